Source: an optimization exercise on an open RTL-to-GDS flow (aim: small area, a short achievable clock period and few clock cycles per item). Production flows keep margins and buffers that such runs may drop.
RTL that was checked went through simulation tests only; none was proved equivalent to the original.
Runs are listed by start time; runs that overlapped did not see each other's results, and the first one shown may already differ from the original design.
The series may have gaps, and a smaller design here may also do less where the tests do not look.
Only the layout flow was run in runs 1 to 4, 19 and 21; the RTL was not checked for function there.

==> flow/design.v <==
module vs4x400_core (
    input clk, input reset,
    input start_search,
    input [9:0] vector_count, 
    input [7:0] dim_size,
    output reg [11:0] mem_addr,
    input signed [63:0] mem_data,
    output reg signed [31:0] max_score,
    output reg [7:0] winner_id,
    output reg busy
);
    reg signed [31:0] acc [0:7];
    reg [7:0] current_vec_id;
    reg [7:0] dim_cnt;
    integer i;
    localparam IDLE = 1'b0, RUN = 1'b1;
    reg state;
    wire signed [31:0] current_total_score = 
        (acc[0] + acc[1]) + (acc[2] + acc[3]) + 
        (acc[4] + acc[5]) + (acc[6] + acc[7]);
    wire signed [31:0] word_score =
        ($signed(mem_data[7:0])   * $signed(mem_data[15:8])) +
        ($signed(mem_data[23:16]) * $signed(mem_data[31:24])) +
        ($signed(mem_data[39:32]) * $signed(mem_data[47:40])) +
        ($signed(mem_data[55:48]) * $signed(mem_data[63:56]));
    wire signed [31:0] final_score = current_total_score + word_score;
    wire is_last_dim = (dim_cnt >= (dim_size >> 3) - 1);
    wire is_last_vec = (current_vec_id >= vector_count - 1);
    always @(posedge clk or posedge reset) begin
        if (reset) begin
            state <= IDLE; busy <= 0; max_score <= -32'sh7FFFFFFF;
            winner_id <= 8'hFF; mem_addr <= 0;
            current_vec_id <= 0; dim_cnt <= 0;
            for (i = 0; i < 8; i = i + 1) acc[i] <= 0;
        end else begin
            case (state)
                IDLE: begin
                    busy <= 0;
                    if (start_search) begin
                        state <= RUN; busy <= 1;
                        current_vec_id <= 0; dim_cnt <= 0; mem_addr <= 0;
                        max_score <= -32'sh7FFFFFFF;
                        for (i = 0; i < 8; i = i + 1) acc[i] <= 0;
                    end
                end
                RUN: begin
                    acc[0] <= acc[0] + ($signed(mem_data[7:0])   * $signed(mem_data[15:8]));
                    acc[1] <= acc[1] + ($signed(mem_data[23:16]) * $signed(mem_data[31:24]));
                    acc[2] <= acc[2] + ($signed(mem_data[39:32]) * $signed(mem_data[47:40]));
                    acc[3] <= acc[3] + ($signed(mem_data[55:48]) * $signed(mem_data[63:56]));
                    if (is_last_dim) begin
                        if (final_score > max_score) begin
                            max_score <= final_score;
                            winner_id <= current_vec_id;
                        end
                        if (is_last_vec) begin
                            state <= IDLE;
                        end else begin
                            current_vec_id <= current_vec_id + 1;
                            dim_cnt <= 0;
                            mem_addr <= mem_addr + 1;
                            for (i = 0; i < 8; i = i + 1) acc[i] <= 0;
                        end
                    end else begin
                        dim_cnt <= dim_cnt + 1;
                        mem_addr <= mem_addr + 1;
                    end
                end
            endcase
        end
    end
endmodule
==> flow/run.sh <==
#!/bin/bash
# synth_recipe.tcl (not shown) runs the flow's synth.tcl, then flattens the netlist and writes it again
# the make line also repeats each setting of config.mk as NAME=value (left out here)
make -C /OpenROAD-flow-scripts/flow DESIGN_CONFIG=/design/flow/config.mk WORK_HOME=/design/flow/orfs CLKGATE_MAP_FILE= SYNTH_SCRIPT=/design/flow/synth_recipe.tcl finish
==> flow/config.mk <==
export PLATFORM = sky130hd
export DESIGN_NAME = vs4x400_core
export DESIGN_NICKNAME = vs4x400_core
export VERILOG_FILES = /design/flow/design.v
export SDC_FILE = /design/flow/constraint.sdc
export NUM_CORES = 4
export LEC_CHECK = 0
export CAP_MARGIN = 20
export CORE_MARGIN = 2
export CORE_UTILIZATION = 40
export SLEW_MARGIN = 20
==> flow/constraint.sdc <==
create_clock -name core_clock -period 16.0 [get_ports {clk}]
set_input_delay 3.2000 -clock core_clock [delete_from_list [all_inputs] [get_ports {clk}]]
set_output_delay 3.2000 -clock core_clock [all_outputs]
set_load 0.01 [all_outputs]
==> results of run 1 <==
-- sequential cells by signal, summed over array words and instances (netlist names) --
register and flops:
winner_id 8, state 1, acc 128, mem_addr 12, max_score 32, dim_cnt 8, current_vec_id 8, busy 1
-- through the flow --
stage	setup TNS (ns)	cells	util, %
after detailed placement	-6.41	4672	46.2
after global routing	-0.297	4710	47.3
after floorplan	0	3371	-
final	0	4710	47.3
after global placement	-7.64	4672	46.2
after CTS	0	4704	46.9
-- layer usage --
layer	wire length, um	vias to the layer above	GRT usage [%]
met5	0	-	0
met4	1070	0	4.36
met3	2970	57	1.96
met2	33500	379	30.6
met1	36200	11632	28.1
li1	-	11838	-
-- cell usage after synthesis, drive strengths merged (45+ instances only) --
cell type,instances
nor2,166
a21oi,172
xnor2,149
o21ai,167
and2,172
o22ai,48
nand3,47
xor2,91
a21o,70
nor3,45
nand2,213
ha,343
dfrtp,188
inv,640
fa,349
-- worst max path at each step --
stage | startpoint | to | cells after the start
after floorplan | mem_data[40] | max_score[1]$_DFFE_PP0P_ | 53
after global placement | mem_data[3] | max_score[5]$_DFFE_PP0P_ | 54
after detailed placement | mem_data[3] | max_score[7]$_DFFE_PP0P_ | 54
after CTS | mem_data[9] | max_score[7]$_DFFE_PP0P_ | 56
after global routing | mem_data[9] | max_score[25]$_DFFE_PP0P_ | 63
final | mem_data[9] | max_score[17]$_DFFE_PP0P_ | 59
-- cell type report --
type                       count  area (um^2)
fill                        7214        39300
tap                          969         1210
sequential                   198         4970
timing repair buffer         385         3310
multi-input combinational   2486        22800
clock inverter                 8         76.3
clock buffer                  24          482
inverter                     640         2410
-- cells by family after synthesis --
| group | after synthesis | synth area share [%] |
|---|---|---|
| AO/OA/AOI/OAI | 686 | 14.9 |
| XOR/XNOR | 240 | 7.00 |
| adder cells (fa/ha/maj) | 692 | 37.4 |
| buffers and inverters | 687 | 8.70 |
| flip-flops | 198 | 16.5 |
| multiplexers | 48 | 1.77 |
| AND/OR/NAND/NOR | 820 | 13.7 |
-- critical path: cells and delay by family --
family,cells,cell delay [ns]
adders and majority gates,14,5.36
AOI/OAI and AO/OA,19,3.40
buffers and inverters,15,1.96
and+or+nand+nor,9,1.41
muxes,1,0.34
xor gates and xnor gates,1,0.14
-- repair_timing --
| item | 4_1_cts | 5_1_grt |
|---|---|---|
| setup endpoints to repair | 0 | 40 |
| buffers inserted | 0 | 5 |
| resized for setup | 0 | 45 |
==> results.txt, run 1 <==
RR Endpoint max_score[17]$_DFFE_PP0P_; clk root buf clkbuf_16; Min-Delay Endpoint busy$_DFFE_PP0N_; Hold Path Cell Cnt 2; full die area roughly 0.078 mm^2; Synth top area share a little under a quarter; ant diodes 0; io pins between 100 and 150; Num CTS Buffers 17; Synth Register Bits 198; largest net degree at the start of global routing slightly below 100; hold_sp busy$_DFFE_PP0N_; setup ws final ~0.53 ns; DIE HEIGHT about 280 um; most common cell after layout, fill and taps aside inv_1; detailed placement HPWL roughly 61,000 um; TritonCTS clock tree yes; fmax roughly 65 MHz; Hold Crit Class flip-flop to flip-flop; antenna violations before repair 0; drt via density 5.08; fin crit share between 90% and 100%; Vias 23.9k; Area Overhead vs Synth 17.0%; outcome timing/DRC/antenna clean; first-pass GRT wire length about 120,000 um; Avg Cell Area, Syn about 8.9 um^2; hold buffers post-CTS 0; CP Launch Type input pin; most frequent cells in the layout 638 x inv_1, 348 x fa_1, 341 x ha_1; CTS Buffer Depth 2; Initial Utilization between 40% and 50%; Crit Path Category input pin to flip-flop; Synthesis Warnings 2; proportion of layout cells with a drive suffix above 1 approximately 11%; number of global-route vias before repair 23.8k; DRC 0; CP max stage delay about 0.55 ns; Worst EP required 16.36 ns; Min Clock Period, post-route 15.47 ns; leading area contributor after synthesis fa_1; DR iter-0 viols approximately 1.2k; Worst R2R Path Depth 31; r2r setup slk ~8.7 ns; Fin. Hold Viols 0; critical path peak fanout 7; ranking of synthesized cells by area fa_1 23%, dfrtp_1 16%, ha_1 14%, inv_1 8.0%, xnor2_1 4.3%; clock skew between 0.01 and 0.015 ns; placer's final routability congestion estimate approximately 0.91; syn_nets between 4k and 5k; dominant synthesized flop cell dfrtp_1; pre-CTS setup slack -0.199 ns; worst skew pair latency approximately 0.47 ns; Min Hold Slack roughly 0.50 ns; ys async rst share 100%; reg-to-reg startpoint acc[0][1]$_DFFE_PP0P_; FP Rows 100; H-tree Lvls 4; slowest CP cell fa_1; final slew viol count 0; Post-DRT Antenna Nets 0; Final Instance Area about 0.035 mm^2; Core Box Area about 0.075 mm^2; final setup vio count 0; Rel. slew slack approximately 26%; synthesized netlist cell count 3,371; number of synthesized flops with an enable pin 0; Worst Tran Pin Value 1.11 ns; final wirelength about 74,000 um; sequential fraction of the synthesis area 16.5%; Die Span X approximately 280 um; IO Port Bufs between 100 and 150; clock slew at reported path FFs approximately 0.07 ns; grt ovf 0; final net count between 4k and 5k; DRT Pass-1 Iters 5; placed inst area approximately 0.034 mm^2; Setup crit end kind flip-flop; Most common cell on crit path fa_1; clock sinks between 150 and 200; Global Route Usage Sum between 10% and 20%; Yosys cell types 89; crit path DAT 15.83 ns; mapped cell area 0.0301 mm^2; maxcap violations 0; post-DR wirelength/cell roughly 16 um
Power of run 1 is not shown: default switching activity piles up to over one toggle a cycle in this logic, so the estimate is an artifact.
==> run 2, diff against run 1 <==
==> flow/design.v (replaced) <==
module vs4x400_core (
    input clk, input reset,
    input start_search,
    input [9:0] vector_count,
    input [7:0] dim_size,
    output reg [11:0] mem_addr,
    input signed [63:0] mem_data,
    output [31:0] max_score,
    output reg [7:0] winner_id,
    output reg busy
);
    reg fetch;             
    reg first;             
    reg [4:0] krem;        
    reg [8:0] vrem;        
    wire last_word = (krem == 5'd1);
    wire last_vec = (vrem == 9'd1);
    always @(posedge clk or posedge reset) begin
        if (reset) begin
            fetch <= 1'b0;
            mem_addr <= 12'd0;
        end else begin
            fetch <= start_search | (fetch & ~(last_word & last_vec));
            mem_addr <= fetch ? mem_addr + 12'd1 : 12'd0;
        end
    end
    always @(posedge clk) begin
        krem <= (~fetch | last_word) ? dim_size[7:3] : krem - 5'd1;
        vrem <= ~fetch ? vector_count[8:0] : (last_word ? vrem - 9'd1 : vrem);
        first <= ~fetch | last_word;
    end
    reg [63:0] d1;
    reg f1;                
    reg l1;                
    reg e1;                
    reg [21:0] acc_s, acc_c;
    wire [21:0] as_q = f1 ? 22'd0 : acc_s;
    wire [21:0] ac_q = f1 ? 22'd0 : acc_c;
    wire pp1;
    wire pp2;
    wire pp3;
    wire pp4;
    wire pp5;
    wire pp6;
    wire pp7;
    wire pp8;
    wire nb9;
    wire pp10;
    wire pp11;
    wire pp12;
    wire pp13;
    wire pp14;
    wire pp15;
    wire pp16;
    wire pp17;
    wire nb18;
    wire pp19;
    wire pp20;
    wire pp21;
    wire pp22;
    wire pp23;
    wire pp24;
    wire pp25;
    wire pp26;
    wire nb27;
    wire pp28;
    wire pp29;
    wire pp30;
    wire pp31;
    wire pp32;
    wire pp33;
    wire pp34;
    wire pp35;
    wire nb36;
    wire pp37;
    wire pp38;
    wire pp39;
    wire pp40;
    wire pp41;
    wire pp42;
    wire pp43;
    wire pp44;
    wire nb45;
    wire pp46;
    wire pp47;
    wire pp48;
    wire pp49;
    wire pp50;
    wire pp51;
    wire pp52;
    wire pp53;
    wire nb54;
    wire pp55;
    wire pp56;
    wire pp57;
    wire pp58;
    wire pp59;
    wire pp60;
    wire pp61;
    wire pp62;
    wire nb63;
    wire pp64;
    wire nb65;
    wire pp66;
    wire nb67;
    wire pp68;
    wire nb69;
    wire pp70;
    wire nb71;
    wire pp72;
    wire nb73;
    wire pp74;
    wire nb75;
    wire pp76;
    wire nb77;
    wire pp78;
    wire pp79;
    wire pp80;
    wire pp81;
    wire pp82;
    wire pp83;
    wire pp84;
    wire pp85;
    wire pp86;
    wire nb87;
    wire pp88;
    wire pp89;
    wire pp90;
    wire pp91;
    wire pp92;
    wire pp93;
    wire pp94;
    wire pp95;
    wire nb96;
    wire pp97;
    wire pp98;
    wire pp99;
    wire pp100;
    wire pp101;
    wire pp102;
    wire pp103;
    wire pp104;
    wire nb105;
    wire pp106;
    wire pp107;
    wire pp108;
    wire pp109;
    wire pp110;
    wire pp111;
    wire pp112;
    wire pp113;
    wire nb114;
    wire pp115;
    wire pp116;
    wire pp117;
    wire pp118;
    wire pp119;
    wire pp120;
    wire pp121;
    wire pp122;
    wire nb123;
    wire pp124;
    wire pp125;
    wire pp126;
    wire pp127;
    wire pp128;
    wire pp129;
    wire pp130;
    wire pp131;
    wire nb132;
    wire pp133;
    wire pp134;
    wire pp135;
    wire pp136;
    wire pp137;
    wire pp138;
    wire pp139;
    wire pp140;
    wire nb141;
    wire pp142;
    wire nb143;
    wire pp144;
    wire nb145;
    wire pp146;
    wire nb147;
    wire pp148;
    wire nb149;
    wire pp150;
    wire nb151;
    wire pp152;
    wire nb153;
    wire pp154;
    wire nb155;
    wire pp156;
    wire pp157;
    wire pp158;
    wire pp159;
    wire pp160;
    wire pp161;
    wire pp162;
    wire pp163;
    wire pp164;
    wire nb165;
    wire pp166;
    wire pp167;
    wire pp168;
    wire pp169;
    wire pp170;
    wire pp171;
    wire pp172;
    wire pp173;
    wire nb174;
    wire pp175;
    wire pp176;
    wire pp177;
    wire pp178;
    wire pp179;
    wire pp180;
    wire pp181;
    wire pp182;
    wire nb183;
    wire pp184;
    wire pp185;
    wire pp186;
    wire pp187;
    wire pp188;
    wire pp189;
    wire pp190;
    wire pp191;
    wire nb192;
    wire pp193;
    wire pp194;
    wire pp195;
    wire pp196;
    wire pp197;
    wire pp198;
    wire pp199;
    wire pp200;
    wire nb201;
    wire pp202;
    wire pp203;
    wire pp204;
    wire pp205;
    wire pp206;
    wire pp207;
    wire pp208;
    wire pp209;
    wire nb210;
    wire pp211;
    wire pp212;
    wire pp213;
    wire pp214;
    wire pp215;
    wire pp216;
    wire pp217;
    wire pp218;
    wire nb219;
    wire pp220;
    wire nb221;
    wire pp222;
    wire nb223;
    wire pp224;
    wire nb225;
    wire pp226;
    wire nb227;
    wire pp228;
    wire nb229;
    wire pp230;
    wire nb231;
    wire pp232;
    wire nb233;
    wire pp234;
    wire pp235;
    wire pp236;
    wire pp237;
    wire pp238;
    wire pp239;
    wire pp240;
    wire pp241;
    wire pp242;
    wire nb243;
    wire pp244;
    wire pp245;
    wire pp246;
    wire pp247;
    wire pp248;
    wire pp249;
    wire pp250;
    wire pp251;
    wire nb252;
    wire pp253;
    wire pp254;
    wire pp255;
    wire pp256;
    wire pp257;
    wire pp258;
    wire pp259;
    wire pp260;
    wire nb261;
    wire pp262;
    wire pp263;
    wire pp264;
    wire pp265;
    wire pp266;
    wire pp267;
    wire pp268;
    wire pp269;
    wire nb270;
    wire pp271;
    wire pp272;
    wire pp273;
    wire pp274;
    wire pp275;
    wire pp276;
    wire pp277;
    wire pp278;
    wire nb279;
    wire pp280;
    wire pp281;
    wire pp282;
    wire pp283;
    wire pp284;
    wire pp285;
    wire pp286;
    wire pp287;
    wire nb288;
    wire pp289;
    wire pp290;
    wire pp291;
    wire pp292;
    wire pp293;
    wire pp294;
    wire pp295;
    wire pp296;
    wire nb297;
    wire pp298;
    wire nb299;
    wire pp300;
    wire nb301;
    wire pp302;
    wire nb303;
    wire pp304;
    wire nb305;
    wire pp306;
    wire nb307;
    wire pp308;
    wire nb309;
    wire pp310;
    wire nb311;
    wire pp312;
    wire s1;
    wire c1;
    wire s2;
    wire c2;
    wire s3;
    wire c3;
    wire s4;
    wire c4;
    wire s5;
    wire c5;
    wire s6;
    wire c6;
    wire s7;
    wire c7;
    wire s8;
    wire c8;
    wire s9;
    wire c9;
    wire s10;
    wire c10;
    wire s11;
    wire c11;
    wire s12;
    wire c12;
    wire s13;
    wire c13;
    wire s14;
    wire c14;
    wire s15;
    wire c15;
    wire s16;
    wire c16;
    wire s17;
    wire c17;
    wire s18;
    wire c18;
    wire s19;
    wire c19;
    wire s20;
    wire c20;
    wire s21;
    wire c21;
    wire s22;
    wire c22;
    wire s23;
    wire c23;
    wire s24;
    wire c24;
    wire s25;
    wire c25;
    wire s26;
    wire c26;
    wire s27;
    wire c27;
    wire s28;
    wire c28;
    wire s29;
    wire c29;
    wire s30;
    wire c30;
    wire s31;
    wire c31;
    wire s32;
    wire c32;
    wire s33;
    wire c33;
    wire s34;
    wire c34;
    wire s35;
    wire c35;
    wire s36;
    wire c36;
    wire s37;
    wire c37;
    wire s38;
    wire c38;
    wire s39;
    wire c39;
    wire s40;
    wire c40;
    wire s41;
    wire c41;
    wire s42;
    wire c42;
    wire s43;
    wire c43;
    wire s44;
    wire c44;
    wire s45;
    wire c45;
    wire s46;
    wire c46;
    wire s47;
    wire c47;
    wire s48;
    wire c48;
    wire s49;
    wire c49;
    wire s50;
    wire c50;
    wire s51;
    wire c51;
    wire s52;
    wire c52;
    wire s53;
    wire c53;
    wire s54;
    wire c54;
    wire s55;
    wire c55;
    wire s56;
    wire c56;
    wire s57;
    wire c57;
    wire s58;
    wire c58;
    wire s59;
    wire c59;
    wire s60;
    wire c60;
    wire s61;
    wire c61;
    wire s62;
    wire c62;
    wire s63;
    wire c63;
    wire s64;
    wire c64;
    wire s65;
    wire c65;
    wire s66;
    wire c66;
    wire s67;
    wire c67;
    wire s68;
    wire c68;
    wire s69;
    wire c69;
    wire s70;
    wire c70;
    wire s71;
    wire c71;
    wire s72;
    wire c72;
    wire s73;
    wire c73;
    wire s74;
    wire c74;
    wire s75;
    wire c75;
    wire s76;
    wire c76;
    wire s77;
    wire c77;
    wire s78;
    wire c78;
    wire s79;
    wire c79;
    wire s80;
    wire c80;
    wire s81;
    wire c81;
    wire s82;
    wire c82;
    wire s83;
    wire c83;
    wire s84;
    wire c84;
    wire s85;
    wire c85;
    wire s86;
    wire c86;
    wire s87;
    wire c87;
    wire s88;
    wire c88;
    wire s89;
    wire c89;
    wire s90;
    wire c90;
    wire s91;
    wire c91;
    wire s92;
    wire c92;
    wire s93;
    wire c93;
    wire s94;
    wire c94;
    wire s95;
    wire c95;
    wire s96;
    wire c96;
    wire s97;
    wire c97;
    wire s98;
    wire c98;
    wire s99;
    wire c99;
    wire s100;
    wire c100;
    wire s101;
    wire c101;
    wire s102;
    wire c102;
    wire s103;
    wire c103;
    wire s104;
    wire c104;
    wire s105;
    wire c105;
    wire s106;
    wire c106;
    wire s107;
    wire c107;
    wire s108;
    wire c108;
    wire s109;
    wire c109;
    wire s110;
    wire c110;
    wire s111;
    wire c111;
    wire s112;
    wire c112;
    wire s113;
    wire c113;
    wire s114;
    wire c114;
    wire s115;
    wire c115;
    wire s116;
    wire c116;
    wire s117;
    wire c117;
    wire s118;
    wire c118;
    wire s119;
    wire c119;
    wire s120;
    wire c120;
    wire s121;
    wire c121;
    wire s122;
    wire c122;
    wire s123;
    wire c123;
    wire s124;
    wire c124;
    wire s125;
    wire c125;
    wire s126;
    wire c126;
    wire s127;
    wire c127;
    wire s128;
    wire c128;
    wire s129;
    wire c129;
    wire s130;
    wire c130;
    wire s131;
    wire c131;
    wire s132;
    wire c132;
    wire s133;
    wire c133;
    wire s134;
    wire c134;
    wire s135;
    wire c135;
    wire s136;
    wire c136;
    wire s137;
    wire c137;
    wire s138;
    wire c138;
    wire s139;
    wire c139;
    wire s140;
    wire c140;
    wire s141;
    wire c141;
    wire s142;
    wire c142;
    wire s143;
    wire c143;
    wire s144;
    wire c144;
    wire s145;
    wire c145;
    wire s146;
    wire c146;
    wire s147;
    wire c147;
    wire s148;
    wire c148;
    wire s149;
    wire c149;
    wire s150;
    wire c150;
    wire s151;
    wire c151;
    wire s152;
    wire c152;
    wire s153;
    wire c153;
    wire s154;
    wire c154;
    wire s155;
    wire c155;
    wire s156;
    wire c156;
    wire s157;
    wire c157;
    wire s158;
    wire c158;
    wire s159;
    wire c159;
    wire s160;
    wire c160;
    wire s161;
    wire c161;
    wire s162;
    wire c162;
    wire s163;
    wire c163;
    wire s164;
    wire c164;
    wire s165;
    wire c165;
    wire s166;
    wire c166;
    wire s167;
    wire c167;
    wire s168;
    wire c168;
    wire s169;
    wire c169;
    wire s170;
    wire c170;
    wire s171;
    wire c171;
    wire s172;
    wire c172;
    wire s173;
    wire c173;
    wire s174;
    wire c174;
    wire s175;
    wire c175;
    wire s176;
    wire c176;
    wire s177;
    wire c177;
    wire s178;
    wire c178;
    wire s179;
    wire c179;
    wire s180;
    wire c180;
    wire s181;
    wire c181;
    wire s182;
    wire c182;
    wire s183;
    wire c183;
    wire s184;
    wire c184;
    wire s185;
    wire c185;
    wire s186;
    wire c186;
    wire s187;
    wire c187;
    wire s188;
    wire c188;
    wire s189;
    wire c189;
    wire s190;
    wire c190;
    wire s191;
    wire c191;
    wire s192;
    wire c192;
    wire s193;
    wire c193;
    wire s194;
    wire c194;
    wire s195;
    wire c195;
    wire s196;
    wire c196;
    wire s197;
    wire c197;
    wire s198;
    wire c198;
    wire s199;
    wire c199;
    wire s200;
    wire c200;
    wire s201;
    wire c201;
    wire s202;
    wire c202;
    wire s203;
    wire c203;
    wire s204;
    wire c204;
    wire s205;
    wire c205;
    wire s206;
    wire c206;
    wire s207;
    wire c207;
    wire s208;
    wire c208;
    wire s209;
    wire c209;
    wire s210;
    wire c210;
    wire s211;
    wire c211;
    wire s212;
    wire c212;
    wire s213;
    wire c213;
    wire s214;
    wire c214;
    wire s215;
    wire c215;
    wire s216;
    wire c216;
    wire s217;
    wire c217;
    wire s218;
    wire c218;
    wire s219;
    wire c219;
    wire s220;
    wire c220;
    wire s221;
    wire c221;
    wire s222;
    wire c222;
    wire s223;
    wire c223;
    wire s224;
    wire c224;
    wire s225;
    wire c225;
    wire s226;
    wire c226;
    wire s227;
    wire c227;
    wire s228;
    wire c228;
    wire s229;
    wire c229;
    wire s230;
    wire c230;
    wire s231;
    wire c231;
    wire s232;
    wire c232;
    wire s233;
    wire c233;
    wire s234;
    wire c234;
    wire s235;
    wire c235;
    wire s236;
    wire c236;
    wire s237;
    wire c237;
    wire s238;
    wire c238;
    wire s239;
    wire c239;
    wire s240;
    wire c240;
    wire s241;
    wire c241;
    wire s242;
    wire c242;
    wire s243;
    wire c243;
    wire s244;
    wire c244;
    wire s245;
    wire c245;
    wire s246;
    wire c246;
    wire s247;
    wire c247;
    wire s248;
    wire c248;
    wire s249;
    wire c249;
    wire s250;
    wire c250;
    wire s251;
    wire c251;
    wire s252;
    wire c252;
    wire s253;
    wire c253;
    wire s254;
    wire c254;
    wire s255;
    wire c255;
    wire s256;
    wire c256;
    wire s257;
    wire c257;
    wire s258;
    wire c258;
    wire s259;
    wire c259;
    wire s260;
    wire c260;
    wire s261;
    wire c261;
    wire s262;
    wire c262;
    wire s263;
    wire c263;
    wire s264;
    wire c264;
    wire s265;
    wire c265;
    wire s266;
    wire c266;
    wire s267;
    wire c267;
    wire s268;
    wire c268;
    wire s269;
    wire c269;
    wire s270;
    wire c270;
    wire s271;
    wire c271;
    wire s272;
    wire c272;
    wire s273;
    wire c273;
    assign pp1 = d1[0] & d1[8];
    assign pp2 = d1[0] & d1[9];
    assign pp3 = d1[0] & d1[10];
    assign pp4 = d1[0] & d1[11];
    assign pp5 = d1[0] & d1[12];
    assign pp6 = d1[0] & d1[13];
    assign pp7 = d1[0] & d1[14];
    assign pp8 = d1[0] & d1[15];
    assign nb9 = ~pp8;
    assign pp10 = d1[1] & d1[8];
    assign pp11 = d1[1] & d1[9];
    assign pp12 = d1[1] & d1[10];
    assign pp13 = d1[1] & d1[11];
    assign pp14 = d1[1] & d1[12];
    assign pp15 = d1[1] & d1[13];
    assign pp16 = d1[1] & d1[14];
    assign pp17 = d1[1] & d1[15];
    assign nb18 = ~pp17;
    assign pp19 = d1[2] & d1[8];
    assign pp20 = d1[2] & d1[9];
    assign pp21 = d1[2] & d1[10];
    assign pp22 = d1[2] & d1[11];
    assign pp23 = d1[2] & d1[12];
    assign pp24 = d1[2] & d1[13];
    assign pp25 = d1[2] & d1[14];
    assign pp26 = d1[2] & d1[15];
    assign nb27 = ~pp26;
    assign pp28 = d1[3] & d1[8];
    assign pp29 = d1[3] & d1[9];
    assign pp30 = d1[3] & d1[10];
    assign pp31 = d1[3] & d1[11];
    assign pp32 = d1[3] & d1[12];
    assign pp33 = d1[3] & d1[13];
    assign pp34 = d1[3] & d1[14];
    assign pp35 = d1[3] & d1[15];
    assign nb36 = ~pp35;
    assign pp37 = d1[4] & d1[8];
    assign pp38 = d1[4] & d1[9];
    assign pp39 = d1[4] & d1[10];
    assign pp40 = d1[4] & d1[11];
    assign pp41 = d1[4] & d1[12];
    assign pp42 = d1[4] & d1[13];
    assign pp43 = d1[4] & d1[14];
    assign pp44 = d1[4] & d1[15];
    assign nb45 = ~pp44;
    assign pp46 = d1[5] & d1[8];
    assign pp47 = d1[5] & d1[9];
    assign pp48 = d1[5] & d1[10];
    assign pp49 = d1[5] & d1[11];
    assign pp50 = d1[5] & d1[12];
    assign pp51 = d1[5] & d1[13];
    assign pp52 = d1[5] & d1[14];
    assign pp53 = d1[5] & d1[15];
    assign nb54 = ~pp53;
    assign pp55 = d1[6] & d1[8];
    assign pp56 = d1[6] & d1[9];
    assign pp57 = d1[6] & d1[10];
    assign pp58 = d1[6] & d1[11];
    assign pp59 = d1[6] & d1[12];
    assign pp60 = d1[6] & d1[13];
    assign pp61 = d1[6] & d1[14];
    assign pp62 = d1[6] & d1[15];
    assign nb63 = ~pp62;
    assign pp64 = d1[7] & d1[8];
    assign nb65 = ~pp64;
    assign pp66 = d1[7] & d1[9];
    assign nb67 = ~pp66;
    assign pp68 = d1[7] & d1[10];
    assign nb69 = ~pp68;
    assign pp70 = d1[7] & d1[11];
    assign nb71 = ~pp70;
    assign pp72 = d1[7] & d1[12];
    assign nb73 = ~pp72;
    assign pp74 = d1[7] & d1[13];
    assign nb75 = ~pp74;
    assign pp76 = d1[7] & d1[14];
    assign nb77 = ~pp76;
    assign pp78 = d1[7] & d1[15];
    assign pp79 = d1[16] & d1[24];
    assign pp80 = d1[16] & d1[25];
    assign pp81 = d1[16] & d1[26];
    assign pp82 = d1[16] & d1[27];
    assign pp83 = d1[16] & d1[28];
    assign pp84 = d1[16] & d1[29];
    assign pp85 = d1[16] & d1[30];
    assign pp86 = d1[16] & d1[31];
    assign nb87 = ~pp86;
    assign pp88 = d1[17] & d1[24];
    assign pp89 = d1[17] & d1[25];
    assign pp90 = d1[17] & d1[26];
    assign pp91 = d1[17] & d1[27];
    assign pp92 = d1[17] & d1[28];
    assign pp93 = d1[17] & d1[29];
    assign pp94 = d1[17] & d1[30];
    assign pp95 = d1[17] & d1[31];
    assign nb96 = ~pp95;
    assign pp97 = d1[18] & d1[24];
    assign pp98 = d1[18] & d1[25];
    assign pp99 = d1[18] & d1[26];
    assign pp100 = d1[18] & d1[27];
    assign pp101 = d1[18] & d1[28];
    assign pp102 = d1[18] & d1[29];
    assign pp103 = d1[18] & d1[30];
    assign pp104 = d1[18] & d1[31];
    assign nb105 = ~pp104;
    assign pp106 = d1[19] & d1[24];
    assign pp107 = d1[19] & d1[25];
    assign pp108 = d1[19] & d1[26];
    assign pp109 = d1[19] & d1[27];
    assign pp110 = d1[19] & d1[28];
    assign pp111 = d1[19] & d1[29];
    assign pp112 = d1[19] & d1[30];
    assign pp113 = d1[19] & d1[31];
    assign nb114 = ~pp113;
    assign pp115 = d1[20] & d1[24];
    assign pp116 = d1[20] & d1[25];
    assign pp117 = d1[20] & d1[26];
    assign pp118 = d1[20] & d1[27];
    assign pp119 = d1[20] & d1[28];
    assign pp120 = d1[20] & d1[29];
    assign pp121 = d1[20] & d1[30];
    assign pp122 = d1[20] & d1[31];
    assign nb123 = ~pp122;
    assign pp124 = d1[21] & d1[24];
    assign pp125 = d1[21] & d1[25];
    assign pp126 = d1[21] & d1[26];
    assign pp127 = d1[21] & d1[27];
    assign pp128 = d1[21] & d1[28];
    assign pp129 = d1[21] & d1[29];
    assign pp130 = d1[21] & d1[30];
    assign pp131 = d1[21] & d1[31];
    assign nb132 = ~pp131;
    assign pp133 = d1[22] & d1[24];
    assign pp134 = d1[22] & d1[25];
    assign pp135 = d1[22] & d1[26];
    assign pp136 = d1[22] & d1[27];
    assign pp137 = d1[22] & d1[28];
    assign pp138 = d1[22] & d1[29];
    assign pp139 = d1[22] & d1[30];
    assign pp140 = d1[22] & d1[31];
    assign nb141 = ~pp140;
    assign pp142 = d1[23] & d1[24];
    assign nb143 = ~pp142;
    assign pp144 = d1[23] & d1[25];
    assign nb145 = ~pp144;
    assign pp146 = d1[23] & d1[26];
    assign nb147 = ~pp146;
    assign pp148 = d1[23] & d1[27];
    assign nb149 = ~pp148;
    assign pp150 = d1[23] & d1[28];
    assign nb151 = ~pp150;
    assign pp152 = d1[23] & d1[29];
    assign nb153 = ~pp152;
    assign pp154 = d1[23] & d1[30];
    assign nb155 = ~pp154;
    assign pp156 = d1[23] & d1[31];
    assign pp157 = d1[32] & d1[40];
    assign pp158 = d1[32] & d1[41];
    assign pp159 = d1[32] & d1[42];
    assign pp160 = d1[32] & d1[43];
    assign pp161 = d1[32] & d1[44];
    assign pp162 = d1[32] & d1[45];
    assign pp163 = d1[32] & d1[46];
    assign pp164 = d1[32] & d1[47];
    assign nb165 = ~pp164;
    assign pp166 = d1[33] & d1[40];
    assign pp167 = d1[33] & d1[41];
    assign pp168 = d1[33] & d1[42];
    assign pp169 = d1[33] & d1[43];
    assign pp170 = d1[33] & d1[44];
    assign pp171 = d1[33] & d1[45];
    assign pp172 = d1[33] & d1[46];
    assign pp173 = d1[33] & d1[47];
    assign nb174 = ~pp173;
    assign pp175 = d1[34] & d1[40];
    assign pp176 = d1[34] & d1[41];
    assign pp177 = d1[34] & d1[42];
    assign pp178 = d1[34] & d1[43];
    assign pp179 = d1[34] & d1[44];
    assign pp180 = d1[34] & d1[45];
    assign pp181 = d1[34] & d1[46];
    assign pp182 = d1[34] & d1[47];
    assign nb183 = ~pp182;
    assign pp184 = d1[35] & d1[40];
    assign pp185 = d1[35] & d1[41];
    assign pp186 = d1[35] & d1[42];
    assign pp187 = d1[35] & d1[43];
    assign pp188 = d1[35] & d1[44];
    assign pp189 = d1[35] & d1[45];
    assign pp190 = d1[35] & d1[46];
    assign pp191 = d1[35] & d1[47];
    assign nb192 = ~pp191;
    assign pp193 = d1[36] & d1[40];
    assign pp194 = d1[36] & d1[41];
    assign pp195 = d1[36] & d1[42];
    assign pp196 = d1[36] & d1[43];
    assign pp197 = d1[36] & d1[44];
    assign pp198 = d1[36] & d1[45];
    assign pp199 = d1[36] & d1[46];
    assign pp200 = d1[36] & d1[47];
    assign nb201 = ~pp200;
    assign pp202 = d1[37] & d1[40];
    assign pp203 = d1[37] & d1[41];
    assign pp204 = d1[37] & d1[42];
    assign pp205 = d1[37] & d1[43];
    assign pp206 = d1[37] & d1[44];
    assign pp207 = d1[37] & d1[45];
    assign pp208 = d1[37] & d1[46];
    assign pp209 = d1[37] & d1[47];
    assign nb210 = ~pp209;
    assign pp211 = d1[38] & d1[40];
    assign pp212 = d1[38] & d1[41];
    assign pp213 = d1[38] & d1[42];
    assign pp214 = d1[38] & d1[43];
    assign pp215 = d1[38] & d1[44];
    assign pp216 = d1[38] & d1[45];
    assign pp217 = d1[38] & d1[46];
    assign pp218 = d1[38] & d1[47];
    assign nb219 = ~pp218;
    assign pp220 = d1[39] & d1[40];
    assign nb221 = ~pp220;
    assign pp222 = d1[39] & d1[41];
    assign nb223 = ~pp222;
    assign pp224 = d1[39] & d1[42];
    assign nb225 = ~pp224;
    assign pp226 = d1[39] & d1[43];
    assign nb227 = ~pp226;
    assign pp228 = d1[39] & d1[44];
    assign nb229 = ~pp228;
    assign pp230 = d1[39] & d1[45];
    assign nb231 = ~pp230;
    assign pp232 = d1[39] & d1[46];
    assign nb233 = ~pp232;
    assign pp234 = d1[39] & d1[47];
    assign pp235 = d1[48] & d1[56];
    assign pp236 = d1[48] & d1[57];
    assign pp237 = d1[48] & d1[58];
    assign pp238 = d1[48] & d1[59];
    assign pp239 = d1[48] & d1[60];
    assign pp240 = d1[48] & d1[61];
    assign pp241 = d1[48] & d1[62];
    assign pp242 = d1[48] & d1[63];
    assign nb243 = ~pp242;
    assign pp244 = d1[49] & d1[56];
    assign pp245 = d1[49] & d1[57];
    assign pp246 = d1[49] & d1[58];
    assign pp247 = d1[49] & d1[59];
    assign pp248 = d1[49] & d1[60];
    assign pp249 = d1[49] & d1[61];
    assign pp250 = d1[49] & d1[62];
    assign pp251 = d1[49] & d1[63];
    assign nb252 = ~pp251;
    assign pp253 = d1[50] & d1[56];
    assign pp254 = d1[50] & d1[57];
    assign pp255 = d1[50] & d1[58];
    assign pp256 = d1[50] & d1[59];
    assign pp257 = d1[50] & d1[60];
    assign pp258 = d1[50] & d1[61];
    assign pp259 = d1[50] & d1[62];
    assign pp260 = d1[50] & d1[63];
    assign nb261 = ~pp260;
    assign pp262 = d1[51] & d1[56];
    assign pp263 = d1[51] & d1[57];
    assign pp264 = d1[51] & d1[58];
    assign pp265 = d1[51] & d1[59];
    assign pp266 = d1[51] & d1[60];
    assign pp267 = d1[51] & d1[61];
    assign pp268 = d1[51] & d1[62];
    assign pp269 = d1[51] & d1[63];
    assign nb270 = ~pp269;
    assign pp271 = d1[52] & d1[56];
    assign pp272 = d1[52] & d1[57];
    assign pp273 = d1[52] & d1[58];
    assign pp274 = d1[52] & d1[59];
    assign pp275 = d1[52] & d1[60];
    assign pp276 = d1[52] & d1[61];
    assign pp277 = d1[52] & d1[62];
    assign pp278 = d1[52] & d1[63];
    assign nb279 = ~pp278;
    assign pp280 = d1[53] & d1[56];
    assign pp281 = d1[53] & d1[57];
    assign pp282 = d1[53] & d1[58];
    assign pp283 = d1[53] & d1[59];
    assign pp284 = d1[53] & d1[60];
    assign pp285 = d1[53] & d1[61];
    assign pp286 = d1[53] & d1[62];
    assign pp287 = d1[53] & d1[63];
    assign nb288 = ~pp287;
    assign pp289 = d1[54] & d1[56];
    assign pp290 = d1[54] & d1[57];
    assign pp291 = d1[54] & d1[58];
    assign pp292 = d1[54] & d1[59];
    assign pp293 = d1[54] & d1[60];
    assign pp294 = d1[54] & d1[61];
    assign pp295 = d1[54] & d1[62];
    assign pp296 = d1[54] & d1[63];
    assign nb297 = ~pp296;
    assign pp298 = d1[55] & d1[56];
    assign nb299 = ~pp298;
    assign pp300 = d1[55] & d1[57];
    assign nb301 = ~pp300;
    assign pp302 = d1[55] & d1[58];
    assign nb303 = ~pp302;
    assign pp304 = d1[55] & d1[59];
    assign nb305 = ~pp304;
    assign pp306 = d1[55] & d1[60];
    assign nb307 = ~pp306;
    assign pp308 = d1[55] & d1[61];
    assign nb309 = ~pp308;
    assign pp310 = d1[55] & d1[62];
    assign nb311 = ~pp310;
    assign pp312 = d1[55] & d1[63];
    assign s1 = as_q[0] ^ ac_q[0] ^ pp1;
    assign c1 = (as_q[0] & ac_q[0]) | ((as_q[0] | ac_q[0]) & pp1);
    assign s2 = pp79 ^ pp157 ^ pp235;
    assign c2 = (pp79 & pp157) | ((pp79 | pp157) & pp235);
    assign s3 = as_q[1] ^ ac_q[1] ^ pp2;
    assign c3 = (as_q[1] & ac_q[1]) | ((as_q[1] | ac_q[1]) & pp2);
    assign s4 = pp10 ^ pp80 ^ pp88;
    assign c4 = (pp10 & pp80) | ((pp10 | pp80) & pp88);
    assign s5 = pp158 ^ pp166 ^ pp236;
    assign c5 = (pp158 & pp166) | ((pp158 | pp166) & pp236);
    assign s6 = pp244 ^ c1 ^ c2;
    assign c6 = (pp244 & c1) | ((pp244 | c1) & c2);
    assign s7 = s3 ^ s4 ^ s5;
    assign c7 = (s3 & s4) | ((s3 | s4) & s5);
    assign s8 = as_q[2] ^ ac_q[2] ^ pp3;
    assign c8 = (as_q[2] & ac_q[2]) | ((as_q[2] | ac_q[2]) & pp3);
    assign s9 = pp11 ^ pp19 ^ pp81;
    assign c9 = (pp11 & pp19) | ((pp11 | pp19) & pp81);
    assign s10 = pp89 ^ pp97 ^ pp159;
    assign c10 = (pp89 & pp97) | ((pp89 | pp97) & pp159);
    assign s11 = pp167 ^ pp175 ^ pp237;
    assign c11 = (pp167 & pp175) | ((pp167 | pp175) & pp237);
    assign s12 = pp245 ^ pp253 ^ c3;
    assign c12 = (pp245 & pp253) | ((pp245 | pp253) & c3);
    assign s13 = c4 ^ c5 ^ s8;
    assign c13 = (c4 & c5) | ((c4 | c5) & s8);
    assign s14 = s9 ^ s10 ^ s11;
    assign c14 = (s9 & s10) | ((s9 | s10) & s11);
    assign s15 = c6 ^ c7 ^ s12;
    assign c15 = (c6 & c7) | ((c6 | c7) & s12);
    assign s16 = s13 ^ s14 ^ s15;
    assign c16 = (s13 & s14) | ((s13 | s14) & s15);
    assign s17 = as_q[3] ^ ac_q[3] ^ pp4;
    assign c17 = (as_q[3] & ac_q[3]) | ((as_q[3] | ac_q[3]) & pp4);
    assign s18 = pp12 ^ pp20 ^ pp28;
    assign c18 = (pp12 & pp20) | ((pp12 | pp20) & pp28);
    assign s19 = pp82 ^ pp90 ^ pp98;
    assign c19 = (pp82 & pp90) | ((pp82 | pp90) & pp98);
    assign s20 = pp106 ^ pp160 ^ pp168;
    assign c20 = (pp106 & pp160) | ((pp106 | pp160) & pp168);
    assign s21 = pp176 ^ pp184 ^ pp238;
    assign c21 = (pp176 & pp184) | ((pp176 | pp184) & pp238);
    assign s22 = pp246 ^ pp254 ^ pp262;
    assign c22 = (pp246 & pp254) | ((pp246 | pp254) & pp262);
    assign s23 = c8 ^ c9 ^ c10;
    assign c23 = (c8 & c9) | ((c8 | c9) & c10);
    assign s24 = c11 ^ s17 ^ s18;
    assign c24 = (c11 & s17) | ((c11 | s17) & s18);
    assign s25 = s19 ^ s20 ^ s21;
    assign c25 = (s19 & s20) | ((s19 | s20) & s21);
    assign s26 = s22 ^ c12 ^ c13;
    assign c26 = (s22 & c12) | ((s22 | c12) & c13);
    assign s27 = c14 ^ s23 ^ s24;
    assign c27 = (c14 & s23) | ((c14 | s23) & s24);
    assign s28 = s25 ^ c15 ^ s26;
    assign c28 = (s25 & c15) | ((s25 | c15) & s26);
    assign s29 = s27 ^ c16 ^ s28;
    assign c29 = (s27 & c16) | ((s27 | c16) & s28);
    assign s30 = as_q[4] ^ ac_q[4] ^ pp5;
    assign c30 = (as_q[4] & ac_q[4]) | ((as_q[4] | ac_q[4]) & pp5);
    assign s31 = pp13 ^ pp21 ^ pp29;
    assign c31 = (pp13 & pp21) | ((pp13 | pp21) & pp29);
    assign s32 = pp37 ^ pp83 ^ pp91;
    assign c32 = (pp37 & pp83) | ((pp37 | pp83) & pp91);
    assign s33 = pp99 ^ pp107 ^ pp115;
    assign c33 = (pp99 & pp107) | ((pp99 | pp107) & pp115);
    assign s34 = pp161 ^ pp169 ^ pp177;
    assign c34 = (pp161 & pp169) | ((pp161 | pp169) & pp177);
    assign s35 = pp185 ^ pp193 ^ pp239;
    assign c35 = (pp185 & pp193) | ((pp185 | pp193) & pp239);
    assign s36 = pp247 ^ pp255 ^ pp263;
    assign c36 = (pp247 & pp255) | ((pp247 | pp255) & pp263);
    assign s37 = pp271 ^ c17 ^ c18;
    assign c37 = (pp271 & c17) | ((pp271 | c17) & c18);
    assign s38 = c19 ^ c20 ^ c21;
    assign c38 = (c19 & c20) | ((c19 | c20) & c21);
    assign s39 = c22 ^ s30 ^ s31;
    assign c39 = (c22 & s30) | ((c22 | s30) & s31);
    assign s40 = s32 ^ s33 ^ s34;
    assign c40 = (s32 & s33) | ((s32 | s33) & s34);
    assign s41 = s35 ^ s36 ^ c23;
    assign c41 = (s35 & s36) | ((s35 | s36) & c23);
    assign s42 = c24 ^ c25 ^ s37;
    assign c42 = (c24 & c25) | ((c24 | c25) & s37);
    assign s43 = s38 ^ s39 ^ s40;
    assign c43 = (s38 & s39) | ((s38 | s39) & s40);
    assign s44 = c26 ^ c27 ^ s41;
    assign c44 = (c26 & c27) | ((c26 | c27) & s41);
    assign s45 = s42 ^ s43 ^ c28;
    assign c45 = (s42 & s43) | ((s42 | s43) & c28);
    assign s46 = s44 ^ c29 ^ s45;
    assign c46 = (s44 & c29) | ((s44 | c29) & s45);
    assign s47 = as_q[5] ^ ac_q[5] ^ pp6;
    assign c47 = (as_q[5] & ac_q[5]) | ((as_q[5] | ac_q[5]) & pp6);
    assign s48 = pp14 ^ pp22 ^ pp30;
    assign c48 = (pp14 & pp22) | ((pp14 | pp22) & pp30);
    assign s49 = pp38 ^ pp46 ^ pp84;
    assign c49 = (pp38 & pp46) | ((pp38 | pp46) & pp84);
    assign s50 = pp92 ^ pp100 ^ pp108;
    assign c50 = (pp92 & pp100) | ((pp92 | pp100) & pp108);
    assign s51 = pp116 ^ pp124 ^ pp162;
    assign c51 = (pp116 & pp124) | ((pp116 | pp124) & pp162);
    assign s52 = pp170 ^ pp178 ^ pp186;
    assign c52 = (pp170 & pp178) | ((pp170 | pp178) & pp186);
    assign s53 = pp194 ^ pp202 ^ pp240;
    assign c53 = (pp194 & pp202) | ((pp194 | pp202) & pp240);
    assign s54 = pp248 ^ pp256 ^ pp264;
    assign c54 = (pp248 & pp256) | ((pp248 | pp256) & pp264);
    assign s55 = pp272 ^ pp280 ^ c30;
    assign c55 = (pp272 & pp280) | ((pp272 | pp280) & c30);
    assign s56 = c31 ^ c32 ^ c33;
    assign c56 = (c31 & c32) | ((c31 | c32) & c33);
    assign s57 = c34 ^ c35 ^ c36;
    assign c57 = (c34 & c35) | ((c34 | c35) & c36);
    assign s58 = s47 ^ s48 ^ s49;
    assign c58 = (s47 & s48) | ((s47 | s48) & s49);
    assign s59 = s50 ^ s51 ^ s52;
    assign c59 = (s50 & s51) | ((s50 | s51) & s52);
    assign s60 = s53 ^ s54 ^ c37;
    assign c60 = (s53 & s54) | ((s53 | s54) & c37);
    assign s61 = c38 ^ c39 ^ c40;
    assign c61 = (c38 & c39) | ((c38 | c39) & c40);
    assign s62 = s55 ^ s56 ^ s57;
    assign c62 = (s55 & s56) | ((s55 | s56) & s57);
    assign s63 = s58 ^ s59 ^ c41;
    assign c63 = (s58 & s59) | ((s58 | s59) & c41);
    assign s64 = c42 ^ c43 ^ s60;
    assign c64 = (c42 & c43) | ((c42 | c43) & s60);
    assign s65 = s61 ^ s62 ^ c44;
    assign c65 = (s61 & s62) | ((s61 | s62) & c44);
    assign s66 = s63 ^ s64 ^ c45;
    assign c66 = (s63 & s64) | ((s63 | s64) & c45);
    assign s67 = s65 ^ c46 ^ s66;
    assign c67 = (s65 & c46) | ((s65 | c46) & s66);
    assign s68 = as_q[6] ^ ac_q[6] ^ pp7;
    assign c68 = (as_q[6] & ac_q[6]) | ((as_q[6] | ac_q[6]) & pp7);
    assign s69 = pp15 ^ pp23 ^ pp31;
    assign c69 = (pp15 & pp23) | ((pp15 | pp23) & pp31);
    assign s70 = pp39 ^ pp47 ^ pp55;
    assign c70 = (pp39 & pp47) | ((pp39 | pp47) & pp55);
    assign s71 = pp85 ^ pp93 ^ pp101;
    assign c71 = (pp85 & pp93) | ((pp85 | pp93) & pp101);
    assign s72 = pp109 ^ pp117 ^ pp125;
    assign c72 = (pp109 & pp117) | ((pp109 | pp117) & pp125);
    assign s73 = pp133 ^ pp163 ^ pp171;
    assign c73 = (pp133 & pp163) | ((pp133 | pp163) & pp171);
    assign s74 = pp179 ^ pp187 ^ pp195;
    assign c74 = (pp179 & pp187) | ((pp179 | pp187) & pp195);
    assign s75 = pp203 ^ pp211 ^ pp241;
    assign c75 = (pp203 & pp211) | ((pp203 | pp211) & pp241);
    assign s76 = pp249 ^ pp257 ^ pp265;
    assign c76 = (pp249 & pp257) | ((pp249 | pp257) & pp265);
    assign s77 = pp273 ^ pp281 ^ pp289;
    assign c77 = (pp273 & pp281) | ((pp273 | pp281) & pp289);
    assign s78 = c47 ^ c48 ^ c49;
    assign c78 = (c47 & c48) | ((c47 | c48) & c49);
    assign s79 = c50 ^ c51 ^ c52;
    assign c79 = (c50 & c51) | ((c50 | c51) & c52);
    assign s80 = c53 ^ c54 ^ s68;
    assign c80 = (c53 & c54) | ((c53 | c54) & s68);
    assign s81 = s69 ^ s70 ^ s71;
    assign c81 = (s69 & s70) | ((s69 | s70) & s71);
    assign s82 = s72 ^ s73 ^ s74;
    assign c82 = (s72 & s73) | ((s72 | s73) & s74);
    assign s83 = s75 ^ s76 ^ s77;
    assign c83 = (s75 & s76) | ((s75 | s76) & s77);
    assign s84 = c55 ^ c56 ^ c57;
    assign c84 = (c55 & c56) | ((c55 | c56) & c57);
    assign s85 = c58 ^ c59 ^ s78;
    assign c85 = (c58 & c59) | ((c58 | c59) & s78);
    assign s86 = s79 ^ s80 ^ s81;
    assign c86 = (s79 & s80) | ((s79 | s80) & s81);
    assign s87 = s82 ^ s83 ^ c60;
    assign c87 = (s82 & s83) | ((s82 | s83) & c60);
    assign s88 = c61 ^ c62 ^ s84;
    assign c88 = (c61 & c62) | ((c61 | c62) & s84);
    assign s89 = s85 ^ s86 ^ c63;
    assign c89 = (s85 & s86) | ((s85 | s86) & c63);
    assign s90 = c64 ^ s87 ^ s88;
    assign c90 = (c64 & s87) | ((c64 | s87) & s88);
    assign s91 = c65 ^ s89 ^ s90;
    assign c91 = (c65 & s89) | ((c65 | s89) & s90);
    assign s92 = c66 ^ s91 ^ c67;
    assign c92 = (c66 & s91) | ((c66 | s91) & c67);
    assign s93 = as_q[7] ^ ac_q[7] ^ nb9;
    assign c93 = (as_q[7] & ac_q[7]) | ((as_q[7] | ac_q[7]) & nb9);
    assign s94 = pp16 ^ pp24 ^ pp32;
    assign c94 = (pp16 & pp24) | ((pp16 | pp24) & pp32);
    assign s95 = pp40 ^ pp48 ^ pp56;
    assign c95 = (pp40 & pp48) | ((pp40 | pp48) & pp56);
    assign s96 = nb65 ^ nb87 ^ pp94;
    assign c96 = (nb65 & nb87) | ((nb65 | nb87) & pp94);
    assign s97 = pp102 ^ pp110 ^ pp118;
    assign c97 = (pp102 & pp110) | ((pp102 | pp110) & pp118);
    assign s98 = pp126 ^ pp134 ^ nb143;
    assign c98 = (pp126 & pp134) | ((pp126 | pp134) & nb143);
    assign s99 = nb165 ^ pp172 ^ pp180;
    assign c99 = (nb165 & pp172) | ((nb165 | pp172) & pp180);
    assign s100 = pp188 ^ pp196 ^ pp204;
    assign c100 = (pp188 & pp196) | ((pp188 | pp196) & pp204);
    assign s101 = pp212 ^ nb221 ^ nb243;
    assign c101 = (pp212 & nb221) | ((pp212 | nb221) & nb243);
    assign s102 = pp250 ^ pp258 ^ pp266;
    assign c102 = (pp250 & pp258) | ((pp250 | pp258) & pp266);
    assign s103 = pp274 ^ pp282 ^ pp290;
    assign c103 = (pp274 & pp282) | ((pp274 | pp282) & pp290);
    assign s104 = nb299 ^ c68 ^ c69;
    assign c104 = (nb299 & c68) | ((nb299 | c68) & c69);
    assign s105 = c70 ^ c71 ^ c72;
    assign c105 = (c70 & c71) | ((c70 | c71) & c72);
    assign s106 = c73 ^ c74 ^ c75;
    assign c106 = (c73 & c74) | ((c73 | c74) & c75);
    assign s107 = c76 ^ c77 ^ s93;
    assign c107 = (c76 & c77) | ((c76 | c77) & s93);
    assign s108 = s94 ^ s95 ^ s96;
    assign c108 = (s94 & s95) | ((s94 | s95) & s96);
    assign s109 = s97 ^ s98 ^ s99;
    assign c109 = (s97 & s98) | ((s97 | s98) & s99);
    assign s110 = s100 ^ s101 ^ s102;
    assign c110 = (s100 & s101) | ((s100 | s101) & s102);
    assign s111 = s103 ^ c78 ^ c79;
    assign c111 = (s103 & c78) | ((s103 | c78) & c79);
    assign s112 = c80 ^ c81 ^ c82;
    assign c112 = (c80 & c81) | ((c80 | c81) & c82);
    assign s113 = c83 ^ s104 ^ s105;
    assign c113 = (c83 & s104) | ((c83 | s104) & s105);
    assign s114 = s106 ^ s107 ^ s108;
    assign c114 = (s106 & s107) | ((s106 | s107) & s108);
    assign s115 = s109 ^ s110 ^ c84;
    assign c115 = (s109 & s110) | ((s109 | s110) & c84);
    assign s116 = c85 ^ c86 ^ s111;
    assign c116 = (c85 & c86) | ((c85 | c86) & s111);
    assign s117 = s112 ^ s113 ^ s114;
    assign c117 = (s112 & s113) | ((s112 | s113) & s114);
    assign s118 = c87 ^ c88 ^ s115;
    assign c118 = (c87 & c88) | ((c87 | c88) & s115);
    assign s119 = s116 ^ s117 ^ c89;
    assign c119 = (s116 & s117) | ((s116 | s117) & c89);
    assign s120 = c90 ^ s118 ^ c91;
    assign c120 = (c90 & s118) | ((c90 | s118) & c91);
    assign s121 = s119 ^ s120;
    assign c121 = s119 & s120;
    assign s122 = as_q[8] ^ ac_q[8] ^ nb18;
    assign c122 = (as_q[8] & ac_q[8]) | ((as_q[8] | ac_q[8]) & nb18);
    assign s123 = pp25 ^ pp33 ^ pp41;
    assign c123 = (pp25 & pp33) | ((pp25 | pp33) & pp41);
    assign s124 = pp49 ^ pp57 ^ nb67;
    assign c124 = (pp49 & pp57) | ((pp49 | pp57) & nb67);
    assign s125 = nb96 ^ pp103 ^ pp111;
    assign c125 = (nb96 & pp103) | ((nb96 | pp103) & pp111);
    assign s126 = pp119 ^ pp127 ^ pp135;
    assign c126 = (pp119 & pp127) | ((pp119 | pp127) & pp135);
    assign s127 = nb145 ^ nb174 ^ pp181;
    assign c127 = (nb145 & nb174) | ((nb145 | nb174) & pp181);
    assign s128 = pp189 ^ pp197 ^ pp205;
    assign c128 = (pp189 & pp197) | ((pp189 | pp197) & pp205);
    assign s129 = pp213 ^ nb223 ^ nb252;
    assign c129 = (pp213 & nb223) | ((pp213 | nb223) & nb252);
    assign s130 = pp259 ^ pp267 ^ pp275;
    assign c130 = (pp259 & pp267) | ((pp259 | pp267) & pp275);
    assign s131 = pp283 ^ pp291 ^ nb301;
    assign c131 = (pp283 & pp291) | ((pp283 | pp291) & nb301);
    assign s132 = c93 ^ c94 ^ c95;
    assign c132 = (c93 & c94) | ((c93 | c94) & c95);
    assign s133 = c96 ^ c97 ^ c98;
    assign c133 = (c96 & c97) | ((c96 | c97) & c98);
    assign s134 = c99 ^ c100 ^ c101;
    assign c134 = (c99 & c100) | ((c99 | c100) & c101);
    assign s135 = c102 ^ c103 ^ s122;
    assign c135 = (c102 & c103) | ((c102 | c103) & s122);
    assign s136 = s123 ^ s124 ^ s125;
    assign c136 = (s123 & s124) | ((s123 | s124) & s125);
    assign s137 = s126 ^ s127 ^ s128;
    assign c137 = (s126 & s127) | ((s126 | s127) & s128);
    assign s138 = s129 ^ s130 ^ s131;
    assign c138 = (s129 & s130) | ((s129 | s130) & s131);
    assign s139 = c104 ^ c105 ^ c106;
    assign c139 = (c104 & c105) | ((c104 | c105) & c106);
    assign s140 = c107 ^ c108 ^ c109;
    assign c140 = (c107 & c108) | ((c107 | c108) & c109);
    assign s141 = c110 ^ s132 ^ s133;
    assign c141 = (c110 & s132) | ((c110 | s132) & s133);
    assign s142 = s134 ^ s135 ^ s136;
    assign c142 = (s134 & s135) | ((s134 | s135) & s136);
    assign s143 = s137 ^ s138 ^ c111;
    assign c143 = (s137 & s138) | ((s137 | s138) & c111);
    assign s144 = c112 ^ c113 ^ c114;
    assign c144 = (c112 & c113) | ((c112 | c113) & c114);
    assign s145 = s139 ^ s140 ^ s141;
    assign c145 = (s139 & s140) | ((s139 | s140) & s141);
    assign s146 = s142 ^ c115 ^ c116;
    assign c146 = (s142 & c115) | ((s142 | c115) & c116);
    assign s147 = c117 ^ s143 ^ s144;
    assign c147 = (c117 & s143) | ((c117 | s143) & s144);
    assign s148 = s145 ^ c118 ^ s146;
    assign c148 = (s145 & c118) | ((s145 | c118) & s146);
    assign s149 = s147 ^ c119 ^ s148;
    assign c149 = (s147 & c119) | ((s147 | c119) & s148);
    assign s150 = c120 ^ s149;
    assign c150 = c120 & s149;
    assign s151 = as_q[9] ^ ac_q[9] ^ nb27;
    assign c151 = (as_q[9] & ac_q[9]) | ((as_q[9] | ac_q[9]) & nb27);
    assign s152 = pp34 ^ pp42 ^ pp50;
    assign c152 = (pp34 & pp42) | ((pp34 | pp42) & pp50);
    assign s153 = pp58 ^ nb69 ^ nb105;
    assign c153 = (pp58 & nb69) | ((pp58 | nb69) & nb105);
    assign s154 = pp112 ^ pp120 ^ pp128;
    assign c154 = (pp112 & pp120) | ((pp112 | pp120) & pp128);
    assign s155 = pp136 ^ nb147 ^ nb183;
    assign c155 = (pp136 & nb147) | ((pp136 | nb147) & nb183);
    assign s156 = pp190 ^ pp198 ^ pp206;
    assign c156 = (pp190 & pp198) | ((pp190 | pp198) & pp206);
    assign s157 = pp214 ^ nb225 ^ nb261;
    assign c157 = (pp214 & nb225) | ((pp214 | nb225) & nb261);
    assign s158 = pp268 ^ pp276 ^ pp284;
    assign c158 = (pp268 & pp276) | ((pp268 | pp276) & pp284);
    assign s159 = pp292 ^ nb303 ^ c122;
    assign c159 = (pp292 & nb303) | ((pp292 | nb303) & c122);
    assign s160 = c123 ^ c124 ^ c125;
    assign c160 = (c123 & c124) | ((c123 | c124) & c125);
    assign s161 = c126 ^ c127 ^ c128;
    assign c161 = (c126 & c127) | ((c126 | c127) & c128);
    assign s162 = c129 ^ c130 ^ c131;
    assign c162 = (c129 & c130) | ((c129 | c130) & c131);
    assign s163 = s151 ^ s152 ^ s153;
    assign c163 = (s151 & s152) | ((s151 | s152) & s153);
    assign s164 = s154 ^ s155 ^ s156;
    assign c164 = (s154 & s155) | ((s154 | s155) & s156);
    assign s165 = s157 ^ s158 ^ c132;
    assign c165 = (s157 & s158) | ((s157 | s158) & c132);
    assign s166 = c133 ^ c134 ^ c135;
    assign c166 = (c133 & c134) | ((c133 | c134) & c135);
    assign s167 = c136 ^ c137 ^ c138;
    assign c167 = (c136 & c137) | ((c136 | c137) & c138);
    assign s168 = s159 ^ s160 ^ s161;
    assign c168 = (s159 & s160) | ((s159 | s160) & s161);
    assign s169 = s162 ^ s163 ^ s164;
    assign c169 = (s162 & s163) | ((s162 | s163) & s164);
    assign s170 = c139 ^ c140 ^ c141;
    assign c170 = (c139 & c140) | ((c139 | c140) & c141);
    assign s171 = c142 ^ s165 ^ s166;
    assign c171 = (c142 & s165) | ((c142 | s165) & s166);
    assign s172 = s167 ^ s168 ^ s169;
    assign c172 = (s167 & s168) | ((s167 | s168) & s169);
    assign s173 = c143 ^ c144 ^ c145;
    assign c173 = (c143 & c144) | ((c143 | c144) & c145);
    assign s174 = s170 ^ s171 ^ s172;
    assign c174 = (s170 & s171) | ((s170 | s171) & s172);
    assign s175 = c146 ^ c147 ^ s173;
    assign c175 = (c146 & c147) | ((c146 | c147) & s173);
    assign s176 = s174 ^ c148 ^ s175;
    assign c176 = (s174 & c148) | ((s174 | c148) & s175);
    assign s177 = c149 ^ s176;
    assign c177 = c149 & s176;
    assign s178 = 1'b1 ^ as_q[10] ^ ac_q[10];
    assign c178 = (1'b1 & as_q[10]) | ((1'b1 | as_q[10]) & ac_q[10]);
    assign s179 = nb36 ^ pp43 ^ pp51;
    assign c179 = (nb36 & pp43) | ((nb36 | pp43) & pp51);
    assign s180 = pp59 ^ nb71 ^ nb114;
    assign c180 = (pp59 & nb71) | ((pp59 | nb71) & nb114);
    assign s181 = pp121 ^ pp129 ^ pp137;
    assign c181 = (pp121 & pp129) | ((pp121 | pp129) & pp137);
    assign s182 = nb149 ^ nb192 ^ pp199;
    assign c182 = (nb149 & nb192) | ((nb149 | nb192) & pp199);
    assign s183 = pp207 ^ pp215 ^ nb227;
    assign c183 = (pp207 & pp215) | ((pp207 | pp215) & nb227);
    assign s184 = nb270 ^ pp277 ^ pp285;
    assign c184 = (nb270 & pp277) | ((nb270 | pp277) & pp285);
    assign s185 = pp293 ^ nb305 ^ s178;
    assign c185 = (pp293 & nb305) | ((pp293 | nb305) & s178);
    assign s186 = c151 ^ c152 ^ c153;
    assign c186 = (c151 & c152) | ((c151 | c152) & c153);
    assign s187 = c154 ^ c155 ^ c156;
    assign c187 = (c154 & c155) | ((c154 | c155) & c156);
    assign s188 = c157 ^ c158 ^ s179;
    assign c188 = (c157 & c158) | ((c157 | c158) & s179);
    assign s189 = s180 ^ s181 ^ s182;
    assign c189 = (s180 & s181) | ((s180 | s181) & s182);
    assign s190 = s183 ^ s184 ^ s185;
    assign c190 = (s183 & s184) | ((s183 | s184) & s185);
    assign s191 = c159 ^ c160 ^ c161;
    assign c191 = (c159 & c160) | ((c159 | c160) & c161);
    assign s192 = c162 ^ c163 ^ c164;
    assign c192 = (c162 & c163) | ((c162 | c163) & c164);
    assign s193 = s186 ^ s187 ^ s188;
    assign c193 = (s186 & s187) | ((s186 | s187) & s188);
    assign s194 = s189 ^ s190 ^ c165;
    assign c194 = (s189 & s190) | ((s189 | s190) & c165);
    assign s195 = c166 ^ c167 ^ c168;
    assign c195 = (c166 & c167) | ((c166 | c167) & c168);
    assign s196 = c169 ^ s191 ^ s192;
    assign c196 = (c169 & s191) | ((c169 | s191) & s192);
    assign s197 = s193 ^ c170 ^ c171;
    assign c197 = (s193 & c170) | ((s193 | c170) & c171);
    assign s198 = c172 ^ s194 ^ s195;
    assign c198 = (c172 & s194) | ((c172 | s194) & s195);
    assign s199 = s196 ^ c173 ^ c174;
    assign c199 = (s196 & c173) | ((s196 | c173) & c174);
    assign s200 = s197 ^ s198 ^ c175;
    assign c200 = (s197 & s198) | ((s197 | s198) & c175);
    assign s201 = s199 ^ c176 ^ s200;
    assign c201 = (s199 & c176) | ((s199 | c176) & s200);
    assign s202 = as_q[11] ^ ac_q[11] ^ nb45;
    assign c202 = (as_q[11] & ac_q[11]) | ((as_q[11] | ac_q[11]) & nb45);
    assign s203 = pp52 ^ pp60 ^ nb73;
    assign c203 = (pp52 & pp60) | ((pp52 | pp60) & nb73);
    assign s204 = nb123 ^ pp130 ^ pp138;
    assign c204 = (nb123 & pp130) | ((nb123 | pp130) & pp138);
    assign s205 = nb151 ^ nb201 ^ pp208;
    assign c205 = (nb151 & nb201) | ((nb151 | nb201) & pp208);
    assign s206 = pp216 ^ nb229 ^ nb279;
    assign c206 = (pp216 & nb229) | ((pp216 | nb229) & nb279);
    assign s207 = pp286 ^ pp294 ^ nb307;
    assign c207 = (pp286 & pp294) | ((pp286 | pp294) & nb307);
    assign s208 = c178 ^ c179 ^ c180;
    assign c208 = (c178 & c179) | ((c178 | c179) & c180);
    assign s209 = c181 ^ c182 ^ c183;
    assign c209 = (c181 & c182) | ((c181 | c182) & c183);
    assign s210 = c184 ^ c185 ^ s202;
    assign c210 = (c184 & c185) | ((c184 | c185) & s202);
    assign s211 = s203 ^ s204 ^ s205;
    assign c211 = (s203 & s204) | ((s203 | s204) & s205);
    assign s212 = s206 ^ s207 ^ c186;
    assign c212 = (s206 & s207) | ((s206 | s207) & c186);
    assign s213 = c187 ^ c188 ^ c189;
    assign c213 = (c187 & c188) | ((c187 | c188) & c189);
    assign s214 = c190 ^ s208 ^ s209;
    assign c214 = (c190 & s208) | ((c190 | s208) & s209);
    assign s215 = s210 ^ s211 ^ c191;
    assign c215 = (s210 & s211) | ((s210 | s211) & c191);
    assign s216 = c192 ^ c193 ^ s212;
    assign c216 = (c192 & c193) | ((c192 | c193) & s212);
    assign s217 = s213 ^ s214 ^ c194;
    assign c217 = (s213 & s214) | ((s213 | s214) & c194);
    assign s218 = c195 ^ c196 ^ s215;
    assign c218 = (c195 & c196) | ((c195 | c196) & s215);
    assign s219 = s216 ^ c197 ^ c198;
    assign c219 = (s216 & c197) | ((s216 | c197) & c198);
    assign s220 = s217 ^ s218 ^ c199;
    assign c220 = (s217 & s218) | ((s217 | s218) & c199);
    assign s221 = s219 ^ c200 ^ s220;
    assign c221 = (s219 & c200) | ((s219 | c200) & s220);
    assign s222 = as_q[12] ^ ac_q[12] ^ nb54;
    assign c222 = (as_q[12] & ac_q[12]) | ((as_q[12] | ac_q[12]) & nb54);
    assign s223 = pp61 ^ nb75 ^ nb132;
    assign c223 = (pp61 & nb75) | ((pp61 | nb75) & nb132);
    assign s224 = pp139 ^ nb153 ^ nb210;
    assign c224 = (pp139 & nb153) | ((pp139 | nb153) & nb210);
    assign s225 = pp217 ^ nb231 ^ nb288;
    assign c225 = (pp217 & nb231) | ((pp217 | nb231) & nb288);
    assign s226 = pp295 ^ nb309 ^ c202;
    assign c226 = (pp295 & nb309) | ((pp295 | nb309) & c202);
    assign s227 = c203 ^ c204 ^ c205;
    assign c227 = (c203 & c204) | ((c203 | c204) & c205);
    assign s228 = c206 ^ c207 ^ s222;
    assign c228 = (c206 & c207) | ((c206 | c207) & s222);
    assign s229 = s223 ^ s224 ^ s225;
    assign c229 = (s223 & s224) | ((s223 | s224) & s225);
    assign s230 = c208 ^ c209 ^ c210;
    assign c230 = (c208 & c209) | ((c208 | c209) & c210);
    assign s231 = c211 ^ s226 ^ s227;
    assign c231 = (c211 & s226) | ((c211 | s226) & s227);
    assign s232 = s228 ^ s229 ^ c212;
    assign c232 = (s228 & s229) | ((s228 | s229) & c212);
    assign s233 = c213 ^ c214 ^ s230;
    assign c233 = (c213 & c214) | ((c213 | c214) & s230);
    assign s234 = s231 ^ c215 ^ c216;
    assign c234 = (s231 & c215) | ((s231 | c215) & c216);
    assign s235 = s232 ^ s233 ^ c217;
    assign c235 = (s232 & s233) | ((s232 | s233) & c217);
    assign s236 = c218 ^ s234 ^ c219;
    assign c236 = (c218 & s234) | ((c218 | s234) & c219);
    assign s237 = s235 ^ c220 ^ s236;
    assign c237 = (s235 & c220) | ((s235 | c220) & s236);
    assign s238 = as_q[13] ^ ac_q[13] ^ nb63;
    assign c238 = (as_q[13] & ac_q[13]) | ((as_q[13] | ac_q[13]) & nb63);
    assign s239 = nb77 ^ nb141 ^ nb155;
    assign c239 = (nb77 & nb141) | ((nb77 | nb141) & nb155);
    assign s240 = nb219 ^ nb233 ^ nb297;
    assign c240 = (nb219 & nb233) | ((nb219 | nb233) & nb297);
    assign s241 = nb311 ^ c222 ^ c223;
    assign c241 = (nb311 & c222) | ((nb311 | c222) & c223);
    assign s242 = c224 ^ c225 ^ s238;
    assign c242 = (c224 & c225) | ((c224 | c225) & s238);
    assign s243 = s239 ^ s240 ^ c226;
    assign c243 = (s239 & s240) | ((s239 | s240) & c226);
    assign s244 = c227 ^ c228 ^ c229;
    assign c244 = (c227 & c228) | ((c227 | c228) & c229);
    assign s245 = s241 ^ s242 ^ c230;
    assign c245 = (s241 & s242) | ((s241 | s242) & c230);
    assign s246 = c231 ^ s243 ^ s244;
    assign c246 = (c231 & s243) | ((c231 | s243) & s244);
    assign s247 = c232 ^ c233 ^ s245;
    assign c247 = (c232 & c233) | ((c232 | c233) & s245);
    assign s248 = s246 ^ c234 ^ s247;
    assign c248 = (s246 & c234) | ((s246 | c234) & s247);
    assign s249 = c235 ^ s248 ^ c236;
    assign c249 = (c235 & s248) | ((c235 | s248) & c236);
    assign s250 = as_q[14] ^ ac_q[14] ^ pp78;
    assign c250 = (as_q[14] & ac_q[14]) | ((as_q[14] | ac_q[14]) & pp78);
    assign s251 = pp156 ^ pp234 ^ pp312;
    assign c251 = (pp156 & pp234) | ((pp156 | pp234) & pp312);
    assign s252 = c238 ^ c239 ^ c240;
    assign c252 = (c238 & c239) | ((c238 | c239) & c240);
    assign s253 = s250 ^ s251 ^ c241;
    assign c253 = (s250 & s251) | ((s250 | s251) & c241);
    assign s254 = c242 ^ s252 ^ c243;
    assign c254 = (c242 & s252) | ((c242 | s252) & c243);
    assign s255 = c244 ^ s253 ^ c245;
    assign c255 = (c244 & s253) | ((c244 | s253) & c245);
    assign s256 = c246 ^ s254 ^ c247;
    assign c256 = (c246 & s254) | ((c246 | s254) & c247);
    assign s257 = s255 ^ c248 ^ s256;
    assign c257 = (s255 & c248) | ((s255 | c248) & s256);
    assign s258 = as_q[15] ^ ac_q[15] ^ c250;
    assign c258 = (as_q[15] & ac_q[15]) | ((as_q[15] | ac_q[15]) & c250);
    assign s259 = c251 ^ c252 ^ s258;
    assign c259 = (c251 & c252) | ((c251 | c252) & s258);
    assign s260 = c253 ^ s259 ^ c254;
    assign c260 = (c253 & s259) | ((c253 | s259) & c254);
    assign s261 = c255 ^ s260 ^ c256;
    assign c261 = (c255 & s260) | ((c255 | s260) & c256);
    assign s262 = as_q[16] ^ ac_q[16] ^ c258;
    assign c262 = (as_q[16] & ac_q[16]) | ((as_q[16] | ac_q[16]) & c258);
    assign s263 = c259 ^ s262 ^ c260;
    assign c263 = (c259 & s262) | ((c259 | s262) & c260);
    assign s264 = 1'b1 ^ as_q[17] ^ ac_q[17];
    assign c264 = (1'b1 & as_q[17]) | ((1'b1 | as_q[17]) & ac_q[17]);
    assign s265 = s264 ^ c262 ^ c263;
    assign c265 = (s264 & c262) | ((s264 | c262) & c263);
    assign s266 = 1'b1 ^ as_q[18] ^ ac_q[18];
    assign c266 = (1'b1 & as_q[18]) | ((1'b1 | as_q[18]) & ac_q[18]);
    assign s267 = c264 ^ s266 ^ c265;
    assign c267 = (c264 & s266) | ((c264 | s266) & c265);
    assign s268 = 1'b1 ^ as_q[19] ^ ac_q[19];
    assign c268 = (1'b1 & as_q[19]) | ((1'b1 | as_q[19]) & ac_q[19]);
    assign s269 = c266 ^ s268;
    assign c269 = c266 & s268;
    assign s270 = 1'b1 ^ as_q[20] ^ ac_q[20];
    assign c270 = (1'b1 & as_q[20]) | ((1'b1 | as_q[20]) & ac_q[20]);
    assign s271 = c268 ^ s270 ^ c269;
    assign c271 = (c268 & s270) | ((c268 | s270) & c269);
    assign s272 = 1'b1 ^ as_q[21] ^ ac_q[21];
    assign c272 = (1'b1 & as_q[21]) | ((1'b1 | as_q[21]) & ac_q[21]);
    assign s273 = c270 ^ s272 ^ c271;
    assign c273 = (c270 & s272) | ((c270 | s272) & c271);
    wire [21:0] acc_s_d = {s273, s271, s269, s267, s265, s263, c257, s257, c237, c221, c201, c177, c150, c121, c92, s92, s67, s46, s29, s16, s6, s1};
    wire [21:0] acc_c_d = {1'b0, 1'b0, c267, 1'b0, 1'b0, c261, s261, c249, s249, s237, s221, s201, s177, s150, s121, 1'b0, 1'b0, 1'b0, 1'b0, 1'b0, s7, s2};
    always @(posedge clk or posedge reset) begin
        if (reset) begin
            l1 <= 1'b0;
            e1 <= 1'b0;
        end else begin
            l1 <= fetch & last_word;
            e1 <= fetch & last_word & last_vec;
        end
    end
    always @(posedge clk) begin
        d1 <= mem_data;
        f1 <= first;
        acc_s <= acc_s_d;
        acc_c <= acc_c_d;
    end
    reg d2;                
    reg e2;                
    reg firstv;            
    reg [7:0] vid;         
    reg [21:0] best;
    reg best31;
    wire signed [21:0] score = acc_s + acc_c;
    wire take = d2 & (firstv | (score > $signed(best)));
    always @(posedge clk or posedge reset) begin
        if (reset) begin
            d2 <= 1'b0;
            e2 <= 1'b0;
            busy <= 1'b0;
            best <= 22'd1;
            best31 <= 1'b1;
            winner_id <= 8'hFF;
        end else begin
            d2 <= l1;
            e2 <= e1;
            busy <= start_search | (busy & ~e2);
            if (take) begin
                best <= score;
                best31 <= score[21];
                winner_id <= vid;
            end
        end
    end
    always @(posedge clk) begin
        firstv <= ~busy | (firstv & ~d2);
        vid <= ~busy ? 8'd0 : vid + {7'd0, d2};
    end
    assign max_score = {best31, {9{best[21]}}, best};
endmodule
==> run 2 against run 1 <==
Largest cell class unchanged. Design area fell by 53%. Die area fell by 53%. Still clean. Worst setup slack improved by 11 ns.
==> results.txt, run 2 <==
outcome timing/DRC/antenna clean; Worst EP required 12.80 ns (-3.56 ns); max FFs per register 64 (-50%); leading area contributor after synthesis fa_1; FP Rows 68 (-32%); DRT Pass-1 Iters 5 (unchanged); slowest CP cell clkdlybuf4s50_1; most flop-heavy register d1; ys async rst share 28.3% (-72 points); crit path DAT 1.62 ns (-14.21 ns); fmax 207 MHz (+220%); Crit Path Category flip-flop to output port; TritonCTS clock tree yes; DRC 0 (unchanged); most frequent cells in the layout 258 x fa_1, 246 x inv_1, 161 x nand2_1; sequential fraction of the synthesis area 27.2% (+11 points); Synth top cells by count 258 x fa_1, 247 x inv_1, 161 x nand2_1, 128 x and2_1, 115 x dfxtp_1; CP Launch Type flip-flop; CP delay by family, top buffers and inverters; Hold Crit Class flip-flop to flip-flop; Num CTS Buffers 17 (unchanged); pre-CTS setup slack 10.82 ns (+11.02 ns); critical path peak fanout 12 (+5); DIE HEIGHT 191 um (-31%); Global Route Usage Sum 20.2% (+1.0 points); number of synthesized flops with an enable pin 9 (+9); Setup crit end kind output port; io pins 138 (unchanged); synthesized netlist cell count 1,318 (-61%); IO Port Bufs 133 (-0.75%); Synthesis Warnings 1 (-1); Setup TNS 0 ns (unchanged); Min Clock Period, post-route 4.82 ns (-10.64 ns); Core Box Area 0.0345 mm^2 (-54%); number of global-route vias before repair 10.4k (-56%); Yosys cell types 55 (-38%); Area Overhead vs Synth 16.9% (about the same); setup bufs post-CTS 0 (unchanged); most common cell after layout, fill and taps aside fa_1; placer's final routability congestion estimate 0.868 (-4.7%); RSZ-0062 raised after global routing no; final net count 1,840 (-59%); final wirelength 33,100 um (-55%); CTS Buffer Depth 2 (unchanged); Worst Tran Pin Value 0.881 ns (-0.233 ns); CP bufs+invs 1 (-14); grt ovf 0 (unchanged); Initial Utilization 40.6% (+0.20 points); H-tree Lvls 4 (unchanged); fin crit share 30.2% (-67 points); CP max stage delay 0.62 ns (+0.07 ns); setup ws final 11.18 ns (+10.64 ns); Worst R2R Path Depth 10 (-68%); final slew viol count 0 (unchanged); clk root buf clkbuf_16; post-CTS sizing 0 (unchanged); antenna violations before repair 1 (+1); clock skew 0.0210 ns (+0.00807 ns); mapped cell area 0.0140 mm^2 (-53%); worst skew pair latency 0.45 ns (-0.02 ns); DR iter-0 viols 416 (-66%); reg-to-reg startpoint f1$_DFF_P_; Die Span X 191 um (-31%); hold buffers post-CTS 0 (unchanged); full die area 0.0366 mm^2 (-53%); detailed placement HPWL 27,200 um (-56%); final setup vio count 0 (unchanged); drt via density 4.80 (-5.4%); Min-Delay Endpoint f1$_DFF_P_; proportion of layout cells with a drive suffix above 1 6.04% (-5.0 points); dominant synthesized flop cell dfxtp_1; ant diodes 0 (unchanged); Synth top area share 36.8% (+14 points); clock sinks 173 (-13%); first-pass GRT wire length 55,700 um (-54%); Fin. Hold Viols 0 (unchanged); Synth Register Bits 173 (-13%); largest net degree at the start of global routing 50 (-49%); Rel. slew slack 41.2% (+15 points); Hold Path Cell Cnt 0 (-2); Vias 9,178 (-62%); ranking of synthesized cells by area fa_1 37%, dfxtp_1 16%, dfrtp_1 7.0%, inv_1 6.6%, and2_1 5.7%; Avg Cell Area, Syn 10.6 um^2 (+19%); maxcap violations 0 (unchanged); Post-DRT Antenna Nets 0 (unchanged); biggest regs d1: 64 flops, acc_s: 22 flops, best: 22 flops; r2r setup slk 11.24 ns (+2.52 ns); post-DR wirelength/cell 17.3 um (+11%); top-count cell post-synth fa_1; hold_sp first$_DFF_P_; crit path cell chain clkdlybuf4s50_1; RR Endpoint acc_c[12]$_DFF_P_; clock slew at reported path FFs 0.07 ns (about the same); syn_nets 1,714 (-59%)
==> run 2: cell types whose count changed after synthesis, sizes merged, moves of 115 or more <==
| cell | delta |
|---|---|
| a21oi | -137 |
| dfrtp | -149 |
| dfxtp | +115 |
| ha | -290 |
| inv | -393 |
| nor2 | -138 |
| o21ai | -150 |
| xnor2 | -121 |
==> run 2: final cells by class <==
cell class	instances	area, um^2
Fill cell	3273	18100
Multi-Input combinational cell	871	9160
Sequential cell	173	3810
Timing Repair Buffer	134	1360
Inverter	247	928
Tap cell	455	569
Clock buffer	21	460
Clock inverter	11	109
==> run 2: how the worst max path moves through the flow <==
| stage | from | end | cells after the start |
|---|---|---|---|
| floorplan | f1$_DFF_P_ | acc_c[10]$_DFF_P_ | 12 |
| global placement | f1$_DFF_P_ | acc_c[10]$_DFF_P_ | 11 |
| detailed placement | f1$_DFF_P_ | acc_c[10]$_DFF_P_ | 11 |
| CTS | f1$_DFF_P_ | acc_c[10]$_DFF_P_ | 11 |
| global route | acc_c[0]$_DFF_P_ | best[2]$_DFFE_PP0P_ | 16 |
| finish | best[21]$_DFFE_PP0P_ | max_score[25] | 1 |
==> run 2: per-layer routing <==
metal  vias to the layer above  part of all wire, %  routed length, um  GRT usage, %
met5                         -                    0                  0             0
met4                         0                  2.9                962          7.43
met3                        50                  4.1               1370          2.88
met2                       185                   49              16200          33.6
met1                      4712                   44              14600          26.8
li1                       4231                    -                  -             -
==> run 2: per-stage QoR <==
step / utilization (%) / hold WS (ns) / instances / instance area (um^2)
floorplan: - / 0.310 / 1318 / 14000
CTS: 47.4 / 0.331 / 1911 / 16400
finish: 47.5 / 0.328 / 1912 / 16400
global placement: 45.7 / 0.312 / 1879 / 15800
global route: 47.5 / 0.330 / 1912 / 16400
detailed placement: 45.7 / 0.315 / 1879 / 15800
==> run 2: cell families (layout without fill, tap and decap cells) <==
family	after synthesis	after routing	synth area share, %
adders and majority gates	311	311	41.5
DFF	173	173	27.2
xor gates and xnor gates	42	42	2.67
and+or+nand+nor	406	406	14.6
AOI/OAI and AO/OA	81	81	3.89
buffers and inverters	274	413	7.63
muxes	31	31	2.51
Power of run 2 is not shown: the default activity estimate is doubtful for this run.
==> run 3, diff against run 2 <==
--- a/flow/config.mk
+++ b/flow/config.mk
@@ -5,6 +5,7 @@
 export SDC_FILE = /design/flow/constraint.sdc
 export NUM_CORES = 4
 export LEC_CHECK = 0
+export ABC_CLOCK_PERIOD_IN_PS = 4000
 export CAP_MARGIN = 20
 export CORE_MARGIN = 2
 export CORE_UTILIZATION = 40
==> run 3 against run 2 <==
Sequential share of layout area stayed put. Synthesized area stayed put. Count of clock-buffer cells in the layout stayed put. Largest cell class unchanged. Non-clock buffer count stayed put. Register-to-register slack hardly changed. Wire length stayed put. First-iteration DRC count stayed put. Flip-flop and latch count stayed put. Critical path type unchanged. Cell count stayed put.
==> results.txt, run 3 <==
ant diodes 0 (unchanged); met3 global-route usage 2.88% (unchanged); ranking of synthesized cells by area fa_1 37%, dfxtp_1 16%, dfrtp_1 7.0%, inv_1 6.6%, and2_1 5.7%; max FFs per register 64 (unchanged); Seq. cell area 0.00381 mm^2 (unchanged); most flop-heavy register d1; drt via density 4.80 (unchanged); final wirelength 33,100 um (unchanged); crit path DAT 1.62 ns (about the same); IO Port Bufs 133 (unchanged); Setup TNS 0 ns (unchanged); post-DR wirelength/cell 17.3 um (unchanged); placer's final routability congestion estimate 0.868 (unchanged); most common cell after layout, fill and taps aside fa_1; Fin. Hold Viols 0 (unchanged); clk root buf clkbuf_16; DIE HEIGHT 191 um (unchanged); CP delay by family, top buffers and inverters; RSZ-0062 raised after global routing no; Setup crit end kind output port; Worst EP required 12.80 ns (about the same); maxcap violations 0 (unchanged); dominant synthesized flop cell dfxtp_1; FILL cells 3,273 (unchanged); Global Route Usage Sum 20.2% (unchanged); Crit Path Category flip-flop to output port; first-pass GRT wire length 55,700 um (unchanged); io pins 138 (unchanged); Area Overhead vs Synth 16.9% (unchanged); syn_nets 1,714 (unchanged); clock slew at reported path FFs 0.07 ns (about the same); most frequent cells in the layout 258 x fa_1, 246 x inv_1, 161 x nand2_1; worst skew pair latency 0.45 ns (about the same); number of synthesized flops with an enable pin 9 (unchanged); CP bufs+invs 1 (unchanged); Initial Utilization 40.6% (unchanged); DRC 0 (unchanged); fmax 207 MHz (unchanged); CP Launch Type flip-flop; sequential fraction of the synthesis area 27.2% (unchanged); TritonCTS clock tree yes; full die area 0.0366 mm^2 (unchanged); Avg Cell Area, Syn 10.6 um^2 (unchanged); Rel. slew slack 41.2% (unchanged); final setup vio count 0 (unchanged); hold buffers post-CTS 0 (unchanged); gr busiest metal met2; Min Clock Period, post-route 4.82 ns (unchanged); GR Util met1 26.8% (unchanged); Core Box Area 0.0345 mm^2 (unchanged); ys async rst share 28.3% (unchanged); mapped cell area 0.0140 mm^2 (unchanged); DR iter-0 viols 416 (unchanged); Worst R2R Path Depth 10 (unchanged); largest net degree at the start of global routing 50 (unchanged); Die Span X 191 um (unchanged); grt ovf 0 (unchanged); DRT Pass-1 Iters 5 (unchanged); Num CTS Buffers 17 (unchanged); biggest regs d1: 64 flops, acc_s: 22 flops, best: 22 flops; post-CTS sizing 0 (unchanged); number of global-route vias before repair 10.4k (unchanged); FP Rows 68 (unchanged); fin crit share 30.2% (unchanged); Hold Crit Class flip-flop to flip-flop; Synth top cells by count 258 x fa_1, 247 x inv_1, 161 x nand2_1, 128 x and2_1, 115 x dfxtp_1; CTS Buffer Depth 2 (unchanged); CP max stage delay 0.62 ns (about the same); Synthesis Warnings 1 (unchanged); outcome timing/DRC/antenna clean; proportion of layout cells with a drive suffix above 1 6.04% (unchanged); top-count cell post-synth fa_1; final net count 1,840 (unchanged); synthesized netlist cell count 1,318 (unchanged); clock sinks 173 (unchanged); Synth top area share 36.8% (unchanged); leading area contributor after synthesis fa_1; slowest CP cell clkdlybuf4s50_1; critical path peak fanout 12 (unchanged); setup bufs post-CTS 0 (unchanged); H-tree Lvls 4 (unchanged); Worst Tran Pin Value 0.881 ns (unchanged); detailed placement HPWL 27,200 um (unchanged); antenna violations before repair 1 (unchanged); Vias 9,178 (unchanged); Post-DRT Antenna Nets 0 (unchanged); multi-input combinational cell area 0.00916 mm^2 (unchanged); r2r setup slk 11.24 ns (about the same); GRT met2 Usage 33.6% (unchanged); Hold Path Cell Cnt 0 (unchanged); clock skew 0.0210 ns (unchanged); crit path cell chain clkdlybuf4s50_1; Synth Register Bits 173 (unchanged); Yosys cell types 55 (unchanged); Levels on crit path 1 (unchanged); final slew viol count 0 (unchanged)
[run 3: kinds of logic (layout without fill, tap and decap cells)]
logic type | after synthesis | after routing | share of synthesized area [%]
xor+xnor | 42 | 42 | 2.67
mux | 31 | 31 | 2.51
simple gates | 406 | 406 | 14.6
compound gates | 81 | 81 | 3.89
fa+ha+maj | 311 | 311 | 41.5
flops | 173 | 173 | 27.2
buf+inv | 274 | 413 | 7.63
[run 3: final cells by class]
type	count	share of cell area, %
inverter	247	5.66
clock buffer	21	2.81
timing repair buffer	134	8.29
clock inverter	11	0.664
tap	455	3.47
multi-input combinational	871	55.9
sequential	173	23.2
[run 3: path summary, 6_finish.rpt]
path	end	startpoint
worst max-delay path	max_score[25]	best[21]$_DFFE_PP0P_
worst min-delay path	f1$_DFF_P_	first$_DFF_P_
worst max register to register	acc_c[12]$_DFF_P_	f1$_DFF_P_
worst min register to register	f1$_DFF_P_	first$_DFF_P_
max in group asynchronous	best[18]$_DFFE_PP0P_	reset
min in group asynchronous	mem_addr[5]$_DFF_PP0_	reset
[run 3: worst register-to-register path: stages (launching register included)]
cell and delay (ns):
dfxtp_2 0.70, nand2b_1 0.24, fa_1 0.45, fa_1 0.60, fa_1 0.44, fa_1 0.43
fa_1 0.47, fa_1 0.38, inv_1 0.08, fa_1 0.43, fa_1 0.44
[run 3: per-stage QoR]
stage / setup slack, ns / instances / instance area (um^2) / hold WS [ns] / utilization, %
2_1_floorplan: 11.57 / 1318 / 14000 / 0.310 / -
3_5_place_dp: 10.82 / 1879 / 15800 / 0.315 / 45.7
5_1_grt: 10.90 / 1912 / 16400 / 0.330 / 47.5
4_1_cts: 10.81 / 1911 / 16400 / 0.331 / 47.4
3_3_place_gp: 10.85 / 1879 / 15800 / 0.312 / 45.7
6_report: 11.18 / 1912 / 16400 / 0.328 / 47.5
[run 3: routing by layer]
| metal | share of wire [%] | up-vias |
|---|---|---|
| met3 | 4.1 | 50 |
| met2 | 49 | 185 |
| met5 | 0 | - |
| li1 | - | 4231 |
| met4 | 2.9 | 0 |
| met1 | 44 | 4712 |
Power of run 3 is not shown: the default activity estimate is doubtful for this run.
==> run 4, diff against run 3 <==
==> flow/flow/run.sh (new file) <==
#!/bin/bash
# Standard layout, with stronger port buffers and a repair target below the clock period.
set -euo pipefail
bash standard.sh \
  BUFFER_PORTS_ARGS="-buffer_cell sky130_fd_sc_hd__buf_4" \
  SETUP_SLACK_MARGIN=11.5 \
  finish > standard.log 2>&1
==> flow/standard.sh (new file) <==
#!/bin/bash
# synth_recipe.tcl (not shown) runs the flow's synth.tcl, then flattens the netlist and writes it again
# the make line also repeats each setting of config.mk as NAME=value (left out here)
make -C /OpenROAD-flow-scripts/flow DESIGN_CONFIG=/design/flow/config.mk WORK_HOME=/design/flow/orfs CLKGATE_MAP_FILE= SYNTH_SCRIPT=/design/flow/synth_recipe.tcl "${@:-finish}"
--- a/flow/config.mk
+++ b/flow/config.mk
@@ -5,7 +5,6 @@
 export SDC_FILE = /design/flow/constraint.sdc
 export NUM_CORES = 4
 export LEC_CHECK = 0
-export ABC_CLOCK_PERIOD_IN_PS = 4000
 export CAP_MARGIN = 20
 export CORE_MARGIN = 2
 export CORE_UTILIZATION = 40
removed: flow/run.sh
==> run 4 against run 3 <==
Design area increased by 0.83%. Flip-flop and latch count unchanged. Clock skew decreased by 0.0080 ns. Non-clock buffer count increased by 12. Count of clock-buffer cells in the layout decreased by 3. Die area unchanged. Synthesized cell count unchanged. Synthesized area unchanged. Worst setup slack improved by 0.41 ns. Highest routed layer unchanged. Cell count increased by 0.68%.
==> results.txt, run 4 <==
Setup TNS 0 ns (unchanged); DRC 0 (unchanged); syn_nets 1,714 (unchanged); RSZ-0062 raised after global routing yes; Vias 9,332 (+1.7%); Synth Register Bits 173 (unchanged); Most common cell on crit path fa_2; CP delay by family, top adder cells; proportion of layout cells with a drive suffix above 1 23.1% (+17 points); CP max stage delay 0.56 ns (-0.06 ns); synthesized netlist cell count 1,318 (unchanged); Placed Cells 1,881 (+0.11%); CP bufs+invs 2 (+1); maxcap violations 0 (unchanged); Worst EP required 16.35 ns (+3.55 ns); most frequent cells in the layout 241 x inv_1, 231 x fa_1, 161 x nand2_1; fin crit share 27.6% (-2.5 points); CP Launch Type flip-flop; Min-Delay Endpoint f1$_DFF_P_; drt via density 4.85 (+0.99%); fmax 226 MHz (+9.2%); ant diodes 0 (unchanged); largest net degree at the start of global routing 50 (unchanged); io pins 138 (unchanged); most common cell after layout, fill and taps aside inv_1; Crit Path Category flip-flop to flip-flop; critical path peak fanout 8 (-4); mapped cell area 0.0140 mm^2 (unchanged); clock sinks 173 (unchanged); Rel. slew slack 54.1% (+13 points); H-tree Lvls 4 (unchanged); worst skew pair latency 0.46 ns (about the same); Area Overhead vs Synth 17.8%; crit path DAT 4.77 ns (+3.15 ns); number of global-route vias before repair 10.4k (-0.12%); FP Rows 68 (unchanged); number of synthesized flops with an enable pin 9 (unchanged); Initial Utilization 40.6% (unchanged); reg-to-reg startpoint d1[6]$_DFF_P_; IO Port Bufs 133 (unchanged); Post-DRT Antenna Nets 0 (unchanged); Setup crit end kind flip-flop; final net count 1,853 (+0.71%); Core Util, Final 47.9% (+0.39 points); clk root buf clkbuf_16; clock skew 0.0130 ns (-0.00803 ns); dominant synthesized flop cell dfxtp_1; Die Span X 191 um (unchanged); clock slew at reported path FFs 0.08 ns (about the same); biggest regs d1: 64 flops, acc_s: 22 flops, best: 22 flops; RR Endpoint acc_c[8]$_DFF_P_; DIE HEIGHT 191 um (unchanged); ranking of synthesized cells by area fa_1 37%, dfxtp_1 16%, dfrtp_1 7.0%, inv_1 6.6%, and2_1 5.7%; fin cells 1,925 (+0.68%); outcome timing/DRC/antenna clean; slowest CP cell fa_2; placer's final routability congestion estimate 0.858 (-1.1%); DRT Pass-1 Iters 4 (-1); Avg Cell Area, Syn 10.6 um^2 (unchanged); Yosys cell types 55 (unchanged); TritonCTS clock tree yes; hold_sp first$_DFF_P_; Worst Tran Pin Value 0.687 ns (-0.194 ns); ys async rst share 28.3% (unchanged); FILL cells 3,293 (+0.61%); leading area contributor after synthesis fa_1; Hold Path Cell Cnt 0 (unchanged); sequential fraction of the synthesis area 27.2% (unchanged); Synth top cells by count 258 x fa_1, 247 x inv_1, 161 x nand2_1, 128 x and2_1, 115 x dfxtp_1; DR iter-0 viols 455 (+9.4%); Worst R2R Path Depth 11 (+1); grt ovf 0 (unchanged); r2r setup slk 11.58 ns (+0.34 ns); Synth top area share 36.8% (unchanged); Global Route Usage Sum 20.2% (+0.032 points); Synthesis Warnings 1 (unchanged); detailed placement HPWL 27,100 um (-0.41%); antenna violations before repair 1 (unchanged); crit path cell chain and2_1, fa_2, inv_1, fa_1, fa_2, fa_1, fa_2, inv_1, fa_2, fa_1, ha_1; Min Clock Period, post-route 4.42 ns (-0.407 ns); top-count cell post-synth fa_1; Hold Crit Class flip-flop to flip-flop; final wirelength 33,900 um (+2.4%); Num CTS Buffers 17 (unchanged); final setup vio count 0 (unchanged); CTS Buffer Depth 2 (unchanged); Core Box Area 0.0345 mm^2 (unchanged); final slew viol count 0 (unchanged); post-DR wirelength/cell 17.6 um (+1.7%); most flop-heavy register d1; first-pass GRT wire length 55,700 um (about the same); full die area 0.0366 mm^2 (unchanged); max FFs per register 64 (unchanged); Fin. Hold Viols 0 (unchanged)
[run 4: cell count changes in the layout (fill, tap and decap cells not counted), sizes merged]
cell and delta:
clkbuf -3, clkinv -2, bufinv +1, clkinvlp -1, clkdlybuf4s50 -133, bufbuf +1
a21oi +1, inv +5, buf +144
[run 4: metal layers]
| metal | track usage, % | wire (um) | share of wire (%) |
|---|---|---|---|
| met1 | 26.6 | 14400 | 42 |
| met2 | 33.4 | 16800 | 50 |
| met3 | 3.62 | 1690 | 5.0 |
| met4 | 7.34 | 991 | 2.9 |
| met5 | 0 | 0 | 0 |
[run 4: how the worst max path moves through the flow]
stage                      from                    to  slack, ns  cells after the start
4_1_cts              f1$_DFF_P_     acc_c[10]$_DFF_P_      11.45                     12
6_report          d1[6]$_DFF_P_      acc_c[8]$_DFF_P_      11.58                     11
2_1_floorplan        f1$_DFF_P_     acc_c[10]$_DFF_P_      11.57                     12
3_3_place_gp   acc_c[0]$_DFF_P_  best[20]$_DFFE_PP0P_      11.07                     15
3_5_place_dp   acc_c[0]$_DFF_P_  best[14]$_DFFE_PP0P_      11.08                     15
5_1_grt          d1[46]$_DFF_P_     acc_c[11]$_DFF_P_      11.45                     13
[run 4: final cells by class]
class | count | area (um^2) | share of cell area [%]
clock buffer | 18 | 439 | 2.66
clock inverter | 14 | 193 | 1.17
inverter | 247 | 927 | 5.61
multi-input combinational | 872 | 9310 | 56.3
sequential | 173 | 3950 | 23.9
tap | 455 | 569 | 3.44
timing repair buffer | 146 | 1150 | 6.93
[run 4: logic make-up after synthesis]
logic type	synth area share, %
AO/OA/AOI/OAI	3.89
XOR/XNOR	2.67
adder cells (fa/ha/maj)	41.5
buffers and inverters	7.63
flip-flops	27.2
multiplexers	2.51
AND/OR/NAND/NOR	14.6
[run 4: per-stage QoR]
| stage | setup WS (ns) | instance area (um^2) | hold slack (ns) |
|---|---|---|---|
| 3_5_place_dp | 11.08 | 15500 | 0.317 |
| 4_1_cts | 11.45 | 16300 | 0.333 |
| 6_report | 11.58 | 16500 | 0.332 |
| 2_1_floorplan | 11.57 | 14000 | 0.310 |
| 5_1_grt | 11.45 | 16500 | 0.340 |
| 3_3_place_gp | 11.07 | 15500 | 0.313 |
[run 4: repair_timing]
item | in CTS | in global routing
setup endpoints to repair | 44 | 43
resized for setup | 61 | 77
cloned | 2 | 0
setup buffers | 3 | 7
pin swaps | 3 | 17
hold buffers | 0 | 0
Power of run 4 is not shown: the default activity estimate is doubtful for this run.
==> run 5, diff against run 4 <==
--- a/flow/design.v
+++ b/flow/design.v
@@ -1207,551 +1207,551 @@
     assign nb311 = ~pp310;
     assign pp312 = d1[55] & d1[63];
     assign s1 = as_q[0] ^ ac_q[0] ^ pp1;
-    assign c1 = (as_q[0] & ac_q[0]) | ((as_q[0] | ac_q[0]) & pp1);
+    assign c1 = (as_q[0] & ac_q[0]) | (pp1 & (as_q[0] ^ ac_q[0]));
     assign s2 = pp79 ^ pp157 ^ pp235;
-    assign c2 = (pp79 & pp157) | ((pp79 | pp157) & pp235);
+    assign c2 = (pp79 & pp157) | (pp235 & (pp79 ^ pp157));
     assign s3 = as_q[1] ^ ac_q[1] ^ pp2;
-    assign c3 = (as_q[1] & ac_q[1]) | ((as_q[1] | ac_q[1]) & pp2);
+    assign c3 = (as_q[1] & ac_q[1]) | (pp2 & (as_q[1] ^ ac_q[1]));
     assign s4 = pp10 ^ pp80 ^ pp88;
-    assign c4 = (pp10 & pp80) | ((pp10 | pp80) & pp88);
+    assign c4 = (pp10 & pp80) | (pp88 & (pp10 ^ pp80));
     assign s5 = pp158 ^ pp166 ^ pp236;
-    assign c5 = (pp158 & pp166) | ((pp158 | pp166) & pp236);
+    assign c5 = (pp158 & pp166) | (pp236 & (pp158 ^ pp166));
     assign s6 = pp244 ^ c1 ^ c2;
-    assign c6 = (pp244 & c1) | ((pp244 | c1) & c2);
+    assign c6 = (pp244 & c1) | (c2 & (pp244 ^ c1));
     assign s7 = s3 ^ s4 ^ s5;
-    assign c7 = (s3 & s4) | ((s3 | s4) & s5);
+    assign c7 = (s3 & s4) | (s5 & (s3 ^ s4));
     assign s8 = as_q[2] ^ ac_q[2] ^ pp3;
-    assign c8 = (as_q[2] & ac_q[2]) | ((as_q[2] | ac_q[2]) & pp3);
+    assign c8 = (as_q[2] & ac_q[2]) | (pp3 & (as_q[2] ^ ac_q[2]));
     assign s9 = pp11 ^ pp19 ^ pp81;
-    assign c9 = (pp11 & pp19) | ((pp11 | pp19) & pp81);
+    assign c9 = (pp11 & pp19) | (pp81 & (pp11 ^ pp19));
     assign s10 = pp89 ^ pp97 ^ pp159;
-    assign c10 = (pp89 & pp97) | ((pp89 | pp97) & pp159);
+    assign c10 = (pp89 & pp97) | (pp159 & (pp89 ^ pp97));
     assign s11 = pp167 ^ pp175 ^ pp237;
-    assign c11 = (pp167 & pp175) | ((pp167 | pp175) & pp237);
+    assign c11 = (pp167 & pp175) | (pp237 & (pp167 ^ pp175));
     assign s12 = pp245 ^ pp253 ^ c3;
-    assign c12 = (pp245 & pp253) | ((pp245 | pp253) & c3);
+    assign c12 = (pp245 & pp253) | (c3 & (pp245 ^ pp253));
     assign s13 = c4 ^ c5 ^ s8;
-    assign c13 = (c4 & c5) | ((c4 | c5) & s8);
+    assign c13 = (c4 & c5) | (s8 & (c4 ^ c5));
     assign s14 = s9 ^ s10 ^ s11;
-    assign c14 = (s9 & s10) | ((s9 | s10) & s11);
+    assign c14 = (s9 & s10) | (s11 & (s9 ^ s10));
     assign s15 = c6 ^ c7 ^ s12;
-    assign c15 = (c6 & c7) | ((c6 | c7) & s12);
+    assign c15 = (c6 & c7) | (s12 & (c6 ^ c7));
     assign s16 = s13 ^ s14 ^ s15;
-    assign c16 = (s13 & s14) | ((s13 | s14) & s15);
+    assign c16 = (s13 & s14) | (s15 & (s13 ^ s14));
     assign s17 = as_q[3] ^ ac_q[3] ^ pp4;
-    assign c17 = (as_q[3] & ac_q[3]) | ((as_q[3] | ac_q[3]) & pp4);
+    assign c17 = (as_q[3] & ac_q[3]) | (pp4 & (as_q[3] ^ ac_q[3]));
     assign s18 = pp12 ^ pp20 ^ pp28;
-    assign c18 = (pp12 & pp20) | ((pp12 | pp20) & pp28);
+    assign c18 = (pp12 & pp20) | (pp28 & (pp12 ^ pp20));
     assign s19 = pp82 ^ pp90 ^ pp98;
-    assign c19 = (pp82 & pp90) | ((pp82 | pp90) & pp98);
+    assign c19 = (pp82 & pp90) | (pp98 & (pp82 ^ pp90));
     assign s20 = pp106 ^ pp160 ^ pp168;
-    assign c20 = (pp106 & pp160) | ((pp106 | pp160) & pp168);
+    assign c20 = (pp106 & pp160) | (pp168 & (pp106 ^ pp160));
     assign s21 = pp176 ^ pp184 ^ pp238;
-    assign c21 = (pp176 & pp184) | ((pp176 | pp184) & pp238);
+    assign c21 = (pp176 & pp184) | (pp238 & (pp176 ^ pp184));
     assign s22 = pp246 ^ pp254 ^ pp262;
-    assign c22 = (pp246 & pp254) | ((pp246 | pp254) & pp262);
+    assign c22 = (pp246 & pp254) | (pp262 & (pp246 ^ pp254));
     assign s23 = c8 ^ c9 ^ c10;
-    assign c23 = (c8 & c9) | ((c8 | c9) & c10);
+    assign c23 = (c8 & c9) | (c10 & (c8 ^ c9));
     assign s24 = c11 ^ s17 ^ s18;
-    assign c24 = (c11 & s17) | ((c11 | s17) & s18);
+    assign c24 = (c11 & s17) | (s18 & (c11 ^ s17));
     assign s25 = s19 ^ s20 ^ s21;
-    assign c25 = (s19 & s20) | ((s19 | s20) & s21);
+    assign c25 = (s19 & s20) | (s21 & (s19 ^ s20));
     assign s26 = s22 ^ c12 ^ c13;
-    assign c26 = (s22 & c12) | ((s22 | c12) & c13);
+    assign c26 = (s22 & c12) | (c13 & (s22 ^ c12));
     assign s27 = c14 ^ s23 ^ s24;
-    assign c27 = (c14 & s23) | ((c14 | s23) & s24);
+    assign c27 = (c14 & s23) | (s24 & (c14 ^ s23));
     assign s28 = s25 ^ c15 ^ s26;
-    assign c28 = (s25 & c15) | ((s25 | c15) & s26);
+    assign c28 = (s25 & c15) | (s26 & (s25 ^ c15));
     assign s29 = s27 ^ c16 ^ s28;
-    assign c29 = (s27 & c16) | ((s27 | c16) & s28);
+    assign c29 = (s27 & c16) | (s28 & (s27 ^ c16));
     assign s30 = as_q[4] ^ ac_q[4] ^ pp5;
-    assign c30 = (as_q[4] & ac_q[4]) | ((as_q[4] | ac_q[4]) & pp5);
+    assign c30 = (as_q[4] & ac_q[4]) | (pp5 & (as_q[4] ^ ac_q[4]));
     assign s31 = pp13 ^ pp21 ^ pp29;
-    assign c31 = (pp13 & pp21) | ((pp13 | pp21) & pp29);
+    assign c31 = (pp13 & pp21) | (pp29 & (pp13 ^ pp21));
     assign s32 = pp37 ^ pp83 ^ pp91;
-    assign c32 = (pp37 & pp83) | ((pp37 | pp83) & pp91);
+    assign c32 = (pp37 & pp83) | (pp91 & (pp37 ^ pp83));
     assign s33 = pp99 ^ pp107 ^ pp115;
-    assign c33 = (pp99 & pp107) | ((pp99 | pp107) & pp115);
+    assign c33 = (pp99 & pp107) | (pp115 & (pp99 ^ pp107));
     assign s34 = pp161 ^ pp169 ^ pp177;
-    assign c34 = (pp161 & pp169) | ((pp161 | pp169) & pp177);
+    assign c34 = (pp161 & pp169) | (pp177 & (pp161 ^ pp169));
     assign s35 = pp185 ^ pp193 ^ pp239;
-    assign c35 = (pp185 & pp193) | ((pp185 | pp193) & pp239);
+    assign c35 = (pp185 & pp193) | (pp239 & (pp185 ^ pp193));
     assign s36 = pp247 ^ pp255 ^ pp263;
-    assign c36 = (pp247 & pp255) | ((pp247 | pp255) & pp263);
+    assign c36 = (pp247 & pp255) | (pp263 & (pp247 ^ pp255));
     assign s37 = pp271 ^ c17 ^ c18;
-    assign c37 = (pp271 & c17) | ((pp271 | c17) & c18);
+    assign c37 = (pp271 & c17) | (c18 & (pp271 ^ c17));
     assign s38 = c19 ^ c20 ^ c21;
-    assign c38 = (c19 & c20) | ((c19 | c20) & c21);
+    assign c38 = (c19 & c20) | (c21 & (c19 ^ c20));
     assign s39 = c22 ^ s30 ^ s31;
-    assign c39 = (c22 & s30) | ((c22 | s30) & s31);
+    assign c39 = (c22 & s30) | (s31 & (c22 ^ s30));
     assign s40 = s32 ^ s33 ^ s34;
-    assign c40 = (s32 & s33) | ((s32 | s33) & s34);
+    assign c40 = (s32 & s33) | (s34 & (s32 ^ s33));
     assign s41 = s35 ^ s36 ^ c23;
-    assign c41 = (s35 & s36) | ((s35 | s36) & c23);
+    assign c41 = (s35 & s36) | (c23 & (s35 ^ s36));
     assign s42 = c24 ^ c25 ^ s37;
-    assign c42 = (c24 & c25) | ((c24 | c25) & s37);
+    assign c42 = (c24 & c25) | (s37 & (c24 ^ c25));
     assign s43 = s38 ^ s39 ^ s40;
-    assign c43 = (s38 & s39) | ((s38 | s39) & s40);
+    assign c43 = (s38 & s39) | (s40 & (s38 ^ s39));
     assign s44 = c26 ^ c27 ^ s41;
-    assign c44 = (c26 & c27) | ((c26 | c27) & s41);
+    assign c44 = (c26 & c27) | (s41 & (c26 ^ c27));
     assign s45 = s42 ^ s43 ^ c28;
-    assign c45 = (s42 & s43) | ((s42 | s43) & c28);
+    assign c45 = (s42 & s43) | (c28 & (s42 ^ s43));
     assign s46 = s44 ^ c29 ^ s45;
-    assign c46 = (s44 & c29) | ((s44 | c29) & s45);
+    assign c46 = (s44 & c29) | (s45 & (s44 ^ c29));
     assign s47 = as_q[5] ^ ac_q[5] ^ pp6;
-    assign c47 = (as_q[5] & ac_q[5]) | ((as_q[5] | ac_q[5]) & pp6);
+    assign c47 = (as_q[5] & ac_q[5]) | (pp6 & (as_q[5] ^ ac_q[5]));
     assign s48 = pp14 ^ pp22 ^ pp30;
-    assign c48 = (pp14 & pp22) | ((pp14 | pp22) & pp30);
+    assign c48 = (pp14 & pp22) | (pp30 & (pp14 ^ pp22));
     assign s49 = pp38 ^ pp46 ^ pp84;
-    assign c49 = (pp38 & pp46) | ((pp38 | pp46) & pp84);
+    assign c49 = (pp38 & pp46) | (pp84 & (pp38 ^ pp46));
     assign s50 = pp92 ^ pp100 ^ pp108;
-    assign c50 = (pp92 & pp100) | ((pp92 | pp100) & pp108);
+    assign c50 = (pp92 & pp100) | (pp108 & (pp92 ^ pp100));
     assign s51 = pp116 ^ pp124 ^ pp162;
-    assign c51 = (pp116 & pp124) | ((pp116 | pp124) & pp162);
+    assign c51 = (pp116 & pp124) | (pp162 & (pp116 ^ pp124));
     assign s52 = pp170 ^ pp178 ^ pp186;
-    assign c52 = (pp170 & pp178) | ((pp170 | pp178) & pp186);
+    assign c52 = (pp170 & pp178) | (pp186 & (pp170 ^ pp178));
     assign s53 = pp194 ^ pp202 ^ pp240;
-    assign c53 = (pp194 & pp202) | ((pp194 | pp202) & pp240);
+    assign c53 = (pp194 & pp202) | (pp240 & (pp194 ^ pp202));
     assign s54 = pp248 ^ pp256 ^ pp264;
-    assign c54 = (pp248 & pp256) | ((pp248 | pp256) & pp264);
+    assign c54 = (pp248 & pp256) | (pp264 & (pp248 ^ pp256));
     assign s55 = pp272 ^ pp280 ^ c30;
-    assign c55 = (pp272 & pp280) | ((pp272 | pp280) & c30);
+    assign c55 = (pp272 & pp280) | (c30 & (pp272 ^ pp280));
     assign s56 = c31 ^ c32 ^ c33;
-    assign c56 = (c31 & c32) | ((c31 | c32) & c33);
+    assign c56 = (c31 & c32) | (c33 & (c31 ^ c32));
     assign s57 = c34 ^ c35 ^ c36;
-    assign c57 = (c34 & c35) | ((c34 | c35) & c36);
+    assign c57 = (c34 & c35) | (c36 & (c34 ^ c35));
     assign s58 = s47 ^ s48 ^ s49;
-    assign c58 = (s47 & s48) | ((s47 | s48) & s49);
+    assign c58 = (s47 & s48) | (s49 & (s47 ^ s48));
     assign s59 = s50 ^ s51 ^ s52;
-    assign c59 = (s50 & s51) | ((s50 | s51) & s52);
+    assign c59 = (s50 & s51) | (s52 & (s50 ^ s51));
     assign s60 = s53 ^ s54 ^ c37;
-    assign c60 = (s53 & s54) | ((s53 | s54) & c37);
+    assign c60 = (s53 & s54) | (c37 & (s53 ^ s54));
     assign s61 = c38 ^ c39 ^ c40;
-    assign c61 = (c38 & c39) | ((c38 | c39) & c40);
+    assign c61 = (c38 & c39) | (c40 & (c38 ^ c39));
     assign s62 = s55 ^ s56 ^ s57;
-    assign c62 = (s55 & s56) | ((s55 | s56) & s57);
+    assign c62 = (s55 & s56) | (s57 & (s55 ^ s56));
     assign s63 = s58 ^ s59 ^ c41;
-    assign c63 = (s58 & s59) | ((s58 | s59) & c41);
+    assign c63 = (s58 & s59) | (c41 & (s58 ^ s59));
     assign s64 = c42 ^ c43 ^ s60;
-    assign c64 = (c42 & c43) | ((c42 | c43) & s60);
+    assign c64 = (c42 & c43) | (s60 & (c42 ^ c43));
     assign s65 = s61 ^ s62 ^ c44;
-    assign c65 = (s61 & s62) | ((s61 | s62) & c44);
+    assign c65 = (s61 & s62) | (c44 & (s61 ^ s62));
     assign s66 = s63 ^ s64 ^ c45;
-    assign c66 = (s63 & s64) | ((s63 | s64) & c45);
+    assign c66 = (s63 & s64) | (c45 & (s63 ^ s64));
     assign s67 = s65 ^ c46 ^ s66;
-    assign c67 = (s65 & c46) | ((s65 | c46) & s66);
+    assign c67 = (s65 & c46) | (s66 & (s65 ^ c46));
     assign s68 = as_q[6] ^ ac_q[6] ^ pp7;
-    assign c68 = (as_q[6] & ac_q[6]) | ((as_q[6] | ac_q[6]) & pp7);
+    assign c68 = (as_q[6] & ac_q[6]) | (pp7 & (as_q[6] ^ ac_q[6]));
     assign s69 = pp15 ^ pp23 ^ pp31;
-    assign c69 = (pp15 & pp23) | ((pp15 | pp23) & pp31);
+    assign c69 = (pp15 & pp23) | (pp31 & (pp15 ^ pp23));
     assign s70 = pp39 ^ pp47 ^ pp55;
-    assign c70 = (pp39 & pp47) | ((pp39 | pp47) & pp55);
+    assign c70 = (pp39 & pp47) | (pp55 & (pp39 ^ pp47));
     assign s71 = pp85 ^ pp93 ^ pp101;
-    assign c71 = (pp85 & pp93) | ((pp85 | pp93) & pp101);
+    assign c71 = (pp85 & pp93) | (pp101 & (pp85 ^ pp93));
     assign s72 = pp109 ^ pp117 ^ pp125;
-    assign c72 = (pp109 & pp117) | ((pp109 | pp117) & pp125);
+    assign c72 = (pp109 & pp117) | (pp125 & (pp109 ^ pp117));
     assign s73 = pp133 ^ pp163 ^ pp171;
-    assign c73 = (pp133 & pp163) | ((pp133 | pp163) & pp171);
+    assign c73 = (pp133 & pp163) | (pp171 & (pp133 ^ pp163));
     assign s74 = pp179 ^ pp187 ^ pp195;
-    assign c74 = (pp179 & pp187) | ((pp179 | pp187) & pp195);
+    assign c74 = (pp179 & pp187) | (pp195 & (pp179 ^ pp187));
     assign s75 = pp203 ^ pp211 ^ pp241;
-    assign c75 = (pp203 & pp211) | ((pp203 | pp211) & pp241);
+    assign c75 = (pp203 & pp211) | (pp241 & (pp203 ^ pp211));
     assign s76 = pp249 ^ pp257 ^ pp265;
-    assign c76 = (pp249 & pp257) | ((pp249 | pp257) & pp265);
+    assign c76 = (pp249 & pp257) | (pp265 & (pp249 ^ pp257));
     assign s77 = pp273 ^ pp281 ^ pp289;
-    assign c77 = (pp273 & pp281) | ((pp273 | pp281) & pp289);
+    assign c77 = (pp273 & pp281) | (pp289 & (pp273 ^ pp281));
     assign s78 = c47 ^ c48 ^ c49;
-    assign c78 = (c47 & c48) | ((c47 | c48) & c49);
+    assign c78 = (c47 & c48) | (c49 & (c47 ^ c48));
     assign s79 = c50 ^ c51 ^ c52;
-    assign c79 = (c50 & c51) | ((c50 | c51) & c52);
+    assign c79 = (c50 & c51) | (c52 & (c50 ^ c51));
     assign s80 = c53 ^ c54 ^ s68;
-    assign c80 = (c53 & c54) | ((c53 | c54) & s68);
+    assign c80 = (c53 & c54) | (s68 & (c53 ^ c54));
     assign s81 = s69 ^ s70 ^ s71;
-    assign c81 = (s69 & s70) | ((s69 | s70) & s71);
+    assign c81 = (s69 & s70) | (s71 & (s69 ^ s70));
     assign s82 = s72 ^ s73 ^ s74;
-    assign c82 = (s72 & s73) | ((s72 | s73) & s74);
+    assign c82 = (s72 & s73) | (s74 & (s72 ^ s73));
     assign s83 = s75 ^ s76 ^ s77;
-    assign c83 = (s75 & s76) | ((s75 | s76) & s77);
+    assign c83 = (s75 & s76) | (s77 & (s75 ^ s76));
     assign s84 = c55 ^ c56 ^ c57;
-    assign c84 = (c55 & c56) | ((c55 | c56) & c57);
+    assign c84 = (c55 & c56) | (c57 & (c55 ^ c56));
     assign s85 = c58 ^ c59 ^ s78;
-    assign c85 = (c58 & c59) | ((c58 | c59) & s78);
+    assign c85 = (c58 & c59) | (s78 & (c58 ^ c59));
     assign s86 = s79 ^ s80 ^ s81;
-    assign c86 = (s79 & s80) | ((s79 | s80) & s81);
+    assign c86 = (s79 & s80) | (s81 & (s79 ^ s80));
     assign s87 = s82 ^ s83 ^ c60;
-    assign c87 = (s82 & s83) | ((s82 | s83) & c60);
+    assign c87 = (s82 & s83) | (c60 & (s82 ^ s83));
     assign s88 = c61 ^ c62 ^ s84;
-    assign c88 = (c61 & c62) | ((c61 | c62) & s84);
+    assign c88 = (c61 & c62) | (s84 & (c61 ^ c62));
     assign s89 = s85 ^ s86 ^ c63;
-    assign c89 = (s85 & s86) | ((s85 | s86) & c63);
+    assign c89 = (s85 & s86) | (c63 & (s85 ^ s86));
     assign s90 = c64 ^ s87 ^ s88;
-    assign c90 = (c64 & s87) | ((c64 | s87) & s88);
+    assign c90 = (c64 & s87) | (s88 & (c64 ^ s87));
     assign s91 = c65 ^ s89 ^ s90;
-    assign c91 = (c65 & s89) | ((c65 | s89) & s90);
+    assign c91 = (c65 & s89) | (s90 & (c65 ^ s89));
     assign s92 = c66 ^ s91 ^ c67;
-    assign c92 = (c66 & s91) | ((c66 | s91) & c67);
+    assign c92 = (c66 & s91) | (c67 & (c66 ^ s91));
     assign s93 = as_q[7] ^ ac_q[7] ^ nb9;
-    assign c93 = (as_q[7] & ac_q[7]) | ((as_q[7] | ac_q[7]) & nb9);
+    assign c93 = (as_q[7] & ac_q[7]) | (nb9 & (as_q[7] ^ ac_q[7]));
     assign s94 = pp16 ^ pp24 ^ pp32;
-    assign c94 = (pp16 & pp24) | ((pp16 | pp24) & pp32);
+    assign c94 = (pp16 & pp24) | (pp32 & (pp16 ^ pp24));
     assign s95 = pp40 ^ pp48 ^ pp56;
-    assign c95 = (pp40 & pp48) | ((pp40 | pp48) & pp56);
+    assign c95 = (pp40 & pp48) | (pp56 & (pp40 ^ pp48));
     assign s96 = nb65 ^ nb87 ^ pp94;
-    assign c96 = (nb65 & nb87) | ((nb65 | nb87) & pp94);
+    assign c96 = (nb65 & nb87) | (pp94 & (nb65 ^ nb87));
     assign s97 = pp102 ^ pp110 ^ pp118;
-    assign c97 = (pp102 & pp110) | ((pp102 | pp110) & pp118);
+    assign c97 = (pp102 & pp110) | (pp118 & (pp102 ^ pp110));
     assign s98 = pp126 ^ pp134 ^ nb143;
-    assign c98 = (pp126 & pp134) | ((pp126 | pp134) & nb143);
+    assign c98 = (pp126 & pp134) | (nb143 & (pp126 ^ pp134));
     assign s99 = nb165 ^ pp172 ^ pp180;
-    assign c99 = (nb165 & pp172) | ((nb165 | pp172) & pp180);
+    assign c99 = (nb165 & pp172) | (pp180 & (nb165 ^ pp172));
     assign s100 = pp188 ^ pp196 ^ pp204;
-    assign c100 = (pp188 & pp196) | ((pp188 | pp196) & pp204);
+    assign c100 = (pp188 & pp196) | (pp204 & (pp188 ^ pp196));
     assign s101 = pp212 ^ nb221 ^ nb243;
-    assign c101 = (pp212 & nb221) | ((pp212 | nb221) & nb243);
+    assign c101 = (pp212 & nb221) | (nb243 & (pp212 ^ nb221));
     assign s102 = pp250 ^ pp258 ^ pp266;
-    assign c102 = (pp250 & pp258) | ((pp250 | pp258) & pp266);
+    assign c102 = (pp250 & pp258) | (pp266 & (pp250 ^ pp258));
     assign s103 = pp274 ^ pp282 ^ pp290;
-    assign c103 = (pp274 & pp282) | ((pp274 | pp282) & pp290);
+    assign c103 = (pp274 & pp282) | (pp290 & (pp274 ^ pp282));
     assign s104 = nb299 ^ c68 ^ c69;
-    assign c104 = (nb299 & c68) | ((nb299 | c68) & c69);
+    assign c104 = (nb299 & c68) | (c69 & (nb299 ^ c68));
     assign s105 = c70 ^ c71 ^ c72;
-    assign c105 = (c70 & c71) | ((c70 | c71) & c72);
+    assign c105 = (c70 & c71) | (c72 & (c70 ^ c71));
     assign s106 = c73 ^ c74 ^ c75;
-    assign c106 = (c73 & c74) | ((c73 | c74) & c75);
+    assign c106 = (c73 & c74) | (c75 & (c73 ^ c74));
     assign s107 = c76 ^ c77 ^ s93;
-    assign c107 = (c76 & c77) | ((c76 | c77) & s93);
+    assign c107 = (c76 & c77) | (s93 & (c76 ^ c77));
     assign s108 = s94 ^ s95 ^ s96;
-    assign c108 = (s94 & s95) | ((s94 | s95) & s96);
+    assign c108 = (s94 & s95) | (s96 & (s94 ^ s95));
     assign s109 = s97 ^ s98 ^ s99;
-    assign c109 = (s97 & s98) | ((s97 | s98) & s99);
+    assign c109 = (s97 & s98) | (s99 & (s97 ^ s98));
     assign s110 = s100 ^ s101 ^ s102;
-    assign c110 = (s100 & s101) | ((s100 | s101) & s102);
+    assign c110 = (s100 & s101) | (s102 & (s100 ^ s101));
     assign s111 = s103 ^ c78 ^ c79;
-    assign c111 = (s103 & c78) | ((s103 | c78) & c79);
+    assign c111 = (s103 & c78) | (c79 & (s103 ^ c78));
     assign s112 = c80 ^ c81 ^ c82;
-    assign c112 = (c80 & c81) | ((c80 | c81) & c82);
+    assign c112 = (c80 & c81) | (c82 & (c80 ^ c81));
     assign s113 = c83 ^ s104 ^ s105;
-    assign c113 = (c83 & s104) | ((c83 | s104) & s105);
+    assign c113 = (c83 & s104) | (s105 & (c83 ^ s104));
     assign s114 = s106 ^ s107 ^ s108;
-    assign c114 = (s106 & s107) | ((s106 | s107) & s108);
+    assign c114 = (s106 & s107) | (s108 & (s106 ^ s107));
     assign s115 = s109 ^ s110 ^ c84;
-    assign c115 = (s109 & s110) | ((s109 | s110) & c84);
+    assign c115 = (s109 & s110) | (c84 & (s109 ^ s110));
     assign s116 = c85 ^ c86 ^ s111;
-    assign c116 = (c85 & c86) | ((c85 | c86) & s111);
+    assign c116 = (c85 & c86) | (s111 & (c85 ^ c86));
     assign s117 = s112 ^ s113 ^ s114;
-    assign c117 = (s112 & s113) | ((s112 | s113) & s114);
+    assign c117 = (s112 & s113) | (s114 & (s112 ^ s113));
     assign s118 = c87 ^ c88 ^ s115;
-    assign c118 = (c87 & c88) | ((c87 | c88) & s115);
+    assign c118 = (c87 & c88) | (s115 & (c87 ^ c88));
     assign s119 = s116 ^ s117 ^ c89;
-    assign c119 = (s116 & s117) | ((s116 | s117) & c89);
+    assign c119 = (s116 & s117) | (c89 & (s116 ^ s117));
     assign s120 = c90 ^ s118 ^ c91;
-    assign c120 = (c90 & s118) | ((c90 | s118) & c91);
+    assign c120 = (c90 & s118) | (c91 & (c90 ^ s118));
     assign s121 = s119 ^ s120;
     assign c121 = s119 & s120;
     assign s122 = as_q[8] ^ ac_q[8] ^ nb18;
-    assign c122 = (as_q[8] & ac_q[8]) | ((as_q[8] | ac_q[8]) & nb18);
+    assign c122 = (as_q[8] & ac_q[8]) | (nb18 & (as_q[8] ^ ac_q[8]));
     assign s123 = pp25 ^ pp33 ^ pp41;
-    assign c123 = (pp25 & pp33) | ((pp25 | pp33) & pp41);
+    assign c123 = (pp25 & pp33) | (pp41 & (pp25 ^ pp33));
     assign s124 = pp49 ^ pp57 ^ nb67;
-    assign c124 = (pp49 & pp57) | ((pp49 | pp57) & nb67);
+    assign c124 = (pp49 & pp57) | (nb67 & (pp49 ^ pp57));
     assign s125 = nb96 ^ pp103 ^ pp111;
-    assign c125 = (nb96 & pp103) | ((nb96 | pp103) & pp111);
+    assign c125 = (nb96 & pp103) | (pp111 & (nb96 ^ pp103));
     assign s126 = pp119 ^ pp127 ^ pp135;
-    assign c126 = (pp119 & pp127) | ((pp119 | pp127) & pp135);
+    assign c126 = (pp119 & pp127) | (pp135 & (pp119 ^ pp127));
     assign s127 = nb145 ^ nb174 ^ pp181;
-    assign c127 = (nb145 & nb174) | ((nb145 | nb174) & pp181);
+    assign c127 = (nb145 & nb174) | (pp181 & (nb145 ^ nb174));
     assign s128 = pp189 ^ pp197 ^ pp205;
-    assign c128 = (pp189 & pp197) | ((pp189 | pp197) & pp205);
+    assign c128 = (pp189 & pp197) | (pp205 & (pp189 ^ pp197));
     assign s129 = pp213 ^ nb223 ^ nb252;
-    assign c129 = (pp213 & nb223) | ((pp213 | nb223) & nb252);
+    assign c129 = (pp213 & nb223) | (nb252 & (pp213 ^ nb223));
     assign s130 = pp259 ^ pp267 ^ pp275;
-    assign c130 = (pp259 & pp267) | ((pp259 | pp267) & pp275);
+    assign c130 = (pp259 & pp267) | (pp275 & (pp259 ^ pp267));
     assign s131 = pp283 ^ pp291 ^ nb301;
-    assign c131 = (pp283 & pp291) | ((pp283 | pp291) & nb301);
+    assign c131 = (pp283 & pp291) | (nb301 & (pp283 ^ pp291));
     assign s132 = c93 ^ c94 ^ c95;
-    assign c132 = (c93 & c94) | ((c93 | c94) & c95);
+    assign c132 = (c93 & c94) | (c95 & (c93 ^ c94));
     assign s133 = c96 ^ c97 ^ c98;
-    assign c133 = (c96 & c97) | ((c96 | c97) & c98);
+    assign c133 = (c96 & c97) | (c98 & (c96 ^ c97));
     assign s134 = c99 ^ c100 ^ c101;
-    assign c134 = (c99 & c100) | ((c99 | c100) & c101);
+    assign c134 = (c99 & c100) | (c101 & (c99 ^ c100));
     assign s135 = c102 ^ c103 ^ s122;
-    assign c135 = (c102 & c103) | ((c102 | c103) & s122);
+    assign c135 = (c102 & c103) | (s122 & (c102 ^ c103));
     assign s136 = s123 ^ s124 ^ s125;
-    assign c136 = (s123 & s124) | ((s123 | s124) & s125);
+    assign c136 = (s123 & s124) | (s125 & (s123 ^ s124));
     assign s137 = s126 ^ s127 ^ s128;
-    assign c137 = (s126 & s127) | ((s126 | s127) & s128);
+    assign c137 = (s126 & s127) | (s128 & (s126 ^ s127));
     assign s138 = s129 ^ s130 ^ s131;
-    assign c138 = (s129 & s130) | ((s129 | s130) & s131);
+    assign c138 = (s129 & s130) | (s131 & (s129 ^ s130));
     assign s139 = c104 ^ c105 ^ c106;
-    assign c139 = (c104 & c105) | ((c104 | c105) & c106);
+    assign c139 = (c104 & c105) | (c106 & (c104 ^ c105));
     assign s140 = c107 ^ c108 ^ c109;
-    assign c140 = (c107 & c108) | ((c107 | c108) & c109);
+    assign c140 = (c107 & c108) | (c109 & (c107 ^ c108));
     assign s141 = c110 ^ s132 ^ s133;
-    assign c141 = (c110 & s132) | ((c110 | s132) & s133);
+    assign c141 = (c110 & s132) | (s133 & (c110 ^ s132));
     assign s142 = s134 ^ s135 ^ s136;
-    assign c142 = (s134 & s135) | ((s134 | s135) & s136);
+    assign c142 = (s134 & s135) | (s136 & (s134 ^ s135));
     assign s143 = s137 ^ s138 ^ c111;
-    assign c143 = (s137 & s138) | ((s137 | s138) & c111);
+    assign c143 = (s137 & s138) | (c111 & (s137 ^ s138));
     assign s144 = c112 ^ c113 ^ c114;
-    assign c144 = (c112 & c113) | ((c112 | c113) & c114);
+    assign c144 = (c112 & c113) | (c114 & (c112 ^ c113));
     assign s145 = s139 ^ s140 ^ s141;
-    assign c145 = (s139 & s140) | ((s139 | s140) & s141);
+    assign c145 = (s139 & s140) | (s141 & (s139 ^ s140));
     assign s146 = s142 ^ c115 ^ c116;
-    assign c146 = (s142 & c115) | ((s142 | c115) & c116);
+    assign c146 = (s142 & c115) | (c116 & (s142 ^ c115));
     assign s147 = c117 ^ s143 ^ s144;
-    assign c147 = (c117 & s143) | ((c117 | s143) & s144);
+    assign c147 = (c117 & s143) | (s144 & (c117 ^ s143));
     assign s148 = s145 ^ c118 ^ s146;
-    assign c148 = (s145 & c118) | ((s145 | c118) & s146);
+    assign c148 = (s145 & c118) | (s146 & (s145 ^ c118));
     assign s149 = s147 ^ c119 ^ s148;
-    assign c149 = (s147 & c119) | ((s147 | c119) & s148);
+    assign c149 = (s147 & c119) | (s148 & (s147 ^ c119));
     assign s150 = c120 ^ s149;
     assign c150 = c120 & s149;
     assign s151 = as_q[9] ^ ac_q[9] ^ nb27;
-    assign c151 = (as_q[9] & ac_q[9]) | ((as_q[9] | ac_q[9]) & nb27);
+    assign c151 = (as_q[9] & ac_q[9]) | (nb27 & (as_q[9] ^ ac_q[9]));
     assign s152 = pp34 ^ pp42 ^ pp50;
-    assign c152 = (pp34 & pp42) | ((pp34 | pp42) & pp50);
+    assign c152 = (pp34 & pp42) | (pp50 & (pp34 ^ pp42));
     assign s153 = pp58 ^ nb69 ^ nb105;
-    assign c153 = (pp58 & nb69) | ((pp58 | nb69) & nb105);
+    assign c153 = (pp58 & nb69) | (nb105 & (pp58 ^ nb69));
     assign s154 = pp112 ^ pp120 ^ pp128;
-    assign c154 = (pp112 & pp120) | ((pp112 | pp120) & pp128);
+    assign c154 = (pp112 & pp120) | (pp128 & (pp112 ^ pp120));
     assign s155 = pp136 ^ nb147 ^ nb183;
-    assign c155 = (pp136 & nb147) | ((pp136 | nb147) & nb183);
+    assign c155 = (pp136 & nb147) | (nb183 & (pp136 ^ nb147));
     assign s156 = pp190 ^ pp198 ^ pp206;
-    assign c156 = (pp190 & pp198) | ((pp190 | pp198) & pp206);
+    assign c156 = (pp190 & pp198) | (pp206 & (pp190 ^ pp198));
     assign s157 = pp214 ^ nb225 ^ nb261;
-    assign c157 = (pp214 & nb225) | ((pp214 | nb225) & nb261);
+    assign c157 = (pp214 & nb225) | (nb261 & (pp214 ^ nb225));
     assign s158 = pp268 ^ pp276 ^ pp284;
-    assign c158 = (pp268 & pp276) | ((pp268 | pp276) & pp284);
+    assign c158 = (pp268 & pp276) | (pp284 & (pp268 ^ pp276));
     assign s159 = pp292 ^ nb303 ^ c122;
-    assign c159 = (pp292 & nb303) | ((pp292 | nb303) & c122);
+    assign c159 = (pp292 & nb303) | (c122 & (pp292 ^ nb303));
     assign s160 = c123 ^ c124 ^ c125;
-    assign c160 = (c123 & c124) | ((c123 | c124) & c125);
+    assign c160 = (c123 & c124) | (c125 & (c123 ^ c124));
     assign s161 = c126 ^ c127 ^ c128;
-    assign c161 = (c126 & c127) | ((c126 | c127) & c128);
+    assign c161 = (c126 & c127) | (c128 & (c126 ^ c127));
     assign s162 = c129 ^ c130 ^ c131;
-    assign c162 = (c129 & c130) | ((c129 | c130) & c131);
+    assign c162 = (c129 & c130) | (c131 & (c129 ^ c130));
     assign s163 = s151 ^ s152 ^ s153;
-    assign c163 = (s151 & s152) | ((s151 | s152) & s153);
+    assign c163 = (s151 & s152) | (s153 & (s151 ^ s152));
     assign s164 = s154 ^ s155 ^ s156;
-    assign c164 = (s154 & s155) | ((s154 | s155) & s156);
+    assign c164 = (s154 & s155) | (s156 & (s154 ^ s155));
     assign s165 = s157 ^ s158 ^ c132;
-    assign c165 = (s157 & s158) | ((s157 | s158) & c132);
+    assign c165 = (s157 & s158) | (c132 & (s157 ^ s158));
     assign s166 = c133 ^ c134 ^ c135;
-    assign c166 = (c133 & c134) | ((c133 | c134) & c135);
+    assign c166 = (c133 & c134) | (c135 & (c133 ^ c134));
     assign s167 = c136 ^ c137 ^ c138;
-    assign c167 = (c136 & c137) | ((c136 | c137) & c138);
+    assign c167 = (c136 & c137) | (c138 & (c136 ^ c137));
     assign s168 = s159 ^ s160 ^ s161;
-    assign c168 = (s159 & s160) | ((s159 | s160) & s161);
+    assign c168 = (s159 & s160) | (s161 & (s159 ^ s160));
     assign s169 = s162 ^ s163 ^ s164;
-    assign c169 = (s162 & s163) | ((s162 | s163) & s164);
+    assign c169 = (s162 & s163) | (s164 & (s162 ^ s163));
     assign s170 = c139 ^ c140 ^ c141;
-    assign c170 = (c139 & c140) | ((c139 | c140) & c141);
+    assign c170 = (c139 & c140) | (c141 & (c139 ^ c140));
     assign s171 = c142 ^ s165 ^ s166;
-    assign c171 = (c142 & s165) | ((c142 | s165) & s166);
+    assign c171 = (c142 & s165) | (s166 & (c142 ^ s165));
     assign s172 = s167 ^ s168 ^ s169;
-    assign c172 = (s167 & s168) | ((s167 | s168) & s169);
+    assign c172 = (s167 & s168) | (s169 & (s167 ^ s168));
     assign s173 = c143 ^ c144 ^ c145;
-    assign c173 = (c143 & c144) | ((c143 | c144) & c145);
+    assign c173 = (c143 & c144) | (c145 & (c143 ^ c144));
     assign s174 = s170 ^ s171 ^ s172;
-    assign c174 = (s170 & s171) | ((s170 | s171) & s172);
+    assign c174 = (s170 & s171) | (s172 & (s170 ^ s171));
     assign s175 = c146 ^ c147 ^ s173;
-    assign c175 = (c146 & c147) | ((c146 | c147) & s173);
+    assign c175 = (c146 & c147) | (s173 & (c146 ^ c147));
     assign s176 = s174 ^ c148 ^ s175;
-    assign c176 = (s174 & c148) | ((s174 | c148) & s175);
+    assign c176 = (s174 & c148) | (s175 & (s174 ^ c148));
     assign s177 = c149 ^ s176;
     assign c177 = c149 & s176;
     assign s178 = 1'b1 ^ as_q[10] ^ ac_q[10];
-    assign c178 = (1'b1 & as_q[10]) | ((1'b1 | as_q[10]) & ac_q[10]);
+    assign c178 = (1'b1 & as_q[10]) | (ac_q[10] & (1'b1 ^ as_q[10]));
     assign s179 = nb36 ^ pp43 ^ pp51;
-    assign c179 = (nb36 & pp43) | ((nb36 | pp43) & pp51);
+    assign c179 = (nb36 & pp43) | (pp51 & (nb36 ^ pp43));
     assign s180 = pp59 ^ nb71 ^ nb114;
-    assign c180 = (pp59 & nb71) | ((pp59 | nb71) & nb114);
+    assign c180 = (pp59 & nb71) | (nb114 & (pp59 ^ nb71));
     assign s181 = pp121 ^ pp129 ^ pp137;
-    assign c181 = (pp121 & pp129) | ((pp121 | pp129) & pp137);
+    assign c181 = (pp121 & pp129) | (pp137 & (pp121 ^ pp129));
     assign s182 = nb149 ^ nb192 ^ pp199;
-    assign c182 = (nb149 & nb192) | ((nb149 | nb192) & pp199);
+    assign c182 = (nb149 & nb192) | (pp199 & (nb149 ^ nb192));
     assign s183 = pp207 ^ pp215 ^ nb227;
-    assign c183 = (pp207 & pp215) | ((pp207 | pp215) & nb227);
+    assign c183 = (pp207 & pp215) | (nb227 & (pp207 ^ pp215));
     assign s184 = nb270 ^ pp277 ^ pp285;
-    assign c184 = (nb270 & pp277) | ((nb270 | pp277) & pp285);
+    assign c184 = (nb270 & pp277) | (pp285 & (nb270 ^ pp277));
     assign s185 = pp293 ^ nb305 ^ s178;
-    assign c185 = (pp293 & nb305) | ((pp293 | nb305) & s178);
+    assign c185 = (pp293 & nb305) | (s178 & (pp293 ^ nb305));
     assign s186 = c151 ^ c152 ^ c153;
-    assign c186 = (c151 & c152) | ((c151 | c152) & c153);
+    assign c186 = (c151 & c152) | (c153 & (c151 ^ c152));
     assign s187 = c154 ^ c155 ^ c156;
-    assign c187 = (c154 & c155) | ((c154 | c155) & c156);
+    assign c187 = (c154 & c155) | (c156 & (c154 ^ c155));
     assign s188 = c157 ^ c158 ^ s179;
-    assign c188 = (c157 & c158) | ((c157 | c158) & s179);
+    assign c188 = (c157 & c158) | (s179 & (c157 ^ c158));
     assign s189 = s180 ^ s181 ^ s182;
-    assign c189 = (s180 & s181) | ((s180 | s181) & s182);
+    assign c189 = (s180 & s181) | (s182 & (s180 ^ s181));
     assign s190 = s183 ^ s184 ^ s185;
-    assign c190 = (s183 & s184) | ((s183 | s184) & s185);
+    assign c190 = (s183 & s184) | (s185 & (s183 ^ s184));
     assign s191 = c159 ^ c160 ^ c161;
-    assign c191 = (c159 & c160) | ((c159 | c160) & c161);
+    assign c191 = (c159 & c160) | (c161 & (c159 ^ c160));
     assign s192 = c162 ^ c163 ^ c164;
-    assign c192 = (c162 & c163) | ((c162 | c163) & c164);
+    assign c192 = (c162 & c163) | (c164 & (c162 ^ c163));
     assign s193 = s186 ^ s187 ^ s188;
-    assign c193 = (s186 & s187) | ((s186 | s187) & s188);
+    assign c193 = (s186 & s187) | (s188 & (s186 ^ s187));
     assign s194 = s189 ^ s190 ^ c165;
-    assign c194 = (s189 & s190) | ((s189 | s190) & c165);
+    assign c194 = (s189 & s190) | (c165 & (s189 ^ s190));
     assign s195 = c166 ^ c167 ^ c168;
-    assign c195 = (c166 & c167) | ((c166 | c167) & c168);
+    assign c195 = (c166 & c167) | (c168 & (c166 ^ c167));
     assign s196 = c169 ^ s191 ^ s192;
-    assign c196 = (c169 & s191) | ((c169 | s191) & s192);
+    assign c196 = (c169 & s191) | (s192 & (c169 ^ s191));
     assign s197 = s193 ^ c170 ^ c171;
-    assign c197 = (s193 & c170) | ((s193 | c170) & c171);
+    assign c197 = (s193 & c170) | (c171 & (s193 ^ c170));
     assign s198 = c172 ^ s194 ^ s195;
-    assign c198 = (c172 & s194) | ((c172 | s194) & s195);
+    assign c198 = (c172 & s194) | (s195 & (c172 ^ s194));
     assign s199 = s196 ^ c173 ^ c174;
-    assign c199 = (s196 & c173) | ((s196 | c173) & c174);
+    assign c199 = (s196 & c173) | (c174 & (s196 ^ c173));
     assign s200 = s197 ^ s198 ^ c175;
-    assign c200 = (s197 & s198) | ((s197 | s198) & c175);
+    assign c200 = (s197 & s198) | (c175 & (s197 ^ s198));
     assign s201 = s199 ^ c176 ^ s200;
-    assign c201 = (s199 & c176) | ((s199 | c176) & s200);
+    assign c201 = (s199 & c176) | (s200 & (s199 ^ c176));
     assign s202 = as_q[11] ^ ac_q[11] ^ nb45;
-    assign c202 = (as_q[11] & ac_q[11]) | ((as_q[11] | ac_q[11]) & nb45);
+    assign c202 = (as_q[11] & ac_q[11]) | (nb45 & (as_q[11] ^ ac_q[11]));
     assign s203 = pp52 ^ pp60 ^ nb73;
-    assign c203 = (pp52 & pp60) | ((pp52 | pp60) & nb73);
+    assign c203 = (pp52 & pp60) | (nb73 & (pp52 ^ pp60));
     assign s204 = nb123 ^ pp130 ^ pp138;
-    assign c204 = (nb123 & pp130) | ((nb123 | pp130) & pp138);
+    assign c204 = (nb123 & pp130) | (pp138 & (nb123 ^ pp130));
     assign s205 = nb151 ^ nb201 ^ pp208;
-    assign c205 = (nb151 & nb201) | ((nb151 | nb201) & pp208);
+    assign c205 = (nb151 & nb201) | (pp208 & (nb151 ^ nb201));
     assign s206 = pp216 ^ nb229 ^ nb279;
-    assign c206 = (pp216 & nb229) | ((pp216 | nb229) & nb279);
+    assign c206 = (pp216 & nb229) | (nb279 & (pp216 ^ nb229));
     assign s207 = pp286 ^ pp294 ^ nb307;
-    assign c207 = (pp286 & pp294) | ((pp286 | pp294) & nb307);
+    assign c207 = (pp286 & pp294) | (nb307 & (pp286 ^ pp294));
     assign s208 = c178 ^ c179 ^ c180;
-    assign c208 = (c178 & c179) | ((c178 | c179) & c180);
+    assign c208 = (c178 & c179) | (c180 & (c178 ^ c179));
     assign s209 = c181 ^ c182 ^ c183;
-    assign c209 = (c181 & c182) | ((c181 | c182) & c183);
+    assign c209 = (c181 & c182) | (c183 & (c181 ^ c182));
     assign s210 = c184 ^ c185 ^ s202;
-    assign c210 = (c184 & c185) | ((c184 | c185) & s202);
+    assign c210 = (c184 & c185) | (s202 & (c184 ^ c185));
     assign s211 = s203 ^ s204 ^ s205;
-    assign c211 = (s203 & s204) | ((s203 | s204) & s205);
+    assign c211 = (s203 & s204) | (s205 & (s203 ^ s204));
     assign s212 = s206 ^ s207 ^ c186;
-    assign c212 = (s206 & s207) | ((s206 | s207) & c186);
+    assign c212 = (s206 & s207) | (c186 & (s206 ^ s207));
     assign s213 = c187 ^ c188 ^ c189;
-    assign c213 = (c187 & c188) | ((c187 | c188) & c189);
+    assign c213 = (c187 & c188) | (c189 & (c187 ^ c188));
     assign s214 = c190 ^ s208 ^ s209;
-    assign c214 = (c190 & s208) | ((c190 | s208) & s209);
+    assign c214 = (c190 & s208) | (s209 & (c190 ^ s208));
     assign s215 = s210 ^ s211 ^ c191;
-    assign c215 = (s210 & s211) | ((s210 | s211) & c191);
+    assign c215 = (s210 & s211) | (c191 & (s210 ^ s211));
     assign s216 = c192 ^ c193 ^ s212;
-    assign c216 = (c192 & c193) | ((c192 | c193) & s212);
+    assign c216 = (c192 & c193) | (s212 & (c192 ^ c193));
     assign s217 = s213 ^ s214 ^ c194;
-    assign c217 = (s213 & s214) | ((s213 | s214) & c194);
+    assign c217 = (s213 & s214) | (c194 & (s213 ^ s214));
     assign s218 = c195 ^ c196 ^ s215;
-    assign c218 = (c195 & c196) | ((c195 | c196) & s215);
+    assign c218 = (c195 & c196) | (s215 & (c195 ^ c196));
     assign s219 = s216 ^ c197 ^ c198;
-    assign c219 = (s216 & c197) | ((s216 | c197) & c198);
+    assign c219 = (s216 & c197) | (c198 & (s216 ^ c197));
     assign s220 = s217 ^ s218 ^ c199;
-    assign c220 = (s217 & s218) | ((s217 | s218) & c199);
+    assign c220 = (s217 & s218) | (c199 & (s217 ^ s218));
     assign s221 = s219 ^ c200 ^ s220;
-    assign c221 = (s219 & c200) | ((s219 | c200) & s220);
+    assign c221 = (s219 & c200) | (s220 & (s219 ^ c200));
     assign s222 = as_q[12] ^ ac_q[12] ^ nb54;
-    assign c222 = (as_q[12] & ac_q[12]) | ((as_q[12] | ac_q[12]) & nb54);
+    assign c222 = (as_q[12] & ac_q[12]) | (nb54 & (as_q[12] ^ ac_q[12]));
     assign s223 = pp61 ^ nb75 ^ nb132;
-    assign c223 = (pp61 & nb75) | ((pp61 | nb75) & nb132);
+    assign c223 = (pp61 & nb75) | (nb132 & (pp61 ^ nb75));
     assign s224 = pp139 ^ nb153 ^ nb210;
-    assign c224 = (pp139 & nb153) | ((pp139 | nb153) & nb210);
+    assign c224 = (pp139 & nb153) | (nb210 & (pp139 ^ nb153));
     assign s225 = pp217 ^ nb231 ^ nb288;
-    assign c225 = (pp217 & nb231) | ((pp217 | nb231) & nb288);
+    assign c225 = (pp217 & nb231) | (nb288 & (pp217 ^ nb231));
     assign s226 = pp295 ^ nb309 ^ c202;
-    assign c226 = (pp295 & nb309) | ((pp295 | nb309) & c202);
+    assign c226 = (pp295 & nb309) | (c202 & (pp295 ^ nb309));
     assign s227 = c203 ^ c204 ^ c205;
-    assign c227 = (c203 & c204) | ((c203 | c204) & c205);
+    assign c227 = (c203 & c204) | (c205 & (c203 ^ c204));
     assign s228 = c206 ^ c207 ^ s222;
-    assign c228 = (c206 & c207) | ((c206 | c207) & s222);
+    assign c228 = (c206 & c207) | (s222 & (c206 ^ c207));
     assign s229 = s223 ^ s224 ^ s225;
-    assign c229 = (s223 & s224) | ((s223 | s224) & s225);
+    assign c229 = (s223 & s224) | (s225 & (s223 ^ s224));
     assign s230 = c208 ^ c209 ^ c210;
-    assign c230 = (c208 & c209) | ((c208 | c209) & c210);
+    assign c230 = (c208 & c209) | (c210 & (c208 ^ c209));
     assign s231 = c211 ^ s226 ^ s227;
-    assign c231 = (c211 & s226) | ((c211 | s226) & s227);
+    assign c231 = (c211 & s226) | (s227 & (c211 ^ s226));
     assign s232 = s228 ^ s229 ^ c212;
-    assign c232 = (s228 & s229) | ((s228 | s229) & c212);
+    assign c232 = (s228 & s229) | (c212 & (s228 ^ s229));
     assign s233 = c213 ^ c214 ^ s230;
-    assign c233 = (c213 & c214) | ((c213 | c214) & s230);
+    assign c233 = (c213 & c214) | (s230 & (c213 ^ c214));
     assign s234 = s231 ^ c215 ^ c216;
-    assign c234 = (s231 & c215) | ((s231 | c215) & c216);
+    assign c234 = (s231 & c215) | (c216 & (s231 ^ c215));
     assign s235 = s232 ^ s233 ^ c217;
-    assign c235 = (s232 & s233) | ((s232 | s233) & c217);
+    assign c235 = (s232 & s233) | (c217 & (s232 ^ s233));
     assign s236 = c218 ^ s234 ^ c219;
-    assign c236 = (c218 & s234) | ((c218 | s234) & c219);
+    assign c236 = (c218 & s234) | (c219 & (c218 ^ s234));
     assign s237 = s235 ^ c220 ^ s236;
-    assign c237 = (s235 & c220) | ((s235 | c220) & s236);
+    assign c237 = (s235 & c220) | (s236 & (s235 ^ c220));
     assign s238 = as_q[13] ^ ac_q[13] ^ nb63;
-    assign c238 = (as_q[13] & ac_q[13]) | ((as_q[13] | ac_q[13]) & nb63);
+    assign c238 = (as_q[13] & ac_q[13]) | (nb63 & (as_q[13] ^ ac_q[13]));
     assign s239 = nb77 ^ nb141 ^ nb155;
-    assign c239 = (nb77 & nb141) | ((nb77 | nb141) & nb155);
+    assign c239 = (nb77 & nb141) | (nb155 & (nb77 ^ nb141));
     assign s240 = nb219 ^ nb233 ^ nb297;
-    assign c240 = (nb219 & nb233) | ((nb219 | nb233) & nb297);
+    assign c240 = (nb219 & nb233) | (nb297 & (nb219 ^ nb233));
     assign s241 = nb311 ^ c222 ^ c223;
-    assign c241 = (nb311 & c222) | ((nb311 | c222) & c223);
+    assign c241 = (nb311 & c222) | (c223 & (nb311 ^ c222));
     assign s242 = c224 ^ c225 ^ s238;
-    assign c242 = (c224 & c225) | ((c224 | c225) & s238);
+    assign c242 = (c224 & c225) | (s238 & (c224 ^ c225));
     assign s243 = s239 ^ s240 ^ c226;
-    assign c243 = (s239 & s240) | ((s239 | s240) & c226);
+    assign c243 = (s239 & s240) | (c226 & (s239 ^ s240));
     assign s244 = c227 ^ c228 ^ c229;
-    assign c244 = (c227 & c228) | ((c227 | c228) & c229);
+    assign c244 = (c227 & c228) | (c229 & (c227 ^ c228));
     assign s245 = s241 ^ s242 ^ c230;
-    assign c245 = (s241 & s242) | ((s241 | s242) & c230);
+    assign c245 = (s241 & s242) | (c230 & (s241 ^ s242));
     assign s246 = c231 ^ s243 ^ s244;
-    assign c246 = (c231 & s243) | ((c231 | s243) & s244);
+    assign c246 = (c231 & s243) | (s244 & (c231 ^ s243));
     assign s247 = c232 ^ c233 ^ s245;
-    assign c247 = (c232 & c233) | ((c232 | c233) & s245);
+    assign c247 = (c232 & c233) | (s245 & (c232 ^ c233));
     assign s248 = s246 ^ c234 ^ s247;
-    assign c248 = (s246 & c234) | ((s246 | c234) & s247);
+    assign c248 = (s246 & c234) | (s247 & (s246 ^ c234));
     assign s249 = c235 ^ s248 ^ c236;
-    assign c249 = (c235 & s248) | ((c235 | s248) & c236);
+    assign c249 = (c235 & s248) | (c236 & (c235 ^ s248));
     assign s250 = as_q[14] ^ ac_q[14] ^ pp78;
-    assign c250 = (as_q[14] & ac_q[14]) | ((as_q[14] | ac_q[14]) & pp78);
+    assign c250 = (as_q[14] & ac_q[14]) | (pp78 & (as_q[14] ^ ac_q[14]));
     assign s251 = pp156 ^ pp234 ^ pp312;
-    assign c251 = (pp156 & pp234) | ((pp156 | pp234) & pp312);
+    assign c251 = (pp156 & pp234) | (pp312 & (pp156 ^ pp234));
     assign s252 = c238 ^ c239 ^ c240;
-    assign c252 = (c238 & c239) | ((c238 | c239) & c240);
+    assign c252 = (c238 & c239) | (c240 & (c238 ^ c239));
     assign s253 = s250 ^ s251 ^ c241;
-    assign c253 = (s250 & s251) | ((s250 | s251) & c241);
+    assign c253 = (s250 & s251) | (c241 & (s250 ^ s251));
     assign s254 = c242 ^ s252 ^ c243;
-    assign c254 = (c242 & s252) | ((c242 | s252) & c243);
+    assign c254 = (c242 & s252) | (c243 & (c242 ^ s252));
     assign s255 = c244 ^ s253 ^ c245;
-    assign c255 = (c244 & s253) | ((c244 | s253) & c245);
+    assign c255 = (c244 & s253) | (c245 & (c244 ^ s253));
     assign s256 = c246 ^ s254 ^ c247;
-    assign c256 = (c246 & s254) | ((c246 | s254) & c247);
+    assign c256 = (c246 & s254) | (c247 & (c246 ^ s254));
     assign s257 = s255 ^ c248 ^ s256;
-    assign c257 = (s255 & c248) | ((s255 | c248) & s256);
+    assign c257 = (s255 & c248) | (s256 & (s255 ^ c248));
     assign s258 = as_q[15] ^ ac_q[15] ^ c250;
-    assign c258 = (as_q[15] & ac_q[15]) | ((as_q[15] | ac_q[15]) & c250);
+    assign c258 = (as_q[15] & ac_q[15]) | (c250 & (as_q[15] ^ ac_q[15]));
     assign s259 = c251 ^ c252 ^ s258;
-    assign c259 = (c251 & c252) | ((c251 | c252) & s258);
+    assign c259 = (c251 & c252) | (s258 & (c251 ^ c252));
     assign s260 = c253 ^ s259 ^ c254;
-    assign c260 = (c253 & s259) | ((c253 | s259) & c254);
+    assign c260 = (c253 & s259) | (c254 & (c253 ^ s259));
     assign s261 = c255 ^ s260 ^ c256;
-    assign c261 = (c255 & s260) | ((c255 | s260) & c256);
+    assign c261 = (c255 & s260) | (c256 & (c255 ^ s260));
     assign s262 = as_q[16] ^ ac_q[16] ^ c258;
-    assign c262 = (as_q[16] & ac_q[16]) | ((as_q[16] | ac_q[16]) & c258);
+    assign c262 = (as_q[16] & ac_q[16]) | (c258 & (as_q[16] ^ ac_q[16]));
     assign s263 = c259 ^ s262 ^ c260;
-    assign c263 = (c259 & s262) | ((c259 | s262) & c260);
+    assign c263 = (c259 & s262) | (c260 & (c259 ^ s262));
     assign s264 = 1'b1 ^ as_q[17] ^ ac_q[17];
-    assign c264 = (1'b1 & as_q[17]) | ((1'b1 | as_q[17]) & ac_q[17]);
+    assign c264 = (1'b1 & as_q[17]) | (ac_q[17] & (1'b1 ^ as_q[17]));
     assign s265 = s264 ^ c262 ^ c263;
-    assign c265 = (s264 & c262) | ((s264 | c262) & c263);
+    assign c265 = (s264 & c262) | (c263 & (s264 ^ c262));
     assign s266 = 1'b1 ^ as_q[18] ^ ac_q[18];
-    assign c266 = (1'b1 & as_q[18]) | ((1'b1 | as_q[18]) & ac_q[18]);
+    assign c266 = (1'b1 & as_q[18]) | (ac_q[18] & (1'b1 ^ as_q[18]));
     assign s267 = c264 ^ s266 ^ c265;
-    assign c267 = (c264 & s266) | ((c264 | s266) & c265);
+    assign c267 = (c264 & s266) | (c265 & (c264 ^ s266));
     assign s268 = 1'b1 ^ as_q[19] ^ ac_q[19];
-    assign c268 = (1'b1 & as_q[19]) | ((1'b1 | as_q[19]) & ac_q[19]);
+    assign c268 = (1'b1 & as_q[19]) | (ac_q[19] & (1'b1 ^ as_q[19]));
     assign s269 = c266 ^ s268;
     assign c269 = c266 & s268;
     assign s270 = 1'b1 ^ as_q[20] ^ ac_q[20];
-    assign c270 = (1'b1 & as_q[20]) | ((1'b1 | as_q[20]) & ac_q[20]);
+    assign c270 = (1'b1 & as_q[20]) | (ac_q[20] & (1'b1 ^ as_q[20]));
     assign s271 = c268 ^ s270 ^ c269;
-    assign c271 = (c268 & s270) | ((c268 | s270) & c269);
+    assign c271 = (c268 & s270) | (c269 & (c268 ^ s270));
     assign s272 = 1'b1 ^ as_q[21] ^ ac_q[21];
-    assign c272 = (1'b1 & as_q[21]) | ((1'b1 | as_q[21]) & ac_q[21]);
+    assign c272 = (1'b1 & as_q[21]) | (ac_q[21] & (1'b1 ^ as_q[21]));
     assign s273 = c270 ^ s272 ^ c271;
-    assign c273 = (c270 & s272) | ((c270 | s272) & c271);
+    assign c273 = (c270 & s272) | (c271 & (c270 ^ s272));
     wire [21:0] acc_s_d = {s273, s271, s269, s267, s265, s263, c257, s257, c237, c221, c201, c177, c150, c121, c92, s92, s67, s46, s29, s16, s6, s1};
     wire [21:0] acc_c_d = {1'b0, 1'b0, c267, 1'b0, 1'b0, c261, s261, c249, s249, s237, s221, s201, s177, s150, s121, 1'b0, 1'b0, 1'b0, 1'b0, 1'b0, s7, s2};
     always @(posedge clk or posedge reset) begin
==> flow/flow/run.sh (replaced) <==
#!/bin/bash
# The standard layout (standard synthesis unchanged), with two changes to how the layout is
# made: every port still gets a buffer, but outputs get buf_4 and inputs buf_1 instead of the
# delay buffer buffer_ports picks by default; and the resizer's repair aims for setup slack
# below the clock period. Each tool's output is in orfs/logs; make's output in standard.log.
set -euo pipefail
here=$(pwd)
bash standard.sh \
  PRE_GLOBAL_PLACE_TCL="$here/flow/ports.tcl" \
  BUFFER_PORTS_ARGS="-inputs -buffer_cell sky130_fd_sc_hd__buf_1" \
  SETUP_SLACK_MARGIN=11.7 \
  finish > standard.log 2>&1
==> flow/flow/ports.tcl (new file) <==
# Sourced before global placement (PRE_GLOBAL_PLACE_TCL): buffer the outputs with buf_4;
# the flow's own buffer_ports call (BUFFER_PORTS_ARGS) then buffers the inputs with buf_1.
buffer_ports -outputs -buffer_cell sky130_fd_sc_hd__buf_4
--- a/flow/config.mk
+++ b/flow/config.mk
@@ -7,5 +7,5 @@
 export LEC_CHECK = 0
 export CAP_MARGIN = 20
 export CORE_MARGIN = 2
-export CORE_UTILIZATION = 40
+export CORE_UTILIZATION = 60
 export SLEW_MARGIN = 20
==> run 5 against run 4 <==
Die area fell by 33%. Sequential share of layout area rose by 1.5 points. Critical path depth rose by 2. Maximum frequency rose by 1.1%. Design area fell by 4.6%. Highest routed layer unchanged. Global-route usage rose by 8.1 points. Cell count fell by 9.8%. Hold slack got worse by 0.0092 ns. Via count rose by 0.78%. First-iteration DRC count rose by 30%. Wire length fell by 4.5%.
==> results.txt, run 5 <==
outcome timing/DRC/antenna clean; clock skew 0.0160 ns (+0.00301 ns); post-DR wirelength/cell 18.6 um (+5.8%); Core Box Area 0.0228 mm^2 (-34%); CP Launch Type flip-flop; sequential fraction of the synthesis area 27.1% (-0.036 points); worst skew pair latency 0.45 ns (about the same); critical path peak fanout 8 (unchanged); ant diodes 0 (unchanged); Placed Cells 1,682 (-11%); grt ovf 0 (unchanged); antenna violations before repair 1 (unchanged); fin cells 1,737 (-9.8%); biggest regs d1: 64 flops, acc_s: 22 flops, best: 22 flops; leading area contributor after synthesis fa_1; pre-CTS setup slack 11.31 ns (+0.232 ns); Global Route Usage Sum 28.3% (+8.1 points); full die area 0.0247 mm^2 (-33%); FILL cells 1,785 (-46%); io pins 138 (unchanged); max FFs per register 64 (unchanged); placer's final routability congestion estimate 0.884 (+3.0%); setup ws final 11.63 ns (+0.0460 ns); multi-input combinational cell area 0.00949 mm^2 (+1.9%); clock slew at reported path FFs 0.08 ns (about the same); Avg Cell Area, Syn 10.7 um^2 (+0.52%); Synth top area share 36.8% (-0.049 points); synthesized netlist cell count 1,313 (-0.38%); Min-Delay Endpoint f1$_DFF_P_; DR iter-0 viols 593 (+30%); most flop-heavy register d1; RSZ-0062 raised after global routing yes; Vias 9,405 (+0.78%); TritonCTS clock tree yes; Synth Register Bits 173 (unchanged); DIE HEIGHT 157 um (-18%); Setup TNS 0 ns (unchanged); first-pass GRT wire length 52,100 um (-6.4%); r2r setup slk 11.63 ns (+0.05 ns); most frequent cells in the layout 206 x inv_1, 206 x fa_1, 154 x nand2_1; syn_nets 1,709 (-0.29%); maxcap violations 0 (unchanged); Hold Crit Class flip-flop to flip-flop; final slew viol count 0 (unchanged); dominant synthesized flop cell dfxtp_1; proportion of layout cells with a drive suffix above 1 15.8% (-7.3 points); ys async rst share 28.3% (unchanged); Setup crit end kind flip-flop; mapped cell area 0.0141 mm^2 (+0.13%); hold buffers post-CTS 0 (unchanged); CP Launch Point d1[30]$_DFF_P_; Worst EP required 16.31 ns (-0.04 ns); detailed placement HPWL 25,500 um (-5.8%); slowest CP cell fa_1; reg-to-reg startpoint d1[30]$_DFF_P_; crit path cell chain and2_4, fa_1, inv_1, fa_1, fa_1, fa_2, fa_2, inv_1, fa_2, inv_2, fa_1, inv_1, fa_1; Worst R2R Path Depth 13 (+2); Seq. cell area 0.00401 mm^2 (+1.5%); CP max stage delay 0.53 ns (-0.03 ns); DRC 0 (unchanged); drt via density 5.41 (+12%); Synth top cells by count 258 x fa_1, 210 x inv_1, 157 x nand2_1, 130 x and2_1, 115 x dfxtp_1; Most common cell on crit path fa_1; Area Overhead vs Synth 12.2%; clock sinks 173 (unchanged); Rel. slew slack 55.0% (+0.92 points); Fin. Hold Viols 0 (unchanged); Post-DRT Antenna Nets 0 (unchanged); hold_sp first$_DFF_P_; Final Instance Area 0.0158 mm^2 (-4.6%); final net count 1,807 (-2.5%); placed inst area 0.0146 mm^2 (-5.8%); RR Endpoint acc_c[11]$_DFF_P_; IO Port Bufs 133 (unchanged); fin crit share 27.3% (-0.29 points); Synthesis Warnings 1 (unchanged); Yosys cell types 59 (+7.3%); top-count cell post-synth fa_1; Die Span X 157 um (-18%); crit path DAT 4.68 ns (-0.09 ns); Crit Path Category flip-flop to flip-flop; final wirelength 32,400 um (-4.5%); number of global-route vias before repair 9,804 (-5.6%); ranking of synthesized cells by area fa_1 37%, dfxtp_1 16%, dfrtp_1 6.9%, and2_1 5.8%, inv_1 5.6%; H-tree Lvls 4 (unchanged); FP Rows 55 (-19%); Num CTS Buffers 17 (unchanged); Worst Tran Pin Value 0.673 ns (-0.0137 ns); largest net degree at the start of global routing 50 (unchanged); number of synthesized flops with an enable pin 9 (unchanged); Hold Path Cell Cnt 0 (unchanged); CTS Buffer Depth 2 (unchanged); final setup vio count 0 (unchanged); Initial Utilization 61.5% (+21 points); DRT Pass-1 Iters 5 (+1); Min Clock Period, post-route 4.37 ns (-0.0460 ns); clk root buf clkbuf_16; fmax 229 MHz (+1.1%)
==> run 5: through the flow <==
| stage | hold slack, ns | util (%) |
|---|---|---|
| final | 0.323 | 69.0 |
| after global routing | 0.332 | 69.0 |
| after CTS | 0.326 | 67.8 |
| after detailed placement | 0.325 | 63.9 |
| after global placement | 0.311 | 63.9 |
| after floorplan | 0.310 | - |
==> run 5: routing by layer <==
layer | vias to the layer above | GRT usage, % | wire length [um]
li1 | 4249 | - | -
met1 | 4816 | 40.0 | 14200
met2 | 288 | 45.2 | 15600
met3 | 52 | 4.52 | 1800
met4 | 0 | 9.31 | 850
met5 | - | 0 | 0
==> run 5: logic make-up (layout without fill, tap and decap cells) <==
| group | count (synthesis) | count (layout) | share of synthesized area, % |
|---|---|---|---|
| AO/OA/AOI/OAI | 109 | 109 | 4.92 |
| multiplexers | 15 | 15 | 1.50 |
| adder cells (fa/ha/maj) | 311 | 311 | 41.5 |
| flip-flops | 173 | 173 | 27.1 |
| AND/OR/NAND/NOR | 434 | 435 | 15.9 |
| buffers and inverters | 235 | 345 | 6.83 |
| XOR/XNOR | 36 | 36 | 2.24 |
==> run 5: final cells by class <==
| cell class | count | area share [%] |
|---|---|---|
| Tap cell | 313 | 2.48 |
| Sequential cell | 173 | 25.4 |
| Clock buffer | 17 | 2.70 |
| Inverter | 210 | 5.02 |
| Clock inverter | 15 | 1.06 |
| Multi-Input combinational cell | 906 | 60.2 |
| Timing Repair Buffer | 103 | 3.10 |
==> run 5: critical path, delay by kind of cell (launching register included) <==
family                     cells  cell delay (ns)
buffers and inverters          4             0.22
adders and majority gates      8             3.44
and+or+nand+nor                1             0.17
DFF                            1             0.39
==> run 5: repair_timing <==
item	CTS	global route
gates cloned	1	0
buffers inserted	8	14
endpoints found under the setup margin	50	41
pin swaps	16	13
gates resized for setup	123	57
==> run 5: worst max path at each step <==
stage	end	slack (ns)	depth (start not counted)
detailed placement	acc_c[10]$_DFF_P_	11.31	10
floorplan	acc_c[10]$_DFF_P_	11.67	11
CTS	acc_c[11]$_DFF_P_	11.61	13
global placement	acc_c[10]$_DFF_P_	11.33	10
global route	acc_c[10]$_DFF_P_	11.55	10
finish	acc_c[11]$_DFF_P_	11.63	13
Testbench counts for the RTL of run 5, summed over its fixed seeds: cycles 76,099, words 75,811.
Power of run 5 is not shown: the default activity estimate is doubtful for this run.
==> run 6, diff against run 5 <==
--- a/flow/config.mk
+++ b/flow/config.mk
@@ -7,5 +7,5 @@
 export LEC_CHECK = 0
 export CAP_MARGIN = 20
 export CORE_MARGIN = 2
-export CORE_UTILIZATION = 60
+export CORE_UTILIZATION = 40
 export SLEW_MARGIN = 20
==> run 6 against run 5 <==
Still clean on timing, DRC and antenna. Clock skew fell by 0.0052 ns. First-iteration DRC count decreased by 9.4%. Via count fell by 1.6%. Count of clock-buffer cells in the layout is the same. Worst setup slack better by 0.018 ns. Cell count is 8.1% higher. Critical path depth unchanged. Synthesized area unchanged. Critical endpoint unchanged.
==> results.txt, run 6 <==
Die Span X 191 um (+22%); Yosys cell types 59 (unchanged); Synth Register Bits 173 (unchanged); detailed placement HPWL 27,400 um (+7.3%); fmax 230 MHz (+0.41%); mapped cell area 0.0141 mm^2 (unchanged); proportion of layout cells with a drive suffix above 1 15.0% (-0.76 points); first-pass GRT wire length 54,200 um (+4.1%); ys async rst share 28.3% (unchanged); top-count cell post-synth fa_1; drt via density 4.93 (-9.0%); ranking of synthesized cells by area fa_1 37%, dfxtp_1 16%, dfrtp_1 6.9%, and2_1 5.8%, inv_1 5.6%; DIE HEIGHT 191 um (+22%); critical path peak fanout 8 (unchanged); Setup crit end kind flip-flop; dominant synthesized flop cell dfxtp_1; number of synthesized flops with an enable pin 9 (unchanged); clock skew 0.0108 ns (-0.00524 ns); syn_nets 1,709 (unchanged); final net count 1,806 (-0.055%); most flop-heavy register d1; leading area contributor after synthesis fa_1; Most common cell on crit path fa_1; number of global-route vias before repair 10.0k (+2.3%); most frequent cells in the layout 214 x fa_1, 205 x inv_1, 155 x nand2_1; Area Overhead vs Synth 13.4%; hold buffers post-CTS 0 (unchanged); Min-Delay Endpoint f1$_DFF_P_; post-DR wirelength/cell 18.1 um (-2.7%); reg-to-reg startpoint d1[14]$_DFF_P_; final wirelength 34,100 um (+5.2%); RR Endpoint acc_c[11]$_DFF_P_; worst skew pair latency 0.46 ns (about the same); Hold Crit Class flip-flop to flip-flop; DRT Pass-1 Iters 5 (unchanged); Hold Path Cell Cnt 0 (unchanged); Core Box Area 0.0345 mm^2 (+51%); Worst R2R Path Depth 13 (unchanged); final slew viol count 0 (unchanged); Worst EP required 16.34 ns (+0.03 ns); fin crit share 27.2% (-0.11 points); H-tree Lvls 4 (unchanged); clock sinks 173 (unchanged); outcome timing/DRC/antenna clean; synthesized netlist cell count 1,313 (unchanged); RSZ-0062 raised after global routing yes; CP bufs+invs 4 (unchanged); Avg Cell Area, Syn 10.7 um^2 (unchanged); final setup vio count 0 (unchanged); full die area 0.0366 mm^2 (+49%); CP max stage delay 0.59 ns (+0.06 ns); crit path cell chain and2_4, fa_1, inv_1, fa_1, fa_1, fa_2, fa_2, inv_2, fa_2, inv_1, fa_1, inv_1, fa_1; Crit Path Category flip-flop to flip-flop; largest net degree at the start of global routing 50 (unchanged); crit path DAT 4.69 ns (about the same); maxcap violations 0 (unchanged); CTS Buffer Depth 2 (unchanged); Setup TNS 0 ns (unchanged); Synth top cells by count 258 x fa_1, 210 x inv_1, 157 x nand2_1, 130 x and2_1, 115 x dfxtp_1; Synth top area share 36.8% (unchanged); biggest regs d1: 64 flops, acc_s: 22 flops, best: 22 flops; max FFs per register 64 (unchanged); Fin. Hold Viols 0 (unchanged); TritonCTS clock tree yes; IO Port Bufs 133 (unchanged); placer's final routability congestion estimate 0.874 (-1.1%); most common cell after layout, fill and taps aside fa_1; slowest CP cell fa_1; Worst Tran Pin Value 1.01 ns (+0.338 ns); Vias 9,255 (-1.6%); Rel. slew slack 32.5% (-23 points); clk root buf clkbuf_16; Post-DRT Antenna Nets 0 (unchanged); clock slew at reported path FFs 0.08 ns (about the same); Num CTS Buffers 17 (unchanged); Initial Utilization 40.7% (-21 points); Min Clock Period, post-route 4.35 ns (-0.0179 ns); antenna violations before repair 0 (-1); hold_sp first$_DFF_P_; CP delay by family, top adder cells; DRC 0 (unchanged); Global Route Usage Sum 19.7% (-8.5 points); CP Launch Type flip-flop; sequential fraction of the synthesis area 27.1% (unchanged); FP Rows 68 (+24%); ant diodes 0 (unchanged); io pins 138 (unchanged); r2r setup slk 11.65 ns (+0.02 ns); Synthesis Warnings 1 (unchanged); grt ovf 0 (unchanged); DR iter-0 viols 537 (-9.4%)
==> run 6: cell count changes in the layout (fill, tap and decap cells not counted), sizes merged <==
cell / previous run / this run
clkinvlp: 3 / 2
buf: 103 / 101
clkdlybuf4s50: 0 / 1
clkinv: 6 / 7
==> run 6: repair_timing <==
action | 4_1_cts | 5_1_grt
resized for setup | 128 | 38
gates cloned | 1 | 0
setup endpoints to repair | 37 | 53
setup buffers | 6 | 15
pin swaps | 8 | 9
endpoints found under the hold margin | 0 | 0
==> run 6: worst max-delay path by stage <==
stage / slack, ns / from / end / cells past startpoint
6_report: 11.65 / d1[14]$_DFF_P_ / acc_c[11]$_DFF_P_ / 13
5_1_grt: 11.56 / d1[13]$_DFF_P_ / acc_c[10]$_DFF_P_ / 10
4_1_cts: 11.63 / f1$_DFF_P_ / acc_c[11]$_DFF_P_ / 12
3_5_place_dp: 11.29 / d1[28]$_DFF_P_ / acc_c[10]$_DFF_P_ / 10
3_3_place_gp: 11.30 / f1$_DFF_P_ / acc_c[10]$_DFF_P_ / 10
2_1_floorplan: 11.67 / f1$_DFF_P_ / acc_c[10]$_DFF_P_ / 11
==> run 6: area by class of cell <==
type / instances / area, um^2
Fill cell: 3277 / 18600
Multi-Input combinational cell: 906 / 9460
Sequential cell: 173 / 4000
Inverter: 210 / 792
Tap cell: 455 / 569
Timing Repair Buffer: 102 / 522
Clock buffer: 17 / 425
Clock inverter: 15 / 168
==> run 6: per-stage QoR <==
stage               hold slack (ns)  instances  worst slack (ns)  utilization (%)  cell area [um^2]
detailed placement            0.314       1823             11.29             42.7             14800
global route                  0.342       1878             11.56             46.1             15900
floorplan                     0.310       1313             11.67                -             14100
finish                        0.326       1878             11.65             46.1             15900
global placement              0.317       1823             11.30             42.7             14800
CTS                           0.328       1862             11.63             45.3             15700
==> run 6: logic make-up after synthesis <==
kind of cell,after synthesis,synth area share (%)
simple gates,434,15.9
fa+ha+maj,311,41.5
buf+inv,235,6.83
flops,173,27.1
compound gates,109,4.92
xor+xnor,36,2.24
mux,15,1.50
==> run 6: metal layers <==
layer  GRT usage (%)  vias to the layer above  part of all wire (%)
met5               0                        -                     0
met4            7.25                        0                   2.6
met3            3.23                       46                   5.1
met2            32.2                      225                    49
met1            26.5                     4737                    43
li1                -                     4247                     -
Power of run 6 is not shown: the default activity estimate is doubtful for this run.
==> run 7, diff against run 6 <==
--- a/flow/config.mk
+++ b/flow/config.mk
@@ -8,4 +8,6 @@
 export CAP_MARGIN = 20
 export CORE_MARGIN = 2
 export CORE_UTILIZATION = 40
+export CTS_BUF_LIST = sky130_fd_sc_hd__clkbuf_8
+export CTS_CLUSTER_SIZE = 25
 export SLEW_MARGIN = 20
==> run 7 against run 6 <==
Cell count up 1.0%. Register-to-register slack about the same. Largest cell class unchanged. Design area up 0.11%. Critical path type is now flip-flop to output port. Core utilization up 0.051 points. Worst setup slack better by 0.012 ns. Non-clock buffer count up 19. Sequential share of layout area up 0.14 points. Via count up 0.50%. First-iteration DRC count down 2.2%. Hold slack better by 0.0046 ns. Count of clock-buffer cells in the layout unchanged. Wire length up 0.44%.
==> results.txt, run 7 <==
outcome timing/DRC/antenna clean; most frequent cells in the layout 206 x fa_1, 200 x inv_1, 155 x nand2_1; Crit Path Category flip-flop to output port; detailed placement HPWL 27,400 um (unchanged); leading area contributor after synthesis fa_1; Area Overhead vs Synth 13.5%; final wirelength 34,200 um (+0.44%); H-tree Lvls 4 (unchanged); DRC 0 (unchanged); final setup vio count 0 (unchanged); max FFs per register 64 (unchanged); hold buffers post-CTS 0 (unchanged); hold_sp first$_DFF_P_; drt via density 4.90 (-0.51%); biggest regs d1: 64 flops, acc_s: 22 flops, best: 22 flops; Die Span X 191 um (unchanged); ys async rst share 28.3% (unchanged); io pins 138 (unchanged); TritonCTS clock tree yes; most common cell after layout, fill and taps aside fa_1; DR iter-0 viols 525 (-2.2%); full die area 0.0366 mm^2 (unchanged); Num CTS Buffers 17 (unchanged); ant diodes 0 (unchanged); Worst EP required 12.80 ns (-3.54 ns); number of global-route vias before repair 10.0k (-0.24%); ranking of synthesized cells by area fa_1 37%, dfxtp_1 16%, dfrtp_1 6.9%, and2_1 5.8%, inv_1 5.6%; clock slew at reported path FFs 0.10 ns (+0.02 ns); Rel. slew slack 29.4% (-3.1 points); clk root buf clkbuf_8; DIE HEIGHT 191 um (unchanged); Synthesis Warnings 1 (unchanged); fmax 230 MHz (+0.27%); RSZ-0062 raised after global routing yes; IO Port Bufs 133 (unchanged); reg-to-reg startpoint d1[14]$_DFF_P_; clock skew 0.0184 ns (+0.00762 ns); clock sinks 173 (unchanged); dominant synthesized flop cell dfxtp_1; maxcap violations 0 (unchanged); grt ovf 0 (unchanged); final net count 1,825 (+1.1%); Initial Utilization 40.7% (unchanged); Synth Register Bits 173 (unchanged); sequential fraction of the synthesis area 27.1% (unchanged); Synth top cells by count 258 x fa_1, 210 x inv_1, 157 x nand2_1, 130 x and2_1, 115 x dfxtp_1; Hold Crit Class flip-flop to flip-flop; Post-DRT Antenna Nets 0 (unchanged); top-count cell post-synth fa_1; crit path DAT 1.14 ns (-3.55 ns); Setup TNS 0 ns (unchanged); CTS Buffer Depth 2 (unchanged); FP Rows 68 (unchanged); synthesized netlist cell count 1,313 (unchanged); CP Launch Type flip-flop; Worst Tran Pin Value 1.06 ns (+0.0464 ns); Vias 9,301 (+0.50%); critical path peak fanout 11 (+3); syn_nets 1,709 (unchanged); antenna violations before repair 0 (unchanged); Min Hold Slack 0.331 ns (+0.00464 ns); Avg Cell Area, Syn 10.7 um^2 (unchanged); final slew viol count 0 (unchanged); post-DR wirelength/cell 18.0 um (-0.56%); mapped cell area 0.0141 mm^2 (unchanged); Synth top area share 36.8% (unchanged); Setup crit end kind output port; Yosys cell types 59 (unchanged); worst skew pair latency 0.51 ns (+0.05 ns); Fin. Hold Viols 0 (unchanged); number of synthesized flops with an enable pin 9 (unchanged); Global Route Usage Sum 19.9% (+0.11 points); most flop-heavy register d1; placer's final routability congestion estimate 0.874 (unchanged); fin crit share 27.1% (-0.074 points); Core Box Area 0.0345 mm^2 (unchanged); Min Clock Period, post-route 4.34 ns (-0.0118 ns); CP Launch Point best[21]$_DFFE_PP0P_; first-pass GRT wire length 54,400 um (+0.32%); proportion of layout cells with a drive suffix above 1 17.8% (+2.7 points); DRT Pass-1 Iters 5 (unchanged); largest net degree at the start of global routing 50 (unchanged)
==> run 7: cell counts after synthesis <==
Identical to the previous run, type by type.
==> run 7: cells by family after synthesis <==
kind of cell | count (synthesis) | synth area share (%)
simple gates | 434 | 15.9
fa+ha+maj | 311 | 41.5
buf+inv | 235 | 6.83
flops | 173 | 27.1
compound gates | 109 | 4.92
xor+xnor | 36 | 2.24
mux | 15 | 1.50
==> run 7: path summary, 6_finish.rpt <==
path	end	slack, ns	depth (start not counted)
setup / recovery	max_score[23]	11.66	0
hold / removal	f1$_DFF_P_	0.33	0
setup reg to reg	acc_c[11]$_DFF_P_	11.66	13
hold reg to reg	f1$_DFF_P_	0.33	0
max in group asynchronous	best31$_DFFE_PP1P_	12.74	3
min in group asynchronous	mem_addr[6]$_DFF_PP0_	2.69	2
==> run 7: what timing repair did <==
item	in CTS	in global routing
buffers inserted	13	27
gates cloned	1	0
pin swaps	11	23
gates resized for setup	133	68
setup endpoints to repair	44	66
==> run 7: routing by layer <==
metal | vias to the layer above | global-route usage, % | wire length, um
li1 | 4282 | - | -
met1 | 4764 | 26.7 | 14700
met4 | 0 | 6.69 | 797
met3 | 44 | 3.16 | 1680
met5 | - | 0 | 0
met2 | 211 | 32.8 | 17000
==> run 7: layout make-up <==
cell class                 count  area [um^2]
multi-input combinational    906         9520
timing repair buffer         121          641
inverter                     210          792
clock inverter                15          168
clock buffer                  17          234
sequential                   173         4030
fill                        3293        18600
tap                          455          569
==> run 7: metrics by stage <==
stage	cell area (um^2)	utilization, %	worst slack [ns]	cells
after detailed placement	14800	42.7	11.29	1823
after global routing	16000	46.2	11.58	1897
after CTS	15500	45.0	11.61	1869
after floorplan	14100	-	11.67	1313
final	16000	46.2	11.66	1897
after global placement	14800	42.7	11.30	1823
Power of run 7 is not shown: the default activity estimate is doubtful for this run.
==> run 8, diff against run 7 <==
==> flow/design.v (replaced) <==
module vs4x400_core (
    input clk, input reset,
    input start_search,
    input [9:0] vector_count,
    input [7:0] dim_size,
    output reg [11:0] mem_addr,
    input signed [63:0] mem_data,
    output [31:0] max_score,
    output reg [7:0] winner_id,
    output reg busy
);
    reg fetch;             
    reg first;             
    reg [4:0] krem;        
    reg [8:0] vrem;        
    wire last_word = (krem == 5'd1);
    wire last_vec = (vrem == 9'd1);
    always @(posedge clk or posedge reset) begin
        if (reset) begin
            fetch <= 1'b0;
            mem_addr <= 12'd0;
        end else begin
            fetch <= start_search | (fetch & ~(last_word & last_vec));
            mem_addr <= fetch ? mem_addr + 12'd1 : 12'd0;
        end
    end
    always @(posedge clk) begin
        krem <= (~fetch | last_word) ? dim_size[7:3] : krem - 5'd1;
        vrem <= ~fetch ? vector_count[8:0] : (last_word ? vrem - 9'd1 : vrem);
        first <= ~fetch | last_word;
    end
    reg [63:0] d1;
    wire [47:0] enc0;
    reg [47:0] enc1;
    assign enc0[0] = mem_data[8] ^ 1'b0;
    assign enc0[1] = (mem_data[9] & ~mem_data[8] & ~1'b0) | (~mem_data[9] & mem_data[8] & 1'b0);
    assign enc0[2] = mem_data[9];
    assign enc0[3] = mem_data[10] ^ mem_data[9];
    assign enc0[4] = (mem_data[11] & ~mem_data[10] & ~mem_data[9]) | (~mem_data[11] & mem_data[10] & mem_data[9]);
    assign enc0[5] = mem_data[11];
    assign enc0[6] = mem_data[12] ^ mem_data[11];
    assign enc0[7] = (mem_data[13] & ~mem_data[12] & ~mem_data[11]) | (~mem_data[13] & mem_data[12] & mem_data[11]);
    assign enc0[8] = mem_data[13];
    assign enc0[9] = mem_data[14] ^ mem_data[13];
    assign enc0[10] = (mem_data[15] & ~mem_data[14] & ~mem_data[13]) | (~mem_data[15] & mem_data[14] & mem_data[13]);
    assign enc0[11] = mem_data[15];
    assign enc0[12] = mem_data[24] ^ 1'b0;
    assign enc0[13] = (mem_data[25] & ~mem_data[24] & ~1'b0) | (~mem_data[25] & mem_data[24] & 1'b0);
    assign enc0[14] = mem_data[25];
    assign enc0[15] = mem_data[26] ^ mem_data[25];
    assign enc0[16] = (mem_data[27] & ~mem_data[26] & ~mem_data[25]) | (~mem_data[27] & mem_data[26] & mem_data[25]);
    assign enc0[17] = mem_data[27];
    assign enc0[18] = mem_data[28] ^ mem_data[27];
    assign enc0[19] = (mem_data[29] & ~mem_data[28] & ~mem_data[27]) | (~mem_data[29] & mem_data[28] & mem_data[27]);
    assign enc0[20] = mem_data[29];
    assign enc0[21] = mem_data[30] ^ mem_data[29];
    assign enc0[22] = (mem_data[31] & ~mem_data[30] & ~mem_data[29]) | (~mem_data[31] & mem_data[30] & mem_data[29]);
    assign enc0[23] = mem_data[31];
    assign enc0[24] = mem_data[40] ^ 1'b0;
    assign enc0[25] = (mem_data[41] & ~mem_data[40] & ~1'b0) | (~mem_data[41] & mem_data[40] & 1'b0);
    assign enc0[26] = mem_data[41];
    assign enc0[27] = mem_data[42] ^ mem_data[41];
    assign enc0[28] = (mem_data[43] & ~mem_data[42] & ~mem_data[41]) | (~mem_data[43] & mem_data[42] & mem_data[41]);
    assign enc0[29] = mem_data[43];
    assign enc0[30] = mem_data[44] ^ mem_data[43];
    assign enc0[31] = (mem_data[45] & ~mem_data[44] & ~mem_data[43]) | (~mem_data[45] & mem_data[44] & mem_data[43]);
    assign enc0[32] = mem_data[45];
    assign enc0[33] = mem_data[46] ^ mem_data[45];
    assign enc0[34] = (mem_data[47] & ~mem_data[46] & ~mem_data[45]) | (~mem_data[47] & mem_data[46] & mem_data[45]);
    assign enc0[35] = mem_data[47];
    assign enc0[36] = mem_data[56] ^ 1'b0;
    assign enc0[37] = (mem_data[57] & ~mem_data[56] & ~1'b0) | (~mem_data[57] & mem_data[56] & 1'b0);
    assign enc0[38] = mem_data[57];
    assign enc0[39] = mem_data[58] ^ mem_data[57];
    assign enc0[40] = (mem_data[59] & ~mem_data[58] & ~mem_data[57]) | (~mem_data[59] & mem_data[58] & mem_data[57]);
    assign enc0[41] = mem_data[59];
    assign enc0[42] = mem_data[60] ^ mem_data[59];
    assign enc0[43] = (mem_data[61] & ~mem_data[60] & ~mem_data[59]) | (~mem_data[61] & mem_data[60] & mem_data[59]);
    assign enc0[44] = mem_data[61];
    assign enc0[45] = mem_data[62] ^ mem_data[61];
    assign enc0[46] = (mem_data[63] & ~mem_data[62] & ~mem_data[61]) | (~mem_data[63] & mem_data[62] & mem_data[61]);
    assign enc0[47] = mem_data[63];
    reg f1;                
    reg l1;                
    reg e1;                
    reg [21:0] acc_s, acc_c;
    wire [21:0] as_q = f1 ? 22'd0 : acc_s;
    wire [21:0] ac_q = f1 ? 22'd0 : acc_c;
    wire q1;
    wire q2;
    wire q3;
    wire q4;
    wire q5;
    wire q6;
    wire q7;
    wire q8;
    wire q9;
    wire nb10;
    wire q11;
    wire q12;
    wire q13;
    wire q14;
    wire q15;
    wire q16;
    wire q17;
    wire q18;
    wire q19;
    wire nb20;
    wire q21;
    wire q22;
    wire q23;
    wire q24;
    wire q25;
    wire q26;
    wire q27;
    wire q28;
    wire q29;
    wire nb30;
    wire q31;
    wire q32;
    wire q33;
    wire q34;
    wire q35;
    wire q36;
    wire q37;
    wire q38;
    wire q39;
    wire nb40;
    wire q41;
    wire q42;
    wire q43;
    wire q44;
    wire q45;
    wire q46;
    wire q47;
    wire q48;
    wire q49;
    wire nb50;
    wire q51;
    wire q52;
    wire q53;
    wire q54;
    wire q55;
    wire q56;
    wire q57;
    wire q58;
    wire q59;
    wire nb60;
    wire q61;
    wire q62;
    wire q63;
    wire q64;
    wire q65;
    wire q66;
    wire q67;
    wire q68;
    wire q69;
    wire nb70;
    wire q71;
    wire q72;
    wire q73;
    wire q74;
    wire q75;
    wire q76;
    wire q77;
    wire q78;
    wire q79;
    wire nb80;
    wire q81;
    wire q82;
    wire q83;
    wire q84;
    wire q85;
    wire q86;
    wire q87;
    wire q88;
    wire q89;
    wire nb90;
    wire q91;
    wire q92;
    wire q93;
    wire q94;
    wire q95;
    wire q96;
    wire q97;
    wire q98;
    wire q99;
    wire nb100;
    wire q101;
    wire q102;
    wire q103;
    wire q104;
    wire q105;
    wire q106;
    wire q107;
    wire q108;
    wire q109;
    wire nb110;
    wire q111;
    wire q112;
    wire q113;
    wire q114;
    wire q115;
    wire q116;
    wire q117;
    wire q118;
    wire q119;
    wire nb120;
    wire q121;
    wire q122;
    wire q123;
    wire q124;
    wire q125;
    wire q126;
    wire q127;
    wire q128;
    wire q129;
    wire nb130;
    wire q131;
    wire q132;
    wire q133;
    wire q134;
    wire q135;
    wire q136;
    wire q137;
    wire q138;
    wire q139;
    wire nb140;
    wire q141;
    wire q142;
    wire q143;
    wire q144;
    wire q145;
    wire q146;
    wire q147;
    wire q148;
    wire q149;
    wire nb150;
    wire q151;
    wire q152;
    wire q153;
    wire q154;
    wire q155;
    wire q156;
    wire q157;
    wire q158;
    wire q159;
    wire nb160;
    wire s1;
    wire c1;
    wire s2;
    wire c2;
    wire s3;
    wire c3;
    wire s4;
    wire c4;
    wire s5;
    wire c5;
    wire s6;
    wire c6;
    wire s7;
    wire c7;
    wire s8;
    wire c8;
    wire s9;
    wire c9;
    wire s10;
    wire c10;
    wire s11;
    wire c11;
    wire s12;
    wire c12;
    wire s13;
    wire c13;
    wire s14;
    wire c14;
    wire s15;
    wire c15;
    wire s16;
    wire c16;
    wire s17;
    wire c17;
    wire s18;
    wire c18;
    wire s19;
    wire c19;
    wire s20;
    wire c20;
    wire s21;
    wire c21;
    wire s22;
    wire c22;
    wire s23;
    wire c23;
    wire s24;
    wire c24;
    wire s25;
    wire c25;
    wire s26;
    wire c26;
    wire s27;
    wire c27;
    wire s28;
    wire c28;
    wire s29;
    wire c29;
    wire s30;
    wire c30;
    wire s31;
    wire c31;
    wire s32;
    wire c32;
    wire s33;
    wire c33;
    wire s34;
    wire c34;
    wire s35;
    wire c35;
    wire s36;
    wire c36;
    wire s37;
    wire c37;
    wire s38;
    wire c38;
    wire s39;
    wire c39;
    wire s40;
    wire c40;
    wire s41;
    wire c41;
    wire s42;
    wire c42;
    wire s43;
    wire c43;
    wire s44;
    wire c44;
    wire s45;
    wire c45;
    wire s46;
    wire c46;
    wire s47;
    wire c47;
    wire s48;
    wire c48;
    wire s49;
    wire c49;
    wire s50;
    wire c50;
    wire s51;
    wire c51;
    wire s52;
    wire c52;
    wire s53;
    wire c53;
    wire s54;
    wire c54;
    wire s55;
    wire c55;
    wire s56;
    wire c56;
    wire s57;
    wire c57;
    wire s58;
    wire c58;
    wire s59;
    wire c59;
    wire s60;
    wire c60;
    wire s61;
    wire c61;
    wire s62;
    wire c62;
    wire s63;
    wire c63;
    wire s64;
    wire c64;
    wire s65;
    wire c65;
    wire s66;
    wire c66;
    wire s67;
    wire c67;
    wire s68;
    wire c68;
    wire s69;
    wire c69;
    wire s70;
    wire c70;
    wire s71;
    wire c71;
    wire s72;
    wire c72;
    wire s73;
    wire c73;
    wire s74;
    wire c74;
    wire s75;
    wire c75;
    wire s76;
    wire c76;
    wire s77;
    wire c77;
    wire s78;
    wire c78;
    wire s79;
    wire c79;
    wire s80;
    wire c80;
    wire s81;
    wire c81;
    wire s82;
    wire c82;
    wire s83;
    wire c83;
    wire s84;
    wire c84;
    wire s85;
    wire c85;
    wire s86;
    wire c86;
    wire s87;
    wire c87;
    wire s88;
    wire c88;
    wire s89;
    wire c89;
    wire s90;
    wire c90;
    wire s91;
    wire c91;
    wire s92;
    wire c92;
    wire s93;
    wire c93;
    wire s94;
    wire c94;
    wire s95;
    wire c95;
    wire s96;
    wire c96;
    wire s97;
    wire c97;
    wire s98;
    wire c98;
    wire s99;
    wire c99;
    wire s100;
    wire c100;
    wire s101;
    wire c101;
    wire s102;
    wire c102;
    wire s103;
    wire c103;
    wire s104;
    wire c104;
    wire s105;
    wire c105;
    wire s106;
    wire c106;
    wire s107;
    wire c107;
    wire s108;
    wire c108;
    wire s109;
    wire c109;
    wire s110;
    wire c110;
    wire s111;
    wire c111;
    wire s112;
    wire c112;
    wire s113;
    wire c113;
    wire s114;
    wire c114;
    wire s115;
    wire c115;
    wire s116;
    wire c116;
    wire s117;
    wire c117;
    wire s118;
    wire c118;
    wire s119;
    wire c119;
    wire s120;
    wire c120;
    wire s121;
    wire c121;
    wire s122;
    wire c122;
    wire s123;
    wire c123;
    wire s124;
    wire c124;
    wire s125;
    wire c125;
    wire s126;
    wire c126;
    wire s127;
    wire c127;
    wire s128;
    wire c128;
    wire s129;
    wire c129;
    wire s130;
    wire c130;
    wire s131;
    wire c131;
    wire s132;
    wire c132;
    wire s133;
    wire c133;
    wire s134;
    wire c134;
    wire s135;
    wire c135;
    wire s136;
    wire c136;
    wire s137;
    wire c137;
    wire s138;
    wire c138;
    wire s139;
    wire c139;
    wire s140;
    wire c140;
    wire s141;
    wire c141;
    wire s142;
    wire c142;
    wire s143;
    wire c143;
    wire s144;
    wire c144;
    wire s145;
    wire c145;
    wire s146;
    wire c146;
    wire s147;
    wire c147;
    wire s148;
    wire c148;
    wire s149;
    wire c149;
    wire s150;
    wire c150;
    wire s151;
    wire c151;
    wire s152;
    wire c152;
    wire s153;
    wire c153;
    wire s154;
    wire c154;
    wire s155;
    wire c155;
    wire s156;
    wire c156;
    wire s157;
    wire c157;
    wire s158;
    wire c158;
    wire s159;
    wire c159;
    wire s160;
    wire c160;
    wire s161;
    wire c161;
    wire s162;
    wire c162;
    wire s163;
    wire c163;
    wire s164;
    wire c164;
    wire s165;
    wire c165;
    wire s166;
    wire c166;
    wire s167;
    wire c167;
    wire s168;
    wire c168;
    wire s169;
    wire c169;
    wire s170;
    wire c170;
    wire s171;
    wire c171;
    wire s172;
    wire c172;
    wire s173;
    wire c173;
    wire s174;
    wire c174;
    wire s175;
    wire c175;
    wire s176;
    wire c176;
    assign q1 = (enc1[0] & d1[0]) ^ enc1[2];
    assign q2 = ((enc1[0] & d1[1]) | (enc1[1] & d1[0])) ^ enc1[2];
    assign q3 = ((enc1[0] & d1[2]) | (enc1[1] & d1[1])) ^ enc1[2];
    assign q4 = ((enc1[0] & d1[3]) | (enc1[1] & d1[2])) ^ enc1[2];
    assign q5 = ((enc1[0] & d1[4]) | (enc1[1] & d1[3])) ^ enc1[2];
    assign q6 = ((enc1[0] & d1[5]) | (enc1[1] & d1[4])) ^ enc1[2];
    assign q7 = ((enc1[0] & d1[6]) | (enc1[1] & d1[5])) ^ enc1[2];
    assign q8 = ((enc1[0] & d1[7]) | (enc1[1] & d1[6])) ^ enc1[2];
    assign q9 = ((enc1[0] & d1[7]) | (enc1[1] & d1[7])) ^ enc1[2];
    assign nb10 = ~q9;
    assign q11 = (enc1[3] & d1[0]) ^ enc1[5];
    assign q12 = ((enc1[3] & d1[1]) | (enc1[4] & d1[0])) ^ enc1[5];
    assign q13 = ((enc1[3] & d1[2]) | (enc1[4] & d1[1])) ^ enc1[5];
    assign q14 = ((enc1[3] & d1[3]) | (enc1[4] & d1[2])) ^ enc1[5];
    assign q15 = ((enc1[3] & d1[4]) | (enc1[4] & d1[3])) ^ enc1[5];
    assign q16 = ((enc1[3] & d1[5]) | (enc1[4] & d1[4])) ^ enc1[5];
    assign q17 = ((enc1[3] & d1[6]) | (enc1[4] & d1[5])) ^ enc1[5];
    assign q18 = ((enc1[3] & d1[7]) | (enc1[4] & d1[6])) ^ enc1[5];
    assign q19 = ((enc1[3] & d1[7]) | (enc1[4] & d1[7])) ^ enc1[5];
    assign nb20 = ~q19;
    assign q21 = (enc1[6] & d1[0]) ^ enc1[8];
    assign q22 = ((enc1[6] & d1[1]) | (enc1[7] & d1[0])) ^ enc1[8];
    assign q23 = ((enc1[6] & d1[2]) | (enc1[7] & d1[1])) ^ enc1[8];
    assign q24 = ((enc1[6] & d1[3]) | (enc1[7] & d1[2])) ^ enc1[8];
    assign q25 = ((enc1[6] & d1[4]) | (enc1[7] & d1[3])) ^ enc1[8];
    assign q26 = ((enc1[6] & d1[5]) | (enc1[7] & d1[4])) ^ enc1[8];
    assign q27 = ((enc1[6] & d1[6]) | (enc1[7] & d1[5])) ^ enc1[8];
    assign q28 = ((enc1[6] & d1[7]) | (enc1[7] & d1[6])) ^ enc1[8];
    assign q29 = ((enc1[6] & d1[7]) | (enc1[7] & d1[7])) ^ enc1[8];
    assign nb30 = ~q29;
    assign q31 = (enc1[9] & d1[0]) ^ enc1[11];
    assign q32 = ((enc1[9] & d1[1]) | (enc1[10] & d1[0])) ^ enc1[11];
    assign q33 = ((enc1[9] & d1[2]) | (enc1[10] & d1[1])) ^ enc1[11];
    assign q34 = ((enc1[9] & d1[3]) | (enc1[10] & d1[2])) ^ enc1[11];
    assign q35 = ((enc1[9] & d1[4]) | (enc1[10] & d1[3])) ^ enc1[11];
    assign q36 = ((enc1[9] & d1[5]) | (enc1[10] & d1[4])) ^ enc1[11];
    assign q37 = ((enc1[9] & d1[6]) | (enc1[10] & d1[5])) ^ enc1[11];
    assign q38 = ((enc1[9] & d1[7]) | (enc1[10] & d1[6])) ^ enc1[11];
    assign q39 = ((enc1[9] & d1[7]) | (enc1[10] & d1[7])) ^ enc1[11];
    assign nb40 = ~q39;
    assign q41 = (enc1[12] & d1[16]) ^ enc1[14];
    assign q42 = ((enc1[12] & d1[17]) | (enc1[13] & d1[16])) ^ enc1[14];
    assign q43 = ((enc1[12] & d1[18]) | (enc1[13] & d1[17])) ^ enc1[14];
    assign q44 = ((enc1[12] & d1[19]) | (enc1[13] & d1[18])) ^ enc1[14];
    assign q45 = ((enc1[12] & d1[20]) | (enc1[13] & d1[19])) ^ enc1[14];
    assign q46 = ((enc1[12] & d1[21]) | (enc1[13] & d1[20])) ^ enc1[14];
    assign q47 = ((enc1[12] & d1[22]) | (enc1[13] & d1[21])) ^ enc1[14];
    assign q48 = ((enc1[12] & d1[23]) | (enc1[13] & d1[22])) ^ enc1[14];
    assign q49 = ((enc1[12] & d1[23]) | (enc1[13] & d1[23])) ^ enc1[14];
    assign nb50 = ~q49;
    assign q51 = (enc1[15] & d1[16]) ^ enc1[17];
    assign q52 = ((enc1[15] & d1[17]) | (enc1[16] & d1[16])) ^ enc1[17];
    assign q53 = ((enc1[15] & d1[18]) | (enc1[16] & d1[17])) ^ enc1[17];
    assign q54 = ((enc1[15] & d1[19]) | (enc1[16] & d1[18])) ^ enc1[17];
    assign q55 = ((enc1[15] & d1[20]) | (enc1[16] & d1[19])) ^ enc1[17];
    assign q56 = ((enc1[15] & d1[21]) | (enc1[16] & d1[20])) ^ enc1[17];
    assign q57 = ((enc1[15] & d1[22]) | (enc1[16] & d1[21])) ^ enc1[17];
    assign q58 = ((enc1[15] & d1[23]) | (enc1[16] & d1[22])) ^ enc1[17];
    assign q59 = ((enc1[15] & d1[23]) | (enc1[16] & d1[23])) ^ enc1[17];
    assign nb60 = ~q59;
    assign q61 = (enc1[18] & d1[16]) ^ enc1[20];
    assign q62 = ((enc1[18] & d1[17]) | (enc1[19] & d1[16])) ^ enc1[20];
    assign q63 = ((enc1[18] & d1[18]) | (enc1[19] & d1[17])) ^ enc1[20];
    assign q64 = ((enc1[18] & d1[19]) | (enc1[19] & d1[18])) ^ enc1[20];
    assign q65 = ((enc1[18] & d1[20]) | (enc1[19] & d1[19])) ^ enc1[20];
    assign q66 = ((enc1[18] & d1[21]) | (enc1[19] & d1[20])) ^ enc1[20];
    assign q67 = ((enc1[18] & d1[22]) | (enc1[19] & d1[21])) ^ enc1[20];
    assign q68 = ((enc1[18] & d1[23]) | (enc1[19] & d1[22])) ^ enc1[20];
    assign q69 = ((enc1[18] & d1[23]) | (enc1[19] & d1[23])) ^ enc1[20];
    assign nb70 = ~q69;
    assign q71 = (enc1[21] & d1[16]) ^ enc1[23];
    assign q72 = ((enc1[21] & d1[17]) | (enc1[22] & d1[16])) ^ enc1[23];
    assign q73 = ((enc1[21] & d1[18]) | (enc1[22] & d1[17])) ^ enc1[23];
    assign q74 = ((enc1[21] & d1[19]) | (enc1[22] & d1[18])) ^ enc1[23];
    assign q75 = ((enc1[21] & d1[20]) | (enc1[22] & d1[19])) ^ enc1[23];
    assign q76 = ((enc1[21] & d1[21]) | (enc1[22] & d1[20])) ^ enc1[23];
    assign q77 = ((enc1[21] & d1[22]) | (enc1[22] & d1[21])) ^ enc1[23];
    assign q78 = ((enc1[21] & d1[23]) | (enc1[22] & d1[22])) ^ enc1[23];
    assign q79 = ((enc1[21] & d1[23]) | (enc1[22] & d1[23])) ^ enc1[23];
    assign nb80 = ~q79;
    assign q81 = (enc1[24] & d1[32]) ^ enc1[26];
    assign q82 = ((enc1[24] & d1[33]) | (enc1[25] & d1[32])) ^ enc1[26];
    assign q83 = ((enc1[24] & d1[34]) | (enc1[25] & d1[33])) ^ enc1[26];
    assign q84 = ((enc1[24] & d1[35]) | (enc1[25] & d1[34])) ^ enc1[26];
    assign q85 = ((enc1[24] & d1[36]) | (enc1[25] & d1[35])) ^ enc1[26];
    assign q86 = ((enc1[24] & d1[37]) | (enc1[25] & d1[36])) ^ enc1[26];
    assign q87 = ((enc1[24] & d1[38]) | (enc1[25] & d1[37])) ^ enc1[26];
    assign q88 = ((enc1[24] & d1[39]) | (enc1[25] & d1[38])) ^ enc1[26];
    assign q89 = ((enc1[24] & d1[39]) | (enc1[25] & d1[39])) ^ enc1[26];
    assign nb90 = ~q89;
    assign q91 = (enc1[27] & d1[32]) ^ enc1[29];
    assign q92 = ((enc1[27] & d1[33]) | (enc1[28] & d1[32])) ^ enc1[29];
    assign q93 = ((enc1[27] & d1[34]) | (enc1[28] & d1[33])) ^ enc1[29];
    assign q94 = ((enc1[27] & d1[35]) | (enc1[28] & d1[34])) ^ enc1[29];
    assign q95 = ((enc1[27] & d1[36]) | (enc1[28] & d1[35])) ^ enc1[29];
    assign q96 = ((enc1[27] & d1[37]) | (enc1[28] & d1[36])) ^ enc1[29];
    assign q97 = ((enc1[27] & d1[38]) | (enc1[28] & d1[37])) ^ enc1[29];
    assign q98 = ((enc1[27] & d1[39]) | (enc1[28] & d1[38])) ^ enc1[29];
    assign q99 = ((enc1[27] & d1[39]) | (enc1[28] & d1[39])) ^ enc1[29];
    assign nb100 = ~q99;
    assign q101 = (enc1[30] & d1[32]) ^ enc1[32];
    assign q102 = ((enc1[30] & d1[33]) | (enc1[31] & d1[32])) ^ enc1[32];
    assign q103 = ((enc1[30] & d1[34]) | (enc1[31] & d1[33])) ^ enc1[32];
    assign q104 = ((enc1[30] & d1[35]) | (enc1[31] & d1[34])) ^ enc1[32];
    assign q105 = ((enc1[30] & d1[36]) | (enc1[31] & d1[35])) ^ enc1[32];
    assign q106 = ((enc1[30] & d1[37]) | (enc1[31] & d1[36])) ^ enc1[32];
    assign q107 = ((enc1[30] & d1[38]) | (enc1[31] & d1[37])) ^ enc1[32];
    assign q108 = ((enc1[30] & d1[39]) | (enc1[31] & d1[38])) ^ enc1[32];
    assign q109 = ((enc1[30] & d1[39]) | (enc1[31] & d1[39])) ^ enc1[32];
    assign nb110 = ~q109;
    assign q111 = (enc1[33] & d1[32]) ^ enc1[35];
    assign q112 = ((enc1[33] & d1[33]) | (enc1[34] & d1[32])) ^ enc1[35];
    assign q113 = ((enc1[33] & d1[34]) | (enc1[34] & d1[33])) ^ enc1[35];
    assign q114 = ((enc1[33] & d1[35]) | (enc1[34] & d1[34])) ^ enc1[35];
    assign q115 = ((enc1[33] & d1[36]) | (enc1[34] & d1[35])) ^ enc1[35];
    assign q116 = ((enc1[33] & d1[37]) | (enc1[34] & d1[36])) ^ enc1[35];
    assign q117 = ((enc1[33] & d1[38]) | (enc1[34] & d1[37])) ^ enc1[35];
    assign q118 = ((enc1[33] & d1[39]) | (enc1[34] & d1[38])) ^ enc1[35];
    assign q119 = ((enc1[33] & d1[39]) | (enc1[34] & d1[39])) ^ enc1[35];
    assign nb120 = ~q119;
    assign q121 = (enc1[36] & d1[48]) ^ enc1[38];
    assign q122 = ((enc1[36] & d1[49]) | (enc1[37] & d1[48])) ^ enc1[38];
    assign q123 = ((enc1[36] & d1[50]) | (enc1[37] & d1[49])) ^ enc1[38];
    assign q124 = ((enc1[36] & d1[51]) | (enc1[37] & d1[50])) ^ enc1[38];
    assign q125 = ((enc1[36] & d1[52]) | (enc1[37] & d1[51])) ^ enc1[38];
    assign q126 = ((enc1[36] & d1[53]) | (enc1[37] & d1[52])) ^ enc1[38];
    assign q127 = ((enc1[36] & d1[54]) | (enc1[37] & d1[53])) ^ enc1[38];
    assign q128 = ((enc1[36] & d1[55]) | (enc1[37] & d1[54])) ^ enc1[38];
    assign q129 = ((enc1[36] & d1[55]) | (enc1[37] & d1[55])) ^ enc1[38];
    assign nb130 = ~q129;
    assign q131 = (enc1[39] & d1[48]) ^ enc1[41];
    assign q132 = ((enc1[39] & d1[49]) | (enc1[40] & d1[48])) ^ enc1[41];
    assign q133 = ((enc1[39] & d1[50]) | (enc1[40] & d1[49])) ^ enc1[41];
    assign q134 = ((enc1[39] & d1[51]) | (enc1[40] & d1[50])) ^ enc1[41];
    assign q135 = ((enc1[39] & d1[52]) | (enc1[40] & d1[51])) ^ enc1[41];
    assign q136 = ((enc1[39] & d1[53]) | (enc1[40] & d1[52])) ^ enc1[41];
    assign q137 = ((enc1[39] & d1[54]) | (enc1[40] & d1[53])) ^ enc1[41];
    assign q138 = ((enc1[39] & d1[55]) | (enc1[40] & d1[54])) ^ enc1[41];
    assign q139 = ((enc1[39] & d1[55]) | (enc1[40] & d1[55])) ^ enc1[41];
    assign nb140 = ~q139;
    assign q141 = (enc1[42] & d1[48]) ^ enc1[44];
    assign q142 = ((enc1[42] & d1[49]) | (enc1[43] & d1[48])) ^ enc1[44];
    assign q143 = ((enc1[42] & d1[50]) | (enc1[43] & d1[49])) ^ enc1[44];
    assign q144 = ((enc1[42] & d1[51]) | (enc1[43] & d1[50])) ^ enc1[44];
    assign q145 = ((enc1[42] & d1[52]) | (enc1[43] & d1[51])) ^ enc1[44];
    assign q146 = ((enc1[42] & d1[53]) | (enc1[43] & d1[52])) ^ enc1[44];
    assign q147 = ((enc1[42] & d1[54]) | (enc1[43] & d1[53])) ^ enc1[44];
    assign q148 = ((enc1[42] & d1[55]) | (enc1[43] & d1[54])) ^ enc1[44];
    assign q149 = ((enc1[42] & d1[55]) | (enc1[43] & d1[55])) ^ enc1[44];
    assign nb150 = ~q149;
    assign q151 = (enc1[45] & d1[48]) ^ enc1[47];
    assign q152 = ((enc1[45] & d1[49]) | (enc1[46] & d1[48])) ^ enc1[47];
    assign q153 = ((enc1[45] & d1[50]) | (enc1[46] & d1[49])) ^ enc1[47];
    assign q154 = ((enc1[45] & d1[51]) | (enc1[46] & d1[50])) ^ enc1[47];
    assign q155 = ((enc1[45] & d1[52]) | (enc1[46] & d1[51])) ^ enc1[47];
    assign q156 = ((enc1[45] & d1[53]) | (enc1[46] & d1[52])) ^ enc1[47];
    assign q157 = ((enc1[45] & d1[54]) | (enc1[46] & d1[53])) ^ enc1[47];
    assign q158 = ((enc1[45] & d1[55]) | (enc1[46] & d1[54])) ^ enc1[47];
    assign q159 = ((enc1[45] & d1[55]) | (enc1[46] & d1[55])) ^ enc1[47];
    assign nb160 = ~q159;
    assign s1 = enc1[2] ^ enc1[14] ^ enc1[26];
    assign c1 = (enc1[2] & enc1[14]) | (enc1[26] & (enc1[2] ^ enc1[14]));
    assign s2 = enc1[38] ^ as_q[0] ^ ac_q[0];
    assign c2 = (enc1[38] & as_q[0]) | (ac_q[0] & (enc1[38] ^ as_q[0]));
    assign s3 = q1 ^ q41 ^ q81;
    assign c3 = (q1 & q41) | (q81 & (q1 ^ q41));
    assign s4 = q121 ^ s1 ^ s2;
    assign c4 = (q121 & s1) | (s2 & (q121 ^ s1));
    assign s5 = as_q[1] ^ ac_q[1] ^ q2;
    assign c5 = (as_q[1] & ac_q[1]) | (q2 & (as_q[1] ^ ac_q[1]));
    assign s6 = q42 ^ q82 ^ q122;
    assign c6 = (q42 & q82) | (q122 & (q42 ^ q82));
    assign s7 = c1 ^ c2 ^ c3;
    assign c7 = (c1 & c2) | (c3 & (c1 ^ c2));
    assign s8 = c4 ^ s5 ^ s6;
    assign c8 = (c4 & s5) | (s6 & (c4 ^ s5));
    assign s9 = enc1[5] ^ enc1[17] ^ enc1[29];
    assign c9 = (enc1[5] & enc1[17]) | (enc1[29] & (enc1[5] ^ enc1[17]));
    assign s10 = enc1[41] ^ as_q[2] ^ ac_q[2];
    assign c10 = (enc1[41] & as_q[2]) | (ac_q[2] & (enc1[41] ^ as_q[2]));
    assign s11 = q3 ^ q11 ^ q43;
    assign c11 = (q3 & q11) | (q43 & (q3 ^ q11));
    assign s12 = q51 ^ q83 ^ q91;
    assign c12 = (q51 & q83) | (q91 & (q51 ^ q83));
    assign s13 = q123 ^ q131 ^ s9;
    assign c13 = (q123 & q131) | (s9 & (q123 ^ q131));
    assign s14 = s10 ^ c5 ^ c6;
    assign c14 = (s10 & c5) | (c6 & (s10 ^ c5));
    assign s15 = s11 ^ s12 ^ s13;
    assign c15 = (s11 & s12) | (s13 & (s11 ^ s12));
    assign s16 = c7 ^ c8 ^ s14;
    assign c16 = (c7 & c8) | (s14 & (c7 ^ c8));
    assign s17 = as_q[3] ^ ac_q[3] ^ q4;
    assign c17 = (as_q[3] & ac_q[3]) | (q4 & (as_q[3] ^ ac_q[3]));
    assign s18 = q12 ^ q44 ^ q52;
    assign c18 = (q12 & q44) | (q52 & (q12 ^ q44));
    assign s19 = q84 ^ q92 ^ q124;
    assign c19 = (q84 & q92) | (q124 & (q84 ^ q92));
    assign s20 = q132 ^ c9 ^ c10;
    assign c20 = (q132 & c9) | (c10 & (q132 ^ c9));
    assign s21 = c11 ^ c12 ^ c13;
    assign c21 = (c11 & c12) | (c13 & (c11 ^ c12));
    assign s22 = s17 ^ s18 ^ s19;
    assign c22 = (s17 & s18) | (s19 & (s17 ^ s18));
    assign s23 = s20 ^ c14 ^ c15;
    assign c23 = (s20 & c14) | (c15 & (s20 ^ c14));
    assign s24 = s21 ^ s22 ^ c16;
    assign c24 = (s21 & s22) | (c16 & (s21 ^ s22));
    assign s25 = enc1[8] ^ enc1[20] ^ enc1[32];
    assign c25 = (enc1[8] & enc1[20]) | (enc1[32] & (enc1[8] ^ enc1[20]));
    assign s26 = enc1[44] ^ as_q[4] ^ ac_q[4];
    assign c26 = (enc1[44] & as_q[4]) | (ac_q[4] & (enc1[44] ^ as_q[4]));
    assign s27 = q5 ^ q13 ^ q21;
    assign c27 = (q5 & q13) | (q21 & (q5 ^ q13));
    assign s28 = q45 ^ q53 ^ q61;
    assign c28 = (q45 & q53) | (q61 & (q45 ^ q53));
    assign s29 = q85 ^ q93 ^ q101;
    assign c29 = (q85 & q93) | (q101 & (q85 ^ q93));
    assign s30 = q125 ^ q133 ^ q141;
    assign c30 = (q125 & q133) | (q141 & (q125 ^ q133));
    assign s31 = s25 ^ s26 ^ c17;
    assign c31 = (s25 & s26) | (c17 & (s25 ^ s26));
    assign s32 = c18 ^ c19 ^ c20;
    assign c32 = (c18 & c19) | (c20 & (c18 ^ c19));
    assign s33 = s27 ^ s28 ^ s29;
    assign c33 = (s27 & s28) | (s29 & (s27 ^ s28));
    assign s34 = s30 ^ c21 ^ c22;
    assign c34 = (s30 & c21) | (c22 & (s30 ^ c21));
    assign s35 = s31 ^ s32 ^ s33;
    assign c35 = (s31 & s32) | (s33 & (s31 ^ s32));
    assign s36 = c23 ^ s34 ^ s35;
    assign c36 = (c23 & s34) | (s35 & (c23 ^ s34));
    assign s37 = as_q[5] ^ ac_q[5] ^ q6;
    assign c37 = (as_q[5] & ac_q[5]) | (q6 & (as_q[5] ^ ac_q[5]));
    assign s38 = q14 ^ q22 ^ q46;
    assign c38 = (q14 & q22) | (q46 & (q14 ^ q22));
    assign s39 = q54 ^ q62 ^ q86;
    assign c39 = (q54 & q62) | (q86 & (q54 ^ q62));
    assign s40 = q94 ^ q102 ^ q126;
    assign c40 = (q94 & q102) | (q126 & (q94 ^ q102));
    assign s41 = q134 ^ q142 ^ c25;
    assign c41 = (q134 & q142) | (c25 & (q134 ^ q142));
    assign s42 = c26 ^ c27 ^ c28;
    assign c42 = (c26 & c27) | (c28 & (c26 ^ c27));
    assign s43 = c29 ^ c30 ^ s37;
    assign c43 = (c29 & c30) | (s37 & (c29 ^ c30));
    assign s44 = s38 ^ s39 ^ s40;
    assign c44 = (s38 & s39) | (s40 & (s38 ^ s39));
    assign s45 = s41 ^ c31 ^ c32;
    assign c45 = (s41 & c31) | (c32 & (s41 ^ c31));
    assign s46 = c33 ^ s42 ^ s43;
    assign c46 = (c33 & s42) | (s43 & (c33 ^ s42));
    assign s47 = s44 ^ c34 ^ c35;
    assign c47 = (s44 & c34) | (c35 & (s44 ^ c34));
    assign s48 = s45 ^ s46 ^ c36;
    assign c48 = (s45 & s46) | (c36 & (s45 ^ s46));
    assign s49 = enc1[11] ^ enc1[23] ^ enc1[35];
    assign c49 = (enc1[11] & enc1[23]) | (enc1[35] & (enc1[11] ^ enc1[23]));
    assign s50 = enc1[47] ^ as_q[6] ^ ac_q[6];
    assign c50 = (enc1[47] & as_q[6]) | (ac_q[6] & (enc1[47] ^ as_q[6]));
    assign s51 = q7 ^ q15 ^ q23;
    assign c51 = (q7 & q15) | (q23 & (q7 ^ q15));
    assign s52 = q31 ^ q47 ^ q55;
    assign c52 = (q31 & q47) | (q55 & (q31 ^ q47));
    assign s53 = q63 ^ q71 ^ q87;
    assign c53 = (q63 & q71) | (q87 & (q63 ^ q71));
    assign s54 = q95 ^ q103 ^ q111;
    assign c54 = (q95 & q103) | (q111 & (q95 ^ q103));
    assign s55 = q127 ^ q135 ^ q143;
    assign c55 = (q127 & q135) | (q143 & (q127 ^ q135));
    assign s56 = q151 ^ s49 ^ s50;
    assign c56 = (q151 & s49) | (s50 & (q151 ^ s49));
    assign s57 = c37 ^ c38 ^ c39;
    assign c57 = (c37 & c38) | (c39 & (c37 ^ c38));
    assign s58 = c40 ^ c41 ^ s51;
    assign c58 = (c40 & c41) | (s51 & (c40 ^ c41));
    assign s59 = s52 ^ s53 ^ s54;
    assign c59 = (s52 & s53) | (s54 & (s52 ^ s53));
    assign s60 = s55 ^ s56 ^ c42;
    assign c60 = (s55 & s56) | (c42 & (s55 ^ s56));
    assign s61 = c43 ^ c44 ^ s57;
    assign c61 = (c43 & c44) | (s57 & (c43 ^ c44));
    assign s62 = s58 ^ s59 ^ c45;
    assign c62 = (s58 & s59) | (c45 & (s58 ^ s59));
    assign s63 = c46 ^ s60 ^ s61;
    assign c63 = (c46 & s60) | (s61 & (c46 ^ s60));
    assign s64 = c47 ^ s62 ^ s63;
    assign c64 = (c47 & s62) | (s63 & (c47 ^ s62));
    assign s65 = as_q[7] ^ ac_q[7] ^ q8;
    assign c65 = (as_q[7] & ac_q[7]) | (q8 & (as_q[7] ^ ac_q[7]));
    assign s66 = q16 ^ q24 ^ q32;
    assign c66 = (q16 & q24) | (q32 & (q16 ^ q24));
    assign s67 = q48 ^ q56 ^ q64;
    assign c67 = (q48 & q56) | (q64 & (q48 ^ q56));
    assign s68 = q72 ^ q88 ^ q96;
    assign c68 = (q72 & q88) | (q96 & (q72 ^ q88));
    assign s69 = q104 ^ q112 ^ q128;
    assign c69 = (q104 & q112) | (q128 & (q104 ^ q112));
    assign s70 = q136 ^ q144 ^ q152;
    assign c70 = (q136 & q144) | (q152 & (q136 ^ q144));
    assign s71 = c49 ^ c50 ^ c51;
    assign c71 = (c49 & c50) | (c51 & (c49 ^ c50));
    assign s72 = c52 ^ c53 ^ c54;
    assign c72 = (c52 & c53) | (c54 & (c52 ^ c53));
    assign s73 = c55 ^ c56 ^ s65;
    assign c73 = (c55 & c56) | (s65 & (c55 ^ c56));
    assign s74 = s66 ^ s67 ^ s68;
    assign c74 = (s66 & s67) | (s68 & (s66 ^ s67));
    assign s75 = s69 ^ s70 ^ c57;
    assign c75 = (s69 & s70) | (c57 & (s69 ^ s70));
    assign s76 = c58 ^ c59 ^ s71;
    assign c76 = (c58 & c59) | (s71 & (c58 ^ c59));
    assign s77 = s72 ^ s73 ^ s74;
    assign c77 = (s72 & s73) | (s74 & (s72 ^ s73));
    assign s78 = c60 ^ c61 ^ s75;
    assign c78 = (c60 & c61) | (s75 & (c60 ^ c61));
    assign s79 = s76 ^ s77 ^ c62;
    assign c79 = (s76 & s77) | (c62 & (s76 ^ s77));
    assign s80 = c63 ^ s78 ^ c64;
    assign c80 = (c63 & s78) | (c64 & (c63 ^ s78));
    assign s81 = as_q[8] ^ ac_q[8] ^ nb10;
    assign c81 = (as_q[8] & ac_q[8]) | (nb10 & (as_q[8] ^ ac_q[8]));
    assign s82 = q17 ^ q25 ^ q33;
    assign c82 = (q17 & q25) | (q33 & (q17 ^ q25));
    assign s83 = nb50 ^ q57 ^ q65;
    assign c83 = (nb50 & q57) | (q65 & (nb50 ^ q57));
    assign s84 = q73 ^ nb90 ^ q97;
    assign c84 = (q73 & nb90) | (q97 & (q73 ^ nb90));
    assign s85 = q105 ^ q113 ^ nb130;
    assign c85 = (q105 & q113) | (nb130 & (q105 ^ q113));
    assign s86 = q137 ^ q145 ^ q153;
    assign c86 = (q137 & q145) | (q153 & (q137 ^ q145));
    assign s87 = c65 ^ c66 ^ c67;
    assign c87 = (c65 & c66) | (c67 & (c65 ^ c66));
    assign s88 = c68 ^ c69 ^ c70;
    assign c88 = (c68 & c69) | (c70 & (c68 ^ c69));
    assign s89 = s81 ^ s82 ^ s83;
    assign c89 = (s81 & s82) | (s83 & (s81 ^ s82));
    assign s90 = s84 ^ s85 ^ s86;
    assign c90 = (s84 & s85) | (s86 & (s84 ^ s85));
    assign s91 = c71 ^ c72 ^ c73;
    assign c91 = (c71 & c72) | (c73 & (c71 ^ c72));
    assign s92 = c74 ^ s87 ^ s88;
    assign c92 = (c74 & s87) | (s88 & (c74 ^ s87));
    assign s93 = s89 ^ s90 ^ c75;
    assign c93 = (s89 & s90) | (c75 & (s89 ^ s90));
    assign s94 = c76 ^ c77 ^ s91;
    assign c94 = (c76 & c77) | (s91 & (c76 ^ c77));
    assign s95 = s92 ^ c78 ^ s93;
    assign c95 = (s92 & c78) | (s93 & (s92 ^ c78));
    assign s96 = s94 ^ c79 ^ s95;
    assign c96 = (s94 & c79) | (s95 & (s94 ^ c79));
    assign s97 = as_q[9] ^ ac_q[9] ^ q18;
    assign c97 = (as_q[9] & ac_q[9]) | (q18 & (as_q[9] ^ ac_q[9]));
    assign s98 = q26 ^ q34 ^ q58;
    assign c98 = (q26 & q34) | (q58 & (q26 ^ q34));
    assign s99 = q66 ^ q74 ^ q98;
    assign c99 = (q66 & q74) | (q98 & (q66 ^ q74));
    assign s100 = q106 ^ q114 ^ q138;
    assign c100 = (q106 & q114) | (q138 & (q106 ^ q114));
    assign s101 = q146 ^ q154 ^ c81;
    assign c101 = (q146 & q154) | (c81 & (q146 ^ q154));
    assign s102 = c82 ^ c83 ^ c84;
    assign c102 = (c82 & c83) | (c84 & (c82 ^ c83));
    assign s103 = c85 ^ c86 ^ s97;
    assign c103 = (c85 & c86) | (s97 & (c85 ^ c86));
    assign s104 = s98 ^ s99 ^ s100;
    assign c104 = (s98 & s99) | (s100 & (s98 ^ s99));
    assign s105 = c87 ^ c88 ^ c89;
    assign c105 = (c87 & c88) | (c89 & (c87 ^ c88));
    assign s106 = c90 ^ s101 ^ s102;
    assign c106 = (c90 & s101) | (s102 & (c90 ^ s101));
    assign s107 = s103 ^ s104 ^ c91;
    assign c107 = (s103 & s104) | (c91 & (s103 ^ s104));
    assign s108 = c92 ^ s105 ^ s106;
    assign c108 = (c92 & s105) | (s106 & (c92 ^ s105));
    assign s109 = c93 ^ c94 ^ s107;
    assign c109 = (c93 & c94) | (s107 & (c93 ^ c94));
    assign s110 = s108 ^ c95 ^ s109;
    assign c110 = (s108 & c95) | (s109 & (s108 ^ c95));
    assign s111 = 1'b1 ^ as_q[10] ^ ac_q[10];
    assign c111 = (1'b1 & as_q[10]) | (ac_q[10] & (1'b1 ^ as_q[10]));
    assign s112 = nb20 ^ q27 ^ q35;
    assign c112 = (nb20 & q27) | (q35 & (nb20 ^ q27));
    assign s113 = nb60 ^ q67 ^ q75;
    assign c113 = (nb60 & q67) | (q75 & (nb60 ^ q67));
    assign s114 = nb100 ^ q107 ^ q115;
    assign c114 = (nb100 & q107) | (q115 & (nb100 ^ q107));
    assign s115 = nb140 ^ q147 ^ q155;
    assign c115 = (nb140 & q147) | (q155 & (nb140 ^ q147));
    assign s116 = s111 ^ c97 ^ c98;
    assign c116 = (s111 & c97) | (c98 & (s111 ^ c97));
    assign s117 = c99 ^ c100 ^ s112;
    assign c117 = (c99 & c100) | (s112 & (c99 ^ c100));
    assign s118 = s113 ^ s114 ^ s115;
    assign c118 = (s113 & s114) | (s115 & (s113 ^ s114));
    assign s119 = c101 ^ c102 ^ c103;
    assign c119 = (c101 & c102) | (c103 & (c101 ^ c102));
    assign s120 = c104 ^ s116 ^ s117;
    assign c120 = (c104 & s116) | (s117 & (c104 ^ s116));
    assign s121 = s118 ^ c105 ^ c106;
    assign c121 = (s118 & c105) | (c106 & (s118 ^ c105));
    assign s122 = s119 ^ s120 ^ c107;
    assign c122 = (s119 & s120) | (c107 & (s119 ^ s120));
    assign s123 = c108 ^ s121 ^ c109;
    assign c123 = (c108 & s121) | (c109 & (c108 ^ s121));
    assign s124 = s122 ^ c110 ^ s123;
    assign c124 = (s122 & c110) | (s123 & (s122 ^ c110));
    assign s125 = 1'b1 ^ as_q[11] ^ ac_q[11];
    assign c125 = (1'b1 & as_q[11]) | (ac_q[11] & (1'b1 ^ as_q[11]));
    assign s126 = q28 ^ q36 ^ q68;
    assign c126 = (q28 & q36) | (q68 & (q28 ^ q36));
    assign s127 = q76 ^ q108 ^ q116;
    assign c127 = (q76 & q108) | (q116 & (q76 ^ q108));
    assign s128 = q148 ^ q156 ^ c111;
    assign c128 = (q148 & q156) | (c111 & (q148 ^ q156));
    assign s129 = s125 ^ c112 ^ c113;
    assign c129 = (s125 & c112) | (c113 & (s125 ^ c112));
    assign s130 = c114 ^ c115 ^ s126;
    assign c130 = (c114 & c115) | (s126 & (c114 ^ c115));
    assign s131 = s127 ^ s128 ^ c116;
    assign c131 = (s127 & s128) | (c116 & (s127 ^ s128));
    assign s132 = c117 ^ c118 ^ s129;
    assign c132 = (c117 & c118) | (s129 & (c117 ^ c118));
    assign s133 = s130 ^ c119 ^ c120;
    assign c133 = (s130 & c119) | (c120 & (s130 ^ c119));
    assign s134 = s131 ^ s132 ^ c121;
    assign c134 = (s131 & s132) | (c121 & (s131 ^ s132));
    assign s135 = s133 ^ c122 ^ s134;
    assign c135 = (s133 & c122) | (s134 & (s133 ^ c122));
    assign s136 = c123 ^ s135;
    assign c136 = c123 & s135;
    assign s137 = as_q[12] ^ ac_q[12] ^ nb30;
    assign c137 = (as_q[12] & ac_q[12]) | (nb30 & (as_q[12] ^ ac_q[12]));
    assign s138 = q37 ^ nb70 ^ q77;
    assign c138 = (q37 & nb70) | (q77 & (q37 ^ nb70));
    assign s139 = nb110 ^ q117 ^ nb150;
    assign c139 = (nb110 & q117) | (nb150 & (nb110 ^ q117));
    assign s140 = q157 ^ c125 ^ c126;
    assign c140 = (q157 & c125) | (c126 & (q157 ^ c125));
    assign s141 = c127 ^ c128 ^ s137;
    assign c141 = (c127 & c128) | (s137 & (c127 ^ c128));
    assign s142 = s138 ^ s139 ^ c129;
    assign c142 = (s138 & s139) | (c129 & (s138 ^ s139));
    assign s143 = c130 ^ s140 ^ s141;
    assign c143 = (c130 & s140) | (s141 & (c130 ^ s140));
    assign s144 = c131 ^ c132 ^ s142;
    assign c144 = (c131 & c132) | (s142 & (c131 ^ c132));
    assign s145 = s143 ^ c133 ^ s144;
    assign c145 = (s143 & c133) | (s144 & (s143 ^ c133));
    assign s146 = c134 ^ s145 ^ c135;
    assign c146 = (c134 & s145) | (c135 & (c134 ^ s145));
    assign s147 = 1'b1 ^ as_q[13] ^ ac_q[13];
    assign c147 = (1'b1 & as_q[13]) | (ac_q[13] & (1'b1 ^ as_q[13]));
    assign s148 = q38 ^ q78 ^ q118;
    assign c148 = (q38 & q78) | (q118 & (q38 ^ q78));
    assign s149 = q158 ^ s147 ^ c137;
    assign c149 = (q158 & s147) | (c137 & (q158 ^ s147));
    assign s150 = c138 ^ c139 ^ s148;
    assign c150 = (c138 & c139) | (s148 & (c138 ^ c139));
    assign s151 = c140 ^ c141 ^ s149;
    assign c151 = (c140 & c141) | (s149 & (c140 ^ c141));
    assign s152 = s150 ^ c142 ^ c143;
    assign c152 = (s150 & c142) | (c143 & (s150 ^ c142));
    assign s153 = s151 ^ c144 ^ s152;
    assign c153 = (s151 & c144) | (s152 & (s151 ^ c144));
    assign s154 = c145 ^ s153;
    assign c154 = c145 & s153;
    assign s155 = as_q[14] ^ ac_q[14] ^ nb40;
    assign c155 = (as_q[14] & ac_q[14]) | (nb40 & (as_q[14] ^ ac_q[14]));
    assign s156 = nb80 ^ nb120 ^ nb160;
    assign c156 = (nb80 & nb120) | (nb160 & (nb80 ^ nb120));
    assign s157 = c147 ^ c148 ^ s155;
    assign c157 = (c147 & c148) | (s155 & (c147 ^ c148));
    assign s158 = s156 ^ c149 ^ c150;
    assign c158 = (s156 & c149) | (c150 & (s156 ^ c149));
    assign s159 = s157 ^ c151 ^ s158;
    assign c159 = (s157 & c151) | (s158 & (s157 ^ c151));
    assign s160 = c152 ^ s159 ^ c153;
    assign c160 = (c152 & s159) | (c153 & (c152 ^ s159));
    assign s161 = 1'b1 ^ as_q[15] ^ ac_q[15];
    assign c161 = (1'b1 & as_q[15]) | (ac_q[15] & (1'b1 ^ as_q[15]));
    assign s162 = s161 ^ c155 ^ c156;
    assign c162 = (s161 & c155) | (c156 & (s161 ^ c155));
    assign s163 = c157 ^ s162 ^ c158;
    assign c163 = (c157 & s162) | (c158 & (c157 ^ s162));
    assign s164 = c159 ^ s163 ^ c160;
    assign c164 = (c159 & s163) | (c160 & (c159 ^ s163));
    assign s165 = as_q[16] ^ ac_q[16] ^ c161;
    assign c165 = (as_q[16] & ac_q[16]) | (c161 & (as_q[16] ^ ac_q[16]));
    assign s166 = s165 ^ c162 ^ c163;
    assign c166 = (s165 & c162) | (c163 & (s165 ^ c162));
    assign s167 = 1'b1 ^ as_q[17] ^ ac_q[17];
    assign c167 = (1'b1 & as_q[17]) | (ac_q[17] & (1'b1 ^ as_q[17]));
    assign s168 = s167 ^ c165 ^ c166;
    assign c168 = (s167 & c165) | (c166 & (s167 ^ c165));
    assign s169 = 1'b1 ^ as_q[18] ^ ac_q[18];
    assign c169 = (1'b1 & as_q[18]) | (ac_q[18] & (1'b1 ^ as_q[18]));
    assign s170 = c167 ^ s169 ^ c168;
    assign c170 = (c167 & s169) | (c168 & (c167 ^ s169));
    assign s171 = 1'b1 ^ as_q[19] ^ ac_q[19];
    assign c171 = (1'b1 & as_q[19]) | (ac_q[19] & (1'b1 ^ as_q[19]));
    assign s172 = c169 ^ s171;
    assign c172 = c169 & s171;
    assign s173 = 1'b1 ^ as_q[20] ^ ac_q[20];
    assign c173 = (1'b1 & as_q[20]) | (ac_q[20] & (1'b1 ^ as_q[20]));
    assign s174 = c171 ^ s173 ^ c172;
    assign c174 = (c171 & s173) | (c172 & (c171 ^ s173));
    assign s175 = 1'b1 ^ as_q[21] ^ ac_q[21];
    assign c175 = (1'b1 & as_q[21]) | (ac_q[21] & (1'b1 ^ as_q[21]));
    assign s176 = c173 ^ s175 ^ c174;
    assign c176 = (c173 & s175) | (c174 & (c173 ^ s175));
    wire [21:0] acc_s_d = {s176, s174, s172, s170, s168, s166, s164, c154, s154, c136, c124, s124, c96, c80, s79, c48, s47, c24, s23, s15, s7, s3};
    wire [21:0] acc_c_d = {1'b0, 1'b0, c170, 1'b0, 1'b0, c164, 1'b0, s160, c146, s146, s136, 1'b0, s110, s96, s80, s64, s48, s36, s24, s16, s8, s4};
    always @(posedge clk or posedge reset) begin
        if (reset) begin
            l1 <= 1'b0;
            e1 <= 1'b0;
        end else begin
            l1 <= fetch & last_word;
            e1 <= fetch & last_word & last_vec;
        end
    end
    always @(posedge clk) begin
        d1 <= mem_data;
        enc1 <= enc0;
        f1 <= first;
        acc_s <= acc_s_d;
        acc_c <= acc_c_d;
    end
    reg d2;                
    reg e2;                
    reg firstv;            
    reg [7:0] vid;         
    reg [21:0] best;
    reg best31;
    wire signed [21:0] score = acc_s + acc_c;
    wire take = d2 & (firstv | (score > $signed(best)));
    always @(posedge clk or posedge reset) begin
        if (reset) begin
            d2 <= 1'b0;
            e2 <= 1'b0;
            busy <= 1'b0;
            best <= 22'd1;
            best31 <= 1'b1;
            winner_id <= 8'hFF;
        end else begin
            d2 <= l1;
            e2 <= e1;
            busy <= start_search | (busy & ~e2);
            if (take) begin
                best <= score;
                best31 <= score[21];
                winner_id <= vid;
            end
        end
    end
    always @(posedge clk) begin
        firstv <= ~busy | (firstv & ~d2);
        vid <= ~busy ? 8'd0 : vid + {7'd0, d2};
    end
    assign max_score = {best31, {9{best[21]}}, best};
endmodule
--- a/flow/config.mk
+++ b/flow/config.mk
@@ -8,6 +8,4 @@
 export CAP_MARGIN = 20
 export CORE_MARGIN = 2
 export CORE_UTILIZATION = 40
-export CTS_BUF_LIST = sky130_fd_sc_hd__clkbuf_8
-export CTS_CLUSTER_SIZE = 25
 export SLEW_MARGIN = 20
==> run 8 against run 7 <==
Still clean. Register-to-register slack better by 0.13 ns. Sequential share of layout area is 1.5 points higher. Synthesized area is 1.5% higher. Design area is 0.74% lower. Wire length is 0.44% lower. Hold slack worse by 0.0029 ns. Critical path depth stayed put. Flip-flop and latch count is 19 higher. Die area is 1.5% higher. First-iteration DRC count is 40% higher. Non-clock buffer count is 24 lower. Synthesized cell count is 7.3% higher. Critical endpoint is now max_score[29].
==> results.txt, run 8 <==
outcome timing/DRC/antenna clean; Seq. cell area 0.00424 mm^2 (+5.3%); IO Port Bufs 133 (unchanged); leading area contributor after synthesis fa_1; max FFs per register 48 (-25%); FILL cells 3,365 (+2.2%); detailed placement HPWL 27,000 um (-1.4%); Synth top cells by count 191 x inv_1, 164 x fa_1, 134 x dfxtp_1, 125 x xnor2_1, 113 x a22oi_1; Yosys cell types 61 (+3.4%); syn_nets 1,709 (unchanged); final wirelength 34,100 um (-0.44%); DR iter-0 viols 734 (+40%); maxcap violations 0 (unchanged); top-count cell post-synth inv_1; Synthesis Warnings 1 (unchanged); most frequent cells in the layout 188 x inv_1, 158 x fa_1, 122 x xnor2_1; full die area 0.0372 mm^2 (+1.5%); clock skew 0.0111 ns (-0.00725 ns); clk root buf clkbuf_16; pre-CTS setup slack 11.06 ns (-0.234 ns); number of global-route vias before repair 9,702 (-3.1%); TritonCTS clock tree yes; setup ws final 11.73 ns (+0.0695 ns); DRT Pass-1 Iters 5 (unchanged); final slew viol count 0 (unchanged); fmax 234 MHz (+1.6%); DRC 0 (unchanged); Core Box Area 0.0353 mm^2 (+2.2%); ant diodes 0 (unchanged); grt ovf 0 (unchanged); dominant synthesized flop cell dfxtp_1; Setup crit end kind output port; Crit Path Category flip-flop to output port; Final Instance Area 0.0158 mm^2 (-0.74%); fin crit share 26.7% (-0.43 points); Initial Utilization 40.4% (-0.27 points); ranking of synthesized cells by area fa_1 23%, dfxtp_1 19%, xnor2_1 7.7%, dfrtp_1 6.8%, a22oi_1 5.9%; Global Route Usage Sum 19.0% (-0.84 points); critical path peak fanout 11 (unchanged); multi-input combinational cell area 0.00916 mm^2 (-3.8%); synthesized netlist cell count 1,409 (+7.3%); Die Span X 193 um (+0.75%); crit path DAT 1.07 ns (-0.07 ns); Post-DRT Antenna Nets 0 (unchanged); Vias 9,651 (+3.8%); first-pass GRT wire length 53,400 um (-1.8%); Rel. slew slack 49.5% (+20 points); Hold Crit Class flip-flop to flip-flop; post-DR wirelength/cell 17.9 um (-1.0%); drt via density 5.06 (+3.2%); final net count 1,734 (-5.0%); worst skew pair latency 0.45 ns (-0.06 ns); FP Rows 69 (+1.5%); most common cell after layout, fill and taps aside inv_1; clock sinks 192 (+11%); Worst Tran Pin Value 0.752 ns (-0.306 ns); H-tree Lvls 4 (unchanged); io pins 138 (unchanged); Num CTS Buffers 17 (unchanged); clock slew at reported path FFs 0.07 ns (-0.03 ns); Worst EP required 12.80 ns (about the same); Core Util, Final 44.8% (-1.3 points); DIE HEIGHT 193 um (+0.75%); final setup vio count 0 (unchanged); CTS Buffer Depth 2 (unchanged); Synth top area share 23.0% (-14 points); placed inst area 0.0148 mm^2 (about the same); placer's final routability congestion estimate 0.961 (+9.9%); sequential fraction of the synthesis area 29.4% (+2.3 points); proportion of layout cells with a drive suffix above 1 11.9% (-5.9 points); Setup TNS 0 ns (unchanged); r2r setup slk 11.79 ns (+0.13 ns); Synth Register Bits 192 (+11%); Min Clock Period, post-route 4.27 ns (-0.0695 ns); Area Overhead vs Synth 11.0%; CP Launch Type flip-flop; antenna violations before repair 1 (+1); ys async rst share 25.5% (-2.8 points); biggest regs enc1: 48 flops, d1: 32 flops; Fin. Hold Viols 0 (unchanged); mapped cell area 0.0143 mm^2 (+1.5%); RSZ-0062 raised after global routing yes; largest net degree at the start of global routing 50 (unchanged); most flop-heavy register enc1; number of synthesized flops with an enable pin 9 (unchanged); Avg Cell Area, Syn 10.1 um^2 (-5.4%)
## run 8: cell types whose count changed in the layout (fill, tap and decap cells not counted), moves of 26 or more
cell | before | now
nand2_1 | 155 | 48
dfxtp_1 | 51 | 100
dfxtp_4 | 52 | 1
buf_4 | 35 | 9
fa_2 | 52 | 6
fa_1 | 206 | 158
xnor2_1 | 21 | 122
a22oi_1 | 1 | 112
and2_1 | 124 | 10
xor2_1 | 15 | 67
## run 8: worst register-to-register path: stages (launching register included)
cell     delay (ns)
dfxtp_1        0.51
a22oi_1        0.13
xnor2_1        0.17
fa_1           0.49
fa_1           0.48
fa_1           0.47
fa_1           0.47
fa_2           0.53
inv_1          0.05
fa_2           0.33
inv_2          0.06
fa_1           0.40
## run 8: metrics by stage
stage          hold WS (ns)  cells
2_1_floorplan         0.310   1409
3_3_place_gp          0.314   1859
3_5_place_dp          0.318   1859
4_1_cts               0.331   1899
5_1_grt               0.336   1908
6_report              0.328   1908
## run 8: cell families (layout without fill, tap and decap cells)
group,count (synthesis),in the layout,synth area share (%)
flip-flops,192,192,29.4
buffers and inverters,292,329,8.07
XOR/XNOR,192,192,11.8
AND/OR/NAND/NOR,230,230,8.51
multiplexers,24,24,1.88
AO/OA/AOI/OAI,264,265,12.9
adder cells (fa/ha/maj),215,215,27.5
## run 8: path summary, 6_finish.rpt
path,from,end,depth (start not counted)
max in group asynchronous,reset,best31$_DFFE_PP1P_,3
worst min-delay path,first$_DFF_P_,f1$_DFF_P_,0
min in group asynchronous,reset,mem_addr[10]$_DFF_PP0_,2
worst max register to register,d1[35]$_DFF_P_,acc_s[10]$_DFF_P_,11
worst max-delay path,best[21]$_DFFE_PP0P_,max_score[29],0
worst min register to register,first$_DFF_P_,f1$_DFF_P_,0
## run 8: timing repair
| item | CTS | global route |
|---|---|---|
| gates resized for setup | 35 | 54 |
| setup buffers | 6 | 8 |
| gates cloned | 2 | 0 |
| hold buffers | 0 | 0 |
| hold endpoints to repair | 0 | 0 |
| endpoints found under the setup margin | 47 | 48 |
| pin swaps | 9 | 20 |
## run 8: area by class of cell
type	count	share of cell area, %
clock buffers	19	2.80
clock inverters	13	0.948
inverters	200	4.79
multi-input cells	926	57.9
flip-flops and latches	192	26.8
well taps	461	3.64
repair buffers	97	3.18
## run 8: routing by layer
| metal | track usage, % | up-vias | routed length [um] |
|---|---|---|---|
| met3 | 4.35 | 29 | 2080 |
| li1 | - | 4631 | - |
| met2 | 29.5 | 260 | 15500 |
| met5 | 0 | - | 0 |
| met4 | 5.58 | 0 | 691 |
| met1 | 26.5 | 4731 | 15800 |
Testbench counts for the RTL of run 8, summed over its fixed seeds: cycles 76,099, words 75,811.
Power of run 8 is not shown: the default activity estimate is doubtful for this run.
==> run 9, diff against run 8 <==
==> flow/design.v: back to that of run 5 <==
--- a/flow/flow/run.sh
+++ b/flow/flow/run.sh
@@ -8,5 +8,4 @@
 bash standard.sh \
   PRE_GLOBAL_PLACE_TCL="$here/flow/ports.tcl" \
   BUFFER_PORTS_ARGS="-inputs -buffer_cell sky130_fd_sc_hd__buf_1" \
-  SETUP_SLACK_MARGIN=11.7 \
   finish > standard.log 2>&1
==> run 9 against run 8 <==
Still clean on timing, DRC and antenna. Maximum frequency down 10%. Flip-flop and latch count fell by 19. Synthesized area down 1.5%. Cell count decreased by 2.7%. Design area decreased by 3.2%. Hold slack improved by 0.0018 ns. Global-route usage is 0.53 points higher. Critical path type is now flip-flop to flip-flop. Critical endpoint is now acc_c[10]$_DFF_P_. Largest cell class unchanged. Highest routed layer unchanged.
==> results.txt, run 9 <==
post-DR wirelength/cell 17.8 um (-0.10%); maxcap violations 0 (unchanged); Worst EP required 16.36 ns (+3.56 ns); most flop-heavy register d1; placer's final routability congestion estimate 0.874 (-9.1%); detailed placement HPWL 27,100 um (+0.54%); crit path cell chain nand2_1, fa_1, fa_1, fa_1, fa_1, fa_1, fa_1, fa_1, fa_1, inv_1; setup ws final 11.25 ns (-0.480 ns); Synth Register Bits 173 (-9.9%); Hold Path Cell Cnt 0 (unchanged); setup bufs post-CTS 0 (-6); CP delay by family, top adder cells; top-count cell post-synth fa_1; DIE HEIGHT 191 um (-0.75%); clk root buf clkbuf_16; H-tree Lvls 4 (unchanged); CTS Buffer Depth 2 (unchanged); ys async rst share 28.3% (+2.8 points); hold buffers post-CTS 0 (unchanged); Avg Cell Area, Syn 10.7 um^2 (+5.7%); Rel. slew slack 34.1% (-15 points); Setup crit end kind flip-flop; FILL cells 3,339 (-0.77%); Fin. Hold Viols 0 (unchanged); Worst R2R Path Depth 10 (-1); Vias 9,124 (-5.5%); proportion of layout cells with a drive suffix above 1 4.93% (-7.0 points); critical path peak fanout 8 (-3); ant diodes 0 (unchanged); drt via density 4.92 (-2.8%); synthesized netlist cell count 1,313 (-6.8%); dominant synthesized flop cell dfxtp_1; Synthesis Warnings 1 (unchanged); Hold Crit Class flip-flop to flip-flop; number of global-route vias before repair 9,902 (+2.1%); Worst Tran Pin Value 0.989 ns (+0.237 ns); Num CTS Buffers 17 (unchanged); grt ovf 0 (unchanged); worst skew pair latency 0.46 ns (about the same); final net count 1,784 (+2.9%); most frequent cells in the layout 258 x fa_1, 209 x inv_1, 157 x nand2_1; mapped cell area 0.0141 mm^2 (-1.5%); DRC 0 (unchanged); sequential fraction of the synthesis area 27.1% (-2.3 points); Core Box Area 0.0345 mm^2 (-2.2%); FP Rows 68 (-1.4%); post-CTS sizing 0 (-100%); final setup vio count 0 (unchanged); Initial Utilization 40.7% (+0.27 points); final wirelength 33,100 um (-2.8%); Setup TNS 0 ns (unchanged); clock slew at reported path FFs 0.08 ns (about the same); final slew viol count 0 (unchanged); crit path DAT 5.11 ns (+4.04 ns); number of synthesized flops with an enable pin 9 (unchanged); fin cells 1,856 (-2.7%); pre-CTS setup slack 11.25 ns (+0.189 ns); Die Span X 191 um (-0.75%); DR iter-0 viols 496 (-32%); reg-to-reg startpoint d1[20]$_DFF_P_; RSZ-0062 raised after global routing no; max FFs per register 64 (+33%); r2r setup slk 11.25 ns (-0.54 ns); IO Port Bufs 133 (unchanged); outcome timing/DRC/antenna clean; Most common cell on crit path fa_1; TritonCTS clock tree yes; Area Overhead vs Synth 9.13%; first-pass GRT wire length 54,000 um (+0.96%); Min Clock Period, post-route 4.75 ns (+0.480 ns); io pins 138 (unchanged); most common cell after layout, fill and taps aside fa_1; Min-Delay Endpoint f1$_DFF_P_; antenna violations before repair 0 (-1); clock skew 0.0126 ns (+0.00146 ns); biggest regs d1: 64 flops, acc_s: 22 flops, best: 22 flops; fmax 210 MHz (-10%); CP Launch Type flip-flop; Global Route Usage Sum 19.5% (+0.53 points); clock sinks 173 (-9.9%); DRT Pass-1 Iters 5 (unchanged); leading area contributor after synthesis fa_1; slowest CP cell dfxtp_1; ranking of synthesized cells by area fa_1 37%, dfxtp_1 16%, dfrtp_1 6.9%, and2_1 5.8%, inv_1 5.6%; CP max stage delay around 0.65 ns; RR Endpoint acc_c[10]$_DFF_P_; Yosys cell types 59 (-3.3%); CP bufs+invs 1; largest net degree at the start of global routing 50 (unchanged); fin crit share 29.7% (+3.0 points); full die area 0.0366 mm^2 (-1.5%); hold_sp first$_DFF_P_; Synth top area share 36.8% (+14 points); Crit Path Category flip-flop to flip-flop; Post-DRT Antenna Nets 0 (unchanged); Synth top cells by count 258 x fa_1, 210 x inv_1, 157 x nand2_1, 130 x and2_1, 115 x dfxtp_1; Placed Cells 1,824 (-1.9%); Min Hold Slack 0.330 ns (+0.00184 ns); syn_nets 1,709 (unchanged)
[run 9: kinds of logic after synthesis]
group,count (synthesis),synth area share (%)
compound gates,109,4.92
xor+xnor,36,2.24
simple gates,434,15.9
flops,173,27.1
fa+ha+maj,311,41.5
buf+inv,235,6.83
mux,15,1.50
[run 9: layout make-up]
type | count | area, um^2 | share of cell area, %
clock buffer | 17 | 425 | 2.77
multi-input combinational | 905 | 9280 | 60.5
clock inverter | 15 | 150 | 0.979
tap | 455 | 569 | 3.71
sequential | 173 | 3810 | 24.9
timing repair buffer | 81 | 308 | 2.01
inverter | 210 | 790 | 5.15
[run 9: stage by stage]
step,area [um^2],util [%]
5_1_grt,15300,44.4
2_1_floorplan,14100,-
3_3_place_gp,14800,42.7
6_report,15300,44.4
4_1_cts,15300,44.4
3_5_place_dp,14800,42.7
[run 9: routing by layer]
metal | global-route usage [%] | up-vias | wire length [um]
met4 | 7.37 | 0 | 896
met5 | 0 | - | 0
li1 | - | 4195 | -
met2 | 31.5 | 221 | 16100
met1 | 26.9 | 4656 | 14600
met3 | 2.75 | 52 | 1480
[run 9: how the worst max path moves through the flow]
stage,depth (start not counted),startpoint,to,slack [ns]
global placement,10,d1[20]$_DFF_P_,acc_c[10]$_DFF_P_,11.24
floorplan,11,f1$_DFF_P_,acc_c[10]$_DFF_P_,11.54
detailed placement,10,d1[19]$_DFF_P_,acc_c[10]$_DFF_P_,11.25
finish,10,d1[20]$_DFF_P_,acc_c[10]$_DFF_P_,11.25
CTS,10,d1[20]$_DFF_P_,acc_c[10]$_DFF_P_,11.19
global route,12,d1[13]$_DFF_P_,acc_c[10]$_DFF_P_,11.04
Testbench counts for the RTL of run 9, summed over its fixed seeds: cycles 76,099, words 75,811.
Power of run 9 is not shown: the default activity estimate is doubtful for this run.
==> run 10, diff against run 9 <==
==> flow/design.v: back to that of run 8 <==
==> flow/flow/run.sh (replaced) <==
#!/bin/bash
# The standard layout (standard synthesis unchanged), with two changes to how the layout is
# made: every port still gets a buffer, but outputs get buf_4 and inputs buf_1 instead of the
# delay buffer buffer_ports picks by default (flow/ports.tcl); and the resizer's repair aims for setup slack
# below the clock period. Each tool's output is in orfs/logs; make's output in standard.log.
set -euo pipefail
here=$(pwd)
bash standard.sh \
  PRE_GLOBAL_PLACE_TCL="$here/flow/ports.tcl" \
  SETUP_SLACK_MARGIN=11.7 \
  finish > standard.log 2>&1
==> flow/flow/ports.tcl (replaced) <==
# Sourced before global placement (PRE_GLOBAL_PLACE_TCL). global_place.tcl then calls
# buffer_ports; this wraps it so that every port still gets a buffer, but inputs get buf_1 and
# outputs buf_4 instead of the delay buffer buffer_ports picks by default. The port buffers are
# marked dont_touch so that later timing repair keeps them.
rename buffer_ports my_std_buffer_ports
proc buffer_ports {args} {
  my_std_buffer_ports -inputs -buffer_cell sky130_fd_sc_hd__buf_1
  my_std_buffer_ports -outputs -buffer_cell sky130_fd_sc_hd__buf_4
  set n 0
  foreach inst [get_cells {input* output*}] {
    set_dont_touch $inst
    incr n
  }
  puts "ports.tcl: $n port buffers marked dont_touch"
}
==> run 10 against run 9 <==
The flow now stops in clock tree synthesis (4_1_cts). Synthesized area increased by 1.5%. Synthesized cell count rose by 7.3%.
==> results.txt, run 10 <==
outcome aborted with a tool error; Stop stage clock tree synthesis (4_1_cts); First Err [ERROR RSZ-3006] Failed to insert buffer before loads for net net95; sequential fraction of the synthesis area 29.4% (+2.3 points); number of synthesized flops with an enable pin 9 (unchanged); leading area contributor after synthesis fa_1; Num CTS Buffers 17 (unchanged); syn_nets 1,709 (unchanged); Yosys cell types 61 (+3.4%); DIE HEIGHT 193 um (+0.75%); synthesized netlist cell count 1,409 (+7.3%); ranking of synthesized cells by area fa_1 23%, dfxtp_1 19%, xnor2_1 7.7%, dfrtp_1 6.8%, a22oi_1 5.9%; Die Span X 193 um (+0.75%); io pins 138 (unchanged); detailed placement HPWL 27,100 um (about the same); ys async rst share 25.5% (-2.8 points); clock sinks 192 (+11%); FP Rows 69 (+1.5%); dominant synthesized flop cell dfxtp_1; mapped cell area 0.0143 mm^2 (+1.5%); Avg Cell Area, Syn 10.1 um^2 (-5.4%); Synth top area share 23.0% (-14 points); IO Port Bufs 133 (unchanged); Initial Utilization 40.4% (-0.27 points); placer's final routability congestion estimate 0.934 (+6.9%); top-count cell post-synth inv_1; H-tree Lvls 4 (unchanged); CTS Buffer Depth 2 (unchanged); Synth top cells by count 191 x inv_1, 164 x fa_1, 134 x dfxtp_1, 125 x xnor2_1, 113 x a22oi_1; Synth Register Bits 192 (+11%); clk root buf clkbuf_16; Synthesis Warnings 1 (unchanged)
run 10: cell types whose count changed after synthesis, moves of 18 or more:
cell | before | now
fa_1 | 258 | 164
a22oi_1 | 1 | 113
inv_1 | 210 | 191
o21ai_0 | 31 | 51
xnor2_1 | 21 | 125
dfxtp_1 | 115 | 134
nand2_1 | 157 | 48
and2_1 | 130 | 10
mux2_2 | 4 | 22
clkbuf_1 | 10 | 78
xor2_1 | 15 | 67
run 10: kinds of logic after synthesis:
kind of cell,count (synthesis),synth area share (%)
adders and majority gates,215,27.5
xor gates and xnor gates,192,11.8
AOI/OAI and AO/OA,264,12.9
DFF,192,29.4
muxes,24,1.88
buffers and inverters,292,8.07
and+or+nand+nor,230,8.51
run 10: worst min-delay path by stage:
stage                  startpoint    endpoint  slack (ns)  cells after the start
floorplan           first$_DFF_P_  f1$_DFF_P_        0.31                      0
global placement    first$_DFF_P_  f1$_DFF_P_        0.31                      0
detailed placement  first$_DFF_P_  f1$_DFF_P_        0.31                      0
run 10: through the flow:
| stage | instances | hold WS [ns] | setup slack [ns] | cell area [um^2] |
|---|---|---|---|---|
| detailed placement | 1912 | 0.314 | 11.07 | 15200 |
| global placement | 1912 | 0.312 | 11.05 | 15200 |
| floorplan | 1409 | 0.310 | 11.79 | 14300 |
Testbench counts for the RTL of run 10, summed over its fixed seeds: cycles 76,099, words 75,811.
==> run 11, diff against run 10 <==
==> flow/flow/ports.tcl (replaced) <==
# Sourced before global placement (PRE_GLOBAL_PLACE_TCL). global_place.tcl then calls
# buffer_ports; this wraps it so that every port still gets a buffer, but inputs get buf_1 and
# outputs buf_4 instead of the delay buffer buffer_ports picks by default.
rename buffer_ports my_std_buffer_ports
proc buffer_ports {args} {
  my_std_buffer_ports -inputs -buffer_cell sky130_fd_sc_hd__buf_1
  my_std_buffer_ports -outputs -buffer_cell sky130_fd_sc_hd__buf_4
}
==> run 11 against run 10 <==
The run now finishes clean. Synthesized area is the same. Synthesized cell count unchanged.
==> results.txt, run 11 <==
ys async rst share 25.5% (unchanged); final net count approximately 1.8k; dominant synthesized flop cell dfxtp_1; maxcap violations 0; clk root buf clkbuf_16; FILL cells around 3.3k; H-tree Lvls 4 (unchanged); io pins 138 (unchanged); RSZ-0062 raised after global routing yes; Synth Register Bits 192 (unchanged); fin crit share between 20 and 30%; CP delay by family, top flip-flops; first-pass GRT wire length between 50,000 and 60,000 um; fmax 232 MHz; final wirelength 34,100 um; r2r setup slk 11.80 ns; Yosys cell types 61 (unchanged); hold buffers post-CTS 0; TritonCTS clock tree yes; Num CTS Buffers 17 (unchanged); Avg Cell Area, Syn 10.1 um^2 (unchanged); final setup vio count 0; largest net degree at the start of global routing 50; Synth top cells by count 191 x inv_1, 164 x fa_1, 134 x dfxtp_1, 125 x xnor2_1, 113 x a22oi_1; ranking of synthesized cells by area fa_1 23%, dfxtp_1 19%, xnor2_1 7.7%, dfrtp_1 6.8%, a22oi_1 5.9%; Global Route Usage Sum between 10% and 20%; antenna violations before repair 0; CP bufs+invs 1; syn_nets 1,709 (unchanged); Min Clock Period, post-route 4.31 ns; CTS Buffer Depth 2 (unchanged); final slew viol count 0; Initial Utilization 40.4% (unchanged); CP max stage delay 0.48 ns; Synth top area share 23.0% (unchanged); most common cell after layout, fill and taps aside inv_1; clock skew between 0.01 and 0.015 ns; Post-DRT Antenna Nets 0; DRT Pass-1 Iters 5; leading area contributor after synthesis fa_1; most frequent cells in the layout 188 x inv_1, 159 x fa_1, 122 x xnor2_1; clock slew at reported path FFs 0.08 ns; full die area ~0.037 mm^2; DR iter-0 viols around 640; Crit Path Category flip-flop to output port; grt ovf 0; outcome timing/DRC/antenna clean; critical path peak fanout 11; Area Overhead vs Synth 15.0%; Worst Tran Pin Value 0.663 ns; Die Span X 193 um (unchanged); Setup crit end kind output port; proportion of layout cells with a drive suffix above 1 between 15 and 20%; Hold Crit Class flip-flop to flip-flop; crit path DAT about 1.1 ns; top-count cell post-synth inv_1; Setup TNS 0 ns; most flop-heavy register enc1; IO Port Bufs 133 (unchanged); Synthesis Warnings 1 (unchanged); Worst EP required between 10 and 15 ns; number of synthesized flops with an enable pin 9 (unchanged); Fin. Hold Viols 0; Vias 9,924; clock sinks 192 (unchanged); post-DR wirelength/cell 17.3 um; ant diodes 0; Rel. slew slack 55.5%; worst skew pair latency 0.46 ns; FP Rows 69 (unchanged); biggest regs enc1: 48 flops, d1: 32 flops; detailed placement HPWL 27,100 um (unchanged); CP Launch Type flip-flop; mapped cell area 0.0143 mm^2 (unchanged); crit path cell chain buf_4; DIE HEIGHT 193 um (unchanged); DRC 0; slowest CP cell dfrtp_2; sequential fraction of the synthesis area 29.4% (unchanged); max FFs per register 48; synthesized netlist cell count 1,409 (unchanged); placer's final routability congestion estimate 0.934 (unchanged); number of global-route vias before repair 9,879; drt via density between 5 and 6; Core Box Area roughly 0.035 mm^2
[run 11: cell counts after synthesis]
Identical to the previous run, type by type.
[run 11: stage by stage]
step / hold slack, ns / setup slack [ns] / util, % / area [um^2] / cells
floorplan: 0.310 / 11.79 / - / 14300 / 1409
CTS: 0.330 / 11.66 / 45.3 / 16000 / 1954
global route: 0.335 / 11.63 / 46.5 / 16400 / 1974
finish: 0.325 / 11.69 / 46.5 / 16400 / 1974
detailed placement: 0.314 / 11.07 / 42.9 / 15200 / 1912
global placement: 0.312 / 11.05 / 42.9 / 15200 / 1912
[run 11: logic make-up after synthesis]
family                   after synthesis  share of synthesized area (%)
AO/OA/AOI/OAI                        264                           12.9
XOR/XNOR                             192                           11.8
adder cells (fa/ha/maj)              215                           27.5
buffers and inverters                292                           8.07
flip-flops                           192                           29.4
multiplexers                          24                           1.88
AND/OR/NAND/NOR                      230                           8.51
[run 11: layout make-up]
class / count / area, um^2 / area share, %
flip-flops and latches: 192 / 4240 / 25.8
clock buffers: 17 / 425 / 2.59
inverters: 200 / 761 / 4.63
repair buffers: 163 / 1050 / 6.42
clock inverters: 15 / 168 / 1.02
multi-input cells: 926 / 9200 / 56.0
well taps: 461 / 577 / 3.51
[run 11: layer usage]
metal  routed length [um]  GRT usage, %
met2                15900          30.9
met3                 1670          3.22
met4                  558          4.82
met1                15900          26.6
met5                    0             0
[run 11: worst reg2reg max path: cells and delay by family (launching register included)]
kind / cells / cell delay, ns
adders and majority gates: 7 / 3.05
buffers and inverters: 1 / 0.08
xor gates and xnor gates: 1 / 0.32
AOI/OAI and AO/OA: 1 / 0.24
DFF: 1 / 0.40
[run 11: final timing paths]
| check | end | startpoint | depth (start not counted) |
|---|---|---|---|
| max | max_score[27] | best[21]$_DFFE_PP0P_ | 1 |
| min | f1$_DFF_P_ | first$_DFF_P_ | 0 |
| max reg2reg | acc_s[15]$_DFF_P_ | enc1[9]$_DFF_P_ | 10 |
| min reg2reg | f1$_DFF_P_ | first$_DFF_P_ | 0 |
| max in group asynchronous | best[0]$_DFFE_PP1P_ | reset | 3 |
| min in group asynchronous | mem_addr[9]$_DFF_PP0_ | reset | 2 |
[run 11: repair_timing]
| action | 4_1_cts | 5_1_grt |
|---|---|---|
| pin swaps | 5 | 20 |
| buffers inserted | 8 | 18 |
| endpoints found under the setup margin | 59 | 63 |
| resized for setup | 40 | 57 |
| cloned | 2 | 1 |
Power of run 11 is not shown: the default activity estimate is doubtful for this run.
==> run 12, diff against run 11 <==
--- a/flow/config.mk
+++ b/flow/config.mk
@@ -8,4 +8,6 @@
 export CAP_MARGIN = 20
 export CORE_MARGIN = 2
 export CORE_UTILIZATION = 40
+export CTS_BUF_LIST = sky130_fd_sc_hd__clkbuf_8
+export CTS_CLUSTER_SIZE = 30
 export SLEW_MARGIN = 20
==> run 12 against run 11 <==
Still clean. Synthesized area unchanged. Critical path depth stayed put. Via count increased by 0.86%. Highest routed layer unchanged. Cell count increased by 1.3%. Clock skew hardly changed. Count of clock-buffer cells in the layout is the same. Sequential share of layout area down 0.18 points. Core utilization is 0.32 points higher. Maximum frequency down 1.4%.
==> results.txt, run 12 <==
outcome timing/DRC/antenna clean; slowest CP cell dfstp_2; IO Port Bufs 133 (unchanged); leading area contributor after synthesis fa_1; final wirelength 34,400 um (+1.0%); DRT Pass-1 Iters 6 (+1); Crit Path Category flip-flop to output port; antenna violations before repair 0 (unchanged); Area Overhead vs Synth 15.8%; final setup vio count 0 (unchanged); most common cell after layout, fill and taps aside inv_1; top-count cell post-synth inv_1; fmax 229 MHz (-1.4%); hold_sp first$_DFF_P_; mapped cell area 0.0143 mm^2 (unchanged); Synth Register Bits 192 (unchanged); Worst R2R Path Depth 16 (+6); ant diodes 0 (unchanged); clock slew at reported path FFs 0.12 ns (+0.04 ns); Synth top cells by count 191 x inv_1, 164 x fa_1, 134 x dfxtp_1, 125 x xnor2_1, 113 x a22oi_1; clk root buf clkbuf_8; drt via density 5.00 (-0.45%); critical path peak fanout 2 (-9); Synthesis Warnings 1 (unchanged); Worst Tran Pin Value 0.670 ns (+0.00748 ns); H-tree Lvls 4 (unchanged); maxcap violations 0 (unchanged); ranking of synthesized cells by area fa_1 23%, dfxtp_1 19%, xnor2_1 7.7%, dfrtp_1 6.8%, a22oi_1 5.9%; met3 global-route usage 3.31% (+0.091 points); Hold Crit Class flip-flop to flip-flop; number of global-route vias before repair 9,945 (+0.67%); io pins 138 (unchanged); reg-to-reg startpoint acc_s[4]$_DFF_P_; clock sinks 192 (unchanged); final net count 1,826 (+1.4%); biggest regs enc1: 48 flops, d1: 32 flops; max FFs per register 48 (unchanged); FP Rows 69 (unchanged); CP bufs+invs 1 (unchanged); r2r setup slk 11.75 ns (-0.05 ns); placer's final routability congestion estimate 0.934 (unchanged); Die Span X 193 um (unchanged); sequential fraction of the synthesis area 29.4% (unchanged); Yosys cell types 61 (unchanged); Rel. slew slack 55.2% (-0.29 points); Core Box Area 0.0353 mm^2 (unchanged); CTS Buffer Depth 2 (unchanged); Vias 10.0k (+0.86%); DR iter-0 viols 606 (-5.5%); Min Clock Period, post-route 4.37 ns (+0.0616 ns); DRC 0 (unchanged); Synth top area share 23.0% (unchanged); most frequent cells in the layout 188 x inv_1, 159 x fa_1, 123 x xnor2_1; RSZ-0062 raised after global routing yes; number of synthesized flops with an enable pin 9 (unchanged); syn_nets 1,709 (unchanged); CP max stage delay 0.56 ns (+0.08 ns); Setup crit end kind output port; largest net degree at the start of global routing 50 (unchanged); final slew viol count 0 (unchanged); Setup TNS 0 ns (unchanged); Worst EP required 12.80 ns (about the same); ys async rst share 25.5% (unchanged); detailed placement HPWL 27,100 um (unchanged); TritonCTS clock tree yes; Initial Utilization 40.4% (unchanged); post-DR wirelength/cell 17.2 um (-0.27%); RR Endpoint best[12]$_DFFE_PP0P_; Hold Path Cell Cnt 0 (unchanged); gr busiest metal met2; most flop-heavy register enc1; full die area 0.0372 mm^2 (unchanged); clock skew 0.0135 ns (-0.000182 ns); Num CTS Buffers 17 (unchanged); CP Launch Type flip-flop; Fin. Hold Viols 0 (unchanged); grt ovf 0 (unchanged); crit path cell chain buf_6; proportion of layout cells with a drive suffix above 1 17.3% (+1.5 points); Global Route Usage Sum 19.2% (+0.052 points); DIE HEIGHT 193 um (unchanged); FILL cells 3,307 (+0.49%); crit path DAT 1.17 ns (+0.06 ns); Min-Delay Endpoint f1$_DFF_P_; Post-DRT Antenna Nets 0 (unchanged); GRT met2 Usage 31.0% (+0.17 points); GR Util met1 26.6% (-0.029 points); Avg Cell Area, Syn 10.1 um^2 (unchanged); first-pass GRT wire length 53,800 um (+0.15%); fin crit share 27.3% (+0.38 points); CP delay by family, top flip-flops; worst skew pair latency 0.50 ns (+0.04 ns); synthesized netlist cell count 1,409 (unchanged); dominant synthesized flop cell dfxtp_1
## run 12: cell counts after synthesis
Identical to the previous run, type by type.
## run 12: cell type report
| cell class | count | area (um^2) | share of cell area [%] |
|---|---|---|---|
| flip-flops and latches | 192 | 4240 | 25.6 |
| well taps | 461 | 577 | 3.49 |
| clock inverters | 15 | 168 | 1.01 |
| multi-input cells | 926 | 9200 | 55.6 |
| clock buffers | 17 | 234 | 1.42 |
| repair buffers | 189 | 1360 | 8.24 |
| inverters | 200 | 758 | 4.59 |
## run 12: how the worst max path moves through the flow
| stage | startpoint | to | cells past startpoint | slack (ns) |
|---|---|---|---|---|
| after CTS | winner_id[2]$_DFFE_PP1P_ | winner_id[2] | 1 | 11.58 |
| after global routing | best[21]$_DFFE_PP0P_ | max_score[27] | 1 | 11.55 |
| after global placement | acc_s[4]$_DFF_P_ | best[18]$_DFFE_PP0P_ | 14 | 11.05 |
| after detailed placement | acc_s[4]$_DFF_P_ | best[6]$_DFFE_PP0P_ | 14 | 11.07 |
| final | winner_id[2]$_DFFE_PP1P_ | winner_id[2] | 1 | 11.63 |
| after floorplan | f1$_DFF_P_ | acc_s[10]$_DFF_P_ | 13 | 11.79 |
## run 12: metal layers
layer | part of all wire (%) | routed length [um]
met5 | 0 | 0
met4 | 1.5 | 523
met1 | 46 | 15800
met2 | 47 | 16200
met3 | 5.4 | 1870
## run 12: what timing repair did
item / in CTS / in global routing
endpoints found under the setup margin: 82 / 86
cloned: 2 / 1
pin swaps: 5 / 18
setup buffers: 32 / 20
hold buffers: 0 / 0
gates resized for setup: 54 / 69
## run 12: cells by family (layout without fill, tap and decap cells)
group	Yosys count	in the layout	share of synthesized area (%)
mux	24	24	1.88
buf+inv	292	421	8.07
xor+xnor	192	192	11.8
simple gates	230	230	8.51
flops	192	192	29.4
fa+ha+maj	215	215	27.5
compound gates	264	265	12.9
## run 12: per-stage QoR
stage,worst slack [ns],hold slack (ns),util [%],cell area (um^2),std cells
5_1_grt,11.55,0.341,46.8,16500,2000
6_report,11.63,0.331,46.8,16500,2000
3_3_place_gp,11.05,0.312,42.9,15200,1912
2_1_floorplan,11.79,0.310,-,14300,1409
4_1_cts,11.58,0.334,45.5,16100,1978
3_5_place_dp,11.07,0.314,42.9,15200,1912
Power of run 12 is not shown: the default activity estimate is doubtful for this run.
==> run 13, diff against run 12 <==
--- a/flow/flow/run.sh
+++ b/flow/flow/run.sh
@@ -7,5 +7,5 @@
 here=$(pwd)
 bash standard.sh \
   PRE_GLOBAL_PLACE_TCL="$here/flow/ports.tcl" \
-  SETUP_SLACK_MARGIN=11.7 \
+  SETUP_SLACK_MARGIN=11.9 \
   finish > standard.log 2>&1
--- a/flow/config.mk
+++ b/flow/config.mk
@@ -8,6 +8,4 @@
 export CAP_MARGIN = 20
 export CORE_MARGIN = 2
 export CORE_UTILIZATION = 40
-export CTS_BUF_LIST = sky130_fd_sc_hd__clkbuf_8
-export CTS_CLUSTER_SIZE = 30
 export SLEW_MARGIN = 20
==> run 13 against run 12 <==
Critical path depth stayed put. Still clean. Register-to-register slack improved by 0.04 ns. Design area rose by 3.7%. Sequential share of layout area is 0.61 points lower. Synthesized cell count did not move. Synthesized area did not move. Non-clock buffer count is 11 higher. Cell count is 0.55% higher. Critical path type unchanged. Via count up 1.3%. Global-route usage shrank 0.18 points. Maximum frequency grew 0.89%.
==> results.txt, run 13 <==
outcome timing/DRC/antenna clean; Hold Crit Class flip-flop to flip-flop; final net count 1,837 (+0.60%); Die Span X 193 um (unchanged); Synth Area in Adders 27.5% (unchanged); DIE HEIGHT 193 um (unchanged); proportion of layout cells with a drive suffix above 1 22.1% (+4.8 points); ys async rst share 25.5% (unchanged); fmax 231 MHz (+0.89%); critical path peak fanout 3 (+1); Min Clock Period, post-route 4.33 ns (-0.0387 ns); multiplexer area fraction after synthesis 1.88% (unchanged); Setup TNS 0 ns (unchanged); leading area contributor after synthesis fa_1; clk root buf clkbuf_16; most flop-heavy register enc1; dominant synthesized flop cell dfxtp_1; Core Util, Final 48.5% (+1.7 points); Global Route Usage Sum 19.0% (-0.18 points); clock slew at reported path FFs 0.08 ns (-0.04 ns); hold_sp first$_DFF_P_; pre-CTS setup slack 11.15 ns (+0.0780 ns); RSZ-0062 raised after global routing yes; final setup vio count 0 (unchanged); number of synthesized flops with an enable pin 9 (unchanged); worst skew pair latency 0.46 ns (-0.04 ns); grt ovf 0 (unchanged); largest family of logic cells by synthesized area adder cells; most common cell after layout, fill and taps aside inv_1; IO Port Bufs 133 (unchanged); full die area 0.0372 mm^2 (unchanged); slowest CP cell dfstp_2; fin cells 2,011 (+0.55%); post-DR wirelength/cell 17.0 um (-1.3%); FILL cells 3,239 (-2.1%); detailed placement HPWL 26,300 um (-2.9%); CP bufs+invs 1 (unchanged); drt via density 5.04 (+0.70%); Crit Path Category flip-flop to output port; Compound-Gate Fraction of Synth Area 12.9% (unchanged); mapped cell area 0.0143 mm^2 (unchanged); ranking of synthesized cells by area fa_1 23%, dfxtp_1 19%, xnor2_1 7.7%, dfrtp_1 6.8%, a22oi_1 5.9%; maxcap violations 0 (unchanged); CP max stage delay 0.57 ns (about the same); CP Launch Point best[0]$_DFFE_PP1P_; biggest regs enc1: 48 flops, d1: 32 flops; placer's final routability congestion estimate 0.900 (-3.7%); Num CTS Buffers 17 (unchanged); Setup crit end kind output port; syn_nets 1,709 (unchanged); Post-DRT Antenna Nets 0 (unchanged); CTS Buffer Depth 2 (unchanged); fin crit share 27.1% (-0.24 points); Avg Cell Area, Syn 10.1 um^2 (unchanged); crit path cell chain buf_6; largest net degree at the start of global routing 50 (unchanged); DR iter-0 viols 629 (+3.8%); FP Rows 69 (unchanged); clock sinks 192 (unchanged); Worst Tran Pin Value 0.677 ns (+0.00635 ns); Synthesis Warnings 1 (unchanged); DRT Pass-1 Iters 5 (-1); Worst R2R Path Depth 13 (-3); r2r setup slk 11.79 ns (+0.04 ns); TritonCTS clock tree yes; setup ws final 11.67 ns (+0.0387 ns); sequential fraction of the synthesis area 29.4% (unchanged); DRC 0 (unchanged); Worst EP required 12.80 ns (about the same); top-count cell post-synth inv_1; multi-input combinational cell area 0.00946 mm^2 (+2.8%); ant diodes 0 (unchanged); Synth top area share 23.0% (unchanged); crit path DAT 1.13 ns (-0.04 ns); Synth Area in XOR/XNOR 11.8% (unchanged); Core Box Area 0.0353 mm^2 (unchanged); max FFs per register 48 (unchanged); Synth Area in Simple Gates 8.51% (unchanged); Synth Register Bits 192 (unchanged); Hold Path Cell Cnt 0 (unchanged); Area Overhead vs Synth 20.1%; Vias 10.1k (+1.3%); reg-to-reg startpoint f1$_DFF_P_; Synth top cells by count 191 x inv_1, 164 x fa_1, 134 x dfxtp_1, 125 x xnor2_1, 113 x a22oi_1; Placed Cells 1,913 (+0.052%); RR Endpoint acc_s[10]$_DFF_P_; Min-Delay Endpoint f1$_DFF_P_; Seq. cell area 0.00429 mm^2 (+1.2%); CP delay by family, top flip-flops; hold buffers post-CTS 0 (unchanged); Yosys cell types 61 (unchanged); clock skew 0.0134 ns (-0.0000750 ns); synthesized netlist cell count 1,409 (unchanged); final slew viol count 0 (unchanged); most frequent cells in the layout 189 x inv_1, 151 x fa_1, 119 x xnor2_1; Rel. slew slack 54.8% (-0.42 points); CP Launch Type flip-flop; final wirelength 34,200 um (-0.76%); io pins 138 (unchanged); antenna violations before repair 0 (unchanged); Initial Utilization 40.4% (unchanged); first-pass GRT wire length 54,100 um (+0.48%); H-tree Lvls 4 (unchanged); number of global-route vias before repair 10.1k (+2.0%); Fin. Hold Viols 0 (unchanged)
-- run 13: logic make-up after synthesis --
group                      count (synthesis)
and+or+nand+nor                          230
xor gates and xnor gates                 192
buffers and inverters                    292
muxes                                     24
AOI/OAI and AO/OA                        264
adders and majority gates                215
DFF                                      192
-- run 13: worst max-delay path by stage --
stage,to,slack [ns],depth (start not counted)
6_report,max_score[0],11.67,1
5_1_grt,max_score[0],11.63,1
4_1_cts,max_score[0],11.64,1
3_5_place_dp,best[10]$_DFFE_PP0P_,11.15,14
3_3_place_gp,best[18]$_DFFE_PP0P_,11.20,14
2_1_floorplan,acc_s[10]$_DFF_P_,11.90,13
-- run 13: layout make-up --
type,count,area share [%]
Inverter,200,4.45
Tap cell,461,3.37
Timing Repair Buffer,200,8.49
Sequential cell,192,25.0
Multi-Input combinational cell,926,55.2
Clock buffer,18,2.63
Clock inverter,14,0.876
-- run 13: layer usage --
metal,track usage (%),wire length (um),vias up
met2,29.8,15700,279
met3,3.24,1700,42
li1,-,-,4835
met5,0,0,-
met4,5.81,771,0
met1,26.7,16000,4979
-- run 13: stage by stage --
stage                     hold slack, ns  cell area, um^2
after global routing               0.332            17100
after detailed placement           0.313            15200
after floorplan                    0.310            14300
after global placement             0.312            15200
final                              0.326            17100
after CTS                          0.328            16600
-- run 13: what timing repair did --
action                                 4_1_cts  5_1_grt
endpoints found under the hold margin        0        0
buffers inserted                            47       16
gates cloned                                 2        1
setup endpoints to repair                   90       93
gates resized for setup                    120      106
pin swaps                                   19       25
Power of run 13 is not shown: the default activity estimate is doubtful for this run.
==> run 14, diff against run 13 <==
--- a/flow/flow/run.sh
+++ b/flow/flow/run.sh
@@ -7,5 +7,5 @@
 here=$(pwd)
 bash standard.sh \
   PRE_GLOBAL_PLACE_TCL="$here/flow/ports.tcl" \
-  SETUP_SLACK_MARGIN=11.9 \
+  SETUP_SLACK_MARGIN=11.7 \
   finish > standard.log 2>&1
--- a/flow/config.mk
+++ b/flow/config.mk
@@ -7,5 +7,5 @@
 export LEC_CHECK = 0
 export CAP_MARGIN = 20
 export CORE_MARGIN = 2
-export CORE_UTILIZATION = 40
+export CORE_UTILIZATION = 55
 export SLEW_MARGIN = 20
==> run 14 against run 13 <==
Synthesized cell count unchanged. Still clean. Non-clock buffer count down 43. Worst setup slack better by 0.043 ns. Critical path depth unchanged. Core utilization up 16 points. Sequential share of layout area up 1.1 points.
==> results.txt, run 14 <==
outcome timing/DRC/antenna clean; IO Port Bufs 133 (unchanged); sequential fraction of the synthesis area 29.4% (unchanged); biggest regs enc1: 48 flops, d1: 32 flops; DIE HEIGHT 165 um (-14%); number of global-route vias before repair 9,782 (-3.6%); ant diodes 0 (unchanged); clk root buf clkbuf_16; Global Route Usage Sum 25.8% (+6.8 points); CP Launch Type flip-flop; Core Box Area 0.0253 mm^2 (-28%); FILL cells 2,130 (-34%); worst skew pair latency 0.44 ns (-0.02 ns); Area Overhead vs Synth 13.9%; largest net degree at the start of global routing 32 (-36%); Vias 9,839 (-2.9%); CTS Buffer Depth 2 (unchanged); dominant synthesized flop cell dfxtp_1; DRT Pass-1 Iters 6 (+1); number of synthesized flops with an enable pin 9 (unchanged); mapped cell area 0.0143 mm^2 (unchanged); Synth top cells by count 191 x inv_1, 164 x fa_1, 134 x dfxtp_1, 125 x xnor2_1, 113 x a22oi_1; hold buffers post-CTS 0 (unchanged); Worst EP required 12.80 ns (about the same); slowest CP cell dfstp_2; placer's final routability congestion estimate 0.941 (+4.5%); antenna violations before repair 0 (unchanged); CP delay by family, top flip-flops; fmax 233 MHz (+1.0%); Num CTS Buffers 17 (unchanged); Setup TNS 0 ns (unchanged); DR iter-0 viols 611 (-2.9%); FP Rows 58 (-16%); Hold Crit Class flip-flop to flip-flop; io pins 138 (unchanged); clock sinks 192 (unchanged); TritonCTS clock tree yes; DRC 0 (unchanged); clock skew 0.0157 ns (+0.00229 ns); crit path cell chain buf_6; final setup vio count 0 (unchanged); final wirelength 33,500 um (-2.0%); Fin. Hold Viols 0 (unchanged); most flop-heavy register enc1; clock slew at reported path FFs 0.08 ns (about the same); most frequent cells in the layout 188 x inv_1, 159 x fa_1, 123 x xnor2_1; drt via density 5.36 (+6.3%); Post-DRT Antenna Nets 0 (unchanged); Initial Utilization 56.3% (+16 points); maxcap violations 0 (unchanged); most common cell after layout, fill and taps aside inv_1; Die Span X 165 um (-14%); first-pass GRT wire length 52,700 um (-2.6%); Yosys cell types 61 (unchanged); Synthesis Warnings 1 (unchanged); full die area 0.0272 mm^2 (-27%); syn_nets 1,709 (unchanged); critical path peak fanout 2 (-1); Min Clock Period, post-route 4.29 ns (-0.0429 ns); Synth Register Bits 192 (unchanged); post-DR wirelength/cell 18.2 um (+7.2%); final net count 1,794 (-2.3%); Worst Tran Pin Value 0.803 ns (+0.126 ns); leading area contributor after synthesis fa_1; Crit Path Category flip-flop to output port; RSZ-0062 raised after global routing yes; detailed placement HPWL 26,600 um (+0.84%); Core Util, Final 64.2% (+16 points); CP max stage delay 0.55 ns (-0.02 ns); CP bufs+invs 1 (unchanged); grt ovf 0 (unchanged); Avg Cell Area, Syn 10.1 um^2 (unchanged); proportion of layout cells with a drive suffix above 1 15.9% (-6.3 points); Rel. slew slack 46.1% (-8.7 points); top-count cell post-synth inv_1; Synth top area share 23.0% (unchanged); Setup crit end kind output port; H-tree Lvls 4 (unchanged); ranking of synthesized cells by area fa_1 23%, dfxtp_1 19%, xnor2_1 7.7%, dfrtp_1 6.8%, a22oi_1 5.9%; max FFs per register 48 (unchanged); crit path DAT 1.09 ns (-0.04 ns); synthesized netlist cell count 1,409 (unchanged); fin crit share 26.8% (-0.27 points); ys async rst share 25.5% (unchanged); final slew viol count 0 (unchanged)
## run 14: changes by cell type in the layout (fill, tap and decap cells not counted), moves of 8 or more
| cell | before | now |
|---|---|---|
| dfxtp_1 | 67 | 99 |
| mux2_2 | 4 | 13 |
| buf_4 | 71 | 60 |
| mux2_4 | 18 | 9 |
| fa_2 | 13 | 5 |
| buf_6 | 43 | 10 |
| fa_1 | 151 | 159 |
| dfxtp_2 | 64 | 33 |
## run 14: what timing repair did
| item | in CTS | in global routing |
|---|---|---|
| gates cloned | 2 | 1 |
| endpoints found under the setup margin | 53 | 59 |
| pin swaps | 12 | 26 |
| buffers inserted | 9 | 11 |
| gates resized for setup | 37 | 73 |
## run 14: layout make-up
class                           count  area, um^2  area share, %
Clock buffer                       17         425           2.62
Tap cell                          330         413           2.54
Inverter                          200         758           4.67
Clock inverter                     15         186           1.15
Timing Repair Buffer              157        1020           6.28
Sequential cell                   192        4250           26.1
Multi-Input combinational cell    926        9200           56.6
## run 14: worst paths after layout
path	start	to	slack [ns]	cells after the start
max	winner_id[1]$_DFFE_PP1P_	winner_id[1]	11.71	1
min	first$_DFF_P_	f1$_DFF_P_	0.35	0
max reg2reg	acc_c[4]$_DFF_P_	best[14]$_DFFE_PP0P_	11.77	16
min reg2reg	first$_DFF_P_	f1$_DFF_P_	0.35	0
max in group asynchronous	reset	best[0]$_DFFE_PP1P_	12.68	3
min in group asynchronous	reset	mem_addr[6]$_DFF_PP0_	2.74	2
## run 14: cell families after synthesis
logic type	count (synthesis)	synth area share [%]
compound gates	264	12.9
xor+xnor	192	11.8
fa+ha+maj	215	27.5
buf+inv	292	8.07
flops	192	29.4
mux	24	1.88
simple gates	230	8.51
## run 14: stage by stage
step           std cells  setup slack [ns]  hold slack [ns]  area [um^2]
2_1_floorplan       1409             11.79            0.310        14300
3_3_place_gp        1781             11.02            0.333        15000
3_5_place_dp        1782             10.99            0.335        15000
4_1_cts             1825             11.69            0.359        15900
5_1_grt             1837             11.64            0.376        16300
6_report            1837             11.71            0.352        16300
## run 14: per-layer routing
metal / vias to the layer above / track usage (%) / share of wire (%)
li1: 4750 / - / -
met1: 4741 / 36.1 / 45
met2: 298 / 40.2 / 45
met3: 50 / 5.69 / 7.0
met4: 0 / 7.75 / 2.7
met5: - / 0 / 0
Power of run 14 is not shown: the default activity estimate is doubtful for this run.
==> run 15, diff against run 14 <==
--- a/flow/flow/run.sh
+++ b/flow/flow/run.sh
@@ -7,5 +7,5 @@
 here=$(pwd)
 bash standard.sh \
   PRE_GLOBAL_PLACE_TCL="$here/flow/ports.tcl" \
-  SETUP_SLACK_MARGIN=11.7 \
+  SETUP_SLACK_MARGIN=11.5 \
   finish > standard.log 2>&1
--- a/flow/config.mk
+++ b/flow/config.mk
@@ -7,5 +7,5 @@
 export LEC_CHECK = 0
 export CAP_MARGIN = 20
 export CORE_MARGIN = 2
-export CORE_UTILIZATION = 55
+export CORE_UTILIZATION = 40
 export SLEW_MARGIN = 20
==> run 15 against run 14 <==
Via count decreased by 0.65%. Flip-flop and latch count unchanged. Cell count increased by 6.3%. Register-to-register slack got worse by 0.17 ns. Design area decreased by 1.7%. Synthesized area unchanged. Hold slack got worse by 0.022 ns. Maximum frequency decreased by 2.7%. Critical path type unchanged. Wire length increased by 0.49%. Die area increased by 37%. First-iteration DRC count decreased by 0.16%.
==> results.txt, run 15 <==
outcome timing/DRC/antenna clean; critical path peak fanout 12 (+10); Synth Register Bits 192 (unchanged); final net count 1,778 (-0.89%); io pins 138 (unchanged); max FFs per register 48 (unchanged); Synth top cells by count 191 x inv_1, 164 x fa_1, 134 x dfxtp_1, 125 x xnor2_1, 113 x a22oi_1; DIE HEIGHT 193 um (+17%); slowest CP cell dfrtp_1; H-tree Lvls 4 (unchanged); number of global-route vias before repair 9,695 (-0.89%); largest net degree at the start of global routing 50 (+56%); Yosys cell types 61 (unchanged); post-DR wirelength/cell 17.2 um (-5.4%); Worst EP required 12.80 ns (about the same); FP Rows 69 (+19%); placer's final routability congestion estimate 0.955 (+1.5%); first-pass GRT wire length 52,900 um (+0.29%); ranking of synthesized cells by area fa_1 23%, dfxtp_1 19%, xnor2_1 7.7%, dfrtp_1 6.8%, a22oi_1 5.9%; hold buffers post-CTS 0 (unchanged); DRC 0 (unchanged); CP bufs+invs 1 (unchanged); fmax 227 MHz (-2.7%); clock sinks 192 (unchanged); number of synthesized flops with an enable pin 9 (unchanged); setup ws final 11.60 ns (-0.118 ns); biggest regs enc1: 48 flops, d1: 32 flops; fin crit share 27.5% (+0.74 points); Crit Path Category flip-flop to output port; clk root buf clkbuf_16; ant diodes 0 (unchanged); Core Box Area 0.0353 mm^2 (+39%); fin cells 1,952 (+6.3%); syn_nets 1,709 (unchanged); leading area contributor after synthesis fa_1; Worst Tran Pin Value 0.893 ns (+0.0907 ns); Vias 9,775 (-0.65%); dominant synthesized flop cell dfxtp_1; ys async rst share 25.5% (unchanged); Avg Cell Area, Syn 10.1 um^2 (unchanged); CTS Buffer Depth 2 (unchanged); final slew viol count 0 (unchanged); Fin. Hold Viols 0 (unchanged); IO Port Bufs 133 (unchanged); clock skew 0.00958 ns (-0.00613 ns); Num CTS Buffers 17 (unchanged); worst skew pair latency 0.45 ns (about the same); Rel. slew slack 40.4% (-5.7 points); DR iter-0 viols 610 (-0.16%); CP delay by family, top flip-flops; Setup crit end kind output port; Global Route Usage Sum 18.8% (-7.0 points); clock slew at reported path FFs 0.07 ns (about the same); Worst R2R Path Depth 10 (-6); Synth top area share 23.0% (unchanged); most common cell after layout, fill and taps aside inv_1; antenna violations before repair 0 (unchanged); Area Overhead vs Synth 11.9%; maxcap violations 0 (unchanged); grt ovf 0 (unchanged); CP max stage delay 0.56 ns (about the same); most flop-heavy register enc1; CP Launch Type flip-flop; DRT Pass-1 Iters 5 (-1); Initial Utilization 40.4% (-16 points); Levels on crit path 1 (unchanged); Hold Crit Class flip-flop to flip-flop; crit path cell chain buf_4; Hold Path Cell Cnt 0 (unchanged); final wirelength 33,600 um (+0.49%); proportion of layout cells with a drive suffix above 1 11.1% (-4.8 points); Placed Cells 1,912 (+7.3%); Min Clock Period, post-route 4.40 ns (+0.118 ns); TritonCTS clock tree yes; Post-DRT Antenna Nets 0 (unchanged); full die area 0.0372 mm^2 (+37%); mapped cell area 0.0143 mm^2 (unchanged); Synthesis Warnings 1 (unchanged); pre-CTS setup slack 11.09 ns (+0.0999 ns); detailed placement HPWL 26,900 um (+1.4%); drt via density 5.01 (-6.5%); RSZ-0062 raised after global routing no; top-count cell post-synth inv_1; Setup TNS 0 ns (unchanged); synthesized netlist cell count 1,409 (unchanged); crit path DAT 1.20 ns (+0.11 ns); sequential fraction of the synthesis area 29.4% (unchanged); final setup vio count 0 (unchanged); most frequent cells in the layout 190 x inv_1, 162 x fa_1, 131 x dfxtp_1; Die Span X 193 um (+17%)
## run 15: changes by cell type in the layout (fill, tap and decap cells not counted), sizes merged
cell,change
inv,-1
o21ai,+1
buf,-16
bufbuf,-1
clkinv,+1
## run 15: path summary, 6_finish.rpt
| path | startpoint | end | slack [ns] |
|---|---|---|---|
| worst max-delay path | best[21]$_DFFE_PP0P_ | max_score[21] | 11.60 |
| worst min-delay path | first$_DFF_P_ | f1$_DFF_P_ | 0.33 |
| worst max register to register | enc1[29]$_DFF_P_ | acc_s[10]$_DFF_P_ | 11.60 |
| worst min register to register | first$_DFF_P_ | f1$_DFF_P_ | 0.33 |
| max in group asynchronous | reset | best[3]$_DFFE_PP0P_ | 12.59 |
| min in group asynchronous | reset | mem_addr[9]$_DFF_PP0_ | 2.89 |
## run 15: timing repair
action,4_1_cts,5_1_grt
endpoints found under the setup margin,32,32
gates resized for setup,5,19
pin swaps,4,7
setup buffers,3,2
gates cloned,1,2
## run 15: per-layer routing
metal | track usage, % | wire length [um] | part of all wire [%]
met1 | 25.8 | 15500 | 46
met5 | 0 | 0 | 0
met4 | 6.22 | 813 | 2.4
met2 | 29.5 | 15500 | 46
met3 | 3.87 | 1820 | 5.4
## run 15: logic make-up after synthesis
family / synth area share, %
multiplexers: 1.88
XOR/XNOR: 11.8
AND/OR/NAND/NOR: 8.51
buffers and inverters: 8.07
AO/OA/AOI/OAI: 12.9
flip-flops: 29.4
adder cells (fa/ha/maj): 27.5
## run 15: final cells by class
cell class,count,area [um^2]
clock buffers,17,425
clock inverters,15,194
fillers,3387,19300
inverters,200,753
multi-input cells,927,9030
flip-flops and latches,192,4200
well taps,461,577
repair buffers,140,793
## run 15: metrics by stage
stage / instance area (um^2) / hold WS, ns / utilization, %
floorplan: 14300 / 0.310 / -
finish: 16000 / 0.330 / 45.2
CTS: 15800 / 0.333 / 44.9
global route: 16000 / 0.335 / 45.2
global placement: 15200 / 0.312 / 42.9
detailed placement: 15200 / 0.314 / 42.9
Power of run 15 is not shown: the default activity estimate is doubtful for this run.
==> run 16, diff against run 15 <==
--- a/flow/flow/run.sh
+++ b/flow/flow/run.sh
@@ -7,5 +7,5 @@
 here=$(pwd)
 bash standard.sh \
   PRE_GLOBAL_PLACE_TCL="$here/flow/ports.tcl" \
-  SETUP_SLACK_MARGIN=11.5 \
+  SETUP_SLACK_MARGIN=11.7 \
   finish > standard.log 2>&1
--- a/flow/config.mk
+++ b/flow/config.mk
@@ -7,5 +7,7 @@
 export LEC_CHECK = 0
 export CAP_MARGIN = 20
 export CORE_MARGIN = 2
-export CORE_UTILIZATION = 40
+export CORE_UTILIZATION = 55
+export CTS_CLUSTER_DIAMETER = 150
+export CTS_CLUSTER_SIZE = 50
 export SLEW_MARGIN = 20
==> run 16 against run 15 <==
Still clean on timing, DRC and antenna. Non-clock buffer count up 17. Critical path type unchanged. Highest routed layer unchanged. Hold slack better by 0.022 ns. Synthesized area unchanged. Global-route usage up 7.0 points.
==> results.txt, run 16 <==
Hold Crit Class flip-flop to flip-flop; CP delay by family, top flip-flops; H-tree Lvls 4 (unchanged); detailed placement HPWL 26,600 um (-1.4%); placer's final routability congestion estimate 0.941 (-1.5%); Vias 9,839 (+0.65%); r2r setup slk 11.77 ns (+0.17 ns); final net count 1,794 (+0.90%); post-DR wirelength/cell 18.2 um (+5.7%); antenna violations before repair 0 (unchanged); sequential fraction of the synthesis area 29.4% (unchanged); clock sinks 192 (unchanged); full die area 0.0272 mm^2 (-27%); Synth top cells by count 191 x inv_1, 164 x fa_1, 134 x dfxtp_1, 125 x xnor2_1, 113 x a22oi_1; Core Box Area 0.0253 mm^2 (-28%); biggest regs enc1: 48 flops, d1: 32 flops; Synthesis Warnings 1 (unchanged); hold_sp first$_DFF_P_; dominant synthesized flop cell dfxtp_1; hold buffers post-CTS 0 (unchanged); fin crit share 26.8% (-0.74 points); number of synthesized flops with an enable pin 9 (unchanged); Min-Delay Endpoint f1$_DFF_P_; RR Endpoint best[14]$_DFFE_PP0P_; critical path peak fanout 2 (-10); Crit Path Category flip-flop to output port; Global Route Usage Sum 25.8% (+7.0 points); Worst EP required 12.80 ns (about the same); clock skew 0.0157 ns (+0.00613 ns); Setup TNS 0 ns (unchanged); first-pass GRT wire length 52,700 um (-0.29%); ranking of synthesized cells by area fa_1 23%, dfxtp_1 19%, xnor2_1 7.7%, dfrtp_1 6.8%, a22oi_1 5.9%; outcome timing/DRC/antenna clean; max FFs per register 48 (unchanged); Hold Path Cell Cnt 0 (unchanged); Die Span X 165 um (-14%); setup ws final 11.71 ns (+0.118 ns); reg-to-reg startpoint acc_c[4]$_DFF_P_; syn_nets 1,709 (unchanged); mapped cell area 0.0143 mm^2 (unchanged); Post-DRT Antenna Nets 0 (unchanged); most common cell after layout, fill and taps aside inv_1; Min Clock Period, post-route 4.29 ns (-0.118 ns); RSZ-0062 raised after global routing yes; CTS Buffer Depth 2 (unchanged); Setup crit end kind output port; CP max stage delay 0.55 ns (about the same); Worst R2R Path Depth 16 (+6); Rel. slew slack 46.1% (+5.7 points); ys async rst share 25.5% (unchanged); DIE HEIGHT 165 um (-14%); leading area contributor after synthesis fa_1; CP bufs+invs 1 (unchanged); Initial Utilization 56.3% (+16 points); Fin. Hold Viols 0 (unchanged); io pins 138 (unchanged); Synth Register Bits 192 (unchanged); top-count cell post-synth inv_1; crit path DAT 1.09 ns (-0.11 ns); CP Launch Type flip-flop; Area Overhead vs Synth 13.9%; clk root buf clkbuf_16; FP Rows 58 (-16%); ant diodes 0 (unchanged); DRC 0 (unchanged); pre-CTS setup slack 10.99 ns (-0.0999 ns); grt ovf 0 (unchanged); worst skew pair latency 0.44 ns (about the same); final wirelength 33,500 um (-0.49%); final slew viol count 0 (unchanged); Worst Tran Pin Value 0.803 ns (-0.0907 ns); drt via density 5.36 (+7.0%); final setup vio count 0 (unchanged); IO Port Bufs 133 (unchanged); most frequent cells in the layout 188 x inv_1, 159 x fa_1, 123 x xnor2_1; Num CTS Buffers 17 (unchanged); DRT Pass-1 Iters 6 (+1); largest net degree at the start of global routing 32 (-36%); maxcap violations 0 (unchanged); number of global-route vias before repair 9,782 (+0.90%); clock slew at reported path FFs 0.08 ns (about the same); proportion of layout cells with a drive suffix above 1 15.9% (+4.8 points); Avg Cell Area, Syn 10.1 um^2 (unchanged); TritonCTS clock tree yes; Yosys cell types 61 (unchanged); DR iter-0 viols 611 (+0.16%); crit path cell chain buf_6; fmax 233 MHz (+2.8%); slowest CP cell dfstp_2; Synth top area share 23.0% (unchanged); synthesized netlist cell count 1,409 (unchanged); most flop-heavy register enc1
## run 16: cell counts after synthesis
No cell type changed its count.
## run 16: worst max-delay path by stage
stage / cells past startpoint / from / slack [ns] / endpoint
after global placement: 14 / acc_s[4]$_DFF_P_ / 11.02 / best[16]$_DFFE_PP0P_
after floorplan: 13 / f1$_DFF_P_ / 11.79 / acc_s[10]$_DFF_P_
after global routing: 15 / acc_s[0]$_DFF_P_ / 11.64 / best[14]$_DFFE_PP0P_
after detailed placement: 14 / acc_s[4]$_DFF_P_ / 10.99 / best[6]$_DFFE_PP0P_
final: 1 / winner_id[1]$_DFFE_PP1P_ / 11.71 / winner_id[1]
after CTS: 15 / acc_s[4]$_DFF_P_ / 11.69 / best[6]$_DFFE_PP0P_
## run 16: timing repair
| action | CTS | global route |
|---|---|---|
| pin swaps | 12 | 26 |
| resized for setup | 37 | 73 |
| buffers inserted | 9 | 11 |
| cloned | 2 | 1 |
| hold endpoints to repair | 0 | 0 |
| setup endpoints to repair | 53 | 59 |
## run 16: cells by family (layout without fill, tap and decap cells)
logic type      Yosys count  count (layout)  share of synthesized area (%)
buf+inv                 292             389                           8.07
compound gates          264             265                           12.9
simple gates            230             230                           8.51
fa+ha+maj               215             215                           27.5
xor+xnor                192             192                           11.8
flops                   192             192                           29.4
mux                      24              24                           1.88
## run 16: through the flow
stage,hold WS (ns),util [%],std cells,instance area [um^2]
6_report,0.352,64.2,1837,16300
5_1_grt,0.376,64.2,1837,16300
4_1_cts,0.359,62.7,1825,15900
3_5_place_dp,0.335,59.3,1782,15000
3_3_place_gp,0.333,59.2,1781,15000
2_1_floorplan,0.310,-,1409,14300
## run 16: cell type report
class	instances	area [um^2]
clock inverters	15	186
well taps	330	413
multi-input cells	926	9200
repair buffers	157	1020
inverters	200	758
flip-flops and latches	192	4250
fillers	2130	9080
clock buffers	17	425
## run 16: layer usage
metal | vias to the layer above | track usage, % | share of wire [%]
li1 | 4750 | - | -
met1 | 4741 | 36.1 | 45
met2 | 298 | 40.2 | 45
met3 | 50 | 5.69 | 7.0
met4 | 0 | 7.75 | 2.7
met5 | - | 0 | 0
Power of run 16 is not shown: the default activity estimate is doubtful for this run.
==> run 17, diff against run 16 <==
--- a/flow/design.v
+++ b/flow/design.v
@@ -12,21 +12,19 @@
     reg fetch;             
     reg first;             
     reg [4:0] krem;        
-    reg [8:0] vrem;        
     wire last_word = (krem == 5'd1);
-    wire last_vec = (vrem == 9'd1);
+    wire done;             
     always @(posedge clk or posedge reset) begin
         if (reset) begin
             fetch <= 1'b0;
             mem_addr <= 12'd0;
         end else begin
-            fetch <= start_search | (fetch & ~(last_word & last_vec));
+            fetch <= start_search | (fetch & ~done);
             mem_addr <= fetch ? mem_addr + 12'd1 : 12'd0;
         end
     end
     always @(posedge clk) begin
         krem <= (~fetch | last_word) ? dim_size[7:3] : krem - 5'd1;
-        vrem <= ~fetch ? vector_count[8:0] : (last_word ? vrem - 9'd1 : vrem);
         first <= ~fetch | last_word;
     end
     reg [63:0] d1;
@@ -82,7 +80,6 @@
     assign enc0[47] = mem_data[63];
     reg f1;                
     reg l1;                
-    reg e1;                
     reg [21:0] acc_s, acc_c;
     wire [21:0] as_q = f1 ? 22'd0 : acc_s;
     wire [21:0] ac_q = f1 ? 22'd0 : acc_c;
@@ -1113,13 +1110,10 @@
     wire [21:0] acc_s_d = {s176, s174, s172, s170, s168, s166, s164, c154, s154, c136, c124, s124, c96, c80, s79, c48, s47, c24, s23, s15, s7, s3};
     wire [21:0] acc_c_d = {1'b0, 1'b0, c170, 1'b0, 1'b0, c164, 1'b0, s160, c146, s146, s136, 1'b0, s110, s96, s80, s64, s48, s36, s24, s16, s8, s4};
     always @(posedge clk or posedge reset) begin
-        if (reset) begin
+        if (reset)
             l1 <= 1'b0;
-            e1 <= 1'b0;
-        end else begin
-            l1 <= fetch & last_word;
-            e1 <= fetch & last_word & last_vec;
-        end
+        else
+            l1 <= fetch & last_word & ~done;
     end
     always @(posedge clk) begin
         d1 <= mem_data;
@@ -1129,25 +1123,23 @@
         acc_c <= acc_c_d;
     end
     reg d2;                
-    reg e2;                
-    reg firstv;            
     reg [7:0] vid;         
     reg [21:0] best;
     reg best31;
+    wire [8:0] vid_next = {1'b0, vid} + 9'd1;
+    assign done = d2 & (vid_next == vector_count[8:0]);
     wire signed [21:0] score = acc_s + acc_c;
-    wire take = d2 & (firstv | (score > $signed(best)));
+    wire take = d2 & ((vid == 8'd0) | (score > $signed(best)));
     always @(posedge clk or posedge reset) begin
         if (reset) begin
             d2 <= 1'b0;
-            e2 <= 1'b0;
             busy <= 1'b0;
             best <= 22'd1;
             best31 <= 1'b1;
             winner_id <= 8'hFF;
         end else begin
-            d2 <= l1;
-            e2 <= e1;
-            busy <= start_search | (busy & ~e2);
+            d2 <= l1 & ~done;
+            busy <= start_search | (busy & ~done);
             if (take) begin
                 best <= score;
                 best31 <= score[21];
@@ -1156,8 +1148,7 @@
         end
     end
     always @(posedge clk) begin
-        firstv <= ~busy | (firstv & ~d2);
-        vid <= ~busy ? 8'd0 : vid + {7'd0, d2};
+        vid <= ~busy ? 8'd0 : (d2 ? vid_next[7:0] : vid);
     end
     assign max_score = {best31, {9{best[21]}}, best};
 endmodule
==> flow/flow/run.sh (replaced) <==
#!/bin/bash
# The standard layout (standard synthesis unchanged), with two changes to how the layout is
# made: every port still gets a buffer, but outputs get buf_2 and inputs buf_1 instead of the
# delay buffer buffer_ports picks by default (flow/ports.tcl); and the resizer's repair aims for setup slack
# below the clock period. Each tool's output is in orfs/logs; make's output in standard.log.
set -euo pipefail
here=$(pwd)
bash standard.sh \
  PRE_GLOBAL_PLACE_TCL="$here/flow/ports.tcl" \
  SETUP_SLACK_MARGIN=11.7 \
  finish > standard.log 2>&1
==> flow/flow/ports.tcl (replaced) <==
# Sourced before global placement (PRE_GLOBAL_PLACE_TCL). global_place.tcl then calls
# buffer_ports; this wraps it so that every port still gets a buffer, but inputs get buf_1 and
# outputs buf_2 instead of the delay buffer buffer_ports picks by default.
rename buffer_ports my_std_buffer_ports
proc buffer_ports {args} {
  my_std_buffer_ports -inputs -buffer_cell sky130_fd_sc_hd__buf_1
  my_std_buffer_ports -outputs -buffer_cell sky130_fd_sc_hd__buf_2
}
--- a/flow/config.mk
+++ b/flow/config.mk
@@ -8,6 +8,4 @@
 export CAP_MARGIN = 20
 export CORE_MARGIN = 2
 export CORE_UTILIZATION = 55
-export CTS_CLUSTER_DIAMETER = 150
-export CTS_CLUSTER_SIZE = 50
 export SLEW_MARGIN = 20
==> run 17 against run 16 <==
Die area fell by 2.3%. Worst setup slack lost 0.0018 ns. Largest cell class unchanged. Register-to-register slack is essentially flat. Highest routed layer unchanged.
==> results.txt, run 17 <==
Fin. Hold Viols 0 (unchanged); most frequent cells in the layout 183 x inv_1, 159 x fa_1, 131 x xnor2_1; dominant synthesized flop cell dfxtp_1; io pins 138 (unchanged); CP Launch Point winner_id[3]$_DFFE_PP1P_; worst skew pair latency 0.44 ns (about the same); Worst R2R Path Depth 11 (-5); reg-to-reg startpoint f1$_DFF_P_; DRT Pass-1 Iters 5 (-1); Levels on crit path 1 (unchanged); mapped cell area 0.0139 mm^2 (-2.3%); Area Overhead vs Synth 11.6%; final wirelength 32,500 um (-2.9%); crit path DAT 1.09 ns (about the same); outcome timing/DRC/antenna clean; post-DR wirelength/cell 18.3 um (+0.36%); clock sinks 180 (-6.3%); number of synthesized flops with an enable pin 0 (-9); number of global-route vias before repair 9,410 (-3.8%); Synthesis Warnings 1 (unchanged); crit path cell chain buf_6; Rel. slew slack 45.1% (-1.0 points); CP Launch Type flip-flop; most flop-heavy register enc1; Hold Crit Class flip-flop to flip-flop; slowest CP cell dfstp_2; critical path peak fanout 2 (unchanged); Worst EP required 12.80 ns (about the same); hold buffers post-CTS 0 (unchanged); Setup TNS 0 ns (unchanged); top-count cell post-synth inv_1; CP delay by family, top flip-flops; fin crit share 26.8% (about the same); leading area contributor after synthesis fa_1; final net count 1,732 (-3.5%); sequential fraction of the synthesis area 27.6% (-1.7 points); clock slew at reported path FFs 0.08 ns (about the same); largest net degree at the start of global routing 48 (+50%); FP Rows 58 (unchanged); fmax 233 MHz (about the same); Synth top cells by count 187 x inv_1, 164 x fa_1, 136 x xnor2_1, 133 x dfxtp_1, 112 x a22oi_1; Crit Path Category flip-flop to output port; Post-DRT Antenna Nets 0 (unchanged); Worst Tran Pin Value 0.812 ns (+0.00993 ns); FILL cells 2,134 (+0.19%); Worst Setup EP winner_id[3]; H-tree Lvls 4 (unchanged); RSZ-0062 raised after global routing yes; r2r setup slk 11.76 ns (about the same); Core Box Area 0.0250 mm^2 (-1.1%); Min Clock Period, post-route 4.29 ns (+0.00180 ns); final setup vio count 0 (unchanged); antenna violations before repair 0 (unchanged); clk root buf clkbuf_16; placer's final routability congestion estimate 0.941 (about the same); Global Route Usage Sum 25.4% (-0.33 points); full die area 0.0266 mm^2 (-2.3%); TritonCTS clock tree yes; clock skew 0.0206 ns (+0.00494 ns); CP max stage delay 0.55 ns (about the same); syn_nets 1,658 (-3.0%); Num CTS Buffers 17 (unchanged); final slew viol count 0 (unchanged); DRC 0 (unchanged); most common cell after layout, fill and taps aside inv_1; DIE HEIGHT 163 um (-1.1%); CP bufs+invs 1 (unchanged); Synth top area share 23.6% (+0.55 points); grt ovf 0 (unchanged); ranking of synthesized cells by area fa_1 24%, dfxtp_1 19%, xnor2_1 8.5%, dfrtp_1 6.6%, a22oi_1 6.0%; max FFs per register 48 (unchanged); DR iter-0 viols 690 (+13%); Yosys cell types 63 (+3.3%); synthesized netlist cell count 1,360 (-3.5%); Synth Register Bits 180 (-6.3%); Setup crit end kind output port; proportion of layout cells with a drive suffix above 1 15.2% (-0.66 points); Vias 9,360 (-4.9%); Avg Cell Area, Syn 10.2 um^2 (+1.2%); Initial Utilization 55.7% (-0.67 points); pre-CTS setup slack 11.34 ns (+0.353 ns); IO Port Bufs 133 (unchanged); maxcap violations 0 (unchanged); detailed placement HPWL 25,800 um (-2.9%); drt via density 5.27 (-1.7%); CTS Buffer Depth 2 (unchanged); ant diodes 0 (unchanged); ys async rst share 26.1% (+0.59 points); setup ws final 11.71 ns (-0.00180 ns); first-pass GRT wire length 51,400 um (-2.4%); biggest regs enc1: 48 flops, d1: 32 flops; RR Endpoint acc_s[10]$_DFF_P_; Die Span X 163 um (-1.1%)
## run 17: changes by cell type in the layout (fill, tap and decap cells not counted), moves of 9 or more
| cell | before | now |
|---|---|---|
| buf_4 | 60 | 12 |
| buf_2 | 0 | 44 |
| nor2_1 | 44 | 20 |
| mux2_4 | 9 | 29 |
| mux2_2 | 13 | 1 |
| a21oi_1 | 28 | 17 |
| edfxtp_1 | 9 | 0 |
## run 17: metrics by stage
stage | hold WS, ns | utilization [%] | instances | area, um^2
4_1_cts | 0.329 | 61.3 | 1768 | 15300
6_report | 0.326 | 62.1 | 1777 | 15600
5_1_grt | 0.332 | 62.1 | 1777 | 15600
2_1_floorplan | 0.310 | - | 1360 | 13900
3_5_place_dp | 0.314 | 57.9 | 1728 | 14500
3_3_place_gp | 0.313 | 57.9 | 1728 | 14500
## run 17: cell type report
cell class                      count  area [um^2]  area share (%)
Multi-Input combinational cell    887         9060            58.3
Tap cell                          330          413            2.65
Sequential cell                   180         3890            25.0
Timing Repair Buffer              152          877            5.64
Clock buffer                       18          429            2.76
Clock inverter                     14          138           0.885
Inverter                          196          741            4.76
## run 17: repair_timing
| action | CTS | global route |
|---|---|---|
| buffers inserted | 6 | 8 |
| cloned | 2 | 1 |
| setup endpoints to repair | 53 | 52 |
| gates resized for setup | 36 | 44 |
| pin swaps | 6 | 22 |
## run 17: cells by family (layout without fill, tap and decap cells)
kind of cell / Yosys count / after routing / synth area share, %
XOR/XNOR: 203 / 203 / 12.8
multiplexers: 34 / 34 / 3.49
AO/OA/AOI/OAI: 228 / 228 / 11.2
AND/OR/NAND/NOR: 209 / 209 / 8.49
adder cells (fa/ha/maj): 213 / 213 / 28.0
flip-flops: 180 / 180 / 27.6
buffers and inverters: 293 / 380 / 8.45
## run 17: worst min path at each step
stage / from / endpoint / slack [ns] / cells past startpoint
after floorplan: first$_DFF_P_ / f1$_DFF_P_ / 0.31 / 0
final: first$_DFF_P_ / f1$_DFF_P_ / 0.33 / 0
after CTS: first$_DFF_P_ / f1$_DFF_P_ / 0.33 / 0
after global routing: first$_DFF_P_ / f1$_DFF_P_ / 0.33 / 0
after global placement: first$_DFF_P_ / f1$_DFF_P_ / 0.31 / 0
after detailed placement: first$_DFF_P_ / f1$_DFF_P_ / 0.31 / 0
## run 17: routing by layer
metal	global-route usage [%]	wire (um)	vias to the layer above
met5	0	0	-
met2	41.9	15600	261
met4	11.2	1370	0
met1	33.3	14100	4533
met3	3.99	1440	53
li1	-	-	4513
Testbench counts for the RTL of run 17, summed over its fixed seeds: cycles 76,099, words 75,811.
Power of run 17 is not shown: the default activity estimate is doubtful for this run.
==> run 18, diff against run 17 <==
==> flow/flow/run.sh (replaced) <==
#!/bin/bash
# The standard layout (standard synthesis unchanged), with two changes to how the layout is
# made: every port still gets a buffer, but outputs get buf_4 and inputs buf_1 instead of the
# delay buffer buffer_ports picks by default (flow/ports.tcl); and the resizer's repair aims for setup slack
# below the clock period. Each tool's output is in orfs/logs; make's output in standard.log.
set -euo pipefail
here=$(pwd)
bash standard.sh \
  PRE_GLOBAL_PLACE_TCL="$here/flow/ports.tcl" \
  SETUP_SLACK_MARGIN=11.7 \
  finish > standard.log 2>&1
==> flow/flow/ports.tcl (replaced) <==
# Sourced before global placement (PRE_GLOBAL_PLACE_TCL). global_place.tcl then calls
# buffer_ports; this wraps it so that every port still gets a buffer, but inputs get buf_1 and
# outputs buf_4 instead of the delay buffer buffer_ports picks by default.
rename buffer_ports my_std_buffer_ports
proc buffer_ports {args} {
  my_std_buffer_ports -inputs -buffer_cell sky130_fd_sc_hd__buf_1
  my_std_buffer_ports -outputs -buffer_cell sky130_fd_sc_hd__buf_4
}
==> run 18 against run 17 <==
Global-route usage shrank 0.086 points. Core utilization grew 0.22 points. Still clean. First-iteration DRC count shrank 0.43%. Critical path depth is the same. Flip-flop and latch count is the same. Clock skew grew 0.0065 ns. Design area grew 0.36%. Die area is the same. Critical endpoint is now max_score[26]. Synthesized area is the same.
==> results.txt, run 18 <==
max FFs per register 48 (unchanged); hold buffers post-CTS 0 (unchanged); crit path DAT 1.08 ns (about the same); DRT Pass-1 Iters 5 (unchanged); Num CTS Buffers 17 (unchanged); grt ovf 0 (unchanged); number of global-route vias before repair 9,256 (-1.6%); TritonCTS clock tree yes; FP Rows 58 (unchanged); ys async rst share 26.1% (unchanged); RSZ-0062 raised after global routing yes; full die area 0.0266 mm^2 (unchanged); ant diodes 0 (unchanged); clock skew 0.0272 ns (+0.00653 ns); Yosys cell types 63 (unchanged); Worst EP required 12.80 ns (about the same); CTS Buffer Depth 2 (unchanged); Synth top area share 23.6% (unchanged); Synthesis Warnings 1 (unchanged); Vias 9,286 (-0.79%); clk root buf clkbuf_16; leading area contributor after synthesis fa_1; biggest regs enc1: 48 flops, d1: 32 flops; Area Overhead vs Synth 12.0%; final slew viol count 0 (unchanged); proportion of layout cells with a drive suffix above 1 15.0% (-0.19 points); critical path peak fanout 12 (+10); placer's final routability congestion estimate 0.960 (+2.0%); most common cell after layout, fill and taps aside inv_1; antenna violations before repair 0 (unchanged); Setup crit end kind output port; pre-CTS setup slack 11.30 ns (-0.0362 ns); mapped cell area 0.0139 mm^2 (unchanged); final setup vio count 0 (unchanged); CP Launch Type flip-flop; top-count cell post-synth inv_1; crit path cell chain buf_4; DR iter-0 viols 687 (-0.43%); setup ws final 11.72 ns (+0.00880 ns); Min Clock Period, post-route 4.28 ns (-0.00880 ns); slowest CP cell dfrtp_2; Fin. Hold Viols 0 (unchanged); Final Instance Area 0.0156 mm^2 (+0.36%); fmax 234 MHz (+0.21%); Global Route Usage Sum 25.4% (-0.086 points); Die Span X 163 um (unchanged); DIE HEIGHT 163 um (unchanged); first-pass GRT wire length 50,900 um (-1.0%); CP bufs+invs 1 (unchanged); Rel. slew slack 43.3% (-1.8 points); most frequent cells in the layout 184 x inv_1, 159 x fa_1, 132 x xnor2_1; H-tree Lvls 4 (unchanged); most flop-heavy register enc1; DRC 0 (unchanged); maxcap violations 0 (unchanged); Initial Utilization 55.7% (unchanged); post-DR wirelength/cell 18.2 um (-0.22%); io pins 138 (unchanged); IO Port Bufs 133 (unchanged); Worst Tran Pin Value 0.839 ns (+0.0262 ns); Post-DRT Antenna Nets 0 (unchanged); Core Box Area 0.0250 mm^2 (unchanged); Synth Register Bits 180 (unchanged); dominant synthesized flop cell dfxtp_1; sequential fraction of the synthesis area 27.6% (unchanged); clock sinks 180 (unchanged); Crit Path Category flip-flop to output port; drt via density 5.23 (-0.68%); worst skew pair latency 0.45 ns (about the same); Setup TNS 0 ns (unchanged); synthesized netlist cell count 1,360 (unchanged); outcome timing/DRC/antenna clean; final wirelength 32,400 um (-0.34%); ranking of synthesized cells by area fa_1 24%, dfxtp_1 19%, xnor2_1 8.5%, dfrtp_1 6.6%, a22oi_1 6.0%; Avg Cell Area, Syn 10.2 um^2 (unchanged); Hold Crit Class flip-flop to flip-flop; final net count 1,730 (-0.12%); largest net degree at the start of global routing 48 (unchanged); CP delay by family, top flip-flops; CP max stage delay 0.47 ns (-0.08 ns); number of synthesized flops with an enable pin 0 (unchanged); fin crit share 26.7% (-0.055 points); clock slew at reported path FFs 0.08 ns (about the same); detailed placement HPWL 25,900 um (+0.32%); FILL cells 2,087 (-2.2%); syn_nets 1,658 (unchanged); placed inst area 0.0146 mm^2 (+0.91%); Synth top cells by count 187 x inv_1, 164 x fa_1, 136 x xnor2_1, 133 x dfxtp_1, 112 x a22oi_1
==> run 18: cell types whose count changed in the layout (fill, tap and decap cells not counted), sizes merged <==
| cell | before | now |
|---|---|---|
| inv | 200 | 197 |
| clkinv | 6 | 10 |
| clkbuf | 20 | 19 |
| clkinvlp | 3 | 1 |
==> run 18: worst paths after layout <==
check                                     startpoint                     to  slack, ns  depth (start not counted)
worst max-delay path            best[21]$_DFFE_PP0P_          max_score[26]      11.72                          1
max in group asynchronous                      reset   best[21]$_DFFE_PP0P_      12.57                          2
worst min register to register         first$_DFF_P_             f1$_DFF_P_       0.31                          0
worst min-delay path                   first$_DFF_P_             f1$_DFF_P_       0.31                          0
worst max register to register      enc1[31]$_DFF_P_      acc_s[10]$_DFF_P_      11.80                         10
min in group asynchronous                      reset  mem_addr[5]$_DFF_PP0_       2.87                          2
==> run 18: logic make-up (layout without fill, tap and decap cells) <==
group | after synthesis | in the layout | synth area share [%]
and+or+nand+nor | 209 | 209 | 8.49
DFF | 180 | 180 | 27.6
xor gates and xnor gates | 203 | 203 | 12.8
buffers and inverters | 293 | 378 | 8.45
adders and majority gates | 213 | 213 | 28.0
AOI/OAI and AO/OA | 228 | 228 | 11.2
muxes | 34 | 34 | 3.49
==> run 18: routing by layer <==
| layer | share of wire (%) | vias up | global-route usage (%) | wire length (um) |
|---|---|---|---|---|
| met3 | 4.6 | 47 | 4.70 | 1500 |
| li1 | - | 4504 | - | - |
| met2 | 48 | 261 | 42.7 | 15700 |
| met1 | 43 | 4474 | 32.5 | 14000 |
| met4 | 3.6 | 0 | 9.65 | 1160 |
| met5 | 0 | - | 0 | 0 |
==> run 18: cell type report <==
cell class              instances  area (um^2)  area share [%]
flip-flops and latches        180         3900            25.0
clock inverters                13          125           0.802
multi-input cells             887         9040            57.9
inverters                     196          741            4.75
well taps                     330          413            2.65
clock buffers                  19          433            2.77
repair buffers                150          956            6.12
==> run 18: what timing repair did <==
action / CTS / global route
resized for setup: 29 / 52
pin swaps: 9 / 11
gates cloned: 2 / 0
setup buffers: 7 / 6
setup endpoints to repair: 47 / 56
==> run 18: stage by stage <==
| stage | util [%] | cells | hold slack, ns |
|---|---|---|---|
| floorplan | - | 1360 | 0.310 |
| finish | 62.3 | 1775 | 0.309 |
| CTS | 61.6 | 1769 | 0.320 |
| global placement | 58.5 | 1728 | 0.312 |
| detailed placement | 58.5 | 1728 | 0.325 |
| global route | 62.3 | 1775 | 0.326 |
Power of run 18 is not shown: the default activity estimate is doubtful for this run.
==> run 19: too many edits to list; what changed since run 18 <==
flow/design.v: 1154 -> 1795 lines; modules unchanged: 0
  vs4x400_core: edited, 1154 -> 1795 lines, shown in part
==> module vs4x400_core as of run 19, first 85 of 1795 lines <==
module vs4x400_core (
    input clk, input reset,
    input start_search,
    input [9:0] vector_count,
    input [7:0] dim_size,
    output reg [11:0] mem_addr,
    input signed [63:0] mem_data,
    output [31:0] max_score,
    output reg [7:0] winner_id,
    output reg busy
);
    reg fetch;             
    reg first;             
    reg [4:0] krem;        
    wire last_word = (krem == 5'd1);
    wire done;             
    always @(posedge clk or posedge reset) begin
        if (reset) begin
            fetch <= 1'b0;
            mem_addr <= 12'd0;
        end else begin
            fetch <= start_search | (fetch & ~done);
            mem_addr <= fetch ? mem_addr + 12'd1 : 12'd0;
        end
    end
    always @(posedge clk) begin
        krem <= (~fetch | last_word) ? dim_size[7:3] : krem - 5'd1;
        first <= ~fetch | last_word;
    end
    reg [63:0] d1;
    reg f1;                
    reg l1;                
    reg [21:0] acc_s, acc_c;
    wire [21:0] as_q = f1 ? 22'd0 : acc_s;
    wire [21:0] ac_q = f1 ? 22'd0 : acc_c;
    wire pp1;
    wire pp2;
    wire pp3;
    wire pp4;
    wire pp5;
    wire pp6;
    wire pp7;
    wire pp8;
    wire nb9;
    wire pp10;
    wire pp11;
    wire pp12;
    wire pp13;
    wire pp14;
    wire pp15;
    wire pp16;
    wire pp17;
    wire nb18;
    wire pp19;
    wire pp20;
    wire pp21;
    wire pp22;
    wire pp23;
    wire pp24;
    wire pp25;
    wire pp26;
    wire nb27;
    wire pp28;
    wire pp29;
    wire pp30;
    wire pp31;
    wire pp32;
    wire pp33;
    wire pp34;
    wire pp35;
    wire nb36;
    wire pp37;
    wire pp38;
    wire pp39;
    wire pp40;
    wire pp41;
    wire pp42;
    wire pp43;
    wire pp44;
    wire nb45;
    wire pp46;
    wire pp47;
    wire pp48;
    wire pp49;
    wire pp50;
==> run 19 against run 18 <==
Still clean. Global-route usage rose by 1.8 points. Via count fell by 0.84%. Maximum frequency fell by 2.2%. Critical path depth rose by 9. Flip-flop and latch count fell by 19. Sequential share of layout area fell by 2.6 points. Core utilization rose by 5.1 points. Clock skew fell by 0.011 ns. Register-to-register slack got worse by 0.18 ns. Non-clock buffer count rose by 35. Critical path type is now flip-flop to flip-flop. Critical endpoint is now acc_c[10]$_DFF_P_.
==> results.txt, run 19 <==
outcome timing/DRC/antenna clean; IO Port Bufs 133 (unchanged); fmax 228 MHz (-2.2%); maxcap violations 0 (unchanged); Rel. slew slack 42.6% (-0.73 points); crit path DAT 4.70 ns (+3.62 ns); worst skew pair latency 0.44 ns (about the same); most flop-heavy register d1; Compound-Gate Fraction of Synth Area 4.26% (-7.0 points); detailed placement HPWL 25,800 um (-0.28%); largest net degree at the start of global routing 48 (unchanged); Synth Area in XOR/XNOR 2.86% (-9.9 points); Crit Path Category flip-flop to flip-flop; Hold Crit Class flip-flop to flip-flop; Synth Register Bits 161 (-11%); most frequent cells in the layout 203 x inv_1, 188 x fa_1, 157 x nand2_1; ys async rst share 29.2% (+3.1 points); CP Launch Type flip-flop; clk root buf clkbuf_16; dominant synthesized flop cell dfxtp_1; number of global-route vias before repair 10.0k (+8.1%); drt via density 5.16 (-1.5%); DIE HEIGHT 162 um (-0.58%); Post-DRT Antenna Nets 0 (unchanged); TritonCTS clock tree yes; FP Rows 57 (-1.7%); Synth top cells by count 258 x fa_1, 214 x inv_1, 161 x nand2_1, 128 x and2_1, 114 x dfxtp_1; Die Span X 162 um (-0.58%); mapped cell area 0.0138 mm^2 (-1.2%); Area Overhead vs Synth 19.7%; largest family of logic cells by synthesized area adder cells; first-pass GRT wire length 53,900 um (+5.9%); Num CTS Buffers 17 (unchanged); Setup crit end kind flip-flop; critical path peak fanout 8 (-4); Synth top area share 37.5% (+14 points); Vias 9,208 (-0.84%); Synthesis Warnings 1 (unchanged); Fin. Hold Viols 0 (unchanged); Core Box Area 0.0245 mm^2 (-2.3%); leading area contributor after synthesis fa_1; Min Clock Period, post-route 4.38 ns (+0.0976 ns); Worst Tran Pin Value 0.860 ns (+0.0217 ns); post-DR wirelength/cell 18.6 um (+2.1%); clock skew 0.0166 ns (-0.0106 ns); RSZ-0062 raised after global routing yes; proportion of layout cells with a drive suffix above 1 25.9% (+11 points); clock sinks 161 (-11%); Synth Area in Adders 42.1% (+14 points); biggest regs d1: 64 flops, acc_s: 22 flops, best: 22 flops; top-count cell post-synth fa_1; DR iter-0 viols 474 (-31%); fin crit share 27.4% (+0.61 points); CTS Buffer Depth 2 (unchanged); placer's final routability congestion estimate 0.864 (-10%); sequential fraction of the synthesis area 25.2% (-2.4 points); DRC 0 (unchanged); syn_nets 1,665 (+0.42%); full die area 0.0263 mm^2 (-1.2%); max FFs per register 64 (+33%); Worst EP required 16.33 ns (+3.53 ns); ant diodes 0 (unchanged); final setup vio count 0 (unchanged); final slew viol count 0 (unchanged); Yosys cell types 58 (-7.9%); Avg Cell Area, Syn 10.8 um^2 (+5.7%); FILL cells 1,978 (-5.2%); antenna violations before repair 0 (unchanged); Synth Area in Simple Gates 15.1% (+6.6 points); clock slew at reported path FFs 0.08 ns (about the same); final net count 1,843 (+6.5%); final wirelength 33,300 um (+2.7%); DRT Pass-1 Iters 5 (unchanged); io pins 138 (unchanged); multiplexer area fraction after synthesis 3.46% (-0.031 points); H-tree Lvls 4 (unchanged); most common cell after layout, fill and taps aside inv_1; Global Route Usage Sum 27.2% (+1.8 points); synthesized netlist cell count 1,271 (-6.5%); ranking of synthesized cells by area fa_1 38%, dfxtp_1 17%, dfrtp_1 6.7%, inv_1 5.8%, and2_1 5.8%; grt ovf 0 (unchanged); Setup TNS 0 ns (unchanged); number of synthesized flops with an enable pin 0 (unchanged); Initial Utilization 56.3% (+0.63 points)
[run 19: cell types whose count changed after synthesis, sizes merged, moves of 19 or more]
cell    previous run  this run
fa               164       258
nand2             41       162
inv              193       214
xor2              67        13
a22oi            112         0
dfxtp            133       114
and2              16       128
o21ai             51        19
xnor2            136        32
clkbuf            78        11
[run 19: cell families (layout without fill, tap and decap cells)]
kind of cell / after synthesis / in the layout
simple gates: 402 / 402
mux: 34 / 34
flops: 161 / 161
compound gates: 80 / 80
xor+xnor: 45 / 45
fa+ha+maj: 309 / 309
buf+inv: 240 / 431
[run 19: critical path, stage by stage (launching register included)]
cell and delay [ns]:
dfxtp_4 0.38, and2_4 0.15, fa_2 0.60, fa_2 0.46
fa_2 0.38, fa_2 0.47, fa_2 0.41, fa_1 0.53
fa_2 0.38, fa_1 0.49, inv_1 0.04
[run 19: area by class of cell]
cell class | count | area (um^2) | share of cell area [%]
Multi-Input combinational cell | 870 | 9790 | 59.4
Tap cell | 324 | 405 | 2.46
Clock inverter | 15 | 166 | 1.01
Clock buffer | 17 | 425 | 2.58
Sequential cell | 161 | 3690 | 22.4
Inverter | 214 | 805 | 4.88
Timing Repair Buffer | 185 | 1210 | 7.34
[run 19: repair_timing]
item | 4_1_cts | 5_1_grt
hold buffers | 0 | 0
setup endpoints to repair | 70 | 68
setup buffers | 28 | 23
pin swaps | 18 | 59
resized for setup | 153 | 112
[run 19: path summary, 6_finish.rpt]
path | slack (ns) | startpoint | cells past startpoint | endpoint
min | 0.34 | first$_DFF_P_ | 0 | f1$_DFF_P_
max in group asynchronous | 12.55 | reset | 2 | busy$_DFF_PP0_
max | 11.62 | d1[0]$_DFF_P_ | 10 | acc_c[10]$_DFF_P_
min reg2reg | 0.34 | first$_DFF_P_ | 0 | f1$_DFF_P_
min in group asynchronous | 2.88 | reset | 2 | mem_addr[10]$_DFF_PP0_
max reg2reg | 11.62 | d1[0]$_DFF_P_ | 10 | acc_c[10]$_DFF_P_
[run 19: stage by stage]
| stage | cell area (um^2) | std cells | util, % | hold WS, ns | setup slack (ns) |
|---|---|---|---|---|---|
| after floorplan | 13800 | 1271 | - | 0.310 | 11.70 |
| after global placement | 14800 | 1703 | 60.3 | 0.311 | 10.86 |
| after detailed placement | 14800 | 1703 | 60.3 | 0.312 | 10.82 |
| after CTS | 15900 | 1763 | 65.1 | 0.329 | 11.61 |
| after global routing | 16500 | 1786 | 67.4 | 0.344 | 11.50 |
| final | 16500 | 1786 | 67.4 | 0.342 | 11.62 |
[run 19: layer usage]
| metal | up-vias | share of wire, % | routed length, um | global-route usage, % |
|---|---|---|---|---|
| met5 | - | 0 | 0 | 0 |
| met3 | 42 | 4.2 | 1380 | 3.45 |
| li1 | 4233 | - | - | - |
| met4 | 0 | 1.9 | 641 | 7.96 |
| met1 | 4721 | 44 | 14600 | 38.2 |
| met2 | 212 | 50 | 16600 | 44.7 |
Power of run 19 is not shown: the default activity estimate is doubtful for this run.
==> run 20, diff against run 19 <==
==> flow/design.v: back to that of run 17 <==
--- a/flow/config.mk
+++ b/flow/config.mk
@@ -5,7 +5,7 @@
 export SDC_FILE = /design/flow/constraint.sdc
 export NUM_CORES = 4
 export LEC_CHECK = 0
-export CAP_MARGIN = 20
+export CAP_MARGIN = 5
 export CORE_MARGIN = 2
 export CORE_UTILIZATION = 55
-export SLEW_MARGIN = 20
+export SLEW_MARGIN = 5
==> run 20 against run 19 <==
Worst setup slack improved by 0.097 ns. Wire length decreased by 2.8%. Critical endpoint is now max_score[26]. Register-to-register slack better by 0.17 ns. Global-route usage is 1.8 points lower. Cell count down 0.62%. Synthesized cell count grew 7.0%. First-iteration DRC count is 49% higher. Still clean on timing, DRC and antenna. Flip-flop and latch count increased by 19. Die area is 1.2% higher. Sequential share of layout area rose by 2.6 points. Core utilization fell by 5.1 points. Design area shrank 5.3%.
==> results.txt, run 20 <==
Crit Path Category flip-flop to output port; Hold Crit Class flip-flop to flip-flop; sequential fraction of the synthesis area 27.6% (+2.4 points); largest net degree at the start of global routing 48 (unchanged); multi-input combinational cell area 0.00904 mm^2 (-7.7%); proportion of layout cells with a drive suffix above 1 15.0% (-11 points); hold buffers post-CTS 0 (unchanged); FILL cells 2,087 (+5.5%); ys async rst share 26.1% (-3.1 points); post-DR wirelength/cell 18.2 um (-2.2%); Post-DRT Antenna Nets 0 (unchanged); DRT Pass-1 Iters 6 (+1); leading area contributor after synthesis fa_1; Setup TNS 0 ns (unchanged); most common cell after layout, fill and taps aside inv_1; final setup vio count 0 (unchanged); slowest CP cell dfrtp_2; Seq. cell area 0.00390 mm^2 (+5.8%); dominant synthesized flop cell dfxtp_1; most flop-heavy register enc1; IO Port Bufs 133 (unchanged); Synthesis Warnings 1 (unchanged); mapped cell area 0.0139 mm^2 (+1.2%); Area Overhead vs Synth 12.0%; final slew viol count 0 (unchanged); grt ovf 0 (unchanged); final wirelength 32,300 um (-2.8%); crit path DAT 1.08 ns (-3.62 ns); RSZ-0062 raised after global routing yes; final net count 1,730 (-6.1%); Core Box Area 0.0250 mm^2 (+2.3%); Core Util, Final 62.3% (-5.1 points); most frequent cells in the layout 184 x inv_1, 159 x fa_1, 132 x xnor2_1; io pins 138 (unchanged); antenna violations before repair 0 (unchanged); biggest regs enc1: 48 flops, d1: 32 flops; CP max stage delay 0.47 ns (-0.13 ns); Yosys cell types 63 (+8.6%); CP bufs+invs 1 (unchanged); first-pass GRT wire length 50,900 um (-5.6%); Num CTS Buffers 17 (unchanged); Initial Utilization 55.7% (-0.63 points); CP delay by family, top flip-flops; Synth top cells by count 187 x inv_1, 164 x fa_1, 136 x xnor2_1, 133 x dfxtp_1, 112 x a22oi_1; Min Clock Period, post-route 4.28 ns (-0.0968 ns); critical path peak fanout 12 (+4); top-count cell post-synth inv_1; Synth Register Bits 180 (+12%); drt via density 5.21 (+1.1%); placer's final routability congestion estimate 0.960 (+11%); fin crit share 26.7% (-0.61 points); ant diodes 0 (unchanged); crit path cell chain buf_4; Rel. slew slack 34.1% (-8.4 points); DRC 0 (unchanged); Worst Tran Pin Value 0.988 ns (+0.128 ns); Synth top area share 23.6% (-14 points); CP Launch Type flip-flop; Die Span X 163 um (+0.59%); Setup crit end kind output port; H-tree Lvls 4 (unchanged); Global Route Usage Sum 25.4% (-1.8 points); full die area 0.0266 mm^2 (+1.2%); Placed Cells 1,728 (+1.5%); maxcap violations 0 (unchanged); CTS Buffer Depth 2 (unchanged); clock slew at reported path FFs 0.08 ns (about the same); DR iter-0 viols 708 (+49%); max FFs per register 48 (-25%); clk root buf clkbuf_16; TritonCTS clock tree yes; Avg Cell Area, Syn 10.2 um^2 (-5.4%); Min Hold Slack 0.311 ns (-0.0308 ns); Vias 9,252 (+0.48%); worst skew pair latency 0.45 ns (about the same); fin cells 1,775 (-0.62%); synthesized netlist cell count 1,360 (+7.0%); number of synthesized flops with an enable pin 0 (unchanged); clock sinks 180 (+12%); outcome timing/DRC/antenna clean; Worst EP required 12.80 ns (-3.53 ns); number of global-route vias before repair 9,256 (-7.5%); syn_nets 1,658 (-0.42%); fmax 234 MHz (+2.3%); clock skew 0.0259 ns (+0.00937 ns); detailed placement HPWL 25,900 um (+0.28%); Fin. Hold Viols 0 (unchanged); FP Rows 58 (+1.8%); ranking of synthesized cells by area fa_1 24%, dfxtp_1 19%, xnor2_1 8.5%, dfrtp_1 6.6%, a22oi_1 6.0%; DIE HEIGHT 163 um (+0.59%)
## run 20: changes by cell type in the layout (fill, tap and decap cells not counted), sizes merged, moves of 54 or more
cell / previous run / this run
nand2: 162 / 41
a22oi: 0 / 112
and2: 128 / 16
xnor2: 32 / 136
fa: 258 / 164
xor2: 13 / 67
## run 20: layer usage
| metal | GRT usage [%] | wire, um |
|---|---|---|
| met1 | 32.5 | 14000 |
| met2 | 42.7 | 15700 |
| met3 | 4.70 | 1520 |
| met4 | 9.65 | 1120 |
| met5 | 0 | 0 |
## run 20: cell type report
| type | count | area share [%] |
|---|---|---|
| timing repair buffer | 150 | 6.12 |
| clock buffer | 19 | 2.77 |
| inverter | 196 | 4.74 |
| tap | 330 | 2.65 |
| clock inverter | 13 | 0.802 |
| sequential | 180 | 25.0 |
| multi-input combinational | 887 | 57.9 |
## run 20: cell families (layout without fill, tap and decap cells)
family	Yosys count	in the layout	synth area share, %
AO/OA/AOI/OAI	228	228	11.2
XOR/XNOR	203	203	12.8
adder cells (fa/ha/maj)	213	213	28.0
buffers and inverters	293	378	8.45
flip-flops	180	180	27.6
multiplexers	34	34	3.49
AND/OR/NAND/NOR	209	209	8.49
## run 20: metrics by stage
stage / worst slack [ns] / instance area, um^2
after detailed placement: 11.30 / 14600
after global routing: 11.66 / 15600
after CTS: 11.68 / 15400
final: 11.72 / 15600
after floorplan: 11.70 / 13900
after global placement: 11.30 / 14600
## run 20: repair_timing
| item | 4_1_cts | 5_1_grt |
|---|---|---|
| gates resized for setup | 29 | 52 |
| cloned | 2 | 0 |
| buffers inserted | 7 | 6 |
| endpoints found under the setup margin | 47 | 56 |
| pin swaps | 9 | 11 |
| endpoints found under the hold margin | 0 | 0 |
## run 20: final timing paths
path	startpoint	endpoint	slack, ns	cells after the start
worst max-delay path	best[21]$_DFFE_PP0P_	max_score[26]	11.72	1
worst min-delay path	first$_DFF_P_	f1$_DFF_P_	0.31	0
worst max register to register	enc1[30]$_DFF_P_	acc_s[10]$_DFF_P_	11.79	10
worst min register to register	first$_DFF_P_	f1$_DFF_P_	0.31	0
max in group asynchronous	reset	best[21]$_DFFE_PP0P_	12.35	2
min in group asynchronous	reset	mem_addr[5]$_DFF_PP0_	2.95	2
Testbench counts for the RTL of run 20, summed over its fixed seeds: cycles 76,099, words 75,811.
Power of run 20 is not shown: the default activity estimate is doubtful for this run.
==> run 21, diff against run 20 <==
--- a/flow/design.v
+++ b/flow/design.v
@@ -757,86 +757,86 @@
     assign nb160 = ~q159;
     assign s1 = enc1[2] ^ enc1[14] ^ enc1[26];
     assign c1 = (enc1[2] & enc1[14]) | (enc1[26] & (enc1[2] ^ enc1[14]));
-    assign s2 = enc1[38] ^ as_q[0] ^ ac_q[0];
-    assign c2 = (enc1[38] & as_q[0]) | (ac_q[0] & (enc1[38] ^ as_q[0]));
-    assign s3 = q1 ^ q41 ^ q81;
-    assign c3 = (q1 & q41) | (q81 & (q1 ^ q41));
-    assign s4 = q121 ^ s1 ^ s2;
-    assign c4 = (q121 & s1) | (s2 & (q121 ^ s1));
-    assign s5 = as_q[1] ^ ac_q[1] ^ q2;
-    assign c5 = (as_q[1] & ac_q[1]) | (q2 & (as_q[1] ^ ac_q[1]));
-    assign s6 = q42 ^ q82 ^ q122;
-    assign c6 = (q42 & q82) | (q122 & (q42 ^ q82));
+    assign s2 = enc1[38] ^ q1 ^ q41;
+    assign c2 = (enc1[38] & q1) | (q41 & (enc1[38] ^ q1));
+    assign s3 = q81 ^ q121 ^ as_q[0];
+    assign c3 = (q81 & q121) | (as_q[0] & (q81 ^ q121));
+    assign s4 = ac_q[0] ^ s1 ^ s2;
+    assign c4 = (ac_q[0] & s1) | (s2 & (ac_q[0] ^ s1));
+    assign s5 = q2 ^ q42 ^ q82;
+    assign c5 = (q2 & q42) | (q82 & (q2 ^ q42));
+    assign s6 = q122 ^ as_q[1] ^ ac_q[1];
+    assign c6 = (q122 & as_q[1]) | (ac_q[1] & (q122 ^ as_q[1]));
     assign s7 = c1 ^ c2 ^ c3;
     assign c7 = (c1 & c2) | (c3 & (c1 ^ c2));
-    assign s8 = c4 ^ s5 ^ s6;
-    assign c8 = (c4 & s5) | (s6 & (c4 ^ s5));
+    assign s8 = s5 ^ s6 ^ c4;
+    assign c8 = (s5 & s6) | (c4 & (s5 ^ s6));
     assign s9 = enc1[5] ^ enc1[17] ^ enc1[29];
     assign c9 = (enc1[5] & enc1[17]) | (enc1[29] & (enc1[5] ^ enc1[17]));
-    assign s10 = enc1[41] ^ as_q[2] ^ ac_q[2];
-    assign c10 = (enc1[41] & as_q[2]) | (ac_q[2] & (enc1[41] ^ as_q[2]));
-    assign s11 = q3 ^ q11 ^ q43;
-    assign c11 = (q3 & q11) | (q43 & (q3 ^ q11));
-    assign s12 = q51 ^ q83 ^ q91;
-    assign c12 = (q51 & q83) | (q91 & (q51 ^ q83));
-    assign s13 = q123 ^ q131 ^ s9;
-    assign c13 = (q123 & q131) | (s9 & (q123 ^ q131));
-    assign s14 = s10 ^ c5 ^ c6;
-    assign c14 = (s10 & c5) | (c6 & (s10 ^ c5));
+    assign s10 = enc1[41] ^ q3 ^ q11;
+    assign c10 = (enc1[41] & q3) | (q11 & (enc1[41] ^ q3));
+    assign s11 = q43 ^ q51 ^ q83;
+    assign c11 = (q43 & q51) | (q83 & (q43 ^ q51));
+    assign s12 = q91 ^ q123 ^ q131;
+    assign c12 = (q91 & q123) | (q131 & (q91 ^ q123));
+    assign s13 = as_q[2] ^ ac_q[2] ^ s9;
+    assign c13 = (as_q[2] & ac_q[2]) | (s9 & (as_q[2] ^ ac_q[2]));
+    assign s14 = c5 ^ c6 ^ s10;
+    assign c14 = (c5 & c6) | (s10 & (c5 ^ c6));
     assign s15 = s11 ^ s12 ^ s13;
     assign c15 = (s11 & s12) | (s13 & (s11 ^ s12));
-    assign s16 = c7 ^ c8 ^ s14;
-    assign c16 = (c7 & c8) | (s14 & (c7 ^ c8));
-    assign s17 = as_q[3] ^ ac_q[3] ^ q4;
-    assign c17 = (as_q[3] & ac_q[3]) | (q4 & (as_q[3] ^ ac_q[3]));
-    assign s18 = q12 ^ q44 ^ q52;
-    assign c18 = (q12 & q44) | (q52 & (q12 ^ q44));
-    assign s19 = q84 ^ q92 ^ q124;
-    assign c19 = (q84 & q92) | (q124 & (q84 ^ q92));
-    assign s20 = q132 ^ c9 ^ c10;
-    assign c20 = (q132 & c9) | (c10 & (q132 ^ c9));
+    assign s16 = c7 ^ s14 ^ s15;
+    assign c16 = (c7 & s14) | (s15 & (c7 ^ s14));
+    assign s17 = q4 ^ q12 ^ q44;
+    assign c17 = (q4 & q12) | (q44 & (q4 ^ q12));
+    assign s18 = q52 ^ q84 ^ q92;
+    assign c18 = (q52 & q84) | (q92 & (q52 ^ q84));
+    assign s19 = q124 ^ q132 ^ as_q[3];
+    assign c19 = (q124 & q132) | (as_q[3] & (q124 ^ q132));
+    assign s20 = ac_q[3] ^ c9 ^ c10;
+    assign c20 = (ac_q[3] & c9) | (c10 & (ac_q[3] ^ c9));
     assign s21 = c11 ^ c12 ^ c13;
     assign c21 = (c11 & c12) | (c13 & (c11 ^ c12));
     assign s22 = s17 ^ s18 ^ s19;
     assign c22 = (s17 & s18) | (s19 & (s17 ^ s18));
-    assign s23 = s20 ^ c14 ^ c15;
-    assign c23 = (s20 & c14) | (c15 & (s20 ^ c14));
+    assign s23 = c14 ^ c15 ^ s20;
+    assign c23 = (c14 & c15) | (s20 & (c14 ^ c15));
     assign s24 = s21 ^ s22 ^ c16;
     assign c24 = (s21 & s22) | (c16 & (s21 ^ s22));
     assign s25 = enc1[8] ^ enc1[20] ^ enc1[32];
     assign c25 = (enc1[8] & enc1[20]) | (enc1[32] & (enc1[8] ^ enc1[20]));
-    assign s26 = enc1[44] ^ as_q[4] ^ ac_q[4];
-    assign c26 = (enc1[44] & as_q[4]) | (ac_q[4] & (enc1[44] ^ as_q[4]));
-    assign s27 = q5 ^ q13 ^ q21;
-    assign c27 = (q5 & q13) | (q21 & (q5 ^ q13));
-    assign s28 = q45 ^ q53 ^ q61;
-    assign c28 = (q45 & q53) | (q61 & (q45 ^ q53));
-    assign s29 = q85 ^ q93 ^ q101;
-    assign c29 = (q85 & q93) | (q101 & (q85 ^ q93));
-    assign s30 = q125 ^ q133 ^ q141;
-    assign c30 = (q125 & q133) | (q141 & (q125 ^ q133));
-    assign s31 = s25 ^ s26 ^ c17;
-    assign c31 = (s25 & s26) | (c17 & (s25 ^ s26));
-    assign s32 = c18 ^ c19 ^ c20;
-    assign c32 = (c18 & c19) | (c20 & (c18 ^ c19));
-    assign s33 = s27 ^ s28 ^ s29;
-    assign c33 = (s27 & s28) | (s29 & (s27 ^ s28));
-    assign s34 = s30 ^ c21 ^ c22;
-    assign c34 = (s30 & c21) | (c22 & (s30 ^ c21));
+    assign s26 = enc1[44] ^ q5 ^ q13;
+    assign c26 = (enc1[44] & q5) | (q13 & (enc1[44] ^ q5));
+    assign s27 = q21 ^ q45 ^ q53;
+    assign c27 = (q21 & q45) | (q53 & (q21 ^ q45));
+    assign s28 = q61 ^ q85 ^ q93;
+    assign c28 = (q61 & q85) | (q93 & (q61 ^ q85));
+    assign s29 = q101 ^ q125 ^ q133;
+    assign c29 = (q101 & q125) | (q133 & (q101 ^ q125));
+    assign s30 = q141 ^ as_q[4] ^ ac_q[4];
+    assign c30 = (q141 & as_q[4]) | (ac_q[4] & (q141 ^ as_q[4]));
+    assign s31 = s25 ^ c17 ^ c18;
+    assign c31 = (s25 & c17) | (c18 & (s25 ^ c17));
+    assign s32 = c19 ^ s26 ^ s27;
+    assign c32 = (c19 & s26) | (s27 & (c19 ^ s26));
+    assign s33 = s28 ^ s29 ^ s30;
+    assign c33 = (s28 & s29) | (s30 & (s28 ^ s29));
+    assign s34 = c20 ^ c21 ^ c22;
+    assign c34 = (c20 & c21) | (c22 & (c20 ^ c21));
     assign s35 = s31 ^ s32 ^ s33;
     assign c35 = (s31 & s32) | (s33 & (s31 ^ s32));
     assign s36 = c23 ^ s34 ^ s35;
     assign c36 = (c23 & s34) | (s35 & (c23 ^ s34));
-    assign s37 = as_q[5] ^ ac_q[5] ^ q6;
-    assign c37 = (as_q[5] & ac_q[5]) | (q6 & (as_q[5] ^ ac_q[5]));
-    assign s38 = q14 ^ q22 ^ q46;
-    assign c38 = (q14 & q22) | (q46 & (q14 ^ q22));
-    assign s39 = q54 ^ q62 ^ q86;
-    assign c39 = (q54 & q62) | (q86 & (q54 ^ q62));
-    assign s40 = q94 ^ q102 ^ q126;
-    assign c40 = (q94 & q102) | (q126 & (q94 ^ q102));
-    assign s41 = q134 ^ q142 ^ c25;
-    assign c41 = (q134 & q142) | (c25 & (q134 ^ q142));
+    assign s37 = q6 ^ q14 ^ q22;
+    assign c37 = (q6 & q14) | (q22 & (q6 ^ q14));
+    assign s38 = q46 ^ q54 ^ q62;
+    assign c38 = (q46 & q54) | (q62 & (q46 ^ q54));
+    assign s39 = q86 ^ q94 ^ q102;
+    assign c39 = (q86 & q94) | (q102 & (q86 ^ q94));
+    assign s40 = q126 ^ q134 ^ q142;
+    assign c40 = (q126 & q134) | (q142 & (q126 ^ q134));
+    assign s41 = as_q[5] ^ ac_q[5] ^ c25;
+    assign c41 = (as_q[5] & ac_q[5]) | (c25 & (as_q[5] ^ ac_q[5]));
     assign s42 = c26 ^ c27 ^ c28;
     assign c42 = (c26 & c27) | (c28 & (c26 ^ c27));
     assign s43 = c29 ^ c30 ^ s37;
@@ -853,58 +853,58 @@
     assign c48 = (s45 & s46) | (c36 & (s45 ^ s46));
     assign s49 = enc1[11] ^ enc1[23] ^ enc1[35];
     assign c49 = (enc1[11] & enc1[23]) | (enc1[35] & (enc1[11] ^ enc1[23]));
-    assign s50 = enc1[47] ^ as_q[6] ^ ac_q[6];
-    assign c50 = (enc1[47] & as_q[6]) | (ac_q[6] & (enc1[47] ^ as_q[6]));
-    assign s51 = q7 ^ q15 ^ q23;
-    assign c51 = (q7 & q15) | (q23 & (q7 ^ q15));
-    assign s52 = q31 ^ q47 ^ q55;
-    assign c52 = (q31 & q47) | (q55 & (q31 ^ q47));
-    assign s53 = q63 ^ q71 ^ q87;
-    assign c53 = (q63 & q71) | (q87 & (q63 ^ q71));
-    assign s54 = q95 ^ q103 ^ q111;
-    assign c54 = (q95 & q103) | (q111 & (q95 ^ q103));
-    assign s55 = q127 ^ q135 ^ q143;
-    assign c55 = (q127 & q135) | (q143 & (q127 ^ q135));
-    assign s56 = q151 ^ s49 ^ s50;
-    assign c56 = (q151 & s49) | (s50 & (q151 ^ s49));
-    assign s57 = c37 ^ c38 ^ c39;
-    assign c57 = (c37 & c38) | (c39 & (c37 ^ c38));
-    assign s58 = c40 ^ c41 ^ s51;
-    assign c58 = (c40 & c41) | (s51 & (c40 ^ c41));
+    assign s50 = enc1[47] ^ q7 ^ q15;
+    assign c50 = (enc1[47] & q7) | (q15 & (enc1[47] ^ q7));
+    assign s51 = q23 ^ q31 ^ q47;
+    assign c51 = (q23 & q31) | (q47 & (q23 ^ q31));
+    assign s52 = q55 ^ q63 ^ q71;
+    assign c52 = (q55 & q63) | (q71 & (q55 ^ q63));
+    assign s53 = q87 ^ q95 ^ q103;
+    assign c53 = (q87 & q95) | (q103 & (q87 ^ q95));
+    assign s54 = q111 ^ q127 ^ q135;
+    assign c54 = (q111 & q127) | (q135 & (q111 ^ q127));
+    assign s55 = q143 ^ q151 ^ as_q[6];
+    assign c55 = (q143 & q151) | (as_q[6] & (q143 ^ q151));
+    assign s56 = ac_q[6] ^ s49 ^ c37;
+    assign c56 = (ac_q[6] & s49) | (c37 & (ac_q[6] ^ s49));
+    assign s57 = c38 ^ c39 ^ c40;
+    assign c57 = (c38 & c39) | (c40 & (c38 ^ c39));
+    assign s58 = c41 ^ s50 ^ s51;
+    assign c58 = (c41 & s50) | (s51 & (c41 ^ s50));
     assign s59 = s52 ^ s53 ^ s54;
     assign c59 = (s52 & s53) | (s54 & (s52 ^ s53));
-    assign s60 = s55 ^ s56 ^ c42;
-    assign c60 = (s55 & s56) | (c42 & (s55 ^ s56));
-    assign s61 = c43 ^ c44 ^ s57;
-    assign c61 = (c43 & c44) | (s57 & (c43 ^ c44));
+    assign s60 = s55 ^ c42 ^ c43;
+    assign c60 = (s55 & c42) | (c43 & (s55 ^ c42));
+    assign s61 = c44 ^ s56 ^ s57;
+    assign c61 = (c44 & s56) | (s57 & (c44 ^ s56));
     assign s62 = s58 ^ s59 ^ c45;
     assign c62 = (s58 & s59) | (c45 & (s58 ^ s59));
     assign s63 = c46 ^ s60 ^ s61;
     assign c63 = (c46 & s60) | (s61 & (c46 ^ s60));
     assign s64 = c47 ^ s62 ^ s63;
     assign c64 = (c47 & s62) | (s63 & (c47 ^ s62));
-    assign s65 = as_q[7] ^ ac_q[7] ^ q8;
-    assign c65 = (as_q[7] & ac_q[7]) | (q8 & (as_q[7] ^ ac_q[7]));
-    assign s66 = q16 ^ q24 ^ q32;
-    assign c66 = (q16 & q24) | (q32 & (q16 ^ q24));
-    assign s67 = q48 ^ q56 ^ q64;
-    assign c67 = (q48 & q56) | (q64 & (q48 ^ q56));
-    assign s68 = q72 ^ q88 ^ q96;
-    assign c68 = (q72 & q88) | (q96 & (q72 ^ q88));
-    assign s69 = q104 ^ q112 ^ q128;
-    assign c69 = (q104 & q112) | (q128 & (q104 ^ q112));
-    assign s70 = q136 ^ q144 ^ q152;
-    assign c70 = (q136 & q144) | (q152 & (q136 ^ q144));
+    assign s65 = q8 ^ q16 ^ q24;
+    assign c65 = (q8 & q16) | (q24 & (q8 ^ q16));
+    assign s66 = q32 ^ q48 ^ q56;
+    assign c66 = (q32 & q48) | (q56 & (q32 ^ q48));
+    assign s67 = q64 ^ q72 ^ q88;
+    assign c67 = (q64 & q72) | (q88 & (q64 ^ q72));
+    assign s68 = q96 ^ q104 ^ q112;
+    assign c68 = (q96 & q104) | (q112 & (q96 ^ q104));
+    assign s69 = q128 ^ q136 ^ q144;
+    assign c69 = (q128 & q136) | (q144 & (q128 ^ q136));
+    assign s70 = q152 ^ as_q[7] ^ ac_q[7];
+    assign c70 = (q152 & as_q[7]) | (ac_q[7] & (q152 ^ as_q[7]));
     assign s71 = c49 ^ c50 ^ c51;
     assign c71 = (c49 & c50) | (c51 & (c49 ^ c50));
     assign s72 = c52 ^ c53 ^ c54;
     assign c72 = (c52 & c53) | (c54 & (c52 ^ c53));
-    assign s73 = c55 ^ c56 ^ s65;
-    assign c73 = (c55 & c56) | (s65 & (c55 ^ c56));
-    assign s74 = s66 ^ s67 ^ s68;
-    assign c74 = (s66 & s67) | (s68 & (s66 ^ s67));
-    assign s75 = s69 ^ s70 ^ c57;
-    assign c75 = (s69 & s70) | (c57 & (s69 ^ s70));
+    assign s73 = c55 ^ s65 ^ s66;
+    assign c73 = (c55 & s65) | (s66 & (c55 ^ s65));
+    assign s74 = s67 ^ s68 ^ s69;
+    assign c74 = (s67 & s68) | (s69 & (s67 ^ s68));
+    assign s75 = s70 ^ c56 ^ c57;
+    assign c75 = (s70 & c56) | (c57 & (s70 ^ c56));
     assign s76 = c58 ^ c59 ^ s71;
     assign c76 = (c58 & c59) | (s71 & (c58 ^ c59));
     assign s77 = s72 ^ s73 ^ s74;
@@ -915,18 +915,18 @@
     assign c79 = (s76 & s77) | (c62 & (s76 ^ s77));
     assign s80 = c63 ^ s78 ^ c64;
     assign c80 = (c63 & s78) | (c64 & (c63 ^ s78));
-    assign s81 = as_q[8] ^ ac_q[8] ^ nb10;
-    assign c81 = (as_q[8] & ac_q[8]) | (nb10 & (as_q[8] ^ ac_q[8]));
-    assign s82 = q17 ^ q25 ^ q33;
-    assign c82 = (q17 & q25) | (q33 & (q17 ^ q25));
-    assign s83 = nb50 ^ q57 ^ q65;
-    assign c83 = (nb50 & q57) | (q65 & (nb50 ^ q57));
-    assign s84 = q73 ^ nb90 ^ q97;
-    assign c84 = (q73 & nb90) | (q97 & (q73 ^ nb90));
-    assign s85 = q105 ^ q113 ^ nb130;
-    assign c85 = (q105 & q113) | (nb130 & (q105 ^ q113));
-    assign s86 = q137 ^ q145 ^ q153;
-    assign c86 = (q137 & q145) | (q153 & (q137 ^ q145));
+    assign s81 = nb10 ^ q17 ^ q25;
+    assign c81 = (nb10 & q17) | (q25 & (nb10 ^ q17));
+    assign s82 = q33 ^ nb50 ^ q57;
+    assign c82 = (q33 & nb50) | (q57 & (q33 ^ nb50));
+    assign s83 = q65 ^ q73 ^ nb90;
+    assign c83 = (q65 & q73) | (nb90 & (q65 ^ q73));
+    assign s84 = q97 ^ q105 ^ q113;
+    assign c84 = (q97 & q105) | (q113 & (q97 ^ q105));
+    assign s85 = nb130 ^ q137 ^ q145;
+    assign c85 = (nb130 & q137) | (q145 & (nb130 ^ q137));
+    assign s86 = q153 ^ as_q[8] ^ ac_q[8];
+    assign c86 = (q153 & as_q[8]) | (ac_q[8] & (q153 ^ as_q[8]));
     assign s87 = c65 ^ c66 ^ c67;
     assign c87 = (c65 & c66) | (c67 & (c65 ^ c66));
     assign s88 = c68 ^ c69 ^ c70;
@@ -947,16 +947,16 @@
     assign c95 = (s92 & c78) | (s93 & (s92 ^ c78));
     assign s96 = s94 ^ c79 ^ s95;
     assign c96 = (s94 & c79) | (s95 & (s94 ^ c79));
-    assign s97 = as_q[9] ^ ac_q[9] ^ q18;
-    assign c97 = (as_q[9] & ac_q[9]) | (q18 & (as_q[9] ^ ac_q[9]));
-    assign s98 = q26 ^ q34 ^ q58;
-    assign c98 = (q26 & q34) | (q58 & (q26 ^ q34));
-    assign s99 = q66 ^ q74 ^ q98;
-    assign c99 = (q66 & q74) | (q98 & (q66 ^ q74));
-    assign s100 = q106 ^ q114 ^ q138;
-    assign c100 = (q106 & q114) | (q138 & (q106 ^ q114));
-    assign s101 = q146 ^ q154 ^ c81;
-    assign c101 = (q146 & q154) | (c81 & (q146 ^ q154));
+    assign s97 = q18 ^ q26 ^ q34;
+    assign c97 = (q18 & q26) | (q34 & (q18 ^ q26));
+    assign s98 = q58 ^ q66 ^ q74;
+    assign c98 = (q58 & q66) | (q74 & (q58 ^ q66));
+    assign s99 = q98 ^ q106 ^ q114;
+    assign c99 = (q98 & q106) | (q114 & (q98 ^ q106));
+    assign s100 = q138 ^ q146 ^ q154;
+    assign c100 = (q138 & q146) | (q154 & (q138 ^ q146));
+    assign s101 = as_q[9] ^ ac_q[9] ^ c81;
+    assign c101 = (as_q[9] & ac_q[9]) | (c81 & (as_q[9] ^ ac_q[9]));
     assign s102 = c82 ^ c83 ^ c84;
     assign c102 = (c82 & c83) | (c84 & (c82 ^ c83));
     assign s103 = c85 ^ c86 ^ s97;
@@ -975,20 +975,20 @@
     assign c109 = (c93 & c94) | (s107 & (c93 ^ c94));
     assign s110 = s108 ^ c95 ^ s109;
     assign c110 = (s108 & c95) | (s109 & (s108 ^ c95));
-    assign s111 = 1'b1 ^ as_q[10] ^ ac_q[10];
-    assign c111 = (1'b1 & as_q[10]) | (ac_q[10] & (1'b1 ^ as_q[10]));
-    assign s112 = nb20 ^ q27 ^ q35;
-    assign c112 = (nb20 & q27) | (q35 & (nb20 ^ q27));
-    assign s113 = nb60 ^ q67 ^ q75;
-    assign c113 = (nb60 & q67) | (q75 & (nb60 ^ q67));
-    assign s114 = nb100 ^ q107 ^ q115;
-    assign c114 = (nb100 & q107) | (q115 & (nb100 ^ q107));
-    assign s115 = nb140 ^ q147 ^ q155;
-    assign c115 = (nb140 & q147) | (q155 & (nb140 ^ q147));
-    assign s116 = s111 ^ c97 ^ c98;
-    assign c116 = (s111 & c97) | (c98 & (s111 ^ c97));
-    assign s117 = c99 ^ c100 ^ s112;
-    assign c117 = (c99 & c100) | (s112 & (c99 ^ c100));
+    assign s111 = 1'b1 ^ nb20 ^ q27;
+    assign c111 = (1'b1 & nb20) | (q27 & (1'b1 ^ nb20));
+    assign s112 = q35 ^ nb60 ^ q67;
+    assign c112 = (q35 & nb60) | (q67 & (q35 ^ nb60));
+    assign s113 = q75 ^ nb100 ^ q107;
+    assign c113 = (q75 & nb100) | (q107 & (q75 ^ nb100));
+    assign s114 = q115 ^ nb140 ^ q147;
+    assign c114 = (q115 & nb140) | (q147 & (q115 ^ nb140));
+    assign s115 = q155 ^ as_q[10] ^ ac_q[10];
+    assign c115 = (q155 & as_q[10]) | (ac_q[10] & (q155 ^ as_q[10]));
+    assign s116 = c97 ^ c98 ^ c99;
+    assign c116 = (c97 & c98) | (c99 & (c97 ^ c98));
+    assign s117 = c100 ^ s111 ^ s112;
+    assign c117 = (c100 & s111) | (s112 & (c100 ^ s111));
     assign s118 = s113 ^ s114 ^ s115;
     assign c118 = (s113 & s114) | (s115 & (s113 ^ s114));
     assign s119 = c101 ^ c102 ^ c103;
@@ -1003,22 +1003,22 @@
     assign c123 = (c108 & s121) | (c109 & (c108 ^ s121));
     assign s124 = s122 ^ c110 ^ s123;
     assign c124 = (s122 & c110) | (s123 & (s122 ^ c110));
-    assign s125 = 1'b1 ^ as_q[11] ^ ac_q[11];
-    assign c125 = (1'b1 & as_q[11]) | (ac_q[11] & (1'b1 ^ as_q[11]));
-    assign s126 = q28 ^ q36 ^ q68;
-    assign c126 = (q28 & q36) | (q68 & (q28 ^ q36));
-    assign s127 = q76 ^ q108 ^ q116;
-    assign c127 = (q76 & q108) | (q116 & (q76 ^ q108));
-    assign s128 = q148 ^ q156 ^ c111;
-    assign c128 = (q148 & q156) | (c111 & (q148 ^ q156));
-    assign s129 = s125 ^ c112 ^ c113;
-    assign c129 = (s125 & c112) | (c113 & (s125 ^ c112));
-    assign s130 = c114 ^ c115 ^ s126;
-    assign c130 = (c114 & c115) | (s126 & (c114 ^ c115));
-    assign s131 = s127 ^ s128 ^ c116;
-    assign c131 = (s127 & s128) | (c116 & (s127 ^ s128));
-    assign s132 = c117 ^ c118 ^ s129;
-    assign c132 = (c117 & c118) | (s129 & (c117 ^ c118));
+    assign s125 = 1'b1 ^ q28 ^ q36;
+    assign c125 = (1'b1 & q28) | (q36 & (1'b1 ^ q28));
+    assign s126 = q68 ^ q76 ^ q108;
+    assign c126 = (q68 & q76) | (q108 & (q68 ^ q76));
+    assign s127 = q116 ^ q148 ^ q156;
+    assign c127 = (q116 & q148) | (q156 & (q116 ^ q148));
+    assign s128 = as_q[11] ^ ac_q[11] ^ c111;
+    assign c128 = (as_q[11] & ac_q[11]) | (c111 & (as_q[11] ^ ac_q[11]));
+    assign s129 = c112 ^ c113 ^ c114;
+    assign c129 = (c112 & c113) | (c114 & (c112 ^ c113));
+    assign s130 = c115 ^ s125 ^ s126;
+    assign c130 = (c115 & s125) | (s126 & (c115 ^ s125));
+    assign s131 = s127 ^ c116 ^ c117;
+    assign c131 = (s127 & c116) | (c117 & (s127 ^ c116));
+    assign s132 = c118 ^ s128 ^ s129;
+    assign c132 = (c118 & s128) | (s129 & (c118 ^ s128));
     assign s133 = s130 ^ c119 ^ c120;
     assign c133 = (s130 & c119) | (c120 & (s130 ^ c119));
     assign s134 = s131 ^ s132 ^ c121;
@@ -1027,18 +1027,18 @@
     assign c135 = (s133 & c122) | (s134 & (s133 ^ c122));
     assign s136 = c123 ^ s135;
     assign c136 = c123 & s135;
-    assign s137 = as_q[12] ^ ac_q[12] ^ nb30;
-    assign c137 = (as_q[12] & ac_q[12]) | (nb30 & (as_q[12] ^ ac_q[12]));
-    assign s138 = q37 ^ nb70 ^ q77;
-    assign c138 = (q37 & nb70) | (q77 & (q37 ^ nb70));
-    assign s139 = nb110 ^ q117 ^ nb150;
-    assign c139 = (nb110 & q117) | (nb150 & (nb110 ^ q117));
-    assign s140 = q157 ^ c125 ^ c126;
-    assign c140 = (q157 & c125) | (c126 & (q157 ^ c125));
-    assign s141 = c127 ^ c128 ^ s137;
-    assign c141 = (c127 & c128) | (s137 & (c127 ^ c128));
-    assign s142 = s138 ^ s139 ^ c129;
-    assign c142 = (s138 & s139) | (c129 & (s138 ^ s139));
+    assign s137 = nb30 ^ q37 ^ nb70;
+    assign c137 = (nb30 & q37) | (nb70 & (nb30 ^ q37));
+    assign s138 = q77 ^ nb110 ^ q117;
+    assign c138 = (q77 & nb110) | (q117 & (q77 ^ nb110));
+    assign s139 = nb150 ^ q157 ^ as_q[12];
+    assign c139 = (nb150 & q157) | (as_q[12] & (nb150 ^ q157));
+    assign s140 = ac_q[12] ^ c125 ^ c126;
+    assign c140 = (ac_q[12] & c125) | (c126 & (ac_q[12] ^ c125));
+    assign s141 = c127 ^ s137 ^ s138;
+    assign c141 = (c127 & s137) | (s138 & (c127 ^ s137));
+    assign s142 = s139 ^ c128 ^ c129;
+    assign c142 = (s139 & c128) | (c129 & (s139 ^ c128));
     assign s143 = c130 ^ s140 ^ s141;
     assign c143 = (c130 & s140) | (s141 & (c130 ^ s140));
     assign s144 = c131 ^ c132 ^ s142;
@@ -1047,14 +1047,14 @@
     assign c145 = (s143 & c133) | (s144 & (s143 ^ c133));
     assign s146 = c134 ^ s145 ^ c135;
     assign c146 = (c134 & s145) | (c135 & (c134 ^ s145));
-    assign s147 = 1'b1 ^ as_q[13] ^ ac_q[13];
-    assign c147 = (1'b1 & as_q[13]) | (ac_q[13] & (1'b1 ^ as_q[13]));
-    assign s148 = q38 ^ q78 ^ q118;
-    assign c148 = (q38 & q78) | (q118 & (q38 ^ q78));
-    assign s149 = q158 ^ s147 ^ c137;
-    assign c149 = (q158 & s147) | (c137 & (q158 ^ s147));
-    assign s150 = c138 ^ c139 ^ s148;
-    assign c150 = (c138 & c139) | (s148 & (c138 ^ c139));
+    assign s147 = 1'b1 ^ q38 ^ q78;
+    assign c147 = (1'b1 & q38) | (q78 & (1'b1 ^ q38));
+    assign s148 = q118 ^ q158 ^ as_q[13];
+    assign c148 = (q118 & q158) | (as_q[13] & (q118 ^ q158));
+    assign s149 = ac_q[13] ^ c137 ^ c138;
+    assign c149 = (ac_q[13] & c137) | (c138 & (ac_q[13] ^ c137));
+    assign s150 = c139 ^ s147 ^ s148;
+    assign c150 = (c139 & s147) | (s148 & (c139 ^ s147));
     assign s151 = c140 ^ c141 ^ s149;
     assign c151 = (c140 & c141) | (s149 & (c140 ^ c141));
     assign s152 = s150 ^ c142 ^ c143;
@@ -1063,10 +1063,10 @@
     assign c153 = (s151 & c144) | (s152 & (s151 ^ c144));
     assign s154 = c145 ^ s153;
     assign c154 = c145 & s153;
-    assign s155 = as_q[14] ^ ac_q[14] ^ nb40;
-    assign c155 = (as_q[14] & ac_q[14]) | (nb40 & (as_q[14] ^ ac_q[14]));
-    assign s156 = nb80 ^ nb120 ^ nb160;
-    assign c156 = (nb80 & nb120) | (nb160 & (nb80 ^ nb120));
+    assign s155 = nb40 ^ nb80 ^ nb120;
+    assign c155 = (nb40 & nb80) | (nb120 & (nb40 ^ nb80));
+    assign s156 = nb160 ^ as_q[14] ^ ac_q[14];
+    assign c156 = (nb160 & as_q[14]) | (ac_q[14] & (nb160 ^ as_q[14]));
     assign s157 = c147 ^ c148 ^ s155;
     assign c157 = (c147 & c148) | (s155 & (c147 ^ c148));
     assign s158 = s156 ^ c149 ^ c150;
@@ -1077,16 +1077,16 @@
     assign c160 = (c152 & s159) | (c153 & (c152 ^ s159));
     assign s161 = 1'b1 ^ as_q[15] ^ ac_q[15];
     assign c161 = (1'b1 & as_q[15]) | (ac_q[15] & (1'b1 ^ as_q[15]));
-    assign s162 = s161 ^ c155 ^ c156;
-    assign c162 = (s161 & c155) | (c156 & (s161 ^ c155));
+    assign s162 = c155 ^ c156 ^ s161;
+    assign c162 = (c155 & c156) | (s161 & (c155 ^ c156));
     assign s163 = c157 ^ s162 ^ c158;
     assign c163 = (c157 & s162) | (c158 & (c157 ^ s162));
     assign s164 = c159 ^ s163 ^ c160;
     assign c164 = (c159 & s163) | (c160 & (c159 ^ s163));
     assign s165 = as_q[16] ^ ac_q[16] ^ c161;
     assign c165 = (as_q[16] & ac_q[16]) | (c161 & (as_q[16] ^ ac_q[16]));
-    assign s166 = s165 ^ c162 ^ c163;
-    assign c166 = (s165 & c162) | (c163 & (s165 ^ c162));
+    assign s166 = c162 ^ s165 ^ c163;
+    assign c166 = (c162 & s165) | (c163 & (c162 ^ s165));
     assign s167 = 1'b1 ^ as_q[17] ^ ac_q[17];
     assign c167 = (1'b1 & as_q[17]) | (ac_q[17] & (1'b1 ^ as_q[17]));
     assign s168 = s167 ^ c165 ^ c166;
@@ -1107,7 +1107,7 @@
     assign c175 = (1'b1 & as_q[21]) | (ac_q[21] & (1'b1 ^ as_q[21]));
     assign s176 = c173 ^ s175 ^ c174;
     assign c176 = (c173 & s175) | (c174 & (c173 ^ s175));
-    wire [21:0] acc_s_d = {s176, s174, s172, s170, s168, s166, s164, c154, s154, c136, c124, s124, c96, c80, s79, c48, s47, c24, s23, s15, s7, s3};
+    wire [21:0] acc_s_d = {s176, s174, s172, s170, s168, s166, s164, c154, s154, c136, c124, s124, c96, c80, s79, c48, s47, c24, s23, c8, s7, s3};
     wire [21:0] acc_c_d = {1'b0, 1'b0, c170, 1'b0, 1'b0, c164, 1'b0, s160, c146, s146, s136, 1'b0, s110, s96, s80, s64, s48, s36, s24, s16, s8, s4};
     always @(posedge clk or posedge reset) begin
         if (reset)
==> flow/flow/run.sh (replaced) <==
#!/bin/bash
# The standard layout, with three changes to how the layout is made:
# - synthesis skips the quick generic abc pass inside yosys's synth (SYNTH_ARGS=-noabc), so that
#   extract_fa sees the full-adder tree as the RTL writes it; the registers are the same, and the
#   final abc mapping runs as usual;
# - every port still gets a buffer, but outputs get buf_4 and inputs buf_1 instead of the delay
#   buffer buffer_ports picks by default (flow/ports.tcl);
# - the resizer's repair aims for setup slack below the clock period. Each tool's output is in orfs/logs; make's output in standard.log.
set -euo pipefail
here=$(pwd)
bash standard.sh \
  PRE_GLOBAL_PLACE_TCL="$here/flow/ports.tcl" \
  SETUP_SLACK_MARGIN=11.7 \
  SYNTH_ARGS=-noabc \
  finish > standard.log 2>&1
--- a/flow/config.mk
+++ b/flow/config.mk
@@ -5,7 +5,7 @@
 export SDC_FILE = /design/flow/constraint.sdc
 export NUM_CORES = 4
 export LEC_CHECK = 0
-export CAP_MARGIN = 5
+export CAP_MARGIN = 20
 export CORE_MARGIN = 2
 export CORE_UTILIZATION = 55
-export SLEW_MARGIN = 5
+export SLEW_MARGIN = 20
==> run 21 against run 20 <==
Still clean. Die area decreased by 4.4%. Synthesized cell count decreased by 9.6%. Design area decreased by 1.0%. Via count decreased by 2.0%. Synthesized area decreased by 4.5%. Global-route usage decreased by 0.32 points. Hold slack improved by 0.023 ns. Wire length decreased by 4.6%. Sequential share of layout area increased by 0.84 points. Cell count decreased by 7.6%. Register-to-register slack got worse by 0.12 ns. Flip-flop and latch count unchanged. Critical path type unchanged.
==> results.txt, run 21 <==
outcome timing/DRC/antenna clean; Synth top cells by count 163 x fa_1, 152 x xnor2_1, 133 x dfxtp_1, 112 x a22oi_1, 86 x clkbuf_1; final slew viol count 0 (unchanged); Fin. Hold Viols 0 (unchanged); DRC 0 (unchanged); DIE HEIGHT 160 um (-2.2%); Synth top area share 24.5% (+0.97 points); ant diodes 0 (unchanged); Setup TNS 0 ns (unchanged); clock sinks 180 (unchanged); proportion of layout cells with a drive suffix above 1 22.6% (+7.5 points); RR Endpoint best[14]$_DFFE_PP0P_; dominant synthesized flop cell dfxtp_1; clk root buf clkbuf_16; fin crit share 27.2% (+0.50 points); post-DR wirelength/cell 18.8 um (+3.3%); detailed placement HPWL 24,000 um (-7.1%); CTS Buffer Depth 2 (unchanged); Min-Delay Endpoint f1$_DFF_P_; Avg Cell Area, Syn 10.8 um^2 (+5.6%); mapped cell area 0.0133 mm^2 (-4.5%); final net count 1,608 (-7.1%); drt via density 5.53 (+6.1%); full die area 0.0255 mm^2 (-4.4%); syn_nets 1,529 (-7.8%); ys async rst share 26.1% (unchanged); Yosys cell types 58 (-7.9%); grt ovf 0 (unchanged); FP Rows 56 (-3.4%); Worst EP required 12.80 ns (about the same); placer's final routability congestion estimate 0.922 (-4.0%); number of synthesized flops with an enable pin 0 (unchanged); synthesized netlist cell count 1,229 (-9.6%); Global Route Usage Sum 25.0% (-0.32 points); DR iter-0 viols 527 (-26%); final wirelength 30,800 um (-4.6%); ranking of synthesized cells by area fa_1 25%, dfxtp_1 20%, xnor2_1 10%, dfrtp_1 7.0%, a22oi_1 6.3%; Synthesis Warnings 1 (unchanged); Placed Cells 1,583 (-8.4%); IO Port Bufs 133 (unchanged); FILL cells 1,893 (-9.3%); Vias 9,068 (-2.0%); DRT Pass-1 Iters 6 (unchanged); sequential fraction of the synthesis area 28.9% (+1.3 points); Setup crit end kind output port; Min Clock Period, post-route 4.36 ns (+0.0801 ns); Num CTS Buffers 17 (unchanged); number of global-route vias before repair 9,305 (+0.53%); clock slew at reported path FFs 0.08 ns (about the same); Synth Register Bits 180 (unchanged); reg-to-reg startpoint acc_s[0]$_DFF_P_; largest net degree at the start of global routing 48 (unchanged); worst skew pair latency 0.45 ns (about the same); Worst Tran Pin Value 0.827 ns (-0.161 ns); hold_sp first$_DFF_P_; most frequent cells in the layout 156 x fa_1, 150 x xnor2_1, 104 x a22oi_1; H-tree Lvls 4 (unchanged); max FFs per register 48 (unchanged); clock skew 0.0141 ns (-0.0118 ns); Core Util, Final 65.4% (+3.1 points); hold buffers post-CTS 0 (unchanged); CP Launch Type flip-flop; Core Box Area 0.0236 mm^2 (-5.7%); Initial Utilization 56.3% (+0.68 points); final setup vio count 0 (unchanged); r2r setup slk 11.67 ns (-0.12 ns); biggest regs enc1: 48 flops, d1: 32 flops; Area Overhead vs Synth 16.1%; leading area contributor after synthesis fa_1; fin cells 1,640 (-7.6%); critical path peak fanout 4 (-8); RSZ-0062 raised after global routing yes; Crit Path Category flip-flop to output port; Die Span X 160 um (-2.2%); antenna violations before repair 0 (unchanged); fmax 229 MHz (-1.8%); TritonCTS clock tree yes; Rel. slew slack 44.8% (+11 points); Post-DRT Antenna Nets 0 (unchanged); io pins 138 (unchanged); first-pass GRT wire length 49,700 um (-2.4%); most flop-heavy register enc1; crit path DAT 1.16 ns (+0.08 ns); Hold Crit Class flip-flop to flip-flop; top-count cell post-synth fa_1; most common cell after layout, fill and taps aside fa_1; Hold Path Cell Cnt 0 (unchanged); Worst R2R Path Depth 17 (+7); maxcap violations 0 (unchanged)
==> run 21: changes by cell type after synthesis, sizes merged, moves of 6 or more <==
| cell | delta |
|---|---|
| a21oi | -7 |
| buf | -6 |
| clkbuf | +8 |
| inv | -113 |
| nand2b | -17 |
| nor2b | +13 |
| o21ai | -9 |
| xnor2 | +16 |
| xor2 | -19 |
==> run 21: worst max-delay path: stages (launching register included) <==
cell     delay (ns)
dfrtp_2        0.43
buf_4          0.15
buf_4          0.13
==> run 21: metal layers <==
metal / GRT usage [%] / share of wire [%]
met1: 33.0 / 44
met2: 41.5 / 48
met3: 3.67 / 4.5
met4: 10.5 / 3.6
met5: 0 / 0
==> run 21: logic make-up after synthesis <==
logic type | Yosys count | share of synthesized area (%)
AO/OA/AOI/OAI | 221 | 12.0
XOR/XNOR | 200 | 13.2
adder cells (fa/ha/maj) | 215 | 29.4
buffers and inverters | 179 | 5.36
flip-flops | 180 | 28.9
multiplexers | 32 | 2.67
AND/OR/NAND/NOR | 202 | 8.45
==> run 21: how the worst max path moves through the flow <==
stage               slack (ns)                  from                   end  cells after the start
floorplan                11.70                 reset  best[10]$_DFFE_PP0P_                      1
global placement         10.92      acc_s[5]$_DFF_P_  best[18]$_DFFE_PP0P_                     16
detailed placement       10.85      acc_s[2]$_DFF_P_  best[10]$_DFFE_PP0P_                     16
CTS                      11.70   best[0]$_DFFE_PP1P_          max_score[0]                      1
global route             11.49      acc_c[3]$_DFF_P_  best[14]$_DFFE_PP0P_                     17
finish                   11.64  best[21]$_DFFE_PP0P_         max_score[21]                      2
==> run 21: through the flow <==
stage	hold slack [ns]	setup slack [ns]	instance area, um^2
2_1_floorplan	0.310	11.70	13300
3_3_place_gp	0.313	10.92	14000
3_5_place_dp	0.316	10.85	14000
4_1_cts	0.336	11.70	15000
5_1_grt	0.353	11.49	15500
6_report	0.333	11.64	15500
==> run 21: layout make-up <==
| class | count | area [um^2] | share of cell area, % |
|---|---|---|---|
| Clock buffer | 17 | 425 | 2.75 |
| Clock inverter | 15 | 203 | 1.31 |
| Inverter | 80 | 302 | 1.95 |
| Multi-Input combinational cell | 872 | 9130 | 59.1 |
| Sequential cell | 180 | 3990 | 25.8 |
| Tap cell | 319 | 399 | 2.58 |
| Timing Repair Buffer | 157 | 998 | 6.46 |
==> run 21: what timing repair did <==
item	4_1_cts	5_1_grt
gates resized for setup	78	110
setup endpoints to repair	56	60
gates cloned	3	0
hold endpoints to repair	0	0
setup buffers	14	8
pin swaps	17	19
Power of run 21 is not shown: the default activity estimate is doubtful for this run.
==> run 22, diff against run 21 <==
--- a/flow/design.v
+++ b/flow/design.v
@@ -757,68 +757,68 @@
     assign nb160 = ~q159;
     assign s1 = enc1[2] ^ enc1[14] ^ enc1[26];
     assign c1 = (enc1[2] & enc1[14]) | (enc1[26] & (enc1[2] ^ enc1[14]));
-    assign s2 = enc1[38] ^ q1 ^ q41;
-    assign c2 = (enc1[38] & q1) | (q41 & (enc1[38] ^ q1));
-    assign s3 = q81 ^ q121 ^ as_q[0];
-    assign c3 = (q81 & q121) | (as_q[0] & (q81 ^ q121));
-    assign s4 = ac_q[0] ^ s1 ^ s2;
-    assign c4 = (ac_q[0] & s1) | (s2 & (ac_q[0] ^ s1));
-    assign s5 = q2 ^ q42 ^ q82;
-    assign c5 = (q2 & q42) | (q82 & (q2 ^ q42));
-    assign s6 = q122 ^ as_q[1] ^ ac_q[1];
-    assign c6 = (q122 & as_q[1]) | (ac_q[1] & (q122 ^ as_q[1]));
+    assign s2 = enc1[38] ^ as_q[0] ^ ac_q[0];
+    assign c2 = (enc1[38] & as_q[0]) | (ac_q[0] & (enc1[38] ^ as_q[0]));
+    assign s3 = q1 ^ q41 ^ q81;
+    assign c3 = (q1 & q41) | (q81 & (q1 ^ q41));
+    assign s4 = q121 ^ s1 ^ s2;
+    assign c4 = (q121 & s1) | (s2 & (q121 ^ s1));
+    assign s5 = as_q[1] ^ ac_q[1] ^ q2;
+    assign c5 = (as_q[1] & ac_q[1]) | (q2 & (as_q[1] ^ ac_q[1]));
+    assign s6 = q42 ^ q82 ^ q122;
+    assign c6 = (q42 & q82) | (q122 & (q42 ^ q82));
     assign s7 = c1 ^ c2 ^ c3;
     assign c7 = (c1 & c2) | (c3 & (c1 ^ c2));
     assign s8 = s5 ^ s6 ^ c4;
     assign c8 = (s5 & s6) | (c4 & (s5 ^ s6));
     assign s9 = enc1[5] ^ enc1[17] ^ enc1[29];
     assign c9 = (enc1[5] & enc1[17]) | (enc1[29] & (enc1[5] ^ enc1[17]));
-    assign s10 = enc1[41] ^ q3 ^ q11;
-    assign c10 = (enc1[41] & q3) | (q11 & (enc1[41] ^ q3));
-    assign s11 = q43 ^ q51 ^ q83;
-    assign c11 = (q43 & q51) | (q83 & (q43 ^ q51));
-    assign s12 = q91 ^ q123 ^ q131;
-    assign c12 = (q91 & q123) | (q131 & (q91 ^ q123));
-    assign s13 = as_q[2] ^ ac_q[2] ^ s9;
-    assign c13 = (as_q[2] & ac_q[2]) | (s9 & (as_q[2] ^ ac_q[2]));
-    assign s14 = c5 ^ c6 ^ s10;
-    assign c14 = (c5 & c6) | (s10 & (c5 ^ c6));
+    assign s10 = enc1[41] ^ as_q[2] ^ ac_q[2];
+    assign c10 = (enc1[41] & as_q[2]) | (ac_q[2] & (enc1[41] ^ as_q[2]));
+    assign s11 = q3 ^ q11 ^ q43;
+    assign c11 = (q3 & q11) | (q43 & (q3 ^ q11));
+    assign s12 = q51 ^ q83 ^ q91;
+    assign c12 = (q51 & q83) | (q91 & (q51 ^ q83));
+    assign s13 = q123 ^ q131 ^ s9;
+    assign c13 = (q123 & q131) | (s9 & (q123 ^ q131));
+    assign s14 = s10 ^ c5 ^ c6;
+    assign c14 = (s10 & c5) | (c6 & (s10 ^ c5));
     assign s15 = s11 ^ s12 ^ s13;
     assign c15 = (s11 & s12) | (s13 & (s11 ^ s12));
     assign s16 = c7 ^ s14 ^ s15;
     assign c16 = (c7 & s14) | (s15 & (c7 ^ s14));
-    assign s17 = q4 ^ q12 ^ q44;
-    assign c17 = (q4 & q12) | (q44 & (q4 ^ q12));
-    assign s18 = q52 ^ q84 ^ q92;
-    assign c18 = (q52 & q84) | (q92 & (q52 ^ q84));
-    assign s19 = q124 ^ q132 ^ as_q[3];
-    assign c19 = (q124 & q132) | (as_q[3] & (q124 ^ q132));
-    assign s20 = ac_q[3] ^ c9 ^ c10;
-    assign c20 = (ac_q[3] & c9) | (c10 & (ac_q[3] ^ c9));
+    assign s17 = as_q[3] ^ ac_q[3] ^ q4;
+    assign c17 = (as_q[3] & ac_q[3]) | (q4 & (as_q[3] ^ ac_q[3]));
+    assign s18 = q12 ^ q44 ^ q52;
+    assign c18 = (q12 & q44) | (q52 & (q12 ^ q44));
+    assign s19 = q84 ^ q92 ^ q124;
+    assign c19 = (q84 & q92) | (q124 & (q84 ^ q92));
+    assign s20 = q132 ^ c9 ^ c10;
+    assign c20 = (q132 & c9) | (c10 & (q132 ^ c9));
     assign s21 = c11 ^ c12 ^ c13;
     assign c21 = (c11 & c12) | (c13 & (c11 ^ c12));
     assign s22 = s17 ^ s18 ^ s19;
     assign c22 = (s17 & s18) | (s19 & (s17 ^ s18));
-    assign s23 = c14 ^ c15 ^ s20;
-    assign c23 = (c14 & c15) | (s20 & (c14 ^ c15));
+    assign s23 = s20 ^ c14 ^ c15;
+    assign c23 = (s20 & c14) | (c15 & (s20 ^ c14));
     assign s24 = s21 ^ s22 ^ c16;
     assign c24 = (s21 & s22) | (c16 & (s21 ^ s22));
     assign s25 = enc1[8] ^ enc1[20] ^ enc1[32];
     assign c25 = (enc1[8] & enc1[20]) | (enc1[32] & (enc1[8] ^ enc1[20]));
-    assign s26 = enc1[44] ^ q5 ^ q13;
-    assign c26 = (enc1[44] & q5) | (q13 & (enc1[44] ^ q5));
-    assign s27 = q21 ^ q45 ^ q53;
-    assign c27 = (q21 & q45) | (q53 & (q21 ^ q45));
-    assign s28 = q61 ^ q85 ^ q93;
-    assign c28 = (q61 & q85) | (q93 & (q61 ^ q85));
-    assign s29 = q101 ^ q125 ^ q133;
-    assign c29 = (q101 & q125) | (q133 & (q101 ^ q125));
-    assign s30 = q141 ^ as_q[4] ^ ac_q[4];
-    assign c30 = (q141 & as_q[4]) | (ac_q[4] & (q141 ^ as_q[4]));
-    assign s31 = s25 ^ c17 ^ c18;
-    assign c31 = (s25 & c17) | (c18 & (s25 ^ c17));
-    assign s32 = c19 ^ s26 ^ s27;
-    assign c32 = (c19 & s26) | (s27 & (c19 ^ s26));
+    assign s26 = enc1[44] ^ as_q[4] ^ ac_q[4];
+    assign c26 = (enc1[44] & as_q[4]) | (ac_q[4] & (enc1[44] ^ as_q[4]));
+    assign s27 = q5 ^ q13 ^ q21;
+    assign c27 = (q5 & q13) | (q21 & (q5 ^ q13));
+    assign s28 = q45 ^ q53 ^ q61;
+    assign c28 = (q45 & q53) | (q61 & (q45 ^ q53));
+    assign s29 = q85 ^ q93 ^ q101;
+    assign c29 = (q85 & q93) | (q101 & (q85 ^ q93));
+    assign s30 = q125 ^ q133 ^ q141;
+    assign c30 = (q125 & q133) | (q141 & (q125 ^ q133));
+    assign s31 = s25 ^ s26 ^ c17;
+    assign c31 = (s25 & s26) | (c17 & (s25 ^ s26));
+    assign s32 = c18 ^ c19 ^ s27;
+    assign c32 = (c18 & c19) | (s27 & (c18 ^ c19));
     assign s33 = s28 ^ s29 ^ s30;
     assign c33 = (s28 & s29) | (s30 & (s28 ^ s29));
     assign s34 = c20 ^ c21 ^ c22;
@@ -827,16 +827,16 @@
     assign c35 = (s31 & s32) | (s33 & (s31 ^ s32));
     assign s36 = c23 ^ s34 ^ s35;
     assign c36 = (c23 & s34) | (s35 & (c23 ^ s34));
-    assign s37 = q6 ^ q14 ^ q22;
-    assign c37 = (q6 & q14) | (q22 & (q6 ^ q14));
-    assign s38 = q46 ^ q54 ^ q62;
-    assign c38 = (q46 & q54) | (q62 & (q46 ^ q54));
-    assign s39 = q86 ^ q94 ^ q102;
-    assign c39 = (q86 & q94) | (q102 & (q86 ^ q94));
-    assign s40 = q126 ^ q134 ^ q142;
-    assign c40 = (q126 & q134) | (q142 & (q126 ^ q134));
-    assign s41 = as_q[5] ^ ac_q[5] ^ c25;
-    assign c41 = (as_q[5] & ac_q[5]) | (c25 & (as_q[5] ^ ac_q[5]));
+    assign s37 = as_q[5] ^ ac_q[5] ^ q6;
+    assign c37 = (as_q[5] & ac_q[5]) | (q6 & (as_q[5] ^ ac_q[5]));
+    assign s38 = q14 ^ q22 ^ q46;
+    assign c38 = (q14 & q22) | (q46 & (q14 ^ q22));
+    assign s39 = q54 ^ q62 ^ q86;
+    assign c39 = (q54 & q62) | (q86 & (q54 ^ q62));
+    assign s40 = q94 ^ q102 ^ q126;
+    assign c40 = (q94 & q102) | (q126 & (q94 ^ q102));
+    assign s41 = q134 ^ q142 ^ c25;
+    assign c41 = (q134 & q142) | (c25 & (q134 ^ q142));
     assign s42 = c26 ^ c27 ^ c28;
     assign c42 = (c26 & c27) | (c28 & (c26 ^ c27));
     assign s43 = c29 ^ c30 ^ s37;
@@ -853,48 +853,48 @@
     assign c48 = (s45 & s46) | (c36 & (s45 ^ s46));
     assign s49 = enc1[11] ^ enc1[23] ^ enc1[35];
     assign c49 = (enc1[11] & enc1[23]) | (enc1[35] & (enc1[11] ^ enc1[23]));
-    assign s50 = enc1[47] ^ q7 ^ q15;
-    assign c50 = (enc1[47] & q7) | (q15 & (enc1[47] ^ q7));
-    assign s51 = q23 ^ q31 ^ q47;
-    assign c51 = (q23 & q31) | (q47 & (q23 ^ q31));
-    assign s52 = q55 ^ q63 ^ q71;
-    assign c52 = (q55 & q63) | (q71 & (q55 ^ q63));
-    assign s53 = q87 ^ q95 ^ q103;
-    assign c53 = (q87 & q95) | (q103 & (q87 ^ q95));
-    assign s54 = q111 ^ q127 ^ q135;
-    assign c54 = (q111 & q127) | (q135 & (q111 ^ q127));
-    assign s55 = q143 ^ q151 ^ as_q[6];
-    assign c55 = (q143 & q151) | (as_q[6] & (q143 ^ q151));
-    assign s56 = ac_q[6] ^ s49 ^ c37;
-    assign c56 = (ac_q[6] & s49) | (c37 & (ac_q[6] ^ s49));
-    assign s57 = c38 ^ c39 ^ c40;
-    assign c57 = (c38 & c39) | (c40 & (c38 ^ c39));
-    assign s58 = c41 ^ s50 ^ s51;
-    assign c58 = (c41 & s50) | (s51 & (c41 ^ s50));
+    assign s50 = enc1[47] ^ as_q[6] ^ ac_q[6];
+    assign c50 = (enc1[47] & as_q[6]) | (ac_q[6] & (enc1[47] ^ as_q[6]));
+    assign s51 = q7 ^ q15 ^ q23;
+    assign c51 = (q7 & q15) | (q23 & (q7 ^ q15));
+    assign s52 = q31 ^ q47 ^ q55;
+    assign c52 = (q31 & q47) | (q55 & (q31 ^ q47));
+    assign s53 = q63 ^ q71 ^ q87;
+    assign c53 = (q63 & q71) | (q87 & (q63 ^ q71));
+    assign s54 = q95 ^ q103 ^ q111;
+    assign c54 = (q95 & q103) | (q111 & (q95 ^ q103));
+    assign s55 = q127 ^ q135 ^ q143;
+    assign c55 = (q127 & q135) | (q143 & (q127 ^ q135));
+    assign s56 = q151 ^ s49 ^ s50;
+    assign c56 = (q151 & s49) | (s50 & (q151 ^ s49));
+    assign s57 = c37 ^ c38 ^ c39;
+    assign c57 = (c37 & c38) | (c39 & (c37 ^ c38));
+    assign s58 = c40 ^ c41 ^ s51;
+    assign c58 = (c40 & c41) | (s51 & (c40 ^ c41));
     assign s59 = s52 ^ s53 ^ s54;
     assign c59 = (s52 & s53) | (s54 & (s52 ^ s53));
-    assign s60 = s55 ^ c42 ^ c43;
-    assign c60 = (s55 & c42) | (c43 & (s55 ^ c42));
-    assign s61 = c44 ^ s56 ^ s57;
-    assign c61 = (c44 & s56) | (s57 & (c44 ^ s56));
+    assign s60 = s55 ^ s56 ^ c42;
+    assign c60 = (s55 & s56) | (c42 & (s55 ^ s56));
+    assign s61 = c43 ^ c44 ^ s57;
+    assign c61 = (c43 & c44) | (s57 & (c43 ^ c44));
     assign s62 = s58 ^ s59 ^ c45;
     assign c62 = (s58 & s59) | (c45 & (s58 ^ s59));
     assign s63 = c46 ^ s60 ^ s61;
     assign c63 = (c46 & s60) | (s61 & (c46 ^ s60));
     assign s64 = c47 ^ s62 ^ s63;
     assign c64 = (c47 & s62) | (s63 & (c47 ^ s62));
-    assign s65 = q8 ^ q16 ^ q24;
-    assign c65 = (q8 & q16) | (q24 & (q8 ^ q16));
-    assign s66 = q32 ^ q48 ^ q56;
-    assign c66 = (q32 & q48) | (q56 & (q32 ^ q48));
-    assign s67 = q64 ^ q72 ^ q88;
-    assign c67 = (q64 & q72) | (q88 & (q64 ^ q72));
-    assign s68 = q96 ^ q104 ^ q112;
-    assign c68 = (q96 & q104) | (q112 & (q96 ^ q104));
-    assign s69 = q128 ^ q136 ^ q144;
-    assign c69 = (q128 & q136) | (q144 & (q128 ^ q136));
-    assign s70 = q152 ^ as_q[7] ^ ac_q[7];
-    assign c70 = (q152 & as_q[7]) | (ac_q[7] & (q152 ^ as_q[7]));
+    assign s65 = as_q[7] ^ ac_q[7] ^ q8;
+    assign c65 = (as_q[7] & ac_q[7]) | (q8 & (as_q[7] ^ ac_q[7]));
+    assign s66 = q16 ^ q24 ^ q32;
+    assign c66 = (q16 & q24) | (q32 & (q16 ^ q24));
+    assign s67 = q48 ^ q56 ^ q64;
+    assign c67 = (q48 & q56) | (q64 & (q48 ^ q56));
+    assign s68 = q72 ^ q88 ^ q96;
+    assign c68 = (q72 & q88) | (q96 & (q72 ^ q88));
+    assign s69 = q104 ^ q112 ^ q128;
+    assign c69 = (q104 & q112) | (q128 & (q104 ^ q112));
+    assign s70 = q136 ^ q144 ^ q152;
+    assign c70 = (q136 & q144) | (q152 & (q136 ^ q144));
     assign s71 = c49 ^ c50 ^ c51;
     assign c71 = (c49 & c50) | (c51 & (c49 ^ c50));
     assign s72 = c52 ^ c53 ^ c54;
@@ -915,18 +915,18 @@
     assign c79 = (s76 & s77) | (c62 & (s76 ^ s77));
     assign s80 = c63 ^ s78 ^ c64;
     assign c80 = (c63 & s78) | (c64 & (c63 ^ s78));
-    assign s81 = nb10 ^ q17 ^ q25;
-    assign c81 = (nb10 & q17) | (q25 & (nb10 ^ q17));
-    assign s82 = q33 ^ nb50 ^ q57;
-    assign c82 = (q33 & nb50) | (q57 & (q33 ^ nb50));
-    assign s83 = q65 ^ q73 ^ nb90;
-    assign c83 = (q65 & q73) | (nb90 & (q65 ^ q73));
-    assign s84 = q97 ^ q105 ^ q113;
-    assign c84 = (q97 & q105) | (q113 & (q97 ^ q105));
-    assign s85 = nb130 ^ q137 ^ q145;
-    assign c85 = (nb130 & q137) | (q145 & (nb130 ^ q137));
-    assign s86 = q153 ^ as_q[8] ^ ac_q[8];
-    assign c86 = (q153 & as_q[8]) | (ac_q[8] & (q153 ^ as_q[8]));
+    assign s81 = as_q[8] ^ ac_q[8] ^ nb10;
+    assign c81 = (as_q[8] & ac_q[8]) | (nb10 & (as_q[8] ^ ac_q[8]));
+    assign s82 = q17 ^ q25 ^ q33;
+    assign c82 = (q17 & q25) | (q33 & (q17 ^ q25));
+    assign s83 = nb50 ^ q57 ^ q65;
+    assign c83 = (nb50 & q57) | (q65 & (nb50 ^ q57));
+    assign s84 = q73 ^ nb90 ^ q97;
+    assign c84 = (q73 & nb90) | (q97 & (q73 ^ nb90));
+    assign s85 = q105 ^ q113 ^ nb130;
+    assign c85 = (q105 & q113) | (nb130 & (q105 ^ q113));
+    assign s86 = q137 ^ q145 ^ q153;
+    assign c86 = (q137 & q145) | (q153 & (q137 ^ q145));
     assign s87 = c65 ^ c66 ^ c67;
     assign c87 = (c65 & c66) | (c67 & (c65 ^ c66));
     assign s88 = c68 ^ c69 ^ c70;
@@ -947,16 +947,16 @@
     assign c95 = (s92 & c78) | (s93 & (s92 ^ c78));
     assign s96 = s94 ^ c79 ^ s95;
     assign c96 = (s94 & c79) | (s95 & (s94 ^ c79));
-    assign s97 = q18 ^ q26 ^ q34;
-    assign c97 = (q18 & q26) | (q34 & (q18 ^ q26));
-    assign s98 = q58 ^ q66 ^ q74;
-    assign c98 = (q58 & q66) | (q74 & (q58 ^ q66));
-    assign s99 = q98 ^ q106 ^ q114;
-    assign c99 = (q98 & q106) | (q114 & (q98 ^ q106));
-    assign s100 = q138 ^ q146 ^ q154;
-    assign c100 = (q138 & q146) | (q154 & (q138 ^ q146));
-    assign s101 = as_q[9] ^ ac_q[9] ^ c81;
-    assign c101 = (as_q[9] & ac_q[9]) | (c81 & (as_q[9] ^ ac_q[9]));
+    assign s97 = as_q[9] ^ ac_q[9] ^ q18;
+    assign c97 = (as_q[9] & ac_q[9]) | (q18 & (as_q[9] ^ ac_q[9]));
+    assign s98 = q26 ^ q34 ^ q58;
+    assign c98 = (q26 & q34) | (q58 & (q26 ^ q34));
+    assign s99 = q66 ^ q74 ^ q98;
+    assign c99 = (q66 & q74) | (q98 & (q66 ^ q74));
+    assign s100 = q106 ^ q114 ^ q138;
+    assign c100 = (q106 & q114) | (q138 & (q106 ^ q114));
+    assign s101 = q146 ^ q154 ^ c81;
+    assign c101 = (q146 & q154) | (c81 & (q146 ^ q154));
     assign s102 = c82 ^ c83 ^ c84;
     assign c102 = (c82 & c83) | (c84 & (c82 ^ c83));
     assign s103 = c85 ^ c86 ^ s97;
@@ -975,20 +975,20 @@
     assign c109 = (c93 & c94) | (s107 & (c93 ^ c94));
     assign s110 = s108 ^ c95 ^ s109;
     assign c110 = (s108 & c95) | (s109 & (s108 ^ c95));
-    assign s111 = 1'b1 ^ nb20 ^ q27;
-    assign c111 = (1'b1 & nb20) | (q27 & (1'b1 ^ nb20));
-    assign s112 = q35 ^ nb60 ^ q67;
-    assign c112 = (q35 & nb60) | (q67 & (q35 ^ nb60));
-    assign s113 = q75 ^ nb100 ^ q107;
-    assign c113 = (q75 & nb100) | (q107 & (q75 ^ nb100));
-    assign s114 = q115 ^ nb140 ^ q147;
-    assign c114 = (q115 & nb140) | (q147 & (q115 ^ nb140));
-    assign s115 = q155 ^ as_q[10] ^ ac_q[10];
-    assign c115 = (q155 & as_q[10]) | (ac_q[10] & (q155 ^ as_q[10]));
-    assign s116 = c97 ^ c98 ^ c99;
-    assign c116 = (c97 & c98) | (c99 & (c97 ^ c98));
-    assign s117 = c100 ^ s111 ^ s112;
-    assign c117 = (c100 & s111) | (s112 & (c100 ^ s111));
+    assign s111 = 1'b1 ^ as_q[10] ^ ac_q[10];
+    assign c111 = (1'b1 & as_q[10]) | (ac_q[10] & (1'b1 ^ as_q[10]));
+    assign s112 = nb20 ^ q27 ^ q35;
+    assign c112 = (nb20 & q27) | (q35 & (nb20 ^ q27));
+    assign s113 = nb60 ^ q67 ^ q75;
+    assign c113 = (nb60 & q67) | (q75 & (nb60 ^ q67));
+    assign s114 = nb100 ^ q107 ^ q115;
+    assign c114 = (nb100 & q107) | (q115 & (nb100 ^ q107));
+    assign s115 = nb140 ^ q147 ^ q155;
+    assign c115 = (nb140 & q147) | (q155 & (nb140 ^ q147));
+    assign s116 = s111 ^ c97 ^ c98;
+    assign c116 = (s111 & c97) | (c98 & (s111 ^ c97));
+    assign s117 = c99 ^ c100 ^ s112;
+    assign c117 = (c99 & c100) | (s112 & (c99 ^ c100));
     assign s118 = s113 ^ s114 ^ s115;
     assign c118 = (s113 & s114) | (s115 & (s113 ^ s114));
     assign s119 = c101 ^ c102 ^ c103;
@@ -1003,22 +1003,22 @@
     assign c123 = (c108 & s121) | (c109 & (c108 ^ s121));
     assign s124 = s122 ^ c110 ^ s123;
     assign c124 = (s122 & c110) | (s123 & (s122 ^ c110));
-    assign s125 = 1'b1 ^ q28 ^ q36;
-    assign c125 = (1'b1 & q28) | (q36 & (1'b1 ^ q28));
-    assign s126 = q68 ^ q76 ^ q108;
-    assign c126 = (q68 & q76) | (q108 & (q68 ^ q76));
-    assign s127 = q116 ^ q148 ^ q156;
-    assign c127 = (q116 & q148) | (q156 & (q116 ^ q148));
-    assign s128 = as_q[11] ^ ac_q[11] ^ c111;
-    assign c128 = (as_q[11] & ac_q[11]) | (c111 & (as_q[11] ^ ac_q[11]));
-    assign s129 = c112 ^ c113 ^ c114;
-    assign c129 = (c112 & c113) | (c114 & (c112 ^ c113));
-    assign s130 = c115 ^ s125 ^ s126;
-    assign c130 = (c115 & s125) | (s126 & (c115 ^ s125));
-    assign s131 = s127 ^ c116 ^ c117;
-    assign c131 = (s127 & c116) | (c117 & (s127 ^ c116));
-    assign s132 = c118 ^ s128 ^ s129;
-    assign c132 = (c118 & s128) | (s129 & (c118 ^ s128));
+    assign s125 = 1'b1 ^ as_q[11] ^ ac_q[11];
+    assign c125 = (1'b1 & as_q[11]) | (ac_q[11] & (1'b1 ^ as_q[11]));
+    assign s126 = q28 ^ q36 ^ q68;
+    assign c126 = (q28 & q36) | (q68 & (q28 ^ q36));
+    assign s127 = q76 ^ q108 ^ q116;
+    assign c127 = (q76 & q108) | (q116 & (q76 ^ q108));
+    assign s128 = q148 ^ q156 ^ c111;
+    assign c128 = (q148 & q156) | (c111 & (q148 ^ q156));
+    assign s129 = s125 ^ c112 ^ c113;
+    assign c129 = (s125 & c112) | (c113 & (s125 ^ c112));
+    assign s130 = c114 ^ c115 ^ s126;
+    assign c130 = (c114 & c115) | (s126 & (c114 ^ c115));
+    assign s131 = s127 ^ s128 ^ c116;
+    assign c131 = (s127 & s128) | (c116 & (s127 ^ s128));
+    assign s132 = c117 ^ c118 ^ s129;
+    assign c132 = (c117 & c118) | (s129 & (c117 ^ c118));
     assign s133 = s130 ^ c119 ^ c120;
     assign c133 = (s130 & c119) | (c120 & (s130 ^ c119));
     assign s134 = s131 ^ s132 ^ c121;
@@ -1027,14 +1027,14 @@
     assign c135 = (s133 & c122) | (s134 & (s133 ^ c122));
     assign s136 = c123 ^ s135;
     assign c136 = c123 & s135;
-    assign s137 = nb30 ^ q37 ^ nb70;
-    assign c137 = (nb30 & q37) | (nb70 & (nb30 ^ q37));
-    assign s138 = q77 ^ nb110 ^ q117;
-    assign c138 = (q77 & nb110) | (q117 & (q77 ^ nb110));
-    assign s139 = nb150 ^ q157 ^ as_q[12];
-    assign c139 = (nb150 & q157) | (as_q[12] & (nb150 ^ q157));
-    assign s140 = ac_q[12] ^ c125 ^ c126;
-    assign c140 = (ac_q[12] & c125) | (c126 & (ac_q[12] ^ c125));
+    assign s137 = as_q[12] ^ ac_q[12] ^ nb30;
+    assign c137 = (as_q[12] & ac_q[12]) | (nb30 & (as_q[12] ^ ac_q[12]));
+    assign s138 = q37 ^ nb70 ^ q77;
+    assign c138 = (q37 & nb70) | (q77 & (q37 ^ nb70));
+    assign s139 = nb110 ^ q117 ^ nb150;
+    assign c139 = (nb110 & q117) | (nb150 & (nb110 ^ q117));
+    assign s140 = q157 ^ c125 ^ c126;
+    assign c140 = (q157 & c125) | (c126 & (q157 ^ c125));
     assign s141 = c127 ^ s137 ^ s138;
     assign c141 = (c127 & s137) | (s138 & (c127 ^ s137));
     assign s142 = s139 ^ c128 ^ c129;
@@ -1047,14 +1047,14 @@
     assign c145 = (s143 & c133) | (s144 & (s143 ^ c133));
     assign s146 = c134 ^ s145 ^ c135;
     assign c146 = (c134 & s145) | (c135 & (c134 ^ s145));
-    assign s147 = 1'b1 ^ q38 ^ q78;
-    assign c147 = (1'b1 & q38) | (q78 & (1'b1 ^ q38));
-    assign s148 = q118 ^ q158 ^ as_q[13];
-    assign c148 = (q118 & q158) | (as_q[13] & (q118 ^ q158));
-    assign s149 = ac_q[13] ^ c137 ^ c138;
-    assign c149 = (ac_q[13] & c137) | (c138 & (ac_q[13] ^ c137));
-    assign s150 = c139 ^ s147 ^ s148;
-    assign c150 = (c139 & s147) | (s148 & (c139 ^ s147));
+    assign s147 = 1'b1 ^ as_q[13] ^ ac_q[13];
+    assign c147 = (1'b1 & as_q[13]) | (ac_q[13] & (1'b1 ^ as_q[13]));
+    assign s148 = q38 ^ q78 ^ q118;
+    assign c148 = (q38 & q78) | (q118 & (q38 ^ q78));
+    assign s149 = q158 ^ s147 ^ c137;
+    assign c149 = (q158 & s147) | (c137 & (q158 ^ s147));
+    assign s150 = c138 ^ c139 ^ s148;
+    assign c150 = (c138 & c139) | (s148 & (c138 ^ c139));
     assign s151 = c140 ^ c141 ^ s149;
     assign c151 = (c140 & c141) | (s149 & (c140 ^ c141));
     assign s152 = s150 ^ c142 ^ c143;
@@ -1063,10 +1063,10 @@
     assign c153 = (s151 & c144) | (s152 & (s151 ^ c144));
     assign s154 = c145 ^ s153;
     assign c154 = c145 & s153;
-    assign s155 = nb40 ^ nb80 ^ nb120;
-    assign c155 = (nb40 & nb80) | (nb120 & (nb40 ^ nb80));
-    assign s156 = nb160 ^ as_q[14] ^ ac_q[14];
-    assign c156 = (nb160 & as_q[14]) | (ac_q[14] & (nb160 ^ as_q[14]));
+    assign s155 = as_q[14] ^ ac_q[14] ^ nb40;
+    assign c155 = (as_q[14] & ac_q[14]) | (nb40 & (as_q[14] ^ ac_q[14]));
+    assign s156 = nb80 ^ nb120 ^ nb160;
+    assign c156 = (nb80 & nb120) | (nb160 & (nb80 ^ nb120));
     assign s157 = c147 ^ c148 ^ s155;
     assign c157 = (c147 & c148) | (s155 & (c147 ^ c148));
     assign s158 = s156 ^ c149 ^ c150;
@@ -1077,16 +1077,16 @@
     assign c160 = (c152 & s159) | (c153 & (c152 ^ s159));
     assign s161 = 1'b1 ^ as_q[15] ^ ac_q[15];
     assign c161 = (1'b1 & as_q[15]) | (ac_q[15] & (1'b1 ^ as_q[15]));
-    assign s162 = c155 ^ c156 ^ s161;
-    assign c162 = (c155 & c156) | (s161 & (c155 ^ c156));
+    assign s162 = s161 ^ c155 ^ c156;
+    assign c162 = (s161 & c155) | (c156 & (s161 ^ c155));
     assign s163 = c157 ^ s162 ^ c158;
     assign c163 = (c157 & s162) | (c158 & (c157 ^ s162));
     assign s164 = c159 ^ s163 ^ c160;
     assign c164 = (c159 & s163) | (c160 & (c159 ^ s163));
     assign s165 = as_q[16] ^ ac_q[16] ^ c161;
     assign c165 = (as_q[16] & ac_q[16]) | (c161 & (as_q[16] ^ ac_q[16]));
-    assign s166 = c162 ^ s165 ^ c163;
-    assign c166 = (c162 & s165) | (c163 & (c162 ^ s165));
+    assign s166 = s165 ^ c162 ^ c163;
+    assign c166 = (s165 & c162) | (c163 & (s165 ^ c162));
     assign s167 = 1'b1 ^ as_q[17] ^ ac_q[17];
     assign c167 = (1'b1 & as_q[17]) | (ac_q[17] & (1'b1 ^ as_q[17]));
     assign s168 = s167 ^ c165 ^ c166;
==> run 22 against run 21 <==
Still clean on timing, DRC and antenna. Worst setup slack better by 0.075 ns. Synthesized cell count up 2.6%. Clock skew up 0.0012 ns. Design area down 1.0%. Wire length up 2.3%. Hold slack worse by 0.0011 ns.
==> results.txt, run 22 <==
dominant synthesized flop cell dfxtp_1; Initial Utilization 55.9% (-0.45 points); max FFs per register 48 (unchanged); detailed placement HPWL 25,100 um (+4.3%); Fin. Hold Viols 0 (unchanged); Vias 9,180 (+1.2%); ranking of synthesized cells by area fa_1 24%, dfxtp_1 20%, xnor2_1 10%, dfrtp_1 6.8%, a22oi_1 6.3%; Area Overhead vs Synth 12.8%; CTS Buffer Depth 2 (unchanged); DIE HEIGHT 161 um (+0.91%); sequential fraction of the synthesis area 28.4% (-0.53 points); slowest CP cell dfstp_2; hold buffers post-CTS 0 (unchanged); TritonCTS clock tree yes; outcome timing/DRC/antenna clean; DRC 0 (unchanged); most flop-heavy register enc1; Core Util, Final 63.1% (-2.4 points); Setup TNS 0 ns (unchanged); Global Route Usage Sum 25.3% (+0.28 points); H-tree Lvls 4 (unchanged); antenna violations before repair 0 (unchanged); synthesized netlist cell count 1,261 (+2.6%); Final Instance Area 0.0153 mm^2 (-1.0%); CP Launch Type flip-flop; Hold Crit Class flip-flop to flip-flop; placed inst area 0.0142 mm^2 (+1.7%); Crit Path Category flip-flop to output port; clock skew 0.0153 ns (+0.00118 ns); IO Port Bufs 133 (unchanged); final wirelength 31,600 um (+2.3%); Synthesis Warnings 1 (unchanged); maxcap violations 0 (unchanged); Placed Cells 1,614 (+2.0%); Rel. slew slack 46.5% (+1.6 points); clk root buf clkbuf_16; Worst EP required 12.80 ns (about the same); Core Box Area 0.0242 mm^2 (+2.7%); crit path cell chain buf_6; Synth top cells by count 164 x fa_1, 156 x xnor2_1, 133 x dfxtp_1, 113 x a22oi_1, 90 x clkbuf_1; most common cell after layout, fill and taps aside fa_1; FILL cells 2,015 (+6.4%); DRT Pass-1 Iters 5 (-1); leading area contributor after synthesis fa_1; full die area 0.0259 mm^2 (+1.8%); final slew viol count 0 (unchanged); ant diodes 0 (unchanged); Num CTS Buffers 17 (unchanged); first-pass GRT wire length 50,400 um (+1.5%); critical path peak fanout 2 (-2); Yosys cell types 59 (+1.7%); Synth Register Bits 180 (unchanged); Min Clock Period, post-route 4.29 ns (-0.0746 ns); top-count cell post-synth fa_1; number of global-route vias before repair 9,317 (+0.13%); Worst Tran Pin Value 0.803 ns (-0.0237 ns); CP max stage delay 0.55 ns (+0.12 ns); RSZ-0062 raised after global routing yes; drt via density 5.54 (+0.26%); most frequent cells in the layout 157 x fa_1, 151 x xnor2_1, 106 x a22oi_1; largest net degree at the start of global routing 48 (unchanged); DR iter-0 viols 507 (-3.8%); proportion of layout cells with a drive suffix above 1 19.4% (-3.1 points); fin cells 1,656 (+0.98%); syn_nets 1,560 (+2.0%); ys async rst share 26.1% (unchanged); CP bufs+invs 1 (-1); multi-input combinational cell area 0.00916 mm^2 (+0.30%); CP delay by family, top flip-flops; clock slew at reported path FFs 0.09 ns (about the same); biggest regs enc1: 48 flops, d1: 32 flops; post-DR wirelength/cell 19.1 um (+1.3%); mapped cell area 0.0136 mm^2 (+1.9%); clock sinks 180 (unchanged); Post-DRT Antenna Nets 0 (unchanged); final net count 1,618 (+0.62%); number of synthesized flops with an enable pin 0 (unchanged); placer's final routability congestion estimate 0.972 (+5.4%); Die Span X 161 um (+0.91%); Avg Cell Area, Syn 10.7 um^2 (-0.70%); crit path DAT 1.09 ns (-0.07 ns); Seq. cell area 0.00400 mm^2 (+0.22%); Synth top area share 24.2% (-0.31 points); io pins 138 (unchanged); Setup crit end kind output port; final setup vio count 0 (unchanged); fin crit share 26.8% (-0.47 points); fmax 233 MHz (+1.7%); FP Rows 57 (+1.8%); worst skew pair latency 0.44 ns (about the same); grt ovf 0 (unchanged)
## run 22: area by class of cell
class / instances / share of cell area [%]
clock buffer: 17 / 2.78
clock inverter: 15 / 1.30
inverter: 70 / 1.73
multi-input combinational: 905 / 59.9
sequential: 180 / 26.2
tap: 324 / 2.65
timing repair buffer: 145 / 5.47
## run 22: cell families after synthesis
logic type | Yosys count | share of synthesized area (%)
AO/OA/AOI/OAI | 238 | 11.9
flip-flops | 180 | 28.4
AND/OR/NAND/NOR | 218 | 8.92
buffers and inverters | 176 | 5.34
multiplexers | 33 | 3.52
adder cells (fa/ha/maj) | 214 | 28.8
XOR/XNOR | 202 | 13.1
## run 22: timing repair
action,4_1_cts,5_1_grt
resized for setup,99,52
pin swaps,5,12
setup buffers,6,4
cloned,0,0
setup endpoints to repair,62,62
## run 22: stage by stage
step,setup WS (ns),hold slack [ns]
finish,11.71,0.332
global route,11.66,0.340
CTS,11.69,0.334
detailed placement,10.87,0.315
global placement,10.95,0.314
floorplan,11.69,0.310
## run 22: final timing paths
check / startpoint / end / slack (ns) / cells past startpoint
min in group asynchronous: reset / mem_addr[9]$_DFF_PP0_ / 2.85 / 2
hold / removal: first$_DFF_P_ / f1$_DFF_P_ / 0.33 / 0
setup / recovery: winner_id[6]$_DFFE_PP1P_ / winner_id[6] / 11.71 / 1
setup reg to reg: enc1[9]$_DFF_P_ / acc_s[10]$_DFF_P_ / 11.78 / 9
hold reg to reg: first$_DFF_P_ / f1$_DFF_P_ / 0.33 / 0
max in group asynchronous: reset / best[21]$_DFFE_PP0P_ / 12.61 / 2
## run 22: per-layer routing
metal	share of wire, %	global-route usage (%)
met1	44	33.0
met2	49	43.4
met3	4.2	3.78
met4	3.1	8.81
met5	0	0
Testbench counts for the RTL of run 22, summed over its fixed seeds: cycles 76,099, words 75,811.
Power of run 22 is not shown: the default activity estimate is doubtful for this run.
==> run 23, diff against run 22 <==
--- a/flow/config.mk
+++ b/flow/config.mk
@@ -8,4 +8,5 @@
 export CAP_MARGIN = 20
 export CORE_MARGIN = 2
 export CORE_UTILIZATION = 55
+export CTS_BUF_LIST = sky130_fd_sc_hd__clkbuf_8
 export SLEW_MARGIN = 20
==> run 23 against run 22 <==
Hold slack gained 0.0087 ns. Critical endpoint is now max_score[0]. Non-clock buffer count increased by 25. First-iteration DRC count is 7.7% lower. Core utilization rose by 0.19 points. Maximum frequency is 1.2% lower. Die area did not move. Count of clock-buffer cells in the layout did not move. Design area rose by 0.29%. Global-route usage fell by 0.078 points. Worst setup slack got worse by 0.052 ns. Register-to-register slack better by 0.02 ns. Via count is 0.76% higher.
==> results.txt, run 23 <==
FP Rows 57 (unchanged); detailed placement HPWL 25,100 um (unchanged); max FFs per register 48 (unchanged); Worst EP required 12.80 ns (about the same); Min Clock Period, post-route 4.34 ns (+0.0520 ns); fmax 231 MHz (-1.2%); Synth top area share 24.2% (unchanged); ant diodes 0 (unchanged); crit path cell chain buf_6; clock sinks 180 (unchanged); first-pass GRT wire length 50,300 um (-0.25%); final slew viol count 0 (unchanged); mapped cell area 0.0136 mm^2 (unchanged); ranking of synthesized cells by area fa_1 24%, dfxtp_1 20%, xnor2_1 10%, dfrtp_1 6.8%, a22oi_1 6.3%; Synth top cells by count 164 x fa_1, 156 x xnor2_1, 133 x dfxtp_1, 113 x a22oi_1, 90 x clkbuf_1; biggest regs enc1: 48 flops, d1: 32 flops; Yosys cell types 59 (unchanged); CTS Buffer Depth 2 (unchanged); number of global-route vias before repair 9,322 (+0.054%); leading area contributor after synthesis fa_1; io pins 138 (unchanged); Crit Path Category flip-flop to output port; Area Overhead vs Synth 13.1%; drt via density 5.50 (-0.74%); dominant synthesized flop cell dfxtp_1; Setup TNS 0 ns (unchanged); ys async rst share 26.1% (unchanged); slowest CP cell dfstp_2; Num CTS Buffers 17 (unchanged); critical path peak fanout 2 (unchanged); proportion of layout cells with a drive suffix above 1 21.2% (+1.8 points); number of synthesized flops with an enable pin 0 (unchanged); clock skew 0.0175 ns (+0.00224 ns); fin crit share 27.1% (+0.33 points); Global Route Usage Sum 25.2% (-0.078 points); post-DR wirelength/cell 18.7 um (-1.7%); synthesized netlist cell count 1,261 (unchanged); Fin. Hold Viols 0 (unchanged); CP delay by family, top flip-flops; Hold Path Cell Cnt 0 (unchanged); CP max stage delay 0.56 ns (about the same); H-tree Lvls 4 (unchanged); final wirelength 31,500 um (-0.25%); Worst R2R Path Depth 9 (unchanged); worst skew pair latency 0.48 ns (+0.04 ns); Die Span X 161 um (unchanged); placer's final routability congestion estimate 0.972 (unchanged); DRC 0 (unchanged); CP bufs+invs 1 (unchanged); Initial Utilization 55.9% (unchanged); largest net degree at the start of global routing 48 (unchanged); top-count cell post-synth fa_1; Hold Crit Class flip-flop to flip-flop; final setup vio count 0 (unchanged); DIE HEIGHT 161 um (unchanged); antenna violations before repair 0 (unchanged); FILL cells 2,035 (+0.99%); CP Launch Type flip-flop; most frequent cells in the layout 154 x fa_1, 150 x xnor2_1, 104 x a22oi_1; DR iter-0 viols 468 (-7.7%); syn_nets 1,560 (unchanged); maxcap violations 0 (unchanged); Worst Tran Pin Value 0.802 ns (-0.00126 ns); sequential fraction of the synthesis area 28.4% (unchanged); Synthesis Warnings 1 (unchanged); hold buffers post-CTS 0 (unchanged); most common cell after layout, fill and taps aside fa_1; grt ovf 0 (unchanged); Synth Register Bits 180 (unchanged); Rel. slew slack 46.5% (about the same); TritonCTS clock tree yes; most flop-heavy register enc1; DRT Pass-1 Iters 5 (unchanged); outcome timing/DRC/antenna clean; Avg Cell Area, Syn 10.7 um^2 (unchanged); full die area 0.0259 mm^2 (unchanged); IO Port Bufs 133 (unchanged); RSZ-0062 raised after global routing yes; clk root buf clkbuf_8; crit path DAT 1.14 ns (+0.05 ns); Core Box Area 0.0242 mm^2 (unchanged); clock slew at reported path FFs 0.12 ns (+0.03 ns); Post-DRT Antenna Nets 0 (unchanged); Vias 9,250 (+0.76%); final net count 1,643 (+1.5%); Setup crit end kind output port; Levels on crit path 1 (unchanged)
## run 23: layout make-up
class | instances | area (um^2) | area share (%)
multi-input combinational | 905 | 9190 | 59.9
sequential | 180 | 3990 | 26.0
timing repair buffer | 170 | 1050 | 6.88
tap | 324 | 405 | 2.64
inverter | 70 | 264 | 1.72
clock buffer | 17 | 234 | 1.53
clock inverter | 15 | 199 | 1.30
## run 23: cells by family after synthesis
kind of cell | count (synthesis) | synth area share [%]
buffers and inverters | 176 | 5.34
DFF | 180 | 28.4
and+or+nand+nor | 218 | 8.92
muxes | 33 | 3.52
AOI/OAI and AO/OA | 238 | 11.9
xor gates and xnor gates | 202 | 13.1
adders and majority gates | 214 | 28.8
## run 23: metal layers
metal  wire length [um]  share of wire, %  vias to the layer above  GRT usage (%)
met4               1070               3.4                        0           9.46
li1                   -                 -                     4370              -
met1              13600                43                     4524           33.0
met2              15500                49                      305           43.0
met5                  0                 0                        -              0
met3               1390               4.4                       51           3.49
## run 23: timing repair
action	in CTS	in global routing
resized for setup	101	60
gates cloned	0	0
setup buffers	16	19
pin swaps	3	6
endpoints found under the hold margin	0	0
endpoints found under the setup margin	70	82
## run 23: worst paths after layout
kind                                      from  slack (ns)                     end
setup reg to reg               enc1[6]$_DFF_P_       11.80       acc_s[15]$_DFF_P_
hold reg to reg                  first$_DFF_P_        0.34              f1$_DFF_P_
max in group asynchronous                reset       12.67    best[21]$_DFFE_PP0P_
setup / recovery           best[0]$_DFFE_PP1P_       11.66            max_score[0]
hold / removal                   first$_DFF_P_        0.34              f1$_DFF_P_
min in group asynchronous                reset        2.81  mem_addr[11]$_DFF_PP0_
## run 23: per-stage QoR
| stage | util, % | std cells | hold slack, ns | worst slack (ns) | instance area, um^2 |
|---|---|---|---|---|---|
| 6_report | 63.2 | 1681 | 0.341 | 11.66 | 15300 |
| 2_1_floorplan | - | 1261 | 0.310 | 11.69 | 13600 |
| 5_1_grt | 63.2 | 1681 | 0.348 | 11.59 | 15300 |
| 4_1_cts | 61.8 | 1662 | 0.344 | 11.63 | 15000 |
| 3_5_place_dp | 58.7 | 1614 | 0.315 | 10.87 | 14200 |
| 3_3_place_gp | 58.7 | 1614 | 0.314 | 10.95 | 14200 |
Power of run 23 is not shown: the default activity estimate is doubtful for this run.
==> run 24, diff against run 23 <==
--- a/flow/config.mk
+++ b/flow/config.mk
@@ -7,6 +7,5 @@
 export LEC_CHECK = 0
 export CAP_MARGIN = 20
 export CORE_MARGIN = 2
-export CORE_UTILIZATION = 55
-export CTS_BUF_LIST = sky130_fd_sc_hd__clkbuf_8
+export CORE_UTILIZATION = 65
 export SLEW_MARGIN = 20
==> run 24 against run 23 <==
Clock skew decreased by 0.0027 ns. Worst setup slack improved by 0.039 ns. Synthesized area is the same. Synthesized cell count did not move. Critical endpoint is now max_score[28]. Critical path type unchanged. Global-route usage is 4.1 points higher. Die area is 15% lower.
==> results.txt, run 24 <==
grt ovf 0 (unchanged); max FFs per register 48 (unchanged); clock slew at reported path FFs 0.08 ns (-0.04 ns); outcome timing/DRC/antenna clean; r2r setup slk 11.79 ns (about the same); Num CTS Buffers 17 (unchanged); synthesized netlist cell count 1,261 (unchanged); CTS Buffer Depth 2 (unchanged); Vias 9,332 (+0.89%); dominant synthesized flop cell dfxtp_1; Global Route Usage Sum 29.3% (+4.1 points); Min-Delay Endpoint f1$_DFF_P_; Worst EP required 12.80 ns (about the same); maxcap violations 0 (unchanged); worst skew pair latency 0.45 ns (-0.03 ns); hold buffers post-CTS 0 (unchanged); most frequent cells in the layout 158 x fa_1, 151 x xnor2_1, 105 x a22oi_1; crit path cell chain buf_4; leading area contributor after synthesis fa_1; final net count 1,618 (-1.5%); drt via density 5.83 (+5.9%); most flop-heavy register enc1; detailed placement HPWL 24,000 um (-4.1%); hold_sp first$_DFF_P_; FP Rows 52 (-8.8%); critical path peak fanout 11 (+9); fmax 233 MHz (+0.91%); Min Clock Period, post-route 4.30 ns (-0.0392 ns); ranking of synthesized cells by area fa_1 24%, dfxtp_1 20%, xnor2_1 10%, dfrtp_1 6.8%, a22oi_1 6.3%; Synth top cells by count 164 x fa_1, 156 x xnor2_1, 133 x dfxtp_1, 113 x a22oi_1, 90 x clkbuf_1; Hold Crit Class flip-flop to flip-flop; Rel. slew slack 36.2% (-10 points); Yosys cell types 59 (unchanged); ant diodes 0 (unchanged); DRC 0 (unchanged); clock skew 0.0149 ns (-0.00266 ns); most common cell after layout, fill and taps aside fa_1; largest net degree at the start of global routing 48 (unchanged); top-count cell post-synth fa_1; ys async rst share 26.1% (unchanged); DR iter-0 viols 606 (+29%); antenna violations before repair 0 (unchanged); number of synthesized flops with an enable pin 0 (unchanged); slowest CP cell dfrtp_2; CP Launch Point best[21]$_DFFE_PP0P_; clock sinks 180 (unchanged); final slew viol count 0 (unchanged); DRT Pass-1 Iters 7 (+2); Core Box Area 0.0204 mm^2 (-16%); Area Overhead vs Synth 12.5%; Synth Register Bits 180 (unchanged); CP Launch Type flip-flop; Synthesis Warnings 1 (unchanged); clk root buf clkbuf_16; sequential fraction of the synthesis area 28.4% (unchanged); Crit Path Category flip-flop to output port; fin crit share 26.9% (-0.25 points); Avg Cell Area, Syn 10.7 um^2 (unchanged); DIE HEIGHT 148 um (-7.8%); Worst R2R Path Depth 9 (unchanged); proportion of layout cells with a drive suffix above 1 19.4% (-1.9 points); Fin. Hold Viols 0 (unchanged); io pins 138 (unchanged); full die area 0.0220 mm^2 (-15%); RR Endpoint acc_c[12]$_DFF_P_; final wirelength 30,600 um (-2.7%); CP bufs+invs 1 (unchanged); number of global-route vias before repair 9,611 (+3.1%); Hold Path Cell Cnt 0 (unchanged); Synth top area share 24.2% (unchanged); syn_nets 1,560 (unchanged); RSZ-0062 raised after global routing yes; IO Port Bufs 133 (unchanged); mapped cell area 0.0136 mm^2 (unchanged); final setup vio count 0 (unchanged); placer's final routability congestion estimate 0.943 (-3.0%); first-pass GRT wire length 50,100 um (-0.40%); TritonCTS clock tree yes; Post-DRT Antenna Nets 0 (unchanged); Setup crit end kind output port; Die Span X 148 um (-7.8%); H-tree Lvls 4 (unchanged); Worst Tran Pin Value 0.956 ns (+0.154 ns); Initial Utilization 66.6% (+11 points); post-DR wirelength/cell 19.1 um (+2.1%); CP delay by family, top flip-flops; crit path DAT 1.10 ns (-0.04 ns); CP max stage delay 0.48 ns (-0.08 ns); Setup TNS 0 ns (unchanged); biggest regs enc1: 48 flops, d1: 32 flops; reg-to-reg startpoint enc1[0]$_DFF_P_
[run 24: cell types whose count changed in the layout (fill, tap and decap cells not counted), sizes merged]
cell      previous run  this run
buf                170       145
clkinv              11         5
inv                 74        79
clkinvlp             0         1
[run 24: worst max path at each step]
stage,slack [ns],end,cells after the start
after floorplan,11.69,busy$_DFF_PP0_,6
after global placement,11.06,best[17]$_DFFE_PP0P_,14
after detailed placement,10.93,winner_id[3]$_DFFE_PP1P_,14
after CTS,11.69,max_score[28],1
after global routing,11.67,winner_id[7],1
final,11.70,max_score[28],1
[run 24: metrics by stage]
step / setup WS [ns] / instances / cell area (um^2) / utilization (%) / hold WS, ns
after CTS: 11.69 / 1600 / 15000 / 73.6 / 0.336
after floorplan: 11.69 / 1261 / 13600 / - / 0.310
after detailed placement: 10.93 / 1560 / 14200 / 69.6 / 0.318
after global routing: 11.67 / 1602 / 15200 / 74.9 / 0.345
after global placement: 11.06 / 1560 / 14200 / 69.6 / 0.312
final: 11.70 / 1602 / 15200 / 74.9 / 0.333
[run 24: layer usage]
metal  track usage (%)  vias up  wire length [um]
li1                  -     4321                 -
met1              38.3     4584             12800
met2              49.3      356             15000
met3              5.09       71              1640
met4              11.3        0              1140
met5                 0        -                 0
[run 24: kinds of logic (layout without fill, tap and decap cells)]
| group | after synthesis | in the layout | synth area share (%) |
|---|---|---|---|
| buf+inv | 176 | 247 | 5.34 |
| compound gates | 238 | 238 | 11.9 |
| simple gates | 218 | 218 | 8.92 |
| xor+xnor | 202 | 202 | 13.1 |
| fa+ha+maj | 214 | 214 | 28.8 |
| mux | 33 | 33 | 3.52 |
| flops | 180 | 180 | 28.4 |
[run 24: timing repair]
item	CTS	global route
hold endpoints to repair	0	0
endpoints found under the setup margin	61	64
gates resized for setup	78	79
pin swaps	7	14
gates cloned	0	0
setup buffers	8	2
[run 24: final cells by class]
class,instances,area (um^2)
multi-input combinational,905,9170
inverter,70,263
fill,1465,5120
tap,270,338
timing repair buffer,145,853
clock buffer,17,425
clock inverter,15,190
sequential,180,4010
Power of run 24 is not shown: the default activity estimate is doubtful for this run.
==> run 25, diff against run 24 <==
--- a/flow/flow/run.sh
+++ b/flow/flow/run.sh
@@ -10,6 +10,6 @@
 here=$(pwd)
 bash standard.sh \
   PRE_GLOBAL_PLACE_TCL="$here/flow/ports.tcl" \
-  SETUP_SLACK_MARGIN=11.7 \
+  SETUP_SLACK_MARGIN=11.8 \
   SYNTH_ARGS=-noabc \
   finish > standard.log 2>&1
--- a/flow/config.mk
+++ b/flow/config.mk
@@ -7,5 +7,5 @@
 export LEC_CHECK = 0
 export CAP_MARGIN = 20
 export CORE_MARGIN = 2
-export CORE_UTILIZATION = 65
+export CORE_UTILIZATION = 55
 export SLEW_MARGIN = 20
==> run 25 against run 24 <==
Still clean on timing, DRC and antenna. Hold slack got worse by 0.00061 ns. Sequential share of layout area is 1.1 points lower. Clock skew hardly changed. Critical endpoint is now winner_id[6]. Largest cell class unchanged.
==> results.txt, run 25 <==
outcome timing/DRC/antenna clean; Vias 9,436 (+1.1%); CP bufs+invs 1 (unchanged); ant diodes 0 (unchanged); DRC 0 (unchanged); worst skew pair latency 0.45 ns (about the same); DRT Pass-1 Iters 5 (-2); CTS Buffer Depth 2 (unchanged); ranking of synthesized cells by area fa_1 24%, dfxtp_1 20%, xnor2_1 10%, dfrtp_1 6.8%, a22oi_1 6.3%; proportion of layout cells with a drive suffix above 1 25.3% (+5.9 points); Area Overhead vs Synth 18.3%; Synth Register Bits 180 (unchanged); Setup TNS 0 ns (unchanged); largest net degree at the start of global routing 48 (unchanged); final wirelength 32,300 um (+5.4%); Yosys cell types 59 (unchanged); Core Util, Final 66.1% (-8.7 points); DIE HEIGHT 161 um (+8.5%); Post-DRT Antenna Nets 0 (unchanged); Synth top cells by count 164 x fa_1, 156 x xnor2_1, 133 x dfxtp_1, 113 x a22oi_1, 90 x clkbuf_1; Worst Tran Pin Value 0.572 ns (-0.384 ns); biggest regs enc1: 48 flops, d1: 32 flops; number of global-route vias before repair 9,725 (+1.2%); Core Box Area 0.0242 mm^2 (+19%); Min Clock Period, post-route 4.29 ns (-0.0119 ns); ys async rst share 26.1% (unchanged); Min Hold Slack 0.332 ns (-0.000610 ns); Synth top area share 24.2% (unchanged); drt via density 5.52 (-5.2%); met3 global-route usage 3.03% (-2.1 points); grt ovf 0 (unchanged); IO Port Bufs 133 (unchanged); most frequent cells in the layout 150 x xnor2_1, 137 x fa_1, 95 x a22oi_1; dominant synthesized flop cell dfxtp_1; RSZ-0062 raised after global routing yes; Worst EP required 12.80 ns (about the same); Global Route Usage Sum 25.9% (-3.5 points); Hold Crit Class flip-flop to flip-flop; Fin. Hold Viols 0 (unchanged); FILL cells 1,993 (+36%); number of synthesized flops with an enable pin 0 (unchanged); Synth Area in XOR/XNOR 13.1% (unchanged); clock skew 0.0148 ns (-0.0000856 ns); crit path cell chain buf_6; multi-input combinational cell area 0.00933 mm^2 (+1.8%); synthesized netlist cell count 1,261 (unchanged); GR Util met1 34.1% (-4.2 points); first-pass GRT wire length 52,200 um (+4.1%); antenna violations before repair 0 (unchanged); Initial Utilization 55.9% (-11 points); slowest CP cell dfstp_2; most common cell after layout, fill and taps aside xnor2_1; syn_nets 1,560 (unchanged); most flop-heavy register enc1; final slew viol count 0 (unchanged); maxcap violations 0 (unchanged); detailed placement HPWL 25,100 um (+4.6%); CP delay by family, top flip-flops; final setup vio count 0 (unchanged); leading area contributor after synthesis fa_1; Rel. slew slack 61.7% (+26 points); fmax 233 MHz (+0.28%); Synth Area in Simple Gates 8.92% (unchanged); placer's final routability congestion estimate 0.927 (-1.7%); Crit Path Category flip-flop to output port; Compound-Gate Fraction of Synth Area 11.9% (unchanged); io pins 138 (unchanged); full die area 0.0259 mm^2 (+18%); hold buffers post-CTS 0 (unchanged); gr busiest metal met2; final net count 1,670 (+3.2%); Synth Area in Adders 28.8% (unchanged); Seq. cell area 0.00404 mm^2 (+0.62%); CP max stage delay 0.55 ns (+0.07 ns); largest family of logic cells by synthesized area adder cells; max FFs per register 48 (unchanged); post-DR wirelength/cell 18.9 um (-1.1%); DR iter-0 viols 533 (-12%); Num CTS Buffers 17 (unchanged); fin crit share 26.8% (-0.074 points); clk root buf clkbuf_16; FP Rows 57 (+9.6%); Setup crit end kind output port; CP Launch Type flip-flop; mapped cell area 0.0136 mm^2 (unchanged); Synthesis Warnings 1 (unchanged); Avg Cell Area, Syn 10.7 um^2 (unchanged); Die Span X 161 um (+8.5%); clock sinks 180 (unchanged); critical path peak fanout 2 (-9); crit path DAT 1.09 ns (about the same); GRT met2 Usage 45.3% (-4.0 points); TritonCTS clock tree yes; H-tree Lvls 4 (unchanged); top-count cell post-synth fa_1; clock slew at reported path FFs 0.08 ns (about the same); sequential fraction of the synthesis area 28.4% (unchanged); multiplexer area fraction after synthesis 3.52% (unchanged)
run 25: what timing repair did:
item / in CTS / in global routing
gates cloned: 0 / 1
gates resized for setup: 134 / 104
setup endpoints to repair: 93 / 89
pin swaps: 6 / 27
buffers inserted: 45 / 15
run 25: cell type report:
type	count	share of cell area (%)
Multi-Input combinational cell	905	58.2
Sequential cell	180	25.2
Timing Repair Buffer	197	8.51
Clock buffer	17	2.65
Tap cell	324	2.53
Inverter	70	1.66
Clock inverter	15	1.29
run 25: worst register-to-register path: stages (launching register included):
cell and delay, ns:
dfxtp_4 0.38, a22oi_1 0.23, xnor2_1 0.13, fa_1 0.65, fa_2 0.48, fa_2 0.38
fa_2 0.38, fa_2 0.38, fa_1 0.53, fa_1 0.43
run 25: layer usage:
metal	wire (um)	share of wire (%)
met2	16400	51
met5	0	0
met3	1320	4.1
met4	733	2.3
met1	13800	43
run 25: path summary, 6_finish.rpt:
| path | start | to | slack (ns) | cells past startpoint |
|---|---|---|---|---|
| max in group asynchronous | reset | winner_id[1]$_DFFE_PP1P_ | 12.75 | 3 |
| setup / recovery | winner_id[6]$_DFFE_PP1P_ | winner_id[6] | 11.71 | 1 |
| setup reg to reg | enc1[9]$_DFF_P_ | acc_s[10]$_DFF_P_ | 11.88 | 9 |
| min in group asynchronous | reset | mem_addr[11]$_DFF_PP0_ | 2.70 | 2 |
| hold / removal | first$_DFF_P_ | f1$_DFF_P_ | 0.33 | 0 |
| hold reg to reg | first$_DFF_P_ | f1$_DFF_P_ | 0.33 | 0 |
run 25: metrics by stage:
stage,instance area [um^2],instances,setup WS (ns)
final,16000,1708,11.71
after global routing,16000,1708,11.67
after CTS,15500,1691,11.69
after detailed placement,14200,1614,10.94
after global placement,14200,1614,10.94
after floorplan,13600,1261,11.69
run 25: logic make-up after synthesis:
group                      after synthesis
adders and majority gates              214
muxes                                   33
DFF                                    180
xor gates and xnor gates               202
buffers and inverters                  176
and+or+nand+nor                        218
AOI/OAI and AO/OA                      238
Power of run 25 is not shown: the default activity estimate is doubtful for this run.

[re-timing with driven ports]
Ports are ideal in the flow. The routed layouts listed here were re-timed in OpenROAD. Step 1, drivers: a clkbuf_16 drives clk and a buf_2 each remaining input, both assumed. Step 2 moves the port delays by t, midway between the first and last clock arrival at a register: inputs arrive t later, outputs are due t later. That takes back most of the time a late clock gives input paths. Slacks: no drivers / after step 1 / after step 2; pairs: no drivers / after step 1.
run	t (ns)	setup slack, ns	latest minus earliest clock arrival (ns)	worst data-port slew with drivers (ns)
run 1	0.520	0.531 / 0.561 / 0.042	0.012 / 0.013	0.06
run 2	0.489	11.176 / 11.128 / 11.243	0.021 / 0.021	0.05
run 3	0.489	11.176 / 11.128 / 11.243	0.021 / 0.021	0.05
run 4	0.504	11.582 / 11.544 / 11.582	0.013 / 0.014	0.05
run 5	0.486	11.628 / 11.628 / 11.628	0.018 / 0.019	0.04
run 6	0.499	11.646 / 11.646 / 11.646	0.012 / 0.012	0.04
run 7	0.544	11.658 / 11.613 / 11.661	0.018 / 0.019	0.04
run 8	0.493	11.728 / 11.676 / 11.790	0.012 / 0.012	0.04
run 9	0.495	11.248 / 11.248 / 11.248	0.012 / 0.012	0.04
run 11	0.502	11.694 / 11.641 / 11.796	0.015 / 0.015	0.04
run 12	0.542	11.632 / 11.587 / 11.751	0.015 / 0.015	0.05
run 13	0.506	11.671 / 11.618 / 11.785	0.013 / 0.013	0.04
run 14	0.482	11.714 / 11.666 / 11.768	0.018 / 0.018	0.04
run 15	0.494	11.596 / 11.548 / 11.600	0.011 / 0.011	0.04
run 16	0.482	11.714 / 11.666 / 11.768	0.018 / 0.018	0.04
run 17	0.483	11.712 / 11.661 / 11.429	0.021 / 0.021	0.04
run 18	0.486	11.721 / 11.673 / 11.311	0.027 / 0.027	0.04
run 19	0.480	11.623 / 11.588 / 11.423	0.017 / 0.016	0.05
run 20	0.487	11.720 / 11.672 / 11.310	0.026 / 0.026	0.04
run 21	0.487	11.640 / 11.592 / 11.500	0.015 / 0.015	0.03
run 22	0.486	11.715 / 11.665 / 11.345	0.016 / 0.015	0.04
run 23	0.520	11.663 / 11.617 / 11.360	0.019 / 0.019	0.04
run 24	0.492	11.702 / 11.655 / 11.355	0.016 / 0.016	0.04
run 25	0.491	11.714 / 11.663 / 11.337	0.015 / 0.015	0.05
After both steps every run listed still meets setup and hold. For run 1, which loses most, drivers alone change the setup slack by +0.030 ns; drivers and shift together by -0.489 ns.
